Source: an optimization exercise on an open RTL-to-GDS flow (aim: small area and a short achievable clock period). Production flows keep margins and buffers that such runs may drop.
Where RTL was checked, it was by simulation tests only, not by an equivalence proof against the original.
Order is by start time. A run may have started before the one above it ended, and the first run may already hold edits.
The series may have gaps, and a smaller design here may also do less where the tests do not look.
The RTL of runs 5, 6 and 8 to 18 was laid out without a check of its function.
The clock cells of runs 23 to 52 come from the design's own scripts or RTL, not from TritonCTS.
The clock port is modelled as an ideal driver, which makes a skipped or thinned clock tree look cheaper than it is; a real chip needs a root buffer or a tree.

`run.sh`:
```
#!/bin/bash
# synth_recipe.tcl (not shown) runs the flow's synth.tcl, then flattens the netlist and writes it again
# the make line also repeats each setting of config.mk as NAME=value (left out here)
make -C /OpenROAD-flow-scripts/flow DESIGN_CONFIG=/design/flow/config.mk WORK_HOME=/design/flow/orfs CLKGATE_MAP_FILE= SYNTH_SCRIPT=/design/flow/synth_recipe.tcl finish
```
`config.mk`:
```
export PLATFORM = sky130hd
export DESIGN_NAME = AGU_top
export DESIGN_NICKNAME = AGU_top
export VERILOG_FILES = /design/flow/design.v
export SDC_FILE = /design/flow/constraint.sdc
export NUM_CORES = 4
export LEC_CHECK = 0
export CAP_MARGIN = 20
export CORE_MARGIN = 2
export CORE_UTILIZATION = 40
export SLEW_MARGIN = 20
```
`constraint.sdc`:
```
create_clock -name core_clock -period 8.0 [get_ports {clk}]
set_input_delay 1.6000 -clock core_clock [delete_from_list [all_inputs] [get_ports {clk}]]
set_output_delay 1.6000 -clock core_clock [all_outputs]
set_load 0.01 [all_outputs]
```
`design.v`:
```
`timescale 10ns / 1ps
module ModAdd(
	input [20-1:0] in_1,
	input [20-1:0] in_2,
	input [20-1:0] modulus,
	output logic [20-1:0] out
);
logic [20:0] ans;
logic [20:0] ans_tmp;
always_comb begin
	ans = in_1 + in_2;
	ans_tmp = ans - modulus;
	out = (ans >= modulus) ? ans_tmp : ans;
end
endmodule
module BitRev(
    input [20-1:0] input_idx,
    input BitRev_enable,
    input [2:0] l,
    input clk,
    input rst,
    output logic [20-1:0] BitRev_out
);
    logic [5:0] BitRev_width;
    logic [2:0] radix_k1 ;
    assign radix_k1= 4;
    assign BitRev_width = radix_k1 * l;
    always_ff @(posedge clk or posedge rst) begin
        integer i;
        if (rst) begin
            for (i = 0; i<20; i=i+1) begin
                BitRev_out[i] <= 'd0;
            end
        end else begin
            if (BitRev_enable) begin
                BitRev_out <= 'd0;
                for (i = 0; i < 20; i = i+1) begin
                    if (i < BitRev_width) begin
                        BitRev_out[BitRev_width - 'd1 - i] <= input_idx[i];
                    end
                end
            end 
        end
    end
endmodule
module AGU(
    input clk,
    input rst,
    input AGU_enable,
    output logic [20-1:0] Order_0,
    output logic [20-1:0] Order_1,
    output logic [20-1:0] Order_2,
    output logic [20-1:0] Order_3,
    output logic [20-1:0] Order_4,
    output logic [20-1:0] Order_5,
    output logic [20-1:0] Order_6,
    output logic [20-1:0] Order_7,
    output logic [20-1:0] Order_8,
    output logic [20-1:0] Order_9,
    output logic [20-1:0] Order_10,
    output logic [20-1:0] Order_11,
    output logic [20-1:0] Order_12,
    output logic [20-1:0] Order_13,
    output logic [20-1:0] Order_14,
    output logic [20-1:0] Order_15,
    output logic AGU_out_en,
    output logic AGU_done,
    output logic [2:0] l
);
    logic [20-1:0] j, i;
    logic [20-1:0] m0_pip, m1_pip, m2_pip, m3_pip, m4_pip, m5_pip, m6_pip, m7_pip, m8_pip, m9_pip, m10_pip,
                         m11_pip, m12_pip, m13_pip, m14_pip, m15_pip;
    logic [20-1:0] j_upper, i_upper;
    logic [20-1:0] tmp1, tmp2, BitRev_out_j;
    logic [20-1:0] tmp1_pip, tmp2_pip, i_pip;
    parameter l_upper = ( $clog2(8192) - 1) / 4 - 1;
    always_ff @(posedge clk or posedge rst) begin
        if (rst) begin
            i_upper <= 'd0;
        end else begin
            i_upper <= (1 << ($clog2(8192) - 4*(l+1)) ) - 'd1;
        end
    end
    always_ff @(posedge clk or posedge rst) begin
        if (rst) begin
            j_upper <= 'd0;
        end else begin
            j_upper <= (1 << (4*l) ) - 'd1;
        end
    end
    always_ff @( posedge clk or posedge rst ) begin
        if (rst) begin
            l <= 'd0;
            AGU_done <= 'd0;
        end else begin
            if (AGU_enable) begin
                if (j == j_upper && i == i_upper && l < l_upper) begin
                    l <= l + 'd1;
                    AGU_done <= 'd0;
                end else begin
                    if (i == i_upper && j == j_upper && l == l_upper) begin
                        l <= 'd0;
                        AGU_done <= 'd1;
                    end else begin
                        l <= l;
                        AGU_done <= 'd0;
                    end
                end
            end else begin
                l <= l;
                AGU_done <= 'd0;
            end
        end
    end
    always_ff @( posedge clk or posedge rst ) begin
        if (rst) begin
            j <= 'd0;
        end else begin
            if (AGU_enable) begin
                if (i == i_upper && j < j_upper) begin
                    j <= j + 'd1;
                end else begin
                    if (i == i_upper && j == j_upper) begin
                        j <= 'd0;
                    end else begin
                        j <= j;
                    end
                end
            end else begin
                j <= 'd0;
            end
        end
    end
    always_ff @( posedge clk or posedge rst ) begin
        if (rst) begin
            i <= 'd0;
        end else begin
            if (AGU_enable) begin
                if (i < i_upper) begin
                    i <= i + 'd1;
                end else begin
                    if (i == i_upper) begin
                        i <= 'd0;
                    end else begin
                        i <= i;
                    end
                end
            end else begin
                i <= 'd0;
            end
        end
    end
    BitRev BitRev1(
        .input_idx(j),
        .BitRev_enable(AGU_enable),
        .l(l),
        .clk(clk),
        .rst(rst),
        .BitRev_out(BitRev_out_j)
    );
    always_comb begin
        if (AGU_enable) begin
            tmp1 = 'd1 << (($clog2(8192)) - 4*l);
            tmp2 = 'd1 << (($clog2(8192)) - 4*(l+1));
        end else begin
            tmp1 = 'd0;
            tmp2 = 'd0;
        end
    end
    always_ff @( posedge clk or posedge rst ) begin
        if (rst) begin
            tmp1_pip <= 'd0;
            tmp2_pip <= 'd0;
            i_pip <= 'd0;
            AGU_out_en <= 'd0;
            m0_pip <= 'd0;
            m1_pip <= 'd0;
            m2_pip <= 'd0;
            m3_pip <= 'd0;
            m4_pip <= 'd0;
            m5_pip <= 'd0;
            m6_pip <= 'd0;
            m7_pip <= 'd0;
            m8_pip <= 'd0;
            m9_pip <= 'd0;
            m10_pip <= 'd0;
            m11_pip <= 'd0;
            m12_pip <= 'd0;
            m13_pip <= 'd0;
            m14_pip <= 'd0;
            m15_pip <= 'd0;
        end else begin
            tmp1_pip <= tmp1;
            tmp2_pip <= tmp2;
            i_pip <= i;
            AGU_out_en <= AGU_enable;
            m0_pip <= 'd0;
            m1_pip <= 'd1;
            m2_pip <= 'd2;
            m3_pip <= 'd3;
            m4_pip <= 'd4;
            m5_pip <= 'd5;
            m6_pip <= 'd6;
            m7_pip <= 'd7;
            m8_pip <= 'd8;
            m9_pip <= 'd9;
            m10_pip <= 'd10;
            m11_pip <= 'd11;
            m12_pip <= 'd12;
            m13_pip <= 'd13;
            m14_pip <= 'd14;
            m15_pip <= 'd15;
        end
    end
    always_comb begin
        Order_0 = (BitRev_out_j * tmp1_pip) + (m0_pip * tmp2_pip) + i_pip;
        Order_1 = (BitRev_out_j * tmp1_pip) + (m1_pip * tmp2_pip) + i_pip;
        Order_2 = (BitRev_out_j * tmp1_pip) + (m2_pip * tmp2_pip) + i_pip;
        Order_3 = (BitRev_out_j * tmp1_pip) + (m3_pip * tmp2_pip) + i_pip;
        Order_4 = (BitRev_out_j * tmp1_pip) + (m4_pip * tmp2_pip) + i_pip;
        Order_5 = (BitRev_out_j * tmp1_pip) + (m5_pip * tmp2_pip) + i_pip;
        Order_6 = (BitRev_out_j * tmp1_pip) + (m6_pip * tmp2_pip) + i_pip;
        Order_7 = (BitRev_out_j * tmp1_pip) + (m7_pip * tmp2_pip) + i_pip;
        Order_8 = (BitRev_out_j * tmp1_pip) + (m8_pip * tmp2_pip) + i_pip;
        Order_9 = (BitRev_out_j * tmp1_pip) + (m9_pip * tmp2_pip) + i_pip;
        Order_10 = (BitRev_out_j * tmp1_pip) + (m10_pip * tmp2_pip) + i_pip;
        Order_11 = (BitRev_out_j * tmp1_pip) + (m11_pip * tmp2_pip) + i_pip;
        Order_12 = (BitRev_out_j * tmp1_pip) + (m12_pip * tmp2_pip) + i_pip;
        Order_13 = (BitRev_out_j * tmp1_pip) + (m13_pip * tmp2_pip) + i_pip;
        Order_14 = (BitRev_out_j * tmp1_pip) + (m14_pip * tmp2_pip) + i_pip;
        Order_15 = (BitRev_out_j * tmp1_pip) + (m15_pip * tmp2_pip) + i_pip;
    end
endmodule
module Order_translate(
    input clk,
    input rst,
    input [20-1:0] Order_0, 
    input [20-1:0] Order_1, 
    input [20-1:0] Order_2, 
    input [20-1:0] Order_3, 
    input [20-1:0] Order_4, 
    input [20-1:0] Order_5, 
    input [20-1:0] Order_6, 
    input [20-1:0] Order_7, 
    input [20-1:0] Order_8, 
    input [20-1:0] Order_9, 
    input [20-1:0] Order_10, 
    input [20-1:0] Order_11, 
    input [20-1:0] Order_12, 
    input [20-1:0] Order_13, 
    input [20-1:0] Order_14, 
    input [20-1:0] Order_15, 
    input r_enable,
    input AGU_done,
    input [2:0] l,
    output logic [$clog2(8192/16)-1:0] MA0_idx,
    output logic [$clog2(16) + 1-1:0] BN0_idx,
    output logic [$clog2(8192/16)-1:0] MA1_idx,
    output logic [$clog2(16) + 1-1:0] BN1_idx,
    output logic [$clog2(8192/16)-1:0] MA2_idx,
    output logic [$clog2(16) + 1-1:0] BN2_idx,
    output logic [$clog2(8192/16)-1:0] MA3_idx,
    output logic [$clog2(16) + 1-1:0] BN3_idx,
    output logic [$clog2(8192/16)-1:0] MA4_idx,
    output logic [$clog2(16) + 1-1:0] BN4_idx,
    output logic [$clog2(8192/16)-1:0] MA5_idx,
    output logic [$clog2(16) + 1-1:0] BN5_idx,
    output logic [$clog2(8192/16)-1:0] MA6_idx,
    output logic [$clog2(16) + 1-1:0] BN6_idx,
    output logic [$clog2(8192/16)-1:0] MA7_idx,
    output logic [$clog2(16) + 1-1:0] BN7_idx,
    output logic [$clog2(8192/16)-1:0] MA8_idx,
    output logic [$clog2(16) + 1-1:0] BN8_idx,
    output logic [$clog2(8192/16)-1:0] MA9_idx,
    output logic [$clog2(16) + 1-1:0] BN9_idx,
    output logic [$clog2(8192/16)-1:0] MA10_idx,
    output logic [$clog2(16) + 1-1:0] BN10_idx,
    output logic [$clog2(8192/16)-1:0] MA11_idx,
    output logic [$clog2(16) + 1-1:0] BN11_idx,
    output logic [$clog2(8192/16)-1:0] MA12_idx,
    output logic [$clog2(16) + 1-1:0] BN12_idx,
    output logic [$clog2(8192/16)-1:0] MA13_idx,
    output logic [$clog2(16) + 1-1:0] BN13_idx,
    output logic [$clog2(8192/16)-1:0] MA14_idx,
    output logic [$clog2(16) + 1-1:0] BN14_idx,
    output logic [$clog2(8192/16)-1:0] MA15_idx,
    output logic [$clog2(16) + 1-1:0] BN15_idx,
    output logic AGU_done_out,
    output logic BN_MA_out_en,
    output logic [2:0] l_AGU_out
);
    logic [20-1:0] Order0_tmp0_pip0, Order0_tmp1_pip0, Order0_tmp2_pip0, Order0_tmp3_pip0;
    logic [20-1:0] Order0_tmp2_pip1, Order0_tmp3_pip1;
    logic [20-1:0] Order0_tmp3_pip2;
    logic [20-1:0] Order0_tmp_out_pip0, Order0_tmp_out_pip1;
    logic [20-1:0] Order0_pip0, Order0_pip1, Order0_pip2;
    logic [20-1:0] Order1_tmp0_pip0, Order1_tmp1_pip0, Order1_tmp2_pip0, Order1_tmp3_pip0;
    logic [20-1:0] Order1_tmp2_pip1, Order1_tmp3_pip1;
    logic [20-1:0] Order1_tmp3_pip2;
    logic [20-1:0] Order1_tmp_out_pip0, Order1_tmp_out_pip1;
    logic [20-1:0] Order1_pip0, Order1_pip1, Order1_pip2;
    logic [20-1:0] Order2_tmp0_pip0, Order2_tmp1_pip0, Order2_tmp2_pip0, Order2_tmp3_pip0;
    logic [20-1:0] Order2_tmp2_pip1, Order2_tmp3_pip1;
    logic [20-1:0] Order2_tmp3_pip2;
    logic [20-1:0] Order2_tmp_out_pip0, Order2_tmp_out_pip1;
    logic [20-1:0] Order2_pip0, Order2_pip1, Order2_pip2;
    logic [20-1:0] Order3_tmp0_pip0, Order3_tmp1_pip0, Order3_tmp2_pip0, Order3_tmp3_pip0;
    logic [20-1:0] Order3_tmp2_pip1, Order3_tmp3_pip1;
    logic [20-1:0] Order3_tmp3_pip2;
    logic [20-1:0] Order3_tmp_out_pip0, Order3_tmp_out_pip1;
    logic [20-1:0] Order3_pip0, Order3_pip1, Order3_pip2;
    logic [20-1:0] Order4_tmp0_pip0, Order4_tmp1_pip0, Order4_tmp2_pip0, Order4_tmp3_pip0;
    logic [20-1:0] Order4_tmp2_pip1, Order4_tmp3_pip1;
    logic [20-1:0] Order4_tmp3_pip2;
    logic [20-1:0] Order4_tmp_out_pip0, Order4_tmp_out_pip1;
    logic [20-1:0] Order4_pip0, Order4_pip1, Order4_pip2;
    logic [20-1:0] Order5_tmp0_pip0, Order5_tmp1_pip0, Order5_tmp2_pip0, Order5_tmp3_pip0;
    logic [20-1:0] Order5_tmp2_pip1, Order5_tmp3_pip1;
    logic [20-1:0] Order5_tmp3_pip2;
    logic [20-1:0] Order5_tmp_out_pip0, Order5_tmp_out_pip1;
    logic [20-1:0] Order5_pip0, Order5_pip1, Order5_pip2;
    logic [20-1:0] Order6_tmp0_pip0, Order6_tmp1_pip0, Order6_tmp2_pip0, Order6_tmp3_pip0;
    logic [20-1:0] Order6_tmp2_pip1, Order6_tmp3_pip1;
    logic [20-1:0] Order6_tmp3_pip2;
    logic [20-1:0] Order6_tmp_out_pip0, Order6_tmp_out_pip1;
    logic [20-1:0] Order6_pip0, Order6_pip1, Order6_pip2;
    logic [20-1:0] Order7_tmp0_pip0, Order7_tmp1_pip0, Order7_tmp2_pip0, Order7_tmp3_pip0;
    logic [20-1:0] Order7_tmp2_pip1, Order7_tmp3_pip1;
    logic [20-1:0] Order7_tmp3_pip2;
    logic [20-1:0] Order7_tmp_out_pip0, Order7_tmp_out_pip1;
    logic [20-1:0] Order7_pip0, Order7_pip1, Order7_pip2;
    logic [20-1:0] Order8_tmp0_pip0, Order8_tmp1_pip0, Order8_tmp2_pip0, Order8_tmp3_pip0;
    logic [20-1:0] Order8_tmp2_pip1, Order8_tmp3_pip1;
    logic [20-1:0] Order8_tmp3_pip2;
    logic [20-1:0] Order8_tmp_out_pip0, Order8_tmp_out_pip1;
    logic [20-1:0] Order8_pip0, Order8_pip1, Order8_pip2;
    logic [20-1:0] Order9_tmp0_pip0, Order9_tmp1_pip0, Order9_tmp2_pip0, Order9_tmp3_pip0;
    logic [20-1:0] Order9_tmp2_pip1, Order9_tmp3_pip1;
    logic [20-1:0] Order9_tmp3_pip2;
    logic [20-1:0] Order9_tmp_out_pip0, Order9_tmp_out_pip1;
    logic [20-1:0] Order9_pip0, Order9_pip1, Order9_pip2;
    logic [20-1:0] Order10_tmp0_pip0, Order10_tmp1_pip0, Order10_tmp2_pip0, Order10_tmp3_pip0;
    logic [20-1:0] Order10_tmp2_pip1, Order10_tmp3_pip1;
    logic [20-1:0] Order10_tmp3_pip2;
    logic [20-1:0] Order10_tmp_out_pip0, Order10_tmp_out_pip1;
    logic [20-1:0] Order10_pip0, Order10_pip1, Order10_pip2;
    logic [20-1:0] Order11_tmp0_pip0, Order11_tmp1_pip0, Order11_tmp2_pip0, Order11_tmp3_pip0;
    logic [20-1:0] Order11_tmp2_pip1, Order11_tmp3_pip1;
    logic [20-1:0] Order11_tmp3_pip2;
    logic [20-1:0] Order11_tmp_out_pip0, Order11_tmp_out_pip1;
    logic [20-1:0] Order11_pip0, Order11_pip1, Order11_pip2;
    logic [20-1:0] Order12_tmp0_pip0, Order12_tmp1_pip0, Order12_tmp2_pip0, Order12_tmp3_pip0;
    logic [20-1:0] Order12_tmp2_pip1, Order12_tmp3_pip1;
    logic [20-1:0] Order12_tmp3_pip2;
    logic [20-1:0] Order12_tmp_out_pip0, Order12_tmp_out_pip1;
    logic [20-1:0] Order12_pip0, Order12_pip1, Order12_pip2;
    logic [20-1:0] Order13_tmp0_pip0, Order13_tmp1_pip0, Order13_tmp2_pip0, Order13_tmp3_pip0;
    logic [20-1:0] Order13_tmp2_pip1, Order13_tmp3_pip1;
    logic [20-1:0] Order13_tmp3_pip2;
    logic [20-1:0] Order13_tmp_out_pip0, Order13_tmp_out_pip1;
    logic [20-1:0] Order13_pip0, Order13_pip1, Order13_pip2;
    logic [20-1:0] Order14_tmp0_pip0, Order14_tmp1_pip0, Order14_tmp2_pip0, Order14_tmp3_pip0;
    logic [20-1:0] Order14_tmp2_pip1, Order14_tmp3_pip1;
    logic [20-1:0] Order14_tmp3_pip2;
    logic [20-1:0] Order14_tmp_out_pip0, Order14_tmp_out_pip1;
    logic [20-1:0] Order14_pip0, Order14_pip1, Order14_pip2;
    logic [20-1:0] Order15_tmp0_pip0, Order15_tmp1_pip0, Order15_tmp2_pip0, Order15_tmp3_pip0;
    logic [20-1:0] Order15_tmp2_pip1, Order15_tmp3_pip1;
    logic [20-1:0] Order15_tmp3_pip2;
    logic [20-1:0] Order15_tmp_out_pip0, Order15_tmp_out_pip1;
    logic [20-1:0] Order15_pip0, Order15_pip1, Order15_pip2;
    logic r_enable_pip0, r_enable_pip1, r_enable_pip2;
    logic AGU_done_pip0, AGU_done_pip1, AGU_done_pip2;
    logic [20-1:0] Order0_tmp_out_stage0, Order0_tmp_out_stage1, Order0_tmp_out_stage2;
    logic [20-1:0] Order1_tmp_out_stage0, Order1_tmp_out_stage1, Order1_tmp_out_stage2;
    logic [20-1:0] Order2_tmp_out_stage0, Order2_tmp_out_stage1, Order2_tmp_out_stage2;
    logic [20-1:0] Order3_tmp_out_stage0, Order3_tmp_out_stage1, Order3_tmp_out_stage2;
    logic [20-1:0] Order4_tmp_out_stage0, Order4_tmp_out_stage1, Order4_tmp_out_stage2;
    logic [20-1:0] Order5_tmp_out_stage0, Order5_tmp_out_stage1, Order5_tmp_out_stage2;
    logic [20-1:0] Order6_tmp_out_stage0, Order6_tmp_out_stage1, Order6_tmp_out_stage2;
    logic [20-1:0] Order7_tmp_out_stage0, Order7_tmp_out_stage1, Order7_tmp_out_stage2;
    logic [20-1:0] Order8_tmp_out_stage0, Order8_tmp_out_stage1, Order8_tmp_out_stage2;
    logic [20-1:0] Order9_tmp_out_stage0, Order9_tmp_out_stage1, Order9_tmp_out_stage2;
    logic [20-1:0] Order10_tmp_out_stage0, Order10_tmp_out_stage1, Order10_tmp_out_stage2;
    logic [20-1:0] Order11_tmp_out_stage0, Order11_tmp_out_stage1, Order11_tmp_out_stage2;
    logic [20-1:0] Order12_tmp_out_stage0, Order12_tmp_out_stage1, Order12_tmp_out_stage2;
    logic [20-1:0] Order13_tmp_out_stage0, Order13_tmp_out_stage1, Order13_tmp_out_stage2;
    logic [20-1:0] Order14_tmp_out_stage0, Order14_tmp_out_stage1, Order14_tmp_out_stage2;
    logic [20-1:0] Order15_tmp_out_stage0, Order15_tmp_out_stage1, Order15_tmp_out_stage2;
    parameter difference_width = 20 - $clog2(8192);
    parameter DW_sub_4 = 20-4;
    parameter DW_sub_16 = 20-16;
    logic [2:0] l_pip0, l_pip1, l_pip2;
    always_ff @( posedge clk or posedge rst ) begin
        if (rst) begin
            Order0_tmp0_pip0 <= 20'd0;
            Order0_tmp1_pip0 <= 20'd0;
            Order0_tmp2_pip0 <= 20'd0;
            Order0_tmp3_pip0 <= 20'd0;
            Order0_pip0 <= 20'd0;
            Order1_tmp0_pip0 <= 20'd0;
            Order1_tmp1_pip0 <= 20'd0;
            Order1_tmp2_pip0 <= 20'd0;
            Order1_tmp3_pip0 <= 20'd0;
            Order1_pip0 <= 20'd0;
            Order2_tmp0_pip0 <= 20'd0;
            Order2_tmp1_pip0 <= 20'd0;
            Order2_tmp2_pip0 <= 20'd0;
            Order2_tmp3_pip0 <= 20'd0;
            Order2_pip0 <= 20'd0;
            Order3_tmp0_pip0 <= 20'd0;
            Order3_tmp1_pip0 <= 20'd0;
            Order3_tmp2_pip0 <= 20'd0;
            Order3_tmp3_pip0 <= 20'd0;
            Order3_pip0 <= 20'd0;
            Order4_tmp0_pip0 <= 20'd0;
            Order4_tmp1_pip0 <= 20'd0;
            Order4_tmp2_pip0 <= 20'd0;
            Order4_tmp3_pip0 <= 20'd0;
            Order4_pip0 <= 20'd0;
            Order5_tmp0_pip0 <= 20'd0;
            Order5_tmp1_pip0 <= 20'd0;
            Order5_tmp2_pip0 <= 20'd0;
            Order5_tmp3_pip0 <= 20'd0;
            Order5_pip0 <= 20'd0;
            Order6_tmp0_pip0 <= 20'd0;
            Order6_tmp1_pip0 <= 20'd0;
            Order6_tmp2_pip0 <= 20'd0;
            Order6_tmp3_pip0 <= 20'd0;
            Order6_pip0 <= 20'd0;
            Order7_tmp0_pip0 <= 20'd0;
            Order7_tmp1_pip0 <= 20'd0;
            Order7_tmp2_pip0 <= 20'd0;
            Order7_tmp3_pip0 <= 20'd0;
            Order7_pip0 <= 20'd0;
            Order8_tmp0_pip0 <= 20'd0;
            Order8_tmp1_pip0 <= 20'd0;
            Order8_tmp2_pip0 <= 20'd0;
            Order8_tmp3_pip0 <= 20'd0;
            Order8_pip0 <= 20'd0;
            Order9_tmp0_pip0 <= 20'd0;
            Order9_tmp1_pip0 <= 20'd0;
            Order9_tmp2_pip0 <= 20'd0;
            Order9_tmp3_pip0 <= 20'd0;
            Order9_pip0 <= 20'd0;
            Order10_tmp0_pip0 <= 20'd0;
            Order10_tmp1_pip0 <= 20'd0;
            Order10_tmp2_pip0 <= 20'd0;
            Order10_tmp3_pip0 <= 20'd0;
            Order10_pip0 <= 20'd0;
            Order11_tmp0_pip0 <= 20'd0;
            Order11_tmp1_pip0 <= 20'd0;
            Order11_tmp2_pip0 <= 20'd0;
            Order11_tmp3_pip0 <= 20'd0;
            Order11_pip0 <= 20'd0;
            Order12_tmp0_pip0 <= 20'd0;
            Order12_tmp1_pip0 <= 20'd0;
            Order12_tmp2_pip0 <= 20'd0;
            Order12_tmp3_pip0 <= 20'd0;
            Order12_pip0 <= 20'd0;
            Order13_tmp0_pip0 <= 20'd0;
            Order13_tmp1_pip0 <= 20'd0;
            Order13_tmp2_pip0 <= 20'd0;
            Order13_tmp3_pip0 <= 20'd0;
            Order13_pip0 <= 20'd0;
            Order14_tmp0_pip0 <= 20'd0;
            Order14_tmp1_pip0 <= 20'd0;
            Order14_tmp2_pip0 <= 20'd0;
            Order14_tmp3_pip0 <= 20'd0;
            Order14_pip0 <= 20'd0;
            Order15_tmp0_pip0 <= 20'd0;
            Order15_tmp1_pip0 <= 20'd0;
            Order15_tmp2_pip0 <= 20'd0;
            Order15_tmp3_pip0 <= 20'd0;
            Order15_pip0 <= 20'd0;
            r_enable_pip0 <= 1'd0;
            AGU_done_pip0 <= 1'd0;
            l_pip0 <= 'd0;
        end else begin
            Order0_tmp0_pip0 <= {{DW_sub_4{1'b0}}, Order_0[3:0]  };
            Order0_tmp1_pip0 <= {{DW_sub_4{1'b0}}, Order_0[7:4]  };
            Order0_tmp2_pip0 <= {{DW_sub_4{1'b0}}, Order_0[11:8] };
            Order0_tmp3_pip0 <= {{DW_sub_4{1'b0}}, Order_0[15:12]};
            Order0_pip0 <= Order_0;
            Order1_tmp0_pip0 <= {{DW_sub_4{1'b0}}, Order_1[3:0]       };
            Order1_tmp1_pip0 <= {{DW_sub_4{1'b0}}, Order_1[7:4]       };
            Order1_tmp2_pip0 <= {{DW_sub_4{1'b0}}, Order_1[11:8]      };
            Order1_tmp3_pip0 <= {{DW_sub_4{1'b0}}, Order_1[15:12]     };
            Order1_pip0 <= Order_1;
            Order2_tmp0_pip0 <= {{DW_sub_4{1'b0}}, Order_2[3:0]        };
            Order2_tmp1_pip0 <= {{DW_sub_4{1'b0}}, Order_2[7:4]        };
            Order2_tmp2_pip0 <= {{DW_sub_4{1'b0}}, Order_2[11:8]       };
            Order2_tmp3_pip0 <= {{DW_sub_4{1'b0}}, Order_2[15:12]      };
            Order2_pip0 <= Order_2;
            Order3_tmp0_pip0 <= {{DW_sub_4{1'b0}}, Order_3[3:0]        };
            Order3_tmp1_pip0 <= {{DW_sub_4{1'b0}}, Order_3[7:4]        };
            Order3_tmp2_pip0 <= {{DW_sub_4{1'b0}}, Order_3[11:8]       };
            Order3_tmp3_pip0 <= {{DW_sub_4{1'b0}}, Order_3[15:12]      };
            Order3_pip0 <= Order_3;
            Order4_tmp0_pip0 <= {{DW_sub_4{1'b0}}, Order_4[3:0]        };
            Order4_tmp1_pip0 <= {{DW_sub_4{1'b0}}, Order_4[7:4]        };
            Order4_tmp2_pip0 <= {{DW_sub_4{1'b0}}, Order_4[11:8]       };
            Order4_tmp3_pip0 <= {{DW_sub_4{1'b0}}, Order_4[15:12]      };
            Order4_pip0 <= Order_4;
            Order5_tmp0_pip0 <= {{DW_sub_4{1'b0}}, Order_5[3:0]        };
            Order5_tmp1_pip0 <= {{DW_sub_4{1'b0}}, Order_5[7:4]        };
            Order5_tmp2_pip0 <= {{DW_sub_4{1'b0}}, Order_5[11:8]       };
            Order5_tmp3_pip0 <= {{DW_sub_4{1'b0}}, Order_5[15:12]      };
            Order5_pip0 <= Order_5;
            Order6_tmp0_pip0 <= {{DW_sub_4{1'b0}}, Order_6[3:0]       };
            Order6_tmp1_pip0 <= {{DW_sub_4{1'b0}}, Order_6[7:4]       };
            Order6_tmp2_pip0 <= {{DW_sub_4{1'b0}}, Order_6[11:8]      };
            Order6_tmp3_pip0 <= {{DW_sub_4{1'b0}}, Order_6[15:12]     };
            Order6_pip0 <= Order_6;
            Order7_tmp0_pip0 <= {{DW_sub_4{1'b0}}, Order_7[3:0]        };
            Order7_tmp1_pip0 <= {{DW_sub_4{1'b0}}, Order_7[7:4]        };
            Order7_tmp2_pip0 <= {{DW_sub_4{1'b0}}, Order_7[11:8]       };
            Order7_tmp3_pip0 <= {{DW_sub_4{1'b0}}, Order_7[15:12]      };
            Order7_pip0 <= Order_7;
            Order8_tmp0_pip0 <= {{DW_sub_4{1'b0}}, Order_8[3:0]        };
            Order8_tmp1_pip0 <= {{DW_sub_4{1'b0}}, Order_8[7:4]        };
            Order8_tmp2_pip0 <= {{DW_sub_4{1'b0}}, Order_8[11:8]       };
            Order8_tmp3_pip0 <= {{DW_sub_4{1'b0}}, Order_8[15:12]      };
            Order8_pip0 <= Order_8;
            Order9_tmp0_pip0 <= {{DW_sub_4{1'b0}}, Order_9[3:0]        };
            Order9_tmp1_pip0 <= {{DW_sub_4{1'b0}}, Order_9[7:4]        };
            Order9_tmp2_pip0 <= {{DW_sub_4{1'b0}}, Order_9[11:8]       };
            Order9_tmp3_pip0 <= {{DW_sub_4{1'b0}}, Order_9[15:12]      };
            Order9_pip0 <= Order_9;
            Order10_tmp0_pip0 <= {{DW_sub_4{1'b0}}, Order_10[3:0]      };
            Order10_tmp1_pip0 <= {{DW_sub_4{1'b0}}, Order_10[7:4]      };
            Order10_tmp2_pip0 <= {{DW_sub_4{1'b0}}, Order_10[11:8]     };
            Order10_tmp3_pip0 <= {{DW_sub_4{1'b0}}, Order_10[15:12]    };
            Order10_pip0 <= Order_10;
            Order11_tmp0_pip0 <= {{DW_sub_4{1'b0}}, Order_11[3:0]      };
            Order11_tmp1_pip0 <= {{DW_sub_4{1'b0}}, Order_11[7:4]      };
            Order11_tmp2_pip0 <= {{DW_sub_4{1'b0}}, Order_11[11:8]     };
            Order11_tmp3_pip0 <= {{DW_sub_4{1'b0}}, Order_11[15:12]    };
            Order11_pip0 <= Order_11;
            Order12_tmp0_pip0 <= {{DW_sub_4{1'b0}}, Order_12[3:0]      };
            Order12_tmp1_pip0 <= {{DW_sub_4{1'b0}}, Order_12[7:4]      };
            Order12_tmp2_pip0 <= {{DW_sub_4{1'b0}}, Order_12[11:8]     };
            Order12_tmp3_pip0 <= {{DW_sub_4{1'b0}}, Order_12[15:12]    };
            Order12_pip0 <= Order_12;
            Order13_tmp0_pip0 <= {{DW_sub_4{1'b0}}, Order_13[3:0]      };
            Order13_tmp1_pip0 <= {{DW_sub_4{1'b0}}, Order_13[7:4]      };
            Order13_tmp2_pip0 <= {{DW_sub_4{1'b0}}, Order_13[11:8]     };
            Order13_tmp3_pip0 <= {{DW_sub_4{1'b0}}, Order_13[15:12]    };
            Order13_pip0 <= Order_13;
            Order14_tmp0_pip0 <= {{DW_sub_4{1'b0}}, Order_14[3:0]      };
            Order14_tmp1_pip0 <= {{DW_sub_4{1'b0}}, Order_14[7:4]      };
            Order14_tmp2_pip0 <= {{DW_sub_4{1'b0}}, Order_14[11:8]     };
            Order14_tmp3_pip0 <= {{DW_sub_4{1'b0}}, Order_14[15:12]    };
            Order14_pip0 <= Order_14;
            Order15_tmp0_pip0 <= {{DW_sub_4{1'b0}}, Order_15[3:0]      };
            Order15_tmp1_pip0 <= {{DW_sub_4{1'b0}}, Order_15[7:4]      };
            Order15_tmp2_pip0 <= {{DW_sub_4{1'b0}}, Order_15[11:8]     };
            Order15_tmp3_pip0 <= {{DW_sub_4{1'b0}}, Order_15[15:12]    };
            Order15_pip0 <= Order_15;
            r_enable_pip0 <= r_enable;
            AGU_done_pip0 <= AGU_done;
            l_pip0 <= l;
        end
    end
    ModAdd add0_0(
        .in_1({Order0_tmp0_pip0 }),
        .in_2({Order0_tmp1_pip0 }),
        .modulus(20'd16),
        .out(Order0_tmp_out_stage0)
    );
    ModAdd add0_1(
        .in_1({Order1_tmp0_pip0 }),
        .in_2({Order1_tmp1_pip0 }),
        .modulus(20'd16),
        .out(Order1_tmp_out_stage0)
    );
    ModAdd add0_2(
        .in_1({Order2_tmp0_pip0 }),
        .in_2({Order2_tmp1_pip0 }),
        .modulus(20'd16),
        .out(Order2_tmp_out_stage0)
    );
    ModAdd add0_3(
        .in_1({Order3_tmp0_pip0 }),
        .in_2({Order3_tmp1_pip0 }),
        .modulus(20'd16),
        .out(Order3_tmp_out_stage0)
    );
    ModAdd add0_4(
        .in_1({Order4_tmp0_pip0 }),
        .in_2({Order4_tmp1_pip0 }),
        .modulus(20'd16),
        .out(Order4_tmp_out_stage0)
    );
    ModAdd add0_5(
        .in_1({Order5_tmp0_pip0 }),
        .in_2({Order5_tmp1_pip0 }),
        .modulus(20'd16),
        .out(Order5_tmp_out_stage0)
    );
    ModAdd add0_6(
        .in_1({Order6_tmp0_pip0 }),
        .in_2({Order6_tmp1_pip0 }),
        .modulus(20'd16),
        .out(Order6_tmp_out_stage0)
    );
    ModAdd add0_7(
        .in_1({Order7_tmp0_pip0 }),
        .in_2({Order7_tmp1_pip0 }),
        .modulus(20'd16),
        .out(Order7_tmp_out_stage0)
    );
    ModAdd add0_8(
        .in_1({Order8_tmp0_pip0 }),
        .in_2({Order8_tmp1_pip0 }),
        .modulus(20'd16),
        .out(Order8_tmp_out_stage0)
    );
    ModAdd add0_9(
        .in_1({Order9_tmp0_pip0 }),
        .in_2({Order9_tmp1_pip0 }),
        .modulus(20'd16),
        .out(Order9_tmp_out_stage0)
    );
    ModAdd add0_10(
        .in_1({Order10_tmp0_pip0 }),
        .in_2({Order10_tmp1_pip0 }),
        .modulus(20'd16),
        .out(Order10_tmp_out_stage0)
    );
    ModAdd add0_11(
        .in_1({Order11_tmp0_pip0 }),
        .in_2({Order11_tmp1_pip0 }),
        .modulus(20'd16),
        .out(Order11_tmp_out_stage0)
    );
    ModAdd add0_12(
        .in_1({Order12_tmp0_pip0 }),
        .in_2({Order12_tmp1_pip0 }),
        .modulus(20'd16),
        .out(Order12_tmp_out_stage0)
    );
    ModAdd add0_13(
        .in_1({Order13_tmp0_pip0 }),
        .in_2({Order13_tmp1_pip0 }),
        .modulus(20'd16),
        .out(Order13_tmp_out_stage0)
    );
    ModAdd add0_14(
        .in_1({Order14_tmp0_pip0 }),
        .in_2({Order14_tmp1_pip0 }),
        .modulus(20'd16),
        .out(Order14_tmp_out_stage0)
    );
    ModAdd add0_15(
        .in_1({Order15_tmp0_pip0 }),
        .in_2({Order15_tmp1_pip0 }),
        .modulus(20'd16),
        .out(Order15_tmp_out_stage0)
    );
    always_ff @( posedge clk or posedge rst ) begin
        if (rst) begin
            Order0_tmp2_pip1 <= 20'd0;
            Order0_tmp3_pip1 <= 20'd0;
            Order0_pip1 <= 20'd0;
            Order0_tmp_out_pip0 <= 20'd0;
            Order1_tmp2_pip1 <= 20'd0;
            Order1_tmp3_pip1 <= 20'd0;
            Order1_pip1 <= 20'd0;
            Order1_tmp_out_pip0 <= 20'd0;
            Order2_tmp2_pip1 <= 20'd0;
            Order2_tmp3_pip1 <= 20'd0;
            Order2_pip1 <= 20'd0;
            Order2_tmp_out_pip0 <= 20'd0;
            Order3_tmp2_pip1 <= 20'd0;
            Order3_tmp3_pip1 <= 20'd0;
            Order3_pip1 <= 20'd0;
            Order3_tmp_out_pip0 <= 20'd0;
            Order4_tmp2_pip1 <= 20'd0;
            Order4_tmp3_pip1 <= 20'd0;
            Order4_pip1 <= 20'd0;
            Order4_tmp_out_pip0 <= 20'd0;
            Order5_tmp2_pip1 <= 20'd0;
            Order5_tmp3_pip1 <= 20'd0;
            Order5_pip1 <= 20'd0;
            Order5_tmp_out_pip0 <= 20'd0;
            Order6_tmp2_pip1 <= 20'd0;
            Order6_tmp3_pip1 <= 20'd0;
            Order6_pip1 <= 20'd0;
            Order6_tmp_out_pip0 <= 20'd0;
            Order7_tmp2_pip1 <= 20'd0;
            Order7_tmp3_pip1 <= 20'd0;
            Order7_pip1 <= 20'd0;
            Order7_tmp_out_pip0 <= 20'd0;
            Order8_tmp2_pip1 <= 20'd0;
            Order8_tmp3_pip1 <= 20'd0;
            Order8_pip1 <= 20'd0;
            Order8_tmp_out_pip0 <= 20'd0;
            Order9_tmp2_pip1 <= 20'd0;
            Order9_tmp3_pip1 <= 20'd0;
            Order9_pip1 <= 20'd0;
            Order9_tmp_out_pip0 <= 20'd0;
            Order10_tmp2_pip1 <= 20'd0;
            Order10_tmp3_pip1 <= 20'd0;
            Order10_pip1 <= 20'd0;
            Order10_tmp_out_pip0 <= 20'd0;
            Order11_tmp2_pip1 <= 20'd0;
            Order11_tmp3_pip1 <= 20'd0;
            Order11_pip1 <= 20'd0;
            Order11_tmp_out_pip0 <= 20'd0;
            Order12_tmp2_pip1 <= 20'd0;
            Order12_tmp3_pip1 <= 20'd0;
            Order12_pip1 <= 20'd0;
            Order12_tmp_out_pip0 <= 20'd0;
            Order13_tmp2_pip1 <= 20'd0;
            Order13_tmp3_pip1 <= 20'd0;
            Order13_pip1 <= 20'd0;
            Order13_tmp_out_pip0 <= 20'd0;
            Order14_tmp2_pip1 <= 20'd0;
            Order14_tmp3_pip1 <= 20'd0;
            Order14_pip1 <= 20'd0;
            Order14_tmp_out_pip0 <= 20'd0;
            Order15_tmp2_pip1 <= 20'd0;
            Order15_tmp3_pip1 <= 20'd0;
            Order15_pip1 <= 20'd0;
            Order15_tmp_out_pip0 <= 20'd0;
            r_enable_pip1 <= 1'd0;
            AGU_done_pip1 <= 1'd0;
            l_pip1 <= 'd0;
        end else begin
            Order0_tmp2_pip1 <= Order0_tmp2_pip0;
            Order0_tmp3_pip1 <= Order0_tmp3_pip0;
            Order0_pip1 <= Order0_pip0;
            Order0_tmp_out_pip0 <= {{DW_sub_16{1'b0}}, Order0_tmp_out_stage0[15:0]};
            Order1_tmp2_pip1 <= Order1_tmp2_pip0;
            Order1_tmp3_pip1 <= Order1_tmp3_pip0;
            Order1_pip1 <= Order1_pip0;
            Order1_tmp_out_pip0 <= {{DW_sub_16{1'b0}}, Order1_tmp_out_stage0[15:0]};
            Order2_tmp2_pip1 <= Order2_tmp2_pip0;
            Order2_tmp3_pip1 <= Order2_tmp3_pip0;
            Order2_pip1 <= Order2_pip0;
            Order2_tmp_out_pip0 <= {{DW_sub_16{1'b0}}, Order2_tmp_out_stage0[15:0]};
            Order3_tmp2_pip1 <= Order3_tmp2_pip0;
            Order3_tmp3_pip1 <= Order3_tmp3_pip0;
            Order3_pip1 <= Order3_pip0;
            Order3_tmp_out_pip0 <= {{DW_sub_16{1'b0}}, Order3_tmp_out_stage0[15:0]};
            Order4_tmp2_pip1 <= Order4_tmp2_pip0;
            Order4_tmp3_pip1 <= Order4_tmp3_pip0;
            Order4_pip1 <= Order4_pip0;
            Order4_tmp_out_pip0 <= {{DW_sub_16{1'b0}}, Order4_tmp_out_stage0[15:0]};
            Order5_tmp2_pip1 <= Order5_tmp2_pip0;
            Order5_tmp3_pip1 <= Order5_tmp3_pip0;
            Order5_pip1 <= Order5_pip0;
            Order5_tmp_out_pip0 <= {{DW_sub_16{1'b0}}, Order5_tmp_out_stage0[15:0]};
            Order6_tmp2_pip1 <= Order6_tmp2_pip0;
            Order6_tmp3_pip1 <= Order6_tmp3_pip0;
            Order6_pip1 <= Order6_pip0;
            Order6_tmp_out_pip0 <= {{DW_sub_16{1'b0}}, Order6_tmp_out_stage0[15:0]};
            Order7_tmp2_pip1 <= Order7_tmp2_pip0;
            Order7_tmp3_pip1 <= Order7_tmp3_pip0;
            Order7_pip1 <= Order7_pip0;
            Order7_tmp_out_pip0 <= {{DW_sub_16{1'b0}}, Order7_tmp_out_stage0[15:0]};
            Order8_tmp2_pip1 <= Order8_tmp2_pip0;
            Order8_tmp3_pip1 <= Order8_tmp3_pip0;
            Order8_pip1 <= Order8_pip0;
            Order8_tmp_out_pip0 <= {{DW_sub_16{1'b0}}, Order8_tmp_out_stage0[15:0]};
            Order9_tmp2_pip1 <= Order9_tmp2_pip0;
            Order9_tmp3_pip1 <= Order9_tmp3_pip0;
            Order9_pip1 <= Order9_pip0;
            Order9_tmp_out_pip0 <= {{DW_sub_16{1'b0}}, Order9_tmp_out_stage0[15:0]};
            Order10_tmp2_pip1 <= Order10_tmp2_pip0;
            Order10_tmp3_pip1 <= Order10_tmp3_pip0;
            Order10_pip1 <= Order10_pip0;
            Order10_tmp_out_pip0 <= {{DW_sub_16{1'b0}}, Order10_tmp_out_stage0[15:0]};
            Order11_tmp2_pip1 <= Order11_tmp2_pip0;
            Order11_tmp3_pip1 <= Order11_tmp3_pip0;
            Order11_pip1 <= Order11_pip0;
            Order11_tmp_out_pip0 <= {{DW_sub_16{1'b0}}, Order11_tmp_out_stage0[15:0]};
            Order12_tmp2_pip1 <= Order12_tmp2_pip0;
            Order12_tmp3_pip1 <= Order12_tmp3_pip0;
            Order12_pip1 <= Order12_pip0;
            Order12_tmp_out_pip0 <= {{DW_sub_16{1'b0}}, Order12_tmp_out_stage0[15:0]};
            Order13_tmp2_pip1 <= Order13_tmp2_pip0;
            Order13_tmp3_pip1 <= Order13_tmp3_pip0;
            Order13_pip1 <= Order13_pip0;
            Order13_tmp_out_pip0 <= {{DW_sub_16{1'b0}}, Order13_tmp_out_stage0[15:0]};
            Order14_tmp2_pip1 <= Order14_tmp2_pip0;
            Order14_tmp3_pip1 <= Order14_tmp3_pip0;
            Order14_pip1 <= Order14_pip0;
            Order14_tmp_out_pip0 <= {{DW_sub_16{1'b0}}, Order14_tmp_out_stage0[15:0]};
            Order15_tmp2_pip1 <= Order15_tmp2_pip0;
            Order15_tmp3_pip1 <= Order15_tmp3_pip0;
            Order15_pip1 <= Order15_pip0;
            Order15_tmp_out_pip0 <= {{DW_sub_16{1'b0}}, Order15_tmp_out_stage0[15:0]};
            r_enable_pip1 <= r_enable_pip0;
            AGU_done_pip1 <= AGU_done_pip0;
            l_pip1 <= l_pip0;
        end
    end
    ModAdd add1_0(
        .in_1({Order0_tmp_out_pip0}),
        .in_2({Order0_tmp2_pip1 }),
        .modulus(20'd16),
        .out(Order0_tmp_out_stage1)
    );
    ModAdd add1_1(
        .in_1({Order1_tmp_out_pip0}),
        .in_2({Order1_tmp2_pip1 }),
        .modulus(20'd16),
        .out(Order1_tmp_out_stage1)
    );
    ModAdd add1_2(
        .in_1({Order2_tmp_out_pip0}),
        .in_2({Order2_tmp2_pip1 }),
        .modulus(20'd16),
        .out(Order2_tmp_out_stage1)
    );
    ModAdd add1_3(
        .in_1({Order3_tmp_out_pip0}),
        .in_2({Order3_tmp2_pip1 }),
        .modulus(20'd16),
        .out(Order3_tmp_out_stage1)
    );
    ModAdd add1_4(
        .in_1({Order4_tmp_out_pip0}),
        .in_2({Order4_tmp2_pip1 }),
        .modulus(20'd16),
        .out(Order4_tmp_out_stage1)
    );
    ModAdd add1_5(
        .in_1({Order5_tmp_out_pip0}),
        .in_2({Order5_tmp2_pip1 }),
        .modulus(20'd16),
        .out(Order5_tmp_out_stage1)
    );
    ModAdd add1_6(
        .in_1({Order6_tmp_out_pip0}),
        .in_2({Order6_tmp2_pip1 }),
        .modulus(20'd16),
        .out(Order6_tmp_out_stage1)
    );
    ModAdd add1_7(
        .in_1({Order7_tmp_out_pip0}),
        .in_2({Order7_tmp2_pip1 }),
        .modulus(20'd16),
        .out(Order7_tmp_out_stage1)
    );
    ModAdd add1_8(
        .in_1({Order8_tmp_out_pip0}),
        .in_2({Order8_tmp2_pip1 }),
        .modulus(20'd16),
        .out(Order8_tmp_out_stage1)
    );
    ModAdd add1_9(
        .in_1({Order9_tmp_out_pip0}),
        .in_2({Order9_tmp2_pip1 }),
        .modulus(20'd16),
        .out(Order9_tmp_out_stage1)
    );
    ModAdd add1_10(
        .in_1({Order10_tmp_out_pip0}),
        .in_2({Order10_tmp2_pip1 }),
        .modulus(20'd16),
        .out(Order10_tmp_out_stage1)
    );
    ModAdd add1_11(
        .in_1({Order11_tmp_out_pip0}),
        .in_2({Order11_tmp2_pip1 }),
        .modulus(20'd16),
        .out(Order11_tmp_out_stage1)
    );
    ModAdd add1_12(
        .in_1({Order12_tmp_out_pip0}),
        .in_2({Order12_tmp2_pip1 }),
        .modulus(20'd16),
        .out(Order12_tmp_out_stage1)
    );
    ModAdd add1_13(
        .in_1({Order13_tmp_out_pip0}),
        .in_2({Order13_tmp2_pip1 }),
        .modulus(20'd16),
        .out(Order13_tmp_out_stage1)
    );
    ModAdd add1_14(
        .in_1({Order14_tmp_out_pip0}),
        .in_2({Order14_tmp2_pip1 }),
        .modulus(20'd16),
        .out(Order14_tmp_out_stage1)
    );
    ModAdd add1_15(
        .in_1({Order15_tmp_out_pip0}),
        .in_2({Order15_tmp2_pip1 }),
        .modulus(20'd16),
        .out(Order15_tmp_out_stage1)
    );
    always_ff @( posedge clk or posedge rst ) begin
        if (rst) begin
            Order0_tmp3_pip2 <= 20'd0;
            Order0_pip2 <= 20'd0;
            Order0_tmp_out_pip1 <= 20'd0;
            Order1_tmp3_pip2 <= 20'd0;
            Order1_pip2 <= 20'd0;
            Order1_tmp_out_pip1 <= 20'd0;
            Order2_tmp3_pip2 <= 20'd0;
            Order2_pip2 <= 20'd0;
            Order2_tmp_out_pip1 <= 20'd0;
            Order3_tmp3_pip2 <= 20'd0;
            Order3_pip2 <= 20'd0;
            Order3_tmp_out_pip1 <= 20'd0;
            Order4_tmp3_pip2 <= 20'd0;
            Order4_pip2 <= 20'd0;
            Order4_tmp_out_pip1 <= 20'd0;
            Order5_tmp3_pip2 <= 20'd0;
            Order5_pip2 <= 20'd0;
            Order5_tmp_out_pip1 <= 20'd0;
            Order6_tmp3_pip2 <= 20'd0;
            Order6_pip2 <= 20'd0;
            Order6_tmp_out_pip1 <= 20'd0;
            Order7_tmp3_pip2 <= 20'd0;
            Order7_pip2 <= 20'd0;
            Order7_tmp_out_pip1 <= 20'd0;
            Order8_tmp3_pip2 <= 20'd0;
            Order8_pip2 <= 20'd0;
            Order8_tmp_out_pip1 <= 20'd0;
            Order9_tmp3_pip2 <= 20'd0;
            Order9_pip2 <= 20'd0;
            Order9_tmp_out_pip1 <= 20'd0;
            Order10_tmp3_pip2 <= 20'd0;
            Order10_pip2 <= 20'd0;
            Order10_tmp_out_pip1 <= 20'd0;
            Order11_tmp3_pip2 <= 20'd0;
            Order11_pip2 <= 20'd0;
            Order11_tmp_out_pip1 <= 20'd0;
            Order12_tmp3_pip2 <= 20'd0;
            Order12_pip2 <= 20'd0;
            Order12_tmp_out_pip1 <= 20'd0;
            Order13_tmp3_pip2 <= 20'd0;
            Order13_pip2 <= 20'd0;
            Order13_tmp_out_pip1 <= 20'd0;
            Order14_tmp3_pip2 <= 20'd0;
            Order14_pip2 <= 20'd0;
            Order14_tmp_out_pip1 <= 20'd0;
            Order15_tmp3_pip2 <= 20'd0;
            Order15_pip2 <= 20'd0;
            Order15_tmp_out_pip1 <= 20'd0;
            r_enable_pip2 <= 1'd0;
            AGU_done_pip2 <= 1'd0;
            l_pip2 <= 'd0;
        end else begin
            Order0_tmp3_pip2    <= Order0_tmp3_pip1;
            Order0_pip2         <= Order0_pip1 >> $clog2(16);
            Order0_tmp_out_pip1 <= {{DW_sub_16{1'b0}}, Order0_tmp_out_stage1[15:0]};
            Order1_tmp3_pip2    <= Order1_tmp3_pip1;
            Order1_pip2         <= Order1_pip1 >> $clog2(16);
            Order1_tmp_out_pip1 <= {{DW_sub_16{1'b0}}, Order1_tmp_out_stage1[15:0]};
            Order2_tmp3_pip2    <= Order2_tmp3_pip1;
            Order2_pip2         <= Order2_pip1 >> $clog2(16);
            Order2_tmp_out_pip1 <= {{DW_sub_16{1'b0}}, Order2_tmp_out_stage1[15:0]};
            Order3_tmp3_pip2    <= Order3_tmp3_pip1;
            Order3_pip2         <= Order3_pip1 >> $clog2(16);
            Order3_tmp_out_pip1 <= {{DW_sub_16{1'b0}}, Order3_tmp_out_stage1[15:0]};
            Order4_tmp3_pip2    <= Order4_tmp3_pip1;
            Order4_pip2         <= Order4_pip1 >> $clog2(16);
            Order4_tmp_out_pip1 <= {{DW_sub_16{1'b0}}, Order4_tmp_out_stage1[15:0]};
            Order5_tmp3_pip2    <= Order5_tmp3_pip1;
            Order5_pip2         <= Order5_pip1 >> $clog2(16);
            Order5_tmp_out_pip1 <= {{DW_sub_16{1'b0}}, Order5_tmp_out_stage1[15:0]};
            Order6_tmp3_pip2    <= Order6_tmp3_pip1;
            Order6_pip2         <= Order6_pip1 >> $clog2(16);
            Order6_tmp_out_pip1 <= {{DW_sub_16{1'b0}}, Order6_tmp_out_stage1[15:0]};
            Order7_tmp3_pip2    <= Order7_tmp3_pip1;
            Order7_pip2         <= Order7_pip1 >> $clog2(16);
            Order7_tmp_out_pip1 <= {{DW_sub_16{1'b0}}, Order7_tmp_out_stage1[15:0]};
            Order8_tmp3_pip2    <= Order8_tmp3_pip1;
            Order8_pip2         <= Order8_pip1 >> $clog2(16);
            Order8_tmp_out_pip1 <= {{DW_sub_16{1'b0}}, Order8_tmp_out_stage1[15:0]};
            Order9_tmp3_pip2    <= Order9_tmp3_pip1;
            Order9_pip2         <= Order9_pip1 >> $clog2(16);
            Order9_tmp_out_pip1 <= {{DW_sub_16{1'b0}}, Order9_tmp_out_stage1[15:0]};
            Order10_tmp3_pip2    <= Order10_tmp3_pip1;
            Order10_pip2         <= Order10_pip1 >> $clog2(16);
            Order10_tmp_out_pip1 <= {{DW_sub_16{1'b0}}, Order10_tmp_out_stage1[15:0]};
            Order11_tmp3_pip2    <= Order11_tmp3_pip1;
            Order11_pip2         <= Order11_pip1 >> $clog2(16);
            Order11_tmp_out_pip1 <= {{DW_sub_16{1'b0}}, Order11_tmp_out_stage1[15:0]};
            Order12_tmp3_pip2    <= Order12_tmp3_pip1;
            Order12_pip2         <= Order12_pip1 >> $clog2(16);
            Order12_tmp_out_pip1 <= {{DW_sub_16{1'b0}}, Order12_tmp_out_stage1[15:0]};
            Order13_tmp3_pip2    <= Order13_tmp3_pip1;
            Order13_pip2         <= Order13_pip1 >> $clog2(16);
            Order13_tmp_out_pip1 <= {{DW_sub_16{1'b0}}, Order13_tmp_out_stage1[15:0]};
            Order14_tmp3_pip2    <= Order14_tmp3_pip1;
            Order14_pip2         <= Order14_pip1 >> $clog2(16);
            Order14_tmp_out_pip1 <= {{DW_sub_16{1'b0}}, Order14_tmp_out_stage1[15:0]};
            Order15_tmp3_pip2    <= Order15_tmp3_pip1;
            Order15_pip2         <= Order15_pip1 >> $clog2(16);
            Order15_tmp_out_pip1 <= {{DW_sub_16{1'b0}}, Order15_tmp_out_stage1[15:0]};
            r_enable_pip2 <= r_enable_pip1;
            AGU_done_pip2 <= AGU_done_pip1;
            l_pip2 <= l_pip1;
        end
    end
    ModAdd add2_0(
        .in_1({ Order0_tmp_out_pip1 }),
        .in_2({ Order0_tmp3_pip2 }),
        .modulus(20'd16),
        .out(Order0_tmp_out_stage2)
    );
    ModAdd add2_1(
        .in_1({ Order1_tmp_out_pip1 }),
        .in_2({ Order1_tmp3_pip2 }),
        .modulus(20'd16),
        .out(Order1_tmp_out_stage2)
    );
    ModAdd add2_2(
        .in_1({ Order2_tmp_out_pip1 }),
        .in_2({ Order2_tmp3_pip2 }),
        .modulus(20'd16),
        .out(Order2_tmp_out_stage2)
    );
    ModAdd add2_3(
        .in_1({ Order3_tmp_out_pip1 }),
        .in_2({ Order3_tmp3_pip2 }),
        .modulus(20'd16),
        .out(Order3_tmp_out_stage2)
    );
    ModAdd add2_4(
        .in_1({ Order4_tmp_out_pip1 }),
        .in_2({ Order4_tmp3_pip2 }),
        .modulus(20'd16),
        .out(Order4_tmp_out_stage2)
    );
    ModAdd add2_5(
        .in_1({ Order5_tmp_out_pip1 }),
        .in_2({ Order5_tmp3_pip2 }),
        .modulus(20'd16),
        .out(Order5_tmp_out_stage2)
    );
    ModAdd add2_6(
        .in_1({ Order6_tmp_out_pip1 }),
        .in_2({ Order6_tmp3_pip2 }),
        .modulus(20'd16),
        .out(Order6_tmp_out_stage2)
    );
    ModAdd add2_7(
        .in_1({ Order7_tmp_out_pip1 }),
        .in_2({ Order7_tmp3_pip2 }),
        .modulus(20'd16),
        .out(Order7_tmp_out_stage2)
    );
    ModAdd add2_8(
        .in_1({ Order8_tmp_out_pip1 }),
        .in_2({ Order8_tmp3_pip2 }),
        .modulus(20'd16),
        .out(Order8_tmp_out_stage2)
    );
    ModAdd add2_9(
        .in_1({ Order9_tmp_out_pip1 }),
        .in_2({ Order9_tmp3_pip2 }),
        .modulus(20'd16),
        .out(Order9_tmp_out_stage2)
    );
    ModAdd add2_10(
        .in_1({ Order10_tmp_out_pip1 }),
        .in_2({ Order10_tmp3_pip2 }),
        .modulus(20'd16),
        .out(Order10_tmp_out_stage2)
    );
    ModAdd add2_11(
        .in_1({ Order11_tmp_out_pip1 }),
        .in_2({ Order11_tmp3_pip2 }),
        .modulus(20'd16),
        .out(Order11_tmp_out_stage2)
    );
    ModAdd add2_12(
        .in_1({ Order12_tmp_out_pip1 }),
        .in_2({ Order12_tmp3_pip2 }),
        .modulus(20'd16),
        .out(Order12_tmp_out_stage2)
    );
    ModAdd add2_13(
        .in_1({ Order13_tmp_out_pip1 }),
        .in_2({ Order13_tmp3_pip2 }),
        .modulus(20'd16),
        .out(Order13_tmp_out_stage2)
    );
    ModAdd add2_14(
        .in_1({ Order14_tmp_out_pip1 }),
        .in_2({ Order14_tmp3_pip2 }),
        .modulus(20'd16),
        .out(Order14_tmp_out_stage2)
    );
    ModAdd add2_15(
        .in_1({ Order15_tmp_out_pip1 }),
        .in_2({ Order15_tmp3_pip2 }),
        .modulus(20'd16),
        .out(Order15_tmp_out_stage2)
    );
    always_ff @( posedge clk or posedge rst ) begin
        if (rst) begin
            MA0_idx <= {$clog2(8192/16){1'd0}};
            BN0_idx <= {$clog2(16) + 1{1'd0}};
            MA1_idx <= {$clog2(8192/16){1'd0}};
            BN1_idx <= {$clog2(16) + 1{1'd0}};
            MA2_idx <= {$clog2(8192/16){1'd0}};
            BN2_idx <= {$clog2(16) + 1{1'd0}};
            MA3_idx <= {$clog2(8192/16){1'd0}};
            BN3_idx <= {$clog2(16) + 1{1'd0}};
            MA4_idx <= {$clog2(8192/16){1'd0}};
            BN4_idx <= {$clog2(16) + 1{1'd0}};
            MA5_idx <= {$clog2(8192/16){1'd0}};
            BN5_idx <= {$clog2(16) + 1{1'd0}};
            MA6_idx <= {$clog2(8192/16){1'd0}};
            BN6_idx <= {$clog2(16) + 1{1'd0}};
            MA7_idx <= {$clog2(8192/16){1'd0}};
            BN7_idx <= {$clog2(16) + 1{1'd0}};
            MA8_idx <= {$clog2(8192/16){1'd0}};
            BN8_idx <= {$clog2(16) + 1{1'd0}};
            MA9_idx <= {$clog2(8192/16){1'd0}};
            BN9_idx <= {$clog2(16) + 1{1'd0}};
            MA10_idx <= {$clog2(8192/16){1'd0}};
            BN10_idx <= {$clog2(16) + 1{1'd0}};
            MA11_idx <= {$clog2(8192/16){1'd0}};
            BN11_idx <= {$clog2(16) + 1{1'd0}};
            MA12_idx <= {$clog2(8192/16){1'd0}};
            BN12_idx <= {$clog2(16) + 1{1'd0}};
            MA13_idx <= {$clog2(8192/16){1'd0}};
            BN13_idx <= {$clog2(16) + 1{1'd0}};
            MA14_idx <= {$clog2(8192/16){1'd0}};
            BN14_idx <= {$clog2(16) + 1{1'd0}};
            MA15_idx <= {$clog2(8192/16){1'd0}};
            BN15_idx <= {$clog2(16) + 1{1'd0}};
            AGU_done_out <= 1'd0;
            BN_MA_out_en <= 1'd0;
            l_AGU_out <= 'd0;
        end else begin
            if (r_enable_pip2) begin
                MA0_idx <= Order0_pip2[$clog2(8192/16)-1:0];
                BN0_idx <= Order0_tmp_out_stage2[$clog2(16) + 1-1:0];
                MA1_idx <= Order1_pip2[$clog2(8192/16)-1:0];
                BN1_idx <= Order1_tmp_out_stage2[$clog2(16) + 1-1:0];
                MA2_idx <= Order2_pip2[$clog2(8192/16)-1:0];
                BN2_idx <= Order2_tmp_out_stage2[$clog2(16) + 1-1:0];
                MA3_idx <= Order3_pip2[$clog2(8192/16)-1:0];
                BN3_idx <= Order3_tmp_out_stage2[$clog2(16) + 1-1:0];
                MA4_idx <= Order4_pip2[$clog2(8192/16)-1:0];
                BN4_idx <= Order4_tmp_out_stage2[$clog2(16) + 1-1:0];
                MA5_idx <= Order5_pip2[$clog2(8192/16)-1:0];
                BN5_idx <= Order5_tmp_out_stage2[$clog2(16) + 1-1:0];
                MA6_idx <= Order6_pip2[$clog2(8192/16)-1:0];
                BN6_idx <= Order6_tmp_out_stage2[$clog2(16) + 1-1:0];
                MA7_idx <= Order7_pip2[$clog2(8192/16)-1:0];
                BN7_idx <= Order7_tmp_out_stage2[$clog2(16) + 1-1:0];
                MA8_idx <= Order8_pip2[$clog2(8192/16)-1:0];
                BN8_idx <= Order8_tmp_out_stage2[$clog2(16) + 1-1:0];
                MA9_idx <= Order9_pip2[$clog2(8192/16)-1:0];
                BN9_idx <= Order9_tmp_out_stage2[$clog2(16) + 1-1:0];
                MA10_idx <= Order10_pip2[$clog2(8192/16)-1:0];
                BN10_idx <= Order10_tmp_out_stage2[$clog2(16) + 1-1:0];
                MA11_idx <= Order11_pip2[$clog2(8192/16)-1:0];
                BN11_idx <= Order11_tmp_out_stage2[$clog2(16) + 1-1:0];
                MA12_idx <= Order12_pip2[$clog2(8192/16)-1:0];
                BN12_idx <= Order12_tmp_out_stage2[$clog2(16) + 1-1:0];
                MA13_idx <= Order13_pip2[$clog2(8192/16)-1:0];
                BN13_idx <= Order13_tmp_out_stage2[$clog2(16) + 1-1:0];
                MA14_idx <= Order14_pip2[$clog2(8192/16)-1:0];
                BN14_idx <= Order14_tmp_out_stage2[$clog2(16) + 1-1:0];
                MA15_idx <= Order15_pip2[$clog2(8192/16)-1:0];
                BN15_idx <= Order15_tmp_out_stage2[$clog2(16) + 1-1:0];
                AGU_done_out <= AGU_done_pip2;
                BN_MA_out_en <= 1'd1;
                l_AGU_out <= l_pip2;
            end else begin
                MA0_idx <= {$clog2(8192/16){1'd0}};
                BN0_idx <= {$clog2(16) + 1{1'd0}};
                MA1_idx <= {$clog2(8192/16){1'd0}};
                BN1_idx <= {$clog2(16) + 1{1'd0}};
                MA2_idx <= {$clog2(8192/16){1'd0}};
                BN2_idx <= {$clog2(16) + 1{1'd0}};
                MA3_idx <= {$clog2(8192/16){1'd0}};
                BN3_idx <= {$clog2(16) + 1{1'd0}};
                MA4_idx <= {$clog2(8192/16){1'd0}};
                BN4_idx <= {$clog2(16) + 1{1'd0}};
                MA5_idx <= {$clog2(8192/16){1'd0}};
                BN5_idx <= {$clog2(16) + 1{1'd0}};
                MA6_idx <= {$clog2(8192/16){1'd0}};
                BN6_idx <= {$clog2(16) + 1{1'd0}};
                MA7_idx <= {$clog2(8192/16){1'd0}};
                BN7_idx <= {$clog2(16) + 1{1'd0}};
                MA8_idx <= {$clog2(8192/16){1'd0}};
                BN8_idx <= {$clog2(16) + 1{1'd0}};
                MA9_idx <= {$clog2(8192/16){1'd0}};
                BN9_idx <= {$clog2(16) + 1{1'd0}};
                MA10_idx <= {$clog2(8192/16){1'd0}};
                BN10_idx <= {$clog2(16) + 1{1'd0}};
                MA11_idx <= {$clog2(8192/16){1'd0}};
                BN11_idx <= {$clog2(16) + 1{1'd0}};
                MA12_idx <= {$clog2(8192/16){1'd0}};
                BN12_idx <= {$clog2(16) + 1{1'd0}};
                MA13_idx <= {$clog2(8192/16){1'd0}};
                BN13_idx <= {$clog2(16) + 1{1'd0}};
                MA14_idx <= {$clog2(8192/16){1'd0}};
                BN14_idx <= {$clog2(16) + 1{1'd0}};
                MA15_idx <= {$clog2(8192/16){1'd0}};
                BN15_idx <= {$clog2(16) + 1{1'd0}};
                AGU_done_out <= AGU_done_pip2;
                BN_MA_out_en <= 1'd0;
                l_AGU_out <= 'd0;
            end
        end
    end
endmodule
module AGU_top(
    input clk,
    input rst,
    input AGU_enable,
    output logic [$clog2(8192/16)-1:0] MA0_idx,
    output logic [$clog2(8192/16)-1:0] MA1_idx,
    output logic [$clog2(8192/16)-1:0] MA2_idx,
    output logic [$clog2(8192/16)-1:0] MA3_idx,
    output logic [$clog2(8192/16)-1:0] MA4_idx,
    output logic [$clog2(8192/16)-1:0] MA5_idx,
    output logic [$clog2(8192/16)-1:0] MA6_idx,
    output logic [$clog2(8192/16)-1:0] MA7_idx,
    output logic [$clog2(8192/16)-1:0] MA8_idx,
    output logic [$clog2(8192/16)-1:0] MA9_idx,
    output logic [$clog2(8192/16)-1:0] MA10_idx,
    output logic [$clog2(8192/16)-1:0] MA11_idx,
    output logic [$clog2(8192/16)-1:0] MA12_idx,
    output logic [$clog2(8192/16)-1:0] MA13_idx,
    output logic [$clog2(8192/16)-1:0] MA14_idx,
    output logic [$clog2(8192/16)-1:0] MA15_idx,
    output logic [$clog2(16) + 1-1:0] BN0_idx,
    output logic [$clog2(16) + 1-1:0] BN1_idx,
    output logic [$clog2(16) + 1-1:0] BN2_idx,
    output logic [$clog2(16) + 1-1:0] BN3_idx,
    output logic [$clog2(16) + 1-1:0] BN4_idx,
    output logic [$clog2(16) + 1-1:0] BN5_idx,
    output logic [$clog2(16) + 1-1:0] BN6_idx,
    output logic [$clog2(16) + 1-1:0] BN7_idx,
    output logic [$clog2(16) + 1-1:0] BN8_idx,
    output logic [$clog2(16) + 1-1:0] BN9_idx,
    output logic [$clog2(16) + 1-1:0] BN10_idx,
    output logic [$clog2(16) + 1-1:0] BN11_idx,
    output logic [$clog2(16) + 1-1:0] BN12_idx,
    output logic [$clog2(16) + 1-1:0] BN13_idx,
    output logic [$clog2(16) + 1-1:0] BN14_idx,
    output logic [$clog2(16) + 1-1:0] BN15_idx,
    output logic AGU_done_out,
    output logic BN_MA_out_en,
    output logic [2:0] l_AGU_out
);
    logic [20-1:0] AGU_order0_out;
    logic [20-1:0] AGU_order1_out;
    logic [20-1:0] AGU_order2_out;
    logic [20-1:0] AGU_order3_out;
    logic [20-1:0] AGU_order4_out;
    logic [20-1:0] AGU_order5_out;
    logic [20-1:0] AGU_order6_out;
    logic [20-1:0] AGU_order7_out;
    logic [20-1:0] AGU_order8_out;
    logic [20-1:0] AGU_order9_out;
    logic [20-1:0] AGU_order10_out;
    logic [20-1:0] AGU_order11_out;
    logic [20-1:0] AGU_order12_out;
    logic [20-1:0] AGU_order13_out;
    logic [20-1:0] AGU_order14_out;
    logic [20-1:0] AGU_order15_out;
    logic AGU_out_en;
    logic AGU_done;
    logic [20-1:0] AGU_order0_out_pip;
    logic [20-1:0] AGU_order1_out_pip;
    logic [20-1:0] AGU_order2_out_pip;
    logic [20-1:0] AGU_order3_out_pip;
    logic [20-1:0] AGU_order4_out_pip;
    logic [20-1:0] AGU_order5_out_pip;
    logic [20-1:0] AGU_order6_out_pip;
    logic [20-1:0] AGU_order7_out_pip;
    logic [20-1:0] AGU_order8_out_pip;
    logic [20-1:0] AGU_order9_out_pip;
    logic [20-1:0] AGU_order10_out_pip;
    logic [20-1:0] AGU_order11_out_pip;
    logic [20-1:0] AGU_order12_out_pip;
    logic [20-1:0] AGU_order13_out_pip;
    logic [20-1:0] AGU_order14_out_pip;
    logic [20-1:0] AGU_order15_out_pip;
    logic AGU_out_en_pip;
    logic AGU_done_pip;
    logic [2:0] l_out, l_out_pip;
    always_ff @( posedge clk or posedge rst ) begin
        if (rst) begin
            AGU_order0_out_pip <= 'd0;
            AGU_order1_out_pip <= 'd0;
            AGU_order2_out_pip <= 'd0;
            AGU_order3_out_pip <= 'd0;
            AGU_order4_out_pip <= 'd0;
            AGU_order5_out_pip <= 'd0;
            AGU_order6_out_pip <= 'd0;
            AGU_order7_out_pip <= 'd0;
            AGU_order8_out_pip <= 'd0;
            AGU_order9_out_pip <= 'd0;
            AGU_order10_out_pip <= 'd0;
            AGU_order11_out_pip <= 'd0;
            AGU_order12_out_pip <= 'd0;
            AGU_order13_out_pip <= 'd0;
            AGU_order14_out_pip <= 'd0;
            AGU_order15_out_pip <= 'd0;
            AGU_out_en_pip <= 'd0;
            AGU_done_pip <= 'd0;
            l_out_pip <= 'd0;
        end else begin
            AGU_order0_out_pip <= AGU_order0_out;
            AGU_order1_out_pip <= AGU_order1_out;
            AGU_order2_out_pip <= AGU_order2_out;
            AGU_order3_out_pip <= AGU_order3_out;
            AGU_order4_out_pip <= AGU_order4_out;
            AGU_order5_out_pip <= AGU_order5_out;
            AGU_order6_out_pip <= AGU_order6_out;
            AGU_order7_out_pip <= AGU_order7_out;
            AGU_order8_out_pip <= AGU_order8_out;
            AGU_order9_out_pip <= AGU_order9_out;
            AGU_order10_out_pip <= AGU_order10_out;
            AGU_order11_out_pip <= AGU_order11_out;
            AGU_order12_out_pip <= AGU_order12_out;
            AGU_order13_out_pip <= AGU_order13_out;
            AGU_order14_out_pip <= AGU_order14_out;
            AGU_order15_out_pip <= AGU_order15_out;
            AGU_out_en_pip <= AGU_out_en;
            AGU_done_pip <= AGU_done;
            l_out_pip <= l_out;
        end
    end
    AGU AGU1(
        .clk(clk),
        .rst(rst),
        .AGU_enable(AGU_enable),
        .Order_0(AGU_order0_out),
        .Order_1(AGU_order1_out),
        .Order_2(AGU_order2_out),
        .Order_3(AGU_order3_out),
        .Order_4(AGU_order4_out),
        .Order_5(AGU_order5_out),
        .Order_6(AGU_order6_out),
        .Order_7(AGU_order7_out),
        .Order_8(AGU_order8_out),
        .Order_9(AGU_order9_out),
        .Order_10(AGU_order10_out),
        .Order_11(AGU_order11_out),
        .Order_12(AGU_order12_out),
        .Order_13(AGU_order13_out),
        .Order_14(AGU_order14_out),
        .Order_15(AGU_order15_out),
        .AGU_out_en(AGU_out_en),
        .AGU_done(AGU_done),
        .l(l_out)
    );
    Order_translate Order_translate(
        .clk(clk),
        .rst(rst),
        .Order_0(AGU_order0_out_pip),
        .Order_1(AGU_order1_out_pip),
        .Order_2(AGU_order2_out_pip),
        .Order_3(AGU_order3_out_pip),
        .Order_4(AGU_order4_out_pip),
        .Order_5(AGU_order5_out_pip),
        .Order_6(AGU_order6_out_pip),
        .Order_7(AGU_order7_out_pip),
        .Order_8(AGU_order8_out_pip),
        .Order_9(AGU_order9_out_pip),
        .Order_10(AGU_order10_out_pip),
        .Order_11(AGU_order11_out_pip),
        .Order_12(AGU_order12_out_pip),
        .Order_13(AGU_order13_out_pip),
        .Order_14(AGU_order14_out_pip),
        .Order_15(AGU_order15_out_pip),
        .r_enable(AGU_out_en_pip),
        .AGU_done(AGU_done_pip),
        .l(l_out_pip),
        .MA0_idx(MA0_idx),
        .BN0_idx(BN0_idx),
        .MA1_idx(MA1_idx),
        .BN1_idx(BN1_idx),
        .MA2_idx(MA2_idx),
        .BN2_idx(BN2_idx),
        .MA3_idx(MA3_idx),
        .BN3_idx(BN3_idx),
        .MA4_idx(MA4_idx),
        .BN4_idx(BN4_idx),
        .MA5_idx(MA5_idx),
        .BN5_idx(BN5_idx),
        .MA6_idx(MA6_idx),
        .BN6_idx(BN6_idx),
        .MA7_idx(MA7_idx),
        .BN7_idx(BN7_idx),
        .MA8_idx(MA8_idx),
        .BN8_idx(BN8_idx),
        .MA9_idx(MA9_idx),
        .BN9_idx(BN9_idx),
        .MA10_idx(MA10_idx),
        .BN10_idx(BN10_idx),
        .MA11_idx(MA11_idx),
        .BN11_idx(BN11_idx),
        .MA12_idx(MA12_idx),
        .BN12_idx(BN12_idx),
        .MA13_idx(MA13_idx),
        .BN13_idx(BN13_idx),
        .MA14_idx(MA14_idx),
        .BN14_idx(BN14_idx),
        .MA15_idx(MA15_idx),
        .BN15_idx(BN15_idx),
        .AGU_done_out(AGU_done_out),
        .BN_MA_out_en(BN_MA_out_en),
        .l_AGU_out(l_AGU_out)
    );
endmodule
```
==> impl_results.md, run 1 <==
- Setup Viol. Count Final: 0
- H-tree lvl count: 4
- Cts hold-fix bufs: 0
- Async SR Flop Fraction: 100%
- GRT Util Overall: 19.1%
- WL met3: 6650 um
- Fin nets: 6871
- Reg2reg end: AGU_order11_out_pip[15]
- Flops & latches, synth: 1498
- Setup TNS: 0 ns
- Clock Latency Late Sink: 0.79 ns
- Max Clk Rate: 160 MHz
- Die width: 418 um
- Detail Route Antenna Nets: 0
- Routability cong.: 0.958
- Placement-stage cell area: 73900 um2
- RSZ-0062 raised after global routing: no
- Layout area overhead: 15.5%
- Syn Inst Count: 5777
- Worst slew pin tran: 1.09 ns
- Root Driver: clkbuf_16
- Mean post-synth cell area: 11.9 um2
- Die Area: 175000 um2
- Clk sink count: 1498
- CTS buffer count: 157
- Highest routed layer: met4
- Number of port buffers: 231
- Sequential area share after synthesis: 54.6%
- Crit path from: AGU1.tmp1_pip[1]
- HPWL after detailed placement: ~120000 um
- Grt ovf: 0
- Fin. Hold Viols: 0
- Crit Path Class: register to register
- Drt first-iter violations: roughly 3200
- CTS tree: yes
- Most common cell after layout, fill and taps aside: dfrtp_1
- Max transition margin: 27.5%
- Synthesized area: 68600 um2
- Final worst-path cycle share: about 78%
- Synth Flop Type: dfrtp_1
- WL/cell: 19.3 um
- Minimum clock period: between 6 and 7 ns
- Top flop regs: AGU1.i (20), AGU1.j (20)
- Yosys top cell area share: 54.6%
- Post-route cell area: just under 80000 um2
- Core area: roughly 170000 um2
- Count of cell types in the netlist: 105
- Synth area leader: dfrtp_1
- Die Ht: 418 um
- Vias: approximately 43000
- DRT Wirelength: roughly 160000 um
- CP endpoint: AGU_order11_out_pip[15]
- Routed wl met2: 80600 um
- EDFF count, synth: 0
- Top cells by area, synth: dfrtp_1, ha_1, xnor2_1
- Hold crit path type: register to register
- Initial antenna violation count: 6
- Max Buffers Root-to-Sink: 3
- First-pass GRT wire length: 257000 um
- Crit. End Element: register
- Flop-to-flop setup slack: between 1.5 and 2 ns
- Post-CTS setup buffers: 0
- FP Rows: 152
- Largest net degree at the start of global routing: 181
- Vias in the first global route: 44200
- Crit Path Max Fanout: 15
- Outcome: finished clean
- Setup Skew: 0.0258 ns
- R2R depth: 22
- Top-Level Pins: 232
- Startpoint types: register
- Vias/cell: 5.04
- Post_cts resized: 0
- Worst Path Required: 8.68 ns
- Met1 Wirelength: 71000 um
- Ratio of cells with drive above 1 in the final layout: 5.77%
- CP arrival: 6.92 ns
- Most frequent cells in the layout: dfrtp_1, ha_1, inv_1, xnor2_1, nor2_1
- Reg-to-reg startpoint: AGU1.tmp1_pip[1]
- Slew Limit Fails: 0
- Number of remaining DRC errors: 0
- Max-Cap Viols: 0
- Starting density of the core: roughly two fifths
- Yosys warns: 5
- Drt first pass iters: 5
- Clock slew at reported path FFs: 0.07 ns
==> per-stage QoR <==
step | util, % | hold WS (ns) | instances | setup slack (ns)
2_1_floorplan | - | 0.331 | 5857 | -14.34
3_3_place_gp | 43.2 | 0.332 | 8230 | 1.84
3_5_place_dp | 43.2 | 0.335 | 8230 | 1.78
4_1_cts | 46.3 | 0.332 | 8509 | 1.73
5_1_grt | 46.3 | 0.334 | 8510 | 1.45
6_report | 46.4 | 0.328 | 8512 | 1.76
==> critical path: stages (launching register included) <==
cell and delay (ns):
dfrtp_1 0.53, and2_1 0.22, ha_1 0.31, ha_1 0.30, ha_1 0.28, inv_1 0.05, fa_1 0.52, inv_1 0.04
ha_1 0.30, inv_1 0.07, fa_1 0.71, inv_1 0.12, ha_1 0.43, ha_1 0.19, inv_1 0.08, fa_1 0.51
inv_1 0.06, ha_1 0.36, and2_1 0.20, o21a_1 0.16, a41o_1 0.22, o41a_1 0.32, xnor2_1 0.14
==> metal layers <==
metal	global-route usage, %	up-vias
met5	0	-
met4	7.21	0
met3	2.85	279
met2	32.2	955
met1	24.8	21300
li1	-	20400
==> synth_stat cells (53+ instances only) <==
| cell | count |
|---|---|
| dfrtp_1 | 1498 |
| nor2_1 | 299 |
| nand4_1 | 53 |
| o21ai_0 | 172 |
| clkbuf_1 | 87 |
| nor3_1 | 133 |
| fa_1 | 125 |
| and2_1 | 263 |
| nand2b_1 | 86 |
| a31oi_1 | 56 |
| a21o_1 | 133 |
| nand2_1 | 277 |
| xor2_1 | 162 |
| xnor2_1 | 314 |
| inv_1 | 398 |
| or3_1 | 62 |
| ha_1 | 586 |
| nor2b_1 | 94 |
| nand3_1 | 152 |
| a21oi_1 | 216 |
==> worst min path at each step <==
| stage | cells past startpoint | to | start | slack, ns |
|---|---|---|---|---|
| floorplan | 0 | AGU_done_pip | AGU1.AGU_done | 0.33 |
| finish | 0 | Order_translate.Order12_tmp3_pip1[0] | Order_translate.Order12_tmp3_pip0[0] | 0.33 |
| global placement | 0 | Order_translate.Order4_pip0[0] | AGU_order15_out_pip[0] | 0.33 |
| global route | 0 | Order_translate.Order12_tmp3_pip1[0] | Order_translate.Order12_tmp3_pip0[0] | 0.33 |
| detailed placement | 0 | AGU_out_en_pip | AGU1.AGU_out_en | 0.33 |
| CTS | 0 | Order_translate.Order12_tmp3_pip1[0] | Order_translate.Order12_tmp3_pip0[0] | 0.33 |
==> cell families (layout without fill, tap and decap cells) <==
family / count (synthesis) / after routing / share of synthesized area [%]
other: 2 / 84 / 0.0109
DFF: 1498 / 1498 / 54.6
AOI/OAI and AO/OA: 880 / 880 / 8.52
buffers and inverters: 522 / 942 / 2.93
xor gates and xnor gates: 479 / 479 / 6.17
and+or+nand+nor: 1655 / 1655 / 13.0
adders and majority gates: 711 / 711 / 14.3
muxes: 30 / 30 / 0.461
==> area by class of cell <==
| type | count | area, um2 |
|---|---|---|
| repair buffers | 258 | 2620 |
| inverters | 405 | 1520 |
| flip-flops and latches | 1498 | 37500 |
| diodes | 2 | 5.00 |
| clock inverters | 73 | 940 |
| clock buffers | 206 | 4440 |
| well taps | 2233 | 2790 |
| fillers | 15300 | 91700 |
| multi-input cells | 3837 | 29400 |
Power of run 1 is not shown: the default activity estimate is doubtful for this run.
==> run 2, diff against run 1 <==
==> design.v (replaced) <==
`timescale 10ns / 1ps
module AGU_top(
    input clk,
    input rst,
    input AGU_enable,
    output logic [$clog2(8192/16)-1:0] MA0_idx,
    output logic [$clog2(8192/16)-1:0] MA1_idx,
    output logic [$clog2(8192/16)-1:0] MA2_idx,
    output logic [$clog2(8192/16)-1:0] MA3_idx,
    output logic [$clog2(8192/16)-1:0] MA4_idx,
    output logic [$clog2(8192/16)-1:0] MA5_idx,
    output logic [$clog2(8192/16)-1:0] MA6_idx,
    output logic [$clog2(8192/16)-1:0] MA7_idx,
    output logic [$clog2(8192/16)-1:0] MA8_idx,
    output logic [$clog2(8192/16)-1:0] MA9_idx,
    output logic [$clog2(8192/16)-1:0] MA10_idx,
    output logic [$clog2(8192/16)-1:0] MA11_idx,
    output logic [$clog2(8192/16)-1:0] MA12_idx,
    output logic [$clog2(8192/16)-1:0] MA13_idx,
    output logic [$clog2(8192/16)-1:0] MA14_idx,
    output logic [$clog2(8192/16)-1:0] MA15_idx,
    output logic [$clog2(16) + 1-1:0] BN0_idx,
    output logic [$clog2(16) + 1-1:0] BN1_idx,
    output logic [$clog2(16) + 1-1:0] BN2_idx,
    output logic [$clog2(16) + 1-1:0] BN3_idx,
    output logic [$clog2(16) + 1-1:0] BN4_idx,
    output logic [$clog2(16) + 1-1:0] BN5_idx,
    output logic [$clog2(16) + 1-1:0] BN6_idx,
    output logic [$clog2(16) + 1-1:0] BN7_idx,
    output logic [$clog2(16) + 1-1:0] BN8_idx,
    output logic [$clog2(16) + 1-1:0] BN9_idx,
    output logic [$clog2(16) + 1-1:0] BN10_idx,
    output logic [$clog2(16) + 1-1:0] BN11_idx,
    output logic [$clog2(16) + 1-1:0] BN12_idx,
    output logic [$clog2(16) + 1-1:0] BN13_idx,
    output logic [$clog2(16) + 1-1:0] BN14_idx,
    output logic [$clog2(16) + 1-1:0] BN15_idx,
    output logic AGU_done_out,
    output logic BN_MA_out_en,
    output logic [2:0] l_AGU_out
);
    logic [4:0] en_d;       
    logic [2:0] rcnt;       
    logic [1:0] L;          
    logic [8:0] C;          
    logic e, first, wrap;
    logic [1:0] L_nxt;
    logic [8:0] C_nxt;
    assign e     = en_d[4];
    assign first = (rcnt == 3'd5);
    assign wrap  = (&C) | first;
    always_comb begin
        if (!e) begin
            C_nxt = 9'd0;
            L_nxt = L;
        end else if (wrap) begin
            C_nxt = 9'd0;
            L_nxt = (L == 2'd2) ? 2'd0 : L + 2'd1;
        end else begin
            C_nxt = C + 9'd1;
            L_nxt = L;
        end
    end
    always_ff @(posedge clk or posedge rst) begin
        if (rst) begin
            en_d <= 5'd0;
            rcnt <= 3'd0;
            L    <= 2'd0;
            C    <= 9'd0;
        end else begin
            en_d <= {en_d[3:0], AGU_enable};
            rcnt <= rcnt + {2'd0, ~&rcnt};
            L    <= L_nxt;
            C    <= C_nxt;
        end
    end
    logic [8:0] ma_l1, ma_l2;
    assign ma_l1 = {C[5], C[6], C[7], C[8], 4'b0000, C[4]};
    assign ma_l2 = {C[1], C[2], C[3], C[4], C[5], C[6], C[7], C[8], 1'b0};
    logic [1:0] ma_d [0:8];
    always_comb begin
        for (int k = 0; k < 9; k++) begin
            for (int b = 0; b < 2; b++) begin
                if (!e)
                    ma_d[k][b] = 1'b0;
                else if (L == 2'd0)
                    ma_d[k][b] = (k >= 5) ? b[0] : C[k+4];
                else if (L == 2'd1)
                    ma_d[k][b] = (k >= 5 || k == 0) ? ma_l1[k] : b[0];
                else
                    ma_d[k][b] = (k >= 1) ? ma_l2[k] : b[0];
            end
        end
    end
    logic [3:0] S;
    always_comb begin
        case (L)
            2'd0:    S = C[3:0] + C[7:4] + {3'd0, C[8]};
            2'd1:    S = C[3:0] + {3'd0, C[4]} + {C[6], C[7], C[8], C[5]};
            default: S = {3'd0, C[0]} + {3'd0, C[1]} + {C[6], C[7], C[8], 1'b0} + {C[2], C[3], C[4], C[5]};
        endcase
    end
    logic [3:0] bsum [0:15];
    always_comb begin
        for (int c = 0; c < 16; c++)
            bsum[c] = e ? (S + c[3:0]) : 4'd0;
    end
    logic [1:0]  ma_r0, ma_r1, ma_r2, ma_r3, ma_r4, ma_r5, ma_r6, ma_r7, ma_r8;
    logic [1:0]  bn_r0;
    logic [3:0]  bn_r1;
    logic [7:0]  bn_r2;
    logic [15:0] bn_r3;
    always_ff @(posedge clk or posedge rst) begin
        if (rst) begin
            ma_r0 <= '0; ma_r1 <= '0; ma_r2 <= '0; ma_r3 <= '0; ma_r4 <= '0;
            ma_r5 <= '0; ma_r6 <= '0; ma_r7 <= '0; ma_r8 <= '0;
            bn_r0 <= '0; bn_r1 <= '0; bn_r2 <= '0; bn_r3 <= '0;
            AGU_done_out <= 1'b0;
            BN_MA_out_en <= 1'b0;
            l_AGU_out    <= 3'd0;
        end else begin
            ma_r0 <= ma_d[0]; ma_r1 <= ma_d[1]; ma_r2 <= ma_d[2];
            ma_r3 <= ma_d[3]; ma_r4 <= ma_d[4]; ma_r5 <= ma_d[5];
            ma_r6 <= ma_d[6]; ma_r7 <= ma_d[7]; ma_r8 <= ma_d[8];
            for (int c = 0; c < 2; c++)  bn_r0[c] <= bsum[c][0];
            for (int c = 0; c < 4; c++)  bn_r1[c] <= bsum[c][1];
            for (int c = 0; c < 8; c++)  bn_r2[c] <= bsum[c][2];
            for (int c = 0; c < 16; c++) bn_r3[c] <= bsum[c][3];
            AGU_done_out <= e & (&C) & (L == 2'd2);
            BN_MA_out_en <= e;
            l_AGU_out    <= e ? {1'b0, L_nxt} : 3'd0;
        end
    end
    assign MA0_idx = {ma_r8[0], ma_r7[0], ma_r6[0], ma_r5[0], ma_r4[0], ma_r3[0], ma_r2[0], ma_r1[0], ma_r0[0]};
    assign MA1_idx = {ma_r8[0], ma_r7[0], ma_r6[0], ma_r5[1], ma_r4[0], ma_r3[0], ma_r2[0], ma_r1[1], ma_r0[0]};
    assign MA2_idx = {ma_r8[0], ma_r7[0], ma_r6[1], ma_r5[0], ma_r4[0], ma_r3[0], ma_r2[1], ma_r1[0], ma_r0[0]};
    assign MA3_idx = {ma_r8[0], ma_r7[0], ma_r6[1], ma_r5[1], ma_r4[0], ma_r3[0], ma_r2[1], ma_r1[1], ma_r0[0]};
    assign MA4_idx = {ma_r8[0], ma_r7[1], ma_r6[0], ma_r5[0], ma_r4[0], ma_r3[1], ma_r2[0], ma_r1[0], ma_r0[0]};
    assign MA5_idx = {ma_r8[0], ma_r7[1], ma_r6[0], ma_r5[1], ma_r4[0], ma_r3[1], ma_r2[0], ma_r1[1], ma_r0[0]};
    assign MA6_idx = {ma_r8[0], ma_r7[1], ma_r6[1], ma_r5[0], ma_r4[0], ma_r3[1], ma_r2[1], ma_r1[0], ma_r0[0]};
    assign MA7_idx = {ma_r8[0], ma_r7[1], ma_r6[1], ma_r5[1], ma_r4[0], ma_r3[1], ma_r2[1], ma_r1[1], ma_r0[0]};
    assign MA8_idx = {ma_r8[1], ma_r7[0], ma_r6[0], ma_r5[0], ma_r4[1], ma_r3[0], ma_r2[0], ma_r1[0], ma_r0[1]};
    assign MA9_idx = {ma_r8[1], ma_r7[0], ma_r6[0], ma_r5[1], ma_r4[1], ma_r3[0], ma_r2[0], ma_r1[1], ma_r0[1]};
    assign MA10_idx = {ma_r8[1], ma_r7[0], ma_r6[1], ma_r5[0], ma_r4[1], ma_r3[0], ma_r2[1], ma_r1[0], ma_r0[1]};
    assign MA11_idx = {ma_r8[1], ma_r7[0], ma_r6[1], ma_r5[1], ma_r4[1], ma_r3[0], ma_r2[1], ma_r1[1], ma_r0[1]};
    assign MA12_idx = {ma_r8[1], ma_r7[1], ma_r6[0], ma_r5[0], ma_r4[1], ma_r3[1], ma_r2[0], ma_r1[0], ma_r0[1]};
    assign MA13_idx = {ma_r8[1], ma_r7[1], ma_r6[0], ma_r5[1], ma_r4[1], ma_r3[1], ma_r2[0], ma_r1[1], ma_r0[1]};
    assign MA14_idx = {ma_r8[1], ma_r7[1], ma_r6[1], ma_r5[0], ma_r4[1], ma_r3[1], ma_r2[1], ma_r1[0], ma_r0[1]};
    assign MA15_idx = {ma_r8[1], ma_r7[1], ma_r6[1], ma_r5[1], ma_r4[1], ma_r3[1], ma_r2[1], ma_r1[1], ma_r0[1]};
    assign BN0_idx = {1'b0, bn_r3[0], bn_r2[0], bn_r1[0], bn_r0[0]};
    assign BN1_idx = {1'b0, bn_r3[2], bn_r2[2], bn_r1[2], bn_r0[0]};
    assign BN2_idx = {1'b0, bn_r3[4], bn_r2[4], bn_r1[0], bn_r0[0]};
    assign BN3_idx = {1'b0, bn_r3[6], bn_r2[6], bn_r1[2], bn_r0[0]};
    assign BN4_idx = {1'b0, bn_r3[8], bn_r2[0], bn_r1[0], bn_r0[0]};
    assign BN5_idx = {1'b0, bn_r3[10], bn_r2[2], bn_r1[2], bn_r0[0]};
    assign BN6_idx = {1'b0, bn_r3[12], bn_r2[4], bn_r1[0], bn_r0[0]};
    assign BN7_idx = {1'b0, bn_r3[14], bn_r2[6], bn_r1[2], bn_r0[0]};
    assign BN8_idx = {1'b0, bn_r3[1], bn_r2[1], bn_r1[1], bn_r0[1]};
    assign BN9_idx = {1'b0, bn_r3[3], bn_r2[3], bn_r1[3], bn_r0[1]};
    assign BN10_idx = {1'b0, bn_r3[5], bn_r2[5], bn_r1[1], bn_r0[1]};
    assign BN11_idx = {1'b0, bn_r3[7], bn_r2[7], bn_r1[3], bn_r0[1]};
    assign BN12_idx = {1'b0, bn_r3[9], bn_r2[1], bn_r1[1], bn_r0[1]};
    assign BN13_idx = {1'b0, bn_r3[11], bn_r2[3], bn_r1[3], bn_r0[1]};
    assign BN14_idx = {1'b0, bn_r3[13], bn_r2[5], bn_r1[1], bn_r0[1]};
    assign BN15_idx = {1'b0, bn_r3[15], bn_r2[7], bn_r1[3], bn_r0[1]};
endmodule
==> run 2 against run 1 <==
  * Sequential share of layout area down 16 points
  * Die area fell by 93%
  * Flip-flop and latch count shrank 1427
  * Global-route usage shrank 4.4 points
  * Design area fell by 93%
  * Fmax up 100%
  * Critical path depth is 11 lower
  * Clock-buffer cell count is 194 lower
  * Final cell count shrank 92%
  * Synthesized cell count decreased by 92%
  * Critical path type unchanged
  * Critical endpoint is now bn_r3[11]
==> impl_results.md, run 2 <==
- Outcome: finished clean
- RSZ-0062 raised after global routing: no
- Setup Skew: around 0.0099 ns
- Count of cell types in the netlist: 39
- Top flop regs: bn_r3 (16), C (9), bn_r2 (8)
- Max-Cap Viols: 0
- Fin nets: 527
- Hold Path Sink: en_d[4]
- Synthesized area: 4490 um2
- CP arrival: 3.37 ns
- Worst slew pin tran: ~0.93 ns
- Vias/cell: ~4.4
- CTS buffer count: 9
- Vias: 2863
- Root Driver: clkbuf_8
- Final worst-path cycle share: 38.8%
- Max transition margin: 37.9%
- Yosys top cell area share: 39.6%
- Vias in the first global route: 2531
- Dpl cells: 630
- Top cells by area, synth: dfrtp_1, buf_4, ha_1
- Ratio of cells with drive above 1 in the final layout: 4.74%
- Routability cong.: 0.770
- EDFF count, synth: 0
- Reg2reg end: bn_r3[11]
- Minimum clock period: ~3.1 ns
- Flop-to-flop setup slack: 4.90 ns
- Filler cells: between 900 and 1000
- Clock Latency Late Sink: 0.35 ns
- Met3 usage: 3.44%
- Worst Path Required: ~8.3 ns
- Crit. End Element: register
- First-pass GRT wire length: approximately 13000 um
- CTS tree: yes
- FP Rows: 38
- Slew Limit Fails: 0
- Hold Path Origin: en_d[3]
- Setup Viol. Count Final: 0
- Detail Route Antenna Nets: 0
- WL/cell: 14.2 um
- Grt met2 use: about a quarter
- Layout area overhead: 26.6%
- H-tree lvl count: 3
- Die width: about 110 um
- Yosys warns: 3
- Crit Path Class: register to register
- Antenna fix cells: 0
- Post-CTS setup buffers: 0
- GRT Util Overall: 14.7%
- Most instantiated cells after synthesis: buf_4, dfrtp_1, nor2_1
- Most common cell in the netlist: buf_4
- R2R depth: 11
- Drt first-iter violations: between 100 and 150
- Clock slew at reported path FFs: 0.08 ns
- Most frequent cells in the layout: clkdlybuf4s50_1, dfrtp_1, nor2_1
- Synth Flop Type: dfrtp_1
- Mean post-synth cell area: approximately 10 um2
- Reg-to-reg startpoint: C[0]
- Startpoint types: register
- Hold Path Depth: 0
- Gr busiest metal: met2
- Sequential area share after synthesis: 39.6%
- Async SR Flop Fraction: 100%
- Starting density of the core: 41.2%
- Post_cts resized: 0
- Fin. Hold Viols: 0
- Number of port buffers: 214
- Most common cell after layout, fill and taps aside: clkdlybuf4s50_1
- Max reg flops: 16
- Final Non-Filler Cells: ~650
- Number of remaining DRC errors: 0
- Post-layout util: 52.2%
- Grt ovf: 0
- HPWL after detailed placement: 6860 um
- Worst hold margin: ~0.35 ns
- Top-Level Pins: around 230
- Max Buffers Root-to-Sink: 2
- Drt first pass iters: 4
- DRT Wirelength: 9180 um
- Synth area leader: dfrtp_1
- Syn Inst Count: about 450
- Core area: 10900 um2
- Cts hold-fix bufs: 0
- Largest net degree at the start of global routing: 72
- Hold crit path type: register to register
- Flops & latches, synth: 71
- Initial antenna violation count: 0
- Max Clk Rate: 322 MHz
- Met1 GRT Util: a little under a fifth
- Clk sink count: 71
- Largest reg by FF count: bn_r3
- Die Ht: 110 um
- Crit Path Max Fanout: 7
- Setup TNS: 0 ns
- Die Area: 12100 um2
[run 2: per-stage QoR]
stage,setup slack [ns],instance area (um2)
3_5_place_dp,4.89,5500
4_1_cts,4.86,5690
6_report,4.90,5690
5_1_grt,4.57,5690
3_3_place_gp,5.01,5500
2_1_floorplan,4.60,4550
[run 2: how the worst max path moves through the flow]
| stage | from | to |
|---|---|---|
| 2_1_floorplan | rst | AGU_done_out |
| 3_3_place_gp | C[0] | bn_r3[3] |
| 3_5_place_dp | C[0] | bn_r3[11] |
| 4_1_cts | C[0] | bn_r3[11] |
| 5_1_grt | C[0] | bn_r3[15] |
| 6_report | C[0] | bn_r3[11] |
[run 2: layout make-up]
class                      count  area, um2  share of cell area [%]
clock inverter                 4       45.0                   0.792
inverter                      17       63.8                    1.12
sequential                    71       1780                    31.2
tap                          140        175                    3.08
multi-input combinational    186       1320                    23.3
clock buffer                  12        145                    2.55
timing repair buffer         216       2160                    37.9
[run 2: cells by family (layout without fill, tap and decap cells)]
kind of cell	count (synthesis)	count (layout)	share of synthesized area, %
xor gates and xnor gates	14	14	2.73
AOI/OAI and AO/OA	32	32	4.90
muxes	19	19	4.29
and+or+nand+nor	81	81	8.69
buffers and inverters	208	249	32.3
DFF	71	71	39.6
other	1	17	0.0835
adders and majority gates	23	23	7.41
[run 2: critical path, stage by stage (launching register included)]
cell	delay (ns)
dfrtp_1	0.49
fa_1	0.48
inv_1	0.09
fa_1	0.41
mux2i_1	0.14
nor2_1	0.06
a21oi_1	0.38
inv_1	0.20
ha_1	0.22
a21o_1	0.16
or2_2	0.28
mux2i_1	0.13
[run 2: layer usage]
| metal | part of all wire, % | vias up |
|---|---|---|
| li1 | - | 1352 |
| met1 | 40 | 1390 |
| met2 | 53 | 112 |
| met3 | 6.2 | 9 |
| met4 | 1.2 | 0 |
| met5 | 0 | - |
Power of run 2 is not shown: the default activity estimate is doubtful for this run.
==> run 3, diff against run 2 <==
==> flow/run.sh (new file) <==
#!/bin/bash
# Standard ORFS layout, with the smallest buffer (buf_1) on every input and
# output port instead of the default pick.
set -euo pipefail
export BUFFER_PORTS_ARGS="-buffer_cell sky130_fd_sc_hd__buf_1"
bash standard.sh > standard_flow.log 2>&1
==> standard.sh (new file) <==
#!/bin/bash
# synth_recipe.tcl (not shown) runs the flow's synth.tcl, then flattens the netlist and writes it again
# the make line also repeats each setting of config.mk as NAME=value (left out here)
make -C /OpenROAD-flow-scripts/flow DESIGN_CONFIG=/design/flow/config.mk WORK_HOME=/design/flow/orfs CLKGATE_MAP_FILE= SYNTH_SCRIPT=/design/flow/synth_recipe.tcl "${@:-finish}"
--- a/config.mk
+++ b/config.mk
@@ -8,4 +8,4 @@
 export CAP_MARGIN = 20
 export CORE_MARGIN = 2
-export CORE_UTILIZATION = 40
+export CORE_UTILIZATION = 65
 export SLEW_MARGIN = 20
removed: run.sh
==> run 3 against run 2 <==
  * Area after synthesis did not move
  * Still clean
  * Routed wire length down 6.8%
  * Die area fell by 37%
  * Critical endpoint is now bn_r3[3]
  * Global-route usage increased by 7.3 points
  * Final cell count down 9.0%
  * Register-to-register slack got worse by 0.04 ns
  * Critical path depth is the same
  * Core utilization grew 12 points
  * Sequential share of layout area up 10 points
  * Clock-buffer cell count decreased by 2
  * Largest cell class is now sequential cells
  * Design area down 24%
  * Worst setup slack got worse by 0.044 ns
==> impl_results.md, run 3 <==
- Crit. End Element: register
- Ratio of cells with drive above 1 in the final layout: 5.31%
- Number of remaining DRC errors: 0
- CTS buffer count: 9
- Vias/cell: 4.87
- Hold Path Origin: en_d[2]
- Cts hold-fix bufs: 0
- Synthesized area: 4490 um2
- Clock slew at reported path FFs: approximately 0.080 ns
- Minimum clock period: ~3.1 ns
- Post_cts resized: 0
- Core area: between 6000 and 7000 um2
- Startpoint types: register
- R2R depth: 11
- Worst slew pin tran: between 0.8 and 0.9 ns
- Antenna fix cells: 0
- Crit Path Max Fanout: 7
- Yosys top cell area share: 39.6%
- Hold crit path type: register to register
- Most instantiated cells after synthesis: buf_4, dfrtp_1, nor2_1
- Final Non-Filler Cells: 588
- Starting density of the core: 66.5%
- CP peak stage delay: 0.50 ns
- Setup Viol. Count Final: 0
- Vias: ~2900
- Max-Cap Viols: 0
- Count of cell types in the netlist: 39
- Clock Latency Late Sink: 0.35 ns
- Max reg flops: 16
- DRT Wirelength: 8550 um
- Dpl cells: between 500 and 600
- Final worst-path cycle share: 39.3%
- Reg2reg end: bn_r3[3]
- Grt ovf: 0
- Routability cong.: slightly below 0.9
- Syn Inst Count: 449
- Max Buffers Root-to-Sink: 2
- Final Worst Setup Slack: approximately 4.9 ns
- WL/cell: 14.5 um
- CP cell instances: fa_1, inv_1, fa_1, mux2i_1, nor2_1, a21oi_1, inv_1, ha_1, a21o_1, or2_2, mux2i_1
- Top cells by area, synth: dfrtp_1, buf_4, ha_1
- Most common cell after layout, fill and taps aside: buf_1
- FP Rows: 30
- GRT Util Overall: 22.1%
- Die Area: 7590 um2
- Slew Limit Fails: 0
- Yosys warns: 3
- Top flop regs: bn_r3 (16), C (9), bn_r2 (8)
- Largest net degree at the start of global routing: 72
- Fin nets: 529
- Setup Skew: about 0.0058 ns
- Die Ht: 87.1 um
- Top-Level Pins: 232
- Synth area leader: dfrtp_1
- Post-CTS setup buffers: 0
- Most frequent cells in the layout: buf_1, dfrtp_1, nor2_1
- Hold Path Depth: 0
- Crit path max-delay cell type: dfrtp_1
- Max Clk Rate: 318 MHz
- Max transition margin: 42.5%
- Number of port buffers: around 210
- Worst hold margin: 0.359 ns
- First-pass GRT wire length: 12500 um
- Drt first-iter violations: 144
- Layout area overhead: -4.04%
- Initial antenna violation count: 0
- Largest reg by FF count: bn_r3
- CP arrival: 3.42 ns
- CP delay by family, top: adder cells
- Filler cells: 553
- Drt first pass iters: 4
- Flop-to-flop setup slack: 4.85 ns
- Detail Route Antenna Nets: 0
- Die width: 87.1 um
- Flops & latches, synth: 71
- Vias in the first global route: between 2000 and 2500
- FF/Latch Area: between 1500 and 2000 um2
- H-tree lvl count: 3
- Async SR Flop Fraction: 100%
- Clk sink count: around 70
- Hold Path Sink: en_d[3]
- Mean post-synth cell area: approximately 10 um2
- Worst Path Required: roughly 8.3 ns
- Fin. Hold Viols: 0
- Outcome: finished clean
- Worst slack, placed: 4.88 ns
- CTS tree: yes
- Crit path buffers/inverters: 2
- Root Driver: clkbuf_8
- EDFF count, synth: 0
- Synth Flop Type: dfrtp_1
- Sequential area share after synthesis: 39.6%
- Most common cell in the netlist: buf_4
- HPWL after detailed placement: 6140 um
- Crit Path Class: register to register
- RSZ-0062 raised after global routing: no
- Setup TNS: 0 ns
- Multi-input combinational cell area: ~1300 um2
- Reg-to-reg startpoint: C[0]
run 3: cell types whose count changed in the layout (fill, tap and decap cells not counted), sizes merged:
| cell | previous run | this run |
|---|---|---|
| clkbuf | 12 | 10 |
| clkinv | 3 | 2 |
| clkdlybuf4s50 | 214 | 0 |
| clkinvlp | 0 | 2 |
| bufinv | 1 | 2 |
| buf | 2 | 218 |
run 3: metrics by stage:
| step | util [%] | area [um2] |
|---|---|---|
| 2_1_floorplan | - | 4550 |
| 3_3_place_gp | 60.6 | 4100 |
| 3_5_place_dp | 60.6 | 4100 |
| 4_1_cts | 63.8 | 4310 |
| 5_1_grt | 63.8 | 4310 |
| 6_report | 63.8 | 4310 |
run 3: how the worst max path moves through the flow:
stage          startpoint  depth (start not counted)      endpoint
2_1_floorplan         rst                          1  AGU_done_out
3_3_place_gp         C[0]                         12      bn_r3[7]
3_5_place_dp         C[0]                         11      bn_r3[3]
4_1_cts              C[0]                         11      bn_r3[3]
5_1_grt              C[0]                         11      bn_r3[3]
6_report             C[0]                         11      bn_r3[3]
run 3: cell families after synthesis:
group           count (synthesis)  share of synthesized area [%]
fa+ha+maj                      23                           7.41
simple gates                   81                           8.69
flops                          71                           39.6
mux                            19                           4.29
other cells                     1                         0.0835
xor+xnor                       14                           2.73
buf+inv                       208                           32.3
compound gates                 32                           4.90
run 3: area by class of cell:
cell class / instances / area share, %
sequential: 71 / 41.2
tap: 80 / 2.32
clock inverter: 6 / 1.97
clock buffer: 10 / 2.96
timing repair buffer: 218 / 19.3
multi-input combinational: 186 / 30.7
inverter: 17 / 1.48
run 3: routing by layer:
| layer | vias up | wire length [um] | global-route usage [%] |
|---|---|---|---|
| li1 | 1352 | - | - |
| met1 | 1381 | 3970 | 32.0 |
| met2 | 116 | 4030 | 32.9 |
| met3 | 12 | 428 | 4.64 |
| met4 | 0 | 120 | 7.97 |
| met5 | - | 0 | 0 |
Power of run 3 is not shown: the default activity estimate is doubtful for this run.
==> run 4, diff against run 3 <==
--- a/config.mk
+++ b/config.mk
@@ -8,4 +8,4 @@
 export CAP_MARGIN = 20
 export CORE_MARGIN = 2
-export CORE_UTILIZATION = 65
+export CORE_UTILIZATION = 40
 export SLEW_MARGIN = 20
==> run 4 against run 3 <==
  * Via count is 1.5% lower
  * Clock-buffer cell count stayed put
  * Synthesized cell count stayed put
  * Core utilization is 24 points lower
  * Flip-flop and latch count stayed put
  * Worst setup slack better by 0.028 ns
  * Non-clock buffer count is 2 lower
  * Clock skew is 0.010 ns higher
  * Design area is 0.49% higher
  * Sequential share of layout area is 0.20 points lower
  * Fmax is 0.90% higher
  * Largest cell class unchanged
  * Worst hold slack worse by 0.014 ns
==> impl_results.md, run 4 <==
- Drt first-iter violations: 175
- Number of remaining DRC errors: 0
- Clock Latency Late Sink: 0.36 ns
- Grt ovf: 0
- Top-Level Pins: approximately 230
- Setup TNS: 0 ns
- Cts hold-fix bufs: 0
- Largest net degree at the start of global routing: 72
- Multiplexer share of the synthesized area: 4.29%
- Slew Limit Fails: 0
- Detail Route Antenna Nets: 0
- Top flop regs: bn_r3 (16), C (9), bn_r2 (8)
- Most Frequent Cell on Critical Path: inv_1
- Minimum clock period: 3.12 ns
- Max Buffers Root-to-Sink: 2
- Largest reg by FF count: bn_r3
- Syn Inst Count: 449
- Vias/cell: 4.36
- Clock slew at reported path FFs: 0.09 ns
- Number of port buffers: 214
- CTS tree: yes
- Clk sink count: 71
- CP cell instances: fa_1, inv_1, fa_1, mux2i_1, nor2_1, a21oi_1, inv_1, ha_1, inv_1, o21ai_0, or2_2, mux2i_1
- Crit Path Class: register to register
- Most common cell in the netlist: buf_4
- Drt first pass iters: 4
- Post-Synth XOR/XNOR Area: 2.73%
- Routability cong.: 0.801
- Die width: 110 um
- Starting density of the core: 41.2%
- Flops & latches, synth: 71
- Root Driver: clkbuf_8
- GRT Util Overall: between 10% and 20%
- Mean post-synth cell area: ~10 um2
- CP arrival: 3.40 ns
- Max transition margin: 36.9%
- Initial antenna violation count: 0
- Layout area overhead: -3.57%
- Fin nets: 527
- Setup Viol. Count Final: 0
- Simple-gate share of the synthesized area: 8.69%
- Synth Flop Type: dfrtp_1
- Die Area: 12100 um2
- Crit Path Max Fanout: 7
- Die Ht: about 110 um
- WL/cell: around 13 um
- Sequential area share after synthesis: 39.6%
- FP Rows: 38
- Synthesized area: 4490 um2
- FF/Latch Area: 1780 um2
- Top cells by area, synth: dfrtp_1, buf_4, ha_1
- Compound-Gate Fraction of Synth Area: 4.90%
- Worst Path Required: just over 8 ns
- Crit path max-delay cell type: dfrtp_1
- Vias in the first global route: between 2000 and 2500
- Hold crit path type: register to register
- HPWL after detailed placement: 5990 um
- First-pass GRT wire length: approximately 12000 um
- Most frequent cells in the layout: buf_1, dfrtp_1, nor2_1
- Setup Skew: between 0.015 and 0.02 ns
- Adder-cell share of the synthesized area: approximately 7.4%
- Startpoint types: register
- Crit. End Element: register
- Synth area leader: dfrtp_1
- Antenna fix cells: 0
- Ratio of cells with drive above 1 in the final layout: between 4 and 5%
- Max-Cap Viols: 0
- EDFF count, synth: 0
- Most common cell after layout, fill and taps aside: buf_1
- Yosys top cell area share: 39.6%
- Fin. Hold Viols: 0
- Main combinational cell family by area after synthesis: buffers and inverters
- Outcome: finished clean
- Final worst-path cycle share: 39.0%
- RSZ-0062 raised after global routing: no
- Post_cts resized: 0
- DRT Wirelength: 8440 um
- Worst slew pin tran: 0.946 ns
- Yosys warns: 3
- Count of cell types in the netlist: 39
- Multi-input combinational cell area: 1320 um2
- Vias: 2818
- Post-CTS setup buffers: 0
- Max Clk Rate: around 320 MHz
- Async SR Flop Fraction: 100%
- CP peak stage delay: 0.51 ns
- Core area: 10900 um2
- Most instantiated cells after synthesis: buf_4, dfrtp_1, nor2_1
- H-tree lvl count: 3
- Filler cells: 1086
- CTS buffer count: 9
- Max reg flops: 16
-- run 4: cell counts after synthesis --
No cell type changed its count.
-- run 4: final timing paths --
check / slack [ns] / cells after the start / startpoint / to
setup / recovery: 4.88 / 12 / C[0] / bn_r3[7]
hold / removal: 0.34 / 0 / en_d[1] / en_d[2]
setup reg to reg: 4.88 / 12 / C[0] / bn_r3[7]
hold reg to reg: 0.34 / 0 / en_d[1] / en_d[2]
max in group asynchronous: 5.93 / 3 / rst / rcnt[2]
min in group asynchronous: 1.49 / 3 / rst / bn_r1[1]
-- run 4: area by class of cell --
type                       count  area share [%]
clock buffer                  10            2.95
clock inverter                 6            1.07
inverter                      17            1.47
multi-input combinational    186            30.5
sequential                    71            41.0
tap                          140            4.05
timing repair buffer         216            18.9
-- run 4: logic make-up after synthesis --
group           after synthesis
compound gates               32
xor+xnor                     14
fa+ha+maj                    23
buf+inv                     208
flops                        71
mux                          19
other cells                   1
simple gates                 81
-- run 4: routing by layer --
| metal | wire length, um | GRT usage [%] | vias to the layer above |
|---|---|---|---|
| met3 | 491 | 2.67 | 10 |
| li1 | - | - | 1345 |
| met1 | 3390 | 17.6 | 1338 |
| met4 | 121 | 5.33 | 0 |
| met5 | 0 | 0 | - |
| met2 | 4440 | 22.0 | 125 |
-- run 4: metrics by stage --
| step | instances | hold slack [ns] | worst slack, ns | area (um2) | utilization [%] |
|---|---|---|---|---|---|
| floorplan | 465 | 0.331 | 4.60 | 4550 | - |
| global placement | 630 | 0.334 | 5.01 | 4160 | 38.2 |
| detailed placement | 630 | 0.336 | 4.87 | 4160 | 38.2 |
| CTS | 646 | 0.353 | 4.85 | 4330 | 39.8 |
| global route | 646 | 0.358 | 4.57 | 4330 | 39.8 |
| finish | 646 | 0.345 | 4.88 | 4330 | 39.8 |
-- run 4: critical path, delay by kind of cell, from the launching register on --
kind	cells	cell delay, ns
flip-flops	1	0.51
AO/OA/AOI/OAI	2	0.46
buffers and inverters	3	0.33
AND/OR/NAND/NOR	2	0.36
adder cells (fa/ha/maj)	3	1.12
multiplexers	2	0.28
Power of run 4 is not shown: the default activity estimate is doubtful for this run.
==> run 5, diff against run 4 <==
--- a/design.v
+++ b/design.v
@@ -93,11 +93,13 @@
         end
     end
-    logic [3:0] S;
+    logic [3:0] S, sa, sb;
+    logic       sc;
     always_comb begin
         case (L)
-            2'd0:    S = C[3:0] + C[7:4] + {3'd0, C[8]};
-            2'd1:    S = C[3:0] + {3'd0, C[4]} + {C[6], C[7], C[8], C[5]};
-            default: S = {3'd0, C[0]} + {3'd0, C[1]} + {C[6], C[7], C[8], 1'b0} + {C[2], C[3], C[4], C[5]};
+            2'd0:    begin sa = C[3:0];                   sb = C[7:4];                   sc = C[8]; end
+            2'd1:    begin sa = C[3:0];                   sb = {C[6], C[7], C[8], C[5]}; sc = C[4]; end
+            default: begin sa = {C[2], C[3], C[4], C[5]}; sb = {C[6], C[7], C[8], C[1]}; sc = C[0]; end
         endcase
+        S = sa + sb + {3'd0, sc};
     end
     logic [3:0] bsum [0:15];
--- a/config.mk
+++ b/config.mk
@@ -6,4 +6,5 @@
 export NUM_CORES = 4
 export LEC_CHECK = 0
+export ABC_CLOCK_PERIOD_IN_PS = 2000
 export CAP_MARGIN = 20
 export CORE_MARGIN = 2
==> run 5 against run 4 <==
  * Sequential share of layout area rose by 2.2 points
  * First-iteration DRC count fell by 70%
  * Clock skew fell by 0.0018 ns
  * Critical path depth fell by 4
  * Via count fell by 6.6%
  * Register-to-register slack got worse by 0.40 ns
==> impl_results.md, run 5 <==
- Layout area overhead: -3.58%
- H-tree lvl count: 3
- Synthesized area: around 4300 um2
- Syn Inst Count: about 440
- Clock slew at reported path FFs: 0.07 ns
- Max-Cap Viols: 0
- Crit path max-delay cell type: dfrtp_1
- Largest net degree at the start of global routing: 38
- Post-CTS setup buffers: 0
- Antenna fix cells: 0
- Post-route cell area: 4110 um2
- Slew Limit Fails: 0
- Top-Level Pins: 232
- Most frequent cells in the layout: buf_1, dfrtp_1, nor2_1, xnor2_1, conb_1
- Number of port buffers: 214
- Grt ovf: 0
- Top flop regs: bn_r3 (16), C (9), bn_r2 (8)
- RSZ-0062 raised after global routing: no
- Drt first pass iters: 4
- Crit path from: L[1]
- Synth Flop Type: dfrtp_1
- Die width: 107 um
- Flops & latches, synth: approximately 70
- Cts hold-fix bufs: 0
- Max Clk Rate: 284 MHz
- Flop-to-flop setup slack: roughly 4.5 ns
- CTS tree: yes
- Mean post-synth cell area: between 9 and 10 um2
- Crit Path Max Fanout: 23
- R2R depth: 8
- Max Buffers Root-to-Sink: 2
- Die Area: about 12000 um2
- EDFF count, synth: 0
- Die Ht: 107 um
- Clk sink count: 71
- Root Driver: clkbuf_8
- Core area: 10300 um2
- Routability cong.: between 0.8 and 0.9
- Starting density of the core: 41.3%
- Clock Latency Late Sink: 0.35 ns
- GRT Util Overall: approximately an eighth
- Worst Path Required: 8.24 ns
- Setup Skew: 0.0143 ns
- Number of remaining DRC errors: 0
- Yosys top cell area share: 41.7%
- Detail Route Antenna Nets: 0
- First-pass GRT wire length: between 10000 and 15000 um
- Crit path depth: 8
- Most common cell in the netlist: buf_4
- CP arrival: about 3.8 ns
- CP delay by family, top: XOR/XNOR gates
- Ratio of cells with drive above 1 in the final layout: 4.48%
- Vias: between 2000 and 3000
- CP cell instances: o21ai_0, fa_1, fa_1, xor2_1, o21ai_0, xnor2_1, xnor2_1, and2_1
- Minimum clock period: about 3.5 ns
- Top cells by area, synth: dfrtp_1, buf_4, xnor2_1
- CP endpoint: bn_r3[13]
- Yosys warns: 3
- Async SR Flop Fraction: between 90% and 100%
- Outcome: finished clean
- Most common cell after layout, fill and taps aside: buf_1
- Vias/cell: around 4.2
- Reg2reg end: bn_r3[13]
- Vias in the first global route: around 2100
- Max transition margin: 43.1%
- CP peak stage delay: 0.80 ns
- Reg-to-reg startpoint: L[1]
- Setup Viol. Count Final: 0
- Max reg flops: 16
- Count of cell types in the netlist: 33
- Fin. Hold Viols: 0
- DRT Wirelength: 7340 um
- FP Rows: 37
- Startpoint types: register
- CTS buffer count: 9
- Synth area leader: dfrtp_1
- Crit. End Element: register
- Post_cts resized: 0
- Worst slew pin tran: between 0.8 and 0.9 ns
- Hold crit path type: register to register
- WL/cell: 11.7 um
- Drt first-iter violations: 52
- Setup TNS: 0 ns
- Sequential area share after synthesis: a little over two fifths
- Largest reg by FF count: bn_r3
- Fin nets: 500
- HPWL after detailed placement: 5490 um
- Initial antenna violation count: 0
- Most instantiated cells after synthesis: buf_4, dfrtp_1, nor2_1
- Crit Path Class: register to register
- Crit path buffers/inverters: 0
- Final worst-path cycle share: between 40% and 50%
- Placement-stage cell area: 3910 um2
- Worst hold margin: 0.349 ns
==> run 5: cell count changes after synthesis, sizes merged, moves of 5 or more <==
cell / before / now
and2: 5 / 12
ha: 17 / 8
xnor2: 9 / 20
nor2: 26 / 41
inv: 17 / 10
nand3: 10 / 5
mux2i: 17 / 5
==> run 5: through the flow <==
step / instances / setup WS, ns / utilization, %
global route: 627 / 4.17 / 39.8
detailed placement: 612 / 4.50 / 37.9
global placement: 612 / 4.56 / 37.9
CTS: 627 / 4.48 / 39.8
finish: 627 / 4.48 / 39.8
floorplan: 451 / 4.60 / -
==> run 5: how the worst min path moves through the flow <==
| stage | to | from | slack, ns | cells past startpoint |
|---|---|---|---|---|
| global route | en_d[2] | en_d[1] | 0.37 | 0 |
| CTS | en_d[2] | en_d[1] | 0.35 | 0 |
| floorplan | en_d[1] | en_d[0] | 0.33 | 0 |
| finish | en_d[4] | en_d[3] | 0.35 | 0 |
| global placement | en_d[4] | en_d[3] | 0.33 | 0 |
| detailed placement | en_d[2] | en_d[1] | 0.33 | 0 |
==> run 5: cells by family (layout without fill, tap and decap cells) <==
family	count (synthesis)	after routing	synth area share (%)
buffers and inverters	203	243	34.0
and+or+nand+nor	92	92	9.86
DFF	71	71	41.7
xor gates and xnor gates	27	27	5.54
AOI/OAI and AO/OA	23	23	3.61
adders and majority gates	10	10	3.29
muxes	8	8	1.97
other	1	17	0.0879
==> run 5: cell type report <==
type / instances / area, um2
Fill cell: 1034 / 6210
Multi-Input combinational cell: 177 / 1100
Clock buffer: 12 / 135
Clock inverter: 3 / 68.8
Sequential cell: 71 / 1780
Inverter: 12 / 45.0
Tap cell: 136 / 170
Timing Repair Buffer: 216 / 818
==> run 5: metal layers <==
layer | track usage [%] | wire length (um) | vias up
li1 | - | - | 1266
met1 | 14.8 | 2870 | 1241
met2 | 20.7 | 3870 | 115
met3 | 2.72 | 455 | 11
met4 | 6.49 | 143 | 0
met5 | 0 | 0 | -
Power of run 5 is not shown: the default activity estimate is doubtful for this run.
==> run 6, diff against run 5 <==
--- a/config.mk
+++ b/config.mk
@@ -6,5 +6,5 @@
 export NUM_CORES = 4
 export LEC_CHECK = 0
-export ABC_CLOCK_PERIOD_IN_PS = 2000
+export ABC_CLOCK_PERIOD_IN_PS = 1200
 export CAP_MARGIN = 20
 export CORE_MARGIN = 2
==> run 6 against run 5 <==
  * Clock skew stayed put
  * Synthesized cell count stayed put
  * Final cell count stayed put
  * Design area stayed put
  * Worst hold slack stayed put
  * Flip-flop and latch count stayed put
  * Largest cell class unchanged
==> impl_results.md, run 6 <==
- Outcome: finished clean
- Cts hold-fix bufs: 0
- Max transition margin: 43.1%
- Die width: around 110 um
- Layout area overhead: -3.58%
- CTS tree: yes
- Mean post-synth cell area: 9.81 um2
- Crit Path Class: register to register
- Worst hold margin: 0.349 ns
- Setup TNS: 0 ns
- Fin nets: 500
- Worst Path Required: between 8 and 9 ns
- Core area: 10300 um2
- FP Rows: 37
- Slew Limit Fails: 0
- Setup Skew: between 0.01 and 0.015 ns
- CTS buffer count: 9
- Starting density of the core: around 41%
- Setup Viol. Count Final: 0
- CP arrival: 3.76 ns
- Flops & latches, synth: 71
- Synthesized area: 4270 um2
- Number of port buffers: 214
- EDFF count, synth: 0
- Max reg flops: 16
- Top cells by area, synth: dfrtp_1, buf_4, xnor2_1
- Worst slew pin tran: 0.850 ns
- DRT Wirelength: ~7300 um
- Ratio of cells with drive above 1 in the final layout: 4.48%
- RSZ-0062 raised after global routing: no
- Startpoint types: register
- Root Driver: clkbuf_8
- Drt first pass iters: 4
- Routability cong.: 0.852
- Syn Inst Count: roughly 440
- Vias: 2633
- Number of remaining DRC errors: 0
- Most instantiated cells after synthesis: buf_4, dfrtp_1, nor2_1
- Hold crit path type: register to register
- Final worst-path cycle share: 44.0%
- Post_cts resized: 0
- Max Buffers Root-to-Sink: 2
- Most frequent cells in the layout: buf_1, dfrtp_1, nor2_1, xnor2_1, conb_1
- Clock Latency Late Sink: about 0.35 ns
- Sequential area share after synthesis: about two fifths
- Post-CTS setup buffers: 0
- Antenna fix cells: 0
- GRT Util Overall: between 10% and 20%
- H-tree lvl count: 3
- Count of cell types in the netlist: 33
- Async SR Flop Fraction: 100%
- Largest net degree at the start of global routing: 38
- WL/cell: 11.7 um
- Grt ovf: 0
- Top flop regs: bn_r3 (16), C (9), bn_r2 (8)
- Crit Path Max Fanout: 23
- Synth Flop Type: dfrtp_1
- Drt first-iter violations: 52
- Largest reg by FF count: bn_r3
- Vias in the first global route: 2130
- Detail Route Antenna Nets: 0
- HPWL after detailed placement: 5490 um
- Most common cell in the netlist: buf_4
- Top-Level Pins: 232
- Clk sink count: 71
- Initial antenna violation count: 0
- Clock slew at reported path FFs: 0.07 ns
- Yosys top cell area share: a little over two fifths
- Filler cells: 1034
- Synth area leader: dfrtp_1
- First-pass GRT wire length: 10900 um
- Yosys warns: 3
- Die Area: 11500 um2
- Fin. Hold Viols: 0
- Vias/cell: ~4.2
- Max Clk Rate: roughly 280 MHz
- Max-Cap Viols: 0
- Most common cell after layout, fill and taps aside: buf_1
- Minimum clock period: between 3 and 4 ns
- Crit. End Element: register
- Die Ht: 107 um
run 6: path summary, 6_finish.rpt:
kind	depth (start not counted)	end	slack, ns	start
setup / recovery	8	bn_r3[13]	4.48	L[1]
hold / removal	0	en_d[4]	0.35	en_d[3]
hold reg to reg	0	en_d[4]	0.35	en_d[3]
setup reg to reg	8	bn_r3[13]	4.48	L[1]
min in group asynchronous	2	en_d[0]	1.34	rst
max in group asynchronous	3	ma_r5[1]	5.74	rst
run 6: area by class of cell:
cell class              instances  area, um2  share of cell area, %
clock buffers                  12        135                   3.29
clock inverters                 3       68.8                   1.67
inverters                      12       45.0                   1.10
multi-input cells             177       1100                   26.7
flip-flops and latches         71       1780                   43.2
well taps                     136        170                   4.14
repair buffers                216        818                   19.9
run 6: metrics by stage:
step | instance area (um2) | instances | setup slack (ns) | utilization, %
floorplan | 4330 | 451 | 4.60 | -
global placement | 3910 | 612 | 4.56 | 37.9
detailed placement | 3910 | 612 | 4.50 | 37.9
CTS | 4110 | 627 | 4.48 | 39.8
global route | 4110 | 627 | 4.17 | 39.8
finish | 4110 | 627 | 4.48 | 39.8
run 6: logic make-up after synthesis:
logic type | Yosys count | synth area share [%]
multiplexers | 8 | 1.97
buffers and inverters | 203 | 34.0
AO/OA/AOI/OAI | 23 | 3.61
flip-flops | 71 | 41.7
AND/OR/NAND/NOR | 92 | 9.86
XOR/XNOR | 27 | 5.54
adder cells (fa/ha/maj) | 10 | 3.29
other | 1 | 0.0879
run 6: per-layer routing:
layer	part of all wire, %	GRT usage, %	wire length [um]	vias to the layer above
met5	0	0	0	-
met4	1.9	6.49	143	0
met3	6.2	2.72	455	11
met2	53	20.7	3870	115
met1	39	14.8	2870	1241
li1	-	-	-	1266
run 6: critical path, cell delays in order, from the launching register on:
cell	delay, ns
dfrtp_1	0.80
o21ai_0	0.26
fa_1	0.51
fa_1	0.40
xor2_1	0.70
o21ai_0	0.24
xnor2_1	0.19
xnor2_1	0.15
and2_1	0.17
Power of run 6 is not shown: the default activity estimate is doubtful for this run.
==> run 7, diff against run 6 <==
--- a/design.v
+++ b/design.v
@@ -93,13 +93,11 @@
         end
     end
-    logic [3:0] S, sa, sb;
-    logic       sc;
+    logic [3:0] S;
     always_comb begin
         case (L)
-            2'd0:    begin sa = C[3:0];                   sb = C[7:4];                   sc = C[8]; end
-            2'd1:    begin sa = C[3:0];                   sb = {C[6], C[7], C[8], C[5]}; sc = C[4]; end
-            default: begin sa = {C[2], C[3], C[4], C[5]}; sb = {C[6], C[7], C[8], C[1]}; sc = C[0]; end
+            2'd0:    S = C[3:0] + C[7:4] + {3'd0, C[8]};
+            2'd1:    S = C[3:0] + {3'd0, C[4]} + {C[6], C[7], C[8], C[5]};
+            default: S = {3'd0, C[0]} + {3'd0, C[1]} + {C[6], C[7], C[8], 1'b0} + {C[2], C[3], C[4], C[5]};
         endcase
-        S = sa + sb + {3'd0, sc};
     end
     logic [3:0] bsum [0:15];
--- a/config.mk
+++ b/config.mk
@@ -6,7 +6,7 @@
 export NUM_CORES = 4
 export LEC_CHECK = 0
-export ABC_CLOCK_PERIOD_IN_PS = 1200
 export CAP_MARGIN = 20
 export CORE_MARGIN = 2
 export CORE_UTILIZATION = 40
+export SETUP_SLACK_MARGIN = 5
 export SLEW_MARGIN = 20
==> run 7 against run 6 <==
  * Synthesized cell count up 3.2%
  * Clock-buffer cell count is the same
  * Routed wire length increased by 16%
  * Area after synthesis grew 5.3%
  * Critical path depth increased by 4
  * Worst hold slack got worse by 0.0031 ns
  * Die area grew 5.1%
  * Sequential share of layout area down 2.9 points
  * Global-route usage grew 1.2 points
  * Via count increased by 8.6%
  * Critical path type unchanged
  * Largest cell class unchanged
==> impl_results.md, run 7 <==
- Crit path depth: 12
- Most frequent cells in the layout: buf_1, dfrtp_1, nor2_1
- HPWL after detailed placement: 5880 um
- CP delay by family, top: adder cells
- Sequential area share after synthesis: 39.6%
- Max Buffers Root-to-Sink: 2
- Layout area overhead: -1.64%
- Slew Limit Fails: 0
- Yosys top cell area share: between 30 and 40%
- R2R depth: 12
- DRT Wirelength: between 8000 and 9000 um
- FP Rows: 38
- Startpoint types: register
- Detail Route Antenna Nets: 0
- Top flop regs: bn_r3 (16), C (9), bn_r2 (8)
- Setup Viol. Count Final: 0
- CP cell instances: fa_1, inv_1, fa_1, mux2i_1, nor2_1, a21oi_2, inv_2, ha_1, inv_1, o21ai_0, or2_2, mux2i_1
- Most common cell in the netlist: buf_4
- Ratio of cells with drive above 1 in the final layout: 7.25%
- Fin nets: 531
- Crit Path Max Fanout: 6
- GRT Util Overall: 13.6%
- Setup Skew: 0.00903 ns
- Grt ovf: 0
- Flops & latches, synth: 71
- Syn Inst Count: 449
- Max-Cap Viols: 0
- Synth area leader: dfrtp_1
- Drt first pass iters: 4
- Die Ht: 110 um
- Max reg flops: 16
- WL met3: about 490 um
- Hold Path Sink: en_d[3]
- Fin. Hold Viols: 0
- Top cells by area, synth: dfrtp_1, buf_4, ha_1
- Synth Flop Type: dfrtp_1
- Vias: 2859
- Routability cong.: 0.852
- Clock slew at reported path FFs: 0.08 ns
- First-pass GRT wire length: roughly 12000 um
- Final worst-path cycle share: 34.8%
- Largest reg by FF count: bn_r3
- Clock Latency Late Sink: roughly 0.35 ns
- Antenna fix cells: 0
- CTS buffer count: 9
- WL/cell: 13.1 um
- Cts hold-fix bufs: 0
- Top-Level Pins: around 230
- H-tree lvl count: 3
- Mean post-synth cell area: 10.0 um2
- Crit path buffers/inverters: 3
- Number of port buffers: 214
- RSZ-0062 raised after global routing: no
- Max Clk Rate: 359 MHz
- Outcome: finished clean
- Worst slew pin tran: 0.969 ns
- Crit path from: C[0]
- Hold crit path type: register to register
- Root Driver: clkbuf_8
- Highest routed layer: met4
- Largest net degree at the start of global routing: 72
- Initial antenna violation count: 0
- CP arrival: around 3.1 ns
- Max transition margin: between 30% and 40%
- Crit. End Element: register
- Met1 Wirelength: 3600 um
- Number of remaining DRC errors: 0
- Drt first-iter violations: 111
- Hold Path Depth: 0
- Crit Path Class: register to register
- Vias/cell: ~4.4
- EDFF count, synth: 0
- CTS tree: yes
- CP peak stage delay: 0.47 ns
- Count of cell types in the netlist: 39
- Routed wl met2: 4270 um
- Die Area: 12100 um2
- Core area: 10900 um2
- Die width: 110 um
- Most common cell after layout, fill and taps aside: buf_1
- Reg-to-reg startpoint: C[0]
- Vias in the first global route: 2430
- Synthesized area: 4490 um2
- Most instantiated cells after synthesis: buf_4, dfrtp_1, nor2_1
- Flop-to-flop setup slack: 5.22 ns
- Yosys warns: 3
- Worst Path Required: 8.27 ns
- Filler cells: 1069
- Hold Path Origin: en_d[2]
- Setup TNS: 0 ns
- Clk sink count: 71
- Crit path max-delay cell type: dfrtp_2
- Reg2reg end: bn_r3[7]
- Starting density of the core: approximately two fifths
- Minimum clock period: 2.78 ns
- Async SR Flop Fraction: 100%
==> run 7: logic make-up (layout without fill, tap and decap cells) <==
kind of cell,after synthesis,in the layout,synth area share (%)
AO/OA/AOI/OAI,32,32,4.90
XOR/XNOR,14,14,2.73
adder cells (fa/ha/maj),23,23,7.41
buffers and inverters,208,253,32.3
flip-flops,71,71,39.6
multiplexers,19,19,4.29
other,1,17,0.0835
AND/OR/NAND/NOR,81,81,8.69
==> run 7: worst max-delay path by stage <==
stage                endpoint
floorplan           bn_r3[11]
global placement     bn_r3[7]
detailed placement   bn_r3[7]
CTS                  bn_r3[5]
global route        bn_r3[15]
finish               bn_r3[7]
==> run 7: layout make-up <==
class,count,area [um2],share of cell area [%]
tap,140,175,3.97
clock inverter,4,51.3,1.16
timing repair buffer,220,848,19.2
sequential,71,1780,40.3
clock buffer,12,165,3.74
multi-input combinational,186,1330,30.1
inverter,17,67.6,1.53
==> run 7: worst reg2reg max path, delay by kind of cell, from the launching register on <==
kind	cells	cell delay, ns
simple gates	2	0.37
flops	1	0.47
buf+inv	3	0.22
mux	2	0.30
compound gates	2	0.30
fa+ha+maj	3	1.06
==> run 7: timing repair <==
| action | in CTS | in global routing |
|---|---|---|
| resized for setup | 1 | 6 |
| pin swaps | 0 | 0 |
| endpoints found under the setup margin | 4 | 7 |
| setup buffers | 1 | 3 |
==> run 7: routing by layer <==
| metal | global-route usage (%) | up-vias |
|---|---|---|
| met3 | 3.20 | 9 |
| met4 | 6.24 | 0 |
| met1 | 17.1 | 1371 |
| li1 | - | 1356 |
| met5 | 0 | - |
| met2 | 22.0 | 123 |
==> run 7: metrics by stage <==
stage	instance area (um2)	setup slack, ns	hold WS, ns	std cells	util (%)
after floorplan	4550	5.20	0.331	465	-
after global placement	4160	5.00	0.332	630	38.2
after detailed placement	4160	4.85	0.336	630	38.2
after CTS	4390	5.04	0.352	647	40.3
after global routing	4420	5.03	0.367	650	40.6
final	4420	5.22	0.346	650	40.6
Power of run 7 is not shown: the default activity estimate is doubtful for this run.
==> run 8, diff against run 7 <==
--- a/design.v
+++ b/design.v
@@ -93,11 +93,13 @@
         end
     end
-    logic [3:0] S;
+    logic [3:0] S, sa, sb;
+    logic       sc;
     always_comb begin
         case (L)
-            2'd0:    S = C[3:0] + C[7:4] + {3'd0, C[8]};
-            2'd1:    S = C[3:0] + {3'd0, C[4]} + {C[6], C[7], C[8], C[5]};
-            default: S = {3'd0, C[0]} + {3'd0, C[1]} + {C[6], C[7], C[8], 1'b0} + {C[2], C[3], C[4], C[5]};
+            2'd0:    begin sa = C[3:0];                   sb = C[7:4];                   sc = C[8]; end
+            2'd1:    begin sa = C[3:0];                   sb = {C[6], C[7], C[8], C[5]}; sc = C[4]; end
+            default: begin sa = {C[2], C[3], C[4], C[5]}; sb = {C[6], C[7], C[8], C[1]}; sc = C[0]; end
         endcase
+        S = sa + sb + {3'd0, sc};
     end
     logic [3:0] bsum [0:15];
==> run 8 against run 7 <==
  * Still clean
  * Worst hold slack gained 0.0046 ns
  * Design area shrank 4.5%
  * First-iteration DRC count shrank 12%
  * Critical path depth shrank 2
  * Largest cell class unchanged
==> impl_results.md, run 8 <==
- Number of remaining DRC errors: 0
- DRT Wirelength: 7380 um
- Starting density of the core: 41.3%
- Async SR Flop Fraction: 100%
- Max reg flops: 16
- Max Clk Rate: approximately 350 MHz
- Ratio of cells with drive above 1 in the final layout: 7.85%
- Max transition margin: approximately two fifths
- Met1 GRT Util: 15.7%
- Flops & latches, synth: a little over 70
- Max-Cap Viols: 0
- Most common cell in the netlist: buf_4
- Final worst-path cycle share: between 30% and 40%
- Sequential area share after synthesis: 41.7%
- Worst slew pin tran: 0.884 ns
- Clock slew at reported path FFs: 0.07 ns
- Top flop regs: bn_r3 (16), C (9), bn_r2 (8)
- Mean post-synth cell area: 9.81 um2
- Antenna fix cells: 0
- GRT Util Overall: 12.2%
- Worst Path Required: about 8.3 ns
- Drt first-iter violations: 98
- CTS buffer count: 9
- H-tree lvl count: 3
- Crit. End Element: register
- Vias: about 2600
- Yosys top cell area share: 41.7%
- Synth area leader: dfrtp_1
- Grt met2 use: between 10% and 20%
- Layout area overhead: -1.11%
- Routability cong.: between 0.7 and 0.8
- Fin nets: 505
- Setup Skew: approximately 0.0088 ns
- Die Ht: ~110 um
- Cts hold-fix bufs: 0
- RSZ-0062 raised after global routing: no
- Largest net degree at the start of global routing: 72
- Die width: 107 um
- Worst slack, placed: 4.50 ns
- Yosys warns: 3
- Crit Path Max Fanout: 8
- Top-Level Pins: ~230
- Syn Inst Count: between 400 and 500
- Final Worst Setup Slack: ~5.2 ns
- Count of cell types in the netlist: 33
- Slew Limit Fails: 0
- Most common cell after layout, fill and taps aside: buf_1
- Post-route cell area: approximately 4200 um2
- Drt first pass iters: 4
- Met3 usage: around 3.4%
- CTS tree: yes
- Top cells by area, synth: dfrtp_1, buf_4, xnor2_1
- HPWL after detailed placement: 5250 um
- Most frequent cells in the layout: buf_1, dfrtp_1, nor2_1, xnor2_1, conb_1
- FP Rows: 37
- Largest reg by FF count: bn_r3
- First-pass GRT wire length: 10700 um
- Crit Path Class: register to register
- WL/cell: 11.7 um
- Max Buffers Root-to-Sink: 2
- Number of port buffers: 214
- Initial antenna violation count: 0
- Synthesized area: 4270 um2
- Placement-stage cell area: 3910 um2
- Clock Latency Late Sink: 0.36 ns
- CP arrival: 3.07 ns
- Core area: 10300 um2
- Synth Flop Type: dfrtp_1
- Setup Viol. Count Final: 0
- Detail Route Antenna Nets: 0
- EDFF count, synth: 0
- Clk sink count: 71
- Minimum clock period: around 2.8 ns
- Grt ovf: 0
- Vias/cell: roughly 4.2
- Gr busiest metal: met2
- Die Area: 11500 um2
- Most instantiated cells after synthesis: buf_4, dfrtp_1, nor2_1
- Vias in the first global route: 2096
- Setup TNS: 0 ns
- Fin. Hold Viols: 0
- Hold crit path type: register to register
- Root Driver: clkbuf_8
- Outcome: finished clean
- Startpoint types: register
run 8: cells by family (layout without fill, tap and decap cells):
kind of cell	after synthesis	count (layout)	share of synthesized area, %
multiplexers	8	8	1.97
XOR/XNOR	27	27	5.54
AND/OR/NAND/NOR	92	92	9.86
buffers and inverters	203	249	34.0
adder cells (fa/ha/maj)	10	10	3.29
flip-flops	71	71	41.7
other	1	17	0.0879
AO/OA/AOI/OAI	23	23	3.61
run 8: timing repair:
action / CTS / global route
gates resized for setup: 5 / 5
endpoints found under the setup margin: 20 / 23
setup buffers: 0 / 6
pin swaps: 0 / 1
run 8: path summary, 6_finish.rpt:
kind	startpoint	to	cells past startpoint	slack, ns
max reg2reg	C[4]	bn_r3[2]	10	5.18
min	en_d[3]	en_d[4]	0	0.35
max	C[4]	bn_r3[2]	10	5.18
max in group asynchronous	rst	L[1]	3	5.86
min in group asynchronous	rst	bn_r1[3]	3	1.51
min reg2reg	en_d[3]	en_d[4]	0	0.35
run 8: layout make-up:
class / count / area (um2)
Clock buffer: 10 / 138
Clock inverter: 6 / 91.3
Inverter: 12 / 52.6
Sequential cell: 71 / 1780
Multi-Input combinational cell: 177 / 1130
Timing Repair Buffer: 221 / 856
Fill cell: 1002 / 6110
Tap cell: 136 / 170
run 8: worst max-delay path, stage by stage (launching register included):
cell     delay, ns
dfrtp_1       0.44
inv_1         0.13
o21ai_0       0.17
o21ai_0       0.14
fa_2          0.44
fa_2          0.51
inv_1         0.14
or2b_1        0.28
xnor2_1       0.15
xnor2_1       0.15
and2_1        0.17
run 8: through the flow:
stage,hold WS [ns],std cells,utilization (%)
2_1_floorplan,0.331,451,-
3_3_place_gp,0.332,611,37.8
3_5_place_dp,0.335,611,37.8
4_1_cts,0.353,627,40.3
5_1_grt,0.368,633,40.9
6_report,0.351,633,40.9
run 8: layer usage:
metal	up-vias	wire [um]	part of all wire (%)
li1	1279	-	-
met1	1223	2930	40
met2	133	3750	51
met3	14	552	7.5
met4	0	148	2.0
met5	-	0	0
Power of run 8 is not shown: the default activity estimate is doubtful for this run.
==> run 9, diff against run 8 <==
--- a/design.v
+++ b/design.v
@@ -75,36 +75,58 @@
         end
     end
-    logic [8:0] ma_l1, ma_l2;
-    assign ma_l1 = {C[5], C[6], C[7], C[8], 4'b0000, C[4]};
-    assign ma_l2 = {C[1], C[2], C[3], C[4], C[5], C[6], C[7], C[8], 1'b0};
-    logic [1:0] ma_d [0:8];
+    logic [2:0] G;
+    always_ff @(posedge clk or posedge rst) begin
+        if (rst) G <= 3'd0;
+        else     G <= {en_d[3] & (L_nxt == 2'd2), en_d[3] & (L_nxt == 2'd1), en_d[3] & (L_nxt == 2'd0)};
+    end
+    logic [8:0] ma_d0, ma_d1;
     always_comb begin
-        for (int k = 0; k < 9; k++) begin
-            for (int b = 0; b < 2; b++) begin
-                if (!e)
-                    ma_d[k][b] = 1'b0;
-                else if (L == 2'd0)
-                    ma_d[k][b] = (k >= 5) ? b[0] : C[k+4];
-                else if (L == 2'd1)
-                    ma_d[k][b] = (k >= 5 || k == 0) ? ma_l1[k] : b[0];
-                else
-                    ma_d[k][b] = (k >= 1) ? ma_l2[k] : b[0];
-            end
+        for (int k = 5; k < 9; k++) begin
+            ma_d0[k] = (G[1] & C[13-k]) | (G[2] & C[9-k]);
+            ma_d1[k] = ma_d0[k] | G[0];
         end
+        for (int k = 1; k < 5; k++) begin
+            ma_d0[k] = (G[0] & C[k+4]) | (G[2] & C[9-k]);
+            ma_d1[k] = ma_d0[k] | G[1];
+        end
+        ma_d0[0] = (G[0] | G[1]) & C[4];
+        ma_d1[0] = ma_d0[0] | G[2];
     end
     logic [3:0] S, sa, sb;
     logic       sc;
     always_comb begin
-        case (L)
-            2'd0:    begin sa = C[3:0];                   sb = C[7:4];                   sc = C[8]; end
-            2'd1:    begin sa = C[3:0];                   sb = {C[6], C[7], C[8], C[5]}; sc = C[4]; end
-            default: begin sa = {C[2], C[3], C[4], C[5]}; sb = {C[6], C[7], C[8], C[1]}; sc = C[0]; end
-        endcase
+        sa = G[2] ? {C[2], C[3], C[4], C[5]} : C[3:0];
+        sb = ({4{G[0]}} & C[7:4]) | ({4{G[1]}} & {C[6], C[7], C[8], C[5]}) | ({4{G[2]}} & {C[6], C[7], C[8], C[1]});
+        sc = (G[0] & C[8]) | (G[1] & C[4]) | (G[2] & C[0]);
         S = sa + sb + {3'd0, sc};
     end
-    logic [3:0] bsum [0:15];
+    logic eS0, eS0n, eS1, eS1n, eS2, eS2n, eS3, eS3n, x10;
+    logic [3:0] cy2;
+    logic [7:0] cy3;
+    logic [1:0] bn_d0;
+    logic [3:0] bn_d1;
+    logic [7:0] bn_d2;
+    logic [15:0] bn_d3;
     always_comb begin
-        for (int c = 0; c < 16; c++)
-            bsum[c] = e ? (S + c[3:0]) : 4'd0;
+        eS0 = e & S[0]; eS0n = e & ~S[0];
+        eS1 = e & S[1]; eS1n = e & ~S[1];
+        eS2 = e & S[2]; eS2n = e & ~S[2];
+        eS3 = e & S[3]; eS3n = e & ~S[3];
+        bn_d0[0] = eS0;
+        bn_d0[1] = eS0n;
+        bn_d1[0] = eS1;
+        bn_d1[1] = S[0] ? eS1n : eS1;
+        bn_d1[2] = eS1n;
+        bn_d1[3] = S[0] ? eS1 : eS1n;
+        for (int v = 0; v < 4; v++) begin
+            cy2[v] = ({1'b0, S[1:0]} + v) >= 3'd4;
+            bn_d2[v]     = cy2[v] ? eS2n : eS2;
+            bn_d2[v + 4] = cy2[v] ? eS2 : eS2n;
+        end
+        for (int v = 0; v < 8; v++) begin
+            cy3[v] = ({1'b0, S[2:0]} + v) >= 4'd8;
+            bn_d3[v]     = cy3[v] ? eS3n : eS3;
+            bn_d3[v + 8] = cy3[v] ? eS3 : eS3n;
+        end
     end
     logic [1:0]  ma_r0, ma_r1, ma_r2, ma_r3, ma_r4, ma_r5, ma_r6, ma_r7, ma_r8;
@@ -122,12 +144,11 @@
             l_AGU_out    <= 3'd0;
         end else begin
-            ma_r0 <= ma_d[0]; ma_r1 <= ma_d[1]; ma_r2 <= ma_d[2];
-            ma_r3 <= ma_d[3]; ma_r4 <= ma_d[4]; ma_r5 <= ma_d[5];
-            ma_r6 <= ma_d[6]; ma_r7 <= ma_d[7]; ma_r8 <= ma_d[8];
-            for (int c = 0; c < 2; c++)  bn_r0[c] <= bsum[c][0];
-            for (int c = 0; c < 4; c++)  bn_r1[c] <= bsum[c][1];
-            for (int c = 0; c < 8; c++)  bn_r2[c] <= bsum[c][2];
-            for (int c = 0; c < 16; c++) bn_r3[c] <= bsum[c][3];
-            AGU_done_out <= e & (&C) & (L == 2'd2);
+            ma_r0 <= {ma_d1[0], ma_d0[0]}; ma_r1 <= {ma_d1[1], ma_d0[1]};
+            ma_r2 <= {ma_d1[2], ma_d0[2]}; ma_r3 <= {ma_d1[3], ma_d0[3]};
+            ma_r4 <= {ma_d1[4], ma_d0[4]}; ma_r5 <= {ma_d1[5], ma_d0[5]};
+            ma_r6 <= {ma_d1[6], ma_d0[6]}; ma_r7 <= {ma_d1[7], ma_d0[7]};
+            ma_r8 <= {ma_d1[8], ma_d0[8]};
+            bn_r0 <= bn_d0; bn_r1 <= bn_d1; bn_r2 <= bn_d2; bn_r3 <= bn_d3;
+            AGU_done_out <= G[2] & (&C);
             BN_MA_out_en <= e;
             l_AGU_out    <= e ? {1'b0, L_nxt} : 3'd0;
--- a/config.mk
+++ b/config.mk
@@ -6,4 +6,5 @@
 export NUM_CORES = 4
 export LEC_CHECK = 0
+export ABC_AREA = 1
 export CAP_MARGIN = 20
 export CORE_MARGIN = 2
==> run 9 against run 8 <==
  * Design area up 0.89%
  * Highest routed layer unchanged
  * Synthesized cell count rose by 13%
  * Global-route usage is 1.1 points higher
  * Via count up 12%
  * Sequential share of layout area grew 1.3 points
  * Critical endpoint unchanged
==> impl_results.md, run 9 <==
- RSZ-0062 raised after global routing: no
- Gr busiest metal: met2
- Syn Inst Count: 491
- CP cell instances: inv_1, o22ai_1, a21oi_1, fa_1, fa_2, or2_2, nand2_2, inv_2, nor2_2, inv_1, nand3_1, nand2_1
- Max Buffers Root-to-Sink: 2
- Die Ht: 108 um
- Vias/cell: 4.28
- Fin. Hold Viols: 0
- Top flop regs: bn_r3 (16), C (9), bn_r2 (8)
- Layout area overhead: -1.65%
- Hold crit path type: register to register
- Fin nets: around 560
- Met3 usage: 2.95%
- CP arrival: slightly below 3 ns
- Final worst-path cycle share: 33.9%
- Drt first-iter violations: 163
- Starting density of the core: 41.5%
- Routability cong.: ~0.96
- EDFF count, synth: 0
- Most frequent cells in the layout: buf_1, dfrtp_1, nand2_1, nand3_1, inv_1
- Flops & latches, synth: 74
- Most common cell in the netlist: buf_4
- DRT Wirelength: between 8000 and 9000 um
- HPWL after detailed placement: about 6100 um
- Max reg flops: 16
- Number of port buffers: 214
- Number of remaining DRC errors: 0
- Worst Path Required: 8.24 ns
- Minimum clock period: between 2 and 3 ns
- Top cells by area, synth: dfrtp_1, buf_4, nand2_1
- Synth area leader: dfrtp_1
- Largest reg by FF count: bn_r3
- Largest net degree at the start of global routing: 75
- Mean post-synth cell area: 8.81 um2
- Ratio of cells with drive above 1 in the final layout: under 10%
- Multiplexer share of the synthesized area: 0%
- Met1 GRT Util: 15.8%
- Core area: 10400 um2
- Crit. End Element: register
- CP peak stage delay: 0.45 ns
- Worst slew pin tran: around 1.0 ns
- CTS buffer count: 9
- Yosys top cell area share: 42.8%
- Max-Cap Viols: 0
- Vias in the first global route: 2446
- Multi-input combinational cell area: 997 um2
- CTS tree: yes
- Crit Path Max Fanout: 8
- Startpoint types: register
- Root Driver: clkbuf_8
- Synthesized area: 4330 um2
- Compound-Gate Fraction of Synth Area: 2.43%
- Crit Path Class: register to register
- Grt ovf: 0
- Filler cells: 1025
- Most instantiated cells after synthesis: buf_4, dfrtp_1, nand2_1
- Top-Level Pins: 232
- Detail Route Antenna Nets: 0
- Vias: just under 3000
- FF/Latch Area: 1850 um2
- Synth Flop Type: dfrtp_1
- Initial antenna violation count: 0
- Main combinational cell family by area after synthesis: buffers and inverters
- Die width: roughly 110 um
- Setup TNS: 0 ns
- Clock slew at reported path FFs: 0.08 ns
- Post-Synth XOR/XNOR Area: less than 1%
- Sequential area share after synthesis: 42.8%
- H-tree lvl count: 3
- FP Rows: 37
- Post-CTS setup buffers: 0
- Slew Limit Fails: 0
- GRT Util Overall: 13.3%
- Async SR Flop Fraction: 100%
- Setup Skew: 0.00783 ns
- Yosys warns: 1
- Max transition margin: between 30% and 40%
- Crit path max-delay cell type: fa_1
- Outcome: finished clean
- Setup Viol. Count Final: 0
- Antenna fix cells: 0
- Adder-cell share of the synthesized area: 2.66%
- Cts hold-fix bufs: 0
- Most common cell after layout, fill and taps aside: buf_1
- Most Frequent Cell on Critical Path: inv_1
- First-pass GRT wire length: approximately 12000 um
- Grt met2 use: 23.2%
- Max Clk Rate: about 370 MHz
- Simple-gate share of the synthesized area: ~16%
- Die Area: 11700 um2
- Clk sink count: 74
- Drt first pass iters: 4
- Post_cts resized: 1
- Clock Latency Late Sink: around 0.35 ns
- Count of cell types in the netlist: 27
- WL/cell: roughly 12 um
run 9: changes by cell type after synthesis, moves of 4 or more:
cell	delta
nor2_1	-14
nand2_2	+4
xor2_1	-5
mux2i_1	-5
and2_1	-12
nor3_1	-4
xnor2_1	-19
nand3_1	+37
clkbuf_1	-6
inv_1	+30
nand2_1	+58
run 9: final cells by class:
| class | instances | area share, % |
|---|---|---|
| Timing Repair Buffer | 218 | 19.6 |
| Tap cell | 136 | 4.00 |
| Multi-Input combinational cell | 205 | 23.4 |
| Clock inverter | 5 | 2.41 |
| Clock buffer | 10 | 3.23 |
| Inverter | 42 | 3.79 |
| Sequential cell | 74 | 43.5 |
run 9: path summary, 6_finish.rpt:
path / startpoint / to / slack [ns] / cells after the start
min reg2reg: en_d[2] / en_d[3] / 0.35 / 0
min: en_d[2] / en_d[3] / 0.35 / 0
min in group asynchronous: rst / bn_r2[2] / 1.53 / 3
max in group asynchronous: rst / G[2] / 5.84 / 3
max reg2reg: G[1] / bn_r3[2] / 5.29 / 12
max: G[1] / bn_r3[2] / 5.29 / 12
run 9: per-layer routing:
metal  routed length [um]  part of all wire (%)
met1                 3180                    40
met2                 4180                    52
met3                  531                   6.6
met5                    0                     0
met4                  146                   1.8
run 9: per-stage QoR:
step,util (%),cells,setup WS (ns),hold WS [ns],area (um2)
global route,40.9,690,5.04,0.357,4260
CTS,40.6,687,5.12,0.351,4230
global placement,38.3,672,5.20,0.334,3990
finish,40.9,690,5.29,0.350,4260
floorplan,-,507,5.53,0.331,4390
detailed placement,38.3,672,5.01,0.335,3990
run 9: critical path, delay by kind of cell (launching register included):
| family | cells | cell delay [ns] |
|---|---|---|
| AOI/OAI and AO/OA | 2 | 0.34 |
| buffers and inverters | 3 | 0.30 |
| adders and majority gates | 2 | 0.80 |
| DFF | 1 | 0.42 |
| and+or+nand+nor | 5 | 0.75 |
run 9: logic make-up (layout without fill, tap and decap cells):
family / count (synthesis) / in the layout
and+or+nand+nor: 158 / 158
AOI/OAI and AO/OA: 19 / 19
xor gates and xnor gates: 3 / 3
buffers and inverters: 228 / 275
adders and majority gates: 8 / 8
DFF: 74 / 74
other: 1 / 17
Power of run 9 is not shown: the default activity estimate is doubtful for this run.
==> run 10, diff against run 9 <==
--- a/config.mk
+++ b/config.mk
@@ -6,5 +6,4 @@
 export NUM_CORES = 4
 export LEC_CHECK = 0
-export ABC_AREA = 1
 export CAP_MARGIN = 20
 export CORE_MARGIN = 2
==> run 10 against run 9 <==
  * Area after synthesis rose by 11%
  * Sequential share of layout area fell by 4.4 points
  * Flip-flop and latch count did not move
  * Die area rose by 11%
  * Critical endpoint is now bn_r3[13]
  * Design area rose by 12%
==> impl_results.md, run 10 <==
- Yosys top cell area share: 38.6%
- RSZ-0062 raised after global routing: no
- Max Buffers Root-to-Sink: 2
- Async SR Flop Fraction: 100%
- Setup Viol. Count Final: 0
- DRT Wirelength: approximately 9600 um
- Die Area: 12900 um2
- Fin nets: 547
- Crit Path Max Fanout: 17
- Root Driver: clkbuf_16
- Initial antenna violation count: 0
- Max Clk Rate: about 350 MHz
- HPWL after detailed placement: 6300 um
- Final worst-path cycle share: 35.2%
- EDFF count, synth: 0
- Post_cts resized: 7
- Number of remaining DRC errors: 0
- Vias/cell: 4.85
- H-tree lvl count: 3
- Fin. Hold Viols: 0
- FP Rows: 40
- Worst slew pin tran: about 1 ns
- Sequential area share after synthesis: 38.6%
- Clock slew at reported path FFs: approximately 0.060 ns
- Ratio of cells with drive above 1 in the final layout: between 9 and 10%
- GRT Util Overall: 14.1%
- Max transition margin: 32.9%
- Most frequent cells in the layout: buf_1, dfrtp_1, nand4_1, nand2_1, nor2_1
- Number of port buffers: between 200 and 250
- Mean post-synth cell area: about 9.7 um2
- Die width: 114 um
- Flops & latches, synth: 74
- Largest net degree at the start of global routing: 75
- Vias in the first global route: ~2700
- First-pass GRT wire length: 14300 um
- Startpoint types: register
- Most instantiated cells after synthesis: buf_4, dfrtp_1, nand4_1
- Antenna fix cells: 0
- Max reg flops: 16
- Outcome: finished clean
- Top flop regs: bn_r3 (16), C (9), bn_r2 (8)
- Setup TNS: 0 ns
- Synth Flop Type: dfrtp_1
- Core area: 11900 um2
- Vias: between 3000 and 4000
- Die Ht: about 110 um
- Count of cell types in the netlist: 51
- Filler cells: about 1200
- Slew Limit Fails: 0
- Clock Latency Late Sink: 0.34 ns
- Layout area overhead: -1.15%
- Post-CTS setup buffers: 0
- Crit. End Element: register
- Drt first pass iters: 4
- Clk sink count: 74
- Synth area leader: dfrtp_1
- WL/cell: 13.9 um
- Most common cell in the netlist: buf_4
- Most common cell after layout, fill and taps aside: buf_1
- CTS buffer count: 9
- Minimum clock period: 2.82 ns
- Worst Path Required: 8.27 ns
- Hold crit path type: register to register
- Top-Level Pins: 232
- Drt first-iter violations: 169
- Grt ovf: 0
- Yosys warns: 1
- Routability cong.: 0.750
- Top cells by area, synth: dfrtp_1, buf_4, nand4_1
- CTS tree: yes
- CP arrival: 3.09 ns
- Cts hold-fix bufs: 0
- Max-Cap Viols: 0
- Largest reg by FF count: bn_r3
- Starting density of the core: approximately 40%
- Setup Skew: 0.00818 ns
- Syn Inst Count: between 400 and 500
- Crit Path Class: register to register
- Synthesized area: 4800 um2
- Detail Route Antenna Nets: 0
[run 10: per-layer routing]
layer | global-route usage (%) | vias up | share of wire (%)
li1 | - | 1566 | -
met1 | 18.3 | 1572 | 43
met2 | 23.6 | 187 | 48
met3 | 2.87 | 13 | 6.4
met4 | 4.63 | 0 | 1.7
met5 | 0 | - | 0
[run 10: path summary, 6_finish.rpt]
| path | endpoint | cells after the start | slack (ns) | start |
|---|---|---|---|---|
| worst max-delay path | bn_r3[13] | 8 | 5.18 | G[2] |
| worst min-delay path | en_d[2] | 0 | 0.35 | en_d[1] |
| worst max register to register | bn_r3[13] | 8 | 5.18 | G[2] |
| worst min register to register | en_d[2] | 0 | 0.35 | en_d[1] |
| max in group asynchronous | G[2] | 3 | 5.78 | rst |
| min in group asynchronous | ma_r0[0] | 3 | 1.56 | rst |
[run 10: cells by family after synthesis]
| kind of cell | synth area share, % |
|---|---|
| compound gates | 8.49 |
| xor+xnor | 2.34 |
| fa+ha+maj | 2.40 |
| buf+inv | 31.9 |
| flops | 38.6 |
| mux | 1.90 |
| other cells | 0.0781 |
| simple gates | 14.3 |
[run 10: final cells by class]
cell class                      count  area, um2  area share (%)
Clock buffer                        9        225            4.74
Timing Repair Buffer              218        833            17.5
Multi-Input combinational cell    224       1560            32.8
Sequential cell                    74       1860            39.1
Inverter                            9       37.5           0.791
Clock inverter                      7       52.6            1.11
Tap cell                          147        184            3.87
[run 10: metrics by stage]
stage               area, um2  cells  util, %  hold slack (ns)  setup WS (ns)
detailed placement       4380    669     36.9            0.337           4.44
global placement         4380    669     36.9            0.336           4.63
finish                   4750    688     40.0            0.348           5.18
global route             4750    688     40.0            0.360           5.00
floorplan                4870    511        -            0.331           5.29
CTS                      4690    685     39.5            0.351           5.10
[run 10: critical path, cell delays in order, from the launching register on]
cell and delay, ns:
dfrtp_4 0.55, a22o_1 0.24, a21oi_1 0.07, fa_1 0.44, fa_2 0.73, nor2_1 0.16, nor4_1 0.28, o21ai_0 0.15
nand4_1 0.12
Power of run 10 is not shown: the default activity estimate is doubtful for this run.
==> run 11, diff against run 10 <==
==> design.v: back to that of run 5 <==
--- a/config.mk
+++ b/config.mk
@@ -9,4 +9,7 @@
 export CORE_MARGIN = 2
 export CORE_UTILIZATION = 40
+export CTS_BUF_LIST = sky130_fd_sc_hd__clkbuf_16
+export CTS_CLUSTER_DIAMETER = 500
+export CTS_CLUSTER_SIZE = 100
 export SETUP_SLACK_MARGIN = 5
 export SLEW_MARGIN = 20
==> run 11 against run 10 <==
  * Clock-buffer cell count is the same
  * Register-to-register slack is essentially flat
  * Worst setup slack gained 0.0011 ns
  * Clock skew shrank 0.00082 ns
  * Critical path depth grew 2
  * Die area shrank 11%
  * Largest cell class unchanged
  * Via count shrank 20%
  * Fmax is essentially flat
  * Global-route usage shrank 1.8 points
  * Area after synthesis shrank 11%
  * Sequential share of layout area grew 2.2 points
  * First-iteration DRC count shrank 42%
==> impl_results.md, run 11 <==
- Drt first pass iters: 4
- Initial antenna violation count: 0
- Vias in the first global route: 2110
- Comb_multi_in: 177
- Reg-to-reg startpoint: C[4]
- Clk cell area share: under 10%
- Die width: between 100 and 150 um
- Layout clock buffers: 9
- Yosys top cell area share: 41.7%
- Synth Flop Type: dfrtp_1
- GRT Util Overall: 12.2%
- Setup Viol. Count Final: 0
- Die Area: ~12000 um2
- Largest net degree at the start of global routing: 72
- Final Worst Setup Slack: 5.18 ns
- Core area: 10300 um2
- FF/Latch Area: approximately 1800 um2
- Number of port buffers: 214
- Crit Path Max Fanout: 8
- First-pass GRT wire length: 10800 um
- CTS buffer count: 9
- Ratio of cells with drive above 1 in the final layout: roughly 7.6%
- Inverters, non-clock: 12
- Startpoint types: register
- H-tree lvl count: 3
- Flop-to-flop setup slack: 5.18 ns
- Flops & latches, synth: 71
- Slew Limit Fails: 0
- Count of cell types in the netlist: 33
- Most common cell after layout, fill and taps aside: buf_1
- FP Rows: 37
- Syn Inst Count: 435
- R2R depth: 10
- Final non-clock buffer share: 19.9%
- Multi-input combinational area share: 26.2%
- Crit Path Class: register to register
- Clock slew at reported path FFs: 0.05 ns
- Final Non-Filler Cells: 633
- Drt first-iter violations: 98
- Max reg flops: 16
- Reg2reg end: bn_r3[2]
- EDFF count, synth: 0
- Hold crit path type: register to register
- Mean post-synth cell area: 9.81 um2
- Clock Latency Late Sink: 0.33 ns
- Filler cells: 995
- Largest cell class by area: sequential cells
- CP arrival: 3.03 ns
- Sequential area share after synthesis: roughly two fifths
- WL/cell: 11.6 um
- Worst Path Required: between 8 and 9 ns
- Starting density of the core: 41.3%
- RSZ-0062 raised after global routing: no
- Multi-input combinational cell area: 1130 um2
- Hold Path Sink: en_d[4]
- Clk sink count: slightly above 70
- Layout area overhead: 1.03%
- Detail Route Antenna Nets: 0
- Max transition margin: 41.1%
- Outcome: finished clean
- Vias: ~2700
- Most common cell in the netlist: buf_4
- Root Driver: clkbuf_16
- Async SR Flop Fraction: 100%
- Post-layout util: 41.7%
- Synthesized area: 4270 um2
- Max Buffers Root-to-Sink: 2
- Crit. End Element: register
- Final worst-path cycle share: 35.2%
- Hold Path Depth: 0
- Total number of sequential cells: slightly above 70
- Max Clk Rate: approximately 350 MHz
- Most frequent cells in the layout: buf_1, dfrtp_1, nor2_1, xnor2_1, conb_1
- Vias/cell: between 4 and 5
- Die Ht: between 100 and 150 um
- Bufs w/o clock: approximately 220
- Top cells by area, synth: dfrtp_1, buf_4, xnor2_1
- Synth area leader: dfrtp_1
- Largest reg by FF count: bn_r3
- Max-Cap Viols: 0
- Fin nets: 505
- HPWL after detailed placement: 5250 um
- Cts hold-fix bufs: 0
- Top-Level Pins: roughly 230
- CTS tree: yes
- Routability cong.: about 0.80
- Fin. Hold Viols: 0
- Number of remaining DRC errors: 0
- Hold Path Origin: en_d[3]
- N_taps: 136
- Most instantiated cells after synthesis: buf_4, dfrtp_1, nor2_1
- Minimum clock period: about 2.8 ns
- Worst slew pin tran: between 0.8 and 0.9 ns
- Top flop regs: bn_r3 (16), C (9), bn_r2 (8)
- DRT Wirelength: between 7000 and 8000 um
- Seq area share: 41.3%
- Setup TNS: 0 ns
- Grt ovf: 0
- Yosys warns: 3
- Antenna fix cells: 0
- Dpl cells: roughly 600
- Worst slack, placed: 4.50 ns
- Setup Skew: 0.00736 ns
run 11: cell types whose count changed in the layout (fill, tap and decap cells not counted), sizes merged, moves of 4 or more:
cell and change:
xnor2 +14, nand2b -4, and2 +6, nor2 +18, o211ai -23, a21oi +4, nand4 -36, or2 -7
nand3 -5, nand2 -5
run 11: worst max-delay path, cell delays in order (launching register included):
cell and delay (ns):
dfrtp_1 0.43, inv_1 0.13, o21ai_0 0.18, o21ai_0 0.14, fa_2 0.43, fa_2 0.51
inv_1 0.14, or2b_1 0.28, xnor2_1 0.15, xnor2_1 0.15, and2_1 0.17
run 11: per-stage QoR:
| stage | hold slack [ns] | instance area [um2] |
|---|---|---|
| floorplan | 0.331 | 4330 |
| global placement | 0.332 | 3910 |
| detailed placement | 0.335 | 3910 |
| CTS | 0.348 | 4250 |
| global route | 0.362 | 4310 |
| finish | 0.347 | 4310 |
run 11: layer usage:
layer  vias up  track usage [%]  wire length [um]
li1       1278                -                 -
met1      1248             15.8              2930
met2       128             19.4              3790
met3        10             3.21               530
met4         0             5.01               115
met5         -                0                 0
run 11: repair_timing:
item,in CTS,in global routing
resized for setup,5,5
setup endpoints to repair,20,23
pin swaps,0,1
hold endpoints to repair,0,0
setup buffers,0,6
run 11: cells by family (layout without fill, tap and decap cells):
group                      count (synthesis)  after routing  synth area share, %
buffers and inverters                    203            249                 34.0
and+or+nand+nor                           92             92                 9.86
DFF                                       71             71                 41.7
xor gates and xnor gates                  27             27                 5.54
AOI/OAI and AO/OA                         23             23                 3.61
adders and majority gates                 10             10                 3.29
muxes                                      8              8                 1.97
other                                      1             17               0.0879
run 11: worst max path at each step:
stage / cells past startpoint / endpoint / start
floorplan: 10 / bn_r3[2] / L[1]
global placement: 8 / bn_r3[13] / L[1]
detailed placement: 8 / bn_r3[13] / L[1]
CTS: 10 / bn_r3[13] / C[5]
global route: 10 / bn_r3[2] / C[4]
finish: 10 / bn_r3[2] / C[4]
Power of run 11 is not shown: the default activity estimate is doubtful for this run.
==> run 12, diff against run 11 <==
==> design.v: back to that of run 9 <==
==> flow/run.sh (replaced) <==
#!/bin/bash
# Standard ORFS layout, with the smallest buffer (buf_1) on every input and
# output port, and clock tree synthesis without dummy loads.
set -euo pipefail
export BUFFER_PORTS_ARGS="-buffer_cell sky130_fd_sc_hd__buf_1"
export CTS_ARGS="-sink_clustering_enable -repair_clock_nets -dont_use_dummy_load"
bash standard.sh > standard_flow.log 2>&1
--- a/config.mk
+++ b/config.mk
@@ -6,10 +6,8 @@
 export NUM_CORES = 4
 export LEC_CHECK = 0
+export ABC_AREA = 1
 export CAP_MARGIN = 20
 export CORE_MARGIN = 2
 export CORE_UTILIZATION = 40
-export CTS_BUF_LIST = sky130_fd_sc_hd__clkbuf_16
-export CTS_CLUSTER_DIAMETER = 500
-export CTS_CLUSTER_SIZE = 100
 export SETUP_SLACK_MARGIN = 5
 export SLEW_MARGIN = 20
==> run 12 against run 11 <==
  * Still clean on timing, DRC and antenna
  * Flip-flop and latch count is 3 higher
  * Worst hold slack is essentially flat
  * Critical path depth unchanged
  * Worst setup slack got worse by 0.0041 ns
  * Design area shrank 4.5%
  * Critical path type unchanged
==> impl_results.md, run 12 <==
- Outcome: finished clean
- CTS tree: yes
- GRT Util Overall: 13.2%
- Clk sink count: 74
- WL/cell: roughly 12 um
- Synthesized area: 4330 um2
- Post-layout util: 39.5%
- Layout area overhead: -4.92%
- Most instantiated cells after synthesis: buf_4, dfrtp_1, nand2_1
- Crit Path Class: register to register
- Post-CTS setup buffers: 0
- Max-Cap Viols: 0
- Routability cong.: 0.957
- Count of cell types in the netlist: 27
- Post_cts resized: 0
- Flops & latches, synth: 74
- Startpoint types: register
- Worst Path Required: 8.22 ns
- Crit path max-delay cell type: fa_2
- Vias: 2933
- Core area: ~10000 um2
- Top flop regs: bn_r3 (16), C (9), bn_r2 (8)
- Setup Skew: 0.0209 ns
- Routed wl met2: approximately 4100 um
- Worst slack, placed: 5.01 ns
- Clock slew at reported path FFs: 0.05 ns
- CP arrival: 3.04 ns
- Synth area leader: dfrtp_1
- Most common cell in the netlist: buf_4
- Initial antenna violation count: 0
- Die Ht: 108 um
- Cts hold-fix bufs: 0
- Ratio of cells with drive above 1 in the final layout: 4.22%
- Most common cell after layout, fill and taps aside: buf_1
- Top-Level Pins: between 200 and 250
- Crit Path Max Fanout: 12
- Yosys top cell area share: a little over two fifths
- Sequential area share after synthesis: 42.8%
- Max Clk Rate: 354 MHz
- Vias in the first global route: 2427
- Number of port buffers: 214
- Syn Inst Count: around 490
- Minimum clock period: 2.82 ns
- Top cells by area, synth: dfrtp_1, buf_4, nand2_1
- Slew Limit Fails: 0
- Final worst-path cycle share: 35.3%
- Mean post-synth cell area: 8.81 um2
- Max transition margin: between 30% and 40%
- Drt first-iter violations: between 150 and 200
- Setup TNS: 0 ns
- Detail Route Antenna Nets: 0
- Worst slew pin tran: 0.999 ns
- Die Area: 11700 um2
- Clock Latency Late Sink: 0.35 ns
- CP peak stage delay: ~0.63 ns
- Fin. Hold Viols: 0
- Final Worst Setup Slack: 5.18 ns
- Met1 Wirelength: 3120 um
- Fin nets: 558
- Die width: around 110 um
- Crit. End Element: register
- Hold crit path type: register to register
- Largest net degree at the start of global routing: 75
- Yosys warns: 1
- Filler cells: ~1000
- HPWL after detailed placement: around 6000 um
- Drt first pass iters: 4
- Starting density of the core: roughly two fifths
- WL met3: 504 um
- CTS buffer count: 9
- Crit path buffers/inverters: 2
- DRT Wirelength: 7940 um
- Largest reg by FF count: bn_r3
- Highest routed layer: met4
- CP cell instances: inv_1, o22ai_1, a21oi_1, fa_1, fa_2, nand2_1, nor2_1, inv_1, nand3_1, nand2_1
- Number of remaining DRC errors: 0
- Grt ovf: 0
- H-tree lvl count: 3
- Vias/cell: roughly 4.3
- FP Rows: 37
- First-pass GRT wire length: 11900 um
- CP delay by family, top: adder cells
- Antenna fix cells: 0
- Max reg flops: 16
- Setup Viol. Count Final: 0
- Async SR Flop Fraction: 100%
- EDFF count, synth: 0
- Max Buffers Root-to-Sink: 2
- Most frequent cells in the layout: buf_1, dfrtp_1, nand2_1, nand3_1, inv_1
- RSZ-0062 raised after global routing: no
- Root Driver: clkbuf_8
- Synth Flop Type: dfrtp_1
## run 12: cell types whose count changed after synthesis, sizes merged, moves of 4 or more
cell / change
nand2: +62
xor2: -5
xnor2: -19
nand3: +37
nor3: -4
mux2i: -5
nor2: -13
and2: -12
o21ai: -4
clkbuf: -7
inv: +32
## run 12: layout make-up
cell class,count,area [um2],area share [%]
timing repair buffer,215,811,19.7
multi-input combinational,205,995,24.2
inverter,42,161,3.92
tap,136,170,4.14
sequential,74,1850,45.0
clock buffer,9,124,3.01
## run 12: kinds of logic after synthesis
logic type / after synthesis / synth area share (%)
buffers and inverters: 228 / 35.7
other: 1 / 0.0867
adder cells (fa/ha/maj): 8 / 2.66
flip-flops: 74 / 42.8
AND/OR/NAND/NOR: 158 / 15.8
AO/OA/AOI/OAI: 19 / 2.43
XOR/XNOR: 3 / 0.607
## run 12: per-layer routing
layer | up-vias | global-route usage, %
li1 | 1428 | -
met1 | 1348 | 15.6
met2 | 141 | 23.0
met3 | 16 | 2.23
met4 | 0 | 6.68
met5 | - | 0
## run 12: metrics by stage
step | area, um2 | hold slack, ns | std cells
floorplan | 4390 | 0.331 | 507
global placement | 3990 | 0.334 | 672
detailed placement | 3990 | 0.335 | 672
CTS | 4110 | 0.347 | 681
global route | 4110 | 0.357 | 681
finish | 4110 | 0.347 | 681
## run 12: worst paths after layout
check | from | to | slack [ns] | cells past startpoint
min | en_d[2] | en_d[3] | 0.35 | 0
max in group asynchronous | rst | G[2] | 5.83 | 3
max reg2reg | G[2] | bn_r3[7] | 5.18 | 10
max | G[2] | bn_r3[7] | 5.18 | 10
min in group asynchronous | rst | bn_r2[2] | 1.53 | 3
min reg2reg | en_d[2] | en_d[3] | 0.35 | 0
Power of run 12 is not shown: the default activity estimate is doubtful for this run.
==> run 13, diff against run 12 <==
--- a/flow/run.sh
+++ b/flow/run.sh
@@ -4,4 +4,4 @@
 set -euo pipefail
 export BUFFER_PORTS_ARGS="-buffer_cell sky130_fd_sc_hd__buf_1"
-export CTS_ARGS="-sink_clustering_enable -repair_clock_nets -dont_use_dummy_load"
+export CTS_ARGS="-sink_clustering_enable -repair_clock_nets -dont_use_dummy_load -sink_clustering_size 100 -sink_clustering_max_diameter 500 -buf_list sky130_fd_sc_hd__clkbuf_16 -root_buf sky130_fd_sc_hd__clkbuf_16"
 bash standard.sh > standard_flow.log 2>&1
==> run 13 against run 12 <==
  * Worst hold slack lost 0.0021 ns
  * Area after synthesis is the same
  * Still clean
  * Core utilization is 1.0 points higher
  * Non-clock buffer count is the same
  * Critical path depth did not move
  * Synthesized cell count stayed put
  * Die area is the same
  * First-iteration DRC count down 17%
  * Final cell count unchanged
  * Fmax increased by 2.0%
  * Critical path type unchanged
  * Sequential share of layout area fell by 1.1 points
==> impl_results.md, run 13 <==
- HPWL after detailed placement: 6080 um
- Starting density of the core: 41.5%
- Slew Limit Fails: 0
- Setup Skew: 0.0149 ns
- Vias: around 2900
- Grt met2 use: 23.2%
- Yosys warns: 1
- Die Area: approximately 12000 um2
- Top cells by area, synth: dfrtp_1, buf_4, nand2_1
- Largest reg by FF count: bn_r3
- Vias/cell: ~4.3
- Initial antenna violation count: 0
- Most instantiated cells after synthesis: buf_4, dfrtp_1, nand2_1
- Worst slew pin tran: 1.01 ns
- First-pass GRT wire length: 12000 um
- Synth Flop Type: dfrtp_1
- Async SR Flop Fraction: between 90% and 100%
- Highest routed layer: met4
- Core area: between 10000 and 15000 um2
- Vias in the first global route: 2438
- Clock Latency Late Sink: 0.33 ns
- Most common cell after layout, fill and taps aside: buf_1
- Max transition margin: 32.4%
- Clock slew at reported path FFs: 0.05 ns
- Routability cong.: approximately 0.96
- Crit Path Max Fanout: 12
- Startpoint types: register
- Gr busiest metal: met2
- Drt first-iter violations: ~160
- Routed wl met2: between 4000 and 5000 um
- Crit Path Class: register to register
- FP Rows: 37
- Crit path from: G[2]
- Grt ovf: 0
- Top flop regs: bn_r3 (16), C (9), bn_r2 (8)
- CTS buffer count: 9
- Post-CTS setup buffers: 0
- Count of cell types in the netlist: 27
- Ratio of cells with drive above 1 in the final layout: 4.40%
- Most frequent cells in the layout: buf_1, dfrtp_1, nand2_1, nand3_1, inv_1
- Clk sink count: 74
- Met1 GRT Util: 15.6%
- Max reg flops: 16
- Max-Cap Viols: 0
- Layout area overhead: -2.52%
- Mean post-synth cell area: 8.81 um2
- Met3 usage: under 10%
- Fin nets: 558
- WL/cell: 11.7 um
- Fin. Hold Viols: 0
- CTS tree: yes
- Most common cell in the netlist: buf_4
- Max Buffers Root-to-Sink: 2
- Yosys top cell area share: 42.8%
- GRT Util Overall: 13.3%
- Die width: 108 um
- Antenna fix cells: 0
- Setup Viol. Count Final: 0
- Sequential area share after synthesis: 42.8%
- Crit. End Element: register
- Reg-to-reg startpoint: G[2]
- EDFF count, synth: 0
- Max Clk Rate: between 300 and 400 MHz
- Top-Level Pins: ~230
- Minimum clock period: 2.77 ns
- DRT Wirelength: roughly 8000 um
- Flop-to-flop setup slack: 5.23 ns
- Hold Path Origin: en_d[2]
- Final worst-path cycle share: approximately a third
- Worst Path Required: 8.20 ns
- WL met3: 460 um
- CP arrival: 2.97 ns
- Number of port buffers: roughly 210
- Synthesized area: 4330 um2
- Number of remaining DRC errors: 0
- Outcome: finished clean
- Drt first pass iters: 4
- RSZ-0062 raised after global routing: no
- Flops & latches, synth: 74
- Hold crit path type: register to register
- Syn Inst Count: 491
- Met1 Wirelength: 3230 um
- Die Ht: 108 um
- Root Driver: clkbuf_16
- Detail Route Antenna Nets: 0
- H-tree lvl count: 3
- Largest net degree at the start of global routing: 75
- Setup TNS: 0 ns
- Synth area leader: dfrtp_1
## run 13: logic make-up (layout without fill, tap and decap cells)
group / count (synthesis) / after routing / share of synthesized area (%)
other: 1 / 17 / 0.0867
buffers and inverters: 228 / 266 / 35.7
AND/OR/NAND/NOR: 158 / 158 / 15.8
AO/OA/AOI/OAI: 19 / 19 / 2.43
adder cells (fa/ha/maj): 8 / 8 / 2.66
flip-flops: 74 / 74 / 42.8
XOR/XNOR: 3 / 3 / 0.607
## run 13: layout make-up
| cell class | instances | area [um2] |
|---|---|---|
| Tap cell | 136 | 170 |
| Sequential cell | 74 | 1850 |
| Inverter | 42 | 161 |
| Timing Repair Buffer | 215 | 811 |
| Multi-Input combinational cell | 205 | 997 |
| Fill cell | 1026 | 6200 |
| Clock buffer | 9 | 225 |
## run 13: worst paths after layout
| path | endpoint | cells past startpoint |
|---|---|---|
| min reg2reg | en_d[3] | 0 |
| max reg2reg | bn_r3[7] | 10 |
| max in group asynchronous | G[2] | 3 |
| min | en_d[3] | 0 |
| max | bn_r3[7] | 10 |
| min in group asynchronous | bn_r2[2] | 3 |
## run 13: what timing repair did
item | in CTS | in global routing
pin swaps | 0 | 0
endpoints found under the setup margin | 1 | 8
hold buffers | 0 | 0
gates resized for setup | 1 | 2
## run 13: metrics by stage
stage | worst slack, ns | utilization (%) | area [um2] | hold slack (ns) | instances
after floorplan | 5.53 | - | 4390 | 0.331 | 507
final | 5.23 | 40.5 | 4220 | 0.345 | 681
after CTS | 5.13 | 40.4 | 4210 | 0.345 | 681
after global routing | 5.01 | 40.5 | 4220 | 0.351 | 681
after global placement | 5.20 | 38.3 | 3990 | 0.334 | 672
after detailed placement | 5.01 | 38.3 | 3990 | 0.335 | 672
## run 13: worst max-delay path, cell delays in order, from the launching register on
cell and delay, ns:
dfrtp_2 0.47, inv_1 0.15, o22ai_1 0.21, a21oi_1 0.11, fa_1 0.45, fa_2 0.63, nand2_1 0.15, nor2_2 0.21
inv_1 0.09, nand3_1 0.09, nand2_1 0.08
Power of run 13 is not shown: the default activity estimate is doubtful for this run.
==> run 14, diff against run 13 <==
==> design.v: back to that of run 5 <==
==> flow/run.sh (replaced) <==
#!/bin/bash
# Standard ORFS layout, with the smallest buffer (buf_1) on every input and
# output port instead of the default pick.
set -euo pipefail
export BUFFER_PORTS_ARGS="-buffer_cell sky130_fd_sc_hd__buf_1"
bash standard.sh > standard_flow.log 2>&1
==> run 14 against run 13 <==
  * Fmax down 2.0%
  * Design area increased by 11%
  * Worst hold slack improved by 0.0028 ns
  * Non-clock buffer count is 8 higher
  * First-iteration DRC count fell by 39%
  * Sequential share of layout area fell by 5.8 points
  * Die area increased by 6.2%
  * Critical endpoint is now bn_r3[15]
==> impl_results.md, run 14 <==
- Count of cell types in the netlist: 32
- Clock Latency Late Sink: approximately 0.33 ns
- Top flop regs: bn_r3 (16), C (9), bn_r2 (8)
- Max reg flops: 16
- EDFF count, synth: 0
- Most common cell in the netlist: buf_4
- CP peak stage delay: about 0.6 ns
- Final worst-path cycle share: 35.3%
- Number of remaining DRC errors: 0
- Antenna fix cells: 0
- Most common cell after layout, fill and taps aside: buf_1
- Worst slew pin tran: 0.856 ns
- GRT Util Overall: approximately 14%
- CP arrival: 3.01 ns
- Worst Path Required: 8.18 ns
- Syn Inst Count: 505
- Die width: about 110 um
- Die Area: 12400 um2
- Slew Limit Fails: 0
- DRT Wirelength: 8750 um
- Root Driver: clkbuf_16
- Largest net degree at the start of global routing: 72
- Drt first-iter violations: 96
- Top cells by area, synth: dfrtp_1, buf_4, nand3_2
- Fin nets: 580
- Fin. Hold Viols: 0
- Max Buffers Root-to-Sink: 2
- Drt first pass iters: 4
- Startpoint types: register
- Number of port buffers: between 200 and 250
- Crit Path Max Fanout: 12
- Vias/cell: approximately 4.3
- CTS buffer count: 9
- Synthesized area: about 4600 um2
- Hold crit path type: register to register
- Clk sink count: 71
- Crit. End Element: register
- Setup TNS: 0 ns
- Crit path max-delay cell type: fa_2
- Routability cong.: 0.791
- Ratio of cells with drive above 1 in the final layout: 13.1%
- Crit Path Class: register to register
- Multi-input combinational cell area: 1350 um2
- WL/cell: 12.2 um
- FF/Latch Area: around 1800 um2
- Largest reg by FF count: bn_r3
- Grt ovf: 0
- Yosys warns: 3
- Setup Skew: about 0.0043 ns
- Max-Cap Viols: 0
- Async SR Flop Fraction: 100%
- CTS tree: yes
- Top-Level Pins: 232
- Vias in the first global route: roughly 2600
- Clock slew at reported path FFs: around 0.05 ns
- Most frequent cells in the layout: buf_1, dfrtp_1, nor2_1, nand2_1, inv_1
- Minimum clock period: between 2 and 3 ns
- Vias: a little over 3000
- Yosys top cell area share: 38.6%
- First-pass GRT wire length: 13200 um
- Flops & latches, synth: 71
- Initial antenna violation count: 0
- Max Clk Rate: 354 MHz
- Outcome: finished clean
- Synth Flop Type: dfrtp_1
- Max transition margin: a little over two fifths
- Synth area leader: dfrtp_1
- Die Ht: 111 um
- Starting density of the core: 40.7%
- Core area: between 10000 and 15000 um2
- FP Rows: 39
- Layout area overhead: 1.22%
- Crit path buffers/inverters: 3
- Detail Route Antenna Nets: 0
- Mean post-synth cell area: 9.12 um2
- CP cell instances: inv_6, nor2_1, a21oi_1, o21ai_0, fa_2, fa_2, inv_1, nor2_4, nand2_1, inv_1, nand3_2, nand2_1, nor2_1
- Setup Viol. Count Final: 0
- Flop-to-flop setup slack: between 5 and 6 ns
- Most instantiated cells after synthesis: buf_4, dfrtp_1, nor2_1
- CP delay by family, top: adder cells
- H-tree lvl count: 3
- Sequential area share after synthesis: 38.6%
- HPWL after detailed placement: around 6400 um
- Filler cells: 1130
- RSZ-0062 raised after global routing: yes
run 14: logic make-up after synthesis:
kind of cell | share of synthesized area, %
simple gates | 19.6
fa+ha+maj | 3.04
buf+inv | 34.2
other cells | 0.0814
xor+xnor | 0.951
compound gates | 3.59
flops | 38.6
run 14: area by class of cell:
class	count	share of cell area, %
Clock buffer	13	5.80
Clock inverter	3	0.859
Inverter	44	3.73
Multi-Input combinational cell	218	28.9
Sequential cell	71	38.2
Tap cell	143	3.84
Timing Repair Buffer	223	18.7
run 14: per-layer routing:
layer	GRT usage, %	up-vias	wire length, um
met4	6.91	0	165
li1	-	1505	-
met1	16.5	1430	3730
met2	22.8	112	4390
met3	2.46	13	467
met5	0	-	0
run 14: what timing repair did:
item / 4_1_cts / 5_1_grt
setup buffers: 3 / 5
hold buffers: 0 / 0
endpoints found under the setup margin: 16 / 15
pin swaps: 2 / 3
resized for setup: 7 / 10
run 14: path summary, 6_finish.rpt:
| kind | startpoint | end | depth (start not counted) |
|---|---|---|---|
| worst max-delay path | L[1] | bn_r3[15] | 13 |
| worst min-delay path | en_d[0] | en_d[1] | 0 |
| worst max register to register | L[1] | bn_r3[15] | 13 |
| worst min register to register | en_d[0] | en_d[1] | 0 |
| max in group asynchronous | rst | L[1] | 3 |
| min in group asynchronous | rst | AGU_done_out | 3 |
run 14: stage by stage:
stage | instances | cell area (um2) | utilization [%] | hold slack, ns | setup slack (ns)
3_3_place_gp | 691 | 4250 | 37.5 | 0.334 | 4.87
2_1_floorplan | 521 | 4670 | - | 0.331 | 5.09
6_report | 715 | 4660 | 41.2 | 0.347 | 5.18
5_1_grt | 715 | 4660 | 41.2 | 0.353 | 4.96
4_1_cts | 710 | 4590 | 40.6 | 0.351 | 5.01
3_5_place_dp | 691 | 4250 | 37.5 | 0.339 | 4.74
run 14: worst register-to-register path: stages (launching register included):
cell and delay (ns):
dfrtp_2 0.48, inv_6 0.14, nor2_1 0.07, a21oi_1 0.11, o21ai_0 0.13, fa_2 0.41, fa_2 0.61, inv_1 0.14
nor2_4 0.15, nand2_1 0.11, inv_1 0.12, nand3_2 0.08, nand2_1 0.07, nor2_1 0.04
Power of run 14 is not shown: the default activity estimate is doubtful for this run.
==> run 15, diff against run 14 <==
--- a/design.v
+++ b/design.v
@@ -75,36 +75,69 @@
         end
     end
-    logic [8:0] ma_l1, ma_l2;
-    assign ma_l1 = {C[5], C[6], C[7], C[8], 4'b0000, C[4]};
-    assign ma_l2 = {C[1], C[2], C[3], C[4], C[5], C[6], C[7], C[8], 1'b0};
-    logic [1:0] ma_d [0:8];
-    always_comb begin
-        for (int k = 0; k < 9; k++) begin
-            for (int b = 0; b < 2; b++) begin
-                if (!e)
-                    ma_d[k][b] = 1'b0;
-                else if (L == 2'd0)
-                    ma_d[k][b] = (k >= 5) ? b[0] : C[k+4];
-                else if (L == 2'd1)
-                    ma_d[k][b] = (k >= 5 || k == 0) ? ma_l1[k] : b[0];
-                else
-                    ma_d[k][b] = (k >= 1) ? ma_l2[k] : b[0];
-            end
-        end
-    end
-    logic [3:0] S, sa, sb;
-    logic       sc;
-    always_comb begin
-        case (L)
-            2'd0:    begin sa = C[3:0];                   sb = C[7:4];                   sc = C[8]; end
-            2'd1:    begin sa = C[3:0];                   sb = {C[6], C[7], C[8], C[5]}; sc = C[4]; end
-            default: begin sa = {C[2], C[3], C[4], C[5]}; sb = {C[6], C[7], C[8], C[1]}; sc = C[0]; end
+    logic [2:0] G;
+    always_ff @(posedge clk or posedge rst) begin
+        if (rst) G <= 3'd0;
+        else     G <= {en_d[3] & (L_nxt == 2'd2), en_d[3] & (L_nxt == 2'd1), en_d[3] & (L_nxt == 2'd0)};
+    end
+    logic [8:0] ma_d0, ma_d1;
+    always_comb begin
+        for (int k = 5; k < 9; k++) begin
+            ma_d0[k] = (G[1] & C[13-k]) | (G[2] & C[9-k]);
+            ma_d1[k] = ma_d0[k] | G[0];
+        end
+        for (int k = 1; k < 5; k++) begin
+            ma_d0[k] = (G[0] & C[k+4]) | (G[2] & C[9-k]);
+            ma_d1[k] = ma_d0[k] | G[1];
+        end
+        ma_d0[0] = (G[0] | G[1]) & C[4];
+        ma_d1[0] = ma_d0[0] | G[2];
+    end
+    logic [3:0] S, dS;
+    always_comb begin
+        casez (C[7:0])
+            8'b???????0: dS = 4'd1;
+            8'b??????01: dS = (L == 2'd2) ? 4'd0  : 4'd1;
+            8'b?????011: dS = (L == 2'd2) ? 4'd6  : 4'd1;
+            8'b????0111: dS = (L == 2'd2) ? 4'd10 : 4'd1;
+            8'b???01111: dS = (L == 2'd2) ? 4'd4  : 4'd2;
+            8'b??011111: dS = (L == 2'd0) ? 4'd2  : 4'd1;
+            8'b?0111111: dS = (L == 2'd0) ? 4'd2  : 4'd7;
+            8'b01111111: dS = (L == 2'd0) ? 4'd2  : 4'd11;
+            default:     dS = (L == 2'd0) ? 4'd3  : 4'd5;
         endcase
-        S = sa + sb + {3'd0, sc};
-    end
-    logic [3:0] bsum [0:15];
-    always_comb begin
-        for (int c = 0; c < 16; c++)
-            bsum[c] = e ? (S + c[3:0]) : 4'd0;
+    end
+    always_ff @(posedge clk or posedge rst) begin
+        if (rst)               S <= 4'd0;
+        else if (!e || wrap)   S <= 4'd0;
+        else                   S <= S + dS;
+    end
+    logic eS0, eS0n, eS1, eS1n, eS2, eS2n, eS3, eS3n, x10;
+    logic [3:0] cy2;
+    logic [7:0] cy3;
+    logic [1:0] bn_d0;
+    logic [3:0] bn_d1;
+    logic [7:0] bn_d2;
+    logic [15:0] bn_d3;
+    always_comb begin
+        eS0 = e & S[0]; eS0n = e & ~S[0];
+        eS1 = e & S[1]; eS1n = e & ~S[1];
+        eS2 = e & S[2]; eS2n = e & ~S[2];
+        eS3 = e & S[3]; eS3n = e & ~S[3];
+        bn_d0[0] = eS0;
+        bn_d0[1] = eS0n;
+        bn_d1[0] = eS1;
+        bn_d1[1] = S[0] ? eS1n : eS1;
+        bn_d1[2] = eS1n;
+        bn_d1[3] = S[0] ? eS1 : eS1n;
+        for (int v = 0; v < 4; v++) begin
+            cy2[v] = ({1'b0, S[1:0]} + v) >= 3'd4;
+            bn_d2[v]     = cy2[v] ? eS2n : eS2;
+            bn_d2[v + 4] = cy2[v] ? eS2 : eS2n;
+        end
+        for (int v = 0; v < 8; v++) begin
+            cy3[v] = ({1'b0, S[2:0]} + v) >= 4'd8;
+            bn_d3[v]     = cy3[v] ? eS3n : eS3;
+            bn_d3[v + 8] = cy3[v] ? eS3 : eS3n;
+        end
     end
     logic [1:0]  ma_r0, ma_r1, ma_r2, ma_r3, ma_r4, ma_r5, ma_r6, ma_r7, ma_r8;
@@ -122,12 +155,11 @@
             l_AGU_out    <= 3'd0;
         end else begin
-            ma_r0 <= ma_d[0]; ma_r1 <= ma_d[1]; ma_r2 <= ma_d[2];
-            ma_r3 <= ma_d[3]; ma_r4 <= ma_d[4]; ma_r5 <= ma_d[5];
-            ma_r6 <= ma_d[6]; ma_r7 <= ma_d[7]; ma_r8 <= ma_d[8];
-            for (int c = 0; c < 2; c++)  bn_r0[c] <= bsum[c][0];
-            for (int c = 0; c < 4; c++)  bn_r1[c] <= bsum[c][1];
-            for (int c = 0; c < 8; c++)  bn_r2[c] <= bsum[c][2];
-            for (int c = 0; c < 16; c++) bn_r3[c] <= bsum[c][3];
-            AGU_done_out <= e & (&C) & (L == 2'd2);
+            ma_r0 <= {ma_d1[0], ma_d0[0]}; ma_r1 <= {ma_d1[1], ma_d0[1]};
+            ma_r2 <= {ma_d1[2], ma_d0[2]}; ma_r3 <= {ma_d1[3], ma_d0[3]};
+            ma_r4 <= {ma_d1[4], ma_d0[4]}; ma_r5 <= {ma_d1[5], ma_d0[5]};
+            ma_r6 <= {ma_d1[6], ma_d0[6]}; ma_r7 <= {ma_d1[7], ma_d0[7]};
+            ma_r8 <= {ma_d1[8], ma_d0[8]};
+            bn_r0 <= bn_d0; bn_r1 <= bn_d1; bn_r2 <= bn_d2; bn_r3 <= bn_d3;
+            AGU_done_out <= G[2] & (&C);
             BN_MA_out_en <= e;
             l_AGU_out    <= e ? {1'b0, L_nxt} : 3'd0;
==> flow/run.sh (replaced) <==
#!/bin/bash
# Standard ORFS layout, with the smallest buffer (buf_1) on every input and
# output port, and clock tree synthesis without dummy loads.
set -euo pipefail
export BUFFER_PORTS_ARGS="-buffer_cell sky130_fd_sc_hd__buf_1"
export CTS_ARGS="-sink_clustering_enable -repair_clock_nets -dont_use_dummy_load"
bash standard.sh > standard_flow.log 2>&1
==> run 15 against run 14 <==
  * Fmax up 7.5%
  * Clock-buffer cell count down 4
  * Sequential share of layout area up 7.2 points
  * Still clean on timing, DRC and antenna
  * Final cell count down 5.6%
  * Worst hold slack better by 0.00059 ns
  * Register-to-register slack better by 0.35 ns
  * Non-clock buffer count down 7
  * Flip-flop and latch count up 7
  * First-iteration DRC count up 38%
==> impl_results.md, run 15 <==
- Outcome: finished clean
- Syn Inst Count: 477
- Hold crit path type: register to register
- Routed wl met2: around 3900 um
- Final worst-path cycle share: roughly a third
- Initial antenna violation count: 0
- Synth Flop Type: dfrtp_1
- First-pass GRT wire length: 11100 um
- Post_cts resized: 0
- Setup Viol. Count Final: 0
- CTS tree: yes
- Filler cells: 1083
- HPWL after detailed placement: 5810 um
- FF/Latch Area: just under 2000 um2
- Crit path depth: 1
- GRT Util Overall: 12.3%
- Minimum clock period: approximately 2.6 ns
- Worst hold margin: 0.348 ns
- WL met3: between 400 and 500 um
- Flops & latches, synth: 78
- Routability cong.: 0.827
- Largest net degree at the start of global routing: 79
- Most frequent cells in the layout: buf_1, dfrtp_1, nand2_1, inv_1, nor2_1
- Highest routed layer: met4
- RSZ-0062 raised after global routing: no
- Die width: around 110 um
- Async SR Flop Fraction: 100%
- Synthesized area: 4480 um2
- Drt first-iter violations: 132
- Vias: 2830
- Sequential area share after synthesis: 43.6%
- Hold Path Depth: 0
- Slew Limit Fails: 0
- CTS buffer count: 9
- Top flop regs: bn_r3 (16), C (9), bn_r2 (8)
- Drt first pass iters: 5
- Cts hold-fix bufs: 0
- CP arrival: 1.03 ns
- Met1 Wirelength: 3160 um
- Die Ht: roughly 110 um
- Crit. End Element: output pin
- DRT Wirelength: 7600 um
- R2R depth: 14
- Largest reg by FF count: bn_r3
- WL/cell: between 10 and 15 um
- Top cells by area, synth: dfrtp_1, buf_4, nand2_1
- Ratio of cells with drive above 1 in the final layout: just under 9%
- Number of port buffers: ~210
- Root Driver: clkbuf_8
- Mean post-synth cell area: 9.39 um2
- Startpoint types: register
- Clk sink count: 78
- Vias/cell: 4.19
- Setup TNS: 0 ns
- Post-CTS setup buffers: 0
- Core area: 10900 um2
- Gr busiest metal: met2
- Synth area leader: dfrtp_1
- Max Clk Rate: 381 MHz
- Die Area: 12100 um2
- Clock slew at reported path FFs: roughly 0.07 ns
- Grt ovf: 0
- Max reg flops: 16
- Fin nets: 551
- Met3 usage: 3.20%
- FP Rows: 38
- Count of cell types in the netlist: 34
- Top-Level Pins: ~230
- Layout area overhead: -3.91%
- Grt met2 use: 19.9%
- Most common cell in the netlist: buf_4
- Yosys top cell area share: 43.6%
- Crit Path Class: register to output pin
- Crit Path Max Fanout: 8
- Number of remaining DRC errors: 0
- Detail Route Antenna Nets: 0
- EDFF count, synth: 0
- Most instantiated cells after synthesis: buf_4, dfrtp_1, nand2_1
- CP delay by family, top: flip-flops
- Fin. Hold Viols: 0
- Worst Path Required: 6.40 ns
- Yosys warns: 1
- Met1 GRT Util: 15.0%
- Crit path buffers/inverters: 1
- Max Buffers Root-to-Sink: 2
- Most common cell after layout, fill and taps aside: buf_1
- CP cell instances: buf_1
- Starting density of the core: 41.1%
- Vias in the first global route: 2316
- Setup Skew: roughly 0.017 ns
- CP peak stage delay: 0.44 ns
- Antenna fix cells: 0
- Multi-input combinational cell area: 1060 um2
- Crit path max-delay cell type: dfrtp_1
- Clock Latency Late Sink: 0.35 ns
- H-tree lvl count: 3
- Max-Cap Viols: 0
## run 15: cell types whose count changed in the layout (fill, tap and decap cells not counted), sizes merged, moves of 4 or more
cell	change
nand3	-31
o21ai	+8
nor3	-4
clkbuf	-4
nand4	+4
buf	-7
or2	+8
o22ai	+8
a21oi	-5
nor2	-10
dfrtp	+7
nor4	-6
## run 15: cell families (layout without fill, tap and decap cells)
| group | after synthesis | after routing | synth area share (%) |
|---|---|---|---|
| other cells | 1 | 17 | 0.0837 |
| simple gates | 119 | 119 | 12.7 |
| flops | 78 | 78 | 43.6 |
| buf+inv | 224 | 266 | 34.0 |
| xor+xnor | 3 | 3 | 0.587 |
| compound gates | 41 | 41 | 5.84 |
| fa+ha+maj | 11 | 11 | 3.24 |
## run 15: path summary, 6_finish.rpt
check                               endpoint  slack (ns)  startpoint
worst max-delay path              MA3_idx[1]        5.37    ma_r1[1]
worst min-delay path                 en_d[1]        0.35     en_d[0]
worst max register to register          S[2]        5.53        C[0]
worst min register to register       en_d[1]        0.35     en_d[0]
max in group asynchronous           ma_r8[0]        6.05         rst
min in group asynchronous       l_AGU_out[0]        1.36         rst
## run 15: worst register-to-register path: stages (launching register included)
cell	delay (ns)
dfrtp_1	0.42
ha_1	0.28
nand2_1	0.10
nor2_2	0.05
ha_1	0.19
inv_1	0.08
nand2_1	0.05
nor2_1	0.14
nand3_1	0.13
nand4_1	0.11
ha_1	0.16
inv_1	0.05
fa_1	0.37
xor2_1	0.16
nor2_1	0.06
## run 15: final cells by class
type | instances | share of cell area [%]
Clock buffer | 9 | 2.88
Inverter | 41 | 3.66
Multi-Input combinational cell | 191 | 24.7
Sequential cell | 78 | 45.4
Tap cell | 140 | 4.07
Timing Repair Buffer | 216 | 19.3
## run 15: metrics by stage
| stage | instance area (um2) | setup WS [ns] | instances | util, % |
|---|---|---|---|---|
| floorplan | 4540 | 5.52 | 493 | - |
| global placement | 4160 | 5.42 | 665 | 38.2 |
| detailed placement | 4160 | 5.38 | 665 | 38.2 |
| CTS | 4280 | 5.33 | 674 | 39.3 |
| global route | 4300 | 5.27 | 675 | 39.5 |
| finish | 4300 | 5.37 | 675 | 39.5 |
Power of run 15 is not shown: the default activity estimate is doubtful for this run.
==> run 16, diff against run 15 <==
--- a/config.mk
+++ b/config.mk
@@ -6,5 +6,4 @@
 export NUM_CORES = 4
 export LEC_CHECK = 0
-export ABC_AREA = 1
 export CAP_MARGIN = 20
 export CORE_MARGIN = 2
==> run 16 against run 15 <==
  * Still clean on timing, DRC and antenna
  * Core utilization is 0.52 points lower
  * Register-to-register slack worse by 0.32 ns
  * Flip-flop and latch count stayed put
  * Routed wire length is 1.9% higher
  * Synthesized cell count is 8.0% lower
  * Final cell count is 7.1% lower
  * Clock skew hardly changed
  * Fmax is 5.7% lower
  * Worst setup slack worse by 0.16 ns
  * Global-route usage is 0.18 points higher
==> impl_results.md, run 16 <==
- Hold crit path type: register to register
- Most frequent cells in the layout: buf_1, dfrtp_1, nor2_1, conb_1, and2_1
- Async SR Flop Fraction: 100%
- CTS buffer count: 9
- Vias: ~2700
- Die width: 109 um
- DRT Wirelength: 7740 um
- Most common cell in the netlist: buf_4
- Crit Path Class: register to register
- Synthesized area: 4450 um2
- Starting density of the core: 41.0%
- H-tree lvl count: 3
- Drt first-iter violations: 306
- Syn Inst Count: 439
- Root Driver: clkbuf_8
- Top flop regs: bn_r3 (16), C (9), bn_r2 (8)
- Max Clk Rate: 359 MHz
- Synth Flop Type: dfrtp_1
- First-pass GRT wire length: 11200 um
- Top cells by area, synth: dfrtp_1, buf_4, nor2_1
- Outcome: finished clean
- Final Worst Setup Slack: between 5 and 6 ns
- Compound-Gate Fraction of Synth Area: 5.29%
- Max Buffers Root-to-Sink: 2
- Clock Latency Late Sink: 0.34 ns
- Clock slew at reported path FFs: about 0.070 ns
- Max-Cap Viols: 0
- Vias/cell: 4.31
- Die Ht: between 100 and 150 um
- Ratio of cells with drive above 1 in the final layout: 6.16%
- Mean post-synth cell area: between 10 and 15 um2
- Number of port buffers: 214
- Most common cell after layout, fill and taps aside: buf_1
- R2R depth: 13
- Yosys warns: 1
- Worst Path Required: 8.25 ns
- Detail Route Antenna Nets: 0
- Crit Path Max Fanout: 6
- Sequential area share after synthesis: between 40% and 50%
- GRT Util Overall: around 12%
- Minimum clock period: between 2 and 3 ns
- Setup Viol. Count Final: 0
- RSZ-0062 raised after global routing: no
- Worst slew pin tran: ~0.95 ns
- Cts hold-fix bufs: 0
- Slew Limit Fails: 0
- Crit. End Element: register
- Fin. Hold Viols: 0
- Post-CTS setup buffers: 0
- FP Rows: 38
- Largest net degree at the start of global routing: approximately 80
- Hold Path Depth: 0
- WL/cell: approximately 12 um
- Multiplexer share of the synthesized area: 0.675%
- Fin nets: approximately 500
- Max transition margin: 36.6%
- Setup TNS: 0 ns
- Layout area overhead: -4.92%
- Adder-cell share of the synthesized area: about 3.3%
- Antenna fix cells: 0
- Core area: 10800 um2
- Grt ovf: 0
- HPWL after detailed placement: 5660 um
- Count of cell types in the netlist: 46
- Worst slack, placed: 5.07 ns
- Number of remaining DRC errors: 0
- Main combinational cell family by area after synthesis: buffers and inverters
- Most instantiated cells after synthesis: buf_4, dfrtp_1, nor2_1
- Flop-to-flop setup slack: 5.21 ns
- Top-Level Pins: 232
- Drt first pass iters: 6
- Synth area leader: dfrtp_1
- Initial antenna violation count: 0
- Routability cong.: 0.805
- Startpoint types: register
- CTS tree: yes
- Flops & latches, synth: 78
- CP arrival: ~3.0 ns
- Die Area: about 12000 um2
- Vias in the first global route: 2205
- Simple-gate share of the synthesized area: roughly 11%
- Max reg flops: 16
- Setup Skew: 0.0172 ns
- Post-Synth XOR/XNOR Area: 3.35%
- Final worst-path cycle share: 34.8%
- Yosys top cell area share: between 40 and 50%
- EDFF count, synth: 0
- Clk sink count: 78
- Largest reg by FF count: bn_r3
==> run 16: per-layer routing <==
layer	track usage, %	share of wire (%)
met5	0	0
met1	15.6	42
met4	5.61	1.7
met3	3.50	5.6
met2	20.0	51
==> run 16: final cells by class <==
class | count | area [um2]
repair buffers | 215 | 811
flip-flops and latches | 78 | 1950
inverters | 10 | 41.3
multi-input cells | 175 | 1120
fillers | 1062 | 6610
well taps | 140 | 175
clock buffers | 9 | 124
==> run 16: per-stage QoR <==
step	instances	util (%)	cell area [um2]	hold WS (ns)
after floorplan	455	-	4510	0.331
after global placement	618	37.8	4090	0.337
after detailed placement	618	37.8	4090	0.337
after CTS	627	38.9	4220	0.341
after global routing	627	39.0	4230	0.343
final	627	39.0	4230	0.335
==> run 16: cells by family (layout without fill, tap and decap cells) <==
group / count (synthesis) / count (layout)
buffers and inverters: 202 / 234
and+or+nand+nor: 96 / 96
DFF: 78 / 78
AOI/OAI and AO/OA: 31 / 31
xor gates and xnor gates: 17 / 17
adders and majority gates: 11 / 11
muxes: 3 / 3
other: 1 / 17
==> run 16: path summary, 6_finish.rpt <==
path / from / end
setup / recovery: C[0] / S[3]
hold reg to reg: en_d[1] / en_d[2]
hold / removal: en_d[1] / en_d[2]
setup reg to reg: C[0] / S[3]
max in group asynchronous: rst / rcnt[2]
min in group asynchronous: rst / bn_r2[0]
==> run 16: repair_timing <==
item	4_1_cts	5_1_grt
endpoints found under the setup margin	0	2
gates resized for setup	0	3
endpoints found under the hold margin	0	0
==> run 16: critical path, stage by stage (launching register included) <==
cell	delay, ns
dfrtp_1	0.43
ha_2	0.26
nand3_2	0.13
inv_1	0.07
ha_1	0.22
nor2_2	0.13
o2111ai_2	0.15
a221o_1	0.34
o21ai_0	0.09
ha_1	0.18
a21oi_1	0.08
and3_1	0.20
a211o_1	0.26
a21oi_1	0.15
Power of run 16 is not shown: the default activity estimate is doubtful for this run.
==> run 17, diff against run 16 <==
--- a/design.v
+++ b/design.v
@@ -41,5 +41,6 @@
 );
     logic [4:0] en_d;       
-    logic [2:0] rcnt;       
+    logic       started;    
+    logic       qpend;      
     logic [1:0] L;          
     logic [8:0] C;          
@@ -48,5 +49,5 @@
     logic [8:0] C_nxt;
     assign e     = en_d[4];
-    assign first = (rcnt == 3'd5);
+    assign first = qpend;
     assign wrap  = (&C) | first;
     always_comb begin
@@ -65,10 +66,12 @@
         if (rst) begin
             en_d <= 5'd0;
-            rcnt <= 3'd0;
+            started <= 1'b0;
+            qpend   <= 1'b0;
             L    <= 2'd0;
             C    <= 9'd0;
         end else begin
             en_d <= {en_d[3:0], AGU_enable};
-            rcnt <= rcnt + {2'd0, ~&rcnt};
+            started <= 1'b1;
+            qpend   <= (~started & AGU_enable) | (qpend & ~e);
             L    <= L_nxt;
             C    <= C_nxt;
--- a/flow/run.sh
+++ b/flow/run.sh
@@ -5,3 +5,4 @@
 export BUFFER_PORTS_ARGS="-buffer_cell sky130_fd_sc_hd__buf_1"
 export CTS_ARGS="-sink_clustering_enable -repair_clock_nets -dont_use_dummy_load"
+export SETUP_SLACK_MARGIN=5.6
 bash standard.sh > standard_flow.log 2>&1
--- a/config.mk
+++ b/config.mk
@@ -6,7 +6,7 @@
 export NUM_CORES = 4
 export LEC_CHECK = 0
+export ABC_AREA = 1
 export CAP_MARGIN = 20
 export CORE_MARGIN = 2
 export CORE_UTILIZATION = 40
-export SETUP_SLACK_MARGIN = 5
 export SLEW_MARGIN = 20
==> run 17 against run 16 <==
  * Still clean on timing, DRC and antenna
  * Global-route usage up 0.085 points
  * Non-clock buffer count up 8
  * Area after synthesis down 0.93%
  * Flip-flop and latch count down 1
  * Critical endpoint is now MA3_idx[5]
  * Highest routed layer unchanged
==> impl_results.md, run 17 <==
- Starting density of the core: about two fifths
- Multi-input combinational cell area: approximately 1100 um2
- CP arrival: 0.99 ns
- H-tree lvl count: 3
- CTS tree: yes
- CTS buffer count: 9
- CP peak stage delay: 0.48 ns
- Largest net degree at the start of global routing: between 70 and 80
- Grt ovf: 0
- Clock Latency Late Sink: about 0.35 ns
- RSZ-0062 raised after global routing: yes
- Detail Route Antenna Nets: 0
- Synth Flop Type: dfrtp_1
- Top cells by area, synth: dfrtp_1, buf_4, nand2_1
- Synthesized area: around 4400 um2
- Number of remaining DRC errors: 0
- Async SR Flop Fraction: 100%
- Max-Cap Viols: 0
- Die width: between 100 and 150 um
- DRT Wirelength: roughly 8000 um
- WL/cell: 11.9 um
- Syn Inst Count: 486
- Fin nets: 567
- Startpoint types: register
- Die Ht: roughly 110 um
- Vias/cell: 4.30
- HPWL after detailed placement: 5530 um
- Max transition margin: 47.5%
- Antenna fix cells: 0
- Filler cells: 1032
- Clk sink count: 77
- Drt first pass iters: 5
- Crit Path Max Fanout: 8
- Die Area: 11900 um2
- Synth area leader: dfrtp_1
- Setup Viol. Count Final: 0
- Mean post-synth cell area: 9.06 um2
- Slew Limit Fails: 0
- Post-layout util: about 47%
- Initial antenna violation count: 0
- Routability cong.: between 0.8 and 0.9
- Max Buffers Root-to-Sink: 2
- Minimum clock period: 2.59 ns
- Most common cell in the netlist: buf_4
- Crit. End Element: output pin
- Most instantiated cells after synthesis: buf_4, dfrtp_1, nand2_1
- CP cell instances: buf_2
- Outcome: finished clean
- Worst slew pin tran: 0.784 ns
- Yosys warns: 1
- Clock slew at reported path FFs: about 0.070 ns
- Root Driver: clkbuf_8
- Ratio of cells with drive above 1 in the final layout: 50.9%
- Top flop regs: bn_r3 (16), C (9), bn_r2 (8)
- Setup Skew: 0.0245 ns
- Most common cell after layout, fill and taps aside: clkbuf_2
- FP Rows: 38
- Worst Path Required: 6.40 ns
- Crit path buffers/inverters: 1
- Flops & latches, synth: 77
- Crit path max-delay cell type: dfrtp_2
- First-pass GRT wire length: ~12000 um
- Sequential area share after synthesis: 43.7%
- Drt first-iter violations: 145
- GRT Util Overall: 12.5%
- Core area: 10800 um2
- Max Clk Rate: 386 MHz
- Top-Level Pins: ~230
- Worst hold margin: 0.342 ns
- Most frequent cells in the layout: clkbuf_2, buf_6, dfrtp_1, nand2_1, inv_1
- Number of port buffers: 214
- Crit Path Class: register to output pin
- Count of cell types in the netlist: 27
- Vias: 2978
- Yosys top cell area share: 43.7%
- Hold crit path type: register to register
- FF/Latch Area: 1950 um2
- Max reg flops: 16
- Layout area overhead: 14.5%
- Largest reg by FF count: bn_r3
- Vias in the first global route: about 2400
- Final worst-path cycle share: 32.4%
- CP delay by family, top: flip-flops
- Cts hold-fix bufs: 0
- Setup TNS: 0 ns
- EDFF count, synth: 0
- Fin. Hold Viols: 0
## run 17: changes by cell type in the layout (fill, tap and decap cells not counted), sizes merged, moves of 9 or more
cell    previous run  this run
clkbuf             9       135
buf              215        97
nand2              8        55
inv                8        46
o21ai              6        20
and2              13         0
xnor2              9         0
## run 17: worst paths after layout
path / to / cells after the start / from / slack [ns]
setup / recovery: MA3_idx[5] / 1 / ma_r5[1] / 5.41
hold / removal: en_d[3] / 0 / en_d[2] / 0.34
setup reg to reg: S[1] / 13 / C[1] / 5.67
hold reg to reg: en_d[3] / 0 / en_d[2] / 0.34
max in group asynchronous: bn_r0[1] / 3 / rst / 6.06
min in group asynchronous: ma_r6[0] / 3 / rst / 1.44
## run 17: stage by stage
stage,area [um2],std cells,setup slack (ns)
2_1_floorplan,4470,502,5.53
5_1_grt,5040,692,5.37
3_5_place_dp,4110,675,5.41
6_report,5040,692,5.41
3_3_place_gp,4110,675,5.42
4_1_cts,4530,689,5.43
## run 17: layout make-up
| type | instances | share of cell area, % |
|---|---|---|
| flip-flops and latches | 77 | 38.7 |
| repair buffers | 223 | 30.8 |
| multi-input cells | 196 | 21.0 |
| inverters | 47 | 3.57 |
| well taps | 140 | 3.47 |
| clock buffers | 9 | 2.46 |
## run 17: cell families (layout without fill, tap and decap cells)
logic type | after synthesis | count (layout) | share of synthesized area [%]
AOI/OAI and AO/OA | 39 | 39 | 5.00
xor gates and xnor gates | 3 | 3 | 0.597
adders and majority gates | 10 | 10 | 3.01
buffers and inverters | 229 | 279 | 34.7
DFF | 77 | 77 | 43.7
other | 2 | 18 | 0.170
and+or+nand+nor | 126 | 126 | 12.8
## run 17: timing repair
action                                  CTS  global route
endpoints found under the setup margin  215           256
pin swaps                                 2             6
buffers inserted                          5             3
resized for setup                       107           229
## run 17: per-layer routing
metal  up-vias  track usage [%]  routed length (um)
li1       1428                -                   -
met1      1420             15.8                3270
met2       122             21.2                4360
met3         8             2.63                 505
met4         0             4.67                  99
met5         -                0                   0
Power of run 17 is not shown: the default activity estimate is doubtful for this run.
==> run 18, diff against run 17 <==
--- a/flow/run.sh
+++ b/flow/run.sh
@@ -5,4 +5,4 @@
 export BUFFER_PORTS_ARGS="-buffer_cell sky130_fd_sc_hd__buf_1"
 export CTS_ARGS="-sink_clustering_enable -repair_clock_nets -dont_use_dummy_load"
-export SETUP_SLACK_MARGIN=5.6
+export SKIP_REPAIR_TIE_FANOUT=1
 bash standard.sh > standard_flow.log 2>&1
--- a/config.mk
+++ b/config.mk
@@ -10,3 +10,4 @@
 export CORE_MARGIN = 2
 export CORE_UTILIZATION = 40
+export SETUP_SLACK_MARGIN = 5
 export SLEW_MARGIN = 20
==> run 18 against run 17 <==
  * Fmax is 1.2% lower
  * Worst setup slack worse by 0.033 ns
  * Routed wire length shrank 10%
  * Clock skew down 0.012 ns
  * Via count down 6.4%
  * Die area did not move
==> impl_results.md, run 18 <==
- Outcome: finished clean
- Worst hold margin: 0.347 ns
- Detail Route Antenna Nets: 0
- Post-Synth XOR/XNOR Area: less than 1%
- Async SR Flop Fraction: 100%
- Minimum clock period: roughly 2.6 ns
- EDFF count, synth: 0
- Simple-gate share of the synthesized area: 12.8%
- Setup TNS: 0 ns
- Count of cell types in the netlist: 27
- Largest net degree at the start of global routing: 78
- Multiplexer share of the synthesized area: 0%
- Cts hold-fix bufs: 0
- WL/cell: 11.1 um
- Max reg flops: 16
- Max Buffers Root-to-Sink: 2
- Syn Inst Count: 486
- Reg2reg end: S[2]
- Reg-to-reg startpoint: C[0]
- Grt ovf: 0
- Crit. End Element: register
- Flop-to-flop setup slack: 5.38 ns
- H-tree lvl count: 3
- DRT Wirelength: between 7000 and 8000 um
- Setup Viol. Count Final: 0
- Yosys top cell area share: 43.7%
- Number of port buffers: 214
- CP arrival: 2.85 ns
- Flops & latches, synth: 77
- Starting density of the core: 40.8%
- Post-CTS setup buffers: 0
- Hold Path Sink: en_d[3]
- Clk sink count: 77
- Top flop regs: bn_r3 (16), C (9), bn_r2 (8)
- Max-Cap Viols: 0
- CTS buffer count: 9
- Fin. Hold Viols: 0
- Sequential area share after synthesis: between 40% and 50%
- Vias/cell: 4.17
- First-pass GRT wire length: 11400 um
- Top cells by area, synth: dfrtp_1, buf_4, nand2_1
- Worst slew pin tran: between 0.9 and 1 ns
- Clock Latency Late Sink: about 0.35 ns
- Most common cell after layout, fill and taps aside: buf_1
- Hold crit path type: register to register
- Clock slew at reported path FFs: 0.07 ns
- Startpoint types: register
- Drt first pass iters: 4
- Layout area overhead: -5.42%
- Number of remaining DRC errors: 0
- Routability cong.: 0.813
- Final worst-path cycle share: about 33%
- GRT Util Overall: 12.4%
- Synth Flop Type: dfrtp_1
- Crit Path Class: register to register
- Worst Path Required: 8.23 ns
- Most common cell in the netlist: buf_4
- Vias: about 2800
- FP Rows: 38
- RSZ-0062 raised after global routing: no
- Most instantiated cells after synthesis: buf_4, dfrtp_1, nand2_1
- Die Area: roughly 12000 um2
- Max transition margin: around 36%
- Fin nets: about 540
- Main combinational cell family by area after synthesis: buffers and inverters
- Crit Path Max Fanout: 7
- Setup Skew: 0.0129 ns
- Filler cells: 1060
- HPWL after detailed placement: ~5600 um
- Ratio of cells with drive above 1 in the final layout: 5.68%
- CTS tree: yes
- Yosys warns: 1
- Synth area leader: dfrtp_1
- Vias in the first global route: 2373
- Post_cts resized: 0
- Drt first-iter violations: 132
- Core area: roughly 11000 um2
- Max Clk Rate: about 380 MHz
- Initial antenna violation count: 0
- Die Ht: roughly 110 um
- Synthesized area: 4410 um2
- Mean post-synth cell area: 9.06 um2
- Hold Path Depth: 0
- Compound-Gate Fraction of Synth Area: 5.00%
- Hold Path Origin: en_d[2]
- Antenna fix cells: 0
- Root Driver: clkbuf_8
- Top-Level Pins: 232
- Die width: 109 um
- Adder-cell share of the synthesized area: 3.01%
- Largest reg by FF count: bn_r3
- Slew Limit Fails: 0
- R2R depth: 14
- Most frequent cells in the layout: buf_1, dfrtp_1, nand2_1, inv_1, nor2_1
## run 18: cell types whose count changed in the layout (fill, tap and decap cells not counted), moves of 3 or more
cell      before  now
buf_6         67    0
buf_4          8    1
dfrtp_2       20    0
buf_2         20    0
conb_1        18    2
buf_1          2  214
clkbuf_2     126    0
dfrtp_1       57   77
ha_1           6    9
## run 18: kinds of logic after synthesis
group                    after synthesis
adder cells (fa/ha/maj)               10
flip-flops                            77
buffers and inverters                229
AO/OA/AOI/OAI                         39
other                                  2
XOR/XNOR                               3
AND/OR/NAND/NOR                      126
## run 18: how the worst max path moves through the flow
stage | depth (start not counted) | startpoint | end
6_report | 14 | C[0] | S[2]
5_1_grt | 14 | C[0] | S[2]
4_1_cts | 14 | C[0] | S[2]
3_5_place_dp | 14 | C[0] | S[2]
3_3_place_gp | 3 | rst | bn_r3[2]
2_1_floorplan | 1 | rst | AGU_done_out
## run 18: layer usage
metal | part of all wire [%] | up-vias | global-route usage [%]
met5 | 0 | - | 0
met4 | 3.0 | 0 | 8.24
met3 | 6.1 | 16 | 2.21
met2 | 48 | 103 | 19.3
met1 | 43 | 1273 | 15.6
li1 | - | 1395 | -
## run 18: area by class of cell
cell class	instances	area (um2)	area share (%)
clock buffer	9	124	2.97
inverter	47	180	4.32
multi-input combinational	180	950	22.8
sequential	77	1930	46.2
tap	140	175	4.20
timing repair buffer	215	811	19.5
## run 18: metrics by stage
stage | setup WS (ns) | util [%] | cells | instance area [um2]
after floorplan | 5.53 | - | 486 | 4410
after global placement | 5.42 | 37.5 | 659 | 4040
after detailed placement | 5.35 | 37.5 | 659 | 4040
after CTS | 5.36 | 38.6 | 668 | 4170
after global routing | 5.09 | 38.6 | 668 | 4170
final | 5.38 | 38.6 | 668 | 4170
## run 18: critical path, stage by stage (launching register included)
cell and delay [ns]:
dfrtp_1 0.44, ha_1 0.25, nand2_1 0.16, nor2_4 0.07
ha_1 0.22, nor2_1 0.11, nand3_1 0.08, nor2_1 0.13
nand2_1 0.12, nand4_1 0.11, ha_1 0.17, inv_1 0.06
fa_1 0.37, xor2_1 0.16, nor2_1 0.05
Power of run 18 is not shown: the default activity estimate is doubtful for this run.
==> run 19, diff against run 18 <==
--- a/design.v
+++ b/design.v
@@ -79,8 +79,5 @@
     end
     logic [2:0] G;
-    always_ff @(posedge clk or posedge rst) begin
-        if (rst) G <= 3'd0;
-        else     G <= {en_d[3] & (L_nxt == 2'd2), en_d[3] & (L_nxt == 2'd1), en_d[3] & (L_nxt == 2'd0)};
-    end
+    assign G = {e & (L == 2'd2), e & (L == 2'd1), e & (L == 2'd0)};
     logic [8:0] ma_d0, ma_d1;
     always_comb begin
--- a/flow/run.sh
+++ b/flow/run.sh
@@ -1,5 +1,6 @@
 #!/bin/bash
 # Standard ORFS layout, with the smallest buffer (buf_1) on every input and
-# output port, and clock tree synthesis without dummy loads.
+# output port, clock tree synthesis without dummy loads, and one shared tie
+# cell for the constant outputs.
 set -euo pipefail
 export BUFFER_PORTS_ARGS="-buffer_cell sky130_fd_sc_hd__buf_1"
==> run 19 against run 18 <==
  * Critical path depth fell by 13
  * Clock skew grew 0.0096 ns
  * Worst hold slack better by 0.0031 ns
  * Sequential share of layout area down 0.90 points
  * Synthesized cell count decreased by 2.3%
  * Non-clock buffer count unchanged
==> impl_results.md, run 19 <==
- Outcome: finished clean
- Final worst-path cycle share: 32.4%
- Flops & latches, synth: 74
- Largest net degree at the start of global routing: 75
- Post-CTS setup buffers: 0
- Mean post-synth cell area: 9.12 um2
- Startpoint types: register
- Crit Path Max Fanout: 8
- Hold Path Origin: en_d[3]
- Hold Path Sink: en_d[4]
- Detail Route Antenna Nets: 0
- Worst Path Required: between 6 and 7 ns
- Setup Viol. Count Final: 0
- Drt first pass iters: 4
- Slew Limit Fails: 0
- Crit. End Element: output pin
- Die Ht: 108 um
- Max Clk Rate: 386 MHz
- Hold Path Depth: 0
- Crit path buffers/inverters: 1
- First-pass GRT wire length: between 10000 and 15000 um
- Clock Latency Late Sink: 0.36 ns
- Syn Inst Count: around 480
- Synthesized area: 4330 um2
- Worst slew pin tran: 0.920 ns
- Yosys warns: 1
- Fin nets: 531
- Vias: roughly 2800
- CP arrival: 0.99 ns
- Die width: around 110 um
- Hold crit path type: register to register
- Setup Skew: 0.0225 ns
- Most instantiated cells after synthesis: buf_4, dfrtp_1, nand2_1
- Number of port buffers: 214
- Max-Cap Viols: 0
- Reg-to-reg startpoint: C[0]
- Largest reg by FF count: bn_r3
- Cts hold-fix bufs: 0
- Fin. Hold Viols: 0
- CP cell instances: buf_1
- Reg2reg end: S[2]
- FP Rows: 37
- Antenna fix cells: 0
- Count of cell types in the netlist: 31
- Flop-to-flop setup slack: about 5.5 ns
- Max reg flops: 16
- CTS buffer count: 9
- Ratio of cells with drive above 1 in the final layout: 8.70%
- Async SR Flop Fraction: 100%
- Layout area overhead: -5.69%
- Crit Path Class: register to output pin
- CP delay by family, top: flip-flops
- Vias in the first global route: 2226
- CTS tree: yes
- RSZ-0062 raised after global routing: no
- Most common cell after layout, fill and taps aside: buf_1
- Drt first-iter violations: 88
- Vias/cell: between 4 and 5
- Sequential area share after synthesis: 42.8%
- Post_cts resized: 0
- Most frequent cells in the layout: buf_1, dfrtp_1, nand2_1, nor2_1, inv_1
- Clk sink count: 74
- Synth Flop Type: dfrtp_1
- Die Area: roughly 12000 um2
- Top cells by area, synth: dfrtp_1, buf_4, nand2_1
- Routability cong.: between 0.8 and 0.9
- Core area: 10400 um2
- Placement-stage cell area: 3960 um2
- Starting density of the core: between 40% and 50%
- Minimum clock period: 2.59 ns
- CP peak stage delay: 0.45 ns
- DRT Wirelength: 7730 um
- Crit path from: ma_r0[1]
- R2R depth: 14
- Root Driver: clkbuf_8
- Yosys top cell area share: 42.8%
- Max Buffers Root-to-Sink: 2
- EDFF count, synth: 0
- Most common cell in the netlist: buf_4
- Clock slew at reported path FFs: 0.06 ns
- Crit path max-delay cell type: dfrtp_1
- H-tree lvl count: 3
- HPWL after detailed placement: approximately 5800 um
- WL/cell: 11.8 um
- Grt ovf: 0
- Number of remaining DRC errors: 0
- Max transition margin: 38.7%
- Top-Level Pins: 232
- Initial antenna violation count: 0
- GRT Util Overall: approximately an eighth
- Synth area leader: dfrtp_1
- Post-route cell area: a little over 4000 um2
- Setup TNS: 0 ns
- Top flop regs: bn_r3 (16), C (9), bn_r2 (8)
[run 19: logic make-up after synthesis]
group | share of synthesized area, %
XOR/XNOR | 0.202
AND/OR/NAND/NOR | 12.5
flip-flops | 42.8
other | 0.173
adder cells (fa/ha/maj) | 2.77
AO/OA/AOI/OAI | 6.33
buffers and inverters | 35.3
[run 19: worst max path at each step]
stage	to	slack [ns]	depth (start not counted)
2_1_floorplan	AGU_done_out	5.57	1
3_3_place_gp	ma_r8[0]	5.47	3
3_5_place_dp	ma_r8[1]	5.42	3
4_1_cts	MA9_idx[0]	5.37	1
5_1_grt	S[3]	5.22	19
6_report	MA9_idx[0]	5.41	1
[run 19: area by class of cell]
| cell class | instances | area [um2] |
|---|---|---|
| well taps | 136 | 170 |
| repair buffers | 215 | 811 |
| clock buffers | 9 | 124 |
| flip-flops and latches | 74 | 1850 |
| multi-input cells | 173 | 951 |
| fillers | 1014 | 6330 |
| inverters | 46 | 176 |
[run 19: through the flow]
stage	utilization, %	instances	setup WS, ns	hold slack [ns]
after global placement	38.0	644	5.47	0.335
after detailed placement	38.0	644	5.42	0.339
after floorplan	-	475	5.57	0.331
after global routing	39.2	653	5.22	0.357
final	39.2	653	5.41	0.351
after CTS	39.2	653	5.37	0.354
[run 19: routing by layer]
layer | wire, um | vias up | global-route usage, %
li1 | - | 1363 | -
met1 | 3230 | 1266 | 15.7
met4 | 105 | 0 | 4.67
met2 | 3930 | 113 | 20.6
met5 | 0 | - | 0
met3 | 462 | 9 | 3.50
Power of run 19 is not shown: the default activity estimate is doubtful for this run.
==> run 20, diff against run 19 <==
--- a/config.mk
+++ b/config.mk
@@ -10,4 +10,4 @@
 export CORE_MARGIN = 2
 export CORE_UTILIZATION = 40
-export SETUP_SLACK_MARGIN = 5
+export SETUP_SLACK_MARGIN = 4
 export SLEW_MARGIN = 20
==> run 20 against run 19 <==
  * Still clean
  * Sequential share of layout area is essentially flat
  * Fmax increased by 0.63%
  * Global-route usage fell by 0.14 points
  * Register-to-register slack gained 0.07 ns
  * Routed wire length is 4.0% lower
  * Core utilization is essentially flat
  * First-iteration DRC count increased by 17%
  * Design area barely moved
  * Worst hold slack got worse by 0.0031 ns
  * Die area did not move
  * Non-clock buffer count is the same
  * Critical endpoint is now MA10_idx[6]
  * Largest cell class unchanged
==> impl_results.md, run 20 <==
- Outcome: finished clean
- Vias: 2740
- Final Non-Filler Cells: approximately 650
- Worst hold margin: 0.348 ns
- FP Rows: 37
- Cts hold-fix bufs: 0
- CP cell instances: buf_1
- Dpl cells: around 640
- DRT Wirelength: roughly 7400 um
- Main combinational cell family by area after synthesis: buffers and inverters
- Compound-Gate Fraction of Synth Area: 6.33%
- Crit Path Class: register to output pin
- Filler cells: 1042
- Count of cell types in the netlist: 31
- Synth area leader: dfrtp_1
- Crit. End Element: output pin
- Largest reg by FF count: bn_r3
- Hold crit path type: register to register
- Worst Path Required: 6.40 ns
- Yosys top cell area share: 42.8%
- Syn Inst Count: 475
- Ratio of cells with drive above 1 in the final layout: 8.70%
- Setup TNS: 0 ns
- Clock Latency Late Sink: 0.35 ns
- WL/cell: 11.4 um
- Crit Path Max Fanout: 8
- Die width: around 110 um
- CP arrival: between 0.9 and 1 ns
- Final worst-path cycle share: 32.2%
- Drt first pass iters: 4
- Max Buffers Root-to-Sink: 2
- Mean post-synth cell area: 9.12 um2
- Number of port buffers: 214
- Synth Flop Type: dfrtp_1
- Routability cong.: 0.803
- Fin. Hold Viols: 0
- EDFF count, synth: 0
- Minimum clock period: 2.57 ns
- Simple-gate share of the synthesized area: about an eighth
- FF/Latch Area: 1850 um2
- Top cells by area, synth: dfrtp_1, buf_4, nand2_1
- RSZ-0062 raised after global routing: no
- Vias/cell: 4.20
- Post-Synth XOR/XNOR Area: less than 1%
- Setup Viol. Count Final: 0
- Root Driver: clkbuf_8
- Top-Level Pins: 232
- Clock slew at reported path FFs: 0.06 ns
- Async SR Flop Fraction: 100%
- HPWL after detailed placement: 5630 um
- Worst slew pin tran: 0.908 ns
- Yosys warns: 1
- Number of remaining DRC errors: 0
- Most instantiated cells after synthesis: buf_4, dfrtp_1, nand2_1
- CP delay by family, top: flip-flops
- Largest net degree at the start of global routing: 75
- Die Area: approximately 12000 um2
- Crit path max-delay cell type: dfrtp_1
- Adder-cell share of the synthesized area: 2.77%
- Top flop regs: bn_r3 (16), C (9), bn_r2 (8)
- CP peak stage delay: 0.46 ns
- Most common cell after layout, fill and taps aside: buf_1
- Post_cts resized: 0
- Multiplexer share of the synthesized area: 0%
- Most frequent cells in the layout: buf_1, dfrtp_1, nand2_1, nor2_1, inv_1
- Flops & latches, synth: 74
- Die Ht: ~110 um
- Fin nets: 531
- Detail Route Antenna Nets: 0
- CTS tree: yes
- Antenna fix cells: 0
- Vias in the first global route: 2286
- H-tree lvl count: 3
- Multi-input combinational cell area: 951 um2
- Synthesized area: 4330 um2
- Post-CTS setup buffers: 0
- Most common cell in the netlist: buf_4
- Max transition margin: 39.5%
- Clk sink count: 74
- Max reg flops: 16
- Post-layout util: about two fifths
- Grt ovf: 0
- Layout area overhead: -5.78%
- CTS buffer count: 9
- GRT Util Overall: between 10% and 20%
- Starting density of the core: 41.6%
- Crit path buffers/inverters: 1
- Core area: 10400 um2
- Initial antenna violation count: 0
- Startpoint types: register
- Slew Limit Fails: 0
- Max Clk Rate: ~400 MHz
- Drt first-iter violations: ~100
- Max-Cap Viols: 0
- Sequential area share after synthesis: 42.8%
- First-pass GRT wire length: 11200 um
- Setup Skew: ~0.019 ns
-- run 20: layout make-up --
type,count,area share (%)
Multi-Input combinational cell,173,23.3
Clock buffer,9,3.04
Tap cell,136,4.17
Sequential cell,74,45.4
Inverter,46,4.23
Timing Repair Buffer,215,19.9
-- run 20: final timing paths --
| kind | startpoint | endpoint | slack [ns] | cells past startpoint |
|---|---|---|---|---|
| min in group asynchronous | rst | bn_r3[8] | 1.50 | 3 |
| setup reg to reg | C[0] | S[2] | 5.52 | 14 |
| hold reg to reg | en_d[3] | en_d[4] | 0.35 | 0 |
| max in group asynchronous | rst | C[0] | 5.87 | 3 |
| hold / removal | en_d[3] | en_d[4] | 0.35 | 0 |
| setup / recovery | ma_r6[1] | MA10_idx[6] | 5.43 | 1 |
-- run 20: cell families after synthesis --
group,after synthesis
other cells,2
fa+ha+maj,9
compound gates,39
buf+inv,228
flops,74
xor+xnor,1
simple gates,122
-- run 20: through the flow --
| stage | cell area, um2 | setup slack (ns) |
|---|---|---|
| 2_1_floorplan | 4330 | 4.52 |
| 3_3_place_gp | 3960 | 5.50 |
| 3_5_place_dp | 3960 | 5.46 |
| 4_1_cts | 4080 | 5.39 |
| 5_1_grt | 4080 | 5.26 |
| 6_report | 4080 | 5.43 |
-- run 20: per-layer routing --
layer	global-route usage, %	routed length, um
met4	3.85	95
met5	0	0
met1	15.9	3100
met2	20.0	3800
met3	3.86	421
Power of run 20 is not shown: the default activity estimate is doubtful for this run.
==> run 21, diff against run 20 <==
--- a/flow/run.sh
+++ b/flow/run.sh
@@ -5,5 +5,5 @@
 set -euo pipefail
 export BUFFER_PORTS_ARGS="-buffer_cell sky130_fd_sc_hd__buf_1"
-export CTS_ARGS="-sink_clustering_enable -repair_clock_nets -dont_use_dummy_load"
+export CTS_ARGS="-sink_clustering_enable -repair_clock_nets -dont_use_dummy_load -sink_buffer_max_cap_derate 1.0 -sink_clustering_size 100 -sink_clustering_max_diameter 500 -buf_list sky130_fd_sc_hd__clkbuf_16 -root_buf sky130_fd_sc_hd__clkbuf_16"
 export SKIP_REPAIR_TIE_FANOUT=1
 bash standard.sh > standard_flow.log 2>&1
--- a/config.mk
+++ b/config.mk
@@ -10,4 +10,4 @@
 export CORE_MARGIN = 2
 export CORE_UTILIZATION = 40
-export SETUP_SLACK_MARGIN = 4
+export SETUP_SLACK_MARGIN = 5
 export SLEW_MARGIN = 20
==> run 21 against run 20 <==
  * Synthesized cell count stayed put
  * Still clean on timing, DRC and antenna
  * Worst hold slack hardly changed
  * Clock-buffer cell count stayed put
  * Design area is 2.6% higher
  * Clock skew is 0.0026 ns lower
  * Critical path type unchanged
==> impl_results.md, run 21 <==
- CP arrival: between 0.9 and 1 ns
- CP cell instances: buf_1
- Async SR Flop Fraction: 100%
- Flop-to-flop setup slack: 5.46 ns
- Post-route cell area: 4190 um2
- Largest reg by FF count: bn_r3
- Synth Flop Type: dfrtp_1
- Synth area leader: dfrtp_1
- Antenna fix cells: 0
- Vias in the first global route: 2226
- HPWL after detailed placement: 5750 um
- Most instantiated cells after synthesis: buf_4, dfrtp_1, nand2_1
- Most frequent cells in the layout: buf_1, dfrtp_1, nand2_1, nor2_1, inv_1
- Slew Limit Fails: 0
- Crit path max-delay cell type: dfrtp_1
- Max Buffers Root-to-Sink: 2
- Post-CTS setup buffers: 0
- Max reg flops: 16
- Hold Path Depth: 0
- Mean post-synth cell area: roughly 9.1 um2
- Detail Route Antenna Nets: 0
- Top-Level Pins: 232
- Outcome: finished clean
- Number of remaining DRC errors: 0
- Setup TNS: 0 ns
- Reg-to-reg startpoint: C[0]
- Yosys warns: 1
- Ratio of cells with drive above 1 in the final layout: between 8 and 9%
- Layout area overhead: -3.35%
- CTS tree: yes
- Vias/cell: 4.24
- Root Driver: clkbuf_16
- Max-Cap Viols: 0
- Crit path from: ma_r7[0]
- Die Area: around 12000 um2
- Cts hold-fix bufs: 0
- Vias: 2767
- Clk sink count: 74
- Max transition margin: 38.5%
- FP Rows: 37
- Setup Viol. Count Final: 0
- Crit Path Max Fanout: 8
- CP endpoint: MA8_idx[7]
- Crit Path Class: register to output pin
- Minimum clock period: 2.58 ns
- Yosys top cell area share: 42.8%
- Flops & latches, synth: 74
- Count of cell types in the netlist: 31
- Post_cts resized: 0
- Dpl cells: 644
- Drt first-iter violations: 86
- CTS buffer count: 9
- Die width: 108 um
- R2R depth: 14
- Initial antenna violation count: 0
- Clock slew at reported path FFs: roughly 0.05 ns
- Setup Skew: between 0.015 and 0.02 ns
- Worst slew pin tran: 0.923 ns
- Sequential area share after synthesis: between 40 and 50%
- Starting density of the core: between 40% and 50%
- FF/Latch Area: roughly 1900 um2
- Routability cong.: roughly 0.8
- RSZ-0062 raised after global routing: no
- Core area: around 10000 um2
- Clock Latency Late Sink: 0.33 ns
- Syn Inst Count: 475
- Drt first pass iters: 4
- Final worst-path cycle share: 32.2%
- Hold Path Origin: en_d[3]
- Hold crit path type: register to register
- Filler cells: 1004
- Placement-stage cell area: 3960 um2
- Fin nets: 531
- Number of port buffers: 214
- CP delay by family, top: flip-flops
- DRT Wirelength: 7690 um
- Final Non-Filler Cells: 653
- Most common cell after layout, fill and taps aside: buf_1
- Most common cell in the netlist: buf_4
- Multi-input combinational cell area: between 900 and 1000 um2
- H-tree lvl count: 3
- Top cells by area, synth: dfrtp_1, buf_4, nand2_1
- Top flop regs: bn_r3 (16), C (9), bn_r2 (8)
- Max Clk Rate: 388 MHz
- Reg2reg end: S[2]
- Die Ht: 108 um
- CP peak stage delay: 0.47 ns
- Grt ovf: 0
- Crit path buffers/inverters: 1
- First-pass GRT wire length: 11200 um
- Crit path depth: 1
- EDFF count, synth: 0
- Worst Path Required: 6.40 ns
- Crit. End Element: output pin
- GRT Util Overall: 12.6%
- Synthesized area: 4330 um2
- Fin. Hold Viols: 0
- WL/cell: 11.8 um
- Largest net degree at the start of global routing: 75
- Startpoint types: register
-- run 21: cell types whose count changed in the layout (fill, tap and decap cells not counted) --
cell and change:
inv_2 -1, clkinvlp_4 +1, clkbuf_8 -9, clkbuf_16 +9
-- run 21: logic make-up (layout without fill, tap and decap cells) --
| group | count (synthesis) | count (layout) | synth area share, % |
|---|---|---|---|
| buffers and inverters | 228 | 270 | 35.3 |
| AND/OR/NAND/NOR | 122 | 122 | 12.5 |
| flip-flops | 74 | 74 | 42.8 |
| AO/OA/AOI/OAI | 39 | 39 | 6.33 |
| adder cells (fa/ha/maj) | 9 | 9 | 2.77 |
| other | 2 | 2 | 0.173 |
| XOR/XNOR | 1 | 1 | 0.202 |
-- run 21: through the flow --
step / setup slack [ns] / hold WS (ns) / util (%)
2_1_floorplan: 5.57 / 0.331 / -
6_report: 5.42 / 0.347 / 40.2
3_5_place_dp: 5.42 / 0.339 / 38.0
4_1_cts: 5.39 / 0.350 / 40.2
5_1_grt: 5.23 / 0.352 / 40.2
3_3_place_gp: 5.47 / 0.335 / 38.0
-- run 21: how the worst min path moves through the flow --
stage	endpoint	slack, ns
after floorplan	en_d[1]	0.33
after global placement	en_d[4]	0.34
after detailed placement	en_d[2]	0.34
after CTS	en_d[2]	0.35
after global routing	en_d[2]	0.35
final	en_d[4]	0.35
-- run 21: cell type report --
class,instances,share of cell area [%]
clock buffers,9,5.38
repair buffers,215,19.4
flip-flops and latches,74,44.2
inverters,46,4.22
multi-input cells,173,22.7
well taps,136,4.07
-- run 21: metal layers --
layer,GRT usage [%],up-vias,routed length (um)
li1,-,1366,-
met1,15.6,1276,3150
met2,20.7,115,3980
met3,3.13,10,436
met4,5.49,0,117
met5,0,-,0
Power of run 21 is not shown: the default activity estimate is doubtful for this run.
==> run 22, diff against run 21 <==
--- a/design.v
+++ b/design.v
@@ -93,22 +93,26 @@
         ma_d1[0] = ma_d0[0] | G[2];
     end
-    logic [3:0] S, dS;
-    always_comb begin
-        casez (C[7:0])
-            8'b???????0: dS = 4'd1;
-            8'b??????01: dS = (L == 2'd2) ? 4'd0  : 4'd1;
-            8'b?????011: dS = (L == 2'd2) ? 4'd6  : 4'd1;
-            8'b????0111: dS = (L == 2'd2) ? 4'd10 : 4'd1;
-            8'b???01111: dS = (L == 2'd2) ? 4'd4  : 4'd2;
-            8'b??011111: dS = (L == 2'd0) ? 4'd2  : 4'd1;
-            8'b?0111111: dS = (L == 2'd0) ? 4'd2  : 4'd7;
-            8'b01111111: dS = (L == 2'd0) ? 4'd2  : 4'd11;
-            default:     dS = (L == 2'd0) ? 4'd3  : 4'd5;
+    logic [3:0] S, dS, dS_nxt, dS_odd;
+    always_comb begin
+        casez (C[7:1])
+            7'b??????0: dS_odd = (L == 2'd2) ? 4'd0  : 4'd1;
+            7'b?????01: dS_odd = (L == 2'd2) ? 4'd6  : 4'd1;
+            7'b????011: dS_odd = (L == 2'd2) ? 4'd10 : 4'd1;
+            7'b???0111: dS_odd = (L == 2'd2) ? 4'd4  : 4'd2;
+            7'b??01111: dS_odd = (L == 2'd0) ? 4'd2  : 4'd1;
+            7'b?011111: dS_odd = (L == 2'd0) ? 4'd2  : 4'd7;
+            7'b0111111: dS_odd = (L == 2'd0) ? 4'd2  : 4'd11;
+            default:    dS_odd = (L == 2'd0) ? 4'd3  : 4'd5;
         endcase
+        dS_nxt = (e && !wrap && !C[0]) ? dS_odd : 4'd1;
     end
     always_ff @(posedge clk or posedge rst) begin
-        if (rst)               S <= 4'd0;
-        else if (!e || wrap)   S <= 4'd0;
-        else                   S <= S + dS;
+        if (rst) begin
+            S  <= 4'd0;
+            dS <= 4'd1;
+        end else begin
+            S  <= (!e || wrap) ? 4'd0 : S + dS;
+            dS <= dS_nxt;
+        end
     end
     logic eS0, eS0n, eS1, eS1n, eS2, eS2n, eS3, eS3n, x10;
==> flow/run.sh (replaced) <==
#!/bin/bash
# Standard ORFS layout, with the smallest buffer (buf_1) on every input and
# output port, clock tree synthesis without dummy loads, and one shared tie
# cell for the constant outputs.
set -euo pipefail
export BUFFER_PORTS_ARGS="-buffer_cell sky130_fd_sc_hd__buf_1"
export CTS_ARGS="-sink_clustering_enable -repair_clock_nets -dont_use_dummy_load"
export SKIP_REPAIR_TIE_FANOUT=1
bash standard.sh > standard_flow.log 2>&1
==> run 22 against run 21 <==
  * Design area fell by 1.5%
  * Area after synthesis rose by 1.0%
  * Worst setup slack got worse by 0.094 ns
  * Register-to-register slack improved by 0.42 ns
  * Critical path type unchanged
==> impl_results.md, run 22 <==
- Setup TNS: 0 ns
- Worst slew pin tran: 0.950 ns
- Max Clk Rate: 374 MHz
- Setup Skew: 0.0175 ns
- Yosys top cell area share: 44.0%
- Crit Path Max Fanout: 8
- Ratio of cells with drive above 1 in the final layout: 6.19%
- Count of cell types in the netlist: 30
- Clk sink count: 78
- Top-Level Pins: 232
- Reg-to-reg startpoint: en_d[4]
- CTS buffer count: 9
- Minimum clock period: approximately 2.7 ns
- Max-Cap Viols: 0
- Crit Path Class: register to output pin
- Die Ht: 109 um
- Die Area: 11800 um2
- Synth area leader: dfrtp_1
- CP cell instances: buf_1
- First-pass GRT wire length: 11200 um
- Setup Viol. Count Final: 0
- Largest reg by FF count: bn_r3
- Max reg flops: 16
- CP peak stage delay: 0.52 ns
- DRT Wirelength: 7820 um
- Vias/cell: 4.21
- Initial antenna violation count: 0
- Starting density of the core: 40.7%
- Flops & latches, synth: 78
- Most common cell after layout, fill and taps aside: buf_1
- Top flop regs: bn_r3 (16), C (9), bn_r2 (8)
- EDFF count, synth: 0
- CP arrival: 1.07 ns
- Top cells by area, synth: dfrtp_1, buf_4, nand2_1
- Crit path from: ma_r5[0]
- Vias in the first global route: 2175
- Synthesized area: approximately 4400 um2
- Fin. Hold Viols: 0
- Number of remaining DRC errors: 0
- Final worst-path cycle share: 33.4%
- Crit path max-delay cell type: dfrtp_1
- Hold crit path type: register to register
- Fin nets: between 500 and 600
- Cts hold-fix bufs: 0
- WL/cell: 11.9 um
- H-tree lvl count: 3
- Grt ovf: 0
- Post-CTS setup buffers: 0
- Most instantiated cells after synthesis: buf_4, dfrtp_1, nand2_1
- Flop-to-flop setup slack: approximately 5.9 ns
- FF/Latch Area: 1950 um2
- Filler cells: 1078
- Most frequent cells in the layout: buf_1, dfrtp_1, nand2_1, inv_1, nor2_1
- Synth Flop Type: dfrtp_1
- Clock slew at reported path FFs: 0.07 ns
- Layout area overhead: -5.75%
- Syn Inst Count: 475
- GRT Util Overall: 12.8%
- Sequential area share after synthesis: between 40 and 50%
- Max Buffers Root-to-Sink: 2
- Routability cong.: 0.854
- Detail Route Antenna Nets: 0
- FP Rows: 38
- Hold Path Origin: en_d[2]
- Drt first pass iters: 5
- Number of port buffers: 214
- CP delay by family, top: flip-flops
- Root Driver: clkbuf_8
- Multi-input combinational cell area: 896 um2
- Most common cell in the netlist: buf_4
- Post_cts resized: 0
- Async SR Flop Fraction: 100%
- Clock Latency Late Sink: 0.35 ns
- Yosys warns: 1
- Antenna fix cells: 0
- Mean post-synth cell area: 9.21 um2
- Worst slack, placed: 5.39 ns
- Max transition margin: 36.7%
- RSZ-0062 raised after global routing: no
- Slew Limit Fails: 0
- Worst Path Required: 6.40 ns
- Startpoint types: register
- CTS tree: yes
- Drt first-iter violations: 176
- Core area: between 10000 and 15000 um2
- Die width: 109 um
- HPWL after detailed placement: 5940 um
- Final Worst Setup Slack: 5.33 ns
- Crit path buffers/inverters: 1
- Crit. End Element: output pin
- Vias: approximately 2800
- Largest net degree at the start of global routing: slightly below 80
- Outcome: finished clean
## run 22: changes by cell type after synthesis, sizes merged, moves of 2 or more
cell	before	now
ha	8	5
nand3	10	7
clkbuf	2	0
inv	46	43
buf	180	182
dfrtp	74	77
xnor2	0	2
a21oi	7	9
nand4	3	0
## run 22: worst paths after layout
kind / to / cells after the start
setup reg to reg: bn_r3[9] / 4
min in group asynchronous: bn_r2[3] / 3
hold reg to reg: en_d[3] / 0
max in group asynchronous: L[1] / 3
hold / removal: en_d[3] / 0
setup / recovery: MA6_idx[5] / 1
## run 22: routing by layer
layer  vias up  GRT usage (%)  part of all wire, %
li1       1369              -                    -
met1      1280           17.0                   43
met4         0           7.42                  2.2
met5         -              0                    0
met2       109           19.6                   49
met3        11           2.47                  5.6
## run 22: logic make-up (layout without fill, tap and decap cells)
| group | after synthesis | after routing | synth area share [%] |
|---|---|---|---|
| buf+inv | 225 | 267 | 34.9 |
| other cells | 2 | 2 | 0.172 |
| xor+xnor | 4 | 4 | 0.801 |
| flops | 78 | 78 | 44.6 |
| fa+ha+maj | 6 | 6 | 1.89 |
| simple gates | 115 | 115 | 10.9 |
| compound gates | 45 | 45 | 6.69 |
## run 22: through the flow
stage	cell area (um2)	cells	hold slack, ns	utilization, %
2_1_floorplan	4380	475	0.331	-
3_3_place_gp	4000	648	0.336	37.2
6_report	4120	657	0.353	38.4
4_1_cts	4120	657	0.355	38.4
3_5_place_dp	4000	648	0.338	37.2
5_1_grt	4120	657	0.364	38.4
## run 22: final cells by class
type	instances	area share (%)
flip-flops and latches	78	47.4
multi-input cells	172	21.7
repair buffers	215	19.7
well taps	140	4.25
inverters	43	4.00
clock buffers	9	3.00
Power of run 22 is not shown: the default activity estimate is doubtful for this run.
==> run 23, diff against run 22 <==
--- a/design.v
+++ b/design.v
@@ -93,26 +93,22 @@
         ma_d1[0] = ma_d0[0] | G[2];
     end
-    logic [3:0] S, dS, dS_nxt, dS_odd;
-    always_comb begin
-        casez (C[7:1])
-            7'b??????0: dS_odd = (L == 2'd2) ? 4'd0  : 4'd1;
-            7'b?????01: dS_odd = (L == 2'd2) ? 4'd6  : 4'd1;
-            7'b????011: dS_odd = (L == 2'd2) ? 4'd10 : 4'd1;
-            7'b???0111: dS_odd = (L == 2'd2) ? 4'd4  : 4'd2;
-            7'b??01111: dS_odd = (L == 2'd0) ? 4'd2  : 4'd1;
-            7'b?011111: dS_odd = (L == 2'd0) ? 4'd2  : 4'd7;
-            7'b0111111: dS_odd = (L == 2'd0) ? 4'd2  : 4'd11;
-            default:    dS_odd = (L == 2'd0) ? 4'd3  : 4'd5;
+    logic [3:0] S, dS;
+    always_comb begin
+        casez (C[7:0])
+            8'b???????0: dS = 4'd1;
+            8'b??????01: dS = (L == 2'd2) ? 4'd0  : 4'd1;
+            8'b?????011: dS = (L == 2'd2) ? 4'd6  : 4'd1;
+            8'b????0111: dS = (L == 2'd2) ? 4'd10 : 4'd1;
+            8'b???01111: dS = (L == 2'd2) ? 4'd4  : 4'd2;
+            8'b??011111: dS = (L == 2'd0) ? 4'd2  : 4'd1;
+            8'b?0111111: dS = (L == 2'd0) ? 4'd2  : 4'd7;
+            8'b01111111: dS = (L == 2'd0) ? 4'd2  : 4'd11;
+            default:     dS = (L == 2'd0) ? 4'd3  : 4'd5;
         endcase
-        dS_nxt = (e && !wrap && !C[0]) ? dS_odd : 4'd1;
     end
     always_ff @(posedge clk or posedge rst) begin
-        if (rst) begin
-            S  <= 4'd0;
-            dS <= 4'd1;
-        end else begin
-            S  <= (!e || wrap) ? 4'd0 : S + dS;
-            dS <= dS_nxt;
-        end
+        if (rst)               S <= 4'd0;
+        else if (!e || wrap)   S <= 4'd0;
+        else                   S <= S + dS;
     end
     logic eS0, eS0n, eS1, eS1n, eS2, eS2n, eS3, eS3n, x10;
==> flow/run.sh (replaced) <==
#!/bin/bash
# Standard ORFS layout, with: the smallest buffer (buf_1) on every input and
# output port; one shared tie cell for the constant outputs; and the clock
# distributed by four quadrant buffers (flow/pre_cts.tcl) instead of an H-tree.
set -euo pipefail
export BUFFER_PORTS_ARGS="-buffer_cell sky130_fd_sc_hd__buf_1"
export SKIP_REPAIR_TIE_FANOUT=1
export PRE_CTS_TCL="$(pwd)/flow/pre_cts.tcl"
export ROOT_CLKBUF=${ROOT_CLKBUF:-sky130_fd_sc_hd__clkbuf_16}
bash standard.sh > standard_flow.log 2>&1
==> flow/pre_cts.tcl (new file) <==
# Clock distribution: the design has under 100 flip-flops on a small die, so
# the clock port drives four buffers (one per quadrant of the flip-flops,
# each at its group's centroid) and each buffer drives its group's clock
# pins directly, instead of TritonCTS's two-level H-tree. The clock port
# feeds only these four buffers. clock_tree_synthesis is then a no-op here.
set cell $::env(ROOT_CLKBUF)
set block [ord::get_db_block]
set clknet [$block findNet clk]
set master [[ord::get_db] findMaster $cell]
set sinks {}
set sx 0
set sy 0
foreach it [$clknet getITerms] {
  set loc [[$it getInst] getLocation]
  lappend sinks [list $it [lindex $loc 0] [lindex $loc 1]]
  set sx [expr {$sx + [lindex $loc 0]}]
  set sy [expr {$sy + [lindex $loc 1]}]
}
set n [llength $sinks]
set cx [expr {$sx / $n}]
set cy [expr {$sy / $n}]
puts "pre_cts: $n clock sinks, centroid $cx $cy"
for {set q 0} {$q < 4} {incr q} { set grp($q) {} }
foreach s $sinks {
  lassign $s it x y
  set q [expr {($x >= $cx ? 1 : 0) + ($y >= $cy ? 2 : 0)}]
  lappend grp($q) $s
}
for {set q 0} {$q < 4} {incr q} {
  set m [llength $grp($q)]
  if {$m == 0} continue
  set gx 0
  set gy 0
  foreach s $grp($q) {
    lassign $s it x y
    set gx [expr {$gx + $x}]
    set gy [expr {$gy + $y}]
  }
  set buf [odb::dbInst_create $block $master clkbuf_q$q]
  set net [odb::dbNet_create $block clknet_q$q]
  $net setSigType CLOCK
  foreach s $grp($q) {
    set it [lindex $s 0]
    $it disconnect
    $it connect $net
  }
  [$buf findITerm A] connect $clknet
  [$buf findITerm X] connect $net
  $buf setLocation [expr {$gx / $m}] [expr {$gy / $m}]
  $buf setPlacementStatus PLACED
  puts "pre_cts: quadrant $q: $m sinks"
}
rename clock_tree_synthesis orig_clock_tree_synthesis
proc clock_tree_synthesis {args} { puts "clock_tree_synthesis skipped (quadrant buffers inserted)" }
==> run 23 against run 22 <==
  * Critical endpoint is now S[2]
  * Final cell count is 1.4% lower
  * Flip-flop and latch count is 4 lower
  * Area after synthesis is 1.0% lower
  * Worst hold slack better by 0.0033 ns
  * Design area is 1.5% lower
  * Fmax is 5.8% higher
  * Sequential share of layout area is 1.8 points lower
  * Highest routed layer unchanged
  * Register-to-register slack worse by 0.41 ns
  * Die area is 0.98% lower
  * Largest cell class unchanged
  * Clock skew hardly changed
  * Core utilization is 0.60 points higher
  * Still clean
==> impl_results.md, run 23 <==
- Outcome: finished clean
- Worst Path Required: 8.03 ns
- Max Clk Rate: 396 MHz
- Top-Level Pins: roughly 230
- Crit Path Max Fanout: 5
- First-pass GRT wire length: 11100 um
- HPWL after detailed placement: approximately 5800 um
- CP delay by family, top: adder cells
- Most instantiated cells after synthesis: buf_4, dfrtp_1, nand2_1
- Max transition margin: between 30% and 40%
- Vias: between 2000 and 3000
- Fin. Hold Viols: 0
- Die Ht: 108 um
- Syn Inst Count: around 480
- Vias in the first global route: 2212
- Post-CTS setup buffers: 0
- Yosys top cell area share: a little over two fifths
- Layout area overhead: -6.24%
- Minimum clock period: 2.53 ns
- Core area: 10400 um2
- Routability cong.: 0.819
- Synthesized area: around 4300 um2
- Setup Skew: 0.0173 ns
- Clock slew at reported path FFs: 0.09 ns
- Ratio of cells with drive above 1 in the final layout: 7.81%
- GRT Util Overall: 11.5%
- Vias/cell: 4.19
- Final worst-path cycle share: 31.6%
- CP arrival: 2.55 ns
- CP cell instances: ha_1, nand3_2, inv_1, ha_1, nor2_1, nand3_1, nor2_1, nand2_1, nand4_1, ha_1, inv_1, fa_1, xor2_1, nor2_1
- Count of cell types in the netlist: 31
- Crit Path Class: register to register
- Worst slew pin tran: 0.928 ns
- Crit path max-delay cell type: dfrtp_1
- Top flop regs: bn_r3 (16), C (9), bn_r2 (8)
- WL/cell: 11.7 um
- RSZ-0062 raised after global routing: no
- Synth area leader: dfrtp_1
- Placement-stage cell area: 3960 um2
- Most common cell in the netlist: buf_4
- Crit. End Element: register
- Max reg flops: 16
- Top cells by area, synth: dfrtp_1, buf_4, nand2_1
- Die Area: 11700 um2
- Slew Limit Fails: 0
- Sequential area share after synthesis: 42.8%
- Antenna fix cells: 0
- DRT Wirelength: 7600 um
- Clock Latency Late Sink: 0.15 ns
- Drt first-iter violations: 67
- Grt ovf: 0
- Post-layout util: 39.0%
- Number of port buffers: 214
- Crit path buffers/inverters: 2
- Most frequent cells in the layout: buf_1, dfrtp_1, nand2_1, nor2_1, inv_1
- Mean post-synth cell area: 9.12 um2
- Post-route cell area: 4060 um2
- Cts hold-fix bufs: 0
- Flops & latches, synth: 74
- Max-Cap Viols: 0
- Starting density of the core: 41.6%
- Final Non-Filler Cells: 648
- Post_cts resized: 0
- Async SR Flop Fraction: 100%
- Hold crit path type: register to register
- FP Rows: 37
- Setup Viol. Count Final: 0
- Detail Route Antenna Nets: 0
- Number of remaining DRC errors: 0
- Largest reg by FF count: bn_r3
- Setup TNS: 0 ns
- Die width: between 100 and 150 um
- Startpoint types: register
- CP peak stage delay: 0.42 ns
- Yosys warns: 1
- Initial antenna violation count: 0
- EDFF count, synth: 0
- Fin nets: 526
- Synth Flop Type: dfrtp_1
- Drt first pass iters: 4
- Most common cell after layout, fill and taps aside: buf_1
- Largest net degree at the start of global routing: 75
- Dpl cells: about 640
-- run 23: logic make-up after synthesis --
logic type      after synthesis  share of synthesized area (%)
buf+inv                     228                           35.3
other cells                   2                          0.173
compound gates               39                           6.33
fa+ha+maj                     9                           2.77
flops                        74                           42.8
xor+xnor                      1                          0.202
simple gates                122                           12.5
-- run 23: layout make-up --
class / instances / area [um2]
flip-flops and latches: 74 / 1850
well taps: 136 / 170
multi-input cells: 173 / 951
repair buffers: 215 / 811
plain buffers: 4 / 100
fillers: 1017 / 6360
inverters: 46 / 176
-- run 23: worst paths after layout --
kind,start,to,slack (ns),cells past startpoint
max in group asynchronous,rst,C[1],5.65,3
hold reg to reg,en_d[1],en_d[2],0.36,0
min in group asynchronous,rst,bn_r3[2],1.72,3
hold / removal,en_d[1],en_d[2],0.36,0
setup reg to reg,C[0],S[2],5.47,14
setup / recovery,C[0],S[2],5.47,14
-- run 23: routing by layer --
| metal | GRT usage (%) | part of all wire (%) | up-vias |
|---|---|---|---|
| li1 | - | - | 1354 |
| met1 | 15.5 | 41 | 1252 |
| met4 | 1.10 | 1.0 | 0 |
| met5 | 0 | 0 | - |
| met3 | 0.844 | 5.4 | 5 |
| met2 | 21.0 | 52 | 105 |
-- run 23: worst register-to-register path: cells and delay by family, from the launching register on --
family,cells,cell delay (ns)
adders and majority gates,4,1.02
and+or+nand+nor,7,0.70
DFF,1,0.42
xor gates and xnor gates,1,0.16
buffers and inverters,2,0.12
-- run 23: per-stage QoR --
| step | setup slack, ns | hold slack (ns) |
|---|---|---|
| 4_1_cts | 5.42 | 0.339 |
| 3_5_place_dp | 5.42 | 0.339 |
| 3_3_place_gp | 5.47 | 0.335 |
| 5_1_grt | 5.25 | 0.364 |
| 6_report | 5.47 | 0.356 |
| 2_1_floorplan | 5.57 | 0.331 |
Power of run 23 is not shown: the default activity estimate is doubtful for this run.
==> run 24, diff against run 23 <==
--- a/design.v
+++ b/design.v
@@ -93,22 +93,26 @@
         ma_d1[0] = ma_d0[0] | G[2];
     end
-    logic [3:0] S, dS;
-    always_comb begin
-        casez (C[7:0])
-            8'b???????0: dS = 4'd1;
-            8'b??????01: dS = (L == 2'd2) ? 4'd0  : 4'd1;
-            8'b?????011: dS = (L == 2'd2) ? 4'd6  : 4'd1;
-            8'b????0111: dS = (L == 2'd2) ? 4'd10 : 4'd1;
-            8'b???01111: dS = (L == 2'd2) ? 4'd4  : 4'd2;
-            8'b??011111: dS = (L == 2'd0) ? 4'd2  : 4'd1;
-            8'b?0111111: dS = (L == 2'd0) ? 4'd2  : 4'd7;
-            8'b01111111: dS = (L == 2'd0) ? 4'd2  : 4'd11;
-            default:     dS = (L == 2'd0) ? 4'd3  : 4'd5;
+    logic [3:0] S, dS, dS_nxt, dS_odd;
+    always_comb begin
+        casez (C[7:1])
+            7'b??????0: dS_odd = (L == 2'd2) ? 4'd0  : 4'd1;
+            7'b?????01: dS_odd = (L == 2'd2) ? 4'd6  : 4'd1;
+            7'b????011: dS_odd = (L == 2'd2) ? 4'd10 : 4'd1;
+            7'b???0111: dS_odd = (L == 2'd2) ? 4'd4  : 4'd2;
+            7'b??01111: dS_odd = (L == 2'd0) ? 4'd2  : 4'd1;
+            7'b?011111: dS_odd = (L == 2'd0) ? 4'd2  : 4'd7;
+            7'b0111111: dS_odd = (L == 2'd0) ? 4'd2  : 4'd11;
+            default:    dS_odd = (L == 2'd0) ? 4'd3  : 4'd5;
         endcase
+        dS_nxt = (e && !wrap && !C[0]) ? dS_odd : 4'd1;
     end
     always_ff @(posedge clk or posedge rst) begin
-        if (rst)               S <= 4'd0;
-        else if (!e || wrap)   S <= 4'd0;
-        else                   S <= S + dS;
+        if (rst) begin
+            S  <= 4'd0;
+            dS <= 4'd1;
+        end else begin
+            S  <= (!e || wrap) ? 4'd0 : S + dS;
+            dS <= dS_nxt;
+        end
     end
     logic eS0, eS0n, eS1, eS1n, eS2, eS2n, eS3, eS3n, x10;
--- a/config.mk
+++ b/config.mk
@@ -6,5 +6,4 @@
 export NUM_CORES = 4
 export LEC_CHECK = 0
-export ABC_AREA = 1
 export CAP_MARGIN = 20
 export CORE_MARGIN = 2
==> run 24 against run 23 <==
  * Still clean on timing, DRC and antenna
  * Synthesized cell count down 6.1%
  * Core utilization is 1.0 points lower
  * Global-route usage up 0.42 points
  * Worst hold slack got worse by 0.0023 ns
  * Design area up 1.4%
  * Clock skew decreased by 0.0053 ns
  * Critical path depth down 13
  * Via count is 2.1% lower
  * Sequential share of layout area up 1.9 points
  * Largest cell class unchanged
  * Highest routed layer unchanged
==> impl_results.md, run 24 <==
- HPWL after detailed placement: around 5700 um
- Clock Latency Late Sink: approximately 0.15 ns
- Clock slew at reported path FFs: roughly 0.080 ns
- Most common cell in the netlist: buf_4
- Top flop regs: bn_r3 (16), C (9), bn_r2 (8)
- Hold crit path type: register to register
- Crit path buffers/inverters: 1
- Startpoint types: register
- Starting density of the core: around 41%
- CP cell instances: buf_1
- Adder-cell share of the synthesized area: between 1.5 and 2%
- Worst slew pin tran: 1.02 ns
- DRT Wirelength: 7990 um
- Post-CTS setup buffers: 0
- Largest reg by FF count: bn_r3
- Yosys warns: 1
- GRT Util Overall: a little under an eighth
- Final worst-path cycle share: 31.1%
- Count of cell types in the netlist: 44
- Crit Path Class: register to output pin
- Flops & latches, synth: 78
- Compound-Gate Fraction of Synth Area: under 10%
- Top-Level Pins: 232
- Post-route cell area: 4120 um2
- Crit Path Max Fanout: 8
- Fin nets: 479
- Fin. Hold Viols: 0
- Minimum clock period: 2.49 ns
- Worst Path Required: 6.40 ns
- Yosys top cell area share: 43.4%
- Most common cell after layout, fill and taps aside: buf_1
- Crit. End Element: output pin
- CP delay by family, top: flip-flops
- Vias: ~2700
- EDFF count, synth: 0
- Crit path max-delay cell type: dfrtp_1
- Max reg flops: 16
- Simple-gate share of the synthesized area: 11.0%
- Layout area overhead: -7.22%
- Max Clk Rate: 402 MHz
- Vias in the first global route: 2198
- Cts hold-fix bufs: 0
- Multiplexer share of the synthesized area: 1.92%
- Async SR Flop Fraction: 100%
- Post-Synth XOR/XNOR Area: 2.96%
- Synth Flop Type: dfrtp_1
- Most instantiated cells after synthesis: buf_4, dfrtp_1, nor2_1
- Max-Cap Viols: 0
- CP arrival: between 0.8 and 0.9 ns
- Grt ovf: 0
- Post_cts resized: 0
- Slew Limit Fails: 0
- Core area: 10800 um2
- WL/cell: 13.1 um
- Placement-stage cell area: 4020 um2
- Die width: 109 um
- Max transition margin: between 30% and 40%
- Setup Skew: 0.0120 ns
- Antenna fix cells: 0
- Most frequent cells in the layout: buf_1, dfrtp_1, nor2_1, and2_1, o21ai_0
- Mean post-synth cell area: 9.95 um2
- CP peak stage delay: 0.55 ns
- Ratio of cells with drive above 1 in the final layout: 2.78%
- RSZ-0062 raised after global routing: no
- Outcome: finished clean
- Largest net degree at the start of global routing: 79
- Synthesized area: 4440 um2
- Die Area: roughly 12000 um2
- Main combinational cell family by area after synthesis: buffers and inverters
- Vias/cell: 4.38
- Syn Inst Count: between 400 and 500
- Die Ht: 109 um
- Drt first pass iters: 4
- Synth area leader: dfrtp_1
- Setup TNS: 0 ns
- Number of remaining DRC errors: 0
- Routability cong.: 0.729
- Setup Viol. Count Final: 0
- First-pass GRT wire length: roughly 12000 um
- Sequential area share after synthesis: 44.0%
- FP Rows: 38
- Initial antenna violation count: 0
- Detail Route Antenna Nets: 0
- Drt first-iter violations: 247
- Top cells by area, synth: dfrtp_1, buf_4, nor2_1
- Post-layout util: 38.0%
- Number of port buffers: between 200 and 250
run 24: final timing paths:
check	from	endpoint	slack (ns)	cells after the start
worst max-delay path	ma_r3[1]	MA6_idx[3]	5.51	1
worst max register to register	C[1]	S[3]	5.67	7
min in group asynchronous	rst	bn_r2[2]	1.76	3
worst min-delay path	en_d[0]	en_d[1]	0.35	0
max in group asynchronous	rst	ma_r3[1]	5.62	3
worst min register to register	en_d[0]	en_d[1]	0.35	0
run 24: stage by stage:
step / hold WS [ns] / setup WS [ns] / cells
after floorplan: 0.331 / 5.52 / 446
after global placement: 0.335 / 5.42 / 604
after detailed placement: 0.335 / 5.39 / 604
after CTS: 0.335 / 5.39 / 608
after global routing: 0.375 / 5.40 / 608
final: 0.354 / 5.51 / 608
run 24: area by class of cell:
class | instances | area (um2)
inverter | 4 | 18.8
buffer | 4 | 100
multi-input combinational | 167 | 1060
fill | 1094 | 6730
sequential | 78 | 1950
tap | 140 | 175
timing repair buffer | 215 | 811
run 24: metal layers:
metal	up-vias	global-route usage (%)	share of wire (%)
li1	1286	-	-
met1	1274	17.0	43
met2	93	20.6	51
met3	7	0.771	4.5
met4	0	1.36	1.0
met5	-	0	0
run 24: kinds of logic after synthesis:
| logic type | after synthesis |
|---|---|
| AND/OR/NAND/NOR | 95 |
| flip-flops | 78 |
| XOR/XNOR | 15 |
| AO/OA/AOI/OAI | 41 |
| adder cells (fa/ha/maj) | 6 |
| other | 2 |
| buffers and inverters | 201 |
| multiplexers | 8 |
Power of run 24 is not shown: the default activity estimate is doubtful for this run.
==> run 25, diff against run 24 <==
--- a/flow/run.sh
+++ b/flow/run.sh
@@ -8,3 +8,4 @@
 export PRE_CTS_TCL="$(pwd)/flow/pre_cts.tcl"
 export ROOT_CLKBUF=${ROOT_CLKBUF:-sky130_fd_sc_hd__clkbuf_16}
+export SETUP_SLACK_MARGIN=5.5
 bash standard.sh > standard_flow.log 2>&1
--- a/config.mk
+++ b/config.mk
@@ -6,7 +6,7 @@
 export NUM_CORES = 4
 export LEC_CHECK = 0
+export ABC_AREA = 1
 export CAP_MARGIN = 20
 export CORE_MARGIN = 2
 export CORE_UTILIZATION = 40
-export SETUP_SLACK_MARGIN = 5
 export SLEW_MARGIN = 20
==> run 25 against run 24 <==
  * Routed wire length shrank 3.0%
  * Design area shrank 0.18%
  * Area after synthesis shrank 1.4%
  * Clock skew grew 0.012 ns
  * Fmax grew 2.8%
  * Die area shrank 1.3%
  * Synthesized cell count grew 6.5%
  * Core utilization grew 0.27 points
  * Worst hold slack gained 0.0038 ns
  * Final cell count grew 7.2%
  * Register-to-register slack gained 0.19 ns
  * Largest cell class unchanged
==> impl_results.md, run 25 <==
- Crit Path Class: register to output pin
- Sequential area share after synthesis: 44.6%
- Die Area: 11800 um2
- Ratio of cells with drive above 1 in the final layout: between 5 and 6%
- Top-Level Pins: 232
- Top cells by area, synth: dfrtp_1, buf_4, nand2_1
- Hold crit path type: register to register
- Max-Cap Viols: 0
- Startpoint types: register
- Drt first pass iters: 4
- Mean post-synth cell area: a little over 9 um2
- Final Non-Filler Cells: 652
- Most instantiated cells after synthesis: buf_4, dfrtp_1, nand2_1
- Grt ovf: 0
- Synthesized area: 4380 um2
- Minimum clock period: between 2 and 2.5 ns
- Vias: 2749
- Vias in the first global route: about 2100
- Drt first-iter violations: 155
- Setup TNS: 0 ns
- Crit path max-delay cell type: dfrtp_1
- Vias/cell: 4.22
- Most frequent cells in the layout: buf_1, dfrtp_1, nand2_1, inv_1, nor2_1
- Multi-input combinational cell area: ~900 um2
- Initial antenna violation count: 0
- Reg-to-reg startpoint: en_d[4]
- FP Rows: 38
- EDFF count, synth: 0
- Hold Path Origin: en_d[3]
- Detail Route Antenna Nets: 0
- Count of cell types in the netlist: 30
- Setup Skew: approximately 0.024 ns
- FF/Latch Area: just under 2000 um2
- Slew Limit Fails: 0
- Largest reg by FF count: bn_r3
- Dpl cells: 648
- Crit path from: ma_r0[0]
- Top flop regs: bn_r3 (16), C (9), bn_r2 (8)
- Synth area leader: dfrtp_1
- Final worst-path cycle share: a little under a third
- Async SR Flop Fraction: between 90% and 100%
- Fin. Hold Viols: 0
- CP delay by family, top: flip-flops
- Crit. End Element: output pin
- Most common cell after layout, fill and taps aside: buf_1
- CP peak stage delay: 0.48 ns
- Filler cells: ~1100
- Outcome: finished clean
- Crit Path Max Fanout: 8
- Worst slew pin tran: around 0.7 ns
- Largest net degree at the start of global routing: 79
- Worst Path Required: roughly 6.4 ns
- CP cell instances: buf_1
- Fin nets: 523
- Max reg flops: 16
- Synth Flop Type: dfrtp_1
- Core area: around 11000 um2
- GRT Util Overall: 11.6%
- Post-CTS setup buffers: 0
- Syn Inst Count: 475
- RSZ-0062 raised after global routing: no
- Die width: 109 um
- Crit path buffers/inverters: 1
- First-pass GRT wire length: roughly 11000 um
- WL/cell: 11.9 um
- Yosys warns: 1
- DRT Wirelength: slightly below 8000 um
- Die Ht: around 110 um
- Cts hold-fix bufs: 0
- Clock Latency Late Sink: 0.15 ns
- Yosys top cell area share: 44.0%
- Max Clk Rate: a little over 400 MHz
- Number of port buffers: 214
- Clock slew at reported path FFs: 0.09 ns
- CP arrival: 0.82 ns
- Layout area overhead: -6.12%
- HPWL after detailed placement: 5940 um
- Starting density of the core: between 40% and 50%
- Max transition margin: 53.4%
- Routability cong.: 0.854
- Number of remaining DRC errors: 0
- Setup Viol. Count Final: 0
- Antenna fix cells: 0
- Flops & latches, synth: 78
- Most common cell in the netlist: buf_4
==> run 25: cell types whose count changed after synthesis, moves of 5 or more <==
cell,previous run,this run
inv_1,4,39
and2_1,18,0
xor2_1,9,2
clkbuf_1,15,0
o22ai_2,0,6
nand2_2,0,5
nand2_1,7,55
==> run 25: final cells by class <==
class                   instances  area share [%]
flip-flops and latches         78            47.6
multi-input cells             172            21.8
well taps                     140            4.26
inverters                      43            4.02
plain buffers                   4            2.44
repair buffers                215            19.8
==> run 25: cell families (layout without fill, tap and decap cells) <==
| family | Yosys count | after routing | share of synthesized area [%] |
|---|---|---|---|
| buffers and inverters | 225 | 262 | 34.9 |
| and+or+nand+nor | 115 | 115 | 10.9 |
| DFF | 78 | 78 | 44.6 |
| AOI/OAI and AO/OA | 45 | 45 | 6.69 |
| adders and majority gates | 6 | 6 | 1.89 |
| xor gates and xnor gates | 4 | 4 | 0.801 |
| other | 2 | 2 | 0.172 |
==> run 25: per-stage QoR <==
stage          area (um2)  utilization [%]  setup WS, ns  hold slack, ns
6_report             4110             38.2          5.58           0.357
2_1_floorplan        4380                -          5.52           0.331
5_1_grt              4110             38.2          5.51           0.373
4_1_cts              4100             38.2          5.66           0.338
3_5_place_dp         4000             37.2          5.39           0.338
3_3_place_gp         4000             37.2          5.42           0.336
==> run 25: final timing paths <==
path	end	slack, ns	cells after the start
max	MA4_idx[0]	5.58	1
min	en_d[4]	0.36	0
max reg2reg	bn_r3[9]	5.86	4
min reg2reg	en_d[4]	0.36	0
max in group asynchronous	ma_r5[0]	5.87	3
min in group asynchronous	bn_r2[7]	1.64	3
==> run 25: repair_timing <==
item	in CTS	in global routing
endpoints found under the setup margin	77	24
resized for setup	1	3
pin swaps	0	0
==> run 25: routing by layer <==
layer	vias to the layer above	track usage, %	part of all wire [%]	wire, um
met5	-	0	0	0
met4	0	1.10	1.0	81
met3	5	0.904	6.3	492
met2	114	19.8	50	3870
met1	1272	16.7	43	3310
li1	1358	-	-	-
Power of run 25 is not shown: the default activity estimate is doubtful for this run.
==> run 26, diff against run 25 <==
--- a/flow/run.sh
+++ b/flow/run.sh
@@ -8,4 +8,4 @@
 export PRE_CTS_TCL="$(pwd)/flow/pre_cts.tcl"
 export ROOT_CLKBUF=${ROOT_CLKBUF:-sky130_fd_sc_hd__clkbuf_16}
-export SETUP_SLACK_MARGIN=5.5
+export SETUP_SLACK_MARGIN=5.65
 bash standard.sh > standard_flow.log 2>&1
==> run 26 against run 25 <==
  * Still clean
  * Clock skew about the same
  * Critical path depth did not move
  * Die area unchanged
  * Register-to-register slack worse by 0.03 ns
  * Final cell count stayed put
  * Worst hold slack got worse by 0.00055 ns
  * Routed wire length rose by 13%
  * Worst setup slack improved by 0.013 ns
  * Core utilization increased by 6.8 points
  * Fmax is 0.55% higher
  * Area after synthesis is the same
  * First-iteration DRC count grew 5.2%
  * Critical endpoint is now MA1_idx[7]
  * Largest cell class unchanged
==> impl_results.md, run 26 <==
- DRT Wirelength: 8770 um
- Fin. Hold Viols: 0
- Worst Path Required: 6.40 ns
- Core area: approximately 11000 um2
- First-pass GRT wire length: approximately 11000 um
- Yosys warns: 1
- Ratio of cells with drive above 1 in the final layout: between 40% and 50%
- Max-Cap Viols: 0
- Vias/cell: roughly 4.3
- Die Area: 11800 um2
- Setup Skew: 0.0242 ns
- Filler cells: 1000
- Worst hold margin: 0.357 ns
- EDFF count, synth: 0
- Crit Path Class: register to output pin
- Most instantiated cells after synthesis: buf_4, dfrtp_1, nand2_1
- Largest net degree at the start of global routing: 79
- Setup TNS: 0 ns
- Flops & latches, synth: 78
- Crit path buffers/inverters: 1
- Mean post-synth cell area: roughly 9.2 um2
- Top cells by area, synth: dfrtp_1, buf_4, nand2_1
- Most frequent cells in the layout: buf_6, clkbuf_2, dfrtp_1, nand2_1, buf_1
- CP peak stage delay: 0.49 ns
- CP cell instances: buf_2
- WL/cell: 13.5 um
- Routability cong.: 0.854
- Fin nets: 523
- Antenna fix cells: 0
- Synthesized area: ~4400 um2
- CP delay by family, top: flip-flops
- Max reg flops: 16
- Crit path max-delay cell type: dfrtp_2
- Outcome: finished clean
- Vias in the first global route: roughly 2100
- Grt ovf: 0
- Max transition margin: 50.6%
- Count of cell types in the netlist: 30
- Cts hold-fix bufs: 0
- CP arrival: around 0.81 ns
- Max Clk Rate: ~420 MHz
- Number of remaining DRC errors: 0
- Drt first pass iters: 5
- Clock Latency Late Sink: 0.15 ns
- Setup Viol. Count Final: 0
- Minimum clock period: 2.41 ns
- Yosys top cell area share: about 44%
- Sequential area share after synthesis: between 40% and 50%
- Startpoint types: register
- Vias: about 2800
- Post-CTS setup buffers: 0
- Clock slew at reported path FFs: 0.09 ns
- Crit. End Element: output pin
- Worst slew pin tran: 0.738 ns
- RSZ-0062 raised after global routing: yes
- Die width: about 110 um
- Drt first-iter violations: 163
- Hold crit path type: register to register
- Number of port buffers: 214
- FP Rows: 38
- Most common cell after layout, fill and taps aside: buf_6
- Top-Level Pins: around 230
- Die Ht: 109 um
- Initial antenna violation count: 0
- HPWL after detailed placement: slightly below 6000 um
- Crit Path Max Fanout: 8
- Layout area overhead: 10.5%
- Syn Inst Count: 475
- Starting density of the core: 40.7%
- Slew Limit Fails: 0
- Final worst-path cycle share: a little under a third
- Top flop regs: bn_r3 (16), C (9), bn_r2 (8)
- Most common cell in the netlist: buf_4
- Async SR Flop Fraction: 100%
- GRT Util Overall: 11.6%
- Synth area leader: dfrtp_1
- Synth Flop Type: dfrtp_1
- Largest reg by FF count: bn_r3
- Detail Route Antenna Nets: 0
-- run 26: cell families (layout without fill, tap and decap cells) --
logic type               after synthesis  after routing  synth area share (%)
AO/OA/AOI/OAI                         45             45                  6.69
XOR/XNOR                               4              4                 0.801
adder cells (fa/ha/maj)                6              6                  1.89
buffers and inverters                225            262                  34.9
flip-flops                            78             78                  44.6
other                                  2              2                 0.172
AND/OR/NAND/NOR                      115            115                  10.9
-- run 26: worst paths after layout --
path / from / to / slack [ns] / cells after the start
worst max-delay path: ma_r7[0] / MA1_idx[7] / 5.59 / 1
min in group asynchronous: rst / bn_r2[7] / 1.64 / 3
max in group asynchronous: rst / ma_r6[1] / 5.82 / 3
worst min-delay path: en_d[3] / en_d[4] / 0.36 / 0
worst min register to register: en_d[3] / en_d[4] / 0.36 / 0
worst max register to register: en_d[4] / bn_r3[9] / 5.83 / 4
-- run 26: area by class of cell --
type,instances,area [um2],share of cell area (%)
Inverter,43,165,3.42
Tap cell,140,175,3.62
Buffer,4,100,2.07
Sequential cell,78,1980,40.9
Multi-Input combinational cell,172,896,18.5
Timing Repair Buffer,215,1520,31.4
-- run 26: layer usage --
| metal | vias up | GRT usage (%) | share of wire, % |
|---|---|---|---|
| met3 | 5 | 0.904 | 6.0 |
| li1 | 1359 | - | - |
| met2 | 110 | 19.8 | 53 |
| met1 | 1345 | 16.7 | 40 |
| met5 | - | 0 | 0 |
| met4 | 0 | 1.10 | 0.92 |
-- run 26: metrics by stage --
step           area [um2]  util [%]  setup WS [ns]  cells
2_1_floorplan        4380         -           5.52    475
3_3_place_gp         4000      37.2           5.42    648
3_5_place_dp         4000      37.2           5.39    648
4_1_cts              4100      38.2           5.66    652
5_1_grt              4830      45.0           5.55    652
6_report             4830      45.0           5.59    652
-- run 26: timing repair --
action,4_1_cts,5_1_grt
hold endpoints to repair,0,0
gates cloned,0,0
gates resized for setup,1,369
setup endpoints to repair,78,175
Power of run 26 is not shown: the default activity estimate is doubtful for this run.
==> run 27, diff against run 26 <==
--- a/flow/run.sh
+++ b/flow/run.sh
@@ -8,4 +8,3 @@
 export PRE_CTS_TCL="$(pwd)/flow/pre_cts.tcl"
 export ROOT_CLKBUF=${ROOT_CLKBUF:-sky130_fd_sc_hd__clkbuf_16}
-export SETUP_SLACK_MARGIN=5.65
 bash standard.sh > standard_flow.log 2>&1
--- a/config.mk
+++ b/config.mk
@@ -10,3 +10,4 @@
 export CORE_MARGIN = 2
 export CORE_UTILIZATION = 40
+export SETUP_SLACK_MARGIN = 5
 export SLEW_MARGIN = 20
==> run 27 against run 26 <==
  * Still clean
  * Clock skew is essentially flat
  * Area after synthesis did not move
  * Synthesized cell count unchanged
  * Final cell count is the same
  * Fmax fell by 3.3%
  * Critical path depth unchanged
  * Core utilization shrank 6.8 points
  * Critical endpoint is now MA6_idx[5]
==> impl_results.md, run 27 <==
- Outcome: finished clean
- GRT Util Overall: 11.6%
- Die Area: 11800 um2
- Post-CTS setup buffers: 0
- Mean post-synth cell area: approximately 9.2 um2
- Setup Viol. Count Final: 0
- Die width: 109 um
- Slew Limit Fails: 0
- Minimum clock period: 2.49 ns
- Grt ovf: 0
- Cts hold-fix bufs: 0
- Worst slew pin tran: 0.946 ns
- Worst Path Required: 6.40 ns
- Synth area leader: dfrtp_1
- EDFF count, synth: 0
- Max-Cap Viols: 0
- Core area: 10700 um2
- Initial antenna violation count: 0
- Setup TNS: 0 ns
- Final worst-path cycle share: 31.1%
- Number of port buffers: 214
- Syn Inst Count: 475
- Drt first-iter violations: approximately 160
- Setup Skew: roughly 0.024 ns
- Flops & latches, synth: 78
- Largest reg by FF count: bn_r3
- Top-Level Pins: 232
- Startpoint types: register
- DRT Wirelength: 7750 um
- Most common cell in the netlist: buf_4
- Crit path buffers/inverters: 1
- Most frequent cells in the layout: buf_1, dfrtp_1, nand2_1, inv_1, nor2_1
- Crit path max-delay cell type: dfrtp_1
- Vias: 2752
- CP arrival: 0.89 ns
- Async SR Flop Fraction: 100%
- Max transition margin: between 30% and 40%
- WL/cell: 11.9 um
- Detail Route Antenna Nets: 0
- Max reg flops: 16
- Clock slew at reported path FFs: around 0.09 ns
- Vias in the first global route: 2133
- Crit Path Max Fanout: 8
- Most instantiated cells after synthesis: buf_4, dfrtp_1, nand2_1
- First-pass GRT wire length: 11000 um
- Number of remaining DRC errors: 0
- Max Clk Rate: around 400 MHz
- Yosys top cell area share: around 44%
- Dpl cells: 648
- HPWL after detailed placement: about 6000 um
- Die Ht: 109 um
- Clock Latency Late Sink: 0.15 ns
- Drt first pass iters: 4
- CP cell instances: buf_1
- FP Rows: 38
- Synth Flop Type: dfrtp_1
- Count of cell types in the netlist: 30
- Sequential area share after synthesis: between 40% and 50%
- Fin nets: 523
- Largest net degree at the start of global routing: 79
- Post-layout util: between 30% and 40%
- Layout area overhead: -6.29%
- Final Non-Filler Cells: 652
- Post_cts resized: 0
- Fin. Hold Viols: 0
- Vias/cell: 4.22
- Starting density of the core: between 40% and 50%
- Routability cong.: 0.854
- Most common cell after layout, fill and taps aside: buf_1
- Ratio of cells with drive above 1 in the final layout: ~5.3%
- Hold crit path type: register to register
- Yosys warns: 1
- Top flop regs: bn_r3 (16), C (9), bn_r2 (8)
- Crit. End Element: output pin
- Crit Path Class: register to output pin
- CP peak stage delay: 0.53 ns
- Top cells by area, synth: dfrtp_1, buf_4, nand2_1
- RSZ-0062 raised after global routing: no
- Antenna fix cells: 0
- Synthesized area: between 4000 and 5000 um2
- CP delay by family, top: flip-flops
[run 27: cell counts after synthesis]
No cell type changed its count.
[run 27: cell type report]
type / instances / area (um2)
sequential: 78 / 1950
multi-input combinational: 172 / 896
fill: 1076 / 6650
timing repair buffer: 215 / 811
tap: 140 / 175
buffer: 4 / 100
inverter: 43 / 165
[run 27: cell families (layout without fill, tap and decap cells)]
kind of cell               after synthesis  count (layout)  share of synthesized area (%)
and+or+nand+nor                        115             115                           10.9
buffers and inverters                  225             262                           34.9
other                                    2               2                          0.172
AOI/OAI and AO/OA                       45              45                           6.69
adders and majority gates                6               6                           1.89
xor gates and xnor gates                 4               4                          0.801
DFF                                     78              78                           44.6
[run 27: worst paths after layout]
| check | start | end | slack, ns | cells past startpoint |
|---|---|---|---|---|
| min in group asynchronous | rst | bn_r2[7] | 1.75 | 3 |
| setup / recovery | ma_r5[0] | MA6_idx[5] | 5.51 | 1 |
| setup reg to reg | en_d[4] | bn_r3[9] | 5.86 | 4 |
| hold / removal | en_d[3] | en_d[4] | 0.36 | 0 |
| hold reg to reg | en_d[3] | en_d[4] | 0.36 | 0 |
| max in group asynchronous | rst | ma_r7[1] | 5.62 | 3 |
[run 27: through the flow]
| stage | hold WS, ns | setup WS [ns] | cell area [um2] |
|---|---|---|---|
| after detailed placement | 0.338 | 5.39 | 4000 |
| after CTS | 0.338 | 5.40 | 4100 |
| after global routing | 0.373 | 5.38 | 4100 |
| after global placement | 0.336 | 5.42 | 4000 |
| after floorplan | 0.331 | 5.52 | 4380 |
| final | 0.357 | 5.51 | 4100 |
[run 27: per-layer routing]
layer	GRT usage [%]	share of wire (%)	vias to the layer above
li1	-	-	1357
met2	19.8	50	114
met5	0	0	-
met4	1.10	1.0	0
met1	16.7	43	1276
met3	0.904	6.3	5
Power of run 27 is not shown: the default activity estimate is doubtful for this run.
==> run 28, diff against run 27 <==
--- a/flow/run.sh
+++ b/flow/run.sh
@@ -8,3 +8,5 @@
 export PRE_CTS_TCL="$(pwd)/flow/pre_cts.tcl"
 export ROOT_CLKBUF=${ROOT_CLKBUF:-sky130_fd_sc_hd__clkbuf_16}
+export SETUP_SLACK_MARGIN=5.5
+export FF_UPSIZE=sky130_fd_sc_hd__dfrtp_2 FF_UPSIZE_MIN_FANOUT=4
 bash standard.sh > standard_flow.log 2>&1
--- a/flow/pre_cts.tcl
+++ b/flow/pre_cts.tcl
@@ -53,2 +53,21 @@
 rename clock_tree_synthesis orig_clock_tree_synthesis
 proc clock_tree_synthesis {args} { puts "clock_tree_synthesis skipped (quadrant buffers inserted)" }
+
+# Flip-flops whose output drives several output-port buffers get a stronger
+# drive (same function, dfrtp_1 -> FF_UPSIZE), so the clock-to-output paths
+# are not slowed by the shared load.
+if {[info exists ::env(FF_UPSIZE)] && $::env(FF_UPSIZE) ne ""} {
+  set big [[ord::get_db] findMaster $::env(FF_UPSIZE)]
+  set nup 0
+  foreach inst [$block getInsts] {
+    if {[[$inst getMaster] getName] ne "sky130_fd_sc_hd__dfrtp_1"} continue
+    set q [$inst findITerm Q]
+    set net [$q getNet]
+    if {$net eq "NULL"} continue
+    if {[llength [$net getITerms]] - 1 >= $::env(FF_UPSIZE_MIN_FANOUT)} {
+      $inst swapMaster $big
+      incr nup
+    }
+  }
+  puts "pre_cts: $nup flip-flops upsized to $::env(FF_UPSIZE)"
+}
--- a/config.mk
+++ b/config.mk
@@ -10,4 +10,3 @@
 export CORE_MARGIN = 2
 export CORE_UTILIZATION = 40
-export SETUP_SLACK_MARGIN = 5
 export SLEW_MARGIN = 20
==> run 28 against run 27 <==
  * Fmax increased by 3.4%
  * Routed wire length unchanged
  * Global-route usage about the same
  * Worst hold slack about the same
  * Critical path depth unchanged
  * Flip-flop and latch count unchanged
==> impl_results.md, run 28 <==
- Placement-stage cell area: between 4000 and 5000 um2
- Crit path buffers/inverters: 1
- Crit path max-delay cell type: dfrtp_2
- Reg2reg end: C[5]
- Fin nets: 523
- GRT Util Overall: a little under an eighth
- Vias: 2744
- Mean post-synth cell area: roughly 9 um2
- Grt ovf: 0
- Ratio of cells with drive above 1 in the final layout: 11.9%
- Flops & latches, synth: 78
- Hold Path Sink: en_d[4]
- Hold Path Origin: en_d[3]
- EDFF count, synth: 0
- Hold crit path type: register to register
- Multiplexer share of the synthesized area: 0%
- Simple-gate share of the synthesized area: roughly 11%
- Most common cell in the netlist: buf_4
- Yosys top cell area share: 44.0%
- Number of port buffers: around 210
- Number of remaining DRC errors: 0
- Fin. Hold Viols: 0
- Syn Inst Count: 475
- Max Clk Rate: 415 MHz
- CP arrival: 0.81 ns
- Post-route cell area: 4150 um2
- Routability cong.: about 0.85
- Sequential area share after synthesis: approximately 45%
- Vias/cell: 4.21
- Post-Synth XOR/XNOR Area: 0.801%
- Largest net degree at the start of global routing: 79
- Largest reg by FF count: bn_r3
- Top-Level Pins: between 200 and 250
- Final Worst Setup Slack: between 5 and 6 ns
- Antenna fix cells: 0
- Max-Cap Viols: 0
- Top cells by area, synth: dfrtp_1, buf_4, nand2_1
- Final worst-path cycle share: 30.1%
- Most instantiated cells after synthesis: buf_4, dfrtp_1, nand2_1
- Initial antenna violation count: 0
- Drt first pass iters: 4
- Flop-to-flop setup slack: 5.97 ns
- Setup TNS: 0 ns
- Worst Path Required: 6.40 ns
- Max transition margin: 53.4%
- CP delay by family, top: flip-flops
- Worst slew pin tran: 0.696 ns
- Compound-Gate Fraction of Synth Area: 6.69%
- R2R depth: 11
- Most frequent cells in the layout: buf_1, nand2_1, dfrtp_1, inv_1, nor2_1
- Synthesized area: 4380 um2
- Die width: ~110 um
- Detail Route Antenna Nets: 0
- Layout area overhead: -5.23%
- Core area: 10700 um2
- Crit Path Class: register to output pin
- Filler cells: 1063
- Outcome: finished clean
- Die Area: 11800 um2
- Post-CTS setup buffers: 0
- Synth area leader: dfrtp_1
- DRT Wirelength: between 7000 and 8000 um
- Die Ht: 109 um
- CP cell instances: buf_1
- Main combinational cell family by area after synthesis: buffers and inverters
- Startpoint types: register
- HPWL after detailed placement: 5940 um
- Minimum clock period: 2.41 ns
- Starting density of the core: 40.7%
- Top flop regs: bn_r3 (16), C (9), bn_r2 (8)
- Synth Flop Type: dfrtp_1
- Drt first-iter violations: between 100 and 150
- Setup Skew: 0.0247 ns
- Slew Limit Fails: 0
- Clock Latency Late Sink: about 0.15 ns
- FP Rows: 38
- Most common cell after layout, fill and taps aside: buf_1
- RSZ-0062 raised after global routing: no
- Clock slew at reported path FFs: roughly 0.09 ns
- CP peak stage delay: 0.47 ns
- WL/cell: ~12 um
- Crit. End Element: output pin
- Vias in the first global route: 2133
- Hold Path Depth: 0
- First-pass GRT wire length: 11000 um
- Crit Path Max Fanout: 8
- Setup Viol. Count Final: 0
- Worst slack, placed: 5.39 ns
- Count of cell types in the netlist: 30
- Post-layout util: 38.6%
- Max reg flops: 16
- Async SR Flop Fraction: between 90% and 100%
- Yosys warns: 1
- Adder-cell share of the synthesized area: about 1.9%
- Reg-to-reg startpoint: C[1]
-- run 28: worst max-delay path by stage --
stage	start	end	slack [ns]	cells after the start
after detailed placement	rst	ma_r6[1]	5.39	3
after global placement	rst	ma_r6[0]	5.42	3
after global routing	ma_r0[1]	MA14_idx[0]	5.52	1
after floorplan	rst	AGU_done_out	5.52	1
after CTS	rst	ma_r7[1]	5.63	3
final	ma_r5[0]	MA6_idx[5]	5.59	1
-- run 28: area by class of cell --
cell class	instances	area, um2	share of cell area [%]
tap	140	175	4.22
sequential	78	2000	48.1
inverter	43	165	3.98
buffer	4	100	2.41
multi-input combinational	172	896	21.6
timing repair buffer	215	815	19.6
-- run 28: per-stage QoR --
step | cells | hold WS, ns
floorplan | 475 | 0.331
global placement | 648 | 0.336
detailed placement | 648 | 0.338
global route | 652 | 0.373
finish | 652 | 0.357
CTS | 652 | 0.338
-- run 28: logic make-up (layout without fill, tap and decap cells) --
| kind of cell | count (synthesis) | count (layout) |
|---|---|---|
| simple gates | 115 | 115 |
| other cells | 2 | 2 |
| xor+xnor | 4 | 4 |
| fa+ha+maj | 6 | 6 |
| compound gates | 45 | 45 |
| buf+inv | 225 | 262 |
| flops | 78 | 78 |
-- run 28: layer usage --
metal	part of all wire, %	track usage, %	routed length, um
met1	43	16.8	3350
met2	50	19.7	3850
met3	6.0	0.904	464
met4	1.0	1.10	81
met5	0	0	0
-- run 28: timing repair --
action,in CTS,in global routing
setup endpoints to repair,77,0
hold buffers,0,0
resized for setup,1,0
Power of run 28 is not shown: the default activity estimate is doubtful for this run.
==> run 29, diff against run 28 <==
--- a/flow/run.sh
+++ b/flow/run.sh
@@ -9,4 +9,4 @@
 export ROOT_CLKBUF=${ROOT_CLKBUF:-sky130_fd_sc_hd__clkbuf_16}
 export SETUP_SLACK_MARGIN=5.5
-export FF_UPSIZE=sky130_fd_sc_hd__dfrtp_2 FF_UPSIZE_MIN_FANOUT=4
+export FF_UPSIZE=sky130_fd_sc_hd__dfrtp_4 FF_UPSIZE_MIN_FANOUT=4
 bash standard.sh > standard_flow.log 2>&1
==> run 29 against run 28 <==
  * Worst setup slack got worse by 0.034 ns
  * Synthesized cell count did not move
  * Global-route usage hardly changed
  * Area after synthesis is the same
  * Fmax down 1.4%
  * Clock skew about the same
  * Design area increased by 2.1%
  * First-iteration DRC count up 12%
  * Die area stayed put
  * Highest routed layer unchanged
==> impl_results.md, run 29 <==
- Yosys top cell area share: 44.0%
- WL/cell: approximately 12 um
- Worst Path Required: 6.40 ns
- Outcome: finished clean
- Cts hold-fix bufs: 0
- Max reg flops: 16
- Fin. Hold Viols: 0
- GRT Util Overall: a little under an eighth
- Max Clk Rate: 410 MHz
- Hold crit path type: register to register
- Antenna fix cells: 0
- CP cell instances: buf_1
- Core area: 10700 um2
- Crit. End Element: output pin
- First-pass GRT wire length: 11100 um
- Final worst-path cycle share: 30.5%
- Sequential area share after synthesis: 44.6%
- Filler cells: 1065
- Flop-to-flop setup slack: 5.91 ns
- DRT Wirelength: 7730 um
- Fin nets: around 520
- Synth Flop Type: dfrtp_1
- Most common cell after layout, fill and taps aside: buf_1
- Most frequent cells in the layout: buf_1, nand2_1, dfrtp_1, inv_1, nor2_1
- Number of port buffers: 214
- Most common cell in the netlist: buf_4
- EDFF count, synth: 0
- Drt first-iter violations: 167
- Top cells by area, synth: dfrtp_1, buf_4, nand2_1
- Crit path buffers/inverters: 1
- Minimum clock period: ~2.4 ns
- Largest reg by FF count: bn_r3
- Clock Latency Late Sink: 0.15 ns
- Max transition margin: between 50 and 60%
- Number of remaining DRC errors: 0
- Crit Path Max Fanout: 8
- Ratio of cells with drive above 1 in the final layout: 11.9%
- Syn Inst Count: 475
- Routability cong.: 0.854
- Slew Limit Fails: 0
- Initial antenna violation count: 0
- Top-Level Pins: 232
- Flops & latches, synth: 78
- Layout area overhead: -3.29%
- Synth area leader: dfrtp_1
- Clock slew at reported path FFs: 0.09 ns
- CP arrival: 0.84 ns
- Vias: between 2000 and 3000
- FP Rows: 38
- Yosys warns: 1
- Die Ht: approximately 110 um
- Mean post-synth cell area: 9.21 um2
- Synthesized area: ~4400 um2
- Startpoint types: register
- Die width: 109 um
- Async SR Flop Fraction: between 90% and 100%
- Vias in the first global route: 2124
- Top flop regs: bn_r3 (16), C (9), bn_r2 (8)
- Largest net degree at the start of global routing: 79
- Vias/cell: 4.20
- Starting density of the core: just over 40%
- Die Area: 11800 um2
- Crit path max-delay cell type: dfrtp_4
- RSZ-0062 raised after global routing: no
- Max-Cap Viols: 0
- Detail Route Antenna Nets: 0
- Grt ovf: 0
- Most instantiated cells after synthesis: buf_4, dfrtp_1, nand2_1
- Worst slew pin tran: 0.696 ns
- CP delay by family, top: flip-flops
- Crit Path Class: register to output pin
- Setup Skew: 0.0248 ns
- Drt first pass iters: 4
- Setup TNS: 0 ns
- HPWL after detailed placement: 5940 um
- Count of cell types in the netlist: 30
- CP peak stage delay: 0.54 ns
- Setup Viol. Count Final: 0
run 29: cell counts after synthesis:
No cell type changed its count.
run 29: worst paths after layout:
kind                          start    endpoint  cells past startpoint
setup / recovery           ma_r5[0]  MA6_idx[5]                      1
setup reg to reg               C[1]        C[5]                     11
min in group asynchronous       rst    bn_r2[7]                      3
hold / removal              en_d[3]     en_d[4]                      0
max in group asynchronous       rst    ma_r8[0]                      3
hold reg to reg             en_d[3]     en_d[4]                      0
run 29: cell families (layout without fill, tap and decap cells):
kind of cell / count (synthesis) / in the layout / share of synthesized area, %
other: 2 / 2 / 0.172
AO/OA/AOI/OAI: 45 / 45 / 6.69
AND/OR/NAND/NOR: 115 / 115 / 10.9
buffers and inverters: 225 / 262 / 34.9
adder cells (fa/ha/maj): 6 / 6 / 1.89
flip-flops: 78 / 78 / 44.6
XOR/XNOR: 4 / 4 / 0.801
run 29: metrics by stage:
stage                     hold slack (ns)  std cells  utilization, %  cell area (um2)  setup WS, ns
after floorplan                     0.331        475               -             4380          5.52
after global placement              0.336        648            37.2             4000          5.42
after detailed placement            0.338        648            37.2             4000          5.39
after CTS                           0.338        652            39.4             4230          5.60
after global routing                0.373        652            39.4             4230          5.52
final                               0.357        652            39.4             4230          5.56
run 29: area by class of cell:
cell class,instances,area (um2),share of cell area (%)
multi-input combinational,172,896,21.2
inverter,43,165,3.90
timing repair buffer,215,815,19.2
tap,140,175,4.14
buffer,4,100,2.37
sequential,78,2080,49.2
run 29: metal layers:
metal / GRT usage (%) / vias up / routed length, um
met4: 1.10 / 0 / 81
met2: 19.6 / 106 / 3870
met5: 0 / - / 0
li1: - / 1359 / -
met3: 0.904 / 5 / 473
met1: 17.0 / 1271 / 3300
run 29: timing repair:
action,CTS,global route
buffers inserted,0,0
setup endpoints to repair,77,0
gates resized for setup,1,0
endpoints found under the hold margin,0,0
Power of run 29 is not shown: the default activity estimate is doubtful for this run.
==> run 30, diff against run 29 <==
--- a/flow/run.sh
+++ b/flow/run.sh
@@ -9,4 +9,3 @@
 export ROOT_CLKBUF=${ROOT_CLKBUF:-sky130_fd_sc_hd__clkbuf_16}
 export SETUP_SLACK_MARGIN=5.5
-export FF_UPSIZE=sky130_fd_sc_hd__dfrtp_4 FF_UPSIZE_MIN_FANOUT=4
 bash standard.sh > standard_flow.log 2>&1
--- a/config.mk
+++ b/config.mk
@@ -9,4 +9,4 @@
 export CAP_MARGIN = 20
 export CORE_MARGIN = 2
-export CORE_UTILIZATION = 40
+export CORE_UTILIZATION = 60
 export SLEW_MARGIN = 20
==> run 30 against run 29 <==
  * Final cell count fell by 6.3%
  * Via count increased by 0.33%
  * Fmax is 0.37% higher
  * Worst hold slack lost 0.016 ns
  * Core utilization increased by 18 points
  * Still clean
  * Area after synthesis stayed put
  * Die area fell by 32%
  * Largest cell class unchanged
==> impl_results.md, run 30 <==
- Outcome: finished clean
- WL/cell: 13.0 um
- Most instantiated cells after synthesis: buf_4, dfrtp_1, nand2_1
- First-pass GRT wire length: 11500 um
- Setup TNS: 0 ns
- Vias/cell: around 4.5
- Crit Path Max Fanout: 8
- Synth Flop Type: dfrtp_1
- Flops & latches, synth: 78
- Initial antenna violation count: 0
- Core area: between 7000 and 8000 um2
- Fin. Hold Viols: 0
- DRT Wirelength: roughly 8000 um
- Clock slew at reported path FFs: 0.08 ns
- Vias: 2750
- Hold Path Depth: 0
- Worst slew pin tran: 0.691 ns
- Top flop regs: bn_r3 (16), C (9), bn_r2 (8)
- R2R depth: 13
- Antenna fix cells: 0
- Die width: roughly 89 um
- Routed wl met2: 3600 um
- Async SR Flop Fraction: between 90% and 100%
- Final Worst Setup Slack: 5.57 ns
- Drt first pass iters: 4
- Largest reg by FF count: bn_r3
- Flop-to-flop setup slack: 5.92 ns
- Reg-to-reg startpoint: C[1]
- Synth area leader: dfrtp_1
- Max reg flops: 16
- HPWL after detailed placement: slightly above 6000 um
- Yosys warns: 1
- Crit path max-delay cell type: dfrtp_1
- CP peak stage delay: 0.49 ns
- WL met3: 411 um
- Met1 Wirelength: approximately 3900 um
- Mean post-synth cell area: 9.21 um2
- Most common cell after layout, fill and taps aside: buf_1
- Max Clk Rate: 411 MHz
- Final worst-path cycle share: between 30% and 40%
- Die Ht: 89.4 um
- Startpoint types: register
- Post-CTS setup buffers: 0
- Detail Route Antenna Nets: 0
- Hold Path Origin: en_d[1]
- Layout area overhead: -7.18%
- Number of remaining DRC errors: 0
- Vias in the first global route: 2140
- Post-layout util: 56.9%
- Max-Cap Viols: 0
- Synthesized area: 4380 um2
- Crit Path Class: register to output pin
- Clock Latency Late Sink: 0.15 ns
- Minimum clock period: 2.43 ns
- Slew Limit Fails: 0
- FP Rows: 31
- Routability cong.: 0.917
- EDFF count, synth: 0
- Highest routed layer: met4
- Hold Path Sink: en_d[2]
- CP delay by family, top: flip-flops
- Reg2reg end: dS[3]
- Sequential area share after synthesis: 44.6%
- Worst Path Required: 6.40 ns
- Setup Skew: approximately 0.018 ns
- Crit path buffers/inverters: 1
- Post-route cell area: 4060 um2
- Ratio of cells with drive above 1 in the final layout: 6.64%
- Most common cell in the netlist: buf_4
- GRT Util Overall: 18.6%
- CP arrival: 0.83 ns
- Drt first-iter violations: 124
- Top cells by area, synth: dfrtp_1, buf_4, nand2_1
- Number of port buffers: 214
- Most frequent cells in the layout: buf_1, dfrtp_1, nand2_1, inv_1, nor2_1
- Yosys top cell area share: 44.0%
- Crit path depth: 1
- Largest net degree at the start of global routing: 79
- Syn Inst Count: 475
- Starting density of the core: 61.3%
- Setup Viol. Count Final: 0
- Hold crit path type: register to register
- Top-Level Pins: 232
- Cts hold-fix bufs: 0
- Worst slack, placed: 5.40 ns
- Die Area: 7990 um2
- CP cell instances: buf_1
- Max transition margin: 53.8%
- Fin nets: 523
- RSZ-0062 raised after global routing: no
- Placement-stage cell area: 3950 um2
- Crit. End Element: output pin
- Grt ovf: 0
- Count of cell types in the netlist: 30
- Filler cells: 655
==> run 30: final cells by class <==
| class | count | area (um2) | share of cell area, % |
|---|---|---|---|
| flip-flops and latches | 78 | 1960 | 48.3 |
| multi-input cells | 172 | 896 | 22.1 |
| repair buffers | 215 | 815 | 20.1 |
| inverters | 43 | 165 | 4.07 |
| well taps | 99 | 124 | 3.05 |
| plain buffers | 4 | 100 | 2.46 |
==> run 30: how the worst max path moves through the flow <==
| stage | start | end |
|---|---|---|
| after floorplan | rst | AGU_done_out |
| after global placement | rst | ma_r6[0] |
| after detailed placement | rst | ma_r6[0] |
| after CTS | ma_r0[1] | MA9_idx[0] |
| after global routing | ma_r0[1] | MA9_idx[0] |
| final | ma_r0[0] | MA4_idx[0] |
==> run 30: timing repair <==
item / 4_1_cts / 5_1_grt
gates resized for setup: 1 / 7
hold endpoints to repair: 0 / 0
endpoints found under the setup margin: 77 / 39
==> run 30: kinds of logic (layout without fill, tap and decap cells) <==
kind of cell,after synthesis,count (layout),synth area share [%]
AND/OR/NAND/NOR,115,115,10.9
adder cells (fa/ha/maj),6,6,1.89
buffers and inverters,225,262,34.9
AO/OA/AOI/OAI,45,45,6.69
XOR/XNOR,4,4,0.801
flip-flops,78,78,44.6
other,2,2,0.172
==> run 30: per-stage QoR <==
step / instances / hold WS (ns)
floorplan: 475 / 0.331
global placement: 607 / 0.331
detailed placement: 607 / 0.339
CTS: 611 / 0.339
global route: 611 / 0.354
finish: 611 / 0.341
==> run 30: routing by layer <==
metal  vias up  track usage (%)
met1      1283             31.2
met5         -                0
met2       101             27.5
li1       1360                -
met4         0             2.31
met3         6            0.831
Power of run 30 is not shown: the default activity estimate is doubtful for this run.
==> run 31, diff against run 30 <==
--- a/config.mk
+++ b/config.mk
@@ -9,4 +9,4 @@
 export CAP_MARGIN = 20
 export CORE_MARGIN = 2
-export CORE_UTILIZATION = 60
+export CORE_UTILIZATION = 75
 export SLEW_MARGIN = 20
==> run 31 against run 30 <==
  * Routed wire length is 17% higher
  * Flip-flop and latch count stayed put
  * Worst hold slack better by 0.014 ns
  * Clock skew is 0.0039 ns higher
  * Worst setup slack worse by 0.025 ns
  * Critical endpoint is now MA11_idx[1]
  * Largest cell class unchanged
==> impl_results.md, run 31 <==
- Routability cong.: 0.923
- GRT Util Overall: between 20% and 30%
- Final Worst Setup Slack: 5.54 ns
- Synth area leader: dfrtp_1
- Die Ht: between 80 and 90 um
- Vias: around 2900
- Max transition margin: a little under three fifths
- Largest reg by FF count: bn_r3
- Crit. End Element: output pin
- Worst slew pin tran: 0.675 ns
- Flop-to-flop setup slack: 5.80 ns
- Detail Route Antenna Nets: 0
- Top flop regs: bn_r3 (16), C (9), bn_r2 (8)
- Yosys top cell area share: 44.0%
- Simple-gate share of the synthesized area: a little over a tenth
- DRT Wirelength: between 9000 and 10000 um
- Flops & latches, synth: 78
- CP arrival: 0.86 ns
- Core area: approximately 5600 um2
- Setup TNS: 0 ns
- Clock slew at reported path FFs: 0.09 ns
- Hold crit path type: register to register
- Post-Synth XOR/XNOR Area: 0.801%
- Setup Skew: about 0.022 ns
- First-pass GRT wire length: 13000 um
- WL/cell: between 15 and 20 um
- Die Area: 6460 um2
- Max Clk Rate: 407 MHz
- Largest net degree at the start of global routing: 79
- Outcome: finished clean
- Compound-Gate Fraction of Synth Area: between 6 and 7%
- Final worst-path cycle share: 30.7%
- Multiplexer share of the synthesized area: 0%
- Max reg flops: 16
- Starting density of the core: between 70% and 80%
- Worst Path Required: 6.40 ns
- Drt first-iter violations: 215
- Crit path buffers/inverters: 1
- Vias/cell: 4.93
- Antenna fix cells: 0
- Post_cts resized: 1
- Async SR Flop Fraction: 100%
- Layout area overhead: -7.78%
- Post-CTS setup buffers: 0
- Crit Path Max Fanout: 8
- Yosys warns: 1
- Main combinational cell family by area after synthesis: buffers and inverters
- Initial antenna violation count: 0
- Crit path depth: 1
- Most common cell in the netlist: buf_4
- Most frequent cells in the layout: buf_1, dfrtp_1, nand2_1, inv_1, nor2_1
- Slew Limit Fails: 0
- R2R depth: 4
- Max-Cap Viols: 0
- Synthesized area: 4380 um2
- Startpoint types: register
- CP delay by family, top: flip-flops
- Crit path max-delay cell type: dfrtp_2
- Vias in the first global route: ~2300
- Mean post-synth cell area: 9.21 um2
- Crit Path Class: register to output pin
- Most instantiated cells after synthesis: buf_4, dfrtp_1, nand2_1
- Fin. Hold Viols: 0
- Hold Path Depth: 0
- Number of port buffers: around 210
- Worst slack, placed: 5.42 ns
- CP peak stage delay: 0.45 ns
- Setup Viol. Count Final: 0
- Sequential area share after synthesis: about 45%
- Worst hold margin: 0.355 ns
- Post-layout util: between 70 and 80%
- Clock Latency Late Sink: 0.15 ns
- Most common cell after layout, fill and taps aside: buf_1
- Count of cell types in the netlist: 30
- Minimum clock period: between 2 and 2.5 ns
- Cts hold-fix bufs: 0
- Fin nets: about 520
- Top cells by area, synth: dfrtp_1, buf_4, nand2_1
- Drt first pass iters: 4
- Synth Flop Type: dfrtp_1
- EDFF count, synth: 0
- FP Rows: 27
- Number of remaining DRC errors: 0
- Syn Inst Count: 475
- Die width: between 80 and 90 um
- HPWL after detailed placement: 7300 um
- Top-Level Pins: approximately 230
- RSZ-0062 raised after global routing: no
- Adder-cell share of the synthesized area: 1.89%
- Grt ovf: 0
- Ratio of cells with drive above 1 in the final layout: 7.81%
- CP cell instances: buf_1
-- run 31: per-stage QoR --
step | instance area, um2 | instances
floorplan | 4380 | 475
global placement | 3920 | 580
detailed placement | 3920 | 580
CTS | 4020 | 584
global route | 4040 | 584
finish | 4040 | 584
-- run 31: final timing paths --
check                      startpoint           to
min reg2reg                   en_d[1]      en_d[2]
min in group asynchronous         rst     bn_r2[7]
max                          ma_r1[1]  MA11_idx[1]
min                           en_d[1]      en_d[2]
max reg2reg                   en_d[4]     bn_r3[5]
max in group asynchronous         rst     ma_r3[0]
-- run 31: metal layers --
layer	global-route usage, %	vias up	routed length, um
met2	43.6	126	4710
met5	0	-	0
met3	1.24	9	639
li1	-	1360	-
met4	3.90	0	137
met1	41.5	1382	3790
-- run 31: kinds of logic after synthesis --
| kind of cell | Yosys count |
|---|---|
| fa+ha+maj | 6 |
| buf+inv | 225 |
| flops | 78 |
| other cells | 2 |
| xor+xnor | 4 |
| compound gates | 45 |
| simple gates | 115 |
-- run 31: layout make-up --
type | instances | area, um2
buffer | 4 | 100
fill | 439 | 1540
inverter | 43 | 165
multi-input combinational | 172 | 896
sequential | 78 | 1970
tap | 72 | 90.1
timing repair buffer | 215 | 815
Power of run 31 is not shown: the default activity estimate is doubtful for this run.
==> run 32, diff against run 31 <==
--- a/config.mk
+++ b/config.mk
@@ -9,4 +9,4 @@
 export CAP_MARGIN = 20
 export CORE_MARGIN = 2
-export CORE_UTILIZATION = 75
+export CORE_UTILIZATION = 40
 export SLEW_MARGIN = 20
==> run 32 against run 31 <==
  * Clock skew is 0.0023 ns higher
  * Still clean
  * Critical path depth stayed put
  * Critical path type unchanged
  * Area after synthesis stayed put
  * Highest routed layer unchanged
  * Die area is 82% higher
==> impl_results.md, run 32 <==
- Layout area overhead: -6.12%
- Most common cell in the netlist: buf_4
- Async SR Flop Fraction: 100%
- Flops & latches, synth: between 70 and 80
- Crit path max-delay cell type: dfrtp_1
- Synth Flop Type: dfrtp_1
- Mean post-synth cell area: 9.21 um2
- Vias: between 2000 and 3000
- Crit. End Element: output pin
- Startpoint types: register
- Worst Path Required: 6.40 ns
- Initial antenna violation count: 0
- Top cells by area, synth: dfrtp_1, buf_4, nand2_1
- Yosys warns: 1
- Crit Path Max Fanout: 8
- Synthesized area: 4380 um2
- Clock Latency Late Sink: around 0.15 ns
- Number of port buffers: 214
- Minimum clock period: 2.42 ns
- Syn Inst Count: 475
- Die Area: between 10000 and 15000 um2
- Crit Path Class: register to output pin
- Setup TNS: 0 ns
- Multi-input combinational cell area: approximately 900 um2
- Reg-to-reg startpoint: en_d[4]
- Final worst-path cycle share: 30.3%
- FF/Latch Area: 1960 um2
- Top-Level Pins: 232
- Drt first-iter violations: 155
- Count of cell types in the netlist: 30
- Reg2reg end: bn_r3[9]
- Met1 GRT Util: 16.7%
- EDFF count, synth: 0
- Drt first pass iters: 4
- Max reg flops: 16
- Clock slew at reported path FFs: 0.09 ns
- Max transition margin: around 53%
- Setup Skew: 0.0244 ns
- Yosys top cell area share: 44.0%
- Max Clk Rate: 413 MHz
- Grt ovf: 0
- FP Rows: 38
- GRT Util Overall: a little under an eighth
- Vias in the first global route: about 2100
- Largest net degree at the start of global routing: 79
- First-pass GRT wire length: ~11000 um
- DRT Wirelength: a little under 8000 um
- R2R depth: 4
- CP delay by family, top: flip-flops
- Die Ht: around 110 um
- Max-Cap Viols: 0
- Synth area leader: dfrtp_1
- WL/cell: 11.9 um
- CP cell instances: buf_1
- Starting density of the core: 40.7%
- Outcome: finished clean
- Met3 usage: 0.904%
- Detail Route Antenna Nets: 0
- Hold crit path type: register to register
- Largest reg by FF count: bn_r3
- Vias/cell: 4.22
- Most frequent cells in the layout: buf_1, dfrtp_1, nand2_1, inv_1, nor2_1
- Grt met2 use: 19.8%
- Hold Path Depth: 0
- Die width: around 110 um
- Hold Path Sink: en_d[4]
- Sequential area share after synthesis: approximately 45%
- CP peak stage delay: between 0.4 and 0.5 ns
- Most common cell after layout, fill and taps aside: buf_1
- Routability cong.: 0.854
- Hold Path Origin: en_d[3]
- Fin. Hold Viols: 0
- Worst slew pin tran: 0.697 ns
- Gr busiest metal: met2
- Antenna fix cells: 0
- Number of remaining DRC errors: 0
- Setup Viol. Count Final: 0
- Core area: around 11000 um2
- CP arrival: 0.82 ns
- Slew Limit Fails: 0
- Post-CTS setup buffers: 0
- Top flop regs: bn_r3 (16), C (9), bn_r2 (8)
- HPWL after detailed placement: 5940 um
- Most instantiated cells after synthesis: buf_4, dfrtp_1, nand2_1
- Crit path buffers/inverters: 1
- Ratio of cells with drive above 1 in the final layout: 5.86%
- Flop-to-flop setup slack: 5.86 ns
- RSZ-0062 raised after global routing: no
- Fin nets: around 520
- Filler cells: 1073
-- run 32: cell counts after synthesis --
Identical to the previous run, type by type.
-- run 32: what timing repair did --
action                                  4_1_cts  5_1_grt
cloned                                        0        0
hold buffers                                  0        0
pin swaps                                     0        0
endpoints found under the setup margin       77       24
gates resized for setup                       1        3
-- run 32: logic make-up after synthesis --
kind of cell / Yosys count / synth area share [%]
AND/OR/NAND/NOR: 115 / 10.9
flip-flops: 78 / 44.6
buffers and inverters: 225 / 34.9
adder cells (fa/ha/maj): 6 / 1.89
other: 2 / 0.172
AO/OA/AOI/OAI: 45 / 6.69
XOR/XNOR: 4 / 0.801
-- run 32: how the worst max path moves through the flow --
stage | from | endpoint | slack, ns | cells after the start
finish | ma_r0[0] | MA4_idx[0] | 5.58 | 1
global route | ma_r5[1] | MA5_idx[5] | 5.51 | 1
CTS | ma_r0[1] | MA14_idx[0] | 5.66 | 1
detailed placement | rst | ma_r6[1] | 5.39 | 3
global placement | rst | ma_r6[0] | 5.42 | 3
floorplan | rst | AGU_done_out | 5.52 | 1
-- run 32: metal layers --
metal	part of all wire, %	up-vias
met5	0	-
met4	1.0	0
met3	6.3	5
met2	50	114
met1	43	1272
li1	-	1358
-- run 32: layout make-up --
type,instances,area share [%]
Tap cell,140,4.26
Inverter,43,4.02
Sequential cell,78,47.6
Multi-Input combinational cell,172,21.8
Buffer,4,2.44
Timing Repair Buffer,215,19.8
-- run 32: through the flow --
step	setup slack [ns]	cell area (um2)	instances	utilization (%)	hold slack [ns]
after global routing	5.51	4110	652	38.2	0.373
final	5.58	4110	652	38.2	0.357
after CTS	5.66	4100	652	38.2	0.338
after detailed placement	5.39	4000	648	37.2	0.338
after global placement	5.42	4000	648	37.2	0.336
after floorplan	5.52	4380	475	-	0.331
Power of run 32 is not shown: the default activity estimate is doubtful for this run.
==> run 33, diff against run 32 <==
--- a/flow/run.sh
+++ b/flow/run.sh
@@ -7,5 +7,5 @@
 export SKIP_REPAIR_TIE_FANOUT=1
 export PRE_CTS_TCL="$(pwd)/flow/pre_cts.tcl"
-export ROOT_CLKBUF=${ROOT_CLKBUF:-sky130_fd_sc_hd__clkbuf_16}
+export ROOT_CLKBUF=${ROOT_CLKBUF:-sky130_fd_sc_hd__clkbuf_8}
 export SETUP_SLACK_MARGIN=5.5
 bash standard.sh > standard_flow.log 2>&1
--- a/flow/pre_cts.tcl
+++ b/flow/pre_cts.tcl
@@ -1,5 +1,5 @@
 # Clock distribution: the design has under 100 flip-flops on a small die, so
-# the clock port drives four buffers (one per quadrant of the flip-flops,
-# each at its group's centroid) and each buffer drives its group's clock
+# the clock port drives four buffers (the flip-flops split in four equal
+# groups by position, each buffer at its group's centroid) and each buffer drives its group's clock
 # pins directly, instead of TritonCTS's two-level H-tree. The clock port
 # feeds only these four buffers. clock_tree_synthesis is then a no-op here.
@@ -21,9 +21,13 @@
 set cy [expr {$sy / $n}]
 puts "pre_cts: $n clock sinks, centroid $cx $cy"
-for {set q 0} {$q < 4} {incr q} { set grp($q) {} }
-foreach s $sinks {
-  lassign $s it x y
-  set q [expr {($x >= $cx ? 1 : 0) + ($y >= $cy ? 2 : 0)}]
-  lappend grp($q) $s
+# Balanced split: halves by x median, then each half by its y median.
+set byx [lsort -integer -index 1 $sinks]
+set h [expr {$n / 2}]
+set halves [list [lrange $byx 0 [expr {$h - 1}]] [lrange $byx $h end]]
+for {set i 0} {$i < 2} {incr i} {
+  set byy [lsort -integer -index 2 [lindex $halves $i]]
+  set k [expr {[llength $byy] / 2}]
+  set grp([expr {2 * $i}]) [lrange $byy 0 [expr {$k - 1}]]
+  set grp([expr {2 * $i + 1}]) [lrange $byy $k end]
 }
 for {set q 0} {$q < 4} {incr q} {
==> run 33 against run 32 <==
  * Flip-flop and latch count stayed put
  * Worst hold slack got worse by 0.0011 ns
  * Sequential share of layout area up 0.71 points
  * First-iteration DRC count is 3.9% higher
  * Still clean on timing, DRC and antenna
  * Critical path depth is the same
  * Via count is 0.76% lower
  * Global-route usage grew 0.10 points
  * Die area is the same
  * Final cell count stayed put
==> impl_results.md, run 33 <==
- Top cells by area, synth: dfrtp_1, buf_4, nand2_1
- Drt first-iter violations: 161
- Top-Level Pins: 232
- Layout area overhead: -6.66%
- HPWL after detailed placement: 5940 um
- Hold Path Origin: en_d[0]
- GRT Util Overall: between 10% and 20%
- Vias in the first global route: 2137
- FF/Latch Area: roughly 2000 um2
- Yosys top cell area share: approximately 44%
- Slew Limit Fails: 0
- Initial antenna violation count: 0
- Clock slew at reported path FFs: 0.12 ns
- Fin. Hold Viols: 0
- Reg-to-reg startpoint: en_d[4]
- Die width: 109 um
- Startpoint types: register
- Hold Path Sink: en_d[1]
- Yosys warns: 1
- RSZ-0062 raised after global routing: yes
- Mean post-synth cell area: about 9 um2
- Count of cell types in the netlist: 30
- CP cell instances: buf_1
- Final worst-path cycle share: 30.5%
- Multi-input combinational cell area: 896 um2
- Hold Path Depth: 0
- Outcome: finished clean
- Worst hold margin: 0.356 ns
- Synth area leader: dfrtp_1
- R2R depth: 4
- FP Rows: 38
- Hold crit path type: register to register
- Die Area: 11800 um2
- Most instantiated cells after synthesis: buf_4, dfrtp_1, nand2_1
- Flops & latches, synth: 78
- CP peak stage delay: 0.49 ns
- Worst Path Required: 6.40 ns
- Max reg flops: 16
- Fin nets: approximately 520
- Antenna fix cells: 0
- EDFF count, synth: 0
- Number of remaining DRC errors: 0
- Largest net degree at the start of global routing: 79
- Die Ht: 109 um
- Flop-to-flop setup slack: 5.90 ns
- Setup TNS: 0 ns
- CP delay by family, top: flip-flops
- Detail Route Antenna Nets: 0
- DRT Wirelength: 7700 um
- Core area: 10700 um2
- Max Clk Rate: 409 MHz
- WL/cell: 11.8 um
- Max transition margin: 54.0%
- Vias: roughly 2700
- First-pass GRT wire length: 11100 um
- Clock Latency Late Sink: ~0.17 ns
- Reg2reg end: bn_r3[9]
- Ratio of cells with drive above 1 in the final layout: under 10%
- Synth Flop Type: dfrtp_1
- Max-Cap Viols: 0
- Grt ovf: 0
- Starting density of the core: 40.7%
- Routability cong.: 0.854
- Top flop regs: bn_r3 (16), C (9), bn_r2 (8)
- Filler cells: 1079
- Sequential area share after synthesis: 44.6%
- Syn Inst Count: 475
- Crit Path Class: register to output pin
- Async SR Flop Fraction: 100%
- Vias/cell: 4.18
- Largest reg by FF count: bn_r3
- Crit. End Element: output pin
- Most common cell after layout, fill and taps aside: buf_1
- Cts hold-fix bufs: 0
- Number of port buffers: 214
- Minimum clock period: between 2 and 2.5 ns
- Crit path max-delay cell type: dfrtp_2
- Crit Path Max Fanout: 8
- Worst slew pin tran: 0.690 ns
- CP arrival: 0.84 ns
- Synthesized area: ~4400 um2
- Setup Skew: 0.0160 ns
- Crit path buffers/inverters: 1
- Drt first pass iters: 4
- Most common cell in the netlist: buf_4
- Most frequent cells in the layout: buf_1, dfrtp_1, nand2_1, inv_1, nor2_1
- Setup Viol. Count Final: 0
-- run 33: cell counts after synthesis --
Identical to the previous run, type by type.
-- run 33: routing by layer --
layer / global-route usage (%) / part of all wire (%) / vias up
met5: 0 / 0 / -
met4: 1.01 / 0.96 / 0
met3: 0.964 / 5.9 / 5
met2: 19.7 / 50 / 102
met1: 17.0 / 43 / 1258
li1: - / - / 1363
-- run 33: how the worst max path moves through the flow --
stage | startpoint | to | slack (ns) | cells after the start
final | ma_r5[0] | MA4_idx[5] | 5.56 | 1
after global routing | ma_r0[1] | MA14_idx[0] | 5.47 | 1
after CTS | ma_r0[1] | MA14_idx[0] | 5.66 | 1
after detailed placement | rst | ma_r6[1] | 5.39 | 3
after global placement | rst | ma_r6[0] | 5.42 | 3
after floorplan | rst | AGU_done_out | 5.52 | 1
-- run 33: worst reg2reg max path: cells and delay by family, from the launching register on --
family	cells	cell delay [ns]
flops	1	0.68
simple gates	1	0.60
buf+inv	2	0.52
compound gates	1	0.23
-- run 33: metrics by stage --
step                      worst slack [ns]  std cells  utilization, %  instance area [um2]
final                                 5.56        652            38.0                 4080
after detailed placement              5.39        648            37.2                 4000
after floorplan                       5.52        475               -                 4380
after global routing                  5.47        652            38.0                 4080
after CTS                             5.66        652            37.8                 4060
after global placement                5.42        648            37.2                 4000
-- run 33: layout make-up --
| class | instances | area share (%) |
|---|---|---|
| buffer | 4 | 1.35 |
| sequential | 78 | 48.3 |
| inverter | 43 | 4.04 |
| tap | 140 | 4.29 |
| timing repair buffer | 215 | 20.0 |
| multi-input combinational | 172 | 21.9 |
-- run 33: repair_timing --
| action | CTS | global route |
|---|---|---|
| setup endpoints to repair | 77 | 121 |
| gates resized for setup | 1 | 20 |
| gates cloned | 0 | 0 |
| buffers inserted | 0 | 0 |
-- run 33: cells by family (layout without fill, tap and decap cells) --
family / count (synthesis) / count (layout) / synth area share (%)
other cells: 2 / 2 / 0.172
xor+xnor: 4 / 4 / 0.801
simple gates: 115 / 115 / 10.9
buf+inv: 225 / 262 / 34.9
compound gates: 45 / 45 / 6.69
flops: 78 / 78 / 44.6
fa+ha+maj: 6 / 6 / 1.89
Power of run 33 is not shown: the default activity estimate is doubtful for this run.
==> run 34, diff against run 33 <==
--- a/design.v
+++ b/design.v
@@ -41,21 +41,21 @@
 );
     logic [4:0] en_d;       
-    logic       started;    
-    logic       qpend;      
     logic [1:0] L;          
     logic [8:0] C;          
-    logic e, first, wrap;
+    logic [3:0] S, dS, dS_nxt, dS_odd;
+    logic e, fresh, first, wrap;
     logic [1:0] L_nxt;
     logic [8:0] C_nxt;
     assign e     = en_d[4];
-    assign first = qpend;
+    assign fresh = dS[3] & ~C[0];
+    assign first = (L == 2'd3);
     assign wrap  = (&C) | first;
     always_comb begin
         if (!e) begin
             C_nxt = 9'd0;
-            L_nxt = L;
+            L_nxt = fresh ? {2{AGU_enable}} : L;
         end else if (wrap) begin
             C_nxt = 9'd0;
-            L_nxt = (L == 2'd2) ? 2'd0 : L + 2'd1;
+            L_nxt = {L == 2'd1, L[1] == L[0]};
         end else begin
             C_nxt = C + 9'd1;
@@ -66,12 +66,8 @@
         if (rst) begin
             en_d <= 5'd0;
-            started <= 1'b0;
-            qpend   <= 1'b0;
             L    <= 2'd0;
             C    <= 9'd0;
         end else begin
             en_d <= {en_d[3:0], AGU_enable};
-            started <= 1'b1;
-            qpend   <= (~started & AGU_enable) | (qpend & ~e);
             L    <= L_nxt;
             C    <= C_nxt;
@@ -79,5 +75,5 @@
     end
     logic [2:0] G;
-    assign G = {e & (L == 2'd2), e & (L == 2'd1), e & (L == 2'd0)};
+    assign G = {e & (L == 2'd2), e & (L == 2'd1), e & (L[1] == L[0])};
     logic [8:0] ma_d0, ma_d1;
     always_comb begin
@@ -93,5 +89,4 @@
         ma_d1[0] = ma_d0[0] | G[2];
     end
-    logic [3:0] S, dS, dS_nxt, dS_odd;
     always_comb begin
         casez (C[7:1])
@@ -110,5 +105,5 @@
         if (rst) begin
             S  <= 4'd0;
-            dS <= 4'd1;
+            dS <= 4'd8;
         end else begin
             S  <= (!e || wrap) ? 4'd0 : S + dS;
--- a/flow/run.sh
+++ b/flow/run.sh
@@ -7,5 +7,5 @@
 export SKIP_REPAIR_TIE_FANOUT=1
 export PRE_CTS_TCL="$(pwd)/flow/pre_cts.tcl"
-export ROOT_CLKBUF=${ROOT_CLKBUF:-sky130_fd_sc_hd__clkbuf_8}
+export ROOT_CLKBUF=${ROOT_CLKBUF:-sky130_fd_sc_hd__clkbuf_16}
 export SETUP_SLACK_MARGIN=5.5
 bash standard.sh > standard_flow.log 2>&1
--- a/flow/pre_cts.tcl
+++ b/flow/pre_cts.tcl
@@ -1,5 +1,5 @@
 # Clock distribution: the design has under 100 flip-flops on a small die, so
-# the clock port drives four buffers (the flip-flops split in four equal
-# groups by position, each buffer at its group's centroid) and each buffer drives its group's clock
+# the clock port drives four buffers (one per quadrant of the flip-flops,
+# each at its group's centroid) and each buffer drives its group's clock
 # pins directly, instead of TritonCTS's two-level H-tree. The clock port
 # feeds only these four buffers. clock_tree_synthesis is then a no-op here.
@@ -21,13 +21,9 @@
 set cy [expr {$sy / $n}]
 puts "pre_cts: $n clock sinks, centroid $cx $cy"
-# Balanced split: halves by x median, then each half by its y median.
-set byx [lsort -integer -index 1 $sinks]
-set h [expr {$n / 2}]
-set halves [list [lrange $byx 0 [expr {$h - 1}]] [lrange $byx $h end]]
-for {set i 0} {$i < 2} {incr i} {
-  set byy [lsort -integer -index 2 [lindex $halves $i]]
-  set k [expr {[llength $byy] / 2}]
-  set grp([expr {2 * $i}]) [lrange $byy 0 [expr {$k - 1}]]
-  set grp([expr {2 * $i + 1}]) [lrange $byy $k end]
+for {set q 0} {$q < 4} {incr q} { set grp($q) {} }
+foreach s $sinks {
+  lassign $s it x y
+  set q [expr {($x >= $cx ? 1 : 0) + ($y >= $cy ? 2 : 0)}]
+  lappend grp($q) $s
 }
 for {set q 0} {$q < 4} {incr q} {
==> run 34 against run 33 <==
  * Critical path type unchanged
  * Via count rose by 1.3%
  * Largest cell class unchanged
  * Register-to-register slack got worse by 0.03 ns
  * Fmax rose by 0.74%
  * Die area fell by 0.10%
  * Worst setup slack improved by 0.018 ns
  * Design area rose by 0.37%
==> impl_results.md, run 34 <==
- Largest net degree at the start of global routing: between 70 and 80
- Max reg flops: 16
- EDFF count, synth: 0
- Minimum clock period: 2.42 ns
- Most common cell in the netlist: buf_4
- Core area: about 11000 um2
- CP delay by family, top: flip-flops
- Die Ht: roughly 110 um
- First-pass GRT wire length: roughly 11000 um
- Drt first pass iters: 4
- Vias: 2764
- Synth area leader: dfrtp_1
- Routability cong.: 0.887
- Ratio of cells with drive above 1 in the final layout: 5.30%
- RSZ-0062 raised after global routing: no
- Max transition margin: 47.9%
- Outcome: finished clean
- Final Non-Filler Cells: 649
- Die Area: 11800 um2
- Clock Latency Late Sink: around 0.15 ns
- HPWL after detailed placement: 5890 um
- Largest reg by FF count: bn_r3
- Top cells by area, synth: dfrtp_1, buf_4, nand2_1
- Max Clk Rate: 413 MHz
- Sequential area share after synthesis: 43.5%
- Vias/cell: 4.26
- Yosys top cell area share: 42.9%
- Slew Limit Fails: 0
- Drt first-iter violations: 166
- Initial antenna violation count: 0
- Crit Path Class: register to output pin
- Synthesized area: 4370 um2
- Most instantiated cells after synthesis: buf_4, dfrtp_1, nand2_1
- CP peak stage delay: 0.44 ns
- Most frequent cells in the layout: buf_1, dfrtp_1, nand2_1, inv_1, nor2_1
- Layout area overhead: -6.21%
- Mean post-synth cell area: 9.24 um2
- Worst slew pin tran: ~0.78 ns
- Post-layout util: between 30% and 40%
- Number of remaining DRC errors: 0
- Yosys warns: 1
- Dpl cells: between 600 and 700
- Hold crit path type: register to register
- Number of port buffers: 214
- Die width: 109 um
- Crit path buffers/inverters: 1
- Fin. Hold Viols: 0
- Syn Inst Count: 473
- Antenna fix cells: 0
- Count of cell types in the netlist: 32
- Setup Viol. Count Final: 0
- Top-Level Pins: 232
- Crit path max-delay cell type: dfrtp_1
- CP cell instances: buf_1
- Startpoint types: register
- Setup TNS: 0 ns
- Max-Cap Viols: 0
- Most common cell after layout, fill and taps aside: buf_1
- GRT Util Overall: 11.7%
- Grt ovf: 0
- Top flop regs: bn_r3 (16), C (9), bn_r2 (8)
- Starting density of the core: 40.7%
- Synth Flop Type: dfrtp_1
- DRT Wirelength: 7780 um
- Crit Path Max Fanout: 8
- CP arrival: 0.82 ns
- Setup Skew: 0.0185 ns
- WL/cell: 12.0 um
- Vias in the first global route: 2204
- FP Rows: 38
- Detail Route Antenna Nets: 0
- Crit. End Element: output pin
- Worst Path Required: 6.40 ns
- Clock slew at reported path FFs: 0.09 ns
- Worst hold margin: ~0.34 ns
- Final worst-path cycle share: 30.3%
- Async SR Flop Fraction: 100%
- Post-CTS setup buffers: 0
- Flops & latches, synth: 76
- Fin nets: 524
run 34: cell count changes after synthesis, moves of 3 or more:
cell and delta:
ha_1 +4, nand2_1 -3, or2_1 +6, nor2_2 -3
nand2_2 -4
run 34: what timing repair did:
item,CTS,global route
endpoints found under the hold margin,0,0
resized for setup,1,3
hold buffers,0,0
setup endpoints to repair,75,10
run 34: layout make-up:
class / instances / area [um2]
Fill cell: 1092 / 6650
Buffer: 4 / 100
Sequential cell: 76 / 1910
Tap cell: 140 / 175
Timing Repair Buffer: 215 / 815
Inverter: 43 / 165
Multi-Input combinational cell: 171 / 937
run 34: stage by stage:
stage               setup slack [ns]  cell area (um2)
floorplan                       5.55             4370
global route                    5.50             4100
finish                          5.58             4100
global placement                5.45             3990
detailed placement              5.41             3990
CTS                             5.68             4100
run 34: logic make-up after synthesis:
group | Yosys count | synth area share [%]
other | 1 | 0.0858
adders and majority gates | 10 | 3.03
buffers and inverters | 226 | 35.0
and+or+nand+nor | 114 | 11.4
xor gates and xnor gates | 2 | 0.401
AOI/OAI and AO/OA | 44 | 6.56
DFF | 76 | 43.5
run 34: layer usage:
layer	wire length (um)	vias to the layer above	global-route usage (%)
met5	0	-	0
met4	71	0	1.01
met3	458	4	0.844
met2	3930	108	20.3
met1	3320	1301	16.6
li1	-	1351	-
run 34: final timing paths:
check                      startpoint  slack, ns    endpoint  depth (start not counted)
setup / recovery             ma_r4[1]       5.58  MA8_idx[4]                          1
hold / removal                en_d[1]       0.34     en_d[2]                          0
setup reg to reg                 C[0]       5.87        L[0]                         10
hold reg to reg               en_d[1]       0.34     en_d[2]                          0
max in group asynchronous         rst       5.86    ma_r0[1]                          3
min in group asynchronous         rst       1.63    bn_r1[0]                          3
Power of run 34 is not shown: the default activity estimate is doubtful for this run.
==> run 35, diff against run 34 <==
--- a/config.mk
+++ b/config.mk
@@ -6,5 +6,4 @@
 export NUM_CORES = 4
 export LEC_CHECK = 0
-export ABC_AREA = 1
 export CAP_MARGIN = 20
 export CORE_MARGIN = 2
==> run 35 against run 34 <==
  * Critical endpoint is now MA7_idx[4]
  * Area after synthesis shrank 0.83%
  * Register-to-register slack worse by 0.27 ns
  * Critical path type unchanged
  * Worst setup slack worse by 0.0081 ns
  * Highest routed layer unchanged
==> impl_results.md, run 35 <==
- Starting density of the core: 40.5%
- Routability cong.: about 0.87
- Mean post-synth cell area: 10.0 um2
- Hold crit path type: register to register
- Grt ovf: 0
- Number of remaining DRC errors: 0
- Drt first pass iters: 4
- Die Ht: between 100 and 150 um
- Largest net degree at the start of global routing: 77
- Crit. End Element: output pin
- Count of cell types in the netlist: 43
- Synth Flop Type: dfrtp_1
- CP peak stage delay: 0.49 ns
- Startpoint types: register
- Drt first-iter violations: 138
- Core area: 10700 um2
- Sequential area share after synthesis: 43.9%
- Most common cell in the netlist: buf_4
- Cts hold-fix bufs: 0
- Async SR Flop Fraction: 100%
- Detail Route Antenna Nets: 0
- Max-Cap Viols: 0
- Clock Latency Late Sink: 0.15 ns
- Most instantiated cells after synthesis: buf_4, dfrtp_1, nor2_1
- Most common cell after layout, fill and taps aside: buf_1
- Fin. Hold Viols: 0
- Crit path buffers/inverters: 1
- Worst slew pin tran: 0.750 ns
- Crit path max-delay cell type: dfrtp_1
- Setup TNS: 0 ns
- Post-route cell area: 4040 um2
- HPWL after detailed placement: around 5500 um
- Max transition margin: 50.0%
- DRT Wirelength: about 7500 um
- Fin nets: 476
- Slew Limit Fails: 0
- CP delay by family, top: flip-flops
- Final worst-path cycle share: 30.4%
- Die Area: 11700 um2
- FP Rows: 38
- Initial antenna violation count: 0
- Crit Path Class: register to output pin
- First-pass GRT wire length: 10900 um
- Largest reg by FF count: bn_r3
- Yosys top cell area share: 43.3%
- Number of port buffers: 214
- Top cells by area, synth: dfrtp_1, buf_4, nor2_1
- Vias/cell: around 4.3
- Clock slew at reported path FFs: about 0.090 ns
- Flops & latches, synth: 76
- RSZ-0062 raised after global routing: no
- Most frequent cells in the layout: buf_1, dfrtp_1, nor2_1, a21oi_1, and2_1
- Syn Inst Count: approximately 430
- Layout area overhead: -6.84%
- CP cell instances: buf_1
- WL/cell: roughly 13 um
- Antenna fix cells: 0
- Synthesized area: 4330 um2
- Max Clk Rate: 411 MHz
- Crit Path Max Fanout: 8
- Top-Level Pins: 232
- Setup Skew: 0.0209 ns
- Worst slack, placed: roughly 5.4 ns
- Setup Viol. Count Final: 0
- Ratio of cells with drive above 1 in the final layout: 3.69%
- GRT Util Overall: 11.3%
- Yosys warns: 1
- CP arrival: 0.83 ns
- Worst Path Required: approximately 6.4 ns
- Die width: 108 um
- Outcome: finished clean
- FF/Latch Area: between 1500 and 2000 um2
- Final Worst Setup Slack: 5.57 ns
- EDFF count, synth: 0
- Minimum clock period: 2.43 ns
- Max reg flops: 16
- Filler cells: 1084
- Synth area leader: dfrtp_1
- Vias in the first global route: 2130
- Top flop regs: bn_r3 (16), C (9), bn_r2 (8)
- Multi-input combinational cell area: 991 um2
- Placement-stage cell area: 3930 um2
- Vias: 2586
==> run 35: cell count changes in the layout (fill, tap and decap cells not counted), sizes merged, moves of 4 or more <==
cell,delta
a21oi,+12
a22oi,+5
and2,+14
and3,+5
inv,-33
nand2,-44
nand3,-5
nor2,-5
o21ai,-13
o22ai,-6
or2,-5
xnor2,+4
xor2,+11
==> run 35: path summary, 6_finish.rpt <==
path	depth (start not counted)	from	slack [ns]	end
max in group asynchronous	3	rst	5.88	ma_r4[1]
worst max-delay path	1	ma_r4[0]	5.57	MA7_idx[4]
min in group asynchronous	3	rst	1.62	bn_r3[0]
worst min-delay path	0	en_d[1]	0.36	en_d[2]
worst min register to register	0	en_d[1]	0.36	en_d[2]
worst max register to register	8	C[0]	5.60	dS[0]
==> run 35: stage by stage <==
step / instances / util (%) / hold WS (ns)
after floorplan: 433 / - / 0.331
after global placement: 597 / 36.8 / 0.334
after detailed placement: 597 / 36.8 / 0.337
after CTS: 601 / 37.7 / 0.337
after global routing: 601 / 37.7 / 0.365
final: 601 / 37.7 / 0.357
==> run 35: area by class of cell <==
class / instances / area share (%)
Sequential cell: 76 / 47.2
Multi-Input combinational cell: 154 / 24.5
Timing Repair Buffer: 216 / 20.4
Tap cell: 140 / 4.34
Buffer: 4 / 2.48
Inverter: 11 / 1.12
==> run 35: repair_timing <==
item	4_1_cts	5_1_grt
gates cloned	0	0
setup endpoints to repair	75	4
gates resized for setup	1	1
setup buffers	0	0
==> run 35: kinds of logic (layout without fill, tap and decap cells) <==
logic type / Yosys count / in the layout / synth area share, %
flip-flops: 76 / 76 / 43.9
other: 1 / 1 / 0.0865
AO/OA/AOI/OAI: 44 / 44 / 6.12
AND/OR/NAND/NOR: 81 / 81 / 9.93
multiplexers: 1 / 1 / 0.231
XOR/XNOR: 17 / 17 / 3.44
adder cells (fa/ha/maj): 10 / 10 / 3.06
buffers and inverters: 203 / 231 / 33.2
==> run 35: routing by layer <==
metal	track usage, %	up-vias	routed length (um)
li1	-	1244	-
met1	15.9	1241	3220
met2	19.9	99	3860
met3	0.784	2	406
met4	1.10	0	57
met5	0	-	0
Power of run 35 is not shown: the default activity estimate is doubtful for this run.
==> run 36, diff against run 35 <==
--- a/flow/run.sh
+++ b/flow/run.sh
@@ -8,4 +8,4 @@
 export PRE_CTS_TCL="$(pwd)/flow/pre_cts.tcl"
 export ROOT_CLKBUF=${ROOT_CLKBUF:-sky130_fd_sc_hd__clkbuf_16}
-export SETUP_SLACK_MARGIN=5.5
+export SETUP_SLACK_MARGIN=5.6
 bash standard.sh > standard_flow.log 2>&1
==> run 36 against run 35 <==
  * Register-to-register slack better by 0.15 ns
  * Via count fell by 0.46%
  * First-iteration DRC count decreased by 13%
  * Flip-flop and latch count unchanged
  * Final cell count unchanged
  * Area after synthesis stayed put
  * Design area increased by 2.9%
  * Die area is the same
  * Core utilization rose by 1.1 points
==> impl_results.md, run 36 <==
- Mean post-synth cell area: 10.0 um2
- Worst Path Required: roughly 6.4 ns
- Hold crit path type: register to register
- Crit. End Element: output pin
- Drt first pass iters: 4
- Synth Flop Type: dfrtp_1
- CP cell instances: buf_1
- Clock slew at reported path FFs: 0.09 ns
- DRT Wirelength: 7670 um
- Outcome: finished clean
- Vias: 2574
- Most instantiated cells after synthesis: buf_4, dfrtp_1, nor2_1
- Max transition margin: 45.6%
- Crit Path Class: register to output pin
- Final worst-path cycle share: between 30 and 40%
- Most frequent cells in the layout: buf_1, dfrtp_1, nor2_1, clkbuf_2
- First-pass GRT wire length: 10900 um
- Flops & latches, synth: 76
- Top cells by area, synth: dfrtp_1, buf_4, nor2_1
- Async SR Flop Fraction: 100%
- RSZ-0062 raised after global routing: yes
- Setup TNS: 0 ns
- Minimum clock period: 2.44 ns
- Crit path buffers/inverters: 1
- Number of port buffers: roughly 210
- CP arrival: 0.84 ns
- Largest net degree at the start of global routing: 77
- Synth area leader: dfrtp_1
- Post-CTS setup buffers: 0
- Startpoint types: register
- Worst slack, placed: 5.40 ns
- EDFF count, synth: 0
- CP delay by family, top: flip-flops
- Slew Limit Fails: 0
- Post-layout util: 38.8%
- CP peak stage delay: 0.51 ns
- Largest reg by FF count: bn_r3
- Yosys top cell area share: 43.3%
- Crit path max-delay cell type: dfrtp_2
- Max Clk Rate: 410 MHz
- Fin. Hold Viols: 0
- Worst slew pin tran: just over 0.8 ns
- Vias in the first global route: 2130
- Top-Level Pins: 232
- Setup Viol. Count Final: 0
- WL/cell: 12.8 um
- Crit Path Max Fanout: 8
- Grt ovf: 0
- Max reg flops: 16
- Post_cts resized: 1
- Sequential area share after synthesis: around 44%
- HPWL after detailed placement: 5460 um
- Routability cong.: 0.870
- Most common cell after layout, fill and taps aside: buf_1
- Most common cell in the netlist: buf_4
- Top flop regs: bn_r3 (16), C (9), bn_r2 (8)
- Cts hold-fix bufs: 0
- Count of cell types in the netlist: 43
- Yosys warns: 1
- Worst hold margin: 0.357 ns
- Drt first-iter violations: 120
- Final Worst Setup Slack: about 5.6 ns
- Number of remaining DRC errors: 0
- Synthesized area: 4330 um2
- Vias/cell: 4.28
- Initial antenna violation count: 0
- Clock Latency Late Sink: 0.16 ns
- FP Rows: 38
- Fin nets: 476
- Die Ht: 108 um
- Max-Cap Viols: 0
- Syn Inst Count: 433
- Core area: 10700 um2
- Starting density of the core: 40.5%
- Die Area: approximately 12000 um2
- Filler cells: 1081
- Die width: 108 um
- Setup Skew: 0.0219 ns
- Detail Route Antenna Nets: 0
- Layout area overhead: -4.19%
- Antenna fix cells: 0
- GRT Util Overall: roughly 11%
- Ratio of cells with drive above 1 in the final layout: 15.4%
run 36: final timing paths:
path | from | to | slack, ns | depth (start not counted)
hold / removal | en_d[1] | en_d[2] | 0.36 | 0
max in group asynchronous | rst | ma_r8[0] | 5.85 | 3
min in group asynchronous | rst | bn_r3[0] | 1.60 | 3
hold reg to reg | en_d[1] | en_d[2] | 0.36 | 0
setup reg to reg | C[0] | dS[0] | 5.75 | 8
setup / recovery | ma_r4[1] | MA10_idx[4] | 5.56 | 1
run 36: per-layer routing:
layer / part of all wire (%) / track usage [%] / wire, um
met1: 43 / 15.9 / 3300
met3: 5.5 / 0.784 / 423
met4: 0.74 / 1.10 / 57
met2: 51 / 19.9 / 3890
met5: 0 / 0 / 0
run 36: layout make-up:
class                      count  area (um2)  share of cell area, %
inverter                      11        48.8                   1.18
sequential                    76        1930                   46.4
tap                          140         175                   4.22
timing repair buffer         216         907                   21.8
buffer                         4         100                   2.41
multi-input combinational    154         993                   23.9
run 36: kinds of logic after synthesis:
kind of cell	synth area share, %
compound gates	6.12
xor+xnor	3.44
fa+ha+maj	3.06
buf+inv	33.2
flops	43.9
mux	0.231
other cells	0.0865
simple gates	9.93
run 36: through the flow:
stage                     cells  area, um2
after detailed placement    597       3930
after global routing        601       4150
final                       601       4150
after CTS                   601       4040
after global placement      597       3930
after floorplan             433       4340
Power of run 36 is not shown: the default activity estimate is doubtful for this run.
==> run 37, diff against run 36 <==
--- a/flow/run.sh
+++ b/flow/run.sh
@@ -8,4 +8,4 @@
 export PRE_CTS_TCL="$(pwd)/flow/pre_cts.tcl"
 export ROOT_CLKBUF=${ROOT_CLKBUF:-sky130_fd_sc_hd__clkbuf_16}
-export SETUP_SLACK_MARGIN=5.6
+export SETUP_SLACK_MARGIN=5.3
 bash standard.sh > standard_flow.log 2>&1
==> run 37 against run 36 <==
  * Still clean
  * Register-to-register slack worse by 0.15 ns
  * Synthesized cell count stayed put
  * Via count is 0.70% higher
  * Worst hold slack worse by 0.0015 ns
  * Global-route usage hardly changed
  * Flip-flop and latch count stayed put
  * Critical path depth stayed put
  * Sequential share of layout area is 0.76 points higher
  * Area after synthesis stayed put
  * Design area is 2.9% lower
  * Worst setup slack worse by 0.0059 ns
  * Highest routed layer unchanged
==> impl_results.md, run 37 <==
- Outcome: finished clean
- Flops & latches, synth: 76
- DRT Wirelength: 7590 um
- FF/Latch Area: about 1900 um2
- Fin nets: roughly 480
- First-pass GRT wire length: 10900 um
- Worst slew pin tran: around 0.94 ns
- Worst Path Required: around 6.4 ns
- Die width: approximately 110 um
- Most frequent cells in the layout: buf_1, dfrtp_1, nor2_1, a21oi_1, and2_1
- CP arrival: 0.84 ns
- Sequential area share after synthesis: between 40% and 50%
- Setup TNS: 0 ns
- Clock slew at reported path FFs: 0.09 ns
- Minimum clock period: 2.44 ns
- Grt ovf: 0
- Async SR Flop Fraction: 100%
- GRT Util Overall: 11.3%
- Detail Route Antenna Nets: 0
- HPWL after detailed placement: 5460 um
- Final worst-path cycle share: 30.5%
- Crit Path Class: register to output pin
- Most common cell in the netlist: buf_4
- Crit path max-delay cell type: dfrtp_1
- Vias/cell: between 4 and 5
- Reg-to-reg startpoint: C[0]
- Crit Path Max Fanout: 8
- Top-Level Pins: 232
- Top flop regs: bn_r3 (16), C (9), bn_r2 (8)
- Vias: 2592
- Antenna fix cells: 0
- Die Area: ~12000 um2
- Top cells by area, synth: dfrtp_1, buf_4, nor2_1
- Starting density of the core: approximately two fifths
- Max Clk Rate: 409 MHz
- CP peak stage delay: about 0.50 ns
- Setup Skew: 0.0202 ns
- Max reg flops: 16
- Post-CTS setup buffers: 0
- Yosys top cell area share: 43.3%
- Initial antenna violation count: 0
- Ratio of cells with drive above 1 in the final layout: under 10%
- Core area: 10700 um2
- Largest reg by FF count: bn_r3
- Cts hold-fix bufs: 0
- Slew Limit Fails: 0
- Post_cts resized: 0
- Synth Flop Type: dfrtp_1
- Startpoint types: register
- CP cell instances: buf_1
- Worst hold margin: 0.356 ns
- Filler cells: 1084
- Most instantiated cells after synthesis: buf_4, dfrtp_1, nor2_1
- Crit path from: ma_r4[1]
- EDFF count, synth: 0
- Largest net degree at the start of global routing: 77
- FP Rows: 38
- Multi-input combinational cell area: 991 um2
- Number of remaining DRC errors: 0
- Fin. Hold Viols: 0
- Crit path buffers/inverters: 1
- Die Ht: roughly 110 um
- WL/cell: approximately 13 um
- RSZ-0062 raised after global routing: no
- Count of cell types in the netlist: 43
- Max transition margin: 37.1%
- Drt first-iter violations: 132
- Number of port buffers: approximately 210
- Synth area leader: dfrtp_1
- Most common cell after layout, fill and taps aside: buf_1
- Layout area overhead: -6.96%
- Mean post-synth cell area: 10.0 um2
- CP delay by family, top: flip-flops
- Yosys warns: 1
- Routability cong.: 0.870
- Max-Cap Viols: 0
- Syn Inst Count: 433
- Synthesized area: 4330 um2
- Clock Latency Late Sink: approximately 0.15 ns
- Hold crit path type: register to register
- Setup Viol. Count Final: 0
- Vias in the first global route: between 2000 and 2500
- Drt first pass iters: 4
- Hold Path Origin: en_d[1]
- Crit. End Element: output pin
==> run 37: cell counts after synthesis <==
No cell type changed its count.
==> run 37: cell families after synthesis <==
group / count (synthesis) / share of synthesized area (%)
XOR/XNOR: 17 / 3.44
AND/OR/NAND/NOR: 81 / 9.93
other: 1 / 0.0865
adder cells (fa/ha/maj): 10 / 3.06
buffers and inverters: 203 / 33.2
flip-flops: 76 / 43.9
AO/OA/AOI/OAI: 44 / 6.12
multiplexers: 1 / 0.231
==> run 37: path summary, 6_finish.rpt <==
path / end / slack, ns / depth (start not counted)
min in group asynchronous: bn_r3[0] / 1.73 / 3
worst max-delay path: MA8_idx[4] / 5.56 / 1
worst max register to register: dS[0] / 5.60 / 8
max in group asynchronous: C[3] / 5.62 / 3
worst min-delay path: en_d[2] / 0.36 / 0
worst min register to register: en_d[2] / 0.36 / 0
==> run 37: per-layer routing <==
| metal | up-vias | track usage (%) | wire length, um |
|---|---|---|---|
| met5 | - | 0 | 0 |
| met4 | 0 | 1.10 | 57 |
| met3 | 2 | 0.784 | 430 |
| met2 | 106 | 19.9 | 3870 |
| met1 | 1242 | 15.9 | 3240 |
| li1 | 1242 | - | - |
==> run 37: area by class of cell <==
type / count / area share, %
repair buffers: 216 / 20.3
multi-input cells: 154 / 24.6
well taps: 140 / 4.34
inverters: 11 / 1.12
plain buffers: 4 / 2.48
flip-flops and latches: 76 / 47.2
==> run 37: stage by stage <==
step	utilization (%)	cells	cell area, um2	setup slack, ns
6_report	37.7	601	4030	5.56
3_5_place_dp	36.8	597	3930	5.40
4_1_cts	37.7	601	4030	5.40
3_3_place_gp	36.8	597	3930	5.44
5_1_grt	37.7	601	4030	5.39
2_1_floorplan	-	433	4340	5.55
Power of run 37 is not shown: the default activity estimate is doubtful for this run.
==> run 38, diff against run 37 <==
--- a/flow/run.sh
+++ b/flow/run.sh
@@ -8,4 +8,4 @@
 export PRE_CTS_TCL="$(pwd)/flow/pre_cts.tcl"
 export ROOT_CLKBUF=${ROOT_CLKBUF:-sky130_fd_sc_hd__clkbuf_16}
-export SETUP_SLACK_MARGIN=5.3
+export SETUP_SLACK_MARGIN=5.5 CLK_GROUPS=3
 bash standard.sh > standard_flow.log 2>&1
--- a/flow/pre_cts.tcl
+++ b/flow/pre_cts.tcl
@@ -1,7 +1,2 @@
-# Clock distribution: the design has under 100 flip-flops on a small die, so
-# the clock port drives four buffers (one per quadrant of the flip-flops,
-# each at its group's centroid) and each buffer drives its group's clock
-# pins directly, instead of TritonCTS's two-level H-tree. The clock port
-# feeds only these four buffers. clock_tree_synthesis is then a no-op here.
 set cell $::env(ROOT_CLKBUF)
 set block [ord::get_db_block]
@@ -21,9 +16,23 @@
 set cy [expr {$sy / $n}]
 puts "pre_cts: $n clock sinks, centroid $cx $cy"
-for {set q 0} {$q < 4} {incr q} { set grp($q) {} }
-foreach s $sinks {
-  lassign $s it x y
-  set q [expr {($x >= $cx ? 1 : 0) + ($y >= $cy ? 2 : 0)}]
-  lappend grp($q) $s
+# Balanced split into CLK_GROUPS groups: with 4, halves by x median and
+# then each half by its y median; otherwise equal strips along x.
+set ng [expr {[info exists ::env(CLK_GROUPS)] ? $::env(CLK_GROUPS) : 4}]
+set byx [lsort -integer -index 1 $sinks]
+if {$ng == 4} {
+  set h [expr {$n / 2}]
+  set halves [list [lrange $byx 0 [expr {$h - 1}]] [lrange $byx $h end]]
+  for {set i 0} {$i < 2} {incr i} {
+    set byy [lsort -integer -index 2 [lindex $halves $i]]
+    set k [expr {[llength $byy] / 2}]
+    set grp([expr {2 * $i}]) [lrange $byy 0 [expr {$k - 1}]]
+    set grp([expr {2 * $i + 1}]) [lrange $byy $k end]
+  }
+} else {
+  for {set q 0} {$q < 4} {incr q} {
+    set lo [expr {$q < $ng ? ($q * $n) / $ng : $n}]
+    set hi [expr {$q < $ng ? (($q + 1) * $n) / $ng - 1 : $n - 1}]
+    set grp($q) [lrange $byx $lo $hi]
+  }
 }
 for {set q 0} {$q < 4} {incr q} {
==> run 38 against run 37 <==
  * Register-to-register slack improved by 0.14 ns
  * Flip-flop and latch count unchanged
  * Worst setup slack improved by 0.0033 ns
  * Fmax increased by 0.13%
  * Routed wire length decreased by 0.78%
  * Final cell count decreased by 0.17%
  * Design area decreased by 0.19%
  * Critical path type unchanged
  * Critical endpoint is now MA8_idx[1]
==> impl_results.md, run 38 <==
- Syn Inst Count: about 430
- Final worst-path cycle share: 30.5%
- Clock slew at reported path FFs: 0.10 ns
- Max reg flops: 16
- Ratio of cells with drive above 1 in the final layout: 5.43%
- Routability cong.: 0.870
- Count of cell types in the netlist: 43
- Top-Level Pins: 232
- Most frequent cells in the layout: buf_1, dfrtp_1, nor2_1, a21oi_1, and2_1
- FP Rows: 38
- Fin. Hold Viols: 0
- Sequential area share after synthesis: 43.9%
- Filler cells: between 1000 and 1500
- Synth Flop Type: dfrtp_1
- Startpoint types: register
- Grt ovf: 0
- First-pass GRT wire length: 10900 um
- Outcome: finished clean
- DRT Wirelength: 7540 um
- Max Clk Rate: 410 MHz
- Crit Path Max Fanout: 8
- HPWL after detailed placement: approximately 5500 um
- Drt first pass iters: 4
- EDFF count, synth: 0
- Multi-input combinational cell area: a little under 1000 um2
- Slew Limit Fails: 0
- Post-route cell area: 4030 um2
- CP cell instances: buf_1
- CP arrival: approximately 0.84 ns
- RSZ-0062 raised after global routing: no
- Number of remaining DRC errors: 0
- Most common cell after layout, fill and taps aside: buf_1
- Minimum clock period: 2.44 ns
- CP peak stage delay: 0.49 ns
- WL/cell: ~13 um
- Largest reg by FF count: bn_r3
- Die Ht: 108 um
- Worst slew pin tran: between 0.7 and 0.8 ns
- Layout area overhead: -7.13%
- Fin nets: around 480
- Setup Skew: 0.00935 ns
- Placement-stage cell area: 3930 um2
- Drt first-iter violations: 122
- GRT Util Overall: 11.3%
- Synth area leader: dfrtp_1
- Setup TNS: 0 ns
- Vias in the first global route: around 2100
- Die Area: 11700 um2
- Final Non-Filler Cells: 600
- Flops & latches, synth: 76
- Die width: 108 um
- Max-Cap Viols: 0
- Yosys top cell area share: 43.3%
- Top cells by area, synth: dfrtp_1, buf_4, nor2_1
- Crit path buffers/inverters: 1
- Clock Latency Late Sink: around 0.16 ns
- CP delay by family, top: flip-flops
- Max transition margin: 49.2%
- Number of port buffers: 214
- Core area: ~11000 um2
- Async SR Flop Fraction: 100%
- Top flop regs: bn_r3 (16), C (9), bn_r2 (8)
- Crit Path Class: register to output pin
- Crit path max-delay cell type: dfrtp_1
- Dpl cells: 597
- Most common cell in the netlist: buf_4
- Worst Path Required: 6.40 ns
- Antenna fix cells: 0
- Crit. End Element: output pin
- Setup Viol. Count Final: 0
- Detail Route Antenna Nets: 0
- Mean post-synth cell area: between 10 and 15 um2
- Vias: 2587
- Yosys warns: 1
- Initial antenna violation count: 0
- Synthesized area: approximately 4300 um2
- Hold crit path type: register to register
- Vias/cell: between 4 and 5
- Starting density of the core: 40.5%
- Largest net degree at the start of global routing: 77
- Most instantiated cells after synthesis: buf_4, dfrtp_1, nor2_1
- FF/Latch Area: about 1900 um2
- Cts hold-fix bufs: 0
[run 38: cell types whose count changed in the layout (fill, tap and decap cells not counted), sizes merged]
cell    previous run  this run
clkbuf             4         3
[run 38: cell type report]
class	count	area share [%]
Sequential cell	76	47.6
Multi-Input combinational cell	154	24.7
Timing Repair Buffer	216	20.4
Tap cell	140	4.35
Buffer	3	1.87
Inverter	11	1.12
[run 38: cells by family after synthesis]
kind of cell | Yosys count | synth area share [%]
other | 1 | 0.0865
AND/OR/NAND/NOR | 81 | 9.93
flip-flops | 76 | 43.9
multiplexers | 1 | 0.231
AO/OA/AOI/OAI | 44 | 6.12
XOR/XNOR | 17 | 3.44
buffers and inverters | 203 | 33.2
adder cells (fa/ha/maj) | 10 | 3.06
[run 38: what timing repair did]
action / in CTS / in global routing
endpoints found under the setup margin: 75 / 38
gates resized for setup: 1 / 10
setup buffers: 0 / 0
[run 38: worst paths after layout]
check                           startpoint    endpoint  slack, ns  depth (start not counted)
worst max-delay path              ma_r1[0]  MA8_idx[1]       5.56                          1
worst min-delay path               en_d[1]     en_d[2]       0.36                          0
worst max register to register        C[0]       dS[0]       5.74                          8
worst min register to register     en_d[1]     en_d[2]       0.36                          0
max in group asynchronous              rst    ma_r7[0]       5.88                          3
min in group asynchronous              rst    bn_r3[0]       1.61                          3
[run 38: through the flow]
stage / hold slack, ns / util [%] / worst slack [ns]
after global placement: 0.334 / 36.8 / 5.44
after floorplan: 0.331 / - / 5.55
after detailed placement: 0.337 / 36.8 / 5.40
after CTS: 0.337 / 37.5 / 5.60
after global routing: 0.367 / 37.6 / 5.51
final: 0.356 / 37.6 / 5.56
[run 38: per-layer routing]
metal	vias up	track usage, %	routed length [um]
li1	1239	-	-
met1	1245	16.1	3310
met2	99	20.1	3820
met3	4	0.542	355
met4	0	0.641	53
met5	-	0	0
Power of run 38 is not shown: the default activity estimate is doubtful for this run.
==> run 39, diff against run 38 <==
--- a/flow/run.sh
+++ b/flow/run.sh
@@ -8,4 +8,4 @@
 export PRE_CTS_TCL="$(pwd)/flow/pre_cts.tcl"
 export ROOT_CLKBUF=${ROOT_CLKBUF:-sky130_fd_sc_hd__clkbuf_16}
-export SETUP_SLACK_MARGIN=5.5 CLK_GROUPS=3
+export SETUP_SLACK_MARGIN=5.5 CLK_GROUPS=4
 bash standard.sh > standard_flow.log 2>&1
==> run 39 against run 38 <==
  * Critical endpoint is now MA7_idx[4]
  * Sequential share of layout area shrank 0.44 points
  * Area after synthesis unchanged
  * Largest cell class unchanged
  * Register-to-register slack barely moved
  * Final cell count is 0.17% higher
  * Worst hold slack got worse by 0.00092 ns
  * Critical path type unchanged
  * First-iteration DRC count rose by 0.82%
==> impl_results.md, run 39 <==
- Final Worst Setup Slack: around 5.6 ns
- Minimum clock period: 2.43 ns
- Max reg flops: 16
- Synthesized area: 4330 um2
- Async SR Flop Fraction: 100%
- Cts hold-fix bufs: 0
- Sequential area share after synthesis: 43.9%
- Syn Inst Count: 433
- WL/cell: 12.5 um
- Layout area overhead: -6.81%
- Flops & latches, synth: 76
- DRT Wirelength: 7530 um
- Setup Skew: approximately 0.0064 ns
- Top-Level Pins: 232
- Top flop regs: bn_r3 (16), C (9), bn_r2 (8)
- Vias/cell: 4.27
- Crit path depth: 1
- Yosys warns: 1
- Vias in the first global route: 2125
- Antenna fix cells: 0
- CP delay by family, top: flip-flops
- Slew Limit Fails: 0
- Most common cell after layout, fill and taps aside: buf_1
- R2R depth: 8
- CP cell instances: buf_1
- Setup TNS: 0 ns
- Fin nets: 476
- Starting density of the core: 40.5%
- Initial antenna violation count: 0
- Most instantiated cells after synthesis: buf_4, dfrtp_1, nor2_1
- Simple-gate share of the synthesized area: 9.93%
- Drt first-iter violations: 123
- Worst Path Required: 6.40 ns
- Clock Latency Late Sink: roughly 0.15 ns
- CP peak stage delay: 0.49 ns
- Number of remaining DRC errors: 0
- Synth area leader: dfrtp_1
- Number of port buffers: 214
- CP arrival: 0.83 ns
- Adder-cell share of the synthesized area: 3.06%
- Worst slew pin tran: 0.769 ns
- Crit path max-delay cell type: dfrtp_1
- Drt first pass iters: 4
- Final worst-path cycle share: 30.4%
- Flop-to-flop setup slack: around 5.7 ns
- Synth Flop Type: dfrtp_1
- Hold Path Depth: 0
- Max-Cap Viols: 0
- Post-Synth XOR/XNOR Area: 3.44%
- Top cells by area, synth: dfrtp_1, buf_4, nor2_1
- Grt ovf: 0
- Outcome: finished clean
- Vias: 2566
- Detail Route Antenna Nets: 0
- Setup Viol. Count Final: 0
- Fin. Hold Viols: 0
- EDFF count, synth: 0
- Hold Path Sink: en_d[2]
- GRT Util Overall: 11.3%
- Most frequent cells in the layout: buf_1, dfrtp_1, nor2_1, a21oi_1, and2_1
- Count of cell types in the netlist: 43
- Multiplexer share of the synthesized area: less than 1%
- Worst slack, placed: approximately 5.4 ns
- Crit. End Element: output pin
- Largest reg by FF count: bn_r3
- Hold Path Origin: en_d[1]
- Clock slew at reported path FFs: about 0.080 ns
- Routability cong.: between 0.8 and 0.9
- Max transition margin: 48.7%
- Ratio of cells with drive above 1 in the final layout: under 10%
- HPWL after detailed placement: 5460 um
- Max Clk Rate: 411 MHz
- Crit Path Class: register to output pin
- Die Area: 11700 um2
- Die Ht: 108 um
- Main combinational cell family by area after synthesis: buffers and inverters
- Compound-Gate Fraction of Synth Area: slightly above 6%
- Core area: 10700 um2
- Reg2reg end: dS[0]
- First-pass GRT wire length: 10900 um
- RSZ-0062 raised after global routing: no
- Mean post-synth cell area: 10.0 um2
- Yosys top cell area share: 43.3%
- Crit Path Max Fanout: 8
- Most common cell in the netlist: buf_4
- Hold crit path type: register to register
- Startpoint types: register
- Die width: 108 um
- Largest net degree at the start of global routing: 77
- Reg-to-reg startpoint: C[0]
- Crit path buffers/inverters: 1
- FP Rows: 38
-- run 39: layer usage --
layer  share of wire, %  global-route usage (%)
met3                4.9                   0.482
met1                 43                    16.2
met4                1.5                    1.56
met2                 51                    19.6
met5                  0                       0
-- run 39: area by class of cell --
| cell class | count | area, um2 |
|---|---|---|
| fill | 1085 | 6660 |
| sequential | 76 | 1900 |
| multi-input combinational | 154 | 993 |
| timing repair buffer | 216 | 822 |
| tap | 140 | 175 |
| buffer | 4 | 100 |
| inverter | 11 | 45.0 |
-- run 39: logic make-up after synthesis --
family | count (synthesis)
buffers and inverters | 203
AND/OR/NAND/NOR | 81
flip-flops | 76
AO/OA/AOI/OAI | 44
XOR/XNOR | 17
adder cells (fa/ha/maj) | 10
other | 1
multiplexers | 1
-- run 39: how the worst max path moves through the flow --
stage	from	end	slack [ns]
detailed placement	rst	ma_r5[0]	5.40
CTS	C[0]	dS[0]	5.60
finish	ma_r4[0]	MA7_idx[4]	5.57
global placement	rst	ma_r5[0]	5.44
floorplan	rst	AGU_done_out	5.55
global route	ma_r4[1]	MA10_idx[4]	5.50
-- run 39: metrics by stage --
stage          hold slack (ns)  util [%]  std cells  instance area [um2]
4_1_cts                  0.337      37.7        601                 4040
2_1_floorplan            0.331         -        433                 4340
6_report                 0.356      37.8        601                 4040
3_3_place_gp             0.334      36.8        597                 3930
3_5_place_dp             0.337      36.8        597                 3930
5_1_grt                  0.362      37.8        601                 4040
-- run 39: worst register-to-register path: cells and delay by family (launching register included) --
kind,cells,cell delay [ns]
fa+ha+maj,2,0.51
simple gates,4,0.81
flops,1,0.51
compound gates,2,0.32
-- run 39: what timing repair did --
item                                    4_1_cts  5_1_grt
endpoints found under the setup margin       75        1
cloned                                        0        0
gates resized for setup                       1        1
buffers inserted                              0        0
Power of run 39 is not shown: the default activity estimate is doubtful for this run.
==> run 40, diff against run 39 <==
--- a/flow/run.sh
+++ b/flow/run.sh
@@ -8,4 +8,4 @@
 export PRE_CTS_TCL="$(pwd)/flow/pre_cts.tcl"
 export ROOT_CLKBUF=${ROOT_CLKBUF:-sky130_fd_sc_hd__clkbuf_16}
-export SETUP_SLACK_MARGIN=5.5 CLK_GROUPS=4
+export SETUP_SLACK_MARGIN=5.5
 bash standard.sh > standard_flow.log 2>&1
--- a/flow/pre_cts.tcl
+++ b/flow/pre_cts.tcl
@@ -1,2 +1,7 @@
+# Clock distribution: the design has under 100 flip-flops on a small die, so
+# the clock port drives four buffers (one per quadrant of the flip-flops,
+# each at its group's centroid) and each buffer drives its group's clock
+# pins directly, instead of TritonCTS's two-level H-tree. The clock port
+# feeds only these four buffers. clock_tree_synthesis is then a no-op here.
 set cell $::env(ROOT_CLKBUF)
 set block [ord::get_db_block]
@@ -16,23 +21,9 @@
 set cy [expr {$sy / $n}]
 puts "pre_cts: $n clock sinks, centroid $cx $cy"
-# Balanced split into CLK_GROUPS groups: with 4, halves by x median and
-# then each half by its y median; otherwise equal strips along x.
-set ng [expr {[info exists ::env(CLK_GROUPS)] ? $::env(CLK_GROUPS) : 4}]
-set byx [lsort -integer -index 1 $sinks]
-if {$ng == 4} {
-  set h [expr {$n / 2}]
-  set halves [list [lrange $byx 0 [expr {$h - 1}]] [lrange $byx $h end]]
-  for {set i 0} {$i < 2} {incr i} {
-    set byy [lsort -integer -index 2 [lindex $halves $i]]
-    set k [expr {[llength $byy] / 2}]
-    set grp([expr {2 * $i}]) [lrange $byy 0 [expr {$k - 1}]]
-    set grp([expr {2 * $i + 1}]) [lrange $byy $k end]
-  }
-} else {
-  for {set q 0} {$q < 4} {incr q} {
-    set lo [expr {$q < $ng ? ($q * $n) / $ng : $n}]
-    set hi [expr {$q < $ng ? (($q + 1) * $n) / $ng - 1 : $n - 1}]
-    set grp($q) [lrange $byx $lo $hi]
-  }
+for {set q 0} {$q < 4} {incr q} { set grp($q) {} }
+foreach s $sinks {
+  lassign $s it x y
+  set q [expr {($x >= $cx ? 1 : 0) + ($y >= $cy ? 2 : 0)}]
+  lappend grp($q) $s
 }
 for {set q 0} {$q < 4} {incr q} {
--- a/config.mk
+++ b/config.mk
@@ -9,3 +9,4 @@
 export CORE_MARGIN = 2
 export CORE_UTILIZATION = 40
+export PLACE_DENSITY = 0.3
 export SLEW_MARGIN = 20
==> run 40 against run 39 <==
  * Clock skew grew 0.0020 ns
  * First-iteration DRC count shrank 57%
  * Via count grew 0.27%
  * Highest routed layer unchanged
  * Register-to-register slack gained 0.06 ns
  * Synthesized cell count is the same
  * Largest cell class unchanged
==> impl_results.md, run 40 <==
- Detail Route Antenna Nets: 0
- Setup TNS: 0 ns
- Dpl cells: 598
- Max transition margin: 52.6%
- Crit path max-delay cell type: dfrtp_1
- FP Rows: 38
- Synthesized area: 4330 um2
- Layout area overhead: -6.09%
- Clock slew at reported path FFs: 0.08 ns
- Max Clk Rate: 411 MHz
- Starting density of the core: 40.5%
- Top cells by area, synth: dfrtp_1, buf_4, nor2_1
- GRT Util Overall: approximately an eighth
- Hold crit path type: register to register
- Flop-to-flop setup slack: 5.79 ns
- Crit path buffers/inverters: 1
- Crit path depth: 1
- Final Non-Filler Cells: between 600 and 700
- Most instantiated cells after synthesis: buf_4, dfrtp_1, nor2_1
- Setup Viol. Count Final: 0
- Mean post-synth cell area: 10.0 um2
- Yosys top cell area share: 43.3%
- R2R depth: 8
- Core area: between 10000 and 15000 um2
- Number of remaining DRC errors: 0
- Final worst-path cycle share: 30.4%
- Most frequent cells in the layout: buf_1, dfrtp_1, nor2_1, a21oi_1, and2_1
- Flops & latches, synth: 76
- Reg2reg end: dS[0]
- Filler cells: 1062
- Cts hold-fix bufs: 0
- Number of port buffers: between 200 and 250
- Startpoint types: register
- Hold Path Depth: 0
- Hold Path Origin: en_d[0]
- CP delay by family, top: flip-flops
- Slew Limit Fails: 0
- Most common cell in the netlist: buf_4
- Clock Latency Late Sink: 0.15 ns
- Die Area: 11700 um2
- CP peak stage delay: around 0.5 ns
- DRT Wirelength: 8190 um
- Grt ovf: 0
- Vias/cell: 4.27
- Die Ht: 108 um
- Largest net degree at the start of global routing: 77
- First-pass GRT wire length: ~12000 um
- Syn Inst Count: 433
- Most common cell after layout, fill and taps aside: buf_1
- Synth Flop Type: dfrtp_1
- RSZ-0062 raised after global routing: no
- Reg-to-reg startpoint: C[0]
- WL/cell: around 14 um
- Synth area leader: dfrtp_1
- Vias in the first global route: 2160
- Post-CTS setup buffers: 0
- Fin nets: between 400 and 500
- Outcome: finished clean
- Max-Cap Viols: 0
- Top-Level Pins: around 230
- Max reg flops: 16
- Setup Skew: 0.00846 ns
- Worst Path Required: 6.40 ns
- Largest reg by FF count: bn_r3
- Sequential area share after synthesis: between 40% and 50%
- Placement-stage cell area: 3960 um2
- HPWL after detailed placement: 5940 um
- Top flop regs: bn_r3 (16), C (9), bn_r2 (8)
- Antenna fix cells: 0
- Worst slew pin tran: 0.712 ns
- CP cell instances: buf_1
- Ratio of cells with drive above 1 in the final layout: 4.55%
- Count of cell types in the netlist: 43
- Async SR Flop Fraction: 100%
- Crit. End Element: output pin
- Crit Path Class: register to output pin
- CP arrival: 0.83 ns
- Initial antenna violation count: 0
- Fin. Hold Viols: 0
- Yosys warns: 1
- EDFF count, synth: 0
- Crit Path Max Fanout: 8
- Post-route cell area: about 4100 um2
- Hold Path Sink: en_d[1]
- Drt first-iter violations: 53
- Routability cong.: 0.836
- Vias: about 2600
- Drt first pass iters: 4
- Die width: about 110 um
- Minimum clock period: approximately 2.4 ns
-- run 40: per-layer routing --
layer / track usage (%) / part of all wire [%] / vias to the layer above / wire, um
met5: 0 / 0 / - / 0
li1: - / - / 1251 / -
met2: 20.9 / 46 / 89 / 3780
met3: 0.723 / 4.4 / 6 / 364
met1: 19.9 / 48 / 1227 / 3950
met4: 1.37 / 1.2 / 0 / 96
-- run 40: per-stage QoR --
| step | hold WS, ns | utilization [%] | setup WS, ns |
|---|---|---|---|
| floorplan | 0.331 | - | 5.55 |
| global placement | 0.335 | 36.8 | 5.36 |
| detailed placement | 0.338 | 37.0 | 5.37 |
| CTS | 0.337 | 38.0 | 5.61 |
| global route | 0.361 | 38.0 | 5.50 |
| finish | 0.353 | 38.0 | 5.57 |
-- run 40: kinds of logic (layout without fill, tap and decap cells) --
group | Yosys count | in the layout | share of synthesized area (%)
fa+ha+maj | 10 | 10 | 3.06
mux | 1 | 1 | 0.231
simple gates | 81 | 81 | 9.93
compound gates | 44 | 44 | 6.12
flops | 76 | 76 | 43.9
buf+inv | 203 | 232 | 33.2
xor+xnor | 17 | 17 | 3.44
other cells | 1 | 1 | 0.0865
-- run 40: worst max-delay path by stage --
stage	startpoint	endpoint	slack, ns
floorplan	rst	AGU_done_out	5.55
global route	ma_r3[0]	MA11_idx[3]	5.50
detailed placement	rst	ma_r1[0]	5.37
global placement	rst	ma_r1[0]	5.36
finish	ma_r3[1]	MA12_idx[3]	5.57
CTS	C[0]	dS[0]	5.61
-- run 40: cell type report --
class / count / area (um2) / area share, %
plain buffers: 4 / 100 / 2.46
inverters: 11 / 45.0 / 1.11
multi-input cells: 154 / 993 / 24.4
flip-flops and latches: 76 / 1910 / 46.8
well taps: 140 / 175 / 4.30
repair buffers: 217 / 850 / 20.9
-- run 40: what timing repair did --
action | in CTS | in global routing
endpoints found under the hold margin | 0 | 0
cloned | 0 | 0
endpoints found under the setup margin | 75 | 18
pin swaps | 0 | 0
gates resized for setup | 1 | 4
Power of run 40 is not shown: the default activity estimate is doubtful for this run.
==> run 41, diff against run 40 <==
--- a/config.mk
+++ b/config.mk
@@ -9,4 +9,4 @@
 export CORE_MARGIN = 2
 export CORE_UTILIZATION = 40
-export PLACE_DENSITY = 0.3
+export PLACE_DENSITY = 0.7
 export SLEW_MARGIN = 20
==> run 41 against run 40 <==
  * Sequential share of layout area increased by 0.36 points
  * First-iteration DRC count up 120%
  * Core utilization fell by 0.29 points
  * Final cell count down 0.33%
  * Area after synthesis did not move
  * Highest routed layer unchanged
  * Critical path depth stayed put
  * Still clean
  * Flip-flop and latch count is the same
  * Worst setup slack gained 0.010 ns
  * Synthesized cell count is the same
  * Via count rose by 0.97%
  * Global-route usage down 1.5 points
==> impl_results.md, run 41 <==
- Die Ht: 108 um
- Hold crit path type: register to register
- Post_cts resized: 1
- Async SR Flop Fraction: 100%
- HPWL after detailed placement: 5600 um
- Layout area overhead: -6.81%
- Final Worst Setup Slack: 5.58 ns
- Yosys warns: 1
- Crit Path Max Fanout: 8
- Largest net degree at the start of global routing: 77
- Worst slack, placed: 5.42 ns
- Final Non-Filler Cells: 600
- Core area: 10700 um2
- Startpoint types: register
- Antenna fix cells: 0
- Slew Limit Fails: 0
- Clock slew at reported path FFs: around 0.09 ns
- Die width: between 100 and 150 um
- Crit path max-delay cell type: dfrtp_1
- Met1 GRT Util: 15.2%
- GRT Util Overall: 11.5%
- Fin. Hold Viols: 0
- Vias: between 2000 and 3000
- Initial antenna violation count: 0
- Gr busiest metal: met2
- Mean post-synth cell area: approximately 10 um2
- Crit Path Class: register to output pin
- DRT Wirelength: just under 8000 um
- Post-route cell area: 4040 um2
- Routability cong.: 0.892
- Crit path depth: 1
- Setup Viol. Count Final: 0
- Top cells by area, synth: dfrtp_1, buf_4, nor2_1
- EDFF count, synth: 0
- Cts hold-fix bufs: 0
- Filler cells: 1039
- CP arrival: around 0.82 ns
- Minimum clock period: 2.42 ns
- Outcome: finished clean
- Number of port buffers: 214
- Grt ovf: 0
- Crit. End Element: output pin
- CP cell instances: buf_1
- Yosys top cell area share: between 40 and 50%
- Dpl cells: 596
- Max reg flops: 16
- Synthesized area: 4330 um2
- Top flop regs: bn_r3 (16), C (9), bn_r2 (8)
- Flops & latches, synth: 76
- CP delay by family, top: flip-flops
- Die Area: around 12000 um2
- WL/cell: 12.9 um
- Clock Latency Late Sink: approximately 0.15 ns
- Hold Path Depth: 0
- Count of cell types in the netlist: 43
- Top-Level Pins: around 230
- RSZ-0062 raised after global routing: no
- Grt met2 use: between 20% and 30%
- Placement-stage cell area: 3930 um2
- Setup TNS: 0 ns
- Drt first-iter violations: about 120
- Post-CTS setup buffers: 0
- Sequential area share after synthesis: 43.9%
- Max transition margin: 47.4%
- Worst slew pin tran: 0.789 ns
- Crit path buffers/inverters: 1
- Number of remaining DRC errors: 0
- Syn Inst Count: about 430
- FP Rows: 38
- Fin nets: 475
- Vias in the first global route: 2096
- CP peak stage delay: roughly 0.48 ns
- First-pass GRT wire length: 10900 um
- Final worst-path cycle share: slightly above 30%
- Worst Path Required: 6.40 ns
- Vias/cell: between 4 and 5
- Largest reg by FF count: bn_r3
- R2R depth: 8
- Max Clk Rate: 413 MHz
- Starting density of the core: 40.5%
- Max-Cap Viols: 0
- Synth area leader: dfrtp_1
- Most common cell after layout, fill and taps aside: buf_1
- Synth Flop Type: dfrtp_1
- Met3 usage: 0.904%
- Detail Route Antenna Nets: 0
- Most frequent cells in the layout: buf_1, dfrtp_1, nor2_1, a21oi_1, and2_1
- Drt first pass iters: 4
- Setup Skew: 0.0186 ns
- Most instantiated cells after synthesis: buf_4, dfrtp_1, nor2_1
- Most common cell in the netlist: buf_4
- Ratio of cells with drive above 1 in the final layout: 4.35%
## run 41: cell types whose count changed in the layout (fill, tap and decap cells not counted)
cell and change:
clkinv_1 -1, buf_4 -1, buf_16 -1, clkinvlp_4 +1
## run 41: layer usage
metal  wire length (um)  share of wire, %
met3                464               6.0
met5                  0                 0
met4                102               1.3
met2               3980                52
met1               3170                41
## run 41: logic make-up (layout without fill, tap and decap cells)
group	Yosys count	after routing	share of synthesized area, %
xor gates and xnor gates	17	17	3.44
AOI/OAI and AO/OA	44	44	6.12
adders and majority gates	10	10	3.06
and+or+nand+nor	81	81	9.93
muxes	1	1	0.231
buffers and inverters	203	230	33.2
other	1	1	0.0865
DFF	76	76	43.9
## run 41: final timing paths
check                          from          to  slack, ns
max                        ma_r1[0]  MA8_idx[1]       5.58
min                         en_d[0]     en_d[1]       0.33
max reg2reg                    C[0]       dS[0]       5.72
min reg2reg                 en_d[0]     en_d[1]       0.33
max in group asynchronous       rst    ma_r0[0]       5.88
min in group asynchronous       rst   bn_r3[12]       1.60
## run 41: per-stage QoR
stage / util, % / hold slack, ns
floorplan: - / 0.331
global placement: 36.7 / 0.336
detailed placement: 36.7 / 0.336
CTS: 37.7 / 0.336
global route: 37.8 / 0.349
finish: 37.8 / 0.335
## run 41: cell type report
cell class                      instances  area [um2]  area share, %
Inverter                               11        48.8           1.21
Timing Repair Buffer                  215         815           20.2
Multi-Input combinational cell        154         993           24.6
Tap cell                              140         175           4.34
Buffer                                  4         100           2.48
Sequential cell                        76        1910           47.2
Power of run 41 is not shown: the default activity estimate is doubtful for this run.
==> run 42, diff against run 41 <==
--- a/config.mk
+++ b/config.mk
@@ -9,4 +9,4 @@
 export CORE_MARGIN = 2
 export CORE_UTILIZATION = 40
-export PLACE_DENSITY = 0.7
+export PLACE_DENSITY = 0.95
 export SLEW_MARGIN = 20
==> run 42 against run 41 <==
  * First-iteration DRC count is 33% higher
  * Die area stayed put
  * Clock skew is 0.0061 ns lower
==> impl_results.md, run 42 <==
- Reg-to-reg startpoint: C[0]
- Clock Latency Late Sink: ~0.15 ns
- Number of port buffers: 214
- Startpoint types: register
- Post-route cell area: 4040 um2
- CP arrival: 0.83 ns
- Crit. End Element: output pin
- RSZ-0062 raised after global routing: no
- WL/cell: 12.7 um
- Top flop regs: bn_r3 (16), C (9), bn_r2 (8)
- HPWL after detailed placement: 5570 um
- Worst Path Required: 6.40 ns
- Largest net degree at the start of global routing: 77
- Max transition margin: 50.2%
- Starting density of the core: between 40% and 50%
- Largest reg by FF count: bn_r3
- Number of remaining DRC errors: 0
- Routability cong.: 0.935
- Die width: 108 um
- Fin nets: between 400 and 500
- Most common cell after layout, fill and taps aside: buf_1
- Yosys warns: 1
- Detail Route Antenna Nets: 0
- DRT Wirelength: ~7600 um
- Hold Path Origin: en_d[0]
- Ratio of cells with drive above 1 in the final layout: 5.43%
- CP delay by family, top: flip-flops
- Vias in the first global route: 2215
- Die Ht: approximately 110 um
- Hold Path Sink: en_d[1]
- Final worst-path cycle share: between 30% and 40%
- Flops & latches, synth: 76
- Setup Viol. Count Final: 0
- Worst slew pin tran: 0.746 ns
- Crit path depth: 1
- Reg2reg end: dS[0]
- Slew Limit Fails: 0
- Clock slew at reported path FFs: 0.08 ns
- Initial antenna violation count: 0
- FP Rows: 38
- Vias/cell: 4.39
- Sequential area share after synthesis: between 40% and 50%
- Vias: 2632
- Crit Path Max Fanout: 8
- Flop-to-flop setup slack: ~5.6 ns
- Hold Path Depth: 0
- R2R depth: 8
- Core area: 10700 um2
- Layout area overhead: -6.70%
- Grt met2 use: 21.7%
- Met1 GRT Util: 15.4%
- Syn Inst Count: between 400 and 500
- Mean post-synth cell area: 10.0 um2
- Crit Path Class: register to output pin
- Antenna fix cells: 0
- Grt ovf: 0
- GRT Util Overall: 11.8%
- Die Area: roughly 12000 um2
- First-pass GRT wire length: 11300 um
- EDFF count, synth: 0
- Max Clk Rate: ~410 MHz
- Async SR Flop Fraction: 100%
- Most instantiated cells after synthesis: buf_4, dfrtp_1, nor2_1
- CP peak stage delay: around 0.50 ns
- Placement-stage cell area: 3930 um2
- Yosys top cell area share: 43.3%
- Max reg flops: 16
- Count of cell types in the netlist: 43
- Setup Skew: ~0.012 ns
- Crit path max-delay cell type: dfrtp_1
- Top-Level Pins: 232
- Minimum clock period: 2.43 ns
- Max-Cap Viols: 0
- Crit path buffers/inverters: 1
- Most common cell in the netlist: buf_4
- Synth Flop Type: dfrtp_1
- CP cell instances: buf_1
- Most frequent cells in the layout: buf_1, dfrtp_1, nor2_1, a21oi_1, and2_1
- Filler cells: 1029
- Met3 usage: 1.33%
- Hold crit path type: register to register
- Synthesized area: 4330 um2
- Gr busiest metal: met2
- Setup TNS: 0 ns
- Outcome: finished clean
- Synth area leader: dfrtp_1
- Drt first-iter violations: 158
- Top cells by area, synth: dfrtp_1, buf_4, nor2_1
- Fin. Hold Viols: 0
- Drt first pass iters: 4
## run 42: cell counts after synthesis
No cell type changed its count.
## run 42: repair_timing
action,4_1_cts,5_1_grt
endpoints found under the setup margin,75,28
pin swaps,0,0
hold buffers,0,0
setup buffers,0,0
gates resized for setup,1,10
## run 42: metal layers
layer | up-vias | share of wire (%)
li1 | 1243 | -
met1 | 1275 | 40
met2 | 107 | 52
met3 | 7 | 6.8
met4 | 0 | 0.93
met5 | - | 0
## run 42: layout make-up
class	instances	area (um2)	share of cell area [%]
sequential	76	1910	47.3
multi-input combinational	154	991	24.5
timing repair buffer	215	815	20.1
tap	140	175	4.33
buffer	4	100	2.48
inverter	11	48.8	1.21
## run 42: how the worst max path moves through the flow
stage | from | end | slack [ns]
final | ma_r3[0] | MA9_idx[3] | 5.57
after global routing | ma_r3[0] | MA2_idx[3] | 5.50
after CTS | en_d[4] | L[1] | 5.54
after detailed placement | rst | ma_r5[0] | 5.45
after global placement | rst | ma_r8[0] | 5.49
after floorplan | rst | AGU_done_out | 5.55
## run 42: cells by family after synthesis
group	Yosys count	synth area share [%]
other	1	0.0865
AND/OR/NAND/NOR	81	9.93
adder cells (fa/ha/maj)	10	3.06
AO/OA/AOI/OAI	44	6.12
flip-flops	76	43.9
multiplexers	1	0.231
buffers and inverters	203	33.2
XOR/XNOR	17	3.44
## run 42: through the flow
stage	hold WS, ns	util [%]	setup WS (ns)	instances
4_1_cts	0.336	37.7	5.54	600
3_3_place_gp	0.333	36.7	5.49	596
2_1_floorplan	0.331	-	5.55	433
3_5_place_dp	0.336	36.7	5.45	596
5_1_grt	0.357	37.8	5.50	600
6_report	0.352	37.8	5.57	600
Power of run 42 is not shown: the default activity estimate is doubtful for this run.
==> run 43, diff against run 42 <==
--- a/config.mk
+++ b/config.mk
@@ -9,4 +9,4 @@
 export CORE_MARGIN = 2
 export CORE_UTILIZATION = 40
-export PLACE_DENSITY = 0.95
+export PLACE_DENSITY = 0.85
 export SLEW_MARGIN = 20
==> run 43 against run 42 <==
  * Highest routed layer unchanged
  * Synthesized cell count did not move
  * Sequential share of layout area decreased by 0.18 points
  * Global-route usage fell by 0.50 points
  * Critical path type unchanged
==> impl_results.md, run 43 <==
- Startpoint types: register
- Drt first pass iters: 4
- Most instantiated cells after synthesis: buf_4, dfrtp_1, nor2_1
- DRT Wirelength: ~7500 um
- Synthesized area: 4330 um2
- Top cells by area, synth: dfrtp_1, buf_4, nor2_1
- Post-Synth XOR/XNOR Area: 3.44%
- Simple-gate share of the synthesized area: 9.93%
- WL/cell: 12.4 um
- Worst slew pin tran: 0.761 ns
- Most frequent cells in the layout: buf_1, dfrtp_1, nor2_1, a21oi_1, and2_1
- Post-CTS setup buffers: 0
- Vias in the first global route: 2102
- Fin. Hold Viols: 0
- Max-Cap Viols: 0
- FP Rows: 38
- Clock slew at reported path FFs: 0.09 ns
- Final worst-path cycle share: 30.1%
- Max transition margin: between 40% and 50%
- Vias: about 2600
- Top-Level Pins: 232
- Flops & latches, synth: 76
- CP peak stage delay: 0.49 ns
- CP delay by family, top: flip-flops
- Number of port buffers: 214
- Die Ht: approximately 110 um
- Largest reg by FF count: bn_r3
- Adder-cell share of the synthesized area: 3.06%
- Async SR Flop Fraction: 100%
- Layout area overhead: -6.90%
- Max Clk Rate: between 400 and 500 MHz
- Most common cell in the netlist: buf_4
- Filler cells: 1059
- CP cell instances: buf_1
- Multiplexer share of the synthesized area: 0.231%
- Routability cong.: 0.843
- Count of cell types in the netlist: 43
- Synth area leader: dfrtp_1
- Vias/cell: 4.41
- Compound-Gate Fraction of Synth Area: 6.12%
- Initial antenna violation count: 0
- HPWL after detailed placement: 5500 um
- Yosys warns: 1
- Crit path buffers/inverters: 1
- Outcome: finished clean
- FF/Latch Area: 1900 um2
- EDFF count, synth: 0
- Mean post-synth cell area: 10.0 um2
- Synth Flop Type: dfrtp_1
- Detail Route Antenna Nets: 0
- Setup Skew: around 0.023 ns
- Minimum clock period: 2.41 ns
- Worst Path Required: 6.40 ns
- Grt ovf: 0
- Max reg flops: 16
- Fin nets: 475
- CP arrival: 0.81 ns
- Setup TNS: 0 ns
- Die Area: 11700 um2
- Number of remaining DRC errors: 0
- Core area: between 10000 and 15000 um2
- Starting density of the core: 40.5%
- Setup Viol. Count Final: 0
- Crit. End Element: output pin
- Main combinational cell family by area after synthesis: buffers and inverters
- Most common cell after layout, fill and taps aside: buf_1
- Ratio of cells with drive above 1 in the final layout: approximately 3.7%
- Syn Inst Count: between 400 and 500
- Drt first-iter violations: 147
- Crit Path Max Fanout: 8
- Yosys top cell area share: about 43%
- Hold crit path type: register to register
- RSZ-0062 raised after global routing: no
- Clock Latency Late Sink: 0.15 ns
- Top flop regs: bn_r3 (16), C (9), bn_r2 (8)
- Sequential area share after synthesis: 43.9%
- Cts hold-fix bufs: 0
- Antenna fix cells: 0
- Die width: roughly 110 um
- Crit Path Class: register to output pin
- Slew Limit Fails: 0
- Multi-input combinational cell area: 993 um2
- First-pass GRT wire length: 10700 um
- GRT Util Overall: 11.3%
- Crit path max-delay cell type: dfrtp_1
- Largest net degree at the start of global routing: 77
- Post-layout util: roughly 38%
## run 43: changes by cell type in the layout (fill, tap and decap cells not counted)
cell / change
or3b_4: +1
dfrtp_2: -9
or3b_1: -1
dfrtp_1: +9
## run 43: what timing repair did
| action | CTS | global route |
|---|---|---|
| hold endpoints to repair | 0 | 0 |
| endpoints found under the setup margin | 75 | 5 |
| resized for setup | 1 | 2 |
## run 43: logic make-up (layout without fill, tap and decap cells)
group | after synthesis | after routing
buf+inv | 203 | 230
simple gates | 81 | 81
flops | 76 | 76
compound gates | 44 | 44
xor+xnor | 17 | 17
fa+ha+maj | 10 | 10
other cells | 1 | 1
mux | 1 | 1
## run 43: per-stage QoR
step | instances | worst slack, ns | area (um2) | hold WS [ns]
finish | 600 | 5.59 | 4040 | 0.326
global route | 600 | 5.52 | 4040 | 0.341
CTS | 600 | 5.58 | 4030 | 0.335
detailed placement | 596 | 5.44 | 3930 | 0.335
global placement | 596 | 5.47 | 3930 | 0.331
floorplan | 433 | 5.55 | 4340 | 0.331
## run 43: worst paths after layout
check,depth (start not counted),endpoint,start,slack [ns]
setup reg to reg,8,dS[0],C[0],5.78
hold / removal,0,en_d[1],en_d[0],0.33
hold reg to reg,0,en_d[1],en_d[0],0.33
max in group asynchronous,3,en_d[0],rst,5.91
min in group asynchronous,3,bn_r3[1],rst,1.62
setup / recovery,1,MA8_idx[0],ma_r0[1],5.59
## run 43: per-layer routing
layer	track usage, %	wire length (um)
met5	0	0
met4	2.29	134
met3	1.45	533
met2	20.4	3920
met1	14.5	2870
## run 43: final cells by class
| cell class | instances | share of cell area (%) |
|---|---|---|
| well taps | 140 | 4.34 |
| multi-input cells | 154 | 24.6 |
| repair buffers | 215 | 20.2 |
| inverters | 11 | 1.21 |
| flip-flops and latches | 76 | 47.2 |
| plain buffers | 4 | 2.48 |
Power of run 43 is not shown: the default activity estimate is doubtful for this run.
==> run 44, diff against run 43 <==
--- a/config.mk
+++ b/config.mk
@@ -6,7 +6,7 @@
 export NUM_CORES = 4
 export LEC_CHECK = 0
-export CAP_MARGIN = 20
+export CAP_MARGIN = 0
 export CORE_MARGIN = 2
 export CORE_UTILIZATION = 40
 export PLACE_DENSITY = 0.85
-export SLEW_MARGIN = 20
+export SLEW_MARGIN = 0
==> run 44 against run 43 <==
  * Still clean on timing, DRC and antenna
  * First-iteration DRC count is the same
  * Design area unchanged
  * Via count unchanged
  * Worst hold slack unchanged
  * Critical path depth stayed put
  * Sequential share of layout area is the same
  * Register-to-register slack about the same
  * Clock skew did not move
  * Global-route usage stayed put
  * Final cell count did not move
  * Fmax is the same
==> impl_results.md, run 44 <==
- Outcome: finished clean
- WL/cell: 12.4 um
- Clock slew at reported path FFs: 0.09 ns
- Die width: approximately 110 um
- Reg-to-reg startpoint: C[0]
- Top-Level Pins: between 200 and 250
- First-pass GRT wire length: 10700 um
- DRT Wirelength: 7460 um
- Synthesized area: 4330 um2
- Die Area: 11700 um2
- Hold Path Origin: en_d[0]
- Worst Path Required: 6.40 ns
- Top flop regs: bn_r3 (16), C (9), bn_r2 (8)
- Core area: 10700 um2
- HPWL after detailed placement: about 5500 um
- Most common cell after layout, fill and taps aside: buf_1
- WL met3: 533 um
- Filler cells: 1059
- Setup TNS: 0 ns
- Die Ht: 108 um
- Vias in the first global route: approximately 2100
- Ratio of cells with drive above 1 in the final layout: approximately 3.7%
- Minimum clock period: between 2 and 2.5 ns
- Max Clk Rate: 415 MHz
- Crit path buffers/inverters: 1
- Setup Skew: 0.0234 ns
- Number of port buffers: 214
- Hold crit path type: register to register
- Most instantiated cells after synthesis: buf_4, dfrtp_1, nor2_1
- Slew Limit Fails: 0
- Fin nets: approximately 480
- Crit Path Max Fanout: 8
- FP Rows: 38
- GRT Util Overall: 11.3%
- Worst slew pin tran: between 0.7 and 0.8 ns
- Max transition margin: 49.2%
- Drt first pass iters: 4
- Post-route cell area: 4040 um2
- Flops & latches, synth: 76
- Sequential area share after synthesis: 43.9%
- Mean post-synth cell area: ~10 um2
- Vias/cell: 4.41
- RSZ-0062 raised after global routing: no
- Drt first-iter violations: about 150
- Most common cell in the netlist: buf_4
- Detail Route Antenna Nets: 0
- CP peak stage delay: 0.49 ns
- Reg2reg end: dS[0]
- Final worst-path cycle share: between 30% and 40%
- Placement-stage cell area: 3930 um2
- Crit path max-delay cell type: dfrtp_1
- Synth area leader: dfrtp_1
- Most frequent cells in the layout: buf_1, dfrtp_1, nor2_1, a21oi_1, and2_1
- Routed wl met2: 3920 um
- Largest net degree at the start of global routing: 77
- R2R depth: 8
- Initial antenna violation count: 0
- Max-Cap Viols: 0
- Number of remaining DRC errors: 0
- EDFF count, synth: 0
- Startpoint types: register
- Grt ovf: 0
- Synth Flop Type: dfrtp_1
- Largest reg by FF count: bn_r3
- Max reg flops: 16
- Hold Path Sink: en_d[1]
- Vias: 2647
- Starting density of the core: between 40 and 50%
- CP arrival: just over 0.8 ns
- Yosys warns: 1
- Async SR Flop Fraction: 100%
- Layout area overhead: -6.90%
- Yosys top cell area share: between 40% and 50%
- CP cell instances: buf_1
- Fin. Hold Viols: 0
- Highest routed layer: met4
- Crit Path Class: register to output pin
- Met1 Wirelength: 2870 um
- Top cells by area, synth: dfrtp_1, buf_4, nor2_1
- Antenna fix cells: 0
- Clock Latency Late Sink: roughly 0.15 ns
- Crit. End Element: output pin
- CP delay by family, top: flip-flops
- Setup Viol. Count Final: 0
- Syn Inst Count: 433
- Routability cong.: 0.843
- Flop-to-flop setup slack: 5.78 ns
- Hold Path Depth: 0
- Post-CTS setup buffers: 0
- Post-layout util: ~38%
- Count of cell types in the netlist: 43
run 44: cells by family (layout without fill, tap and decap cells):
kind of cell	Yosys count	after routing	synth area share, %
AOI/OAI and AO/OA	44	44	6.12
and+or+nand+nor	81	81	9.93
buffers and inverters	203	230	33.2
DFF	76	76	43.9
adders and majority gates	10	10	3.06
muxes	1	1	0.231
other	1	1	0.0865
xor gates and xnor gates	17	17	3.44
run 44: stage by stage:
step | hold WS (ns) | setup slack (ns) | instances
after detailed placement | 0.335 | 5.44 | 596
after global routing | 0.341 | 5.52 | 600
after global placement | 0.331 | 5.47 | 596
after floorplan | 0.331 | 5.55 | 433
after CTS | 0.335 | 5.58 | 600
final | 0.326 | 5.59 | 600
run 44: layout make-up:
cell class	count	area, um2	area share [%]
inverter	11	48.8	1.21
tap	140	175	4.34
timing repair buffer	215	815	20.2
buffer	4	100	2.48
multi-input combinational	154	993	24.6
sequential	76	1900	47.2
run 44: routing by layer:
metal / global-route usage, % / vias up
met5: 0 / -
met4: 2.29 / 0
met3: 1.45 / 10
met2: 20.4 / 118
met1: 14.5 / 1278
li1: - / 1241
run 44: what timing repair did:
item / in CTS / in global routing
hold buffers: 0 / 0
pin swaps: 0 / 0
endpoints found under the setup margin: 75 / 5
gates resized for setup: 1 / 2
endpoints found under the hold margin: 0 / 0
run 44: worst max-delay path by stage:
stage | start | endpoint | slack (ns) | cells after the start
floorplan | rst | AGU_done_out | 5.55 | 1
global placement | rst | ma_r7[0] | 5.47 | 3
detailed placement | rst | ma_r6[0] | 5.44 | 3
CTS | en_d[4] | L[1] | 5.58 | 3
global route | ma_r1[1] | MA13_idx[1] | 5.52 | 1
finish | ma_r0[1] | MA8_idx[0] | 5.59 | 1
Power of run 44 is not shown: the default activity estimate is doubtful for this run.
==> run 45, diff against run 44 <==
--- a/flow/run.sh
+++ b/flow/run.sh
@@ -8,4 +8,4 @@
 export PRE_CTS_TCL="$(pwd)/flow/pre_cts.tcl"
 export ROOT_CLKBUF=${ROOT_CLKBUF:-sky130_fd_sc_hd__clkbuf_16}
-export SETUP_SLACK_MARGIN=5.5
+export SETUP_SLACK_MARGIN=5.5 CLK_GROUPS=3
 bash standard.sh > standard_flow.log 2>&1
--- a/flow/pre_cts.tcl
+++ b/flow/pre_cts.tcl
@@ -1,7 +1,2 @@
-# Clock distribution: the design has under 100 flip-flops on a small die, so
-# the clock port drives four buffers (one per quadrant of the flip-flops,
-# each at its group's centroid) and each buffer drives its group's clock
-# pins directly, instead of TritonCTS's two-level H-tree. The clock port
-# feeds only these four buffers. clock_tree_synthesis is then a no-op here.
 set cell $::env(ROOT_CLKBUF)
 set block [ord::get_db_block]
@@ -21,9 +16,23 @@
 set cy [expr {$sy / $n}]
 puts "pre_cts: $n clock sinks, centroid $cx $cy"
-for {set q 0} {$q < 4} {incr q} { set grp($q) {} }
-foreach s $sinks {
-  lassign $s it x y
-  set q [expr {($x >= $cx ? 1 : 0) + ($y >= $cy ? 2 : 0)}]
-  lappend grp($q) $s
+# Balanced split into CLK_GROUPS groups: with 4, halves by x median and
+# then each half by its y median; otherwise equal strips along x.
+set ng [expr {[info exists ::env(CLK_GROUPS)] ? $::env(CLK_GROUPS) : 4}]
+set byx [lsort -integer -index 1 $sinks]
+if {$ng == 4} {
+  set h [expr {$n / 2}]
+  set halves [list [lrange $byx 0 [expr {$h - 1}]] [lrange $byx $h end]]
+  for {set i 0} {$i < 2} {incr i} {
+    set byy [lsort -integer -index 2 [lindex $halves $i]]
+    set k [expr {[llength $byy] / 2}]
+    set grp([expr {2 * $i}]) [lrange $byy 0 [expr {$k - 1}]]
+    set grp([expr {2 * $i + 1}]) [lrange $byy $k end]
+  }
+} else {
+  for {set q 0} {$q < 4} {incr q} {
+    set lo [expr {$q < $ng ? ($q * $n) / $ng : $n}]
+    set hi [expr {$q < $ng ? (($q + 1) * $n) / $ng - 1 : $n - 1}]
+    set grp($q) [lrange $byx $lo $hi]
+  }
 }
 for {set q 0} {$q < 4} {incr q} {
--- a/config.mk
+++ b/config.mk
@@ -6,7 +6,7 @@
 export NUM_CORES = 4
 export LEC_CHECK = 0
-export CAP_MARGIN = 0
+export CAP_MARGIN = 20
 export CORE_MARGIN = 2
 export CORE_UTILIZATION = 40
 export PLACE_DENSITY = 0.85
-export SLEW_MARGIN = 0
+export SLEW_MARGIN = 20
==> run 45 against run 44 <==
  * Clock skew shrank 0.017 ns
  * Core utilization decreased by 0.18 points
  * Still clean on timing, DRC and antenna
  * Register-to-register slack worse by 0.04 ns
  * Fmax shrank 0.40%
  * Routed wire length shrank 0.75%
  * Critical endpoint is now BN7_idx[0]
  * Synthesized cell count is the same
  * Area after synthesis stayed put
  * Final cell count shrank 0.17%
==> impl_results.md, run 45 <==
- Post-CTS setup buffers: 0
- Reg2reg end: dS[0]
- Count of cell types in the netlist: 43
- Synth area leader: dfrtp_1
- FP Rows: 38
- Core area: 10700 um2
- Most common cell after layout, fill and taps aside: buf_1
- Top cells by area, synth: dfrtp_1, buf_4, nor2_1
- DRT Wirelength: about 7400 um
- Initial antenna violation count: 0
- Final worst-path cycle share: 30.2%
- CP peak stage delay: 0.47 ns
- Number of remaining DRC errors: 0
- Most common cell in the netlist: buf_4
- Layout area overhead: -7.33%
- CP delay by family, top: flip-flops
- Most frequent cells in the layout: buf_1, dfrtp_1, nor2_1, a21oi_1, and2_1
- Crit path buffers/inverters: 1
- Starting density of the core: 40.5%
- Hold crit path type: register to register
- Top-Level Pins: 232
- Vias/cell: 4.38
- Setup Skew: around 0.0067 ns
- Flops & latches, synth: 76
- Syn Inst Count: 433
- Max reg flops: 16
- R2R depth: 8
- WL/cell: around 12 um
- Top flop regs: bn_r3 (16), C (9), bn_r2 (8)
- CP arrival: 0.82 ns
- Drt first-iter violations: 87
- First-pass GRT wire length: 10800 um
- Flop-to-flop setup slack: 5.74 ns
- Die Area: ~12000 um2
- Drt first pass iters: 4
- Antenna fix cells: 0
- Number of port buffers: roughly 210
- Routability cong.: 0.843
- Post-layout util: a little under two fifths
- Worst Path Required: 6.40 ns
- Fin nets: 474
- Synthesized area: 4330 um2
- Max Clk Rate: 414 MHz
- Yosys top cell area share: 43.3%
- Minimum clock period: between 2 and 2.5 ns
- CP endpoint: BN7_idx[0]
- Die width: 108 um
- HPWL after detailed placement: 5500 um
- Max-Cap Viols: 0
- CP cell instances: buf_1
- Largest net degree at the start of global routing: 77
- Reg-to-reg startpoint: C[0]
- GRT Util Overall: 11.3%
- Vias: 2621
- Fin. Hold Viols: 0
- Largest reg by FF count: bn_r3
- Crit path from: bn_r0[0]
- Ratio of cells with drive above 1 in the final layout: 4.58%
- Crit path max-delay cell type: dfrtp_1
- Outcome: finished clean
- Slew Limit Fails: 0
- EDFF count, synth: 0
- Max transition margin: 50.0%
- Crit. End Element: output pin
- Vias in the first global route: 2121
- Worst slew pin tran: 0.750 ns
- Cts hold-fix bufs: 0
- Startpoint types: register
- Synth Flop Type: dfrtp_1
- Crit Path Max Fanout: 8
- Setup TNS: 0 ns
- Grt ovf: 0
- Clock slew at reported path FFs: 0.09 ns
- Die Ht: ~110 um
- Yosys warns: 1
- Async SR Flop Fraction: 100%
- Most instantiated cells after synthesis: buf_4, dfrtp_1, nor2_1
- Mean post-synth cell area: 10.0 um2
- Setup Viol. Count Final: 0
- Crit path depth: 1
- RSZ-0062 raised after global routing: no
- Crit Path Class: register to output pin
- Clock Latency Late Sink: 0.16 ns
- Sequential area share after synthesis: 43.9%
- Detail Route Antenna Nets: 0
run 45: cell counts after synthesis:
Identical to the previous run, type by type.
run 45: how the worst min path moves through the flow:
stage                       start      end  depth (start not counted)
after global placement    en_d[3]  en_d[4]                          0
after detailed placement  en_d[1]  en_d[2]                          0
after CTS                 en_d[1]  en_d[2]                          0
final                     en_d[1]  en_d[2]                          0
after global routing      en_d[3]  en_d[4]                          0
after floorplan           en_d[0]  en_d[1]                          0
run 45: repair_timing:
action                                  CTS  global route
resized for setup                         1             7
gates cloned                              0             0
hold endpoints to repair                  0             0
endpoints found under the setup margin   75            23
run 45: metrics by stage:
| step | instance area [um2] | setup WS, ns | instances | hold WS, ns |
|---|---|---|---|---|
| after floorplan | 4340 | 5.55 | 433 | 0.331 |
| after global placement | 3930 | 5.47 | 596 | 0.331 |
| after detailed placement | 3930 | 5.44 | 596 | 0.335 |
| after CTS | 4000 | 5.58 | 599 | 0.335 |
| after global routing | 4020 | 5.50 | 599 | 0.368 |
| final | 4020 | 5.58 | 599 | 0.355 |
run 45: cell families after synthesis:
logic type / count (synthesis) / share of synthesized area, %
compound gates: 44 / 6.12
xor+xnor: 17 / 3.44
fa+ha+maj: 10 / 3.06
buf+inv: 203 / 33.2
flops: 76 / 43.9
mux: 1 / 0.231
other cells: 1 / 0.0865
simple gates: 81 / 9.93
run 45: final cells by class:
class	instances	area, um2
plain buffers	3	75.1
fillers	1060	6680
inverters	11	48.8
multi-input cells	154	993
flip-flops and latches	76	1910
well taps	140	175
repair buffers	215	815
run 45: metal layers:
metal | track usage (%) | up-vias | share of wire, % | routed length (um)
met4 | 1.92 | 0 | 1.2 | 92
met2 | 21.2 | 102 | 54 | 4000
met5 | 0 | - | 0 | 0
met3 | 1.08 | 8 | 6.5 | 480
li1 | - | 1241 | - | -
met1 | 14.4 | 1270 | 38 | 2830
Power of run 45 is not shown: the default activity estimate is doubtful for this run.
==> run 46, diff against run 45 <==
==> flow/run.sh (replaced) <==
#!/bin/bash
# Standard ORFS layout, with: the smallest buffer (buf_1) on every input and
# output port; one shared tie cell for the constant outputs; and the clock
# distributed by four quadrant buffers (flow/pre_cts.tcl) instead of an H-tree;
# ports fed by one shared register are kept together (flow/pin_groups.tcl).
set -euo pipefail
export BUFFER_PORTS_ARGS="-buffer_cell sky130_fd_sc_hd__buf_1"
export SKIP_REPAIR_TIE_FANOUT=1
export PRE_IO_PLACEMENT_TCL="$(pwd)/flow/pin_groups.tcl"
export PRE_CTS_TCL="$(pwd)/flow/pre_cts.tcl"
export ROOT_CLKBUF=${ROOT_CLKBUF:-sky130_fd_sc_hd__clkbuf_16}
export SETUP_SLACK_MARGIN=5.5
bash standard.sh > standard_flow.log 2>&1
==> flow/pin_groups.tcl (new file) <==
# Keep the output ports driven by one shared register next to each other,
# so the register and its port buffers sit together (generated by
# gen/mk_pins.py).
set_io_pin_constraint -group -order -pin_names {MA0_idx[0] MA1_idx[0] MA2_idx[0] MA3_idx[0] MA4_idx[0] MA5_idx[0] MA6_idx[0] MA7_idx[0]}
set_io_pin_constraint -group -order -pin_names {MA8_idx[0] MA9_idx[0] MA10_idx[0] MA11_idx[0] MA12_idx[0] MA13_idx[0] MA14_idx[0] MA15_idx[0]}
set_io_pin_constraint -group -order -pin_names {MA0_idx[1] MA2_idx[1] MA4_idx[1] MA6_idx[1] MA8_idx[1] MA10_idx[1] MA12_idx[1] MA14_idx[1]}
set_io_pin_constraint -group -order -pin_names {MA1_idx[1] MA3_idx[1] MA5_idx[1] MA7_idx[1] MA9_idx[1] MA11_idx[1] MA13_idx[1] MA15_idx[1]}
set_io_pin_constraint -group -order -pin_names {MA0_idx[2] MA1_idx[2] MA4_idx[2] MA5_idx[2] MA8_idx[2] MA9_idx[2] MA12_idx[2] MA13_idx[2]}
set_io_pin_constraint -group -order -pin_names {MA2_idx[2] MA3_idx[2] MA6_idx[2] MA7_idx[2] MA10_idx[2] MA11_idx[2] MA14_idx[2] MA15_idx[2]}
set_io_pin_constraint -group -order -pin_names {MA0_idx[3] MA1_idx[3] MA2_idx[3] MA3_idx[3] MA8_idx[3] MA9_idx[3] MA10_idx[3] MA11_idx[3]}
set_io_pin_constraint -group -order -pin_names {MA4_idx[3] MA5_idx[3] MA6_idx[3] MA7_idx[3] MA12_idx[3] MA13_idx[3] MA14_idx[3] MA15_idx[3]}
set_io_pin_constraint -group -order -pin_names {MA0_idx[4] MA1_idx[4] MA2_idx[4] MA3_idx[4] MA4_idx[4] MA5_idx[4] MA6_idx[4] MA7_idx[4]}
set_io_pin_constraint -group -order -pin_names {MA8_idx[4] MA9_idx[4] MA10_idx[4] MA11_idx[4] MA12_idx[4] MA13_idx[4] MA14_idx[4] MA15_idx[4]}
set_io_pin_constraint -group -order -pin_names {MA0_idx[5] MA2_idx[5] MA4_idx[5] MA6_idx[5] MA8_idx[5] MA10_idx[5] MA12_idx[5] MA14_idx[5]}
set_io_pin_constraint -group -order -pin_names {MA1_idx[5] MA3_idx[5] MA5_idx[5] MA7_idx[5] MA9_idx[5] MA11_idx[5] MA13_idx[5] MA15_idx[5]}
set_io_pin_constraint -group -order -pin_names {MA0_idx[6] MA1_idx[6] MA4_idx[6] MA5_idx[6] MA8_idx[6] MA9_idx[6] MA12_idx[6] MA13_idx[6]}
set_io_pin_constraint -group -order -pin_names {MA2_idx[6] MA3_idx[6] MA6_idx[6] MA7_idx[6] MA10_idx[6] MA11_idx[6] MA14_idx[6] MA15_idx[6]}
set_io_pin_constraint -group -order -pin_names {MA0_idx[7] MA1_idx[7] MA2_idx[7] MA3_idx[7] MA8_idx[7] MA9_idx[7] MA10_idx[7] MA11_idx[7]}
set_io_pin_constraint -group -order -pin_names {MA4_idx[7] MA5_idx[7] MA6_idx[7] MA7_idx[7] MA12_idx[7] MA13_idx[7] MA14_idx[7] MA15_idx[7]}
set_io_pin_constraint -group -order -pin_names {MA0_idx[8] MA1_idx[8] MA2_idx[8] MA3_idx[8] MA4_idx[8] MA5_idx[8] MA6_idx[8] MA7_idx[8]}
set_io_pin_constraint -group -order -pin_names {MA8_idx[8] MA9_idx[8] MA10_idx[8] MA11_idx[8] MA12_idx[8] MA13_idx[8] MA14_idx[8] MA15_idx[8]}
set_io_pin_constraint -group -order -pin_names {BN0_idx[0] BN1_idx[0] BN2_idx[0] BN3_idx[0] BN4_idx[0] BN5_idx[0] BN6_idx[0] BN7_idx[0]}
set_io_pin_constraint -group -order -pin_names {BN8_idx[0] BN9_idx[0] BN10_idx[0] BN11_idx[0] BN12_idx[0] BN13_idx[0] BN14_idx[0] BN15_idx[0]}
set_io_pin_constraint -group -order -pin_names {BN0_idx[1] BN2_idx[1] BN4_idx[1] BN6_idx[1]}
set_io_pin_constraint -group -order -pin_names {BN8_idx[1] BN10_idx[1] BN12_idx[1] BN14_idx[1]}
set_io_pin_constraint -group -order -pin_names {BN1_idx[1] BN3_idx[1] BN5_idx[1] BN7_idx[1]}
set_io_pin_constraint -group -order -pin_names {BN9_idx[1] BN11_idx[1] BN13_idx[1] BN15_idx[1]}
set_io_pin_constraint -group -order -pin_names {BN0_idx[2] BN4_idx[2]}
set_io_pin_constraint -group -order -pin_names {BN8_idx[2] BN12_idx[2]}
set_io_pin_constraint -group -order -pin_names {BN1_idx[2] BN5_idx[2]}
set_io_pin_constraint -group -order -pin_names {BN9_idx[2] BN13_idx[2]}
set_io_pin_constraint -group -order -pin_names {BN2_idx[2] BN6_idx[2]}
set_io_pin_constraint -group -order -pin_names {BN10_idx[2] BN14_idx[2]}
set_io_pin_constraint -group -order -pin_names {BN3_idx[2] BN7_idx[2]}
set_io_pin_constraint -group -order -pin_names {BN11_idx[2] BN15_idx[2]}
--- a/flow/pre_cts.tcl
+++ b/flow/pre_cts.tcl
@@ -1,2 +1,7 @@
+# Clock distribution: the design has under 100 flip-flops on a small die, so
+# the clock port drives four buffers (one per quadrant of the flip-flops,
+# each at its group's centroid) and each buffer drives its group's clock
+# pins directly, instead of TritonCTS's two-level H-tree. The clock port
+# feeds only these four buffers. clock_tree_synthesis is then a no-op here.
 set cell $::env(ROOT_CLKBUF)
 set block [ord::get_db_block]
@@ -16,23 +21,9 @@
 set cy [expr {$sy / $n}]
 puts "pre_cts: $n clock sinks, centroid $cx $cy"
-# Balanced split into CLK_GROUPS groups: with 4, halves by x median and
-# then each half by its y median; otherwise equal strips along x.
-set ng [expr {[info exists ::env(CLK_GROUPS)] ? $::env(CLK_GROUPS) : 4}]
-set byx [lsort -integer -index 1 $sinks]
-if {$ng == 4} {
-  set h [expr {$n / 2}]
-  set halves [list [lrange $byx 0 [expr {$h - 1}]] [lrange $byx $h end]]
-  for {set i 0} {$i < 2} {incr i} {
-    set byy [lsort -integer -index 2 [lindex $halves $i]]
-    set k [expr {[llength $byy] / 2}]
-    set grp([expr {2 * $i}]) [lrange $byy 0 [expr {$k - 1}]]
-    set grp([expr {2 * $i + 1}]) [lrange $byy $k end]
-  }
-} else {
-  for {set q 0} {$q < 4} {incr q} {
-    set lo [expr {$q < $ng ? ($q * $n) / $ng : $n}]
-    set hi [expr {$q < $ng ? (($q + 1) * $n) / $ng - 1 : $n - 1}]
-    set grp($q) [lrange $byx $lo $hi]
-  }
+for {set q 0} {$q < 4} {incr q} { set grp($q) {} }
+foreach s $sinks {
+  lassign $s it x y
+  set q [expr {($x >= $cx ? 1 : 0) + ($y >= $cy ? 2 : 0)}]
+  lappend grp($q) $s
 }
 for {set q 0} {$q < 4} {incr q} {
==> run 46 against run 45 <==
  * Design area grew 0.56%
  * Via count shrank 1.1%
  * First-iteration DRC count grew 98%
  * Area after synthesis is the same
  * Critical path type unchanged
  * Highest routed layer unchanged
==> impl_results.md, run 46 <==
- FP Rows: 38
- Worst Path Required: ~6.4 ns
- Largest net degree at the start of global routing: 77
- Crit path depth: 1
- CP endpoint: MA2_idx[7]
- Fin. Hold Viols: 0
- Crit. End Element: output pin
- Final worst-path cycle share: 29.7%
- Worst slack, placed: ~5.4 ns
- Yosys warns: 1
- Yosys top cell area share: 43.3%
- Die Ht: 108 um
- Number of port buffers: roughly 210
- Layout area overhead: -6.81%
- Synth Flop Type: dfrtp_1
- Sequential area share after synthesis: 43.9%
- Hold Path Depth: 0
- Detail Route Antenna Nets: 0
- Starting density of the core: 40.5%
- Reg-to-reg startpoint: C[0]
- Crit path max-delay cell type: dfrtp_1
- Filler cells: 1070
- Clock slew at reported path FFs: 0.08 ns
- Flop-to-flop setup slack: between 5 and 6 ns
- Routability cong.: 0.934
- Top flop regs: bn_r3 (16), C (9), bn_r2 (8)
- CP delay by family, top: flip-flops
- Count of cell types in the netlist: 43
- Clock Latency Late Sink: approximately 0.16 ns
- Post-CTS setup buffers: 0
- EDFF count, synth: 0
- Die width: 108 um
- Reg2reg end: dS[0]
- Max transition margin: 47.5%
- Final Worst Setup Slack: 5.63 ns
- Mean post-synth cell area: between 10 and 15 um2
- Drt first-iter violations: roughly 170
- Most instantiated cells after synthesis: buf_4, dfrtp_1, nor2_1
- Setup TNS: 0 ns
- Initial antenna violation count: 0
- Slew Limit Fails: 0
- Max-Cap Viols: 0
- Crit Path Max Fanout: 8
- Top cells by area, synth: dfrtp_1, buf_4, nor2_1
- CP cell instances: buf_1
- Core area: 10700 um2
- Worst slew pin tran: 0.787 ns
- CP arrival: 0.77 ns
- HPWL after detailed placement: about 5400 um
- GRT Util Overall: 11.6%
- Vias/cell: roughly 4.3
- Die Area: approximately 12000 um2
- First-pass GRT wire length: around 11000 um
- Max reg flops: 16
- Synthesized area: around 4300 um2
- Setup Viol. Count Final: 0
- RSZ-0062 raised after global routing: no
- CP peak stage delay: 0.45 ns
- Grt ovf: 0
- Async SR Flop Fraction: 100%
- Placement-stage cell area: 3930 um2
- Most frequent cells in the layout: buf_1, dfrtp_1, nor2_1, a21oi_1, and2_1
- Largest reg by FF count: bn_r3
- Synth area leader: dfrtp_1
- Hold crit path type: register to register
- Startpoint types: register
- Crit path buffers/inverters: 1
- DRT Wirelength: ~7400 um
- Fin nets: 476
- Max Clk Rate: roughly 420 MHz
- WL/cell: 12.3 um
- Crit path from: ma_r7[0]
- Crit Path Class: register to output pin
- Minimum clock period: between 2 and 2.5 ns
- Most common cell in the netlist: buf_4
- Drt first pass iters: 4
- Setup Skew: 0.0266 ns
- Outcome: finished clean
- R2R depth: 8
- Ratio of cells with drive above 1 in the final layout: under 10%
- Flops & latches, synth: 76
- Most common cell after layout, fill and taps aside: buf_1
- Vias: 2592
- Syn Inst Count: 433
- Antenna fix cells: 0
- Top-Level Pins: 232
- Post-route cell area: around 4000 um2
- Vias in the first global route: approximately 2100
- Number of remaining DRC errors: 0
run 46: cell counts after synthesis:
No cell type changed its count.
run 46: repair_timing:
item                                    in CTS  in global routing
hold buffers                                 0                  0
hold endpoints to repair                     0                  0
gates resized for setup                      1                  1
endpoints found under the setup margin      75                  1
pin swaps                                    0                  0
run 46: through the flow:
stage | hold WS (ns) | util, % | instances
2_1_floorplan | 0.331 | - | 433
3_3_place_gp | 0.333 | 36.8 | 597
3_5_place_dp | 0.343 | 36.8 | 597
4_1_cts | 0.343 | 37.7 | 601
5_1_grt | 0.359 | 37.8 | 601
6_report | 0.352 | 37.8 | 601
run 46: layer usage:
| metal | vias up | global-route usage, % | wire length, um |
|---|---|---|---|
| met4 | 0 | 2.47 | 150 |
| li1 | 1246 | - | - |
| met5 | - | 0 | 0 |
| met2 | 110 | 20.4 | 3800 |
| met1 | 1228 | 15.3 | 2900 |
| met3 | 8 | 1.45 | 538 |
run 46: worst reg2reg max path, cell delays in order, from the launching register on:
cell and delay [ns]:
dfrtp_1 0.48, ha_1 0.27, nand2_1 0.12, nor3_1 0.07, ha_1 0.23, or3b_4 0.48, nor2_8 0.13, o21ai_2 0.07
a211o_1 0.22
run 46: logic make-up after synthesis:
group           count (synthesis)  share of synthesized area, %
simple gates                   81                          9.93
compound gates                 44                          6.12
fa+ha+maj                      10                          3.06
other cells                     1                        0.0865
flops                          76                          43.9
mux                             1                         0.231
buf+inv                       203                          33.2
xor+xnor                       17                          3.44
run 46: final cells by class:
type / instances / area [um2] / area share, %
flip-flops and latches: 76 / 1900 / 47.1
repair buffers: 216 / 822 / 20.4
multi-input cells: 154 / 993 / 24.6
well taps: 140 / 175 / 4.34
plain buffers: 4 / 100 / 2.48
inverters: 11 / 45.0 / 1.12
run 46: worst min path at each step:
stage,start,to,slack [ns]
finish,en_d[3],en_d[4],0.35
global route,en_d[3],en_d[4],0.36
CTS,en_d[1],en_d[2],0.34
detailed placement,en_d[1],en_d[2],0.34
global placement,en_d[3],en_d[4],0.33
floorplan,en_d[0],en_d[1],0.33
Power of run 46 is not shown: the default activity estimate is doubtful for this run.
==> run 47, diff against run 46 <==
--- a/flow/run.sh
+++ b/flow/run.sh
@@ -11,3 +11,4 @@
 export ROOT_CLKBUF=${ROOT_CLKBUF:-sky130_fd_sc_hd__clkbuf_16}
 export SETUP_SLACK_MARGIN=5.5
+export FF_UPSIZE=sky130_fd_sc_hd__dfrtp_2 FF_UPSIZE_MIN_FANOUT=8
 bash standard.sh > standard_flow.log 2>&1
==> run 47 against run 46 <==
  * Clock skew up 0.0013 ns
  * Global-route usage hardly changed
  * Sequential share of layout area increased by 0.45 points
  * First-iteration DRC count grew 0.58%
  * Core utilization rose by 0.33 points
  * Worst hold slack is essentially flat
  * Via count fell by 0.73%
  * Register-to-register slack about the same
  * Area after synthesis did not move
  * Synthesized cell count unchanged
  * Critical path depth unchanged
  * Still clean on timing, DRC and antenna
==> impl_results.md, run 47 <==
- Outcome: finished clean
- Synthesized area: between 4000 and 5000 um2
- Ratio of cells with drive above 1 in the final layout: 9.76%
- Number of remaining DRC errors: 0
- CP delay by family, top: flip-flops
- Minimum clock period: 2.33 ns
- Crit path max-delay cell type: dfrtp_2
- Mean post-synth cell area: 10.0 um2
- Filler cells: 1065
- R2R depth: 8
- Clock slew at reported path FFs: 0.07 ns
- Worst Path Required: 6.40 ns
- Number of port buffers: 214
- CP cell instances: buf_1
- Starting density of the core: 40.5%
- Initial antenna violation count: 0
- Multi-input combinational cell area: 993 um2
- Setup TNS: 0 ns
- Async SR Flop Fraction: 100%
- Hold Path Depth: 0
- Crit path depth: 1
- Most frequent cells in the layout: buf_1, dfrtp_1, nor2_1, dfrtp_2, a21oi_1
- WL/cell: 12.2 um
- CP peak stage delay: between 0.4 and 0.5 ns
- Layout area overhead: -6.00%
- Fin. Hold Viols: 0
- Hold crit path type: register to register
- Largest net degree at the start of global routing: 77
- Largest reg by FF count: bn_r3
- Sequential area share after synthesis: 43.9%
- Cts hold-fix bufs: 0
- Top cells by area, synth: dfrtp_1, buf_4, nor2_1
- Worst hold margin: approximately 0.35 ns
- Yosys warns: 1
- Syn Inst Count: 433
- Drt first pass iters: 4
- Grt ovf: 0
- Slew Limit Fails: 0
- CP arrival: 0.73 ns
- Crit Path Max Fanout: 8
- Worst slew pin tran: 0.650 ns
- Drt first-iter violations: 173
- Most common cell after layout, fill and taps aside: buf_1
- Max transition margin: 56.7%
- Top-Level Pins: 232
- Antenna fix cells: 0
- HPWL after detailed placement: 5420 um
- Yosys top cell area share: between 40% and 50%
- EDFF count, synth: 0
- Flops & latches, synth: 76
- Die Area: 11700 um2
- RSZ-0062 raised after global routing: no
- Most instantiated cells after synthesis: buf_4, dfrtp_1, nor2_1
- Final Non-Filler Cells: 601
- Top flop regs: bn_r3 (16), C (9), bn_r2 (8)
- Max-Cap Viols: 0
- FP Rows: 38
- Die Ht: 108 um
- Fin nets: 476
- Detail Route Antenna Nets: 0
- Vias/cell: 4.28
- Startpoint types: register
- Die width: 108 um
- Flop-to-flop setup slack: 5.81 ns
- Core area: ~11000 um2
- Synth area leader: dfrtp_1
- Setup Viol. Count Final: 0
- Routability cong.: 0.934
- Vias in the first global route: about 2100
- Synth Flop Type: dfrtp_1
- Crit path buffers/inverters: 1
- Dpl cells: around 600
- Max reg flops: 16
- FF/Latch Area: ~1900 um2
- DRT Wirelength: roughly 7300 um
- Final worst-path cycle share: between 20% and 30%
- Clock Latency Late Sink: 0.16 ns
- First-pass GRT wire length: 10900 um
- GRT Util Overall: 11.6%
- Crit Path Class: register to output pin
- Max Clk Rate: 429 MHz
- Count of cell types in the netlist: 43
- Crit. End Element: output pin
- Setup Skew: ~0.028 ns
- Vias: 2573
- Most common cell in the netlist: buf_4
## run 47: per-stage QoR
stage               worst slack [ns]  utilization (%)  area [um2]
floorplan                       5.55                -        4340
finish                          5.67             38.1        4070
detailed placement              5.41             36.8        3930
global placement                5.44             36.8        3930
CTS                             5.64             38.1        4070
global route                    5.61             38.1        4070
## run 47: cell type report
type | instances | area share (%)
Sequential cell | 76 | 47.6
Tap cell | 140 | 4.30
Buffer | 4 | 2.46
Timing Repair Buffer | 216 | 20.2
Multi-Input combinational cell | 154 | 24.4
Inverter | 11 | 1.11
## run 47: cells by family after synthesis
group / after synthesis / share of synthesized area [%]
muxes: 1 / 0.231
xor gates and xnor gates: 17 / 3.44
other: 1 / 0.0865
DFF: 76 / 43.9
AOI/OAI and AO/OA: 44 / 6.12
adders and majority gates: 10 / 3.06
buffers and inverters: 203 / 33.2
and+or+nand+nor: 81 / 9.93
## run 47: final timing paths
path                               start         end
worst max-delay path            ma_r7[0]  MA2_idx[7]
worst min-delay path             en_d[0]     en_d[1]
worst max register to register      C[0]       dS[0]
worst min register to register   en_d[0]     en_d[1]
max in group asynchronous            rst    ma_r6[1]
min in group asynchronous            rst    bn_r3[5]
## run 47: timing repair
action | CTS | global route
resized for setup | 1 | 1
cloned | 0 | 0
pin swaps | 0 | 0
setup endpoints to repair | 75 | 1
buffers inserted | 0 | 0
## run 47: per-layer routing
metal	vias to the layer above	track usage (%)	share of wire, %
met4	0	2.47	2.0
met2	118	20.6	51
met3	8	1.45	7.8
met1	1203	15.1	39
met5	-	0	0
li1	1244	-	-
Power of run 47 is not shown: the default activity estimate is doubtful for this run.
==> run 48, diff against run 47 <==
--- a/flow/run.sh
+++ b/flow/run.sh
@@ -10,5 +10,4 @@
 export PRE_CTS_TCL="$(pwd)/flow/pre_cts.tcl"
 export ROOT_CLKBUF=${ROOT_CLKBUF:-sky130_fd_sc_hd__clkbuf_16}
-export SETUP_SLACK_MARGIN=5.5
-export FF_UPSIZE=sky130_fd_sc_hd__dfrtp_2 FF_UPSIZE_MIN_FANOUT=8
+export SETUP_SLACK_MARGIN=5.7
 bash standard.sh > standard_flow.log 2>&1
==> run 48 against run 47 <==
  * Critical endpoint is now MA15_idx[4]
  * Clock skew shrank 0.00061 ns
  * Worst setup slack worse by 0.016 ns
  * Sequential share of layout area is 4.6 points lower
  * Highest routed layer unchanged
  * Area after synthesis unchanged
  * First-iteration DRC count is 4.0% lower
  * Still clean
  * Worst hold slack worse by 0.0040 ns
==> impl_results.md, run 48 <==
- Most instantiated cells after synthesis: buf_4, dfrtp_1, nor2_1
- Crit Path Class: register to output pin
- Drt first pass iters: 5
- Most common cell in the netlist: buf_4
- Minimum clock period: roughly 2.3 ns
- Die Area: 11700 um2
- Antenna fix cells: 0
- Layout area overhead: 3.64%
- DRT Wirelength: 7820 um
- Vias in the first global route: 2131
- Syn Inst Count: 433
- CP cell instances: clkbuf_2
- Yosys warns: 1
- Top cells by area, synth: dfrtp_1, buf_4, nor2_1
- Flops & latches, synth: 76
- Core area: 10700 um2
- Worst slew pin tran: 0.788 ns
- Largest net degree at the start of global routing: 77
- Fin nets: about 480
- Vias: 2632
- Largest reg by FF count: bn_r3
- Final worst-path cycle share: around 29%
- Drt first-iter violations: 166
- Detail Route Antenna Nets: 0
- Startpoint types: register
- Number of port buffers: approximately 210
- Count of cell types in the netlist: 43
- Outcome: finished clean
- CP arrival: 0.75 ns
- Top flop regs: bn_r3 (16), C (9), bn_r2 (8)
- Setup Skew: ~0.027 ns
- Ratio of cells with drive above 1 in the final layout: 47.9%
- Crit path buffers/inverters: 1
- First-pass GRT wire length: 11000 um
- Crit path max-delay cell type: dfrtp_2
- Crit Path Max Fanout: 8
- Routability cong.: 0.934
- Crit. End Element: output pin
- Cts hold-fix bufs: 0
- Fin. Hold Viols: 0
- Post-CTS setup buffers: 0
- Die Ht: about 110 um
- Worst Path Required: 6.40 ns
- EDFF count, synth: 0
- Most frequent cells in the layout: clkbuf_2, dfrtp_1, nor2_1, buf_1, buf_6
- CP delay by family, top: flip-flops
- Max transition margin: 47.5%
- FP Rows: 38
- RSZ-0062 raised after global routing: yes
- Synthesized area: around 4300 um2
- Yosys top cell area share: roughly 43%
- Top-Level Pins: between 200 and 250
- Starting density of the core: 40.5%
- Setup Viol. Count Final: 0
- Max-Cap Viols: 0
- Number of remaining DRC errors: 0
- Mean post-synth cell area: 10.0 um2
- Grt ovf: 0
- Synth Flop Type: dfrtp_1
- Max Clk Rate: 426 MHz
- Clock Latency Late Sink: 0.16 ns
- Async SR Flop Fraction: 100%
- Slew Limit Fails: 0
- Vias/cell: 4.38
- Max reg flops: 16
- Initial antenna violation count: 0
- Setup TNS: 0 ns
- Synth area leader: dfrtp_1
- Clock slew at reported path FFs: 0.08 ns
- CP peak stage delay: 0.46 ns
- Most common cell after layout, fill and taps aside: clkbuf_2
- Hold crit path type: register to register
- WL/cell: 13.0 um
- GRT Util Overall: 11.6%
- HPWL after detailed placement: 5420 um
- Sequential area share after synthesis: between 40% and 50%
- Die width: between 100 and 150 um
## run 48: cell counts after synthesis
Identical to the previous run, type by type.
## run 48: cells by family after synthesis
group	Yosys count	synth area share, %
AOI/OAI and AO/OA	44	6.12
xor gates and xnor gates	17	3.44
adders and majority gates	10	3.06
buffers and inverters	203	33.2
DFF	76	43.9
muxes	1	0.231
other	1	0.0865
and+or+nand+nor	81	9.93
## run 48: layout make-up
type,instances,area [um2]
inverter,11,45.0
fill,1037,6210
multi-input combinational,154,993
buffer,4,100
sequential,76,1930
timing repair buffer,216,1250
tap,140,175
## run 48: what timing repair did
| item | 4_1_cts | 5_1_grt |
|---|---|---|
| endpoints found under the setup margin | 77 | 188 |
| gates resized for setup | 3 | 268 |
| pin swaps | 0 | 0 |
## run 48: path summary, 6_finish.rpt
check,start,endpoint,slack (ns),cells past startpoint
worst max register to register,C[2],dS[0],5.84,8
worst max-delay path,ma_r4[1],MA15_idx[4],5.65,1
worst min-delay path,en_d[3],en_d[4],0.35,0
min in group asynchronous,rst,bn_r3[1],1.56,3
max in group asynchronous,rst,C[0],5.97,3
worst min register to register,en_d[3],en_d[4],0.35,0
## run 48: per-layer routing
metal | track usage [%] | share of wire, % | vias up
li1 | - | - | 1245
met1 | 15.3 | 37 | 1254
met2 | 20.4 | 53 | 123
met3 | 1.45 | 8.1 | 10
met4 | 2.47 | 2.2 | 0
met5 | 0 | 0 | -
## run 48: per-stage QoR
step	worst slack [ns]	util, %	hold slack (ns)	area, um2	cells
detailed placement	5.41	36.8	0.343	3930	597
global placement	5.44	36.8	0.333	3930	597
finish	5.65	42.0	0.349	4490	601
CTS	5.78	37.8	0.343	4040	601
floorplan	5.55	-	0.331	4340	433
global route	5.62	42.0	0.357	4490	601
Power of run 48 is not shown: the default activity estimate is doubtful for this run.
==> run 49, diff against run 48 <==
--- a/flow/run.sh
+++ b/flow/run.sh
@@ -10,4 +10,5 @@
 export PRE_CTS_TCL="$(pwd)/flow/pre_cts.tcl"
 export ROOT_CLKBUF=${ROOT_CLKBUF:-sky130_fd_sc_hd__clkbuf_16}
-export SETUP_SLACK_MARGIN=5.7
+export SETUP_SLACK_MARGIN=5.6
+export FF_UPSIZE=sky130_fd_sc_hd__dfrtp_2 FF_UPSIZE_MIN_FANOUT=8
 bash standard.sh > standard_flow.log 2>&1
==> run 49 against run 48 <==
  * Still clean on timing, DRC and antenna
  * Worst hold slack gained 0.0040 ns
  * Area after synthesis unchanged
  * First-iteration DRC count increased by 4.2%
  * Routed wire length fell by 6.0%
  * Sequential share of layout area increased by 4.6 points
  * Die area did not move
  * Via count shrank 2.2%
  * Final cell count unchanged
  * Critical path depth stayed put
  * Core utilization shrank 3.9 points
==> impl_results.md, run 49 <==
- Multi-input combinational cell area: roughly 990 um2
- Count of cell types in the netlist: between 40 and 50
- Fin nets: 476
- Clock Latency Late Sink: roughly 0.16 ns
- Die Ht: about 110 um
- Simple-gate share of the synthesized area: 9.93%
- Grt ovf: 0
- Async SR Flop Fraction: 100%
- Vias/cell: 4.28
- Filler cells: 1065
- Main combinational cell family by area after synthesis: buffers and inverters
- Setup Skew: 0.0278 ns
- Flops & latches, synth: 76
- Max reg flops: 16
- CP arrival: 0.73 ns
- Placement-stage cell area: about 4000 um2
- Largest net degree at the start of global routing: slightly below 80
- Top flop regs: bn_r3 (16), C (9), bn_r2 (8)
- Crit Path Max Fanout: 8
- EDFF count, synth: 0
- Ratio of cells with drive above 1 in the final layout: between 9 and 10%
- GRT Util Overall: approximately 12%
- Worst slack, placed: 5.41 ns
- Setup TNS: 0 ns
- Detail Route Antenna Nets: 0
- Post-CTS setup buffers: 0
- Crit Path Class: register to output pin
- Compound-Gate Fraction of Synth Area: 6.12%
- Post-Synth XOR/XNOR Area: 3.44%
- Outcome: finished clean
- Final worst-path cycle share: 29.1%
- Max Clk Rate: around 430 MHz
- Yosys warns: 1
- Synth area leader: dfrtp_1
- Adder-cell share of the synthesized area: roughly 3.1%
- CP peak stage delay: ~0.45 ns
- Minimum clock period: around 2.3 ns
- FP Rows: 38
- Fin. Hold Viols: 0
- Setup Viol. Count Final: 0
- Clock slew at reported path FFs: 0.07 ns
- Initial antenna violation count: 0
- Die width: 108 um
- Most frequent cells in the layout: buf_1, dfrtp_1, nor2_1, dfrtp_2, a21oi_1
- Crit path buffers/inverters: 1
- Top cells by area, synth: dfrtp_1, buf_4, nor2_1
- Mean post-synth cell area: 10.0 um2
- Syn Inst Count: 433
- Post-route cell area: 4070 um2
- Core area: 10700 um2
- Most common cell after layout, fill and taps aside: buf_1
- Number of port buffers: 214
- DRT Wirelength: 7340 um
- Drt first pass iters: 4
- CP delay by family, top: flip-flops
- Synth Flop Type: dfrtp_1
- Largest reg by FF count: bn_r3
- CP cell instances: buf_1
- First-pass GRT wire length: 10900 um
- Crit path max-delay cell type: dfrtp_2
- Hold crit path type: register to register
- Multiplexer share of the synthesized area: 0.231%
- Drt first-iter violations: 173
- Startpoint types: register
- FF/Latch Area: 1940 um2
- Antenna fix cells: 0
- Synthesized area: 4330 um2
- Worst slew pin tran: 0.650 ns
- Top-Level Pins: 232
- Layout area overhead: -6.00%
- Flop-to-flop setup slack: 5.81 ns
- Yosys top cell area share: 43.3%
- Crit. End Element: output pin
- Most instantiated cells after synthesis: buf_4, dfrtp_1, nor2_1
- Vias in the first global route: 2137
- Routability cong.: 0.934
- Most common cell in the netlist: buf_4
- Max transition margin: 56.7%
- Final Worst Setup Slack: 5.67 ns
- Die Area: 11700 um2
- Worst Path Required: 6.40 ns
- WL/cell: 12.2 um
- Sequential area share after synthesis: 43.9%
- Max-Cap Viols: 0
- Worst hold margin: 0.353 ns
- Slew Limit Fails: 0
- RSZ-0062 raised after global routing: no
- HPWL after detailed placement: 5420 um
- Number of remaining DRC errors: 0
- Vias: 2573
- Starting density of the core: 40.5%
==> run 49: cell counts after synthesis <==
Identical to the previous run, type by type.
==> run 49: metrics by stage <==
stage	utilization, %	cells
final	38.1	601
after global routing	38.1	601
after CTS	38.1	601
after detailed placement	36.8	597
after global placement	36.8	597
after floorplan	-	433
==> run 49: layer usage <==
metal,wire [um],global-route usage (%)
met5,0,0
met4,150,2.47
met3,570,1.45
met2,3780,20.6
met1,2850,15.1
==> run 49: what timing repair did <==
action,CTS,global route
gates cloned,0,0
gates resized for setup,1,1
pin swaps,0,0
setup endpoints to repair,76,2
hold buffers,0,0
==> run 49: layout make-up <==
type                    instances  share of cell area, %
repair buffers                216                   20.2
inverters                      11                   1.11
plain buffers                   4                   2.46
multi-input cells             154                   24.4
flip-flops and latches         76                   47.6
well taps                     140                   4.30
==> run 49: cells by family after synthesis <==
family	Yosys count
other cells	1
simple gates	81
buf+inv	203
compound gates	44
flops	76
xor+xnor	17
fa+ha+maj	10
mux	1
==> run 49: path summary, 6_finish.rpt <==
kind                          start          to  cells past startpoint
max                        ma_r7[0]  MA2_idx[7]                      1
max in group asynchronous       rst    ma_r6[1]                      3
max reg2reg                    C[0]       dS[0]                      8
min                         en_d[0]     en_d[1]                      0
min reg2reg                 en_d[0]     en_d[1]                      0
min in group asynchronous       rst    bn_r3[5]                      3
Power of run 49 is not shown: the default activity estimate is doubtful for this run.
==> run 50, diff against run 49 <==
--- a/flow/run.sh
+++ b/flow/run.sh
@@ -11,4 +11,3 @@
 export ROOT_CLKBUF=${ROOT_CLKBUF:-sky130_fd_sc_hd__clkbuf_16}
 export SETUP_SLACK_MARGIN=5.6
-export FF_UPSIZE=sky130_fd_sc_hd__dfrtp_2 FF_UPSIZE_MIN_FANOUT=8
 bash standard.sh > standard_flow.log 2>&1
==> run 50 against run 49 <==
  * Critical path depth did not move
  * Largest cell class unchanged
  * Flip-flop and latch count stayed put
  * Core utilization shrank 0.094 points
  * Critical path type unchanged
  * Highest routed layer unchanged
==> impl_results.md, run 50 <==
- Max transition margin: 47.4%
- DRT Wirelength: 7380 um
- Crit Path Class: register to output pin
- Vias: 2587
- Most frequent cells in the layout: buf_1, dfrtp_1, nor2_1, a21oi_1, dfrtp_2
- Ratio of cells with drive above 1 in the final layout: under 10%
- Clock slew at reported path FFs: ~0.080 ns
- FF/Latch Area: 1930 um2
- First-pass GRT wire length: 11000 um
- Flops & latches, synth: 76
- Worst Path Required: 6.40 ns
- Synth Flop Type: dfrtp_1
- Antenna fix cells: 0
- CP peak stage delay: around 0.45 ns
- Detail Route Antenna Nets: 0
- R2R depth: 8
- Grt ovf: 0
- Crit path depth: 1
- Fin. Hold Viols: 0
- Core area: 10700 um2
- Synthesized area: 4330 um2
- Largest net degree at the start of global routing: 77
- Setup Viol. Count Final: 0
- Top-Level Pins: between 200 and 250
- Max reg flops: 16
- Vias/cell: 4.30
- Die Ht: 108 um
- HPWL after detailed placement: 5420 um
- Hold crit path type: register to register
- Mean post-synth cell area: about 10 um2
- Max Clk Rate: approximately 430 MHz
- Minimum clock period: 2.33 ns
- GRT Util Overall: 11.6%
- Slew Limit Fails: 0
- Final worst-path cycle share: 29.2%
- Async SR Flop Fraction: 100%
- Hold Path Depth: 0
- Most common cell in the netlist: buf_4
- Setup Skew: 0.0274 ns
- Startpoint types: register
- Count of cell types in the netlist: 43
- FP Rows: 38
- CP arrival: 0.73 ns
- Crit path max-delay cell type: dfrtp_2
- Die width: 108 um
- Die Area: 11700 um2
- Syn Inst Count: 433
- Initial antenna violation count: 0
- Most instantiated cells after synthesis: buf_4, dfrtp_1, nor2_1
- Sequential area share after synthesis: 43.9%
- WL/cell: 12.3 um
- CP delay by family, top: flip-flops
- Cts hold-fix bufs: 0
- Top flop regs: bn_r3 (16), C (9), bn_r2 (8)
- Crit. End Element: output pin
- Layout area overhead: -6.24%
- Post_cts resized: 1
- Yosys top cell area share: a little over two fifths
- CP cell instances: buf_1
- Max-Cap Viols: 0
- Fin nets: between 400 and 500
- Crit Path Max Fanout: 8
- Top cells by area, synth: dfrtp_1, buf_4, nor2_1
- Outcome: finished clean
- Number of port buffers: 214
- Crit path buffers/inverters: 1
- Number of remaining DRC errors: 0
- Largest reg by FF count: bn_r3
- Starting density of the core: 40.5%
- Yosys warns: 1
- Drt first-iter violations: 190
- Worst slew pin tran: 0.788 ns
- Setup TNS: 0 ns
- Clock Latency Late Sink: 0.16 ns
- Post-CTS setup buffers: 0
- Vias in the first global route: roughly 2100
- Synth area leader: dfrtp_1
- Filler cells: 1063
- RSZ-0062 raised after global routing: no
- Routability cong.: ~0.93
- Most common cell after layout, fill and taps aside: buf_1
- Drt first pass iters: 5
- Multi-input combinational cell area: roughly 990 um2
- EDFF count, synth: 0
## run 50: cell types whose count changed in the layout (fill, tap and decap cells not counted)
cell and delta:
dfrtp_1 +8, dfrtp_2 -8
## run 50: area by class of cell
class | count | share of cell area [%]
plain buffers | 4 | 2.46
inverters | 11 | 1.11
multi-input cells | 154 | 24.4
flip-flops and latches | 76 | 47.4
well taps | 140 | 4.31
repair buffers | 216 | 20.2
## run 50: metal layers
metal	share of wire (%)	vias up	global-route usage, %
li1	-	1242	-
met4	2.0	0	2.47
met3	7.4	8	1.45
met1	39	1225	15.3
met5	0	-	0
met2	51	112	20.4
## run 50: path summary, 6_finish.rpt
path | from | to | slack [ns]
worst max-delay path | ma_r7[0] | MA2_idx[7] | 5.67
min in group asynchronous | rst | bn_r3[1] | 1.63
worst min-delay path | en_d[3] | en_d[4] | 0.35
worst min register to register | en_d[3] | en_d[4] | 0.35
max in group asynchronous | rst | ma_r6[1] | 5.86
worst max register to register | C[0] | dS[0] | 5.81
## run 50: kinds of logic (layout without fill, tap and decap cells)
family | Yosys count | after routing | synth area share, %
AOI/OAI and AO/OA | 44 | 44 | 6.12
xor gates and xnor gates | 17 | 17 | 3.44
DFF | 76 | 76 | 43.9
and+or+nand+nor | 81 | 81 | 9.93
buffers and inverters | 203 | 231 | 33.2
muxes | 1 | 1 | 0.231
adders and majority gates | 10 | 10 | 3.06
other | 1 | 1 | 0.0865
## run 50: metrics by stage
| stage | utilization (%) | std cells | worst slack [ns] | cell area [um2] | hold slack, ns |
|---|---|---|---|---|---|
| 5_1_grt | 38.0 | 601 | 5.60 | 4060 | 0.357 |
| 2_1_floorplan | - | 433 | 5.55 | 4340 | 0.331 |
| 4_1_cts | 37.7 | 601 | 5.67 | 4040 | 0.343 |
| 3_3_place_gp | 36.8 | 597 | 5.44 | 3930 | 0.333 |
| 3_5_place_dp | 36.8 | 597 | 5.41 | 3930 | 0.343 |
| 6_report | 38.0 | 601 | 5.67 | 4060 | 0.351 |
Power of run 50 is not shown: the default activity estimate is doubtful for this run.
==> run 51, diff against run 50 <==
--- a/flow/run.sh
+++ b/flow/run.sh
@@ -11,3 +11,4 @@
 export ROOT_CLKBUF=${ROOT_CLKBUF:-sky130_fd_sc_hd__clkbuf_16}
 export SETUP_SLACK_MARGIN=5.6
+export CLK_GROUPS=3
 bash standard.sh > standard_flow.log 2>&1
--- a/flow/pre_cts.tcl
+++ b/flow/pre_cts.tcl
@@ -1,7 +1,2 @@
-# Clock distribution: the design has under 100 flip-flops on a small die, so
-# the clock port drives four buffers (one per quadrant of the flip-flops,
-# each at its group's centroid) and each buffer drives its group's clock
-# pins directly, instead of TritonCTS's two-level H-tree. The clock port
-# feeds only these four buffers. clock_tree_synthesis is then a no-op here.
 set cell $::env(ROOT_CLKBUF)
 set block [ord::get_db_block]
@@ -21,9 +16,23 @@
 set cy [expr {$sy / $n}]
 puts "pre_cts: $n clock sinks, centroid $cx $cy"
-for {set q 0} {$q < 4} {incr q} { set grp($q) {} }
-foreach s $sinks {
-  lassign $s it x y
-  set q [expr {($x >= $cx ? 1 : 0) + ($y >= $cy ? 2 : 0)}]
-  lappend grp($q) $s
+# Balanced split into CLK_GROUPS groups: with 4, halves by x median and
+# then each half by its y median; otherwise equal strips along x.
+set ng [expr {[info exists ::env(CLK_GROUPS)] ? $::env(CLK_GROUPS) : 4}]
+set byx [lsort -integer -index 1 $sinks]
+if {$ng == 4} {
+  set h [expr {$n / 2}]
+  set halves [list [lrange $byx 0 [expr {$h - 1}]] [lrange $byx $h end]]
+  for {set i 0} {$i < 2} {incr i} {
+    set byy [lsort -integer -index 2 [lindex $halves $i]]
+    set k [expr {[llength $byy] / 2}]
+    set grp([expr {2 * $i}]) [lrange $byy 0 [expr {$k - 1}]]
+    set grp([expr {2 * $i + 1}]) [lrange $byy $k end]
+  }
+} else {
+  for {set q 0} {$q < 4} {incr q} {
+    set lo [expr {$q < $ng ? ($q * $n) / $ng : $n}]
+    set hi [expr {$q < $ng ? (($q + 1) * $n) / $ng - 1 : $n - 1}]
+    set grp($q) [lrange $byx $lo $hi]
+  }
 }
 for {set q 0} {$q < 4} {incr q} {
==> run 51 against run 50 <==
  * Register-to-register slack about the same
  * Fmax decreased by 3.7%
  * Largest cell class unchanged
  * Final cell count decreased by 0.17%
  * Core utilization increased by 2.7 points
  * Still clean
  * Routed wire length increased by 1.9%
  * Critical path type unchanged
  * Design area increased by 7.1%
==> impl_results.md, run 51 <==
- Outcome: finished clean
- Worst hold margin: ~0.36 ns
- CP peak stage delay: 0.50 ns
- Core area: approximately 11000 um2
- Setup TNS: 0 ns
- Vias in the first global route: 2132
- Max-Cap Viols: 0
- Die width: 108 um
- CP cell instances: buf_2
- Final Worst Setup Slack: approximately 5.6 ns
- Max reg flops: 16
- Top flop regs: bn_r3 (16), C (9), bn_r2 (8)
- Max transition margin: 47.6%
- RSZ-0062 raised after global routing: yes
- Slew Limit Fails: 0
- Placement-stage cell area: 3930 um2
- Vias: 2590
- Layout area overhead: 0.375%
- Setup Skew: between 0.003 and 0.004 ns
- Drt first pass iters: 4
- Setup Viol. Count Final: 0
- Worst slew pin tran: 0.786 ns
- Most instantiated cells after synthesis: buf_4, dfrtp_1, nor2_1
- Crit Path Class: register to output pin
- Initial antenna violation count: 0
- Minimum clock period: about 2.4 ns
- Multi-input combinational cell area: 993 um2
- Max Clk Rate: 413 MHz
- Startpoint types: register
- Post-route cell area: 4350 um2
- Grt ovf: 0
- Largest reg by FF count: bn_r3
- EDFF count, synth: 0
- Clock slew at reported path FFs: ~0.090 ns
- CP delay by family, top: flip-flops
- Number of port buffers: approximately 210
- Antenna fix cells: 0
- Most common cell in the netlist: buf_4
- HPWL after detailed placement: 5420 um
- Syn Inst Count: 433
- Crit path buffers/inverters: 1
- Ratio of cells with drive above 1 in the final layout: 30.4%
- Sequential area share after synthesis: 43.9%
- Mean post-synth cell area: 10.0 um2
- First-pass GRT wire length: 10800 um
- GRT Util Overall: 11.4%
- Die Ht: 108 um
- Final worst-path cycle share: 30.3%
- Clock Latency Late Sink: 0.16 ns
- FP Rows: 38
- Most frequent cells in the layout: buf_1, clkbuf_2, dfrtp_1, nor2_1, buf_6
- Crit. End Element: output pin
- Vias/cell: 4.32
- Die Area: 11700 um2
- Count of cell types in the netlist: 43
- Worst Path Required: 6.40 ns
- Synth area leader: dfrtp_1
- Most common cell after layout, fill and taps aside: buf_1
- Starting density of the core: 40.5%
- Async SR Flop Fraction: 100%
- Fin nets: about 480
- Synthesized area: 4330 um2
- Fin. Hold Viols: 0
- Crit Path Max Fanout: 8
- Yosys warns: 1
- WL/cell: 12.5 um
- Synth Flop Type: dfrtp_1
- Yosys top cell area share: 43.3%
- Top-Level Pins: 232
- Detail Route Antenna Nets: 0
- FF/Latch Area: 1930 um2
- Hold crit path type: register to register
- Routability cong.: 0.934
- Flops & latches, synth: 76
- Crit path max-delay cell type: dfrtp_2
- CP arrival: 0.82 ns
- Number of remaining DRC errors: 0
- DRT Wirelength: approximately 7500 um
- Top cells by area, synth: dfrtp_1, buf_4, nor2_1
- Largest net degree at the start of global routing: 77
- Worst slack, placed: 5.41 ns
- Drt first-iter violations: 142
- Filler cells: about 1100
==> run 51: per-stage QoR <==
| step | cells | util (%) |
|---|---|---|
| 6_report | 600 | 40.7 |
| 4_1_cts | 600 | 37.5 |
| 2_1_floorplan | 433 | - |
| 3_3_place_gp | 597 | 36.8 |
| 5_1_grt | 600 | 40.7 |
| 3_5_place_dp | 597 | 36.8 |
==> run 51: what timing repair did <==
item / 4_1_cts / 5_1_grt
setup endpoints to repair: 76 / 162
gates resized for setup: 1 / 186
hold buffers: 0 / 0
setup buffers: 0 / 0
==> run 51: cells by family (layout without fill, tap and decap cells) <==
group,after synthesis,after routing,share of synthesized area (%)
AOI/OAI and AO/OA,44,44,6.12
muxes,1,1,0.231
adders and majority gates,10,10,3.06
xor gates and xnor gates,17,17,3.44
buffers and inverters,203,230,33.2
DFF,76,76,43.9
and+or+nand+nor,81,81,9.93
other,1,1,0.0865
==> run 51: area by class of cell <==
cell class	instances	area share [%]
multi-input cells	154	22.8
inverters	11	1.04
repair buffers	216	26.1
flip-flops and latches	76	44.3
well taps	140	4.03
plain buffers	3	1.73
==> run 51: path summary, 6_finish.rpt <==
kind	start	to	slack [ns]	depth (start not counted)
worst max-delay path	ma_r8[0]	MA5_idx[8]	5.58	1
worst min-delay path	en_d[0]	en_d[1]	0.36	0
worst max register to register	C[0]	dS[0]	5.80	8
worst min register to register	en_d[0]	en_d[1]	0.36	0
max in group asynchronous	rst	ma_r8[1]	5.89	3
min in group asynchronous	rst	bn_r3[1]	1.62	3
==> run 51: metal layers <==
layer  GRT usage [%]  vias to the layer above  wire, um
met5               0                        -         0
met4            2.11                        0       133
met3            1.08                        9       537
met2            20.5                      109      3930
met1            15.0                     1228      2920
li1                -                     1244         -
Power of run 51 is not shown: the default activity estimate is doubtful for this run.
==> run 52, diff against run 51 <==
--- a/flow/run.sh
+++ b/flow/run.sh
@@ -11,4 +11,3 @@
 export ROOT_CLKBUF=${ROOT_CLKBUF:-sky130_fd_sc_hd__clkbuf_16}
 export SETUP_SLACK_MARGIN=5.6
-export CLK_GROUPS=3
 bash standard.sh > standard_flow.log 2>&1
--- a/flow/pre_cts.tcl
+++ b/flow/pre_cts.tcl
@@ -1,2 +1,7 @@
+# Clock distribution: the design has under 100 flip-flops on a small die, so
+# the clock port drives four buffers (one per quadrant of the flip-flops,
+# each at its group's centroid) and each buffer drives its group's clock
+# pins directly, instead of TritonCTS's two-level H-tree. The clock port
+# feeds only these four buffers. clock_tree_synthesis is then a no-op here.
 set cell $::env(ROOT_CLKBUF)
 set block [ord::get_db_block]
@@ -16,23 +21,9 @@
 set cy [expr {$sy / $n}]
 puts "pre_cts: $n clock sinks, centroid $cx $cy"
-# Balanced split into CLK_GROUPS groups: with 4, halves by x median and
-# then each half by its y median; otherwise equal strips along x.
-set ng [expr {[info exists ::env(CLK_GROUPS)] ? $::env(CLK_GROUPS) : 4}]
-set byx [lsort -integer -index 1 $sinks]
-if {$ng == 4} {
-  set h [expr {$n / 2}]
-  set halves [list [lrange $byx 0 [expr {$h - 1}]] [lrange $byx $h end]]
-  for {set i 0} {$i < 2} {incr i} {
-    set byy [lsort -integer -index 2 [lindex $halves $i]]
-    set k [expr {[llength $byy] / 2}]
-    set grp([expr {2 * $i}]) [lrange $byy 0 [expr {$k - 1}]]
-    set grp([expr {2 * $i + 1}]) [lrange $byy $k end]
-  }
-} else {
-  for {set q 0} {$q < 4} {incr q} {
-    set lo [expr {$q < $ng ? ($q * $n) / $ng : $n}]
-    set hi [expr {$q < $ng ? (($q + 1) * $n) / $ng - 1 : $n - 1}]
-    set grp($q) [lrange $byx $lo $hi]
-  }
+for {set q 0} {$q < 4} {incr q} { set grp($q) {} }
+foreach s $sinks {
+  lassign $s it x y
+  set q [expr {($x >= $cx ? 1 : 0) + ($y >= $cy ? 2 : 0)}]
+  lappend grp($q) $s
 }
 for {set q 0} {$q < 4} {incr q} {
--- a/config.mk
+++ b/config.mk
@@ -9,4 +9,4 @@
 export CORE_MARGIN = 2
 export CORE_UTILIZATION = 40
-export PLACE_DENSITY = 0.85
+export PLACE_DENSITY = 0.7
 export SLEW_MARGIN = 20
==> run 52 against run 51 <==
  * Area after synthesis stayed put
  * Register-to-register slack got worse by 0.02 ns
  * Via count grew 0.69%
  * Critical endpoint is now BN5_idx[0]
  * Largest cell class unchanged
==> impl_results.md, run 52 <==
- Sequential area share after synthesis: 43.9%
- Top cells by area, synth: dfrtp_1, buf_4, nor2_1
- Most instantiated cells after synthesis: buf_4, dfrtp_1, nor2_1
- Final worst-path cycle share: 29.5%
- Worst hold margin: 0.332 ns
- Max reg flops: 16
- Crit. End Element: output pin
- Worst Path Required: 6.40 ns
- Clock slew at reported path FFs: 0.09 ns
- Largest reg by FF count: bn_r3
- Syn Inst Count: 433
- Largest net degree at the start of global routing: 77
- Most common cell after layout, fill and taps aside: buf_1
- Outcome: finished clean
- Worst slew pin tran: around 0.77 ns
- Die Ht: between 100 and 150 um
- DRT Wirelength: 7570 um
- Post-route cell area: 4080 um2
- Synth area leader: dfrtp_1
- Mean post-synth cell area: 10.0 um2
- Number of remaining DRC errors: 0
- Final Non-Filler Cells: 600
- R2R depth: 8
- Setup TNS: 0 ns
- CP delay by family, top: flip-flops
- Drt first-iter violations: 121
- Synth Flop Type: dfrtp_1
- Max-Cap Viols: 0
- Detail Route Antenna Nets: 0
- Crit path depth: 1
- HPWL after detailed placement: 5480 um
- Fin nets: about 480
- Placement-stage cell area: 3930 um2
- Crit Path Max Fanout: 8
- Core area: 10700 um2
- FP Rows: 38
- Yosys warns: 1
- Hold crit path type: register to register
- Number of port buffers: 214
- CP peak stage delay: 0.43 ns
- Flops & latches, synth: between 70 and 80
- Minimum clock period: 2.36 ns
- Antenna fix cells: 0
- Most frequent cells in the layout: buf_1, dfrtp_1, nor2_1, clkbuf_2
- Setup Viol. Count Final: 0
- Slew Limit Fails: 0
- Die width: 108 um
- GRT Util Overall: 11.9%
- Fin. Hold Viols: 0
- Vias in the first global route: 2180
- Top-Level Pins: 232
- Most common cell in the netlist: buf_4
- Setup Skew: 0.0243 ns
- First-pass GRT wire length: 11400 um
- Synthesized area: 4330 um2
- Max transition margin: approximately half
- Vias/cell: between 4 and 5
- RSZ-0062 raised after global routing: yes
- Die Area: between 10000 and 15000 um2
- Starting density of the core: 40.5%
- Dpl cells: 596
- CP arrival: 0.76 ns
- Initial antenna violation count: 0
- Clock Latency Late Sink: 0.15 ns
- Routability cong.: 0.874
- Async SR Flop Fraction: 100%
- WL/cell: 12.6 um
- Crit path max-delay cell type: dfrtp_2
- Layout area overhead: -5.77%
- Crit path buffers/inverters: 1
- EDFF count, synth: 0
- Post-CTS setup buffers: 0
- Max Clk Rate: about 420 MHz
- Drt first pass iters: 4
- Top flop regs: bn_r3 (16), C (9), bn_r2 (8)
- CP cell instances: buf_1
- Cts hold-fix bufs: 0
- Grt ovf: 0
- Crit Path Class: register to output pin
- Yosys top cell area share: a little over two fifths
- Count of cell types in the netlist: 43
- Ratio of cells with drive above 1 in the final layout: ~13%
- Startpoint types: register
- Hold Path Depth: 0
- Vias: 2608
[run 52: cell counts after synthesis]
No cell type changed its count.
[run 52: cell families (layout without fill, tap and decap cells)]
family	after synthesis	count (layout)	synth area share, %
other	1	1	0.0865
DFF	76	76	43.9
buffers and inverters	203	230	33.2
AOI/OAI and AO/OA	44	44	6.12
adders and majority gates	10	10	3.06
muxes	1	1	0.231
and+or+nand+nor	81	81	9.93
xor gates and xnor gates	17	17	3.44
[run 52: layer usage]
| metal | part of all wire [%] | wire length (um) | global-route usage, % | vias up |
|---|---|---|---|---|
| li1 | - | - | - | 1240 |
| met1 | 40 | 3030 | 15.6 | 1235 |
| met2 | 52 | 3930 | 21.8 | 122 |
| met3 | 6.3 | 477 | 0.904 | 11 |
| met4 | 1.7 | 131 | 2.11 | 0 |
| met5 | 0 | 0 | 0 | - |
[run 52: timing repair]
item,4_1_cts,5_1_grt
pin swaps,0,0
resized for setup,2,42
setup endpoints to repair,80,161
[run 52: cell type report]
cell class	instances	area, um2
fill	1057	6610
multi-input combinational	154	993
inverter	11	46.3
timing repair buffer	215	841
sequential	76	1930
buffer	4	100
tap	140	175
[run 52: final timing paths]
kind	from	end	slack (ns)
setup / recovery	bn_r0[0]	BN5_idx[0]	5.64
hold / removal	en_d[0]	en_d[1]	0.33
setup reg to reg	C[0]	dS[0]	5.78
hold reg to reg	en_d[0]	en_d[1]	0.33
max in group asynchronous	rst	ma_r8[0]	5.84
min in group asynchronous	rst	bn_r3[4]	1.62
[run 52: metrics by stage]
step | setup WS [ns] | utilization [%]
finish | 5.64 | 38.2
CTS | 5.61 | 37.7
detailed placement | 5.40 | 36.7
global placement | 5.46 | 36.7
global route | 5.58 | 38.2
floorplan | 5.55 | -
Power of run 52 is not shown: the default activity estimate is doubtful for this run.

==> static timing again, ports no longer ideal <==
Ports are ideal in the flow. The routed layouts listed here were re-timed in OpenROAD. Step 1, drivers: a clkbuf_16 drives clk and a buf_2 each remaining input, both assumed. Step 2 also shifts input and output timing later by t, the mid clock arrival at the registers, as if the neighbouring blocks saw the same clock. Slacks: ideal ports / drivers / drivers and shift; pairs: ideal ports / drivers.
run | t, ns | slack for setup (ns) | worst setup path at the end
run 1 | 0.871 | 1.760 / 1.760 / 1.760 | register to register
run 2 | 0.373 | 4.896 / 4.896 / 4.896 | register to register
run 3 | 0.372 | 4.852 / 4.852 / 4.852 | register to register
run 4 | 0.381 | 4.880 / 4.880 / 4.880 | register to register
run 5 | 0.374 | 4.479 / 4.479 / 4.479 | register to register
run 6 | 0.374 | 4.479 / 4.479 / 4.479 | register to register
run 7 | 0.376 | 5.215 / 5.215 / 5.215 | register to register
run 8 | 0.388 | 5.177 / 5.177 / 5.177 | register to register
run 9 | 0.372 | 5.289 / 5.289 / 5.289 | register to register
run 10 | 0.367 | 5.181 / 5.181 / 5.181 | register to register
run 11 | 0.365 | 5.182 / 5.182 / 5.182 | register to register
run 12 | 0.365 | 5.178 / 5.178 / 5.178 | register to register
run 13 | 0.360 | 5.234 / 5.234 / 5.234 | register to register
run 14 | 0.365 | 5.176 / 5.176 / 5.176 | register to register
run 15 | 0.373 | 5.373 / 5.340 / 5.532 | register to register
run 16 | 0.366 | 5.213 / 5.213 / 5.213 | register to register
run 17 | 0.364 | 5.410 / 5.383 / 5.671 | register to register
run 18 | 0.372 | 5.378 / 5.378 / 5.378 | register to register
run 19 | 0.369 | 5.409 / 5.380 / 5.452 | register to register
run 20 | 0.361 | 5.426 / 5.396 / 5.518 | input, reset recovery
run 21 | 0.362 | 5.421 / 5.381 / 5.458 | register to register
run 22 | 0.374 | 5.327 / 5.295 / 5.453 | input, reset recovery
run 23 | 0.218 | 5.474 / 5.474 / 5.474 | register to register
run 24 | 0.221 | 5.512 / 5.435 / 5.452 | input, reset recovery
run 25 | 0.216 | 5.579 / 5.501 / 5.709 | input, reset recovery
run 26 | 0.216 | 5.592 / 5.515 / 5.664 | input, reset recovery
run 27 | 0.216 | 5.510 / 5.432 / 5.461 | input, reset recovery
run 28 | 0.215 | 5.592 / 5.515 / 5.671 | input, reset recovery
run 29 | 0.215 | 5.559 / 5.481 / 5.647 | input, reset recovery
run 30 | 0.218 | 5.568 / 5.489 / 5.697 | input, reset recovery
run 31 | 0.217 | 5.543 / 5.469 / 5.686 | register to output
run 32 | 0.216 | 5.579 / 5.501 / 5.709 | input, reset recovery
run 33 | 0.228 | 5.558 / 5.495 / 5.699 | input, reset recovery
run 34 | 0.224 | 5.576 / 5.495 / 5.673 | input to register
run 35 | 0.220 | 5.568 / 5.493 / 5.601 | register to register
run 36 | 0.220 | 5.563 / 5.487 / 5.683 | input, reset recovery
run 37 | 0.220 | 5.557 / 5.481 / 5.458 | input, reset recovery
run 38 | 0.213 | 5.560 / 5.503 / 5.700 | input, reset recovery
run 39 | 0.218 | 5.568 / 5.492 / 5.710 | register to output
run 40 | 0.222 | 5.570 / 5.490 / 5.658 | input, reset recovery
run 41 | 0.218 | 5.580 / 5.503 / 5.713 | input, reset recovery
run 42 | 0.213 | 5.568 / 5.495 / 5.617 | register to register
run 43 | 0.218 | 5.591 / 5.516 / 5.735 | register to output
run 44 | 0.218 | 5.591 / 5.516 / 5.735 | register to output
run 45 | 0.214 | 5.582 / 5.521 / 5.728 | input, reset recovery
run 46 | 0.222 | 5.627 / 5.549 / 5.735 | input, reset recovery
run 47 | 0.221 | 5.669 / 5.592 / 5.698 | input, reset recovery
run 48 | 0.222 | 5.653 / 5.575 / 5.797 | register to output
run 49 | 0.221 | 5.669 / 5.592 / 5.698 | input, reset recovery
run 50 | 0.222 | 5.666 / 5.588 / 5.693 | input, reset recovery
run 51 | 0.212 | 5.577 / 5.519 / 5.714 | input, reset recovery
run 52 | 0.217 | 5.639 / 5.563 / 5.682 | input, reset recovery
After both steps every run listed still meets setup and hold. For run 37, which loses most, drivers alone change the setup slack by -0.076 ns; drivers and shift together by -0.099 ns. The worst setup slack also covers recovery checks on asynchronous resets.
